Source: an optimization exercise on an open RTL-to-GDS flow (aim: small area). Production flows keep margins and buffers that such runs may drop.
RTL that was checked went through simulation tests only; none was proved equivalent to the original.
Runs are listed by start time; runs that overlapped did not see each other's results, and the first one shown may already differ from the original design.
Some runs may be left out. An edit can pass the tests and still lose a function that they never use.
Function not checked in runs 4, 5, 8, 12 to 23, 25, 28, 30 and 32 to 35: the RTL went through the layout flow alone.
Power and IR drop assume default switching activity.

$ cat flow/run.sh
#!/bin/bash
# synth_recipe.tcl (not shown) runs the flow's synth.tcl, then flattens the netlist and writes it again
# the make line also repeats each setting of config.mk as NAME=value (left out here)
make -C /OpenROAD-flow-scripts/flow DESIGN_CONFIG=/design/flow/config.mk WORK_HOME=/design/flow/orfs CLKGATE_MAP_FILE= SYNTH_SCRIPT=/design/flow/synth_recipe.tcl finish
$ cat flow/constraint.sdc
create_clock -name core_clock -period 12.0 [get_ports {clk}]
set_input_delay 2.4000 -clock core_clock [delete_from_list [all_inputs] [get_ports {clk}]]
set_output_delay 2.4000 -clock core_clock [all_outputs]
set_load 0.01 [all_outputs]
$ cat flow/design.v
module DFT( output [31:0] real_value,
            output [31:0] imag_value,
            input [7:0] in,
            input clk, rst );
function [26:0] radd;
  input [26:0] a, b;
  input ci;
  integer i;
  reg c;
  begin
    c = ci;
    for (i = 0; i < 27; i = i + 1) begin
      radd[i] = a[i] ^ b[i] ^ c;
      c = (a[i] & b[i]) | (a[i] & c) | (b[i] & c);
    end
  end
endfunction
function [8:0] radd9;
  input [8:0] a, b;
  input ci;
  integer i;
  reg c;
  begin
    c = ci;
    for (i = 0; i < 9; i = i + 1) begin
      radd9[i] = a[i] ^ b[i] ^ c;
      c = (a[i] & b[i]) | (a[i] & c) | (b[i] & c);
    end
  end
endfunction
function [22:0] tab;
  input [2:0] c;
  input [2:0] d;
  begin
    case (c)
      3'd1: case (d) 3'd1: tab = 23'd1048576; 3'd2: tab = 23'd2097152; 3'd3: tab = 23'd3145728; 3'd4: tab = 23'd4194304; default: tab = 23'd0; endcase
      3'd2: case (d) 3'd1: tab = 23'd968758; 3'd2: tab = 23'd1937516; 3'd3: tab = 23'd2906274; 3'd4: tab = 23'd3875032; default: tab = 23'd0; endcase
      3'd3: case (d) 3'd1: tab = 23'd741456; 3'd2: tab = 23'd1482912; 3'd3: tab = 23'd2224368; 3'd4: tab = 23'd2965824; default: tab = 23'd0; endcase
      3'd4: case (d) 3'd1: tab = 23'd741455; 3'd2: tab = 23'd1482910; 3'd3: tab = 23'd2224365; 3'd4: tab = 23'd2965820; default: tab = 23'd0; endcase
      3'd5: case (d) 3'd1: tab = 23'd401272; 3'd2: tab = 23'd802544; 3'd3: tab = 23'd1203816; 3'd4: tab = 23'd1605088; default: tab = 23'd0; endcase
      3'd6: case (d) 3'd1: tab = 23'd401273; 3'd2: tab = 23'd802546; 3'd3: tab = 23'd1203819; 3'd4: tab = 23'd1605092; default: tab = 23'd0; endcase
      default: tab = 23'd0;
    endcase
  end
endfunction
reg [7:0] lo [0:7];    
reg [7:0] hi [0:7];    
reg [4:0] j;           
reg [3:0] k;           
reg ld;                
reg [26:0] accr, acci;
reg [25:0] outr, outi;
wire ldA = ld & ~k[0] & j[4] & j[0];
wire ldB = ld &  k[0] & ~j[4] & ~j[3] & j[0];
wire ldC = ld &  k[0] & ~j[4] &  j[3] & j[0];
wire ldD = ld &  k[0] &  j[4] & j[0];
integer q;
always @(posedge clk) begin
  lo[0] <= ldA ? in : lo[7];
  lo[1] <= ldB ? in : lo[0];
  hi[0] <= ldC ? in : hi[7];
  hi[1] <= ldD ? in : hi[0];
  for (q = 2; q < 8; q = q + 1) begin
    lo[q] <= lo[q-1];
    hi[q] <= hi[q-1];
  end
end
always @(posedge clk) begin
  if (rst) begin
    j <= 5'd16;
    k <= 4'd14;
    ld <= 1'b1;
  end else if (j == 5'd23) begin
    j <= 5'd0;
    k <= k + 4'd1;
    if (k == 4'd15) ld <= 1'b0;
  end else begin
    j <= j + 5'd1;
  end
end
wire [7:0] a = lo[0];
wire [7:0] b = hi[0];
wire [8:0] u = radd9({a[7], a}, {b[7], b} ^ {9{k[0]}}, k[0]);
reg [2:0] n;
always @(*) begin
  case (j[2:0])
    3'd0: n = 3'd3;
    3'd1: n = 3'd4;
    3'd2: n = 3'd0;
    3'd3: n = 3'd5;
    3'd4: n = 3'd1;
    3'd5: n = 3'd6;
    3'd6: n = 3'd2;
    3'd7: n = 3'd7;
  endcase
end
reg [3:0] g;
always @(*) begin
  case (j[4:3])
    2'd0: g = {u[2:0], 1'b0};
    2'd1: g = u[5:2];
    default: g = u[8:5];
  endcase
end
reg [2:0] dm;
reg dn;
always @(*) begin
  case (g)
    4'd0: begin dm = 3'd0; dn = 1'b0; end
    4'd1: begin dm = 3'd1; dn = 1'b0; end
    4'd2: begin dm = 3'd1; dn = 1'b0; end
    4'd3: begin dm = 3'd2; dn = 1'b0; end
    4'd4: begin dm = 3'd2; dn = 1'b0; end
    4'd5: begin dm = 3'd3; dn = 1'b0; end
    4'd6: begin dm = 3'd3; dn = 1'b0; end
    4'd7: begin dm = 3'd4; dn = 1'b0; end
    4'd8: begin dm = 3'd4; dn = 1'b1; end
    4'd9: begin dm = 3'd3; dn = 1'b1; end
    4'd10: begin dm = 3'd3; dn = 1'b1; end
    4'd11: begin dm = 3'd2; dn = 1'b1; end
    4'd12: begin dm = 3'd2; dn = 1'b1; end
    4'd13: begin dm = 3'd1; dn = 1'b1; end
    4'd14: begin dm = 3'd1; dn = 1'b1; end
    4'd15: begin dm = 3'd0; dn = 1'b0; end
  endcase
end
reg [2:0] rc, ic;
reg rs, is;
always @(*) begin
  case ({k, n})
    7'd0: begin rs = 1'b0; rc = 3'd1; is = 1'b0; ic = 3'd0; end
    7'd1: begin rs = 1'b0; rc = 3'd1; is = 1'b0; ic = 3'd0; end
    7'd2: begin rs = 1'b0; rc = 3'd1; is = 1'b0; ic = 3'd0; end
    7'd3: begin rs = 1'b0; rc = 3'd1; is = 1'b0; ic = 3'd0; end
    7'd4: begin rs = 1'b0; rc = 3'd1; is = 1'b0; ic = 3'd0; end
    7'd5: begin rs = 1'b0; rc = 3'd1; is = 1'b0; ic = 3'd0; end
    7'd6: begin rs = 1'b0; rc = 3'd1; is = 1'b0; ic = 3'd0; end
    7'd7: begin rs = 1'b0; rc = 3'd1; is = 1'b0; ic = 3'd0; end
    7'd8: begin rs = 1'b0; rc = 3'd1; is = 1'b0; ic = 3'd0; end
    7'd9: begin rs = 1'b0; rc = 3'd2; is = 1'b1; ic = 3'd5; end
    7'd10: begin rs = 1'b0; rc = 3'd4; is = 1'b1; ic = 3'd3; end
    7'd11: begin rs = 1'b0; rc = 3'd6; is = 1'b1; ic = 3'd2; end
    7'd12: begin rs = 1'b0; rc = 3'd0; is = 1'b1; ic = 3'd1; end
    7'd13: begin rs = 1'b1; rc = 3'd5; is = 1'b1; ic = 3'd2; end
    7'd14: begin rs = 1'b1; rc = 3'd3; is = 1'b1; ic = 3'd4; end
    7'd15: begin rs = 1'b1; rc = 3'd2; is = 1'b1; ic = 3'd6; end
    7'd16: begin rs = 1'b0; rc = 3'd1; is = 1'b0; ic = 3'd0; end
    7'd17: begin rs = 1'b0; rc = 3'd3; is = 1'b1; ic = 3'd3; end
    7'd18: begin rs = 1'b0; rc = 3'd0; is = 1'b1; ic = 3'd1; end
    7'd19: begin rs = 1'b1; rc = 3'd3; is = 1'b1; ic = 3'd3; end
    7'd20: begin rs = 1'b1; rc = 3'd1; is = 1'b0; ic = 3'd0; end
    7'd21: begin rs = 1'b1; rc = 3'd3; is = 1'b0; ic = 3'd3; end
    7'd22: begin rs = 1'b0; rc = 3'd0; is = 1'b0; ic = 3'd1; end
    7'd23: begin rs = 1'b0; rc = 3'd3; is = 1'b0; ic = 3'd3; end
    7'd24: begin rs = 1'b0; rc = 3'd1; is = 1'b0; ic = 3'd0; end
    7'd25: begin rs = 1'b0; rc = 3'd5; is = 1'b1; ic = 3'd2; end
    7'd26: begin rs = 1'b1; rc = 3'd3; is = 1'b1; ic = 3'd4; end
    7'd27: begin rs = 1'b1; rc = 3'd2; is = 1'b0; ic = 3'd6; end
    7'd28: begin rs = 1'b0; rc = 3'd0; is = 1'b0; ic = 3'd1; end
    7'd29: begin rs = 1'b0; rc = 3'd2; is = 1'b0; ic = 3'd5; end
    7'd30: begin rs = 1'b0; rc = 3'd4; is = 1'b1; ic = 3'd3; end
    7'd31: begin rs = 1'b1; rc = 3'd6; is = 1'b1; ic = 3'd2; end
    7'd32: begin rs = 1'b0; rc = 3'd1; is = 1'b0; ic = 3'd0; end
    7'd33: begin rs = 1'b0; rc = 3'd0; is = 1'b1; ic = 3'd1; end
    7'd34: begin rs = 1'b1; rc = 3'd1; is = 1'b0; ic = 3'd0; end
    7'd35: begin rs = 1'b0; rc = 3'd0; is = 1'b0; ic = 3'd1; end
    7'd36: begin rs = 1'b0; rc = 3'd1; is = 1'b0; ic = 3'd0; end
    7'd37: begin rs = 1'b0; rc = 3'd0; is = 1'b1; ic = 3'd1; end
    7'd38: begin rs = 1'b1; rc = 3'd1; is = 1'b0; ic = 3'd0; end
    7'd39: begin rs = 1'b0; rc = 3'd0; is = 1'b0; ic = 3'd1; end
    7'd40: begin rs = 1'b0; rc = 3'd1; is = 1'b0; ic = 3'd0; end
    7'd41: begin rs = 1'b1; rc = 3'd5; is = 1'b1; ic = 3'd2; end
    7'd42: begin rs = 1'b1; rc = 3'd3; is = 1'b0; ic = 3'd4; end
    7'd43: begin rs = 1'b0; rc = 3'd2; is = 1'b0; ic = 3'd6; end
    7'd44: begin rs = 1'b0; rc = 3'd0; is = 1'b1; ic = 3'd1; end
    7'd45: begin rs = 1'b1; rc = 3'd2; is = 1'b0; ic = 3'd5; end
    7'd46: begin rs = 1'b0; rc = 3'd4; is = 1'b0; ic = 3'd3; end
    7'd47: begin rs = 1'b0; rc = 3'd6; is = 1'b1; ic = 3'd2; end
    7'd48: begin rs = 1'b0; rc = 3'd1; is = 1'b0; ic = 3'd0; end
    7'd49: begin rs = 1'b1; rc = 3'd3; is = 1'b1; ic = 3'd3; end
    7'd50: begin rs = 1'b0; rc = 3'd0; is = 1'b0; ic = 3'd1; end
    7'd51: begin rs = 1'b0; rc = 3'd3; is = 1'b1; ic = 3'd3; end
    7'd52: begin rs = 1'b1; rc = 3'd1; is = 1'b0; ic = 3'd0; end
    7'd53: begin rs = 1'b0; rc = 3'd3; is = 1'b0; ic = 3'd3; end
    7'd54: begin rs = 1'b0; rc = 3'd0; is = 1'b1; ic = 3'd1; end
    7'd55: begin rs = 1'b1; rc = 3'd3; is = 1'b0; ic = 3'd3; end
    7'd56: begin rs = 1'b0; rc = 3'd1; is = 1'b0; ic = 3'd0; end
    7'd57: begin rs = 1'b1; rc = 3'd2; is = 1'b1; ic = 3'd5; end
    7'd58: begin rs = 1'b0; rc = 3'd4; is = 1'b0; ic = 3'd3; end
    7'd59: begin rs = 1'b1; rc = 3'd6; is = 1'b1; ic = 3'd2; end
    7'd60: begin rs = 1'b0; rc = 3'd0; is = 1'b0; ic = 3'd1; end
    7'd61: begin rs = 1'b0; rc = 3'd5; is = 1'b1; ic = 3'd2; end
    7'd62: begin rs = 1'b1; rc = 3'd3; is = 1'b0; ic = 3'd4; end
    7'd63: begin rs = 1'b0; rc = 3'd2; is = 1'b1; ic = 3'd6; end
    7'd64: begin rs = 1'b0; rc = 3'd1; is = 1'b0; ic = 3'd0; end
    7'd65: begin rs = 1'b1; rc = 3'd1; is = 1'b0; ic = 3'd0; end
    7'd66: begin rs = 1'b0; rc = 3'd1; is = 1'b0; ic = 3'd0; end
    7'd67: begin rs = 1'b1; rc = 3'd1; is = 1'b0; ic = 3'd0; end
    7'd68: begin rs = 1'b0; rc = 3'd1; is = 1'b0; ic = 3'd0; end
    7'd69: begin rs = 1'b1; rc = 3'd1; is = 1'b0; ic = 3'd0; end
    7'd70: begin rs = 1'b0; rc = 3'd1; is = 1'b0; ic = 3'd0; end
    7'd71: begin rs = 1'b1; rc = 3'd1; is = 1'b0; ic = 3'd0; end
    7'd72: begin rs = 1'b0; rc = 3'd1; is = 1'b0; ic = 3'd0; end
    7'd73: begin rs = 1'b1; rc = 3'd2; is = 1'b0; ic = 3'd5; end
    7'd74: begin rs = 1'b0; rc = 3'd4; is = 1'b1; ic = 3'd3; end
    7'd75: begin rs = 1'b1; rc = 3'd6; is = 1'b0; ic = 3'd2; end
    7'd76: begin rs = 1'b0; rc = 3'd0; is = 1'b1; ic = 3'd1; end
    7'd77: begin rs = 1'b0; rc = 3'd5; is = 1'b0; ic = 3'd2; end
    7'd78: begin rs = 1'b1; rc = 3'd3; is = 1'b1; ic = 3'd4; end
    7'd79: begin rs = 1'b0; rc = 3'd2; is = 1'b0; ic = 3'd6; end
    7'd80: begin rs = 1'b0; rc = 3'd1; is = 1'b0; ic = 3'd0; end
    7'd81: begin rs = 1'b1; rc = 3'd3; is = 1'b0; ic = 3'd3; end
    7'd82: begin rs = 1'b0; rc = 3'd0; is = 1'b1; ic = 3'd1; end
    7'd83: begin rs = 1'b0; rc = 3'd3; is = 1'b0; ic = 3'd3; end
    7'd84: begin rs = 1'b1; rc = 3'd1; is = 1'b0; ic = 3'd0; end
    7'd85: begin rs = 1'b0; rc = 3'd3; is = 1'b1; ic = 3'd3; end
    7'd86: begin rs = 1'b0; rc = 3'd0; is = 1'b0; ic = 3'd1; end
    7'd87: begin rs = 1'b1; rc = 3'd3; is = 1'b1; ic = 3'd3; end
    7'd88: begin rs = 1'b0; rc = 3'd1; is = 1'b0; ic = 3'd0; end
    7'd89: begin rs = 1'b1; rc = 3'd5; is = 1'b0; ic = 3'd2; end
    7'd90: begin rs = 1'b1; rc = 3'd3; is = 1'b1; ic = 3'd4; end
    7'd91: begin rs = 1'b0; rc = 3'd2; is = 1'b1; ic = 3'd6; end
    7'd92: begin rs = 1'b0; rc = 3'd0; is = 1'b0; ic = 3'd1; end
    7'd93: begin rs = 1'b1; rc = 3'd2; is = 1'b1; ic = 3'd5; end
    7'd94: begin rs = 1'b0; rc = 3'd4; is = 1'b1; ic = 3'd3; end
    7'd95: begin rs = 1'b0; rc = 3'd6; is = 1'b0; ic = 3'd2; end
    7'd96: begin rs = 1'b0; rc = 3'd1; is = 1'b0; ic = 3'd0; end
    7'd97: begin rs = 1'b0; rc = 3'd0; is = 1'b0; ic = 3'd1; end
    7'd98: begin rs = 1'b1; rc = 3'd1; is = 1'b0; ic = 3'd0; end
    7'd99: begin rs = 1'b0; rc = 3'd0; is = 1'b1; ic = 3'd1; end
    7'd100: begin rs = 1'b0; rc = 3'd1; is = 1'b0; ic = 3'd0; end
    7'd101: begin rs = 1'b0; rc = 3'd0; is = 1'b0; ic = 3'd1; end
    7'd102: begin rs = 1'b1; rc = 3'd1; is = 1'b0; ic = 3'd0; end
    7'd103: begin rs = 1'b0; rc = 3'd0; is = 1'b1; ic = 3'd1; end
    7'd104: begin rs = 1'b0; rc = 3'd1; is = 1'b0; ic = 3'd0; end
    7'd105: begin rs = 1'b0; rc = 3'd5; is = 1'b0; ic = 3'd2; end
    7'd106: begin rs = 1'b1; rc = 3'd3; is = 1'b0; ic = 3'd4; end
    7'd107: begin rs = 1'b1; rc = 3'd2; is = 1'b1; ic = 3'd6; end
    7'd108: begin rs = 1'b0; rc = 3'd0; is = 1'b1; ic = 3'd1; end
    7'd109: begin rs = 1'b0; rc = 3'd2; is = 1'b1; ic = 3'd5; end
    7'd110: begin rs = 1'b0; rc = 3'd4; is = 1'b0; ic = 3'd3; end
    7'd111: begin rs = 1'b1; rc = 3'd6; is = 1'b0; ic = 3'd2; end
    7'd112: begin rs = 1'b0; rc = 3'd1; is = 1'b0; ic = 3'd0; end
    7'd113: begin rs = 1'b0; rc = 3'd3; is = 1'b0; ic = 3'd3; end
    7'd114: begin rs = 1'b0; rc = 3'd0; is = 1'b0; ic = 3'd1; end
    7'd115: begin rs = 1'b1; rc = 3'd3; is = 1'b0; ic = 3'd3; end
    7'd116: begin rs = 1'b1; rc = 3'd1; is = 1'b0; ic = 3'd0; end
    7'd117: begin rs = 1'b1; rc = 3'd3; is = 1'b1; ic = 3'd3; end
    7'd118: begin rs = 1'b0; rc = 3'd0; is = 1'b1; ic = 3'd1; end
    7'd119: begin rs = 1'b0; rc = 3'd3; is = 1'b1; ic = 3'd3; end
    7'd120: begin rs = 1'b0; rc = 3'd1; is = 1'b0; ic = 3'd0; end
    7'd121: begin rs = 1'b0; rc = 3'd2; is = 1'b0; ic = 3'd5; end
    7'd122: begin rs = 1'b0; rc = 3'd4; is = 1'b0; ic = 3'd3; end
    7'd123: begin rs = 1'b0; rc = 3'd6; is = 1'b0; ic = 3'd2; end
    7'd124: begin rs = 1'b0; rc = 3'd0; is = 1'b0; ic = 3'd1; end
    7'd125: begin rs = 1'b1; rc = 3'd5; is = 1'b0; ic = 3'd2; end
    7'd126: begin rs = 1'b1; rc = 3'd3; is = 1'b0; ic = 3'd4; end
    7'd127: begin rs = 1'b1; rc = 3'd2; is = 1'b0; ic = 3'd6; end
  endcase
end
wire [22:0] mr = tab(rc, dm);
wire [22:0] mi = tab(ic, dm);
wire nr = dn ^ rs;
wire ni = dn ^ is;
wire first = (j == 5'd0);
wire shift = (j == 5'd8) | (j == 5'd16);
wire [26:0] br = first ? 27'd0  : shift ? {{3{accr[26]}}, accr[26:3]} : accr;
wire [26:0] bi = first ? 27'd63 : shift ? {{3{acci[26]}}, acci[26:3]} : acci;
wire [26:0] sr = radd(br, {4'd0, mr} ^ {27{nr}}, nr);
wire [26:0] si = radd(bi, {4'd0, mi} ^ {27{ni}}, ni);
always @(posedge clk) begin
  accr <= sr;
  acci <= si;
  if (j == 5'd23) begin
    outr <= sr[25:0];
    outi <= si[25:0];
  end
end
assign real_value = {{3{outr[25]}}, outr, 3'b000};
assign imag_value = {{3{outi[25]}}, outi, 3'b000};
endmodule
$ cat flow/config.mk
export PLATFORM = sky130hd
export DESIGN_NAME = DFT
export DESIGN_NICKNAME = DFT
export VERILOG_FILES = /design/flow/design.v
export SDC_FILE = /design/flow/constraint.sdc
export NUM_CORES = 4
export LEC_CHECK = 0
export ABC_AREA = 1
export CAP_MARGIN = 20
export CORE_MARGIN = 2
export CORE_UTILIZATION = 60
export SLEW_MARGIN = 20
==> reports/metrics.csv, run 1 <==
stage,metric,value,unit
worst_setup_path,cp_arrival,13.62,ns
synthesis,dominantRegCellSynth,dfxtp_1,
pwr,peakVddDrop,0.182,mV
timing,final_worst_clock_skew,0.0128,ns
pwr,power_density_over_the_cells,243,nW/µm²
place,dpl.cell_count,1507,
place,post_dp_cell_area,12400,µm²
global_routing,antenna_violations_before_repair,0,
drt,drc,0,
layout,instances_no_fill,1564,
worst_setup_path,setup.worst_path.end_class,register,
worst_setup_path,crit_path_end,outr[25]$_DFFE_PP_,
clocking,ctsHtreeMaxLevel,1,
worst_setup_path,crit_path_start,hi[0][0]$_DFF_P_,
synthesis,synthesis.area_per_instance,9.23,µm²
worst_setup_path,worstPathMaxFanout,6,
hold_path,worstHoldPathType,register to register,
drt,detailedRoute.firstIterationViolations,481,
layout,layout_cell_share_with_drive_strength_beyond_1,21.3,%
global_routing,groute.layer.met3.usage,3.07,%
global_routing,use_met2,44.1,%
synthesis,ys_async_sr_fraction,0,%
synthesis,synth-edff-count,52,
pwr,finalPower,3270,µW
synthesis,yosys.cell_types.count,36,
worst_setup_path,worst_r2r_path_depth,49,
place,dp_hpwl,16200,µm
worst_setup_path,slowest_delay,0.57,ns
clocking,cts.path.max_buffers,3,
clocking,tritoncts_num_sinks,247,
timing,layout_worst_path_cycle_share,111,%
global_routing,use_met1,31.9,%
outcome,outcome,failed layout checks,
timing,slew_viol_final,0,
timing,period_needed,13.34,ns
synthesis,syn_area,10900,µm²
die,rows,49,
drt,final_antenna_net_count,0,
place,portBuffers,67,
worst_setup_path,reg2reg_from,hi[0][0]$_DFF_P_,
worst_setup_path,setup.worst_path.start_class,register,
layout,postLayoutCoreUtil,75.4,%
die,initial_utilization,60.9,%
die,horizontal_die_dimension,139,µm
layout,antenna_cells_inserted,0,
timing,setup_violations,17,
global_routing,grt.busiest_layer,met2,
timing,worst_pin_slew,0.741,ns
clocking,worst_skew_pair.late_latency,0.53,ns
place,globalplace.congestion,0.949,
synthesis,ys_seq_elements,247,
clocking,cts_inserted_buffers,24,
drt,wl_final,23300,µm
drt,vias_per_cell,5.11,
synthesis,synth-seq-area-share,50.3,%
timing,clock.fmax,75.0,MHz
die,area_enclosed_by_the_die_boundary,19200,µm²
drt,vias,7989,
global_routing,groute.usage.overall,24.7,%
timing,rsz0062_at_grt,yes,
synthesis,postSynthCellCount,1177,
die,design.portCount,74,
clocking,cts_root_buffer,clkbuf_16,
synthesis,ys_warn_count,3,
global_routing,grt_pass1_vias,7950,
worst_setup_path,worst-endpoint-required,12.28,ns
timing,hold_violations,0,
clocking,cts_tree,done,
worst_setup_path,cpMaxStageDelayCell,fa_2,
global_routing,largest_net_degree_at_the_start_of_global_routing,57,
pwr,total_leakage_power,0.00617,µW
timing,worst_slew_margin_rel,50.6,%
global_routing,first_pass_grt_wire_length,39000,µm
layout,final_area,13500,µm²
clocking,clk_pin_slew_worst_paths,0.07,ns
worst_setup_path,worst-r2r-setup-slack,-1.34,ns
timing,timing.final.ws_setup,-1.34,ns
worst_setup_path,rr_endpoint,outr[25]$_DFFE_PP_,
die,fp.coreArea,17800,µm²
worst_setup_path,cpMostUsedCell,fa_2,
die,die_h,139,µm
drt,firstDrtPassIters,5,
flow_run,max_cap_violations,0,
drt,detail_route.wl_per_cell,14.9,µm
outcome,check-failures,negative setup slack,
layout,layout.cells.most_common,nand2_1,
worst_setup_path,path_class,register to register,
clocking,hold_fix_buffer_count_after_cts,0,
timing,final.hold.worst_slack,0.316,ns
layout,most-common-layout-cells,"286 x nand2_1, 192 x dfxtp_1, 113 x inv_1, 87 x buf_4, 84 x nand3_1",
global_routing,gr-total-overflow,0,
layout,area_growth_syn_to_layout,23.8,%
layout,finalNetCount,1400,
## power by group
part	leakage, µW	switching, µW	internal [µW]
combinational	0.00368	785	554
sequential	0.00210	58.2	1120
clock	0.000392	315	434
total	0.00617	1160	2110
## cell type report
type                            count  area (µm²)
Inverter                          142         546
Tap cell                          229         287
Multi-Input combinational cell    746        4970
Sequential cell                   247        5470
Clock buffer                       36         748
Clock inverter                      7        60.1
Fill cell                        1278        4390
Timing Repair Buffer              157        1370
## registers in the layout, summed over array words and instances, names as in the netlist
signal,cells
accr,27
ld,1
hi,64
lo,64
outi,26
n,3
outr,26
j,5
k,4
acci,27
## repair_timing
action,CTS,global route
resized for setup,37,16
buffers inserted,10,4
setup endpoints to repair,20,22
pin swaps,37,10
## worst min-delay path by stage
stage | startpoint | end | slack, ns | cells past startpoint
finish | lo[6][0]$_DFF_P_ | lo[7][0]$_DFF_P_ | 0.32 | 0
global placement | hi[4][1]$_DFF_P_ | hi[5][1]$_DFF_P_ | 0.31 | 0
detailed placement | lo[1][3]$_DFF_P_ | lo[2][3]$_DFF_P_ | 0.31 | 0
floorplan | hi[1][0]$_DFF_P_ | hi[2][0]$_DFF_P_ | 0.31 | 0
global route | lo[3][2]$_DFF_P_ | lo[4][2]$_DFF_P_ | 0.33 | 0
CTS | lo[6][0]$_DFF_P_ | lo[7][0]$_DFF_P_ | 0.32 | 0
## synthesized netlist by cell type (2+ instances only)
library cell	count	area, µm²
a21oi_1	35	175
buf_1	6	22.5
buf_2	7	35.0
buf_4	19	143
buf_6	2	22.5
clkbuf_1	13	48.8
dfxtp_1	195	3900
edfxtp_1	52	1560
fa_1	57	1140
ha_1	15	188
inv_1	129	484
inv_2	12	45.0
nand2_1	301	1130
nand2_2	20	125
nand2_4	5	56.3
nand3_1	88	440
nand3_2	4	40.0
nand4_1	15	93.8
nor2_1	38	143
nor2_2	2	12.5
nor2_4	3	33.8
nor3_1	5	25.0
o211ai_1	21	158
o21ai_0	80	400
o21ai_1	5	25.0
xnor2_1	14	123
xor2_1	25	219
## cells by family (layout without fill, tap and decap cells)
group	after synthesis	count (layout)	synth area share [%]
compound gates	144	144	7.17
xor+xnor	39	39	3.14
fa+ha+maj	72	72	12.2
buf+inv	189	342	7.43
flops	247	247	50.3
other cells	1	6	0.0345
simple gates	485	485	19.7
## worst max-delay path, delay by kind of cell (launching register included)
family                   cells  cell delay (ns)
AND/OR/NAND/NOR             11             0.94
flip-flops                   1             0.36
XOR/XNOR                     1             0.16
buffers and inverters        5             0.22
adder cells (fa/ha/maj)     32            11.41
## per-stage QoR
| step | TNS [ns] | setup WS [ns] |
|---|---|---|
| floorplan | -14.87 | -1.38 |
| global placement | -15.42 | -1.41 |
| detailed placement | -17.45 | -1.56 |
| CTS | -12.92 | -1.36 |
| global route | -19.90 | -1.80 |
| finish | -12.12 | -1.34 |
## metal layers
metal  vias to the layer above  part of all wire, %
li1                       4024                    -
met1                      3751                   43
met2                       173                   51
met3                        41                  3.9
met4                         0                  2.3
met5                         -                    0
==> run 2: changes to the inputs <==
==> flow/design.v (replaced) <==
module DFT( output [31:0] real_value,
            output [31:0] imag_value,
            input [7:0] in,
            input clk, rst );
function [16:0] raddl;
  input [15:0] a, b;
  input ci;
  integer i;
  reg c;
  begin
    c = ci;
    for (i = 0; i < 16; i = i + 1) begin
      raddl[i] = a[i] ^ b[i] ^ c;
      c = (a[i] & b[i]) | (a[i] & c) | (b[i] & c);
    end
    raddl[16] = c;
  end
endfunction
function [9:0] raddh;
  input [9:0] a, b;
  input ci;
  integer i;
  reg c;
  begin
    c = ci;
    for (i = 0; i < 10; i = i + 1) begin
      raddh[i] = a[i] ^ b[i] ^ c;
      c = (a[i] & b[i]) | (a[i] & c) | (b[i] & c);
    end
  end
endfunction
function [25:0] radd;
  input [25:0] a, b;
  input ci;
  reg [16:0] l;
  reg [9:0] h0, h1;
  begin
    l = raddl(a[15:0], b[15:0], ci);
    h0 = raddh(a[25:16], b[25:16], 1'b0);
    h1 = raddh(a[25:16], b[25:16], 1'b1);
    radd = {l[16] ? h1 : h0, l[15:0]};
  end
endfunction
function [8:0] radd9;
  input [8:0] a, b;
  input ci;
  integer i;
  reg c;
  begin
    c = ci;
    for (i = 0; i < 9; i = i + 1) begin
      radd9[i] = a[i] ^ b[i] ^ c;
      c = (a[i] & b[i]) | (a[i] & c) | (b[i] & c);
    end
  end
endfunction
function [22:0] tab;
  input [2:0] c;
  input [2:0] d;
  begin
    case (c)
      3'd1: case (d) 3'd1: tab = 23'd1048576; 3'd2: tab = 23'd2097152; 3'd3: tab = 23'd3145728; 3'd4: tab = 23'd4194304; default: tab = 23'd0; endcase
      3'd2: case (d) 3'd1: tab = 23'd968758; 3'd2: tab = 23'd1937516; 3'd3: tab = 23'd2906274; 3'd4: tab = 23'd3875032; default: tab = 23'd0; endcase
      3'd3: case (d) 3'd1: tab = 23'd741456; 3'd2: tab = 23'd1482912; 3'd3: tab = 23'd2224368; 3'd4: tab = 23'd2965824; default: tab = 23'd0; endcase
      3'd4: case (d) 3'd1: tab = 23'd741455; 3'd2: tab = 23'd1482910; 3'd3: tab = 23'd2224365; 3'd4: tab = 23'd2965820; default: tab = 23'd0; endcase
      3'd5: case (d) 3'd1: tab = 23'd401272; 3'd2: tab = 23'd802544; 3'd3: tab = 23'd1203816; 3'd4: tab = 23'd1605088; default: tab = 23'd0; endcase
      3'd6: case (d) 3'd1: tab = 23'd401273; 3'd2: tab = 23'd802546; 3'd3: tab = 23'd1203819; 3'd4: tab = 23'd1605092; default: tab = 23'd0; endcase
      default: tab = 23'd0;
    endcase
  end
endfunction
reg [7:0] lo [0:7];    
reg [7:0] hi [0:7];    
reg [4:0] j;           
reg [3:0] k;           
reg ld;                
reg [25:0] accr, acci;
reg [25:0] outr, outi;
wire ldA = ld & ~k[0] & j[4] & j[0];
wire ldB = ld &  k[0] & ~j[4] & ~j[3] & j[0];
wire ldC = ld &  k[0] & ~j[4] &  j[3] & j[0];
wire ldD = ld &  k[0] &  j[4] & j[0];
integer q;
always @(posedge clk) begin
  lo[0] <= ldA ? in : lo[7];
  lo[1] <= ldB ? in : lo[0];
  hi[0] <= ldC ? in : hi[7];
  hi[1] <= ldD ? in : hi[0];
  for (q = 2; q < 8; q = q + 1) begin
    lo[q] <= lo[q-1];
    hi[q] <= hi[q-1];
  end
end
always @(posedge clk) begin
  if (rst) begin
    j <= 5'd16;
    k <= 4'd14;
    ld <= 1'b1;
  end else if (j == 5'd23) begin
    j <= 5'd0;
    k <= k + 4'd1;
    if (k == 4'd15) ld <= 1'b0;
  end else begin
    j <= j + 5'd1;
  end
end
wire [7:0] a = lo[7];
wire [7:0] b = hi[7];
wire kn0 = k[0] ^ (j == 5'd23);    
wire [8:0] un = radd9({a[7], a}, {b[7], b} ^ {9{kn0}}, kn0);
reg [8:0] u;
always @(posedge clk) u <= un;
reg [2:0] n;
always @(*) begin
  case (j[2:0])
    3'd0: n = 3'd3;
    3'd1: n = 3'd4;
    3'd2: n = 3'd0;
    3'd3: n = 3'd5;
    3'd4: n = 3'd1;
    3'd5: n = 3'd6;
    3'd6: n = 3'd2;
    3'd7: n = 3'd7;
  endcase
end
reg [3:0] g;
always @(*) begin
  case (j[4:3])
    2'd0: g = {u[2:0], 1'b0};
    2'd1: g = u[5:2];
    default: g = u[8:5];
  endcase
end
reg [2:0] dm;
reg dn;
always @(*) begin
  case (g)
    4'd0: begin dm = 3'd0; dn = 1'b0; end
    4'd1: begin dm = 3'd1; dn = 1'b0; end
    4'd2: begin dm = 3'd1; dn = 1'b0; end
    4'd3: begin dm = 3'd2; dn = 1'b0; end
    4'd4: begin dm = 3'd2; dn = 1'b0; end
    4'd5: begin dm = 3'd3; dn = 1'b0; end
    4'd6: begin dm = 3'd3; dn = 1'b0; end
    4'd7: begin dm = 3'd4; dn = 1'b0; end
    4'd8: begin dm = 3'd4; dn = 1'b1; end
    4'd9: begin dm = 3'd3; dn = 1'b1; end
    4'd10: begin dm = 3'd3; dn = 1'b1; end
    4'd11: begin dm = 3'd2; dn = 1'b1; end
    4'd12: begin dm = 3'd2; dn = 1'b1; end
    4'd13: begin dm = 3'd1; dn = 1'b1; end
    4'd14: begin dm = 3'd1; dn = 1'b1; end
    4'd15: begin dm = 3'd0; dn = 1'b0; end
  endcase
end
wire [3:0] m = ({4{n[0]}} & k) + ({4{n[1]}} & {k[2:0], 1'b0}) + ({4{n[2]}} & {k[1:0], 2'b00});
wire altc = k[0] & n[1];
wire alt_r = altc & (n[2] == (k[1] ^ k[2]));
wire alt_i = altc & (n[2] != (k[1] ^ k[2]));
reg [2:0] rc, ic;
reg rs, is;
always @(*) begin
  case (m)
    4'd0: begin rs = 1'b0; rc = 3'd1; is = 1'b0; ic = 3'd0; end
    4'd1: begin rs = 1'b0; rc = 3'd2; is = 1'b1; ic = (alt_i ? 3'd6 : 3'd5); end
    4'd2: begin rs = 1'b0; rc = (alt_r ? 3'd4 : 3'd3); is = 1'b1; ic = (alt_i ? 3'd4 : 3'd3); end
    4'd3: begin rs = 1'b0; rc = (alt_r ? 3'd6 : 3'd5); is = 1'b1; ic = 3'd2; end
    4'd4: begin rs = 1'b0; rc = 3'd0; is = 1'b1; ic = 3'd1; end
    4'd5: begin rs = 1'b1; rc = (alt_r ? 3'd6 : 3'd5); is = 1'b1; ic = 3'd2; end
    4'd6: begin rs = 1'b1; rc = (alt_r ? 3'd4 : 3'd3); is = 1'b1; ic = (alt_i ? 3'd4 : 3'd3); end
    4'd7: begin rs = 1'b1; rc = 3'd2; is = 1'b1; ic = (alt_i ? 3'd6 : 3'd5); end
    4'd8: begin rs = 1'b1; rc = 3'd1; is = 1'b0; ic = 3'd0; end
    4'd9: begin rs = 1'b1; rc = 3'd2; is = 1'b0; ic = (alt_i ? 3'd6 : 3'd5); end
    4'd10: begin rs = 1'b1; rc = (alt_r ? 3'd4 : 3'd3); is = 1'b0; ic = (alt_i ? 3'd4 : 3'd3); end
    4'd11: begin rs = 1'b1; rc = (alt_r ? 3'd6 : 3'd5); is = 1'b0; ic = 3'd2; end
    4'd12: begin rs = 1'b0; rc = 3'd0; is = 1'b0; ic = 3'd1; end
    4'd13: begin rs = 1'b0; rc = (alt_r ? 3'd6 : 3'd5); is = 1'b0; ic = 3'd2; end
    4'd14: begin rs = 1'b0; rc = (alt_r ? 3'd4 : 3'd3); is = 1'b0; ic = (alt_i ? 3'd4 : 3'd3); end
    4'd15: begin rs = 1'b0; rc = 3'd2; is = 1'b0; ic = (alt_i ? 3'd6 : 3'd5); end
  endcase
end
wire [22:0] mr = tab(rc, dm);
wire [22:0] mi = tab(ic, dm);
wire nr = dn ^ rs;
wire ni = dn ^ is;
wire first = (j == 5'd0);
wire shift = (j == 5'd8) | (j == 5'd16);
wire [25:0] br = first ? 26'd0  : shift ? {{3{accr[25]}}, accr[25:3]} : accr;
wire [25:0] bi = first ? 26'd63 : shift ? {{3{acci[25]}}, acci[25:3]} : acci;
wire [25:0] sr = radd(br, {3'd0, mr} ^ {26{nr}}, nr);
wire [25:0] si = radd(bi, {3'd0, mi} ^ {26{ni}}, ni);
always @(posedge clk) begin
  accr <= sr;
  acci <= si;
  if (j == 5'd23) begin
    outr <= sr[25:0];
    outi <= si[25:0];
  end
end
assign real_value = {{3{outr[25]}}, outr, 3'b000};
assign imag_value = {{3{outi[25]}}, outi, 3'b000};
endmodule
==> run 2 against run 1 <==
  * Now clean on timing, DRC and antenna
  * Register-to-register slack improved by 2.5 ns
  * Via count down 9.4%
  * Total power is 13% higher
  * Count of clock-buffer cells in the layout shrank 1
  * Design area is 8.4% lower
  * Largest power group unchanged
==> reports/metrics.csv, run 2 <==
stage,metric,value,unit,change
outcome,outcome,timing/DRC/antenna clean,,
synthesis,synth.mux.area_fraction,0.0937,%,+0.094 points
hold_path,worstHoldPathType,register to register,,
flow_run,max_cap_violations,0,,unchanged
clocking,ctsHtreeMaxLevel,1,,unchanged
worst_setup_path,setup.worst_path.end_class,register,,
pwr,total_leakage_power,0.00564,µW,-8.6%
drt,vias,7237,,-9.4%
place,portBuffers,67,,unchanged
drt,detailedRoute.firstIterationViolations,374,,-22%
die,rows,48,,-2.0%
synthesis,postSynthCellCount,1095,,-7.0%
synthesis,dominantRegCellSynth,dfxtp_1,,
worst_setup_path,path_class,register to register,,
die,initial_utilization,61.5,%,+0.64 points
drt,detail_route.wl_per_cell,15.5,µm,+4.1%
synthesis,yosys.area.top_type,dfxtp_1,,
place,globalplace.congestion,0.969,,+2.1%
timing,setup_total_negative_slack,0,ns,+12.12 ns
layout,area_growth_syn_to_layout,15.4,%,
clocking,number_of_gates_resized_after_cts,0,,-100%
pwr,clock_power_share,20.0,%,-2.9 points
clocking,cts_root_buffer,clkbuf_16,,
global_routing,antenna_violations_before_repair,0,,unchanged
timing,worst_pin_slew,0.768,ns,+0.0264 ns
synthesis,ys_async_sr_fraction,0,%,unchanged
layout,antenna_cells_inserted,0,,unchanged
clocking,clk_pin_slew_worst_paths,0.07,ns,about the same
pwr,power_density_over_the_cells,300,nW/µm²,+23%
layout,layout_cell_share_with_drive_strength_beyond_1,8.80,%,-12 points
die,horizontal_die_dimension,137,µm,-0.83%
worst_setup_path,cp_arrival,11.08,ns,-2.54 ns
die,die_h,137,µm,-0.83%
timing,rsz0062_at_grt,no,,
pwr,seq_power_share,34.3,%,-1.8 points
synthesis,ys_warn_count,3,,unchanged
layout,most-common-layout-cells,"202 x dfxtp_1, 189 x nand2_1, 149 x inv_1, 83 x o21ai_0, 67 x clkdlybuf4s50_1",,
synthesis,synth-edff-count,52,,unchanged
timing,period_needed,10.81,ns,-2.53 ns
pwr,internal-power,2260,µW,+6.8%
layout,layout.cells.most_common,dfxtp_1,,
synthesis,yosys.cell_types.count,41,,+14%
clocking,cts_inserted_buffers,24,,unchanged
worst_setup_path,slowest_delay,0.54,ns,-0.03 ns
timing,hold_violations,0,,unchanged
layout,reg_top3,"hi: 64 flops, lo: 64 flops",,
global_routing,first_pass_grt_wire_length,35300,µm,-9.4%
worst_setup_path,cpMaxStageDelayCell,fa_1,,
pwr,power.combinational.fraction,45.7,%,+4.8 points
synthesis,yosys.area_share.simple,15.9,%,-3.8 points
worst_setup_path,cpMostUsedCell,fa_1,,
drt,drc,0,,unchanged
clocking,worst_skew_pair.late_latency,0.52,ns,about the same
timing,final.hold.worst_slack,0.323,ns,+0.00693 ns
synthesis,synthesis.area_per_instance,9.75,µm²,+5.7%
drt,firstDrtPassIters,6,,+1
global_routing,grt_pass1_vias,7216,,-9.2%
clocking,postCtsSetupBuffers,0,,-10
layout,multiInputGateArea,4330,µm²,-13%
layout,final-seq-area,5610,µm²,+2.4%
synthesis,post-synth-top-count-cell,dfxtp_1,,
global_routing,gr-total-overflow,0,,unchanged
die,design.portCount,74,,unchanged
clocking,hold_fix_buffer_count_after_cts,0,,unchanged
worst_setup_path,worstPathMaxFanout,7,,+1
worst_setup_path,worst-endpoint-required,12.27,ns,about the same
pwr,peakVddDrop,0.192,mV,+5.2%
synthesis,main_combinational_cell_family_by_area_after_synthesis,simple AND/OR/NAND/NOR gates,,
synthesis,synthTopCellsByCount,"202 x dfxtp_1, 189 x nand2_1, 149 x inv_1",,
timing,final_worst_clock_skew,0.0215,ns,+0.00864 ns
hold_path,worst_min_path_start,hi[4][6]$_DFF_P_,,
global_routing,largest_net_degree_at_the_start_of_global_routing,49,,-14%
worst_setup_path,setup.worst_path.start_class,register,,
timing,worst_slew_margin_rel,48.7,%,-1.9 points
clocking,cts_tree,done,,
die,area_enclosed_by_the_die_boundary,18900,µm²,-1.6%
timing,setup_violations,0,,-17
synthesis,synth_adder_area_share,11.1,%,-1.2 points
clocking,cts.path.max_buffers,3,,unchanged
synthesis,netlist_top_cells_area,"dfxtp_1 38%, edfxtp_1 15%, fa_1 7.3%",,
worst_setup_path,crit_path_start,k[0]$_SDFFE_PP0P_,,
synthesis,synth-compound-area-share,7.15,%,-0.017 points
timing,clock.fmax,92.5,MHz,+23%
synthesis,synth_largest_type_area_fraction,37.9,%,+1.9 points
die,fp.coreArea,17400,µm²,-2.7%
drt,wl_final,21800,µm,-6.3%
drt,vias_per_cell,5.14,,+0.70%
layout,finalNetCount,1245,,-11%
worst_setup_path,reg2reg_from,k[0]$_SDFFE_PP0P_,,
clocking,tritoncts_num_sinks,254,,+2.8%
worst_setup_path,worst-r2r-setup-slack,1.19,ns,+2.53 ns
layout,filler_cells,1303,,+2.0%
drt,final_antenna_net_count,0,,unchanged
synthesis,syn_area,10700,µm²,-1.7%
pwr,power.net_switching,1440,µW,+24%
synthesis,ys_seq_elements,254,,+2.8%
timing,slew_viol_final,0,,unchanged
synthesis,synth-seq-area-share,52.5,%,+2.2 points
place,dp_hpwl,15600,µm,-3.5%
pwr,power.switching_fraction,39.0,%,+3.6 points
synthesis,synthXorXnorAreaFrac,6.06,%,+2.9 points
global_routing,groute.usage.overall,24.0,%,-0.73 points
timing,layout_worst_path_cycle_share,90.1,%,-21 points
run 2: cell types whose count changed after synthesis, moves of 7 or more:
| cell | before | now |
|---|---|---|
| a21oi_1 | 35 | 23 |
| fa_1 | 57 | 39 |
| ha_1 | 15 | 32 |
| nand4_1 | 15 | 8 |
| nand3_1 | 88 | 52 |
| nand2_1 | 301 | 189 |
| nor2_1 | 38 | 58 |
| buf_4 | 19 | 12 |
| inv_2 | 12 | 4 |
| inv_1 | 129 | 149 |
| nand2_2 | 20 | 30 |
| dfxtp_1 | 195 | 202 |
| xor2_1 | 25 | 58 |
run 2: worst max-delay path, delay by kind of cell, from the launching register on:
kind / cells / cell delay [ns]
adders and majority gates: 17 / 7.67
and+or+nand+nor: 17 / 1.41
buffers and inverters: 5 / 0.60
DFF: 1 / 0.44
xor gates and xnor gates: 1 / 0.23
AOI/OAI and AO/OA: 1 / 0.20
run 2: layout make-up:
type                       count  area share [%]
timing repair buffer          75            5.93
sequential                   254            45.5
clock inverter                 9           0.589
tap                          225            2.29
multi-input combinational    656            35.2
inverter                     153            4.66
clock buffer                  35            5.87
run 2: metal layers:
metal  vias up  share of wire [%]  global-route usage (%)
met2       227                 49                    41.8
met4         0                4.1                    10.3
met1      3359                 42                    29.9
met3        56                4.7                    3.35
li1       3595                  -                       -
met5         -                  0                       0
run 2: final timing paths:
path / to / cells past startpoint
hold / removal: hi[5][6]$_DFF_P_ / 0
setup / recovery: outr[25]$_DFFE_PP_ / 41
hold reg to reg: hi[5][6]$_DFF_P_ / 0
setup reg to reg: outr[25]$_DFFE_PP_ / 41
run 2: through the flow:
step	instances	area [µm²]	utilization [%]	total power [µW]	setup slack, ns
finish	1407	12300	71.0	3700	1.19
global route	1407	12300	71.0	4000	0.594
CTS	1407	12300	71.0	3730	1.17
detailed placement	1363	11500	66.4	2970	1.18
global placement	1363	11500	66.4	2930	1.41
floorplan	1100	10700	-	2540	1.97
run 2: power by group through the flow:
stage	registers [µW]	logic [µW]	clock network, µW
after detailed placement	1280	1690	0
after global placement	1280	1650	0
after CTS	1270	1710	754
after floorplan	1260	1280	0
final	1270	1690	741
after global routing	1280	1940	787
run 2: cell families (layout without fill, tap and decap cells):
| logic type | count (synthesis) | count (layout) |
|---|---|---|
| and+or+nand+nor | 368 | 368 |
| xor gates and xnor gates | 73 | 73 |
| other | 1 | 6 |
| adders and majority gates | 71 | 71 |
| muxes | 1 | 1 |
| DFF | 254 | 254 |
| AOI/OAI and AO/OA | 137 | 137 |
| buffers and inverters | 190 | 272 |
==> run 3: changes to the inputs <==
--- a/flow/config.mk
+++ b/flow/config.mk
@@ -11,2 +11,3 @@
 export CORE_UTILIZATION = 60
+export CTS_BUF_LIST = sky130_fd_sc_hd__clkbuf_8
 export SLEW_MARGIN = 20
==> run 3 against run 2 <==
  * Clock power decreased by 3.0%
  * Die area did not move
  * Via count is 0.65% higher
  * Final cell count is 1.9% higher
  * Maximum frequency hardly changed
  * Worst hold slack gained 0.0011 ns
  * Non-clock buffer count did not move
  * Register-to-register slack about the same
  * Global-route usage down 0.097 points
  * Wire length down 0.87%
  * Synthesized cell count unchanged
  * Total power decreased by 0.79%
  * Critical path type unchanged
  * Largest cell class unchanged
==> reports/metrics.csv, run 3 <==
stage,metric,value,unit,change
clocking,cts_inserted_buffers,39,,+63%
worst_setup_path,slowest_delay,0.54,ns,about the same
timing,final.hold.worst_slack,0.325,ns,+0.00114 ns
layout,most-common-layout-cells,"202 x dfxtp_1, 189 x nand2_1, 157 x inv_1, 83 x o21ai_0, 67 x clkdlybuf4s50_1",,
timing,hold_violations,0,,unchanged
synthesis,ys_async_sr_fraction,0,%,unchanged
synthesis,ys_warn_count,3,,unchanged
layout,reg_top3,"hi: 64 flops, lo: 64 flops",,
pwr,clock_power_share,19.6,%,-0.4 points
timing,final_worst_clock_skew,0.0134,ns,-0.00811 ns
pwr,internal-power,2220,µW,-1.8%
synthesis,postSynthCellCount,1095,,unchanged
drt,vias_per_cell,5.08,,-1.2%
flow_run,max_cap_violations,0,,unchanged
die,rows,48,,unchanged
synthesis,synth-edff-count,52,,unchanged
clocking,ctsHtreeMaxLevel,2,,+1
timing,setup_violations,0,,unchanged
hold_path,holdPathEnd,lo[7][2]$_DFF_P_,,
worst_setup_path,rr_endpoint,outr[25]$_DFFE_PP_,,
timing,setup_total_negative_slack,0,ns,unchanged
clocking,cts.path.max_buffers,3,,unchanged
place,post-place-ws,1.18,ns,unchanged
synthesis,post-synth-top-count-cell,dfxtp_1,,
clocking,postCtsSetupBuffers,0,,unchanged
timing,timing.final.ws_setup,1.19,ns,-0.00684 ns
layout,finalNetCount,1260,,+1.2%
die,fp.coreArea,17400,µm²,unchanged
synthesis,synth-seq-area-share,52.5,%,unchanged
global_routing,groute.usage.overall,23.9,%,-0.097 points
timing,slew_viol_final,0,,unchanged
timing,period_needed,10.81,ns,+0.00684 ns
clocking,hold_fix_buffer_count_after_cts,0,,unchanged
clocking,number_of_gates_resized_after_cts,0,,unchanged
pwr,power.combinational.fraction,45.9,%,+0.2 points
worst_setup_path,cp_arrival,11.10,ns,+0.02 ns
hold_path,timing.hold.worst_path_depth,0,,unchanged
die,horizontal_die_dimension,137,µm,unchanged
pwr,power.switching_fraction,39.6,%,+0.60 points
pwr,peakVddDrop,0.210,mV,+9.5%
drt,drc,0,,unchanged
synthesis,dominantRegCellSynth,dfxtp_1,,
global_routing,largest_net_degree_at_the_start_of_global_routing,49,,unchanged
clocking,cts_tree,done,,
clocking,cts_root_buffer,clkbuf_8,,
pwr,total_leakage_power,0.00570,µW,+1.1%
layout,filler_cells,1329,,+2.0%
place,portBuffers,67,,unchanged
timing,rsz0062_at_grt,no,,
hold_path,worstHoldPathType,register to register,,
worst_setup_path,cpMostUsedCell,fa_1,,
global_routing,gr-total-overflow,0,,unchanged
synthesis,yosys.cell_types.count,41,,unchanged
pwr,finalPower,3670,µW,-0.79%
layout,instances_no_fill,1434,,+1.9%
worst_setup_path,setup.worst_path.end_class,register,,
drt,final_antenna_net_count,0,,unchanged
synthesis,yosys.area.top_type,dfxtp_1,,
layout,area_growth_syn_to_layout,15.4,%,about the same
pwr,power_density_over_the_cells,298,nW/µm²,-0.86%
global_routing,first_pass_grt_wire_length,35200,µm,-0.39%
synthesis,synthTopCellsByCount,"202 x dfxtp_1, 189 x nand2_1, 149 x inv_1",,
worst_setup_path,worstPathMaxFanout,7,,unchanged
timing,layout_worst_path_cycle_share,90.1,%,about the same
hold_path,worst_min_path_start,lo[6][2]$_DFF_P_,,
place,dpl.cell_count,1363,,unchanged
die,initial_utilization,61.5,%,unchanged
drt,firstDrtPassIters,5,,-1
worst_setup_path,worst-r2r-setup-slack,1.19,ns,about the same
layout,layout_cell_share_with_drive_strength_beyond_1,10.3,%,+1.5 points
worst_setup_path,cpMaxStageDelayCell,fa_1,,
global_routing,grt_pass1_vias,7288,,+1.0%
die,area_enclosed_by_the_die_boundary,18900,µm²,unchanged
clocking,clk_pin_slew_worst_paths,0.07,ns,about the same
drt,detailedRoute.firstIterationViolations,399,,+6.7%
layout,layout.cells.most_common,dfxtp_1,,
pwr,power.net_switching,1450,µW,+0.73%
worst_setup_path,setup.worst_path.start_class,register,,
worst_setup_path,path_class,register to register,,
worst_setup_path,reg2reg_from,k[0]$_SDFFE_PP0P_,,
synthesis,synth_largest_type_area_fraction,37.9,%,unchanged
place,globalplace.congestion,0.969,,unchanged
clocking,worst_skew_pair.late_latency,0.54,ns,+0.02 ns
timing,worst_pin_slew,0.738,ns,-0.0296 ns
clocking,tritoncts_num_sinks,254,,unchanged
timing,clock.fmax,92.5,MHz,about the same
worst_setup_path,worst_r2r_path_depth,41,,unchanged
layout,antenna_cells_inserted,0,,unchanged
worst_setup_path,worst-endpoint-required,12.28,ns,about the same
drt,detail_route.wl_per_cell,15.1,µm,-2.7%
synthesis,ys_seq_elements,254,,unchanged
place,dp_hpwl,15600,µm,unchanged
outcome,outcome,timing/DRC/antenna clean,,
synthesis,syn_area,10700,µm²,unchanged
synthesis,synthesis.area_per_instance,9.75,µm²,unchanged
global_routing,antenna_violations_before_repair,0,,unchanged
synthesis,netlist_top_cells_area,"dfxtp_1 38%, edfxtp_1 15%, fa_1 7.3%",,
drt,wl_final,21600,µm,-0.87%
die,die_h,137,µm,unchanged
timing,worst_slew_margin_rel,50.7,%,+2.0 points
die,design.portCount,74,,unchanged
pwr,seq_power_share,34.5,%,+0.2 points
drt,vias,7284,,+0.65%
==> run 3: cell count changes in the layout (fill, tap and decap cells not counted), moves of 2 or more <==
cell / previous run / this run
clkbuf_1: 4 / 0
clkbuf_16: 25 / 0
clkbuf_8: 6 / 47
clkinv_1: 0 / 3
clkinv_2: 2 / 9
inv_1: 149 / 157
inv_4: 2 / 0
==> run 3: worst max path at each step <==
| stage | from | end | slack [ns] | depth (start not counted) |
|---|---|---|---|---|
| 6_report | k[0]$_SDFFE_PP0P_ | outr[25]$_DFFE_PP_ | 1.19 | 41 |
| 5_1_grt | k[0]$_SDFFE_PP0P_ | outr[25]$_DFFE_PP_ | 0.62 | 41 |
| 4_1_cts | k[0]$_SDFFE_PP0P_ | outr[25]$_DFFE_PP_ | 1.17 | 41 |
| 3_5_place_dp | k[0]$_SDFFE_PP0P_ | outr[25]$_DFFE_PP_ | 1.18 | 41 |
| 3_3_place_gp | k[0]$_SDFFE_PP0P_ | outr[25]$_DFFE_PP_ | 1.41 | 41 |
| 2_1_floorplan | k[0]$_SDFFE_PP0P_ | outr[25]$_DFFE_PP_ | 1.97 | 41 |
==> run 3: layout make-up <==
cell class	instances	area [µm²]	area share, %
flip-flops and latches	254	5610	45.5
inverters	153	574	4.66
repair buffers	75	731	5.93
clock buffers	47	647	5.25
multi-input cells	656	4330	35.1
clock inverters	24	158	1.28
well taps	225	282	2.28
==> run 3: worst max-delay path, delay by kind of cell, from the launching register on <==
family	cells	cell delay (ns)
and+or+nand+nor	17	1.43
DFF	1	0.45
xor gates and xnor gates	1	0.23
buffers and inverters	5	0.60
AOI/OAI and AO/OA	1	0.20
adders and majority gates	17	7.67
==> run 3: kinds of logic after synthesis <==
group	synth area share, %
and+or+nand+nor	15.9
DFF	52.5
buffers and inverters	7.19
AOI/OAI and AO/OA	7.15
xor gates and xnor gates	6.06
adders and majority gates	11.1
other	0.0351
muxes	0.0937
==> run 3: power by group through the flow <==
stage	logic [µW]	registers, µW	clock network, µW
after CTS	1700	1270	736
after detailed placement	1690	1280	0
final	1680	1270	719
after floorplan	1280	1260	0
after global placement	1650	1280	0
after global routing	1930	1280	770
==> run 3: per-layer routing <==
layer | wire length (µm) | share of wire [%] | up-vias | GRT usage [%]
li1 | - | - | 3628 | -
met1 | 9200 | 43 | 3375 | 29.3
met2 | 10500 | 49 | 218 | 41.2
met3 | 964 | 4.5 | 63 | 4.01
met4 | 941 | 4.4 | 0 | 11.2
met5 | 0 | 0 | - | 0
==> run 3: metrics by stage <==
stage / instance area (µm²) / util, %
floorplan: 10700 / -
global placement: 11500 / 66.4
detailed placement: 11500 / 66.4
CTS: 12300 / 71.0
global route: 12300 / 71.0
finish: 12300 / 71.0
==> run 4: changes to the inputs <==
--- a/flow/design.v
+++ b/flow/design.v
@@ -4,4 +4,4 @@
             input clk, rst );
-function [16:0] raddl;
-  input [15:0] a, b;
+function [12:0] raddl;
+  input [11:0] a, b;
   input ci;
@@ -11,3 +11,3 @@
     c = ci;
-    for (i = 0; i < 16; i = i + 1) begin
+    for (i = 0; i < 12; i = i + 1) begin
       raddl[i] = a[i] ^ b[i] ^ c;
@@ -15,13 +15,12 @@
     end
-    raddl[16] = c;
-  end
-endfunction
-function [9:0] raddh;
-  input [9:0] a, b;
-  input ci;
-  integer i;
-  reg c;
-  begin
-    c = ci;
-    for (i = 0; i < 10; i = i + 1) begin
+    raddl[12] = c;
+  end
+endfunction
+function [13:0] raddh;
+  input [13:0] a, b;
+  integer i;
+  reg c;
+  begin
+    c = 1'b0;
+    for (i = 0; i < 14; i = i + 1) begin
       raddh[i] = a[i] ^ b[i] ^ c;
@@ -31,2 +30,15 @@
 endfunction
+function [13:0] rinc;
+  input [13:0] a;
+  input ci;
+  integer i;
+  reg c;
+  begin
+    c = ci;
+    for (i = 0; i < 14; i = i + 1) begin
+      rinc[i] = a[i] ^ c;
+      c = c & a[i];
+    end
+  end
+endfunction
 function [25:0] radd;
@@ -34,9 +46,6 @@
   input ci;
-  reg [16:0] l;
-  reg [9:0] h0, h1;
-  begin
-    l = raddl(a[15:0], b[15:0], ci);
-    h0 = raddh(a[25:16], b[25:16], 1'b0);
-    h1 = raddh(a[25:16], b[25:16], 1'b1);
-    radd = {l[16] ? h1 : h0, l[15:0]};
+  reg [12:0] l;
+  begin
+    l = raddl(a[11:0], b[11:0], ci);
+    radd = {rinc(raddh(a[25:12], b[25:12]), l[12]), l[11:0]};
   end
--- a/flow/config.mk
+++ b/flow/config.mk
@@ -11,3 +11,2 @@
 export CORE_UTILIZATION = 60
-export CTS_BUF_LIST = sky130_fd_sc_hd__clkbuf_8
 export SLEW_MARGIN = 20
==> run 4 against run 3 <==
  * Clock skew hardly changed
  * Largest cell class unchanged
  * Critical path depth shrank 1
  * Final cell count shrank 4.9%
  * Count of clock-buffer cells in the layout decreased by 12
  * Critical path type unchanged
  * Non-clock buffer count decreased by 3
  * Combinational power shrank 11%
==> reports/metrics.csv, run 4 <==
stage,metric,value,unit,change
synthesis,synthTopCellsByCount,"202 x dfxtp_1, 197 x nand2_1, 112 x inv_1",,
global_routing,antenna_violations_before_repair,0,,unchanged
clocking,postCtsSetupBuffers,0,,unchanged
global_routing,first_pass_grt_wire_length,35500,µm,+0.96%
drt,final_antenna_net_count,0,,unchanged
timing,timing.final.ws_setup,1.94,ns,+0.754 ns
synthesis,ys_async_sr_fraction,0,%,unchanged
synthesis,post-synth-top-count-cell,dfxtp_1,,
synthesis,synth-seq-area-share,52.1,%,-0.43 points
worst_setup_path,worstPathMaxFanout,9,,+2
drt,firstDrtPassIters,6,,+1
clocking,tritoncts_num_sinks,254,,unchanged
synthesis,dominantRegCellSynth,dfxtp_1,,
worst_setup_path,path_delay_family,adder cells,,
timing,hold_violations,0,,unchanged
place,portBuffers,67,,unchanged
layout,antenna_cells_inserted,0,,unchanged
pwr,finalPower,3520,µW,-4.0%
clocking,ctsHtreeMaxLevel,1,,-1
timing,layout_worst_path_cycle_share,83.8,%,-6.3 points
synthesis,syn_area,10800,µm²,+0.82%
outcome,outcome,timing/DRC/antenna clean,,
worst_setup_path,slowest_delay,0.57,ns,+0.03 ns
timing,slew_viol_final,0,,unchanged
layout,finalNetCount,1226,,-2.7%
timing,setup_total_negative_slack,0,ns,unchanged
timing,setup_violations,0,,unchanged
worst_setup_path,cpMostUsedCell,ha_1,,
synthesis,yosys.cell_types.count,40,,-2.4%
synthesis,yosys.area.top_type,dfxtp_1,,
flow_run,max_cap_violations,0,,unchanged
worst_setup_path,worst-endpoint-required,12.26,ns,-0.02 ns
drt,vias_per_cell,5.18,,+2.0%
synthesis,postSynthCellCount,1054,,-3.7%
worst_setup_path,timing.critical_path.buf_inv,4,,-1
pwr,total_leakage_power,0.00569,µW,-0.15%
die,design.portCount,74,,unchanged
pwr,power_density_over_the_cells,284,nW/µm²,-4.6%
die,fp.coreArea,17400,µm²,+0.35%
die,initial_utilization,61.8,%,+0.29 points
worst_setup_path,cp_arrival,10.32,ns,-0.78 ns
die,horizontal_die_dimension,138,µm,+0.40%
layout,reg_top3,"hi: 64 flops, lo: 64 flops",,
worst_setup_path,setup.worst_path.end_class,register,,
clocking,cts_tree,done,,
global_routing,largest_net_degree_at_the_start_of_global_routing,51,,+4.1%
place,post_dp_cell_area,11600,µm²,+0.51%
layout,layout_cell_share_with_drive_strength_beyond_1,9.31,%,-0.95 points
synthesis,synth_largest_type_area_fraction,37.6,%,-0.31 points
drt,detail_route.wl_per_cell,15.7,µm,+4.3%
place,dp_hpwl,15300,µm,-1.6%
drt,detailedRoute.firstIterationViolations,358,,-10%
layout,final_area,12400,µm²,+0.70%
drt,wl_final,21500,µm,-0.76%
layout,most-common-layout-cells,"202 x dfxtp_1, 197 x nand2_1, 112 x inv_1, 68 x nor2_1, 67 x clkdlybuf4s50_1",,
synthesis,ys_warn_count,3,,unchanged
worst_setup_path,path_class,register to register,,
timing,period_needed,10.06,ns,-0.754 ns
timing,rsz0062_at_grt,no,,
timing,clock.fmax,99.4,MHz,+7.5%
place,post-place-ws,1.99,ns,+0.811 ns
die,die_h,138,µm,+0.40%
global_routing,grt_pass1_vias,7178,,-1.5%
drt,vias,7070,,-2.9%
pwr,peakVddDrop,0.186,mV,-11%
synthesis,synth-edff-count,52,,unchanged
die,area_enclosed_by_the_die_boundary,19000,µm²,+0.80%
clocking,cts_root_buffer,clkbuf_16,,
worst_setup_path,cpMaxStageDelayCell,dfxtp_1,,
global_routing,gr-total-overflow,0,,unchanged
clocking,cts.path.max_buffers,3,,unchanged
layout,filler_cells,1278,,-3.8%
synthesis,ys_seq_elements,254,,unchanged
hold_path,worstHoldPathType,register to register,,
timing,worst_slew_margin_rel,44.1,%,-6.6 points
synthesis,netlist_top_cells_area,"dfxtp_1 38%, edfxtp_1 15%, fa_1 10%",,
worst_setup_path,setup.worst_path.start_class,register,,
clocking,hold_fix_buffer_count_after_cts,0,,unchanged
layout,layout.cells.most_common,dfxtp_1,,
timing,final_worst_clock_skew,0.0138,ns,+0.000462 ns
clocking,worst_skew_pair.late_latency,0.53,ns,about the same
clocking,clk_pin_slew_worst_paths,0.06,ns,about the same
timing,worst_pin_slew,0.837,ns,+0.0993 ns
synthesis,synthesis.area_per_instance,10.2,µm²,+4.7%
layout,final-seq-area,5610,µm²,unchanged
die,rows,48,,unchanged
layout,area_growth_syn_to_layout,15.3,%,
drt,drc,0,,unchanged
place,globalplace.congestion,0.939,,-3.1%
clocking,cts_inserted_buffers,24,,-38%
clocking,number_of_gates_resized_after_cts,0,,unchanged
layout,multiInputGateArea,4530,µm²,+4.5%
global_routing,groute.usage.overall,24.1,%,+0.15 points
run 4: cells by family (layout without fill, tap and decap cells):
kind of cell	after synthesis	after routing	share of synthesized area [%]
fa+ha+maj	95	95	14.9
flops	254	254	52.1
xor+xnor	43	43	3.67
buf+inv	158	238	6.19
other cells	1	6	0.0348
simple gates	388	388	17.2
compound gates	114	114	5.83
mux	1	1	0.0930
run 4: path summary, 6_finish.rpt:
check | startpoint | to | slack, ns | cells past startpoint
worst max-delay path | j[4]$_SDFF_PP1_ | outr[25]$_DFFE_PP_ | 1.94 | 40
worst min-delay path | lo[5][7]$_DFF_P_ | lo[6][7]$_DFF_P_ | 0.32 | 0
worst max register to register | j[4]$_SDFF_PP1_ | outr[25]$_DFFE_PP_ | 1.94 | 40
worst min register to register | lo[5][7]$_DFF_P_ | lo[6][7]$_DFF_P_ | 0.32 | 0
run 4: area by class of cell:
| cell class | instances | share of cell area, % |
|---|---|---|
| well taps | 225 | 2.27 |
| clock inverters | 9 | 0.968 |
| repair buffers | 72 | 5.71 |
| clock buffers | 35 | 5.74 |
| inverters | 122 | 3.70 |
| multi-input cells | 647 | 36.5 |
| flip-flops and latches | 254 | 45.2 |
run 4: per-layer routing:
metal  routed length, µm  part of all wire, %  track usage (%)
met3                1030                  4.8             3.58
met1                8770                   41             29.0
met5                   0                    0                0
met2               11000                   51             44.2
met4                 647                  3.0             7.37
run 4: where the power goes:
group | internal (µW) | switching (µW) | total [µW]
sequential | 1200 | 61.4 | 1260
combinational | 578 | 912 | 1490
clock | 457 | 311 | 768
run 4: stage by stage:
step	utilization (%)	instances	hold WS, ns
final	71.3	1364	0.322
after global routing	71.3	1364	0.326
after CTS	71.3	1364	0.322
after detailed placement	66.5	1320	0.312
after global placement	66.5	1320	0.311
after floorplan	-	1059	0.310
==> run 5: changes to the inputs <==
--- a/flow/config.mk
+++ b/flow/config.mk
@@ -11,2 +11,4 @@
 export CORE_UTILIZATION = 60
+export CTS_CLUSTER_DIAMETER = 80
+export CTS_CLUSTER_SIZE = 24
 export SLEW_MARGIN = 20
==> run 5 against run 4 <==
  * Still clean
  * Maximum frequency increased by 0.58%
  * Final cell count down 1.5%
  * First-iteration DRC count increased by 15%
  * Critical path depth unchanged
  * Area after synthesis stayed put
  * Register-to-register slack better by 0.06 ns
  * Core utilization fell by 2.1 points
  * Count of clock-buffer cells in the layout shrank 16
  * Largest cell class unchanged
==> reports/metrics.csv, run 5 <==
stage,metric,value,unit,change
drt,final_antenna_net_count,0,,unchanged
worst_setup_path,cp_arrival,10.24,ns,-0.08 ns
clocking,cts.path.max_buffers,3,,unchanged
clocking,cts_tree,done,,
clocking,postCtsSetupBuffers,0,,unchanged
place,globalplace.congestion,0.939,,unchanged
drt,wl_final,21100,µm,-1.7%
layout,reg_top3,"hi: 64 flops, lo: 64 flops",,
drt,vias_per_cell,5.19,,+0.21%
global_routing,first_pass_grt_wire_length,34800,µm,-2.0%
worst_setup_path,path_class,register to register,,
synthesis,syn_area,10800,µm²,unchanged
timing,final_worst_clock_skew,0.0228,ns,+0.00899 ns
synthesis,synthXorXnorAreaFrac,3.67,%,unchanged
global_routing,largest_net_degree_at_the_start_of_global_routing,51,,unchanged
die,design.portCount,74,,unchanged
timing,clock.fmax,100,MHz,+0.58%
worst_setup_path,setup.worst_path.start_class,register,,
worst_setup_path,worst-endpoint-required,12.24,ns,-0.02 ns
synthesis,yosys.cell_types.count,40,,unchanged
layout,most-common-layout-cells,"202 x dfxtp_1, 197 x nand2_1, 112 x inv_1, 68 x nor2_1, 67 x clkdlybuf4s50_1",,
layout,final-seq-area,5610,µm²,unchanged
synthesis,ys_async_sr_fraction,0,%,unchanged
global_routing,antenna_violations_before_repair,0,,unchanged
flow_run,max_cap_violations,0,,unchanged
place,portBuffers,67,,unchanged
die,die_h,138,µm,unchanged
timing,rsz0062_at_grt,no,,
pwr,finalPower,3280,µW,-6.8%
timing,worst_slew_margin_rel,43.9,%,-0.17 points
global_routing,groute.usage.overall,23.6,%,-0.46 points
synthesis,synth-edff-count,52,,unchanged
clocking,hold_fix_buffer_count_after_cts,0,,unchanged
synthesis,ys_warn_count,3,,unchanged
worst_setup_path,cpMostUsedCell,ha_1,,
outcome,outcome,timing/DRC/antenna clean,,
timing,worst_pin_slew,0.840,ns,+0.00259 ns
synthesis,yosys.area.top_type,dfxtp_1,,
layout,instances_no_fill,1343,,-1.5%
synthesis,synth_adder_area_share,14.9,%,unchanged
drt,detail_route.wl_per_cell,15.7,µm,-0.14%
clocking,worst_skew_pair.late_latency,0.50,ns,-0.03 ns
timing,final.hold.worst_slack,0.317,ns,-0.00429 ns
drt,firstDrtPassIters,5,,-1
pwr,peakVddDrop,0.171,mV,-8.0%
global_routing,grt_pass1_vias,7030,,-2.1%
synthesis,post-synth-top-count-cell,dfxtp_1,,
timing,hold_violations,0,,unchanged
pwr,power_density_over_the_cells,273,nW/µm²,-3.9%
place,dpl.cell_count,1320,,unchanged
worst_setup_path,cpMaxStageDelayCell,dfxtp_1,,
clocking,cts_root_buffer,clkbuf_16,,
timing,period_needed,10.00,ns,-0.0581 ns
layout,antenna_cells_inserted,0,,unchanged
timing,layout_worst_path_cycle_share,83.3,%,-0.48 points
synthesis,ys_seq_elements,254,,unchanged
timing,slew_viol_final,0,,unchanged
worst_setup_path,setup.worst_path.end_class,register,,
layout,layout.cells.most_common,dfxtp_1,,
layout,layout_cell_share_with_drive_strength_beyond_1,7.69,%,-1.6 points
drt,vias,6976,,-1.3%
clocking,tritoncts_num_sinks,254,,unchanged
worst_setup_path,slowest_delay,0.58,ns,about the same
layout,area_growth_syn_to_layout,11.9,%,
layout,filler_cells,1353,,+5.9%
synthesis,dominantRegCellSynth,dfxtp_1,,
synthesis,yosys.area_share.simple,17.2,%,unchanged
synthesis,synth.mux.area_fraction,0.0930,%,unchanged
clocking,cts_inserted_buffers,15,,-38%
timing,setup_total_negative_slack,0,ns,unchanged
pwr,total_leakage_power,0.00550,µW,-3.3%
synthesis,synth-seq-area-share,52.1,%,unchanged
place,dp_hpwl,15300,µm,unchanged
die,rows,48,,unchanged
synthesis,synth-compound-area-share,5.83,%,unchanged
clocking,clk_pin_slew_worst_paths,0.09,ns,+0.03 ns
synthesis,netlist_top_cells_area,"dfxtp_1 38%, edfxtp_1 15%, fa_1 10%",,
synthesis,synthesis.area_per_instance,10.2,µm²,unchanged
layout,multiInputGateArea,4530,µm²,unchanged
die,initial_utilization,61.8,%,unchanged
die,horizontal_die_dimension,138,µm,unchanged
die,area_enclosed_by_the_die_boundary,19000,µm²,unchanged
synthesis,main_combinational_cell_family_by_area_after_synthesis,simple AND/OR/NAND/NOR gates,,
synthesis,synth_largest_type_area_fraction,37.6,%,unchanged
worst_setup_path,worstPathMaxFanout,9,,unchanged
clocking,ctsHtreeMaxLevel,1,,unchanged
hold_path,worstHoldPathType,register to register,,
drt,drc,0,,unchanged
synthesis,postSynthCellCount,1054,,unchanged
timing,setup_violations,0,,unchanged
die,fp.coreArea,17400,µm²,unchanged
layout,finalNetCount,1217,,-0.73%
synthesis,synthTopCellsByCount,"202 x dfxtp_1, 197 x nand2_1, 112 x inv_1",,
drt,detailedRoute.firstIterationViolations,412,,+15%
global_routing,gr-total-overflow,0,,unchanged
clocking,number_of_gates_resized_after_cts,0,,unchanged
==> run 5: cell counts after synthesis <==
Identical to the previous run, type by type.
==> run 5: cells by family after synthesis <==
logic type,Yosys count
adders and majority gates,95
AOI/OAI and AO/OA,114
xor gates and xnor gates,43
buffers and inverters,158
and+or+nand+nor,388
other,1
muxes,1
DFF,254
==> run 5: stage by stage <==
stage          instance area, µm²  worst slack [ns]  utilization (%)
3_3_place_gp                11600              2.16             66.5
2_1_floorplan               10800              2.86                -
3_5_place_dp                11600              1.99             66.5
4_1_cts                     12000              1.98             69.2
6_report                    12000              2.00             69.2
5_1_grt                     12000              1.37             69.2
==> run 5: power by group <==
| group | internal, µW | switching (µW) | leakage, µW |
|---|---|---|---|
| registers | 1200 | 60.2 | 0.00216 |
| logic | 578 | 908 | 0.00312 |
| clock network | 261 | 275 | 0.000225 |
| total | 2040 | 1240 | 0.00550 |
==> run 5: critical path, delay by kind of cell (launching register included) <==
family | cells | cell delay [ns]
buffers and inverters | 4 | 0.43
adder cells (fa/ha/maj) | 25 | 6.90
XOR/XNOR | 4 | 0.65
AND/OR/NAND/NOR | 6 | 0.74
AO/OA/AOI/OAI | 1 | 0.43
flip-flops | 1 | 0.58
==> run 5: path summary, 6_finish.rpt <==
check / slack [ns] / depth (start not counted) / from / to
hold reg to reg: 0.32 / 0 / lo[4][5]$_DFF_P_ / lo[5][5]$_DFF_P_
hold / removal: 0.32 / 0 / lo[4][5]$_DFF_P_ / lo[5][5]$_DFF_P_
setup / recovery: 2.00 / 40 / j[4]$_SDFF_PP1_ / outr[25]$_DFFE_PP_
setup reg to reg: 2.00 / 40 / j[4]$_SDFF_PP1_ / outr[25]$_DFFE_PP_
==> run 5: final cells by class <==
type | instances | area share (%)
multi-input cells | 647 | 37.6
inverters | 122 | 3.81
clock inverters | 4 | 0.623
repair buffers | 72 | 5.88
flip-flops and latches | 254 | 46.5
well taps | 225 | 2.34
clock buffers | 19 | 3.24
==> run 5: routing by layer <==
| metal | share of wire, % | global-route usage, % |
|---|---|---|
| met5 | 0 | 0.278 |
| met4 | 2.8 | 6.63 |
| met3 | 4.0 | 3.11 |
| met2 | 51 | 43.0 |
| met1 | 43 | 29.3 |
==> run 6: changes to the inputs <==
--- a/flow/design.v
+++ b/flow/design.v
@@ -4,4 +4,4 @@
             input clk, rst );
-function [12:0] raddl;
-  input [11:0] a, b;
+function [16:0] raddl;
+  input [15:0] a, b;
   input ci;
@@ -11,3 +11,3 @@
     c = ci;
-    for (i = 0; i < 12; i = i + 1) begin
+    for (i = 0; i < 16; i = i + 1) begin
       raddl[i] = a[i] ^ b[i] ^ c;
@@ -15,7 +15,7 @@
     end
-    raddl[12] = c;
-  end
-endfunction
-function [13:0] raddh;
-  input [13:0] a, b;
+    raddl[16] = c;
+  end
+endfunction
+function [9:0] raddh0;
+  input [9:0] a, b;
   integer i;
@@ -24,18 +24,17 @@
     c = 1'b0;
-    for (i = 0; i < 14; i = i + 1) begin
-      raddh[i] = a[i] ^ b[i] ^ c;
-      c = (a[i] & b[i]) | (a[i] & c) | (b[i] & c);
-    end
-  end
-endfunction
-function [13:0] rinc;
-  input [13:0] a;
-  input ci;
-  integer i;
-  reg c;
-  begin
-    c = ci;
-    for (i = 0; i < 14; i = i + 1) begin
-      rinc[i] = a[i] ^ c;
-      c = c & a[i];
+    for (i = 0; i < 10; i = i + 1) begin
+      raddh0[i] = a[i] ^ b[i] ^ c;
+      c = (a[i] & b[i]) | (a[i] & c) | (b[i] & c);
+    end
+  end
+endfunction
+function [9:0] raddh1;
+  input [9:0] a, b;
+  integer i;
+  reg c;
+  begin
+    c = 1'b1;
+    for (i = 0; i < 10; i = i + 1) begin
+      raddh1[i] = a[i] ^ b[i] ^ c;
+      c = (a[i] & b[i]) | (a[i] & c) | (b[i] & c);
     end
@@ -46,6 +45,6 @@
   input ci;
-  reg [12:0] l;
-  begin
-    l = raddl(a[11:0], b[11:0], ci);
-    radd = {rinc(raddh(a[25:12], b[25:12]), l[12]), l[11:0]};
+  reg [16:0] l;
+  begin
+    l = raddl(a[15:0], b[15:0], ci);
+    radd = {l[16] ? raddh1(a[25:16], b[25:16]) : raddh0(a[25:16], b[25:16]), l[15:0]};
   end
==> run 6 against run 5 <==
  * Still clean on timing, DRC and antenna
  * Clock skew is 0.011 ns lower
  * Synthesized cell count grew 3.9%
  * Total power up 5.0%
  * Register-to-register slack worse by 0.83 ns
  * Worst setup slack lost 0.83 ns
  * Largest cell class unchanged
  * Largest power group unchanged
==> reports/metrics.csv, run 6 <==
stage,metric,value,unit,change
timing,rsz0062_at_grt,no,,
drt,wl_final,20900,µm,-1.2%
synthesis,syn_area,10700,µm²,-0.81%
synthesis,synthTopCellsByCount,"202 x dfxtp_1, 189 x nand2_1, 149 x inv_1",,
synthesis,dominantRegCellSynth,dfxtp_1,,
drt,final_antenna_net_count,0,,unchanged
timing,slew_viol_final,0,,unchanged
global_routing,antenna_violations_before_repair,0,,unchanged
timing,worst_pin_slew,0.756,ns,-0.0838 ns
flow_run,max_cap_violations,0,,unchanged
synthesis,post-synth-top-count-cell,dfxtp_1,,
global_routing,first_pass_grt_wire_length,33800,µm,-3.0%
die,area_enclosed_by_the_die_boundary,18900,µm²,-0.80%
die,die_h,137,µm,-0.40%
die,horizontal_die_dimension,137,µm,-0.40%
die,fp.coreArea,17400,µm²,-0.35%
timing,setup_total_negative_slack,0,ns,unchanged
outcome,outcome,timing/DRC/antenna clean,,
drt,firstDrtPassIters,5,,unchanged
clocking,worst_skew_pair.late_latency,0.48,ns,-0.02 ns
worst_setup_path,setup.worst_path.end_class,register,,
layout,finalNetCount,1235,,+1.5%
worst_setup_path,cpMostUsedCell,fa_1,,
layout,instances_no_fill,1385,,+3.1%
clocking,postCtsSetupBuffers,0,,unchanged
place,dpl.cell_count,1363,,+3.3%
drt,vias_per_cell,5.14,,-1.1%
die,design.portCount,74,,unchanged
clocking,clk_pin_slew_worst_paths,0.09,ns,about the same
drt,vias,7112,,+1.9%
worst_setup_path,worst-r2r-setup-slack,1.17,ns,-0.83 ns
clocking,cts.path.max_buffers,3,,unchanged
synthesis,postSynthCellCount,1095,,+3.9%
timing,timing.final.ws_setup,1.17,ns,-0.829 ns
synthesis,synth_largest_type_area_fraction,37.9,%,+0.31 points
drt,detailedRoute.firstIterationViolations,355,,-14%
timing,final_worst_clock_skew,0.0122,ns,-0.0106 ns
global_routing,grt_pass1_vias,6919,,-1.6%
synthesis,synth-seq-area-share,52.5,%,+0.43 points
timing,layout_worst_path_cycle_share,90.3,%,+6.9 points
drt,drc,0,,unchanged
clocking,tritoncts_num_sinks,254,,unchanged
timing,period_needed,10.83,ns,+0.829 ns
pwr,peakVddDrop,0.184,mV,+7.3%
pwr,total_leakage_power,0.00546,µW,-0.73%
clocking,ctsHtreeMaxLevel,1,,unchanged
worst_setup_path,worstPathMaxFanout,7,,-2
worst_setup_path,path_delay_family,adder cells,,
clocking,cts_root_buffer,clkbuf_16,,
synthesis,netlist_top_cells_area,"dfxtp_1 38%, edfxtp_1 15%, fa_1 7.3%",,
pwr,power_density_over_the_cells,288,nW/µm²,+5.8%
timing,worst_slew_margin_rel,49.4,%,+5.5 points
place,dp_hpwl,15600,µm,+1.6%
layout,reg_top3,"hi: 64 flops, lo: 64 flops",,
worst_setup_path,cp_arrival,11.06,ns,+0.82 ns
layout,area_growth_syn_to_layout,12.0,%,about the same
clocking,number_of_gates_resized_after_cts,0,,unchanged
layout,layout_cell_share_with_drive_strength_beyond_1,7.07,%,-0.62 points
place,portBuffers,67,,unchanged
place,post-place-ws,1.18,ns,-0.811 ns
timing,setup_violations,0,,unchanged
worst_setup_path,cpMaxStageDelayCell,fa_1,,
place,globalplace.congestion,0.969,,+3.2%
synthesis,ys_async_sr_fraction,0,%,unchanged
timing,hold_violations,0,,unchanged
die,initial_utilization,61.5,%,-0.29 points
worst_setup_path,setup.worst_path.start_class,register,,
synthesis,yosys.cell_types.count,41,,+2.5%
timing,clock.fmax,92.3,MHz,-7.7%
worst_setup_path,slowest_delay,0.54,ns,-0.04 ns
die,rows,48,,unchanged
layout,layout.cells.most_common,dfxtp_1,,
synthesis,synth-edff-count,52,,unchanged
synthesis,ys_warn_count,3,,unchanged
synthesis,yosys.area.top_type,dfxtp_1,,
global_routing,groute.usage.overall,22.9,%,-0.72 points
clocking,hold_fix_buffer_count_after_cts,0,,unchanged
worst_setup_path,worst-endpoint-required,12.23,ns,about the same
global_routing,largest_net_degree_at_the_start_of_global_routing,49,,-3.9%
layout,antenna_cells_inserted,0,,unchanged
layout,most-common-layout-cells,"202 x dfxtp_1, 189 x nand2_1, 150 x inv_1, 83 x o21ai_0, 67 x clkdlybuf4s50_1",,
hold_path,worstHoldPathType,register to register,,
clocking,cts_inserted_buffers,14,,-1
worst_setup_path,path_class,register to register,,
global_routing,gr-total-overflow,0,,unchanged
worst_setup_path,timing.critical_path.buf_inv,5,,+1
clocking,cts_tree,done,,
synthesis,ys_seq_elements,254,,unchanged
synthesis,synthesis.area_per_instance,9.75,µm²,-4.5%
drt,detail_route.wl_per_cell,15.1,µm,-4.2%
[run 6: changes by cell type after synthesis, sizes merged, moves of 9 or more]
cell,change
xor2,+23
nand3,+9
o21ai,+21
a21oi,-12
nor2,-11
inv,+34
nand4,-15
nand2,-9
fa,-16
[run 6: worst paths after layout]
path	start	end	depth (start not counted)
min reg2reg	lo[3][7]$_DFF_P_	lo[4][7]$_DFF_P_	0
min	lo[3][7]$_DFF_P_	lo[4][7]$_DFF_P_	0
max	k[0]$_SDFFE_PP0P_	outr[25]$_DFFE_PP_	41
max reg2reg	k[0]$_SDFFE_PP0P_	outr[25]$_DFFE_PP_	41
[run 6: metrics by stage]
| stage | utilization [%] | total power [µW] | hold WS, ns | cell area [µm²] |
|---|---|---|---|---|
| 6_report | 68.9 | 3450 | 0.323 | 12000 |
| 5_1_grt | 68.9 | 3750 | 0.328 | 12000 |
| 4_1_cts | 68.9 | 3480 | 0.324 | 12000 |
| 3_5_place_dp | 66.4 | 2970 | 0.312 | 11500 |
| 3_3_place_gp | 66.4 | 2930 | 0.310 | 11500 |
| 2_1_floorplan | - | 2540 | 0.310 | 10700 |
[run 6: power breakdown]
| group | total (µW) | switching (µW) | internal (µW) |
|---|---|---|---|
| Sequential | 1260 | 61.3 | 1200 |
| Combinational | 1680 | 1050 | 628 |
| Clock | 503 | 254 | 249 |
[run 6: final cells by class]
type	count	area, µm²
Sequential cell	254	5610
Fill cell	1367	5400
Multi-Input combinational cell	656	4330
Timing Repair Buffer	75	731
Inverter	153	574
Clock buffer	20	425
Tap cell	225	282
Clock inverter	2	8.76
[run 6: per-layer routing]
layer	up-vias	wire [µm]	global-route usage (%)
met5	-	0	0
met4	0	827	9.51
met3	45	906	2.76
met2	195	10000	39.4
met1	3314	9090	29.2
li1	3558	-	-
[run 6: logic make-up after synthesis]
| family | Yosys count | share of synthesized area, % |
|---|---|---|
| flops | 254 | 52.5 |
| other cells | 1 | 0.0351 |
| mux | 1 | 0.0937 |
| simple gates | 368 | 15.9 |
| compound gates | 137 | 7.15 |
| xor+xnor | 73 | 6.06 |
| fa+ha+maj | 71 | 11.1 |
| buf+inv | 190 | 7.19 |
==> run 7: changes to the inputs <==
==> flow/flow/run.sh (new file) <==
#!/bin/bash
# The standard layout, with the port buffers made from the smallest buffer cell.
set -euo pipefail
export BUFFER_PORTS_ARGS="-buffer_cell sky130_fd_sc_hd__buf_1"
bash standard.sh > standard.log 2>&1
==> flow/standard.sh (new file) <==
#!/bin/bash
# synth_recipe.tcl (not shown) runs the flow's synth.tcl, then flattens the netlist and writes it again
# the make line also repeats each setting of config.mk as NAME=value (left out here)
make -C /OpenROAD-flow-scripts/flow DESIGN_CONFIG=/design/flow/config.mk WORK_HOME=/design/flow/orfs CLKGATE_MAP_FILE= SYNTH_SCRIPT=/design/flow/synth_recipe.tcl "${@:-finish}"
removed: flow/run.sh
==> run 7 against run 6 <==
  * Still clean on timing, DRC and antenna
  * Die area unchanged
  * Clock skew grew 0.0094 ns
  * Sequential share of layout area grew 1.8 points
  * Worst hold slack lost 0.00097 ns
  * Area after synthesis stayed put
  * Critical path type unchanged
  * Non-clock buffer count unchanged
  * Via count up 0.18%
  * Largest cell class unchanged
  * Combinational power hardly changed
==> reports/metrics.csv, run 7 <==
stage,metric,value,unit,change
place,dp_hpwl,15500,µm,-0.87%
synthesis,yosys.area_share.simple,15.9,%,unchanged
clocking,tritoncts_num_sinks,254,,unchanged
clocking,number_of_gates_resized_after_cts,0,,unchanged
timing,layout_worst_path_cycle_share,89.8,%,-0.48 points
worst_setup_path,slowest_delay,0.58,ns,+0.04 ns
synthesis,synthXorXnorAreaFrac,6.06,%,unchanged
die,design.portCount,74,,unchanged
die,rows,48,,unchanged
drt,vias_per_cell,5.14,,+0.18%
drt,detail_route.wl_per_cell,15.2,µm,+0.75%
clocking,cts.path.max_buffers,3,,unchanged
layout,layout.cells.most_common,dfxtp_1,,
clocking,cts_root_buffer,clkbuf_16,,
layout,final_area,11500,µm²,-3.7%
die,fp.coreArea,17400,µm²,unchanged
worst_setup_path,worstPathMaxFanout,7,,unchanged
synthesis,yosys.cell_types.count,41,,unchanged
place,portBuffers,67,,unchanged
synthesis,post-synth-top-count-cell,dfxtp_1,,
clocking,hold_fix_buffer_count_after_cts,0,,unchanged
synthesis,yosys.area.top_type,dfxtp_1,,
clocking,worst_skew_pair.late_latency,0.49,ns,about the same
drt,drc,0,,unchanged
timing,setup_violations,0,,unchanged
drt,wl_final,21000,µm,+0.75%
layout,finalNetCount,1235,,unchanged
synthesis,ys_seq_elements,254,,unchanged
synthesis,synth-edff-count,52,,unchanged
place,globalplace.congestion,1.00,,+3.5%
global_routing,groute.layer.met3.usage,2.94,%,+0.18 points
hold_path,worstHoldPathType,register to register,,
timing,rsz0062_at_grt,no,,
clocking,cts_tree,done,,
worst_setup_path,cpMaxStageDelayCell,fa_1,,
pwr,peakVddDrop,0.157,mV,-15%
worst_setup_path,path_delay_family,adder cells,,
die,horizontal_die_dimension,137,µm,unchanged
synthesis,synth-compound-area-share,7.15,%,unchanged
drt,final_antenna_net_count,0,,unchanged
synthesis,syn_area,10700,µm²,unchanged
worst_setup_path,cp_arrival,11.02,ns,-0.04 ns
synthesis,ys_async_sr_fraction,0,%,unchanged
global_routing,groute.usage.overall,23.1,%,+0.27 points
timing,final_worst_clock_skew,0.0217,ns,+0.00944 ns
synthesis,synth-seq-area-share,52.5,%,unchanged
synthesis,dominantRegCellSynth,dfxtp_1,,
global_routing,use_met2,40.3,%,+0.88 points
synthesis,ys_warn_count,3,,unchanged
pwr,power_density_over_the_cells,298,nW/µm²,+3.5%
clocking,ctsHtreeMaxLevel,1,,unchanged
timing,worst_slew_margin_rel,50.9,%,+1.5 points
worst_setup_path,cpMostUsedCell,fa_1,,
global_routing,use_met1,30.0,%,+0.83 points
clocking,clk_pin_slew_worst_paths,0.09,ns,about the same
layout,layout_cell_share_with_drive_strength_beyond_1,6.98,%,-0.086 points
drt,vias,7125,,+0.18%
synthesis,synthesis.area_per_instance,9.75,µm²,unchanged
timing,setup_total_negative_slack,0,ns,unchanged
pwr,total_leakage_power,0.00526,µW,-3.7%
synthesis,synth_largest_type_area_fraction,37.9,%,unchanged
timing,worst_pin_slew,0.736,ns,-0.0200 ns
clocking,cts_inserted_buffers,14,,unchanged
global_routing,gr-total-overflow,0,,unchanged
synthesis,main_combinational_cell_family_by_area_after_synthesis,simple AND/OR/NAND/NOR gates,,
synthesis,synth.mux.area_fraction,0.0937,%,unchanged
drt,firstDrtPassIters,5,,unchanged
worst_setup_path,worst-endpoint-required,12.24,ns,about the same
timing,hold_violations,0,,unchanged
global_routing,antenna_violations_before_repair,0,,unchanged
layout,reg_top3,"hi: 64 flops, lo: 64 flops",,
global_routing,grt.busiest_layer,met2,,
worst_setup_path,setup.worst_path.end_class,register,,
synthesis,synthTopCellsByCount,"202 x dfxtp_1, 189 x nand2_1, 149 x inv_1",,
timing,final.hold.worst_slack,0.322,ns,-0.000969 ns
timing,slew_viol_final,0,,unchanged
place,post_dp_cell_area,11100,µm²,-3.6%
global_routing,grt_pass1_vias,6893,,-0.38%
worst_setup_path,path_class,register to register,,
timing,period_needed,10.77,ns,-0.0579 ns
die,area_enclosed_by_the_die_boundary,18900,µm²,unchanged
layout,antenna_cells_inserted,0,,unchanged
flow_run,max_cap_violations,0,,unchanged
die,die_h,137,µm,unchanged
timing,clock.fmax,92.8,MHz,+0.54%
clocking,postCtsSetupBuffers,0,,unchanged
global_routing,largest_net_degree_at_the_start_of_global_routing,57,,+16%
worst_setup_path,timing.critical_path.buf_inv,5,,unchanged
drt,detailedRoute.firstIterationViolations,328,,-7.6%
layout,most-common-layout-cells,"202 x dfxtp_1, 189 x nand2_1, 149 x inv_1, 83 x o21ai_0, 67 x buf_1",,
die,initial_utilization,61.5,%,unchanged
synthesis,synth_adder_area_share,11.1,%,unchanged
synthesis,postSynthCellCount,1095,,unchanged
synthesis,netlist_top_cells_area,"dfxtp_1 38%, edfxtp_1 15%, fa_1 7.3%",,
worst_setup_path,setup.worst_path.start_class,register,,
global_routing,first_pass_grt_wire_length,34300,µm,+1.7%
outcome,outcome,timing/DRC/antenna clean,,
layout,area_growth_syn_to_layout,7.80,%,
run 7: path summary, 6_finish.rpt:
check	start	end	slack, ns	depth (start not counted)
setup / recovery	k[0]$_SDFFE_PP0P_	outr[25]$_DFFE_PP_	1.23	41
hold reg to reg	lo[4][7]$_DFF_P_	lo[5][7]$_DFF_P_	0.32	0
setup reg to reg	k[0]$_SDFFE_PP0P_	outr[25]$_DFFE_PP_	1.23	41
hold / removal	lo[4][7]$_DFF_P_	lo[5][7]$_DFF_P_	0.32	0
run 7: cells by family after synthesis:
kind of cell	after synthesis
muxes	1
DFF	254
other	1
xor gates and xnor gates	73
buffers and inverters	190
and+or+nand+nor	368
adders and majority gates	71
AOI/OAI and AO/OA	137
run 7: routing by layer:
layer / part of all wire [%] / vias to the layer above
met5: 0 / -
met4: 2.8 / 0
met3: 4.4 / 44
met2: 49 / 179
met1: 44 / 3343
li1: - / 3559
run 7: area by class of cell:
cell class / count / area, µm²
fillers: 1372 / 5850
inverters: 153 / 574
multi-input cells: 656 / 4330
clock buffers: 21 / 399
well taps: 225 / 282
clock inverters: 1 / 8.76
repair buffers: 75 / 312
flip-flops and latches: 254 / 5610
run 7: report_power, final:
group          total [µW]  internal, µW  switching, µW
combinational        1680           615           1060
sequential           1270          1200           63.8
clock                 493           234            259
run 7: through the flow:
step	util, %	worst slack, ns	power, µW	cells
6_report	66.3	1.23	3430	1385
5_1_grt	66.3	0.645	3740	1385
4_1_cts	66.3	1.23	3470	1385
3_5_place_dp	64.0	1.26	2970	1363
3_3_place_gp	64.0	1.45	2930	1363
2_1_floorplan	-	1.97	2540	1100
==> run 8: changes to the inputs <==
--- a/flow/design.v
+++ b/flow/design.v
@@ -4,4 +4,4 @@
             input clk, rst );
-function [16:0] raddl;
-  input [15:0] a, b;
+function [20:0] raddl;
+  input [19:0] a, b;
   input ci;
@@ -11,3 +11,3 @@
     c = ci;
-    for (i = 0; i < 16; i = i + 1) begin
+    for (i = 0; i < 20; i = i + 1) begin
       raddl[i] = a[i] ^ b[i] ^ c;
@@ -15,7 +15,7 @@
     end
-    raddl[16] = c;
-  end
-endfunction
-function [9:0] raddh0;
-  input [9:0] a, b;
+    raddl[20] = c;
+  end
+endfunction
+function [5:0] raddh0;
+  input [5:0] a, b;
   integer i;
@@ -24,3 +24,3 @@
     c = 1'b0;
-    for (i = 0; i < 10; i = i + 1) begin
+    for (i = 0; i < 6; i = i + 1) begin
       raddh0[i] = a[i] ^ b[i] ^ c;
@@ -30,4 +30,4 @@
 endfunction
-function [9:0] raddh1;
-  input [9:0] a, b;
+function [5:0] raddh1;
+  input [5:0] a, b;
   integer i;
@@ -36,3 +36,3 @@
     c = 1'b1;
-    for (i = 0; i < 10; i = i + 1) begin
+    for (i = 0; i < 6; i = i + 1) begin
       raddh1[i] = a[i] ^ b[i] ^ c;
@@ -45,6 +45,6 @@
   input ci;
-  reg [16:0] l;
-  begin
-    l = raddl(a[15:0], b[15:0], ci);
-    radd = {l[16] ? raddh1(a[25:16], b[25:16]) : raddh0(a[25:16], b[25:16]), l[15:0]};
+  reg [20:0] l;
+  begin
+    l = raddl(a[19:0], b[19:0], ci);
+    radd = {l[20] ? raddh1(a[25:20], b[25:20]) : raddh0(a[25:20], b[25:20]), l[19:0]};
   end
@@ -118,4 +118,2 @@
 wire [8:0] un = radd9({a[7], a}, {b[7], b} ^ {9{kn0}}, kn0);
-reg [8:0] u;
-always @(posedge clk) u <= un;
 reg [2:0] n;
@@ -134,7 +132,30 @@
 reg [3:0] g;
-always @(*) begin
-  case (j[4:3])
-    2'd0: g = {u[2:0], 1'b0};
-    2'd1: g = u[5:2];
-    default: g = u[8:5];
+wire [1:0] pn = (j == 5'd23) ? 2'd0 : (j == 5'd7) ? 2'd1 : (j == 5'd15) ? 2'd2 : j[4:3];
+always @(*) begin
+  case (pn)
+    2'd0: g = {un[2:0], 1'b0};
+    2'd1: g = un[5:2];
+    default: g = un[8:5];
+  endcase
+end
+reg [2:0] dmn;
+reg dnn;
+always @(*) begin
+  case (g)
+    4'd0: begin dmn = 3'd0; dnn = 1'b0; end
+    4'd1: begin dmn = 3'd1; dnn = 1'b0; end
+    4'd2: begin dmn = 3'd1; dnn = 1'b0; end
+    4'd3: begin dmn = 3'd2; dnn = 1'b0; end
+    4'd4: begin dmn = 3'd2; dnn = 1'b0; end
+    4'd5: begin dmn = 3'd3; dnn = 1'b0; end
+    4'd6: begin dmn = 3'd3; dnn = 1'b0; end
+    4'd7: begin dmn = 3'd4; dnn = 1'b0; end
+    4'd8: begin dmn = 3'd4; dnn = 1'b1; end
+    4'd9: begin dmn = 3'd3; dnn = 1'b1; end
+    4'd10: begin dmn = 3'd3; dnn = 1'b1; end
+    4'd11: begin dmn = 3'd2; dnn = 1'b1; end
+    4'd12: begin dmn = 3'd2; dnn = 1'b1; end
+    4'd13: begin dmn = 3'd1; dnn = 1'b1; end
+    4'd14: begin dmn = 3'd1; dnn = 1'b1; end
+    4'd15: begin dmn = 3'd0; dnn = 1'b0; end
   endcase
@@ -143,21 +164,5 @@
 reg dn;
-always @(*) begin
-  case (g)
-    4'd0: begin dm = 3'd0; dn = 1'b0; end
-    4'd1: begin dm = 3'd1; dn = 1'b0; end
-    4'd2: begin dm = 3'd1; dn = 1'b0; end
-    4'd3: begin dm = 3'd2; dn = 1'b0; end
-    4'd4: begin dm = 3'd2; dn = 1'b0; end
-    4'd5: begin dm = 3'd3; dn = 1'b0; end
-    4'd6: begin dm = 3'd3; dn = 1'b0; end
-    4'd7: begin dm = 3'd4; dn = 1'b0; end
-    4'd8: begin dm = 3'd4; dn = 1'b1; end
-    4'd9: begin dm = 3'd3; dn = 1'b1; end
-    4'd10: begin dm = 3'd3; dn = 1'b1; end
-    4'd11: begin dm = 3'd2; dn = 1'b1; end
-    4'd12: begin dm = 3'd2; dn = 1'b1; end
-    4'd13: begin dm = 3'd1; dn = 1'b1; end
-    4'd14: begin dm = 3'd1; dn = 1'b1; end
-    4'd15: begin dm = 3'd0; dn = 1'b0; end
-  endcase
+always @(posedge clk) begin
+  dm <= dmn;
+  dn <= dnn;
 end
==> run 8 against run 7 <==
  * Still clean
  * Register-to-register slack got worse by 0.59 ns
  * Non-clock buffer count increased by 1
  * Via count decreased by 4.9%
  * Die area decreased by 3.9%
  * Sequential power decreased by 3%
  * Clock skew decreased by 0.0027 ns
  * Global-route usage increased by 0.27 points
  * Count of clock-buffer cells in the layout decreased by 4
  * Total power decreased by 8.7%
  * Wire length decreased by 2.8%
  * Worst hold slack got worse by 0.0015 ns
  * Highest routed layer unchanged
==> reports/metrics.csv, run 8 <==
stage,metric,value,unit,change
outcome,outcome,timing/DRC/antenna clean,,
place,globalplace.congestion,0.922,,-8.1%
worst_setup_path,cpMostUsedCell,fa_1,,
die,die_h,135,µm,-2.0%
die,horizontal_die_dimension,135,µm,-2.0%
worst_setup_path,worstPathMaxFanout,8,,+1
worst_setup_path,path_class,register to register,,
drt,detail_route.wl_per_cell,15.6,µm,+2.7%
clocking,ctsHtreeMaxLevel,1,,unchanged
clocking,tritoncts_num_sinks,249,,-2.0%
global_routing,gr-total-overflow,0,,unchanged
place,portBuffers,67,,unchanged
die,initial_utilization,61.6,%,+0.085 points
clocking,cts_inserted_buffers,14,,unchanged
synthesis,synth-compound-area-share,8.14,%,+0.99 points
timing,final.hold.worst_slack,0.320,ns,-0.00150 ns
clocking,postCtsSetupBuffers,0,,unchanged
drt,vias_per_cell,5.17,,+0.45%
synthesis,synth_largest_type_area_fraction,38.5,%,+0.60 points
clocking,cts_tree,done,,
worst_setup_path,setup.worst_path.start_class,register,,
clocking,cts_root_buffer,clkbuf_16,,
hold_path,worstHoldPathType,register to register,,
timing,setup_total_negative_slack,0,ns,unchanged
synthesis,ys_warn_count,3,,unchanged
layout,area_growth_syn_to_layout,8.32,%,
timing,slew_viol_final,0,,unchanged
global_routing,largest_net_degree_at_the_start_of_global_routing,56,,-1.8%
synthesis,synthTopCellsByCount,"197 x dfxtp_1, 178 x nand2_1, 137 x inv_1",,
timing,period_needed,11.36,ns,+0.591 ns
drt,firstDrtPassIters,5,,unchanged
synthesis,dominantRegCellSynth,dfxtp_1,,
die,design.portCount,74,,unchanged
layout,layout.cells.most_common,dfxtp_1,,
drt,final_antenna_net_count,0,,unchanged
pwr,power_density_over_the_cells,282,nW/µm²,-5.4%
synthesis,synth.mux.area_fraction,0.0976,%,+0.0039 points
synthesis,netlist_top_cells_area,"dfxtp_1 38%, edfxtp_1 15%, fa_1 9.0%",,
timing,worst_pin_slew,0.758,ns,+0.0220 ns
synthesis,yosys.area.top_type,dfxtp_1,,
layout,reg_top3,"hi: 64 flops, lo: 64 flops",,
synthesis,syn_area,10300,µm²,-4.0%
synthesis,yosys.area_share.simple,13.0,%,-2.9 points
layout,antenna_cells_inserted,0,,unchanged
synthesis,ys_seq_elements,249,,-2.0%
global_routing,antenna_violations_before_repair,0,,unchanged
synthesis,synthesis.area_per_instance,10.0,µm²,+2.9%
drt,wl_final,20400,µm,-2.8%
drt,vias,6775,,-4.9%
timing,worst_slew_margin_rel,49.2,%,-1.8 points
layout,filler_cells,1310,,-4.5%
drt,drc,0,,unchanged
worst_setup_path,cp_arrival,11.61,ns,+0.59 ns
flow_run,max_cap_violations,0,,unchanged
global_routing,groute.usage.overall,23.4,%,+0.27 points
layout,layout_cell_share_with_drive_strength_beyond_1,5.50,%,-1.5 points
layout,instances_no_fill,1311,,-5.3%
synthesis,synth_adder_area_share,12.2,%,+1.1 points
global_routing,first_pass_grt_wire_length,33600,µm,-2.2%
synthesis,postSynthCellCount,1022,,-6.7%
layout,most-common-layout-cells,"195 x dfxtp_1, 178 x nand2_1, 137 x inv_1, 73 x o21ai_0, 67 x buf_1",,
synthesis,post-synth-top-count-cell,dfxtp_1,,
pwr,total_leakage_power,0.00496,µW,-5.8%
worst_setup_path,cpMaxStageDelayCell,fa_1,,
global_routing,grt_pass1_vias,6719,,-2.5%
worst_setup_path,slowest_delay,0.54,ns,-0.04 ns
clocking,cts.path.max_buffers,3,,unchanged
timing,rsz0062_at_grt,no,,
timing,hold_violations,0,,unchanged
timing,layout_worst_path_cycle_share,94.7,%,+4.9 points
layout,finalNetCount,1168,,-5.4%
die,fp.coreArea,16600,µm²,-4.1%
pwr,peakVddDrop,0.158,mV,+0.55%
worst_setup_path,worst-endpoint-required,12.25,ns,about the same
timing,timing.final.ws_setup,0.637,ns,-0.591 ns
place,dpl.cell_count,1290,,-5.4%
place,post-place-ws,0.438,ns,-0.817 ns
synthesis,synth-seq-area-share,53.7,%,+1.2 points
synthesis,synth-edff-count,52,,unchanged
clocking,clk_pin_slew_worst_paths,0.09,ns,about the same
worst_setup_path,setup.worst_path.end_class,register,,
place,dp_hpwl,15000,µm,-3.1%
clocking,worst_skew_pair.late_latency,0.50,ns,about the same
synthesis,synthXorXnorAreaFrac,5.87,%,-0.19 points
drt,detailedRoute.firstIterationViolations,398,,+21%
timing,final_worst_clock_skew,0.0190,ns,-0.00270 ns
timing,setup_violations,0,,unchanged
synthesis,main_combinational_cell_family_by_area_after_synthesis,simple AND/OR/NAND/NOR gates,,
synthesis,yosys.cell_types.count,46,,+12%
die,area_enclosed_by_the_die_boundary,18100,µm²,-3.9%
timing,clock.fmax,88.0,MHz,-5.2%
die,rows,47,,-2.1%
synthesis,ys_async_sr_fraction,0,%,unchanged
run 8: what timing repair did:
item | CTS | global route
gates resized for setup | 0 | 4
setup endpoints to repair | 0 | 8
hold buffers | 0 | 0
run 8: area by class of cell:
cell class              count  area (µm²)  share of cell area (%)
flip-flops and latches    249        5510                    49.6
multi-input cells         601        4060                    36.6
inverters                 144         541                    4.87
clock buffers              17         362                    3.26
repair buffers             76         319                    2.87
well taps                 220         275                    2.48
clock inverters             4        37.5                   0.338
run 8: path summary, 6_finish.rpt:
kind	from	to	slack (ns)	depth (start not counted)
max	k[0]$_SDFFE_PP0P_	outr[23]$_DFFE_PP_	0.64	34
max reg2reg	k[0]$_SDFFE_PP0P_	outr[23]$_DFFE_PP_	0.64	34
min	lo[1][6]$_DFF_P_	lo[2][6]$_DFF_P_	0.32	0
min reg2reg	lo[1][6]$_DFF_P_	lo[2][6]$_DFF_P_	0.32	0
run 8: stage by stage:
stage	cell area [µm²]	power (µW)	util [%]
detailed placement	10700	2670	64.3
CTS	11100	3150	66.7
global placement	10700	2630	64.3
global route	11100	3420	66.7
floorplan	10300	2320	-
finish	11100	3130	66.7
run 8: where the power goes:
group	total [µW]	switching [µW]	internal, µW	leakage [µW]
logic	1420	890	535	0.00265
registers	1230	63.3	1170	0.00211
clock network	478	258	220	0.000197
run 8: logic make-up after synthesis:
kind of cell             after synthesis
other                                  1
adder cells (fa/ha/maj)               72
flip-flops                           249
buffers and inverters                177
multiplexers                           1
AO/OA/AOI/OAI                        145
XOR/XNOR                              67
AND/OR/NAND/NOR                      310
run 8: layer usage:
| layer | wire length (µm) | part of all wire [%] | GRT usage [%] | vias to the layer above |
|---|---|---|---|---|
| li1 | - | - | - | 3353 |
| met1 | 8740 | 43 | 30.0 | 3204 |
| met5 | 0 | 0 | 0 | - |
| met2 | 10100 | 50 | 40.7 | 175 |
| met3 | 842 | 4.1 | 3.23 | 43 |
| met4 | 732 | 3.6 | 8.60 | 0 |
run 8: critical path: cells and delay by family (launching register included):
family	cells	cell delay, ns
compound gates	3	0.49
simple gates	3	0.39
xor+xnor	3	0.53
flops	1	0.39
buf+inv	4	0.29
fa+ha+maj	21	9.01
==> run 9: changes to the inputs <==
--- a/flow/design.v
+++ b/flow/design.v
@@ -172,24 +172,26 @@
 wire alt_i = altc & (n[2] != (k[1] ^ k[2]));
-reg [2:0] rc, ic;
-reg rs, is;
+reg [2:0] rcn, icn;
+reg rsn, isn;
 always @(*) begin
   case (m)
-    4'd0: begin rs = 1'b0; rc = 3'd1; is = 1'b0; ic = 3'd0; end
-    4'd1: begin rs = 1'b0; rc = 3'd2; is = 1'b1; ic = (alt_i ? 3'd6 : 3'd5); end
-    4'd2: begin rs = 1'b0; rc = (alt_r ? 3'd4 : 3'd3); is = 1'b1; ic = (alt_i ? 3'd4 : 3'd3); end
-    4'd3: begin rs = 1'b0; rc = (alt_r ? 3'd6 : 3'd5); is = 1'b1; ic = 3'd2; end
-    4'd4: begin rs = 1'b0; rc = 3'd0; is = 1'b1; ic = 3'd1; end
-    4'd5: begin rs = 1'b1; rc = (alt_r ? 3'd6 : 3'd5); is = 1'b1; ic = 3'd2; end
-    4'd6: begin rs = 1'b1; rc = (alt_r ? 3'd4 : 3'd3); is = 1'b1; ic = (alt_i ? 3'd4 : 3'd3); end
-    4'd7: begin rs = 1'b1; rc = 3'd2; is = 1'b1; ic = (alt_i ? 3'd6 : 3'd5); end
-    4'd8: begin rs = 1'b1; rc = 3'd1; is = 1'b0; ic = 3'd0; end
-    4'd9: begin rs = 1'b1; rc = 3'd2; is = 1'b0; ic = (alt_i ? 3'd6 : 3'd5); end
-    4'd10: begin rs = 1'b1; rc = (alt_r ? 3'd4 : 3'd3); is = 1'b0; ic = (alt_i ? 3'd4 : 3'd3); end
-    4'd11: begin rs = 1'b1; rc = (alt_r ? 3'd6 : 3'd5); is = 1'b0; ic = 3'd2; end
-    4'd12: begin rs = 1'b0; rc = 3'd0; is = 1'b0; ic = 3'd1; end
-    4'd13: begin rs = 1'b0; rc = (alt_r ? 3'd6 : 3'd5); is = 1'b0; ic = 3'd2; end
-    4'd14: begin rs = 1'b0; rc = (alt_r ? 3'd4 : 3'd3); is = 1'b0; ic = (alt_i ? 3'd4 : 3'd3); end
-    4'd15: begin rs = 1'b0; rc = 3'd2; is = 1'b0; ic = (alt_i ? 3'd6 : 3'd5); end
-  endcase
-end
+    4'd0: begin rsn = 1'b0; rcn = 3'd1; isn = 1'b0; icn = 3'd0; end
+    4'd1: begin rsn = 1'b0; rcn = 3'd2; isn = 1'b1; icn = (alt_i ? 3'd6 : 3'd5); end
+    4'd2: begin rsn = 1'b0; rcn = (alt_r ? 3'd4 : 3'd3); isn = 1'b1; icn = (alt_i ? 3'd4 : 3'd3); end
+    4'd3: begin rsn = 1'b0; rcn = (alt_r ? 3'd6 : 3'd5); isn = 1'b1; icn = 3'd2; end
+    4'd4: begin rsn = 1'b0; rcn = 3'd0; isn = 1'b1; icn = 3'd1; end
+    4'd5: begin rsn = 1'b1; rcn = (alt_r ? 3'd6 : 3'd5); isn = 1'b1; icn = 3'd2; end
+    4'd6: begin rsn = 1'b1; rcn = (alt_r ? 3'd4 : 3'd3); isn = 1'b1; icn = (alt_i ? 3'd4 : 3'd3); end
+    4'd7: begin rsn = 1'b1; rcn = 3'd2; isn = 1'b1; icn = (alt_i ? 3'd6 : 3'd5); end
+    4'd8: begin rsn = 1'b1; rcn = 3'd1; isn = 1'b0; icn = 3'd0; end
+    4'd9: begin rsn = 1'b1; rcn = 3'd2; isn = 1'b0; icn = (alt_i ? 3'd6 : 3'd5); end
+    4'd10: begin rsn = 1'b1; rcn = (alt_r ? 3'd4 : 3'd3); isn = 1'b0; icn = (alt_i ? 3'd4 : 3'd3); end
+    4'd11: begin rsn = 1'b1; rcn = (alt_r ? 3'd6 : 3'd5); isn = 1'b0; icn = 3'd2; end
+    4'd12: begin rsn = 1'b0; rcn = 3'd0; isn = 1'b0; icn = 3'd1; end
+    4'd13: begin rsn = 1'b0; rcn = (alt_r ? 3'd6 : 3'd5); isn = 1'b0; icn = 3'd2; end
+    4'd14: begin rsn = 1'b0; rcn = (alt_r ? 3'd4 : 3'd3); isn = 1'b0; icn = (alt_i ? 3'd4 : 3'd3); end
+    4'd15: begin rsn = 1'b0; rcn = 3'd2; isn = 1'b0; icn = (alt_i ? 3'd6 : 3'd5); end
+  endcase
+end
+wire [2:0] rc = rcn, ic = icn;
+wire rs = rsn, is = isn;
 wire [22:0] mr = tab(rc, dm);
==> run 9 against run 8 <==
  * Critical path depth is the same
  * Clock skew unchanged
  * Final cell count did not move
  * Area after synthesis unchanged
  * Synthesized cell count is the same
  * Via count did not move
  * Core utilization stayed put
  * Largest power group unchanged
  * Worst hold slack unchanged
  * Die area is the same
  * Critical endpoint unchanged
==> reports/metrics.csv, run 9 <==
stage,metric,value,unit,change
outcome,outcome,timing/DRC/antenna clean,,
global_routing,largest_net_degree_at_the_start_of_global_routing,56,,unchanged
clocking,cts_inserted_buffers,14,,unchanged
drt,wl_final,20400,µm,unchanged
worst_setup_path,cpMostUsedCell,fa_1,,
worst_setup_path,setup.worst_path.end_class,register,,
clocking,ctsHtreeMaxLevel,1,,unchanged
clocking,hold_fix_buffer_count_after_cts,0,,unchanged
layout,antenna_cells_inserted,0,,unchanged
worst_setup_path,setup.worst_path.start_class,register,,
timing,slew_viol_final,0,,unchanged
timing,hold_violations,0,,unchanged
pwr,clock_power_share,15.2,%,about the same
synthesis,yosys.cell_types.count,46,,unchanged
timing,setup_total_negative_slack,0,ns,unchanged
synthesis,synthTopCellsByCount,"197 x dfxtp_1, 178 x nand2_1, 137 x inv_1",,
clocking,cts.path.max_buffers,3,,unchanged
layout,multiInputGateArea,4060,µm²,unchanged
worst_setup_path,slowest_delay,0.54,ns,about the same
die,fp.coreArea,16600,µm²,unchanged
pwr,power.combinational.fraction,45.5,%,about the same
pwr,power.switching_fraction,38.6,%,unchanged
synthesis,post-synth-top-count-cell,dfxtp_1,,
worst_setup_path,reg2reg_from,k[0]$_SDFFE_PP0P_,,
synthesis,postSynthCellCount,1022,,unchanged
hold_path,worstHoldPathType,register to register,,
synthesis,netlist_top_cells_area,"dfxtp_1 38%, edfxtp_1 15%, fa_1 9.0%",,
timing,setup_violations,0,,unchanged
die,rows,47,,unchanged
global_routing,groute.usage.overall,23.4,%,unchanged
drt,drc,0,,unchanged
die,design.portCount,74,,unchanged
synthesis,synth-edff-count,52,,unchanged
pwr,power.net_switching,1210,µW,unchanged
pwr,total_leakage_power,0.00496,µW,unchanged
worst_setup_path,cpMaxStageDelayCell,fa_1,,
layout,layout_cell_share_with_drive_strength_beyond_1,5.50,%,unchanged
pwr,seq_power_share,39.3,%,about the same
timing,rsz0062_at_grt,no,,
timing,period_needed,11.36,ns,unchanged
layout,most-common-layout-cells,"195 x dfxtp_1, 178 x nand2_1, 137 x inv_1, 73 x o21ai_0, 67 x buf_1",,
layout,reg_top3,"hi: 64 flops, lo: 64 flops",,
worst_setup_path,worst-endpoint-required,12.25,ns,about the same
die,horizontal_die_dimension,135,µm,unchanged
timing,clock.fmax,88.0,MHz,unchanged
synthesis,synth-seq-area-share,53.7,%,unchanged
timing,worst_pin_slew,0.758,ns,unchanged
place,dpl.cell_count,1290,,unchanged
drt,detailedRoute.firstIterationViolations,398,,unchanged
drt,vias,6775,,unchanged
pwr,power_density_over_the_cells,282,nW/µm²,unchanged
synthesis,dominantRegCellSynth,dfxtp_1,,
synthesis,yosys.area.top_type,dfxtp_1,,
clocking,clk_pin_slew_worst_paths,0.09,ns,about the same
drt,final_antenna_net_count,0,,unchanged
die,area_enclosed_by_the_die_boundary,18100,µm²,unchanged
timing,final_worst_clock_skew,0.0190,ns,unchanged
die,initial_utilization,61.6,%,unchanged
synthesis,ys_async_sr_fraction,0,%,unchanged
timing,layout_worst_path_cycle_share,94.7,%,unchanged
clocking,worst_skew_pair.late_latency,0.50,ns,about the same
global_routing,gr-total-overflow,0,,unchanged
die,die_h,135,µm,unchanged
place,portBuffers,67,,unchanged
synthesis,ys_seq_elements,249,,unchanged
drt,detail_route.wl_per_cell,15.6,µm,unchanged
place,dp_hpwl,15000,µm,unchanged
global_routing,antenna_violations_before_repair,0,,unchanged
drt,firstDrtPassIters,5,,unchanged
pwr,internal-power,1920,µW,unchanged
hold_path,worst_min_path_start,lo[1][6]$_DFF_P_,,
global_routing,first_pass_grt_wire_length,33600,µm,unchanged
synthesis,synth_largest_type_area_fraction,38.5,%,unchanged
drt,vias_per_cell,5.17,,unchanged
timing,timing.final.ws_setup,0.637,ns,unchanged
clocking,tritoncts_num_sinks,249,,unchanged
clocking,cts_root_buffer,clkbuf_16,,
synthesis,synthesis.area_per_instance,10.0,µm²,unchanged
place,post-place-ws,0.438,ns,unchanged
worst_setup_path,crit_path_start,k[0]$_SDFFE_PP0P_,,
synthesis,ys_warn_count,3,,unchanged
flow_run,max_cap_violations,0,,unchanged
worst_setup_path,path_class,register to register,,
layout,area_growth_syn_to_layout,8.32,%,unchanged
pwr,peakVddDrop,0.158,mV,unchanged
layout,final-seq-area,5510,µm²,unchanged
global_routing,grt_pass1_vias,6719,,unchanged
synthesis,syn_area,10300,µm²,unchanged
worst_setup_path,cp_arrival,11.61,ns,about the same
timing,worst_slew_margin_rel,49.2,%,unchanged
layout,instances_no_fill,1311,,unchanged
clocking,cts_tree,done,,
layout,finalNetCount,1168,,unchanged
place,globalplace.congestion,0.922,,unchanged
layout,layout.cells.most_common,dfxtp_1,,
worst_setup_path,worstPathMaxFanout,8,,unchanged
layout,filler_cells,1310,,unchanged
run 9: logic make-up after synthesis:
logic type	after synthesis	synth area share [%]
adders and majority gates	72	12.2
and+or+nand+nor	310	13.0
other	1	0.0366
buffers and inverters	177	6.98
muxes	1	0.0976
AOI/OAI and AO/OA	145	8.14
xor gates and xnor gates	67	5.87
DFF	249	53.7
run 9: path summary, 6_finish.rpt:
path / endpoint / slack [ns] / depth (start not counted)
setup / recovery: outr[23]$_DFFE_PP_ / 0.64 / 34
hold / removal: lo[2][6]$_DFF_P_ / 0.32 / 0
setup reg to reg: outr[23]$_DFFE_PP_ / 0.64 / 34
hold reg to reg: lo[2][6]$_DFF_P_ / 0.32 / 0
run 9: what timing repair did:
action,CTS,global route
buffers inserted,0,0
gates resized for setup,0,4
endpoints found under the setup margin,0,8
run 9: metal layers:
| metal | wire (µm) | vias to the layer above | track usage, % |
|---|---|---|---|
| met5 | 0 | - | 0 |
| met4 | 732 | 0 | 8.60 |
| met3 | 842 | 43 | 3.23 |
| met2 | 10100 | 175 | 40.7 |
| met1 | 8740 | 3204 | 30.0 |
| li1 | - | 3353 | - |
run 9: critical path: cells and delay by family (launching register included):
| family | cells | cell delay [ns] |
|---|---|---|
| DFF | 1 | 0.39 |
| buffers and inverters | 4 | 0.29 |
| adders and majority gates | 21 | 9.01 |
| AOI/OAI and AO/OA | 3 | 0.49 |
| xor gates and xnor gates | 3 | 0.53 |
| and+or+nand+nor | 3 | 0.39 |
run 9: metrics by stage:
| stage | util (%) | hold slack, ns | cell area (µm²) | power (µW) |
|---|---|---|---|---|
| floorplan | - | 0.310 | 10300 | 2320 |
| global placement | 64.3 | 0.310 | 10700 | 2630 |
| detailed placement | 64.3 | 0.312 | 10700 | 2670 |
| CTS | 66.7 | 0.323 | 11100 | 3150 |
| global route | 66.7 | 0.332 | 11100 | 3420 |
| finish | 66.7 | 0.320 | 11100 | 3130 |
run 9: final cells by class:
type	count	area share, %
Clock inverter	4	0.338
Tap cell	220	2.48
Timing Repair Buffer	76	2.87
Inverter	144	4.87
Clock buffer	17	3.26
Sequential cell	249	49.6
Multi-Input combinational cell	601	36.6
run 9: power groups by stage:
stage          clock network [µW]  logic (µW)  registers, µW
2_1_floorplan                   0        1100           1230
3_3_place_gp                    0        1380           1250
3_5_place_dp                    0        1420           1250
4_1_cts                       489        1430           1230
5_1_grt                       514        1660           1240
6_report                      478        1420           1230
==> run 10: changes to the inputs <==
--- a/flow/config.mk
+++ b/flow/config.mk
@@ -10,3 +10,3 @@
 export CORE_MARGIN = 2
-export CORE_UTILIZATION = 60
+export CORE_UTILIZATION = 75
 export CTS_CLUSTER_DIAMETER = 80
==> run 10 against run 9 <==
  * Flip-flop and latch count stayed put
  * Maximum frequency is 1.4% lower
  * Sequential share of layout area increased by 0.15 points
  * Final cell count shrank 3.2%
  * Wire length increased by 17%
  * Critical path depth unchanged
  * Area after synthesis unchanged
==> reports/metrics.csv, run 10 <==
stage,metric,value,unit,change
clocking,cts_inserted_buffers,14,,unchanged
global_routing,grt.busiest_layer,met2,,
synthesis,syn_area,10300,µm²,unchanged
worst_setup_path,worst-r2r-setup-slack,0.48,ns,-0.16 ns
worst_setup_path,rr_endpoint,outr[23]$_DFFE_PP_,,
drt,vias,7328,,+8.2%
worst_setup_path,crit_path_start,k[0]$_SDFFE_PP0P_,,
timing,setup_violations,0,,unchanged
clocking,number_of_gates_resized_after_cts,0,,unchanged
drt,wl_final,24000,µm,+17%
worst_setup_path,worst-endpoint-required,12.24,ns,about the same
layout,multiInputGateArea,4060,µm²,unchanged
outcome,outcome,timing/DRC/antenna clean,,
synthesis,post-synth-top-count-cell,dfxtp_1,,
place,globalplace.congestion,0.939,,+1.8%
synthesis,synthTopCellsByCount,"197 x dfxtp_1, 178 x nand2_1, 137 x inv_1",,
clocking,hold_fix_buffer_count_after_cts,0,,unchanged
pwr,power.net_switching,1270,µW,+4.9%
pwr,power.switching_fraction,39.4,%,+0.81 points
worst_setup_path,cp_arrival,11.76,ns,+0.15 ns
synthesis,postSynthCellCount,1022,,unchanged
timing,slew_viol_final,0,,unchanged
synthesis,synth_largest_type_area_fraction,38.5,%,unchanged
worst_setup_path,cpMostUsedCell,fa_1,,
clocking,clk_pin_slew_worst_paths,0.10,ns,about the same
synthesis,yosys.cell_types.count,46,,unchanged
layout,finalNetCount,1169,,+0.086%
worst_setup_path,slowest_delay,0.54,ns,about the same
timing,worst_slew_margin_rel,43.6,%,-5.6 points
clocking,tritoncts_num_sinks,249,,unchanged
layout,instances_no_fill,1269,,-3.2%
synthesis,ys_warn_count,3,,unchanged
die,design.portCount,74,,unchanged
global_routing,groute.usage.overall,33.8,%,+10 points
layout,reg_top3,"hi: 64 flops, lo: 64 flops",,
worst_setup_path,worst_r2r_path_depth,34,,unchanged
pwr,clock_power_share,15.3,%,about the same
synthesis,synthesis.area_per_instance,10.0,µm²,unchanged
timing,worst_pin_slew,0.841,ns,+0.0832 ns
layout,area_growth_syn_to_layout,8.02,%,
pwr,seq_power_share,38.4,%,-0.9 points
global_routing,groute.layer.met3.usage,4.98,%,+1.8 points
drt,vias_per_cell,5.77,,+12%
worst_setup_path,crit_path_end,outr[23]$_DFFE_PP_,,
worst_setup_path,timing.critical_path.buf_inv,4,,unchanged
layout,layout_cell_share_with_drive_strength_beyond_1,5.49,%,-0.010 points
timing,final_worst_clock_skew,0.0352,ns,+0.0163 ns
global_routing,use_met1,39.8,%,+9.8 points
clocking,ctsHtreeMaxLevel,1,,unchanged
pwr,peakVddDrop,0.194,mV,+23%
die,rows,42,,-11%
worst_setup_path,cp.depth,34,,unchanged
layout,final-seq-area,5510,µm²,about the same
drt,firstDrtPassIters,6,,+1
synthesis,synth-edff-count,52,,unchanged
clocking,cts_root_buffer,clkbuf_16,,
drt,detail_route.wl_per_cell,18.9,µm,+21%
worst_setup_path,path_class,register to register,,
timing,layout_worst_path_cycle_share,96.0,%,+1.3 points
global_routing,gr-total-overflow,0,,unchanged
global_routing,largest_net_degree_at_the_start_of_global_routing,56,,unchanged
place,post-place-ws,0.383,ns,-0.0547 ns
worst_setup_path,reg2reg_from,k[0]$_SDFFE_PP0P_,,
timing,clock.fmax,86.8,MHz,-1.4%
drt,drc,0,,unchanged
worst_setup_path,setup.worst_path.start_class,register,,
synthesis,netlist_top_cells_area,"dfxtp_1 38%, edfxtp_1 15%, fa_1 9.0%",,
die,initial_utilization,77.1,%,+16 points
die,fp.coreArea,13300,µm²,-20%
timing,hold_violations,0,,unchanged
global_routing,antenna_violations_before_repair,0,,unchanged
global_routing,grt_pass1_vias,7503,,+12%
die,die_h,121,µm,-10%
hold_path,worstHoldPathType,register to register,,
worst_setup_path,setup.worst_path.end_class,register,,
pwr,power.combinational.fraction,46.3,%,+0.8 points
timing,setup_total_negative_slack,0,ns,unchanged
worst_setup_path,worstPathMaxFanout,8,,unchanged
timing,period_needed,11.52,ns,+0.158 ns
place,portBuffers,67,,unchanged
worst_setup_path,path_delay_family,adder cells,,
die,area_enclosed_by_the_die_boundary,14600,µm²,-19%
place,dp_hpwl,16500,µm,+10%
synthesis,dominantRegCellSynth,dfxtp_1,,
clocking,cts_tree,done,,
synthesis,ys_async_sr_fraction,0,%,unchanged
clocking,cts.path.max_buffers,3,,unchanged
global_routing,use_met2,59.7,%,+19 points
pwr,power_density_over_the_cells,291,nW/µm²,+3.1%
pwr,total_leakage_power,0.00496,µW,+0.14%
drt,final_antenna_net_count,0,,unchanged
synthesis,yosys.area.top_type,dfxtp_1,,
global_routing,first_pass_grt_wire_length,38100,µm,+13%
layout,layout.cells.most_common,dfxtp_1,,
timing,timing.final.ws_setup,0.478,ns,-0.158 ns
synthesis,synth-seq-area-share,53.7,%,unchanged
flow_run,max_cap_violations,0,,unchanged
synthesis,ys_seq_elements,249,,unchanged
layout,postLayoutCoreUtil,83.3,%,+17 points
layout,most-common-layout-cells,"194 x dfxtp_1, 178 x nand2_1, 137 x inv_1, 73 x o21ai_0, 67 x buf_1",,
clocking,worst_skew_pair.late_latency,0.49,ns,about the same
layout,antenna_cells_inserted,0,,unchanged
die,horizontal_die_dimension,121,µm,-10%
clocking,postCtsSetupBuffers,0,,unchanged
place,dpl.cell_count,1247,,-3.3%
drt,detailedRoute.firstIterationViolations,639,,+61%
worst_setup_path,cpMaxStageDelayCell,fa_1,,
layout,filler_cells,749,,-43%
pwr,internal-power,1950,µW,+1.4%
-- run 10: worst register-to-register path, delay by kind of cell, from the launching register on --
family                     cells  cell delay [ns]
and+or+nand+nor                3             0.41
AOI/OAI and AO/OA              3             0.53
buffers and inverters          4             0.30
xor gates and xnor gates       3             0.54
adders and majority gates     21             9.13
DFF                            1             0.41
-- run 10: metal layers --
metal	vias to the layer above	share of wire, %	routed length (µm)
met4	0	5.5	1330
met3	101	6.4	1530
met1	3529	37	8820
li1	3372	-	-
met5	-	0	0
met2	326	51	12300
-- run 10: logic make-up after synthesis --
group | Yosys count | share of synthesized area (%)
XOR/XNOR | 67 | 5.87
multiplexers | 1 | 0.0976
other | 1 | 0.0366
buffers and inverters | 177 | 6.98
AO/OA/AOI/OAI | 145 | 8.14
adder cells (fa/ha/maj) | 72 | 12.2
AND/OR/NAND/NOR | 310 | 13.0
flip-flops | 249 | 53.7
-- run 10: power by group through the flow --
| stage | clock, µW | combinational (µW) | sequential [µW] |
|---|---|---|---|
| after global placement | 0 | 1360 | 1240 |
| after CTS | 498 | 1480 | 1240 |
| after floorplan | 0 | 1100 | 1230 |
| after detailed placement | 0 | 1450 | 1250 |
| final | 494 | 1490 | 1240 |
| after global routing | 525 | 1690 | 1250 |
-- run 10: how the worst min path moves through the flow --
stage | from | end | slack, ns | cells past startpoint
floorplan | hi[1][0]$_DFF_P_ | hi[2][0]$_DFF_P_ | 0.31 | 0
global placement | lo[3][3]$_DFF_P_ | lo[4][3]$_DFF_P_ | 0.31 | 0
detailed placement | hi[5][5]$_DFF_P_ | hi[6][5]$_DFF_P_ | 0.31 | 0
CTS | lo[6][2]$_DFF_P_ | lo[7][2]$_DFF_P_ | 0.32 | 0
global route | lo[3][3]$_DFF_P_ | lo[4][3]$_DFF_P_ | 0.33 | 0
finish | lo[6][2]$_DFF_P_ | lo[7][2]$_DFF_P_ | 0.32 | 0
-- run 10: stage by stage --
step	power (µW)	hold WS, ns	area (µm²)
global route	3470	0.331	11100
CTS	3210	0.322	11100
finish	3220	0.320	11100
floorplan	2320	0.310	10300
global placement	2600	0.310	10700
detailed placement	2700	0.312	10700
-- run 10: layout make-up --
cell class | count | area share (%)
clock buffer | 21 | 3.59
tap | 176 | 1.99
inverter | 144 | 4.88
sequential | 249 | 49.7
multi-input combinational | 601 | 36.7
timing repair buffer | 77 | 2.95
clock inverter | 1 | 0.147
==> run 11: changes to the inputs <==
--- a/flow/config.mk
+++ b/flow/config.mk
@@ -10,5 +10,5 @@
 export CORE_MARGIN = 2
-export CORE_UTILIZATION = 75
-export CTS_CLUSTER_DIAMETER = 80
-export CTS_CLUSTER_SIZE = 24
+export CORE_UTILIZATION = 60
+export CTS_CLUSTER_DIAMETER = 70
+export CTS_CLUSTER_SIZE = 30
 export SLEW_MARGIN = 20
==> run 11 against run 10 <==
  * Still clean on timing, DRC and antenna
  * Worst setup slack gained 0.12 ns
  * Core utilization shrank 16 points
  * Count of clock-buffer cells in the layout shrank 5
  * Synthesized cell count is the same
  * Critical path depth is the same
  * Die area grew 24%
  * Critical path type unchanged
  * Critical endpoint unchanged
  * Largest power group unchanged
==> reports/metrics.csv, run 11 <==
stage,metric,value,unit,change
outcome,outcome,timing/DRC/antenna clean,,
global_routing,antenna_violations_before_repair,0,,unchanged
worst_setup_path,cp_arrival,11.64,ns,-0.12 ns
pwr,clock_power_share,16.8,%,+1.5 points
hold_path,worst_min_path_start,lo[4][1]$_DFF_P_,,
timing,setup_violations,0,,unchanged
worst_setup_path,cpMaxStageDelayCell,fa_1,,
place,portBuffers,67,,unchanged
synthesis,ys_async_sr_fraction,0,%,unchanged
worst_setup_path,slowest_delay,0.54,ns,about the same
clocking,tritoncts_num_sinks,249,,unchanged
die,rows,47,,+12%
pwr,seq_power_share,38.5,%,about the same
clocking,clk_pin_slew_worst_paths,0.10,ns,about the same
clocking,ctsHtreeMaxLevel,1,,unchanged
drt,firstDrtPassIters,5,,-1
worst_setup_path,worstPathMaxFanout,8,,unchanged
global_routing,groute.usage.overall,23.7,%,-10 points
global_routing,first_pass_grt_wire_length,34100,µm,-11%
synthesis,synth_largest_type_area_fraction,38.5,%,unchanged
clocking,worst_skew_pair.late_latency,0.49,ns,about the same
synthesis,ys_warn_count,3,,unchanged
worst_setup_path,worst-endpoint-required,12.23,ns,about the same
synthesis,synth-edff-count,52,,unchanged
global_routing,gr-total-overflow,0,,unchanged
clocking,postCtsSetupBuffers,0,,unchanged
timing,final.hold.worst_slack,0.334,ns,+0.0139 ns
clocking,cts.path.max_buffers,3,,unchanged
worst_setup_path,rr_endpoint,outr[23]$_DFFE_PP_,,
timing,rsz0062_at_grt,no,,
layout,antenna_cells_inserted,0,,unchanged
synthesis,syn_area,10300,µm²,unchanged
layout,most-common-layout-cells,"194 x dfxtp_1, 178 x nand2_1, 137 x inv_1, 73 x o21ai_0, 67 x buf_1",,
drt,detail_route.wl_per_cell,15.7,µm,-17%
worst_setup_path,reg2reg_from,k[0]$_SDFFE_PP0P_,,
pwr,power.switching_fraction,39.0,%,-0.49 points
die,horizontal_die_dimension,135,µm,+11%
timing,period_needed,11.40,ns,-0.119 ns
place,dp_hpwl,15000,µm,-9.5%
global_routing,largest_net_degree_at_the_start_of_global_routing,56,,unchanged
global_routing,grt_pass1_vias,6812,,-9.2%
layout,layout_cell_share_with_drive_strength_beyond_1,6.04,%,+0.55 points
worst_setup_path,cpMostUsedCell,fa_1,,
worst_setup_path,worst_r2r_path_depth,34,,unchanged
synthesis,netlist_top_cells_area,"dfxtp_1 38%, edfxtp_1 15%, fa_1 9.0%",,
worst_setup_path,path_class,register to register,,
synthesis,synthTopCellsByCount,"197 x dfxtp_1, 178 x nand2_1, 137 x inv_1",,
synthesis,yosys.area.top_type,dfxtp_1,,
synthesis,postSynthCellCount,1022,,unchanged
hold_path,timing.hold.worst_path_depth,0,,unchanged
timing,hold_violations,0,,unchanged
timing,slew_viol_final,0,,unchanged
clocking,cts_inserted_buffers,14,,unchanged
clocking,cts_tree,done,,
synthesis,dominantRegCellSynth,dfxtp_1,,
layout,filler_cells,1313,,+75%
timing,worst_slew_margin_rel,48.8,%,+5.2 points
pwr,power_density_over_the_cells,286,nW/µm²,-1.6%
synthesis,post-synth-top-count-cell,dfxtp_1,,
pwr,internal-power,1960,µW,+0.25%
hold_path,holdPathEnd,lo[5][1]$_DFF_P_,,
layout,reg_top3,"hi: 64 flops, lo: 64 flops",,
pwr,total_leakage_power,0.00500,µW,+0.68%
worst_setup_path,setup.worst_path.start_class,register,,
timing,clock.fmax,87.7,MHz,+1.0%
drt,drc,0,,unchanged
drt,final_antenna_net_count,0,,unchanged
layout,layout.cells.most_common,dfxtp_1,,
timing,timing.final.ws_setup,0.597,ns,+0.119 ns
worst_setup_path,setup.worst_path.end_class,register,,
timing,final_worst_clock_skew,0.0152,ns,-0.0200 ns
pwr,power.net_switching,1250,µW,-1.8%
synthesis,synthesis.area_per_instance,10.0,µm²,unchanged
layout,finalNetCount,1168,,-0.086%
die,die_h,135,µm,+11%
synthesis,synth-seq-area-share,53.7,%,unchanged
timing,worst_pin_slew,0.764,ns,-0.0776 ns
timing,setup_total_negative_slack,0,ns,unchanged
pwr,power.combinational.fraction,44.8,%,-1.5 points
synthesis,ys_seq_elements,249,,unchanged
die,fp.coreArea,16600,µm²,+25%
layout,area_growth_syn_to_layout,9.15,%,
pwr,peakVddDrop,0.174,mV,-10%
synthesis,yosys.cell_types.count,46,,unchanged
drt,detailedRoute.firstIterationViolations,406,,-36%
clocking,cts_root_buffer,clkbuf_16,,
drt,vias_per_cell,5.18,,-10%
drt,vias,6796,,-7.3%
flow_run,max_cap_violations,0,,unchanged
worst_setup_path,worst-r2r-setup-slack,0.60,ns,+0.12 ns
clocking,number_of_gates_resized_after_cts,0,,unchanged
drt,wl_final,20600,µm,-14%
hold_path,worstHoldPathType,register to register,,
place,globalplace.congestion,0.922,,-1.8%
die,initial_utilization,61.6,%,-16 points
die,area_enclosed_by_the_die_boundary,18100,µm²,+24%
clocking,hold_fix_buffer_count_after_cts,0,,unchanged
timing,layout_worst_path_cycle_share,95.0,%,-0.99 points
place,post-place-ws,0.438,ns,+0.0547 ns
die,design.portCount,74,,unchanged
[run 11: how the worst max path moves through the flow]
| stage | start | to | slack [ns] | cells past startpoint |
|---|---|---|---|---|
| floorplan | k[0]$_SDFFE_PP0P_ | outr[23]$_DFFE_PP_ | 1.03 | 35 |
| global placement | k[0]$_SDFFE_PP0P_ | outr[23]$_DFFE_PP_ | 0.55 | 35 |
| detailed placement | k[0]$_SDFFE_PP0P_ | outr[23]$_DFFE_PP_ | 0.44 | 35 |
| finish | k[0]$_SDFFE_PP0P_ | outr[23]$_DFFE_PP_ | 0.60 | 34 |
| CTS | k[0]$_SDFFE_PP0P_ | outr[23]$_DFFE_PP_ | 0.38 | 36 |
| global route | k[0]$_SDFFE_PP0P_ | outr[23]$_DFFE_PP_ | 0.02 | 34 |
[run 11: area by class of cell]
cell class,instances,area [µm²],area share (%)
clock buffer,16,389,3.48
clock inverter,7,93.8,0.839
inverter,144,541,4.83
multi-input combinational,601,4060,36.3
sequential,249,5510,49.2
tap,220,275,2.46
timing repair buffer,76,319,2.85
[run 11: worst max-delay path: cells and delay by family, from the launching register on]
| kind | cells | cell delay, ns |
|---|---|---|
| fa+ha+maj | 21 | 9.04 |
| compound gates | 3 | 0.51 |
| buf+inv | 4 | 0.30 |
| flops | 1 | 0.40 |
| xor+xnor | 3 | 0.53 |
| simple gates | 3 | 0.39 |
[run 11: power groups by stage]
stage,Clock [µW],Sequential (µW),Combinational (µW)
2_1_floorplan,0,1230,1100
3_3_place_gp,0,1250,1380
3_5_place_dp,0,1250,1420
4_1_cts,551,1230,1440
5_1_grt,575,1240,1670
6_report,537,1230,1430
[run 11: cell families after synthesis]
family,share of synthesized area (%)
DFF,53.7
adders and majority gates,12.2
xor gates and xnor gates,5.87
and+or+nand+nor,13.0
other,0.0366
buffers and inverters,6.98
muxes,0.0976
AOI/OAI and AO/OA,8.14
[run 11: metrics by stage]
| step | total power (µW) | instances | utilization, % | cell area, µm² |
|---|---|---|---|---|
| finish | 3200 | 1313 | 67.2 | 11200 |
| global route | 3490 | 1313 | 67.2 | 11200 |
| CTS | 3220 | 1313 | 67.2 | 11200 |
| detailed placement | 2670 | 1290 | 64.3 | 10700 |
| global placement | 2630 | 1290 | 64.3 | 10700 |
| floorplan | 2320 | 1027 | - | 10300 |
[run 11: metal layers]
metal	global-route usage, %	wire length [µm]	up-vias
li1	-	-	3366
met1	30.4	8870	3213
met2	41.3	10200	175
met3	3.38	917	42
met4	7.95	600	0
met5	0	0	-
==> run 12: changes to the inputs <==
==> flow/design.v: back to that of run 8 <==
--- a/flow/config.mk
+++ b/flow/config.mk
@@ -11,4 +11,5 @@
 export CORE_UTILIZATION = 60
-export CTS_CLUSTER_DIAMETER = 70
-export CTS_CLUSTER_SIZE = 30
+export CTS_BUF_LIST = sky130_fd_sc_hd__clkbuf_4 sky130_fd_sc_hd__clkbuf_8 sky130_fd_sc_hd__clkbuf_16
+export CTS_CLUSTER_DIAMETER = 60
+export CTS_CLUSTER_SIZE = 16
 export SLEW_MARGIN = 20
==> run 12 against run 11 <==
  * Die area unchanged
  * Wire length increased by 0.47%
  * Design area is 0.69% higher
  * Area after synthesis unchanged
  * Sequential share of layout area fell by 0.35 points
  * Critical path depth grew 1
  * Clock skew rose by 0.0064 ns
  * First-iteration DRC count increased by 3.7%
  * Largest power group unchanged
  * Highest routed layer unchanged
==> reports/metrics.csv, run 12 <==
stage,metric,value,unit,change
flow_run,max_cap_violations,0,,unchanged
synthesis,synth-seq-area-share,53.7,%,unchanged
pwr,power_density_over_the_cells,289,nW/µm²,+0.99%
synthesis,synth-edff-count,52,,unchanged
drt,vias_per_cell,5.18,,+0.13%
die,initial_utilization,61.6,%,unchanged
drt,firstDrtPassIters,5,,unchanged
clocking,cts.path.max_buffers,3,,unchanged
timing,worst_pin_slew,0.761,ns,-0.00229 ns
global_routing,gr-total-overflow,0,,unchanged
place,portBuffers,67,,unchanged
global_routing,grt_pass1_vias,6827,,+0.22%
timing,setup_total_negative_slack,0,ns,unchanged
worst_setup_path,slowest_delay,0.54,ns,about the same
die,horizontal_die_dimension,135,µm,unchanged
hold_path,worstHoldPathType,register to register,,
clocking,worst_skew_pair.late_latency,0.51,ns,+0.02 ns
timing,hold_violations,0,,unchanged
layout,area_growth_syn_to_layout,9.91,%,
drt,vias,6836,,+0.59%
worst_setup_path,cp_arrival,11.72,ns,+0.08 ns
synthesis,ys_warn_count,3,,unchanged
clocking,cts_tree,done,,
layout,layout_cell_share_with_drive_strength_beyond_1,6.55,%,+0.51 points
timing,layout_worst_path_cycle_share,94.8,%,-0.19 points
timing,period_needed,11.38,ns,-0.0229 ns
clocking,postCtsSetupBuffers,0,,unchanged
pwr,power.switching_fraction,37.9,%,-1.1 points
die,fp.coreArea,16600,µm²,unchanged
place,dpl.cell_count,1290,,unchanged
drt,drc,0,,unchanged
pwr,peakVddDrop,0.183,mV,+4.9%
synthesis,yosys.cell_types.count,46,,unchanged
synthesis,post-synth-top-count-cell,dfxtp_1,,
clocking,hold_fix_buffer_count_after_cts,0,,unchanged
die,design.portCount,74,,unchanged
worst_setup_path,worst-endpoint-required,12.34,ns,+0.11 ns
die,rows,47,,unchanged
timing,slew_viol_final,0,,unchanged
worst_setup_path,worstPathMaxFanout,8,,unchanged
global_routing,antenna_violations_before_repair,0,,unchanged
layout,finalNetCount,1173,,+0.43%
clocking,number_of_gates_resized_after_cts,0,,unchanged
global_routing,largest_net_degree_at_the_start_of_global_routing,56,,unchanged
layout,antenna_cells_inserted,0,,unchanged
pwr,clock_power_share,18.1,%,+1.3 points
global_routing,groute.usage.overall,23.7,%,+0.064 points
worst_setup_path,path_class,register to register,,
synthesis,postSynthCellCount,1022,,unchanged
worst_setup_path,cpMaxStageDelayCell,fa_1,,
worst_setup_path,setup.worst_path.start_class,register,,
layout,layout.cells.most_common,dfxtp_1,,
drt,final_antenna_net_count,0,,unchanged
synthesis,dominantRegCellSynth,dfxtp_1,,
drt,detailedRoute.firstIterationViolations,421,,+3.7%
layout,multiInputGateArea,4070,µm²,about the same
place,post_dp_cell_area,10700,µm²,unchanged
synthesis,synthesis.area_per_instance,10.0,µm²,unchanged
pwr,seq_power_share,37.8,%,-0.7 points
clocking,cts_root_buffer,clkbuf_16,,
timing,clock.fmax,87.9,MHz,+0.20%
layout,instances_no_fill,1319,,+0.46%
pwr,internal-power,2020,µW,+3.5%
die,area_enclosed_by_the_die_boundary,18100,µm²,unchanged
timing,worst_slew_margin_rel,49.2,%,+0.46 points
timing,rsz0062_at_grt,no,,
synthesis,ys_seq_elements,249,,unchanged
worst_setup_path,setup.worst_path.end_class,register,,
synthesis,synthTopCellsByCount,"197 x dfxtp_1, 178 x nand2_1, 137 x inv_1",,
layout,reg_top3,"hi: 64 flops, lo: 64 flops",,
timing,setup_violations,0,,unchanged
layout,filler_cells,1297,,-1.2%
pwr,finalPower,3260,µW,+1.7%
global_routing,first_pass_grt_wire_length,34000,µm,-0.14%
clocking,ctsHtreeMaxLevel,1,,unchanged
worst_setup_path,cpMostUsedCell,fa_1,,
drt,wl_final,20700,µm,+0.47%
pwr,total_leakage_power,0.00504,µW,+0.85%
place,dp_hpwl,15000,µm,unchanged
pwr,power.combinational.fraction,44.1,%,-0.7 points
outcome,outcome,timing/DRC/antenna clean,,
layout,final-seq-area,5510,µm²,about the same
clocking,cts_inserted_buffers,19,,+5
synthesis,synth_largest_type_area_fraction,38.5,%,unchanged
clocking,tritoncts_num_sinks,249,,unchanged
layout,most-common-layout-cells,"195 x dfxtp_1, 178 x nand2_1, 137 x inv_1, 73 x o21ai_0, 67 x buf_1",,
layout,final_area,11300,µm²,+0.69%
place,globalplace.congestion,0.922,,unchanged
timing,final_worst_clock_skew,0.0216,ns,+0.00638 ns
drt,detail_route.wl_per_cell,15.7,µm,about the same
pwr,power.net_switching,1230,µW,-1.1%
synthesis,syn_area,10300,µm²,unchanged
synthesis,yosys.area.top_type,dfxtp_1,,
synthesis,netlist_top_cells_area,"dfxtp_1 38%, edfxtp_1 15%, fa_1 9.0%",,
die,die_h,135,µm,unchanged
clocking,clk_pin_slew_worst_paths,0.08,ns,-0.02 ns
synthesis,ys_async_sr_fraction,0,%,unchanged
[run 12: cell counts after synthesis]
No cell type changed its count.
[run 12: per-layer routing]
layer	wire length, µm	GRT usage [%]	vias up
li1	-	-	3362
met5	0	0	-
met4	704	8.65	0
met3	1020	4.02	41
met1	8770	30.1	3238
met2	10200	41.0	195
[run 12: path summary, 6_finish.rpt]
path / from / to / slack [ns] / cells after the start
worst min-delay path: lo[6][2]$_DFF_P_ / lo[7][2]$_DFF_P_ / 0.32 / 0
worst max register to register: k[0]$_SDFFE_PP0P_ / outr[23]$_DFFE_PP_ / 0.62 / 35
worst max-delay path: k[0]$_SDFFE_PP0P_ / outr[23]$_DFFE_PP_ / 0.62 / 35
worst min register to register: lo[6][2]$_DFF_P_ / lo[7][2]$_DFF_P_ / 0.32 / 0
[run 12: cell type report]
class / count / area share (%)
clock buffer: 27 / 4.81
multi-input combinational: 601 / 36.1
sequential: 249 / 48.9
tap: 220 / 2.44
clock inverter: 2 / 0.144
inverter: 144 / 4.80
timing repair buffer: 76 / 2.83
[run 12: kinds of logic after synthesis]
logic type / count (synthesis) / synth area share, %
flops: 249 / 53.7
other cells: 1 / 0.0366
fa+ha+maj: 72 / 12.2
buf+inv: 177 / 6.98
mux: 1 / 0.0976
simple gates: 310 / 13.0
xor+xnor: 67 / 5.87
compound gates: 145 / 8.14
[run 12: per-stage QoR]
stage | util (%) | hold WS [ns] | setup slack, ns
global placement | 64.3 | 0.310 | 0.546
floorplan | - | 0.310 | 1.03
global route | 67.7 | 0.326 | 0.0514
detailed placement | 64.3 | 0.312 | 0.438
CTS | 67.6 | 0.320 | 0.386
finish | 67.7 | 0.316 | 0.620
[run 12: worst max-delay path: cells and delay by family (launching register included)]
kind	cells	cell delay [ns]
xor gates and xnor gates	3	0.58
buffers and inverters	4	0.31
and+or+nand+nor	4	0.52
DFF	1	0.39
AOI/OAI and AO/OA	3	0.40
adders and majority gates	21	9.05
[run 12: power groups by stage]
stage	sequential, µW	clock, µW	combinational, µW
2_1_floorplan	1230	0	1100
3_3_place_gp	1250	0	1380
3_5_place_dp	1250	0	1420
4_1_cts	1230	601	1430
5_1_grt	1240	628	1660
6_report	1230	590	1440
==> run 13: changes to the inputs <==
--- a/flow/config.mk
+++ b/flow/config.mk
@@ -11,5 +11,5 @@
 export CORE_UTILIZATION = 60
-export CTS_BUF_LIST = sky130_fd_sc_hd__clkbuf_4 sky130_fd_sc_hd__clkbuf_8 sky130_fd_sc_hd__clkbuf_16
-export CTS_CLUSTER_DIAMETER = 60
-export CTS_CLUSTER_SIZE = 16
+export CTS_BUF_LIST = sky130_fd_sc_hd__clkbuf_8
+export CTS_CLUSTER_DIAMETER = 50
+export CTS_CLUSTER_SIZE = 12
 export SLEW_MARGIN = 20
==> run 13 against run 12 <==
  * Core utilization down 0.54 points
  * Count of clock-buffer cells in the layout is the same
  * Critical path type unchanged
  * Clock power down 14%
  * Wire length is 0.59% higher
  * Highest routed layer unchanged
  * Critical endpoint unchanged
  * Worst setup slack lost 0.0044 ns
  * Total power shrank 2.8%
  * Synthesized cell count stayed put
  * Non-clock buffer count did not move
==> reports/metrics.csv, run 13 <==
stage,metric,value,unit,change
global_routing,antenna_violations_before_repair,0,,unchanged
outcome,outcome,timing/DRC/antenna clean,,
drt,detail_route.wl_per_cell,15.6,µm,-0.39%
worst_setup_path,cp_arrival,11.71,ns,about the same
die,initial_utilization,61.6,%,unchanged
clocking,cts.path.max_buffers,3,,unchanged
synthesis,netlist_top_cells_area,"dfxtp_1 38%, edfxtp_1 15%, fa_1 9.0%",,
layout,final-seq-area,5510,µm²,about the same
place,dp_hpwl,15000,µm,unchanged
clocking,worst_skew_pair.late_latency,0.57,ns,+0.06 ns
synthesis,yosys.cell_types.count,46,,unchanged
die,horizontal_die_dimension,135,µm,unchanged
drt,wl_final,20800,µm,+0.59%
hold_path,worstHoldPathType,register to register,,
drt,detailedRoute.firstIterationViolations,385,,-8.6%
global_routing,largest_net_degree_at_the_start_of_global_routing,56,,unchanged
die,area_enclosed_by_the_die_boundary,18100,µm²,unchanged
worst_setup_path,cpMaxStageDelayCell,fa_1,,
die,die_h,135,µm,unchanged
worst_setup_path,rr_endpoint,outr[23]$_DFFE_PP_,,
layout,reg_top3,"hi: 64 flops, lo: 64 flops",,
worst_setup_path,setup.worst_path.start_class,register,,
clocking,cts_root_buffer,clkbuf_8,,
worst_setup_path,cpMostUsedCell,fa_1,,
die,design.portCount,74,,unchanged
global_routing,grt_pass1_vias,6884,,+0.83%
pwr,total_leakage_power,0.00504,µW,about the same
clocking,hold_fix_buffer_count_after_cts,0,,unchanged
clocking,ctsHtreeMaxLevel,1,,unchanged
synthesis,synth_largest_type_area_fraction,38.5,%,unchanged
clocking,cts_tree,done,,
hold_path,holdPathEnd,lo[6][0]$_DFF_P_,,
layout,multiInputGateArea,4060,µm²,about the same
clocking,tritoncts_num_sinks,249,,unchanged
synthesis,ys_seq_elements,249,,unchanged
hold_path,worst_min_path_start,lo[5][0]$_DFF_P_,,
hold_path,timing.hold.worst_path_depth,0,,unchanged
worst_setup_path,slowest_delay,0.54,ns,about the same
synthesis,post-synth-top-count-cell,dfxtp_1,,
synthesis,synthTopCellsByCount,"197 x dfxtp_1, 178 x nand2_1, 137 x inv_1",,
pwr,peakVddDrop,0.140,mV,-23%
global_routing,groute.usage.overall,23.8,%,+0.095 points
synthesis,synth-seq-area-share,53.7,%,unchanged
layout,most-common-layout-cells,"194 x dfxtp_1, 178 x nand2_1, 147 x inv_1, 73 x o21ai_0, 67 x buf_1",,
timing,worst_pin_slew,0.765,ns,+0.00405 ns
timing,worst_slew_margin_rel,49.0,%,-0.27 points
timing,layout_worst_path_cycle_share,94.9,%,about the same
layout,area_growth_syn_to_layout,9.03,%,
drt,final_antenna_net_count,0,,unchanged
layout,finalNetCount,1180,,+0.60%
timing,slew_viol_final,0,,unchanged
timing,setup_total_negative_slack,0,ns,unchanged
layout,layout.cells.most_common,dfxtp_1,,
synthesis,yosys.area.top_type,dfxtp_1,,
place,globalplace.congestion,0.922,,unchanged
global_routing,first_pass_grt_wire_length,34100,µm,+0.26%
die,fp.coreArea,16600,µm²,unchanged
die,rows,47,,unchanged
synthesis,postSynthCellCount,1022,,unchanged
timing,period_needed,11.38,ns,+0.00443 ns
synthesis,syn_area,10300,µm²,unchanged
synthesis,synthesis.area_per_instance,10.0,µm²,unchanged
worst_setup_path,worst_r2r_path_depth,34,,-2.9%
drt,firstDrtPassIters,5,,unchanged
layout,antenna_cells_inserted,0,,unchanged
synthesis,ys_async_sr_fraction,0,%,unchanged
drt,drc,0,,unchanged
timing,hold_violations,0,,unchanged
global_routing,gr-total-overflow,0,,unchanged
drt,vias_per_cell,5.13,,-1.0%
worst_setup_path,path_class,register to register,,
timing,final_worst_clock_skew,0.0298,ns,+0.00823 ns
place,portBuffers,67,,unchanged
worst_setup_path,worst-endpoint-required,12.32,ns,-0.02 ns
clocking,clk_pin_slew_worst_paths,0.09,ns,about the same
synthesis,synth-edff-count,52,,unchanged
worst_setup_path,worst-r2r-setup-slack,0.62,ns,about the same
synthesis,dominantRegCellSynth,dfxtp_1,,
layout,layout_cell_share_with_drive_strength_beyond_1,6.74,%,+0.19 points
timing,setup_violations,0,,unchanged
worst_setup_path,setup.worst_path.end_class,register,,
flow_run,max_cap_violations,0,,unchanged
clocking,cts_inserted_buffers,26,,+7
synthesis,ys_warn_count,3,,unchanged
timing,clock.fmax,87.8,MHz,about the same
timing,rsz0062_at_grt,no,,
worst_setup_path,worstPathMaxFanout,8,,unchanged
drt,vias,6832,,-0.059%
worst_setup_path,reg2reg_from,n[2]$_DFF_P_,,
layout,filler_cells,1332,,+2.7%
pwr,power_density_over_the_cells,283,nW/µm²,-2.0%
layout,postLayoutCoreUtil,67.2,%,-0.54 points
[run 13: cell counts after synthesis]
No cell type changed its count.
[run 13: logic make-up after synthesis]
family                     Yosys count  synth area share, %
other                                1               0.0366
AOI/OAI and AO/OA                  145                 8.14
DFF                                249                 53.7
muxes                                1               0.0976
adders and majority gates           72                 12.2
and+or+nand+nor                    310                 13.0
buffers and inverters              177                 6.98
xor gates and xnor gates            67                 5.87
[run 13: area by class of cell]
cell class | count | area share (%)
Clock buffer | 27 | 3.32
Clock inverter | 15 | 0.884
Timing Repair Buffer | 76 | 2.85
Inverter | 144 | 4.84
Sequential cell | 249 | 49.3
Tap cell | 220 | 2.46
Multi-Input combinational cell | 601 | 36.4
[run 13: what timing repair did]
item | in CTS | in global routing
endpoints found under the setup margin | 0 | 7
buffers inserted | 0 | 0
resized for setup | 0 | 5
endpoints found under the hold margin | 0 | 0
[run 13: worst max path at each step]
stage,start,end,slack [ns],cells after the start
6_report,n[2]$_DFF_P_,outr[23]$_DFFE_PP_,0.62,34
5_1_grt,n[2]$_DFF_P_,outr[23]$_DFFE_PP_,0.06,33
4_1_cts,k[0]$_SDFFE_PP0P_,outr[23]$_DFFE_PP_,0.38,36
3_5_place_dp,k[0]$_SDFFE_PP0P_,outr[23]$_DFFE_PP_,0.44,35
3_3_place_gp,k[0]$_SDFFE_PP0P_,outr[23]$_DFFE_PP_,0.55,35
2_1_floorplan,k[0]$_SDFFE_PP0P_,outr[23]$_DFFE_PP_,1.03,35
[run 13: worst max-delay path: cells and delay by family (launching register included)]
family	cells	cell delay (ns)
simple gates	3	0.41
flops	1	0.38
compound gates	3	0.50
xor+xnor	3	0.53
buf+inv	4	0.31
fa+ha+maj	21	9.05
[run 13: power by group]
| group | switching (µW) | internal, µW | total [µW] |
|---|---|---|---|
| Sequential | 64.1 | 1170 | 1230 |
| Clock | 276 | 232 | 508 |
| Combinational | 891 | 535 | 1430 |
| Total | 1230 | 1940 | 3170 |
[run 13: metal layers]
metal | vias up | track usage [%] | routed length, µm
li1 | 3385 | - | -
met1 | 3232 | 29.9 | 8840
met2 | 169 | 41.7 | 10400
met3 | 46 | 3.45 | 943
met4 | 0 | 9.24 | 692
met5 | - | 0 | 0
[run 13: metrics by stage]
step / worst slack, ns / total power [µW] / hold slack, ns / std cells / instance area (µm²)
detailed placement: 0.438 / 2670 / 0.312 / 1290 / 10700
CTS: 0.379 / 3190 / 0.322 / 1332 / 11200
global route: 0.0577 / 3450 / 0.329 / 1332 / 11200
floorplan: 1.03 / 2320 / 0.310 / 1027 / 10300
finish: 0.616 / 3170 / 0.320 / 1332 / 11200
global placement: 0.546 / 2630 / 0.310 / 1290 / 10700
==> run 14: changes to the inputs <==
--- a/flow/design.v
+++ b/flow/design.v
@@ -74,3 +74,2 @@
       3'd5: case (d) 3'd1: tab = 23'd401272; 3'd2: tab = 23'd802544; 3'd3: tab = 23'd1203816; 3'd4: tab = 23'd1605088; default: tab = 23'd0; endcase
-      3'd6: case (d) 3'd1: tab = 23'd401273; 3'd2: tab = 23'd802546; 3'd3: tab = 23'd1203819; 3'd4: tab = 23'd1605092; default: tab = 23'd0; endcase
       default: tab = 23'd0;
@@ -172,26 +171,31 @@
 wire alt_i = altc & (n[2] != (k[1] ^ k[2]));
-reg [2:0] rc, ic;
-reg rs, is;
+reg [2:0] rcn, icn;
+reg rsn, isn;
 always @(*) begin
   case (m)
-    4'd0: begin rs = 1'b0; rc = 3'd1; is = 1'b0; ic = 3'd0; end
-    4'd1: begin rs = 1'b0; rc = 3'd2; is = 1'b1; ic = (alt_i ? 3'd6 : 3'd5); end
-    4'd2: begin rs = 1'b0; rc = (alt_r ? 3'd4 : 3'd3); is = 1'b1; ic = (alt_i ? 3'd4 : 3'd3); end
-    4'd3: begin rs = 1'b0; rc = (alt_r ? 3'd6 : 3'd5); is = 1'b1; ic = 3'd2; end
-    4'd4: begin rs = 1'b0; rc = 3'd0; is = 1'b1; ic = 3'd1; end
-    4'd5: begin rs = 1'b1; rc = (alt_r ? 3'd6 : 3'd5); is = 1'b1; ic = 3'd2; end
-    4'd6: begin rs = 1'b1; rc = (alt_r ? 3'd4 : 3'd3); is = 1'b1; ic = (alt_i ? 3'd4 : 3'd3); end
-    4'd7: begin rs = 1'b1; rc = 3'd2; is = 1'b1; ic = (alt_i ? 3'd6 : 3'd5); end
-    4'd8: begin rs = 1'b1; rc = 3'd1; is = 1'b0; ic = 3'd0; end
-    4'd9: begin rs = 1'b1; rc = 3'd2; is = 1'b0; ic = (alt_i ? 3'd6 : 3'd5); end
-    4'd10: begin rs = 1'b1; rc = (alt_r ? 3'd4 : 3'd3); is = 1'b0; ic = (alt_i ? 3'd4 : 3'd3); end
-    4'd11: begin rs = 1'b1; rc = (alt_r ? 3'd6 : 3'd5); is = 1'b0; ic = 3'd2; end
-    4'd12: begin rs = 1'b0; rc = 3'd0; is = 1'b0; ic = 3'd1; end
-    4'd13: begin rs = 1'b0; rc = (alt_r ? 3'd6 : 3'd5); is = 1'b0; ic = 3'd2; end
-    4'd14: begin rs = 1'b0; rc = (alt_r ? 3'd4 : 3'd3); is = 1'b0; ic = (alt_i ? 3'd4 : 3'd3); end
-    4'd15: begin rs = 1'b0; rc = 3'd2; is = 1'b0; ic = (alt_i ? 3'd6 : 3'd5); end
-  endcase
-end
-wire [22:0] mr = tab(rc, dm);
-wire [22:0] mi = tab(ic, dm);
+    4'd0: begin rsn = 1'b0; rcn = 3'd1; isn = 1'b0; icn = 3'd0; end
+    4'd1: begin rsn = 1'b0; rcn = 3'd2; isn = 1'b1; icn = 3'd5; end
+    4'd2: begin rsn = 1'b0; rcn = (alt_r ? 3'd4 : 3'd3); isn = 1'b1; icn = (alt_i ? 3'd4 : 3'd3); end
+    4'd3: begin rsn = 1'b0; rcn = 3'd5; isn = 1'b1; icn = 3'd2; end
+    4'd4: begin rsn = 1'b0; rcn = 3'd0; isn = 1'b1; icn = 3'd1; end
+    4'd5: begin rsn = 1'b1; rcn = 3'd5; isn = 1'b1; icn = 3'd2; end
+    4'd6: begin rsn = 1'b1; rcn = (alt_r ? 3'd4 : 3'd3); isn = 1'b1; icn = (alt_i ? 3'd4 : 3'd3); end
+    4'd7: begin rsn = 1'b1; rcn = 3'd2; isn = 1'b1; icn = 3'd5; end
+    4'd8: begin rsn = 1'b1; rcn = 3'd1; isn = 1'b0; icn = 3'd0; end
+    4'd9: begin rsn = 1'b1; rcn = 3'd2; isn = 1'b0; icn = 3'd5; end
+    4'd10: begin rsn = 1'b1; rcn = (alt_r ? 3'd4 : 3'd3); isn = 1'b0; icn = (alt_i ? 3'd4 : 3'd3); end
+    4'd11: begin rsn = 1'b1; rcn = 3'd5; isn = 1'b0; icn = 3'd2; end
+    4'd12: begin rsn = 1'b0; rcn = 3'd0; isn = 1'b0; icn = 3'd1; end
+    4'd13: begin rsn = 1'b0; rcn = 3'd5; isn = 1'b0; icn = 3'd2; end
+    4'd14: begin rsn = 1'b0; rcn = (alt_r ? 3'd4 : 3'd3); isn = 1'b0; icn = (alt_i ? 3'd4 : 3'd3); end
+    4'd15: begin rsn = 1'b0; rcn = 3'd2; isn = 1'b0; icn = 3'd5; end
+  endcase
+end
+wire r3n = alt_r & ((m == 4'd3) | (m == 4'd5) | (m == 4'd11) | (m == 4'd13));
+wire i3n = alt_i & ((m == 4'd1) | (m == 4'd7) | (m == 4'd9) | (m == 4'd15));
+wire [2:0] rc = rcn, ic = icn;
+wire rs = rsn, is = isn;
+wire r3 = r3n, i3 = i3n;
+wire [22:0] mr = tab(rc, dm) | {20'd0, dm & {3{r3}}};
+wire [22:0] mi = tab(ic, dm) | {20'd0, dm & {3{i3}}};
 wire nr = dn ^ rs;
--- a/flow/config.mk
+++ b/flow/config.mk
@@ -11,5 +11,4 @@
 export CORE_UTILIZATION = 60
-export CTS_BUF_LIST = sky130_fd_sc_hd__clkbuf_8
-export CTS_CLUSTER_DIAMETER = 50
-export CTS_CLUSTER_SIZE = 12
+export CTS_CLUSTER_DIAMETER = 80
+export CTS_CLUSTER_SIZE = 24
 export SLEW_MARGIN = 20
==> run 14 against run 13 <==
  * Still clean
  * Sequential power grew 3%
  * Register-to-register slack gained 0.02 ns
  * Count of clock-buffer cells in the layout shrank 6
  * Largest cell class unchanged
==> reports/metrics.csv, run 14 <==
stage,metric,value,unit,change
worst_setup_path,cp_arrival,11.62,ns,-0.09 ns
worst_setup_path,setup.worst_path.start_class,register,,
die,horizontal_die_dimension,134,µm,-0.29%
synthesis,syn_area,10200,µm²,-0.59%
worst_setup_path,crit_path_start,k[2]$_SDFFE_PP1P_,,
synthesis,yosys.area_share.simple,12.8,%,-0.19 points
synthesis,main_combinational_cell_family_by_area_after_synthesis,simple AND/OR/NAND/NOR gates,,
drt,highest_routed_layer,met4,,
drt,met3WireLength,852,µm,-9.7%
timing,worst_slew_margin_rel,49.4,%,+0.39 points
drt,detailedRoute.firstIterationViolations,377,,-2.1%
synthesis,synthXorXnorAreaFrac,5.76,%,-0.11 points
flow_run,max_cap_violations,0,,unchanged
global_routing,groute.usage.overall,22.4,%,-1.4 points
global_routing,antenna_violations_before_repair,0,,unchanged
layout,antenna_cells_inserted,0,,unchanged
worst_setup_path,cp.depth,42,,+24%
layout,most-common-layout-cells,"195 x dfxtp_1, 175 x nand2_1, 141 x inv_1, 70 x o21ai_0, 67 x buf_1",,
drt,wl_final,19700,µm,-5.6%
global_routing,largest_net_degree_at_the_start_of_global_routing,56,,unchanged
clocking,clk_pin_slew_worst_paths,0.10,ns,about the same
hold_path,worstHoldPathType,register to register,,
timing,worst_pin_slew,0.757,ns,-0.00812 ns
worst_setup_path,path_class,register to register,,
clocking,hold_fix_buffer_count_after_cts,0,,unchanged
synthesis,synth-edff-count,52,,unchanged
drt,final_antenna_net_count,0,,unchanged
synthesis,synth_adder_area_share,12.2,%,+0.072 points
drt,vias,6656,,-2.6%
pwr,finalPower,3410,µW,+7.5%
worst_setup_path,setup.worst_path.end_class,register,,
timing,period_needed,11.37,ns,-0.0168 ns
worst_setup_path,slowest_delay,0.50,ns,-0.04 ns
global_routing,gr-total-overflow,0,,unchanged
clocking,tritoncts_num_sinks,249,,unchanged
layout,layout.cells.most_common,dfxtp_1,,
synthesis,ys_warn_count,3,,unchanged
drt,firstDrtPassIters,5,,unchanged
synthesis,netlist_top_cells_area,"dfxtp_1 39%, edfxtp_1 15%, fa_1 9.0%",,
timing,slew_viol_final,0,,unchanged
global_routing,grt_pass1_vias,6527,,-5.2%
synthesis,postSynthCellCount,1016,,-0.59%
drt,vias_per_cell,5.10,,-0.64%
synthesis,post-synth-top-count-cell,dfxtp_1,,
timing,layout_worst_path_cycle_share,94.7,%,-0.14 points
die,fp.coreArea,16600,µm²,-0.35%
die,initial_utilization,61.5,%,-0.14 points
clocking,cts.path.max_buffers,3,,unchanged
drt,detail_route.wl_per_cell,15.1,µm,-3.7%
clocking,cts_inserted_buffers,14,,-46%
outcome,outcome,timing/DRC/antenna clean,,
timing,setup_violations,0,,unchanged
pwr,total_leakage_power,0.00491,µW,-2.6%
clocking,ctsHtreeMaxLevel,1,,unchanged
place,dp_hpwl,14400,µm,-4.0%
worst_setup_path,crit_path_end,outr[25]$_DFFE_PP_,,
timing,final_worst_clock_skew,0.0187,ns,-0.0111 ns
timing,rsz0062_at_grt,no,,
worst_setup_path,reg2reg_from,k[2]$_SDFFE_PP1P_,,
clocking,cts_root_buffer,clkbuf_16,,
die,area_enclosed_by_the_die_boundary,18000,µm²,-0.57%
synthesis,synth.mux.area_fraction,0.0982,%,+0.00058 points
drt,route.met2.wl,9720,µm,-6.2%
synthesis,ys_seq_elements,249,,unchanged
worst_setup_path,worst-r2r-setup-slack,0.63,ns,+0.02 ns
synthesis,synthTopCellsByCount,"197 x dfxtp_1, 175 x nand2_1, 143 x inv_1",,
layout,area_growth_syn_to_layout,8.78,%,
layout,layout_cell_share_with_drive_strength_beyond_1,6.35,%,-0.39 points
timing,hold_violations,0,,unchanged
worst_setup_path,worst_r2r_path_depth,42,,+24%
worst_setup_path,worstPathMaxFanout,6,,-2
timing,clock.fmax,88.0,MHz,+0.15%
synthesis,synthesis.area_per_instance,10.0,µm²,about the same
worst_setup_path,rr_endpoint,outr[25]$_DFFE_PP_,,
die,rows,47,,unchanged
timing,setup_total_negative_slack,0,ns,unchanged
worst_setup_path,worst-endpoint-required,12.25,ns,-0.07 ns
drt,m1WireLength,8440,µm,-4.6%
clocking,worst_skew_pair.late_latency,0.49,ns,-0.08 ns
worst_setup_path,path_delay_family,adder cells,,
die,design.portCount,74,,unchanged
clocking,cts_tree,done,,
global_routing,first_pass_grt_wire_length,32200,µm,-5.5%
synthesis,yosys.cell_types.count,42,,-8.7%
synthesis,synth_largest_type_area_fraction,38.7,%,+0.23 points
place,globalplace.congestion,0.923,,about the same
worst_setup_path,cpMaxStageDelayCell,fa_1,,
place,portBuffers,67,,unchanged
synthesis,synth-compound-area-share,7.70,%,-0.44 points
layout,finalNetCount,1161,,-1.6%
drt,drc,0,,unchanged
worst_setup_path,cpMostUsedCell,fa_1,,
synthesis,dominantRegCellSynth,dfxtp_1,,
clocking,postCtsSetupBuffers,0,,unchanged
pwr,power_density_over_the_cells,307,nW/µm²,+8.4%
pwr,peakVddDrop,0.184,mV,+32%
layout,reg_top3,"hi: 64 flops, lo: 64 flops",,
worst_setup_path,timing.critical_path.buf_inv,4,,unchanged
synthesis,synth-seq-area-share,54.0,%,+0.32 points
synthesis,yosys.area.top_type,dfxtp_1,,
synthesis,ys_async_sr_fraction,0,%,unchanged
die,die_h,134,µm,-0.29%
[run 14: cell types whose count changed after synthesis, moves of 3 or more]
| cell | before | now |
|---|---|---|
| nand3_1 | 48 | 35 |
| inv_1 | 137 | 143 |
| xnor2_1 | 23 | 29 |
| nand2_2 | 7 | 12 |
| xor2_1 | 42 | 38 |
| inv_2 | 6 | 9 |
| nand2_1 | 178 | 175 |
[run 14: logic make-up after synthesis]
logic type | after synthesis
other | 1
and+or+nand+nor | 303
AOI/OAI and AO/OA | 137
DFF | 249
adders and majority gates | 72
buffers and inverters | 186
muxes | 1
xor gates and xnor gates | 67
[run 14: metrics by stage]
step / utilization (%) / cell area (µm²) / setup slack (ns) / hold slack [ns] / cells
floorplan: - / 10200 / 0.949 / 0.310 / 1021
global placement: 64.1 / 10600 / 0.496 / 0.310 / 1283
detailed placement: 64.1 / 10600 / 0.332 / 0.312 / 1283
CTS: 66.8 / 11100 / 0.255 / 0.321 / 1306
global route: 66.9 / 11100 / 0.00604 / 0.324 / 1306
finish: 66.9 / 11100 / 0.633 / 0.321 / 1306
[run 14: cell type report]
type	count	area, µm²
Clock inverter	2	46.3
Multi-Input combinational cell	586	3970
Fill cell	1337	5500
Clock buffer	21	398
Inverter	152	571
Timing Repair Buffer	76	319
Tap cell	220	275
Sequential cell	249	5510
[run 14: worst min-delay path by stage]
| stage | from | end | slack [ns] | depth (start not counted) |
|---|---|---|---|---|
| after floorplan | hi[1][0]$_DFF_P_ | hi[2][0]$_DFF_P_ | 0.31 | 0 |
| after global placement | lo[3][2]$_DFF_P_ | lo[4][2]$_DFF_P_ | 0.31 | 0 |
| after detailed placement | lo[1][0]$_DFF_P_ | lo[2][0]$_DFF_P_ | 0.31 | 0 |
| after CTS | lo[5][5]$_DFF_P_ | lo[6][5]$_DFF_P_ | 0.32 | 0 |
| after global routing | lo[5][5]$_DFF_P_ | lo[6][5]$_DFF_P_ | 0.32 | 0 |
| final | lo[5][0]$_DFF_P_ | lo[6][0]$_DFF_P_ | 0.32 | 0 |
[run 14: power breakdown]
part,internal [µW],total (µW),switching [µW]
clock,256,515,259
sequential,1200,1270,63.1
combinational,612,1620,1010
total,2070,3410,1330
[run 14: routing by layer]
metal  GRT usage, %  up-vias
li1               -     3311
met5              0        -
met4           7.25        0
met2           39.2      160
met1           28.9     3135
met3           3.14       50
[run 14: repair_timing]
action | in CTS | in global routing
endpoints found under the hold margin | 0 | 0
gates resized for setup | 0 | 8
endpoints found under the setup margin | 0 | 7
==> run 15: changes to the inputs <==
--- a/flow/design.v
+++ b/flow/design.v
@@ -4,4 +4,4 @@
             input clk, rst );
-function [20:0] raddl;
-  input [19:0] a, b;
+function [18:0] raddl;
+  input [17:0] a, b;
   input ci;
@@ -11,3 +11,3 @@
     c = ci;
-    for (i = 0; i < 20; i = i + 1) begin
+    for (i = 0; i < 18; i = i + 1) begin
       raddl[i] = a[i] ^ b[i] ^ c;
@@ -15,7 +15,7 @@
     end
-    raddl[20] = c;
-  end
-endfunction
-function [5:0] raddh0;
-  input [5:0] a, b;
+    raddl[18] = c;
+  end
+endfunction
+function [7:0] raddh0;
+  input [7:0] a, b;
   integer i;
@@ -24,3 +24,3 @@
     c = 1'b0;
-    for (i = 0; i < 6; i = i + 1) begin
+    for (i = 0; i < 8; i = i + 1) begin
       raddh0[i] = a[i] ^ b[i] ^ c;
@@ -30,4 +30,4 @@
 endfunction
-function [5:0] raddh1;
-  input [5:0] a, b;
+function [7:0] raddh1;
+  input [7:0] a, b;
   integer i;
@@ -36,3 +36,3 @@
     c = 1'b1;
-    for (i = 0; i < 6; i = i + 1) begin
+    for (i = 0; i < 8; i = i + 1) begin
       raddh1[i] = a[i] ^ b[i] ^ c;
@@ -45,6 +45,6 @@
   input ci;
-  reg [20:0] l;
-  begin
-    l = raddl(a[19:0], b[19:0], ci);
-    radd = {l[20] ? raddh1(a[25:20], b[25:20]) : raddh0(a[25:20], b[25:20]), l[19:0]};
+  reg [18:0] l;
+  begin
+    l = raddl(a[17:0], b[17:0], ci);
+    radd = {l[18] ? raddh1(a[25:18], b[25:18]) : raddh0(a[25:18], b[25:18]), l[17:0]};
   end
@@ -74,2 +74,3 @@
       3'd5: case (d) 3'd1: tab = 23'd401272; 3'd2: tab = 23'd802544; 3'd3: tab = 23'd1203816; 3'd4: tab = 23'd1605088; default: tab = 23'd0; endcase
+      3'd6: case (d) 3'd1: tab = 23'd401273; 3'd2: tab = 23'd802546; 3'd3: tab = 23'd1203819; 3'd4: tab = 23'd1605092; default: tab = 23'd0; endcase
       default: tab = 23'd0;
@@ -176,26 +177,23 @@
     4'd0: begin rsn = 1'b0; rcn = 3'd1; isn = 1'b0; icn = 3'd0; end
-    4'd1: begin rsn = 1'b0; rcn = 3'd2; isn = 1'b1; icn = 3'd5; end
+    4'd1: begin rsn = 1'b0; rcn = 3'd2; isn = 1'b1; icn = (alt_i ? 3'd6 : 3'd5); end
     4'd2: begin rsn = 1'b0; rcn = (alt_r ? 3'd4 : 3'd3); isn = 1'b1; icn = (alt_i ? 3'd4 : 3'd3); end
-    4'd3: begin rsn = 1'b0; rcn = 3'd5; isn = 1'b1; icn = 3'd2; end
+    4'd3: begin rsn = 1'b0; rcn = (alt_r ? 3'd6 : 3'd5); isn = 1'b1; icn = 3'd2; end
     4'd4: begin rsn = 1'b0; rcn = 3'd0; isn = 1'b1; icn = 3'd1; end
-    4'd5: begin rsn = 1'b1; rcn = 3'd5; isn = 1'b1; icn = 3'd2; end
+    4'd5: begin rsn = 1'b1; rcn = (alt_r ? 3'd6 : 3'd5); isn = 1'b1; icn = 3'd2; end
     4'd6: begin rsn = 1'b1; rcn = (alt_r ? 3'd4 : 3'd3); isn = 1'b1; icn = (alt_i ? 3'd4 : 3'd3); end
-    4'd7: begin rsn = 1'b1; rcn = 3'd2; isn = 1'b1; icn = 3'd5; end
+    4'd7: begin rsn = 1'b1; rcn = 3'd2; isn = 1'b1; icn = (alt_i ? 3'd6 : 3'd5); end
     4'd8: begin rsn = 1'b1; rcn = 3'd1; isn = 1'b0; icn = 3'd0; end
-    4'd9: begin rsn = 1'b1; rcn = 3'd2; isn = 1'b0; icn = 3'd5; end
+    4'd9: begin rsn = 1'b1; rcn = 3'd2; isn = 1'b0; icn = (alt_i ? 3'd6 : 3'd5); end
     4'd10: begin rsn = 1'b1; rcn = (alt_r ? 3'd4 : 3'd3); isn = 1'b0; icn = (alt_i ? 3'd4 : 3'd3); end
-    4'd11: begin rsn = 1'b1; rcn = 3'd5; isn = 1'b0; icn = 3'd2; end
+    4'd11: begin rsn = 1'b1; rcn = (alt_r ? 3'd6 : 3'd5); isn = 1'b0; icn = 3'd2; end
     4'd12: begin rsn = 1'b0; rcn = 3'd0; isn = 1'b0; icn = 3'd1; end
-    4'd13: begin rsn = 1'b0; rcn = 3'd5; isn = 1'b0; icn = 3'd2; end
+    4'd13: begin rsn = 1'b0; rcn = (alt_r ? 3'd6 : 3'd5); isn = 1'b0; icn = 3'd2; end
     4'd14: begin rsn = 1'b0; rcn = (alt_r ? 3'd4 : 3'd3); isn = 1'b0; icn = (alt_i ? 3'd4 : 3'd3); end
-    4'd15: begin rsn = 1'b0; rcn = 3'd2; isn = 1'b0; icn = 3'd5; end
-  endcase
-end
-wire r3n = alt_r & ((m == 4'd3) | (m == 4'd5) | (m == 4'd11) | (m == 4'd13));
-wire i3n = alt_i & ((m == 4'd1) | (m == 4'd7) | (m == 4'd9) | (m == 4'd15));
+    4'd15: begin rsn = 1'b0; rcn = 3'd2; isn = 1'b0; icn = (alt_i ? 3'd6 : 3'd5); end
+  endcase
+end
 wire [2:0] rc = rcn, ic = icn;
 wire rs = rsn, is = isn;
-wire r3 = r3n, i3 = i3n;
-wire [22:0] mr = tab(rc, dm) | {20'd0, dm & {3{r3}}};
-wire [22:0] mi = tab(ic, dm) | {20'd0, dm & {3{i3}}};
+wire [22:0] mr = tab(rc, dm);
+wire [22:0] mi = tab(ic, dm);
 wire nr = dn ^ rs;
==> run 15 against run 14 <==
  * Final cell count rose by 2.6%
  * Sequential share of layout area fell by 0.63 points
  * Critical path type unchanged
  * Synthesized cell count rose by 3.1%
  * Combinational power fell by 12%
  * Register-to-register slack improved by 0.02 ns
  * Non-clock buffer count fell by 1
  * Core utilization fell by 1.0 points
  * Highest routed layer unchanged
  * Clock skew fell by 0.0057 ns
  * Die area rose by 1.5%
  * Largest cell class unchanged
  * Area after synthesis rose by 1.6%
  * First-iteration DRC count fell by 7.2%
==> reports/metrics.csv, run 15 <==
stage,metric,value,unit,change
die,initial_utilization,60.7,%,-0.76 points
drt,firstDrtPassIters,4,,-1
pwr,power_density_over_the_cells,281,nW/µm²,-8.5%
die,die_h,135,µm,+0.76%
timing,hold_violations,0,,unchanged
synthesis,synth-edff-count,52,,unchanged
worst_setup_path,path_delay_family,adder cells,,
die,fp.coreArea,17100,µm²,+2.9%
worst_setup_path,reg2reg_from,k[0]$_SDFFE_PP0P_,,
die,horizontal_die_dimension,135,µm,+0.76%
timing,final_worst_clock_skew,0.0131,ns,-0.00566 ns
worst_setup_path,setup.worst_path.end_class,register,,
clocking,worst_skew_pair.late_latency,0.49,ns,about the same
layout,instances_no_fill,1340,,+2.6%
timing,rsz0062_at_grt,no,,
layout,layout.cells.most_common,dfxtp_1,,
drt,vias_per_cell,5.03,,-1.4%
pwr,peakVddDrop,0.160,mV,-13%
worst_setup_path,worstPathMaxFanout,6,,unchanged
synthesis,synth.mux.area_fraction,0.205,%,+0.11 points
timing,setup_violations,0,,unchanged
layout,finalNetCount,1191,,+2.6%
global_routing,grt_pass1_vias,6469,,-0.89%
drt,final_antenna_net_count,0,,unchanged
hold_path,timing.hold.worst_path_depth,0,,unchanged
drt,vias,6736,,+1.2%
drt,wl_final,19500,µm,-0.65%
timing,worst_slew_margin_rel,48.2,%,-1.2 points
drt,drc,0,,unchanged
worst_setup_path,path_class,register to register,,
layout,layout_cell_share_with_drive_strength_beyond_1,7.98,%,+1.6 points
synthesis,synth-compound-area-share,7.17,%,-0.53 points
synthesis,main_combinational_cell_family_by_area_after_synthesis,simple AND/OR/NAND/NOR gates,,
place,globalplace.congestion,0.922,,about the same
die,area_enclosed_by_the_die_boundary,18300,µm²,+1.5%
outcome,outcome,timing/DRC/antenna clean,,
place,dp_hpwl,14600,µm,+1.5%
clocking,cts_tree,done,,
flow_run,max_cap_violations,0,,unchanged
synthesis,yosys.area.top_type,dfxtp_1,,
worst_setup_path,crit_path_start,k[0]$_SDFFE_PP0P_,,
timing,worst_pin_slew,0.775,ns,+0.0179 ns
synthesis,ys_warn_count,3,,unchanged
synthesis,synth_largest_type_area_fraction,38.1,%,-0.60 points
synthesis,yosys.cell_types.count,43,,+2.4%
timing,setup_total_negative_slack,0,ns,unchanged
die,design.portCount,74,,unchanged
synthesis,ys_async_sr_fraction,0,%,unchanged
global_routing,first_pass_grt_wire_length,32000,µm,-0.77%
timing,slew_viol_final,0,,unchanged
worst_setup_path,cpMostUsedCell,fa_1,,
worst_setup_path,worst_r2r_path_depth,44,,+4.8%
synthesis,synthesis.area_per_instance,9.89,µm²,-1.4%
clocking,clk_pin_slew_worst_paths,0.09,ns,about the same
place,portBuffers,67,,unchanged
hold_path,worst_min_path_start,hi[4][5]$_DFF_P_,,
synthesis,synth-seq-area-share,53.2,%,-0.84 points
synthesis,post-synth-top-count-cell,dfxtp_1,,
synthesis,netlist_top_cells_area,"dfxtp_1 38%, edfxtp_1 15%, fa_1 8.1%",,
worst_setup_path,setup.worst_path.start_class,register,,
layout,antenna_cells_inserted,0,,unchanged
synthesis,yosys.area_share.simple,13.8,%,+0.98 points
worst_setup_path,slowest_delay,0.54,ns,+0.04 ns
worst_setup_path,cp.depth,44,,+4.8%
pwr,total_leakage_power,0.00502,µW,+2.4%
worst_setup_path,worst-endpoint-required,12.25,ns,about the same
synthesis,syn_area,10400,µm²,+1.6%
worst_setup_path,cp_arrival,11.59,ns,-0.03 ns
global_routing,largest_net_degree_at_the_start_of_global_routing,41,,-27%
drt,detail_route.wl_per_cell,14.6,µm,-3.2%
clocking,tritoncts_num_sinks,249,,unchanged
drt,detailedRoute.firstIterationViolations,350,,-7.2%
clocking,cts.path.max_buffers,3,,unchanged
clocking,ctsHtreeMaxLevel,1,,unchanged
global_routing,antenna_violations_before_repair,0,,unchanged
clocking,cts_root_buffer,clkbuf_16,,
worst_setup_path,cpMaxStageDelayCell,fa_1,,
synthesis,postSynthCellCount,1047,,+3.1%
synthesis,synthTopCellsByCount,"197 x dfxtp_1, 155 x inv_1, 150 x nand2_1",,
synthesis,ys_seq_elements,249,,unchanged
layout,most-common-layout-cells,"196 x dfxtp_1, 155 x inv_1, 150 x nand2_1, 76 x o21ai_0, 69 x nor2_1",,
synthesis,synthXorXnorAreaFrac,6.08,%,+0.32 points
layout,reg_top3,"hi: 64 flops, lo: 64 flops",,
timing,clock.fmax,88.1,MHz,+0.19%
hold_path,worstHoldPathType,register to register,,
global_routing,groute.usage.overall,22.1,%,-0.34 points
synthesis,dominantRegCellSynth,dfxtp_1,,
global_routing,gr-total-overflow,0,,unchanged
clocking,cts_inserted_buffers,14,,unchanged
timing,layout_worst_path_cycle_share,94.6,%,-0.18 points
worst_setup_path,timing.critical_path.buf_inv,5,,+1
die,rows,48,,+2.1%
timing,period_needed,11.35,ns,-0.0212 ns
synthesis,synth_adder_area_share,11.7,%,-0.48 points
place,dpl.cell_count,1318,,+2.7%
clocking,postCtsSetupBuffers,0,,unchanged
layout,area_growth_syn_to_layout,8.42,%,
==> run 15: path summary, 6_finish.rpt <==
path	endpoint	slack (ns)
max	outr[25]$_DFFE_PP_	0.65
max reg2reg	outr[25]$_DFFE_PP_	0.65
min	hi[5][5]$_DFF_P_	0.32
min reg2reg	hi[5][5]$_DFF_P_	0.32
==> run 15: metrics by stage <==
step	util, %	cell area [µm²]	hold WS (ns)	total power (µW)	setup WS (ns)
2_1_floorplan	-	10400	0.310	2340	1.00
3_3_place_gp	63.3	10800	0.309	2670	0.692
3_5_place_dp	63.3	10800	0.312	2700	0.553
4_1_cts	65.8	11200	0.325	3190	0.480
5_1_grt	65.8	11200	0.328	3440	0.0354
6_report	65.8	11200	0.322	3160	0.654
==> run 15: power by group <==
group          internal [µW]  switching [µW]
logic                    547             886
clock network            237             255
registers               1170            63.3
==> run 15: what timing repair did <==
| action | in CTS | in global routing |
|---|---|---|
| endpoints found under the hold margin | 0 | 0 |
| hold buffers | 0 | 0 |
| gates resized for setup | 0 | 3 |
| endpoints found under the setup margin | 0 | 3 |
==> run 15: final cells by class <==
type / count / area (µm²)
multi-input cells: 602 / 4080
repair buffers: 75 / 312
clock buffers: 19 / 400
clock inverters: 3 / 18.8
flip-flops and latches: 249 / 5510
fillers: 1430 / 5830
well taps: 225 / 282
inverters: 167 / 629
==> run 15: cells by family (layout without fill, tap and decap cells) <==
| kind of cell | after synthesis | after routing |
|---|---|---|
| buffers and inverters | 201 | 264 |
| xor gates and xnor gates | 71 | 71 |
| AOI/OAI and AO/OA | 131 | 131 |
| adders and majority gates | 72 | 72 |
| muxes | 2 | 2 |
| and+or+nand+nor | 320 | 320 |
| DFF | 249 | 249 |
| other | 1 | 6 |
==> run 15: per-layer routing <==
metal	wire length (µm)	vias to the layer above	track usage, %
met5	0	-	0
met4	386	0	5.67
met3	835	26	3.52
met2	9590	134	38.7
met1	8730	3186	28.7
li1	-	3390	-
==> run 16: changes to the inputs <==
--- a/flow/design.v
+++ b/flow/design.v
@@ -4,4 +4,4 @@
             input clk, rst );
-function [18:0] raddl;
-  input [17:0] a, b;
+function [21:0] raddl;
+  input [20:0] a, b;
   input ci;
@@ -11,3 +11,3 @@
     c = ci;
-    for (i = 0; i < 18; i = i + 1) begin
+    for (i = 0; i < 21; i = i + 1) begin
       raddl[i] = a[i] ^ b[i] ^ c;
@@ -15,7 +15,7 @@
     end
-    raddl[18] = c;
-  end
-endfunction
-function [7:0] raddh0;
-  input [7:0] a, b;
+    raddl[21] = c;
+  end
+endfunction
+function [4:0] raddh0;
+  input [4:0] a, b;
   integer i;
@@ -24,3 +24,3 @@
     c = 1'b0;
-    for (i = 0; i < 8; i = i + 1) begin
+    for (i = 0; i < 5; i = i + 1) begin
       raddh0[i] = a[i] ^ b[i] ^ c;
@@ -30,4 +30,4 @@
 endfunction
-function [7:0] raddh1;
-  input [7:0] a, b;
+function [4:0] raddh1;
+  input [4:0] a, b;
   integer i;
@@ -36,3 +36,3 @@
     c = 1'b1;
-    for (i = 0; i < 8; i = i + 1) begin
+    for (i = 0; i < 5; i = i + 1) begin
       raddh1[i] = a[i] ^ b[i] ^ c;
@@ -45,6 +45,6 @@
   input ci;
-  reg [18:0] l;
-  begin
-    l = raddl(a[17:0], b[17:0], ci);
-    radd = {l[18] ? raddh1(a[25:18], b[25:18]) : raddh0(a[25:18], b[25:18]), l[17:0]};
+  reg [21:0] l;
+  begin
+    l = raddl(a[20:0], b[20:0], ci);
+    radd = {l[21] ? raddh1(a[25:21], b[25:21]) : raddh0(a[25:21], b[25:21]), l[20:0]};
   end
==> run 16 against run 15 <==
  * Wire length fell by 0.73%
  * First-iteration DRC count shrank 22%
  * Total power up 10%
  * Largest power group unchanged
==> reports/metrics.csv, run 16 <==
stage,metric,value,unit,change
timing,rsz0062_at_grt,no,,
pwr,power.net_switching,1380,µW,+15%
outcome,outcome,timing/DRC/antenna clean,,
layout,instances_no_fill,1276,,-4.8%
place,dp_hpwl,14400,µm,-1.6%
synthesis,netlist_top_cells_area,"dfxtp_1 39%, edfxtp_1 15%, fa_1 9.5%",,
die,area_enclosed_by_the_die_boundary,17900,µm²,-2.4%
layout,layout.cells.most_common,dfxtp_1,,
clocking,cts_tree,done,,
pwr,power_density_over_the_cells,317,nW/µm²,+13%
drt,firstDrtPassIters,4,,unchanged
layout,antenna_cells_inserted,0,,unchanged
layout,final-seq-area,5510,µm²,+0.14%
die,rows,47,,-2.1%
drt,detailedRoute.firstIterationViolations,274,,-22%
timing,layout_worst_path_cycle_share,95.4,%,+0.85 points
drt,final_antenna_net_count,0,,unchanged
hold_path,worstHoldPathType,register to register,,
pwr,internal-power,2090,µW,+7.3%
clocking,clk_pin_slew_worst_paths,0.09,ns,about the same
clocking,cts_inserted_buffers,14,,unchanged
pwr,power.switching_fraction,39.7,%,+1.6 points
timing,setup_total_negative_slack,0,ns,unchanged
flow_run,max_cap_violations,0,,unchanged
worst_setup_path,slowest_delay,0.54,ns,about the same
layout,filler_cells,1329,,-7.1%
timing,period_needed,11.45,ns,+0.102 ns
place,dpl.cell_count,1253,,-4.9%
worst_setup_path,cpMaxStageDelayCell,fa_1,,
synthesis,synth_largest_type_area_fraction,39.0,%,+0.96 points
synthesis,ys_async_sr_fraction,0,%,unchanged
worst_setup_path,setup.worst_path.start_class,register,,
layout,reg_top3,"hi: 64 flops, lo: 64 flops",,
layout,multiInputGateArea,3910,µm²,-4.1%
synthesis,postSynthCellCount,987,,-5.7%
worst_setup_path,worst-endpoint-required,12.23,ns,-0.02 ns
timing,worst_pin_slew,0.733,ns,-0.0422 ns
worst_setup_path,setup.worst_path.end_class,register,,
timing,clock.fmax,87.4,MHz,-0.89%
worst_setup_path,cpMostUsedCell,fa_1,,
clocking,cts.path.max_buffers,3,,unchanged
timing,final_worst_clock_skew,0.0119,ns,-0.00120 ns
pwr,power.combinational.fraction,49.3,%,+3.9 points
place,globalplace.congestion,0.960,,+4.0%
synthesis,ys_warn_count,3,,unchanged
timing,setup_violations,0,,unchanged
die,initial_utilization,61.1,%,+0.42 points
timing,worst_slew_margin_rel,51.0,%,+2.8 points
synthesis,yosys.area.top_type,dfxtp_1,,
synthesis,syn_area,10100,µm²,-2.5%
place,portBuffers,67,,unchanged
clocking,cts_root_buffer,clkbuf_16,,
global_routing,gr-total-overflow,0,,unchanged
global_routing,antenna_violations_before_repair,0,,unchanged
worst_setup_path,worstPathMaxFanout,7,,+1
drt,detail_route.wl_per_cell,15.2,µm,+4.3%
global_routing,grt_pass1_vias,6498,,+0.45%
synthesis,dominantRegCellSynth,dfxtp_1,,
die,horizontal_die_dimension,134,µm,-1.2%
layout,layout_cell_share_with_drive_strength_beyond_1,7.95,%,-0.028 points
global_routing,groute.usage.overall,22.6,%,+0.50 points
layout,finalNetCount,1131,,-5.0%
drt,vias_per_cell,5.06,,+0.65%
synthesis,synth-seq-area-share,54.5,%,+1.3 points
clocking,hold_fix_buffer_count_after_cts,0,,unchanged
die,design.portCount,74,,unchanged
synthesis,post-synth-top-count-cell,dfxtp_1,,
die,fp.coreArea,16500,µm²,-3.1%
synthesis,synthTopCellsByCount,"197 x dfxtp_1, 153 x nand2_1, 132 x inv_1",,
synthesis,synth-edff-count,52,,unchanged
layout,most-common-layout-cells,"192 x dfxtp_1, 151 x nand2_1, 131 x inv_1, 67 x buf_1, 62 x o21ai_0",,
die,die_h,134,µm,-1.2%
layout,postLayoutCoreUtil,66.4,%,+0.60 points
clocking,ctsHtreeMaxLevel,1,,unchanged
global_routing,largest_net_degree_at_the_start_of_global_routing,51,,+24%
drt,drc,0,,unchanged
pwr,clock_power_share,13.9,%,-1.7 points
worst_setup_path,path_class,register to register,,
pwr,peakVddDrop,0.160,mV,about the same
layout,area_growth_syn_to_layout,8.66,%,
drt,wl_final,19400,µm,-0.73%
clocking,worst_skew_pair.late_latency,0.48,ns,about the same
synthesis,ys_seq_elements,249,,unchanged
pwr,seq_power_share,36.8,%,-2.2 points
synthesis,yosys.cell_types.count,33,,-23%
timing,slew_viol_final,0,,unchanged
timing,hold_violations,0,,unchanged
synthesis,synthesis.area_per_instance,10.2,µm²,+3.5%
clocking,tritoncts_num_sinks,249,,unchanged
drt,vias,6456,,-4.2%
clocking,postCtsSetupBuffers,0,,unchanged
worst_setup_path,cp_arrival,11.68,ns,+0.09 ns
pwr,total_leakage_power,0.00487,µW,-3.0%
global_routing,first_pass_grt_wire_length,32000,µm,about the same
run 16: cell types whose count changed after synthesis, moves of 6 or more:
cell	previous run	this run
ha_1	30	24
xor2_1	43	37
fa_1	42	48
nor2_1	71	56
inv_1	155	132
o21ai_0	76	64
nand3_1	52	34
o211ai_1	8	22
run 16: cell families (layout without fill, tap and decap cells):
group / count (synthesis) / after routing / share of synthesized area (%)
flip-flops: 249 / 249 / 54.5
multiplexers: 1 / 1 / 0.0991
adder cells (fa/ha/maj): 72 / 72 / 12.5
other: 1 / 6 / 0.0371
AND/OR/NAND/NOR: 285 / 285 / 12.4
XOR/XNOR: 66 / 66 / 5.72
AO/OA/AOI/OAI: 135 / 135 / 7.54
buffers and inverters: 178 / 242 / 7.19
run 16: final cells by class:
| class | instances | area share, % |
|---|---|---|
| Tap cell | 220 | 2.51 |
| Clock inverter | 3 | 0.182 |
| Inverter | 143 | 4.91 |
| Sequential cell | 249 | 50.2 |
| Clock buffer | 20 | 3.59 |
| Timing Repair Buffer | 76 | 2.91 |
| Multi-Input combinational cell | 565 | 35.7 |
run 16: final timing paths:
| check | from | endpoint | slack, ns | cells past startpoint |
|---|---|---|---|---|
| worst max-delay path | k[0]$_SDFFE_PP0P_ | outr[25]$_DFFE_PP_ | 0.55 | 40 |
| worst min-delay path | lo[2][6]$_DFF_P_ | lo[3][6]$_DFF_P_ | 0.32 | 0 |
| worst max register to register | k[0]$_SDFFE_PP0P_ | outr[25]$_DFFE_PP_ | 0.55 | 40 |
| worst min register to register | lo[2][6]$_DFF_P_ | lo[3][6]$_DFF_P_ | 0.32 | 0 |
run 16: power groups by stage:
stage | sequential, µW | combinational (µW) | clock, µW
floorplan | 1280 | 1280 | 0
global placement | 1300 | 1660 | 0
detailed placement | 1300 | 1730 | 0
CTS | 1280 | 1730 | 496
global route | 1290 | 1970 | 529
finish | 1280 | 1710 | 484
run 16: worst max-delay path: cells and delay by family, from the launching register on:
| family | cells | cell delay (ns) |
|---|---|---|
| AND/OR/NAND/NOR | 12 | 0.93 |
| flip-flops | 1 | 0.39 |
| AO/OA/AOI/OAI | 1 | 0.21 |
| buffers and inverters | 4 | 0.29 |
| adder cells (fa/ha/maj) | 22 | 9.13 |
| XOR/XNOR | 1 | 0.20 |
run 16: stage by stage:
| stage | total power [µW] | setup slack (ns) | cell area [µm²] | hold slack (ns) |
|---|---|---|---|---|
| after global routing | 3800 | 0.0384 | 11000 | 0.323 |
| after floorplan | 2560 | 0.677 | 10100 | 0.310 |
| after CTS | 3500 | 0.0836 | 10900 | 0.320 |
| final | 3470 | 0.552 | 11000 | 0.319 |
| after global placement | 2960 | 0.307 | 10500 | 0.310 |
| after detailed placement | 3020 | 0.0290 | 10500 | 0.312 |
run 16: layer usage:
metal / part of all wire [%] / up-vias / routed length (µm) / global-route usage [%]
met5: 0 / - / 0 / 0
met4: 2.9 / 0 / 570 / 8.45
met3: 3.5 / 40 / 670 / 3.04
met2: 50 / 135 / 9760 / 39.9
met1: 43 / 3041 / 8410 / 28.3
li1: - / 3240 / - / -
run 16: timing repair:
item                                    in CTS  in global routing
endpoints found under the setup margin       1                  8
pin swaps                                    0                  1
gates resized for setup                      1                 14
==> run 17: changes to the inputs <==
--- a/flow/design.v
+++ b/flow/design.v
@@ -4,4 +4,4 @@
             input clk, rst );
-function [21:0] raddl;
-  input [20:0] a, b;
+function [20:0] raddl;
+  input [19:0] a, b;
   input ci;
@@ -11,3 +11,3 @@
     c = ci;
-    for (i = 0; i < 21; i = i + 1) begin
+    for (i = 0; i < 20; i = i + 1) begin
       raddl[i] = a[i] ^ b[i] ^ c;
@@ -15,7 +15,7 @@
     end
-    raddl[21] = c;
-  end
-endfunction
-function [4:0] raddh0;
-  input [4:0] a, b;
+    raddl[20] = c;
+  end
+endfunction
+function [5:0] raddh0;
+  input [5:0] a, b;
   integer i;
@@ -24,3 +24,3 @@
     c = 1'b0;
-    for (i = 0; i < 5; i = i + 1) begin
+    for (i = 0; i < 6; i = i + 1) begin
       raddh0[i] = a[i] ^ b[i] ^ c;
@@ -30,4 +30,4 @@
 endfunction
-function [4:0] raddh1;
-  input [4:0] a, b;
+function [5:0] raddh1;
+  input [5:0] a, b;
   integer i;
@@ -36,3 +36,3 @@
     c = 1'b1;
-    for (i = 0; i < 5; i = i + 1) begin
+    for (i = 0; i < 6; i = i + 1) begin
       raddh1[i] = a[i] ^ b[i] ^ c;
@@ -45,6 +45,6 @@
   input ci;
-  reg [21:0] l;
-  begin
-    l = raddl(a[20:0], b[20:0], ci);
-    radd = {l[21] ? raddh1(a[25:21], b[25:21]) : raddh0(a[25:21], b[25:21]), l[20:0]};
+  reg [20:0] l;
+  begin
+    l = raddl(a[19:0], b[19:0], ci);
+    radd = {l[20] ? raddh1(a[25:20], b[25:20]) : raddh0(a[25:20], b[25:20]), l[19:0]};
   end
@@ -168,6 +168,21 @@
 end
-wire [3:0] m = ({4{n[0]}} & k) + ({4{n[1]}} & {k[2:0], 1'b0}) + ({4{n[2]}} & {k[1:0], 2'b00});
-wire altc = k[0] & n[1];
-wire alt_r = altc & (n[2] == (k[1] ^ k[2]));
-wire alt_i = altc & (n[2] != (k[1] ^ k[2]));
+wire [4:0] jn = (j == 5'd23) ? 5'd0 : j + 5'd1;
+wire [3:0] kk = (j == 5'd23) ? k + 4'd1 : k;
+reg [2:0] nn;
+always @(*) begin
+  case (jn[2:0])
+    3'd0: nn = 3'd3;
+    3'd1: nn = 3'd4;
+    3'd2: nn = 3'd0;
+    3'd3: nn = 3'd5;
+    3'd4: nn = 3'd1;
+    3'd5: nn = 3'd6;
+    3'd6: nn = 3'd2;
+    3'd7: nn = 3'd7;
+  endcase
+end
+wire [3:0] m = ({4{nn[0]}} & kk) + ({4{nn[1]}} & {kk[2:0], 1'b0}) + ({4{nn[2]}} & {kk[1:0], 2'b00});
+wire altc = kk[0] & nn[1];
+wire alt_r = altc & (nn[2] == (kk[1] ^ kk[2]));
+wire alt_i = altc & (nn[2] != (kk[1] ^ kk[2]));
 reg [2:0] rcn, icn;
@@ -194,4 +209,7 @@
 end
-wire [2:0] rc = rcn, ic = icn;
-wire rs = rsn, is = isn;
+reg [2:0] rc, ic;
+reg rs, is;
+always @(posedge clk) begin
+  rc <= rcn; rs <= rsn; ic <= icn; is <= isn;
+end
 wire [22:0] mr = tab(rc, dm);
==> run 17 against run 16 <==
  * Sequential share of layout area is 1.6 points lower
  * Total power is 5.0% higher
  * Worst setup slack better by 0.92 ns
  * Clock skew is 0.0050 ns higher
  * Wire length is 0.97% higher
  * Critical endpoint is now outr[25]$_DFFE_PN_
==> reports/metrics.csv, run 17 <==
stage,metric,value,unit,change
outcome,outcome,timing/DRC/antenna clean,,
drt,drc,0,,unchanged
drt,wl_final,19600,µm,+0.97%
synthesis,yosys.area.top_type,dfxtp_1,,
worst_setup_path,path_delay_family,adder cells,,
layout,most-common-layout-cells,"202 x dfxtp_1, 188 x nand2_1, 153 x inv_1, 77 x o21ai_0, 67 x buf_1",,
die,design.portCount,74,,unchanged
drt,vias_per_cell,5.05,,-0.27%
pwr,clock_power_share,13.5,%,-0.4 points
place,dp_hpwl,14600,µm,+1.7%
pwr,internal-power,2190,µW,+4.4%
drt,final_antenna_net_count,0,,unchanged
synthesis,ys_seq_elements,254,,+2.0%
synthesis,synth_largest_type_area_fraction,37.8,%,-1.3 points
global_routing,first_pass_grt_wire_length,32200,µm,+0.54%
clocking,cts_root_buffer,clkbuf_16,,
timing,layout_worst_path_cycle_share,87.7,%,-7.7 points
worst_setup_path,setup.worst_path.start_class,register,,
global_routing,gr-total-overflow,0,,unchanged
worst_setup_path,setup.worst_path.end_class,register,,
global_routing,antenna_violations_before_repair,0,,unchanged
layout,area_growth_syn_to_layout,7.64,%,
worst_setup_path,worst-r2r-setup-slack,1.47,ns,+0.92 ns
layout,multiInputGateArea,4300,µm²,+9.8%
timing,setup_total_negative_slack,0,ns,unchanged
die,horizontal_die_dimension,138,µm,+2.9%
layout,finalNetCount,1225,,+8.3%
global_routing,groute.usage.overall,21.5,%,-1.1 points
layout,filler_cells,1442,,+8.5%
worst_setup_path,reg2reg_from,j[0]$_SDFF_PP0_,,
clocking,ctsHtreeMaxLevel,1,,unchanged
clocking,cts.path.max_buffers,3,,unchanged
timing,final_worst_clock_skew,0.0168,ns,+0.00496 ns
flow_run,max_cap_violations,0,,unchanged
drt,firstDrtPassIters,7,,+3
global_routing,largest_net_degree_at_the_start_of_global_routing,56,,+9.8%
die,fp.coreArea,17400,µm²,+5.0%
die,die_h,138,µm,+2.9%
place,globalplace.congestion,1.01,,+5.4%
worst_setup_path,cp_arrival,10.76,ns,-0.92 ns
die,area_enclosed_by_the_die_boundary,18900,µm²,+5.8%
die,rows,48,,+2.1%
hold_path,timing.hold.worst_path_depth,0,,unchanged
worst_setup_path,worst-endpoint-required,12.24,ns,about the same
pwr,power.switching_fraction,40.1,%,+0.33 points
timing,slew_viol_final,0,,unchanged
clocking,cts_tree,done,,
clocking,postCtsSetupBuffers,0,,unchanged
synthesis,yosys.cell_types.count,51,,+55%
drt,vias,6943,,+7.5%
worst_setup_path,cpMaxStageDelayCell,fa_1,,
worst_setup_path,crit_path_end,outr[25]$_DFFE_PN_,,
global_routing,grt_pass1_vias,6835,,+5.2%
hold_path,worstHoldPathType,register to register,,
drt,detailedRoute.firstIterationViolations,316,,+15%
synthesis,ys_async_sr_fraction,0,%,unchanged
timing,clock.fmax,95.0,MHz,+8.7%
layout,layout_cell_share_with_drive_strength_beyond_1,5.82,%,-2.1 points
worst_setup_path,worstPathMaxFanout,46,,+39
synthesis,synth-seq-area-share,52.4,%,-2.1 points
synthesis,postSynthCellCount,1086,,+10%
pwr,seq_power_share,36.4,%,-0.4 points
global_routing,use_met1,27.2,%,-1.1 points
layout,reg_top3,"hi: 64 flops, lo: 64 flops",,
clocking,tritoncts_num_sinks,254,,+2.0%
clocking,hold_fix_buffer_count_after_cts,0,,unchanged
pwr,peakVddDrop,0.197,mV,+23%
synthesis,synth-edff-count,52,,unchanged
pwr,power.combinational.fraction,50.0,%,+0.7 points
clocking,number_of_gates_resized_after_cts,0,,-1
worst_setup_path,cp.depth,36,,-10%
timing,period_needed,10.53,ns,-0.919 ns
die,initial_utilization,61.7,%,+0.56 points
synthesis,synthesis.area_per_instance,9.86,µm²,-3.7%
clocking,cts_inserted_buffers,14,,unchanged
global_routing,grt.busiest_layer,met2,,
timing,worst_slew_margin_rel,54.7,%,+3.6 points
layout,antenna_cells_inserted,0,,unchanged
timing,setup_violations,0,,unchanged
pwr,power.net_switching,1460,µW,+5.8%
place,portBuffers,67,,unchanged
timing,final.hold.worst_slack,0.326,ns,+0.00673 ns
timing,worst_pin_slew,0.678,ns,-0.0549 ns
worst_setup_path,rr_endpoint,outr[25]$_DFFE_PN_,,
synthesis,ys_warn_count,3,,unchanged
synthesis,synthTopCellsByCount,"202 x dfxtp_1, 188 x nand2_1, 153 x inv_1",,
synthesis,netlist_top_cells_area,"dfxtp_1 38%, edfxtp_1 15%, fa_1 8.6%",,
timing,hold_violations,0,,unchanged
synthesis,syn_area,10700,µm²,+6.0%
worst_setup_path,path_class,register to register,,
pwr,power_density_over_the_cells,317,nW/µm²,about the same
pwr,total_leakage_power,0.00520,µW,+6.7%
clocking,worst_skew_pair.late_latency,0.48,ns,about the same
worst_setup_path,slowest_delay,0.52,ns,-0.02 ns
worst_setup_path,worst_r2r_path_depth,36,,-10%
worst_setup_path,crit_path_start,j[0]$_SDFF_PP0_,,
drt,detail_route.wl_per_cell,14.2,µm,-6.4%
synthesis,post-synth-top-count-cell,dfxtp_1,,
clocking,clk_pin_slew_worst_paths,0.09,ns,about the same
timing,rsz0062_at_grt,no,,
layout,layout.cells.most_common,dfxtp_1,,
worst_setup_path,cpMostUsedCell,fa_1,,
global_routing,use_met2,39.1,%,-0.80 points
layout,final-seq-area,5610,µm²,+1.7%
worst_setup_path,timing.critical_path.buf_inv,5,,+1
global_routing,groute.layer.met3.usage,2.87,%,-0.17 points
synthesis,dominantRegCellSynth,dfxtp_1,,
-- run 17: cell type report --
cell class                 count  share of cell area (%)
clock buffer                  21                    3.45
clock inverter                 1                  0.0977
inverter                     165                    5.44
multi-input combinational    636                    37.3
sequential                   254                    48.6
tap                          225                    2.44
timing repair buffer          74                    2.64
-- run 17: how the worst min path moves through the flow --
stage,slack (ns),start,to
global placement,0.31,hi[1][2]$_DFF_P_,hi[2][2]$_DFF_P_
floorplan,0.31,hi[1][0]$_DFF_P_,hi[2][0]$_DFF_P_
global route,0.33,hi[4][5]$_DFF_P_,hi[5][5]$_DFF_P_
CTS,0.32,hi[4][5]$_DFF_P_,hi[5][5]$_DFF_P_
finish,0.33,hi[3][6]$_DFF_P_,hi[4][6]$_DFF_P_
detailed placement,0.31,hi[4][2]$_DFF_P_,hi[5][2]$_DFF_P_
-- run 17: power by group through the flow --
stage	logic [µW]	registers, µW	clock network (µW)
CTS	1860	1330	505
global placement	1800	1350	0
floorplan	1420	1330	0
global route	2130	1340	537
detailed placement	1850	1350	0
finish	1820	1330	494
-- run 17: worst register-to-register path, delay by kind of cell, from the launching register on --
kind / cells / cell delay (ns)
DFF: 1 / 0.43
AOI/OAI and AO/OA: 2 / 0.27
buffers and inverters: 5 / 0.82
adders and majority gates: 20 / 8.03
and+or+nand+nor: 9 / 0.78
-- run 17: kinds of logic after synthesis --
family / share of synthesized area (%)
AOI/OAI and AO/OA: 8.02
xor gates and xnor gates: 6.45
adders and majority gates: 11.4
buffers and inverters: 7.75
DFF: 52.4
other: 0.0350
and+or+nand+nor: 14.0
-- run 17: stage by stage --
| stage | cell area, µm² | std cells | utilization [%] | power, µW | setup WS [ns] |
|---|---|---|---|---|---|
| floorplan | 10700 | 1091 | - | 2750 | 2.00 |
| global placement | 11100 | 1354 | 64.0 | 3140 | 1.62 |
| global route | 11500 | 1376 | 66.4 | 4010 | 0.921 |
| detailed placement | 11100 | 1354 | 64.0 | 3200 | 1.47 |
| finish | 11500 | 1376 | 66.4 | 3650 | 1.47 |
| CTS | 11500 | 1376 | 66.4 | 3690 | 1.46 |
-- run 17: metal layers --
metal / vias up / wire [µm]
met2: 145 / 9920
met1: 3249 / 8520
met5: - / 0
met4: 0 / 368
li1: 3519 / -
met3: 30 / 790
==> run 18: changes to the inputs <==
--- a/flow/design.v
+++ b/flow/design.v
@@ -4,4 +4,4 @@
             input clk, rst );
-function [20:0] raddl;
-  input [19:0] a, b;
+function [22:0] raddl;
+  input [21:0] a, b;
   input ci;
@@ -11,3 +11,3 @@
     c = ci;
-    for (i = 0; i < 20; i = i + 1) begin
+    for (i = 0; i < 22; i = i + 1) begin
       raddl[i] = a[i] ^ b[i] ^ c;
@@ -15,7 +15,7 @@
     end
-    raddl[20] = c;
-  end
-endfunction
-function [5:0] raddh0;
-  input [5:0] a, b;
+    raddl[22] = c;
+  end
+endfunction
+function [3:0] raddh0;
+  input [3:0] a, b;
   integer i;
@@ -24,3 +24,3 @@
     c = 1'b0;
-    for (i = 0; i < 6; i = i + 1) begin
+    for (i = 0; i < 4; i = i + 1) begin
       raddh0[i] = a[i] ^ b[i] ^ c;
@@ -30,4 +30,4 @@
 endfunction
-function [5:0] raddh1;
-  input [5:0] a, b;
+function [3:0] raddh1;
+  input [3:0] a, b;
   integer i;
@@ -36,3 +36,3 @@
     c = 1'b1;
-    for (i = 0; i < 6; i = i + 1) begin
+    for (i = 0; i < 4; i = i + 1) begin
       raddh1[i] = a[i] ^ b[i] ^ c;
@@ -45,6 +45,6 @@
   input ci;
-  reg [20:0] l;
-  begin
-    l = raddl(a[19:0], b[19:0], ci);
-    radd = {l[20] ? raddh1(a[25:20], b[25:20]) : raddh0(a[25:20], b[25:20]), l[19:0]};
+  reg [22:0] l;
+  begin
+    l = raddl(a[21:0], b[21:0], ci);
+    radd = {l[22] ? raddh1(a[25:22], b[25:22]) : raddh0(a[25:22], b[25:22]), l[21:0]};
   end
==> run 18 against run 17 <==
  * Largest power group unchanged
  * Clock power rose by 5.7%
  * Critical endpoint unchanged
  * Largest cell class unchanged
  * Worst hold slack got worse by 0.0059 ns
  * Flip-flop and latch count unchanged
  * Still clean
==> reports/metrics.csv, run 18 <==
stage,metric,value,unit,change
worst_setup_path,setup.worst_path.start_class,register,,
clocking,worst_skew_pair.late_latency,0.49,ns,about the same
drt,detailedRoute.firstIterationViolations,306,,-3.2%
die,design.portCount,74,,unchanged
layout,antenna_cells_inserted,0,,unchanged
synthesis,synthesis.area_per_instance,9.85,µm²,about the same
timing,final_worst_clock_skew,0.0149,ns,-0.00197 ns
die,area_enclosed_by_the_die_boundary,18700,µm²,-1.0%
drt,detail_route.wl_per_cell,14.8,µm,+3.7%
pwr,power.switching_fraction,38.8,%,-1.2 points
die,initial_utilization,61.2,%,-0.44 points
clocking,cts_root_buffer,clkbuf_16,,
synthesis,dominantRegCellSynth,dfxtp_1,,
pwr,power.combinational.fraction,46.2,%,-3.8 points
layout,layout.cells.most_common,nand2_1,,
clocking,clk_pin_slew_worst_paths,0.09,ns,about the same
hold_path,worstHoldPathType,register to register,,
global_routing,first_pass_grt_wire_length,32700,µm,+1.7%
synthesis,synthXorXnorAreaFrac,5.38,%,-1.1 points
drt,final_antenna_net_count,0,,unchanged
synthesis,yosys.cell_types.count,41,,-20%
die,fp.coreArea,17300,µm²,-0.35%
timing,rsz0062_at_grt,no,,
place,dp_hpwl,14800,µm,+1.1%
drt,vias_per_cell,4.99,,-1.2%
layout,finalNetCount,1214,,-0.90%
timing,hold_violations,0,,unchanged
synthesis,synth-edff-count,52,,unchanged
place,portBuffers,67,,unchanged
worst_setup_path,cp_arrival,11.64,ns,+0.88 ns
synthesis,ys_async_sr_fraction,0,%,unchanged
worst_setup_path,setup.worst_path.end_class,register,,
drt,vias,6797,,-2.1%
pwr,clock_power_share,15.4,%,+1.9 points
clocking,hold_fix_buffer_count_after_cts,0,,unchanged
clocking,ctsHtreeMaxLevel,1,,unchanged
synthesis,synth-compound-area-share,6.75,%,-1.3 points
global_routing,gr-total-overflow,0,,unchanged
pwr,seq_power_share,38.4,%,+2.0 points
global_routing,largest_net_degree_at_the_start_of_global_routing,60,,+7.1%
pwr,total_leakage_power,0.00524,µW,+0.72%
worst_setup_path,worstPathMaxFanout,26,,-43%
place,dpl.cell_count,1342,,-0.89%
timing,period_needed,11.39,ns,+0.860 ns
worst_setup_path,worst-endpoint-required,12.25,ns,about the same
timing,setup_violations,0,,unchanged
flow_run,max_cap_violations,0,,unchanged
clocking,cts_tree,done,,
layout,area_growth_syn_to_layout,7.95,%,
synthesis,synth-seq-area-share,52.9,%,+0.56 points
synthesis,yosys.area_share.simple,15.6,%,+1.6 points
global_routing,antenna_violations_before_repair,0,,unchanged
drt,firstDrtPassIters,4,,-3
synthesis,post-synth-top-count-cell,nand2_1,,
layout,postLayoutCoreUtil,66.1,%,-0.29 points
layout,instances_no_fill,1363,,-0.94%
synthesis,synth.mux.area_fraction,0,%,unchanged
die,rows,48,,unchanged
synthesis,synth_largest_type_area_fraction,38.2,%,+0.41 points
place,globalplace.congestion,0.872,,-14%
outcome,outcome,timing/DRC/antenna clean,,
synthesis,synth_adder_area_share,11.9,%,+0.52 points
synthesis,netlist_top_cells_area,"dfxtp_1 38%, edfxtp_1 15%, fa_1 9.5%",,
worst_setup_path,worst-r2r-setup-slack,0.61,ns,-0.86 ns
timing,worst_pin_slew,1.01,ns,+0.331 ns
timing,worst_slew_margin_rel,32.7,%,-22 points
synthesis,synthTopCellsByCount,"233 x nand2_1, 202 x dfxtp_1, 140 x inv_1",,
pwr,peakVddDrop,0.216,mV,+9.5%
layout,layout_cell_share_with_drive_strength_beyond_1,5.71,%,-0.11 points
die,die_h,137,µm,-0.52%
clocking,cts_inserted_buffers,14,,unchanged
global_routing,groute.usage.overall,22.2,%,+0.68 points
drt,wl_final,20100,µm,+2.8%
synthesis,ys_seq_elements,254,,unchanged
layout,most-common-layout-cells,"233 x nand2_1, 202 x dfxtp_1, 140 x inv_1, 67 x buf_1, 62 x o21ai_0",,
clocking,cts.path.max_buffers,3,,unchanged
synthesis,postSynthCellCount,1075,,-1.0%
worst_setup_path,cpMostUsedCell,fa_1,,
timing,setup_total_negative_slack,0,ns,unchanged
die,horizontal_die_dimension,137,µm,-0.52%
pwr,power_density_over_the_cells,296,nW/µm²,-6.4%
synthesis,syn_area,10600,µm²,-1.1%
clocking,number_of_gates_resized_after_cts,0,,unchanged
synthesis,main_combinational_cell_family_by_area_after_synthesis,simple AND/OR/NAND/NOR gates,,
worst_setup_path,cpMaxStageDelayCell,fa_1,,
layout,filler_cells,1412,,-2.1%
global_routing,grt_pass1_vias,6620,,-3.1%
drt,drc,0,,unchanged
timing,slew_viol_final,0,,unchanged
worst_setup_path,path_class,register to register,,
worst_setup_path,slowest_delay,0.49,ns,-0.03 ns
synthesis,ys_warn_count,3,,unchanged
timing,layout_worst_path_cycle_share,94.9,%,+7.2 points
timing,clock.fmax,87.8,MHz,-7.5%
clocking,postCtsSetupBuffers,0,,unchanged
synthesis,yosys.area.top_type,dfxtp_1,,
clocking,tritoncts_num_sinks,254,,unchanged
layout,reg_top3,"hi: 64 flops, lo: 64 flops",,
pwr,power.net_switching,1320,µW,-10%
pwr,internal-power,2070,µW,-5.2%
[run 18: cell count changes in the layout (fill, tap and decap cells not counted), moves of 5 or more]
cell	before	now
xor2_1	53	58
nand2_1	188	233
inv_1	153	140
o21ai_0	77	62
nand2_2	8	14
xnor2_1	18	5
nand4_1	5	12
nor2_1	66	37
nand3_1	38	58
[run 18: final cells by class]
class	instances	area, µm²	area share, %
Clock buffer	17	362	3.16
Clock inverter	4	80.1	0.700
Sequential cell	254	5610	49.0
Tap cell	225	282	2.46
Multi-Input combinational cell	641	4230	37.0
Timing Repair Buffer	76	319	2.79
Inverter	146	553	4.84
[run 18: layer usage]
layer	GRT usage [%]	share of wire [%]	up-vias
met5	0	0	-
met4	4.30	1.5	0
met3	2.78	3.2	23
met2	39.2	50	129
met1	29.5	45	3154
li1	-	-	3491
[run 18: logic make-up (layout without fill, tap and decap cells)]
| kind of cell | Yosys count | in the layout |
|---|---|---|
| simple gates | 375 | 375 |
| flops | 254 | 254 |
| buf+inv | 185 | 243 |
| compound gates | 124 | 124 |
| fa+ha+maj | 71 | 71 |
| xor+xnor | 65 | 65 |
| other cells | 1 | 6 |
[run 18: worst paths after layout]
kind	startpoint	to	cells past startpoint
max reg2reg	j[0]$_SDFF_PP0_	outr[25]$_DFFE_PN_	38
min	lo[6][1]$_DFF_P_	lo[7][1]$_DFF_P_	0
max	j[0]$_SDFF_PP0_	outr[25]$_DFFE_PN_	38
min reg2reg	lo[6][1]$_DFF_P_	lo[7][1]$_DFF_P_	0
[run 18: through the flow]
step / power, µW / hold slack, ns / setup WS, ns / instance area [µm²]
2_1_floorplan: 2480 / 0.310 / 1.39 / 10600
3_3_place_gp: 2840 / 0.310 / 0.746 / 11000
3_5_place_dp: 2900 / 0.312 / 0.490 / 11000
4_1_cts: 3420 / 0.317 / 0.437 / 11400
5_1_grt: 3690 / 0.322 / 0.0877 / 11400
6_report: 3390 / 0.320 / 0.612 / 11400
[run 18: power by group through the flow]
stage          Combinational (µW)  Clock [µW]  Sequential [µW]
6_report                     1560         522             1300
5_1_grt                      1820         562             1320
4_1_cts                      1580         538             1300
3_5_place_dp                 1580           0             1320
3_3_place_gp                 1520           0             1320
2_1_floorplan                1190           0             1300
[run 18: worst max-delay path: cells and delay by family, from the launching register on]
| family | cells | cell delay, ns |
|---|---|---|
| flip-flops | 1 | 0.36 |
| AO/OA/AOI/OAI | 3 | 0.56 |
| AND/OR/NAND/NOR | 9 | 0.89 |
| buffers and inverters | 4 | 0.46 |
| adder cells (fa/ha/maj) | 22 | 8.85 |
==> run 19: changes to the inputs <==
--- a/flow/design.v
+++ b/flow/design.v
@@ -4,4 +4,4 @@
             input clk, rst );
-function [22:0] raddl;
-  input [21:0] a, b;
+function [20:0] raddl;
+  input [19:0] a, b;
   input ci;
@@ -11,3 +11,3 @@
     c = ci;
-    for (i = 0; i < 22; i = i + 1) begin
+    for (i = 0; i < 20; i = i + 1) begin
       raddl[i] = a[i] ^ b[i] ^ c;
@@ -15,7 +15,7 @@
     end
-    raddl[22] = c;
-  end
-endfunction
-function [3:0] raddh0;
-  input [3:0] a, b;
+    raddl[20] = c;
+  end
+endfunction
+function [5:0] raddh0;
+  input [5:0] a, b;
   integer i;
@@ -24,3 +24,3 @@
     c = 1'b0;
-    for (i = 0; i < 4; i = i + 1) begin
+    for (i = 0; i < 6; i = i + 1) begin
       raddh0[i] = a[i] ^ b[i] ^ c;
@@ -30,4 +30,4 @@
 endfunction
-function [3:0] raddh1;
-  input [3:0] a, b;
+function [5:0] raddh1;
+  input [5:0] a, b;
   integer i;
@@ -36,3 +36,3 @@
     c = 1'b1;
-    for (i = 0; i < 4; i = i + 1) begin
+    for (i = 0; i < 6; i = i + 1) begin
       raddh1[i] = a[i] ^ b[i] ^ c;
@@ -45,6 +45,6 @@
   input ci;
-  reg [22:0] l;
-  begin
-    l = raddl(a[21:0], b[21:0], ci);
-    radd = {l[22] ? raddh1(a[25:22], b[25:22]) : raddh0(a[25:22], b[25:22]), l[21:0]};
+  reg [20:0] l;
+  begin
+    l = raddl(a[19:0], b[19:0], ci);
+    radd = {l[20] ? raddh1(a[25:20], b[25:20]) : raddh0(a[25:20], b[25:20]), l[19:0]};
   end
@@ -168,21 +168,6 @@
 end
-wire [4:0] jn = (j == 5'd23) ? 5'd0 : j + 5'd1;
-wire [3:0] kk = (j == 5'd23) ? k + 4'd1 : k;
-reg [2:0] nn;
-always @(*) begin
-  case (jn[2:0])
-    3'd0: nn = 3'd3;
-    3'd1: nn = 3'd4;
-    3'd2: nn = 3'd0;
-    3'd3: nn = 3'd5;
-    3'd4: nn = 3'd1;
-    3'd5: nn = 3'd6;
-    3'd6: nn = 3'd2;
-    3'd7: nn = 3'd7;
-  endcase
-end
-wire [3:0] m = ({4{nn[0]}} & kk) + ({4{nn[1]}} & {kk[2:0], 1'b0}) + ({4{nn[2]}} & {kk[1:0], 2'b00});
-wire altc = kk[0] & nn[1];
-wire alt_r = altc & (nn[2] == (kk[1] ^ kk[2]));
-wire alt_i = altc & (nn[2] != (kk[1] ^ kk[2]));
+wire [3:0] m = ({4{n[0]}} & k) + ({4{n[1]}} & {k[2:0], 1'b0}) + ({4{n[2]}} & {k[1:0], 2'b00});
+wire altc = k[0] & n[1];
+wire alt_r = altc & (n[2] == (k[1] ^ k[2]));
+wire alt_i = altc & (n[2] != (k[1] ^ k[2]));
 reg [2:0] rcn, icn;
@@ -209,7 +194,4 @@
 end
-reg [2:0] rc, ic;
-reg rs, is;
-always @(posedge clk) begin
-  rc <= rcn; rs <= rsn; ic <= icn; is <= isn;
-end
+wire [2:0] rc = rcn, ic = icn;
+wire rs = rsn, is = isn;
 wire [22:0] mr = tab(rc, dm);
@@ -220,6 +202,6 @@
 wire shift = (j == 5'd8) | (j == 5'd16);
-wire [25:0] br = first ? 26'd0  : shift ? {{3{accr[25]}}, accr[25:3]} : accr;
-wire [25:0] bi = first ? 26'd63 : shift ? {{3{acci[25]}}, acci[25:3]} : acci;
-wire [25:0] sr = radd(br, {3'd0, mr} ^ {26{nr}}, nr);
-wire [25:0] si = radd(bi, {3'd0, mi} ^ {26{ni}}, ni);
+wire [25:0] br = first ? ~26'd0  : shift ? {{3{accr[25]}}, accr[25:3]} : accr;
+wire [25:0] bi = first ? ~26'd63 : shift ? {{3{acci[25]}}, acci[25:3]} : acci;
+wire [25:0] sr = radd(br, ~({3'd0, mr} ^ {26{nr}}), ~nr);
+wire [25:0] si = radd(bi, ~({3'd0, mi} ^ {26{ni}}), ~ni);
 always @(posedge clk) begin
@@ -228,4 +210,4 @@
   if (j == 5'd23) begin
-    outr <= sr[25:0];
-    outi <= si[25:0];
+    outr <= ~sr[25:0];
+    outi <= ~si[25:0];
   end
==> run 19 against run 18 <==
  * Still clean
  * Flip-flop and latch count decreased by 5
  * Via count decreased by 3.3%
  * Clock skew increased by 0.0080 ns
  * Global-route usage increased by 0.15 points
  * Final cell count decreased by 3.0%
==> reports/metrics.csv, run 19 <==
stage,metric,value,unit,change
global_routing,grt_pass1_vias,6575,,-0.68%
timing,setup_total_negative_slack,0,ns,unchanged
die,die_h,136,µm,-0.97%
synthesis,netlist_top_cells_area,"dfxtp_1 38%, edfxtp_1 15%, fa_1 8.9%",,
synthesis,synthTopCellsByCount,"197 x dfxtp_1, 193 x nand2_1, 149 x inv_1",,
clocking,cts_tree,done,,
drt,detail_route.wl_per_cell,14.8,µm,about the same
synthesis,yosys.area.top_type,dfxtp_1,,
pwr,peakVddDrop,0.163,mV,-25%
timing,period_needed,10.99,ns,-0.401 ns
die,fp.coreArea,17100,µm²,-1.0%
hold_path,worstHoldPathType,register to register,,
synthesis,synthesis.area_per_instance,10.1,µm²,+2.1%
synthesis,postSynthCellCount,1032,,-4.0%
place,portBuffers,67,,unchanged
timing,final_worst_clock_skew,0.0229,ns,+0.00800 ns
drt,vias,6570,,-3.3%
place,dpl.cell_count,1299,,-3.2%
timing,worst_slew_margin_rel,39.5,%,+6.7 points
outcome,outcome,timing/DRC/antenna clean,,
die,initial_utilization,60.6,%,-0.59 points
clocking,cts_inserted_buffers,14,,unchanged
timing,layout_worst_path_cycle_share,91.6,%,-3.3 points
place,globalplace.congestion,0.954,,+9.3%
timing,clock.fmax,91.0,MHz,+3.7%
flow_run,max_cap_violations,0,,unchanged
global_routing,antenna_violations_before_repair,0,,unchanged
clocking,worst_skew_pair.late_latency,0.48,ns,about the same
die,design.portCount,74,,unchanged
clocking,cts_root_buffer,clkbuf_16,,
clocking,ctsHtreeMaxLevel,1,,unchanged
layout,layout.cells.most_common,dfxtp_1,,
synthesis,dominantRegCellSynth,dfxtp_1,,
pwr,clock_power_share,14.1,%,-1.3 points
global_routing,gr-total-overflow,0,,unchanged
synthesis,syn_area,10400,µm²,-2.0%
worst_setup_path,worstPathMaxFanout,7,,-73%
clocking,tritoncts_num_sinks,249,,-2.0%
worst_setup_path,setup.worst_path.start_class,register,,
pwr,power_density_over_the_cells,314,nW/µm²,+6.0%
worst_setup_path,slowest_delay,0.54,ns,+0.05 ns
worst_setup_path,path_class,register to register,,
clocking,number_of_gates_resized_after_cts,0,,unchanged
layout,filler_cells,1423,,+0.78%
layout,area_growth_syn_to_layout,8.04,%,about the same
synthesis,yosys.cell_types.count,45,,+9.8%
synthesis,ys_warn_count,3,,unchanged
pwr,power.combinational.fraction,50.1,%,+3.9 points
layout,antenna_cells_inserted,0,,unchanged
die,area_enclosed_by_the_die_boundary,18400,µm²,-1.9%
global_routing,groute.usage.overall,22.3,%,+0.15 points
timing,rsz0062_at_grt,no,,
layout,layout_cell_share_with_drive_strength_beyond_1,7.84,%,+2.1 points
drt,detailedRoute.firstIterationViolations,193,,-37%
pwr,seq_power_share,35.9,%,-2.5 points
worst_setup_path,cpMostUsedCell,fa_1,,
layout,finalNetCount,1172,,-3.5%
worst_setup_path,worst-r2r-setup-slack,1.01,ns,+0.40 ns
timing,worst_pin_slew,0.906,ns,-0.103 ns
drt,wl_final,19500,µm,-2.9%
pwr,total_leakage_power,0.00511,µW,-2.3%
drt,drc,0,,unchanged
worst_setup_path,cp_arrival,11.24,ns,-0.40 ns
layout,most-common-layout-cells,"197 x dfxtp_1, 193 x nand2_1, 149 x inv_1, 67 x buf_1, 56 x nand3_1",,
drt,final_antenna_net_count,0,,unchanged
pwr,internal-power,2130,µW,+2.7%
clocking,cts.path.max_buffers,3,,unchanged
synthesis,ys_async_sr_fraction,0,%,unchanged
pwr,power.net_switching,1390,µW,+5.9%
die,horizontal_die_dimension,136,µm,-0.97%
synthesis,synth-edff-count,52,,unchanged
timing,setup_violations,0,,unchanged
place,dp_hpwl,14500,µm,-1.5%
clocking,clk_pin_slew_worst_paths,0.09,ns,about the same
global_routing,largest_net_degree_at_the_start_of_global_routing,56,,-6.7%
timing,hold_violations,0,,unchanged
synthesis,synth_largest_type_area_fraction,38.0,%,-0.19 points
worst_setup_path,setup.worst_path.end_class,register,,
layout,reg_top3,"hi: 64 flops, lo: 64 flops",,
drt,firstDrtPassIters,5,,+1
global_routing,first_pass_grt_wire_length,32500,µm,-0.55%
drt,vias_per_cell,4.97,,-0.34%
die,rows,48,,unchanged
worst_setup_path,worst-endpoint-required,12.25,ns,about the same
pwr,power.switching_fraction,39.5,%,+0.72 points
synthesis,ys_seq_elements,249,,-2.0%
layout,instances_no_fill,1322,,-3.0%
timing,slew_viol_final,0,,unchanged
synthesis,post-synth-top-count-cell,dfxtp_1,,
synthesis,synth-seq-area-share,53.0,%,+0.11 points
clocking,postCtsSetupBuffers,0,,unchanged
worst_setup_path,cpMaxStageDelayCell,fa_1,,
clocking,hold_fix_buffer_count_after_cts,0,,unchanged
run 19: changes by cell type after synthesis, sizes merged, moves of 6 or more:
cell / change
clkbuf: +6
xor2: -18
or2: +6
buf: -10
o21ai: -25
nor2: +11
inv: +10
nand4: -11
nand2: -29
xnor2: +20
run 19: worst paths after layout:
path | from | endpoint | cells after the start
max | k[0]$_SDFFE_PP0P_ | outr[24]$_DFFE_PP_ | 44
min | hi[3][6]$_DFF_P_ | hi[4][6]$_DFF_P_ | 0
max reg2reg | k[0]$_SDFFE_PP0P_ | outr[24]$_DFFE_PP_ | 44
min reg2reg | hi[3][6]$_DFF_P_ | hi[4][6]$_DFF_P_ | 0
run 19: kinds of logic after synthesis:
family                   Yosys count  share of synthesized area [%]
XOR/XNOR                          67                           5.87
other                              1                         0.0361
AND/OR/NAND/NOR                  353                           15.8
buffers and inverters            191                           7.43
AO/OA/AOI/OAI                     98                           5.73
multiplexers                       1                         0.0964
adder cells (fa/ha/maj)           72                           12.0
flip-flops                       249                           53.0
run 19: layout make-up:
cell class              instances  area [µm²]  share of cell area (%)
clock inverters                 2        15.0                   0.134
multi-input cells             597        4130                    36.8
inverters                     156         586                    5.22
repair buffers                 72         289                    2.58
clock buffers                  21         408                    3.64
flip-flops and latches        249        5510                    49.1
well taps                     225         282                    2.51
run 19: metrics by stage:
| stage | power, µW | setup WS (ns) | hold WS [ns] | utilization, % | cell area (µm²) |
|---|---|---|---|---|---|
| after floorplan | 2600 | 1.57 | 0.310 | - | 10400 |
| after global placement | 3010 | 1.13 | 0.310 | 63.0 | 10800 |
| final | 3520 | 1.01 | 0.324 | 65.5 | 11200 |
| after CTS | 3570 | 0.940 | 0.327 | 65.5 | 11200 |
| after detailed placement | 3060 | 0.924 | 0.312 | 63.0 | 10800 |
| after global routing | 3850 | 0.343 | 0.334 | 65.5 | 11200 |
run 19: critical path, delay by kind of cell, from the launching register on:
family / cells / cell delay (ns)
buffers and inverters: 7 / 0.53
adders and majority gates: 21 / 8.05
xor gates and xnor gates: 1 / 0.15
AOI/OAI and AO/OA: 3 / 0.50
and+or+nand+nor: 12 / 1.07
DFF: 1 / 0.46
run 19: per-layer routing:
layer  track usage (%)  wire, µm  up-vias
met1              28.2      8380     3076
met2              40.2      9870      130
met4              6.71       551        0
li1                  -         -     3328
met5                 0         0        -
met3              2.92       744       36
run 19: power groups by stage:
stage | clock network, µW | logic, µW | registers [µW]
6_report | 495 | 1760 | 1260
5_1_grt | 534 | 2040 | 1280
4_1_cts | 511 | 1790 | 1260
3_5_place_dp | 0 | 1780 | 1280
3_3_place_gp | 0 | 1730 | 1280
2_1_floorplan | 0 | 1340 | 1270
==> run 20: changes to the inputs <==
--- a/flow/design.v
+++ b/flow/design.v
@@ -74,3 +74,2 @@
       3'd5: case (d) 3'd1: tab = 23'd401272; 3'd2: tab = 23'd802544; 3'd3: tab = 23'd1203816; 3'd4: tab = 23'd1605088; default: tab = 23'd0; endcase
-      3'd6: case (d) 3'd1: tab = 23'd401273; 3'd2: tab = 23'd802546; 3'd3: tab = 23'd1203819; 3'd4: tab = 23'd1605092; default: tab = 23'd0; endcase
       default: tab = 23'd0;
@@ -177,23 +176,26 @@
     4'd0: begin rsn = 1'b0; rcn = 3'd1; isn = 1'b0; icn = 3'd0; end
-    4'd1: begin rsn = 1'b0; rcn = 3'd2; isn = 1'b1; icn = (alt_i ? 3'd6 : 3'd5); end
+    4'd1: begin rsn = 1'b0; rcn = 3'd2; isn = 1'b1; icn = 3'd5; end
     4'd2: begin rsn = 1'b0; rcn = (alt_r ? 3'd4 : 3'd3); isn = 1'b1; icn = (alt_i ? 3'd4 : 3'd3); end
-    4'd3: begin rsn = 1'b0; rcn = (alt_r ? 3'd6 : 3'd5); isn = 1'b1; icn = 3'd2; end
+    4'd3: begin rsn = 1'b0; rcn = 3'd5; isn = 1'b1; icn = 3'd2; end
     4'd4: begin rsn = 1'b0; rcn = 3'd0; isn = 1'b1; icn = 3'd1; end
-    4'd5: begin rsn = 1'b1; rcn = (alt_r ? 3'd6 : 3'd5); isn = 1'b1; icn = 3'd2; end
+    4'd5: begin rsn = 1'b1; rcn = 3'd5; isn = 1'b1; icn = 3'd2; end
     4'd6: begin rsn = 1'b1; rcn = (alt_r ? 3'd4 : 3'd3); isn = 1'b1; icn = (alt_i ? 3'd4 : 3'd3); end
-    4'd7: begin rsn = 1'b1; rcn = 3'd2; isn = 1'b1; icn = (alt_i ? 3'd6 : 3'd5); end
+    4'd7: begin rsn = 1'b1; rcn = 3'd2; isn = 1'b1; icn = 3'd5; end
     4'd8: begin rsn = 1'b1; rcn = 3'd1; isn = 1'b0; icn = 3'd0; end
-    4'd9: begin rsn = 1'b1; rcn = 3'd2; isn = 1'b0; icn = (alt_i ? 3'd6 : 3'd5); end
+    4'd9: begin rsn = 1'b1; rcn = 3'd2; isn = 1'b0; icn = 3'd5; end
     4'd10: begin rsn = 1'b1; rcn = (alt_r ? 3'd4 : 3'd3); isn = 1'b0; icn = (alt_i ? 3'd4 : 3'd3); end
-    4'd11: begin rsn = 1'b1; rcn = (alt_r ? 3'd6 : 3'd5); isn = 1'b0; icn = 3'd2; end
+    4'd11: begin rsn = 1'b1; rcn = 3'd5; isn = 1'b0; icn = 3'd2; end
     4'd12: begin rsn = 1'b0; rcn = 3'd0; isn = 1'b0; icn = 3'd1; end
-    4'd13: begin rsn = 1'b0; rcn = (alt_r ? 3'd6 : 3'd5); isn = 1'b0; icn = 3'd2; end
+    4'd13: begin rsn = 1'b0; rcn = 3'd5; isn = 1'b0; icn = 3'd2; end
     4'd14: begin rsn = 1'b0; rcn = (alt_r ? 3'd4 : 3'd3); isn = 1'b0; icn = (alt_i ? 3'd4 : 3'd3); end
-    4'd15: begin rsn = 1'b0; rcn = 3'd2; isn = 1'b0; icn = (alt_i ? 3'd6 : 3'd5); end
-  endcase
-end
+    4'd15: begin rsn = 1'b0; rcn = 3'd2; isn = 1'b0; icn = 3'd5; end
+  endcase
+end
+wire r3n = alt_r & ((m == 4'd3) | (m == 4'd5) | (m == 4'd11) | (m == 4'd13));
+wire i3n = alt_i & ((m == 4'd1) | (m == 4'd7) | (m == 4'd9) | (m == 4'd15));
 wire [2:0] rc = rcn, ic = icn;
 wire rs = rsn, is = isn;
-wire [22:0] mr = tab(rc, dm);
-wire [22:0] mi = tab(ic, dm);
+wire r3 = r3n, i3 = i3n;
+wire [22:0] mr = tab(rc, dm) | {20'd0, dm & {3{r3}}};
+wire [22:0] mi = tab(ic, dm) | {20'd0, dm & {3{i3}}};
 wire nr = dn ^ rs;
==> run 20 against run 19 <==
  * Still clean on timing, DRC and antenna
  * Worst setup slack worse by 0.24 ns
  * Final cell count is 0.76% higher
  * Die area decreased by 0.65%
  * Worst hold slack worse by 0.0030 ns
  * Maximum frequency down 2.2%
  * Synthesized cell count is 1.3% higher
==> reports/metrics.csv, run 20 <==
stage,metric,value,unit,change
synthesis,dominantRegCellSynth,dfxtp_1,,
drt,vias,6749,,+2.7%
drt,final_antenna_net_count,0,,unchanged
drt,vias_per_cell,5.07,,+2.0%
timing,worst_slew_margin_rel,44.3,%,+4.9 points
clocking,hold_fix_buffer_count_after_cts,0,,unchanged
drt,m1WireLength,8740,µm,+4.4%
clocking,worst_skew_pair.late_latency,0.49,ns,about the same
layout,area_growth_syn_to_layout,8.29,%,
synthesis,post-synth-top-count-cell,nand2_1,,
timing,layout_worst_path_cycle_share,93.6,%,+2.0 points
layout,most-common-layout-cells,"209 x nand2_1, 197 x dfxtp_1, 153 x inv_1, 67 x buf_1, 60 x nand3_1",,
synthesis,yosys.area.top_type,dfxtp_1,,
die,area_enclosed_by_the_die_boundary,18200,µm²,-0.65%
synthesis,netlist_top_cells_area,"dfxtp_1 38%, edfxtp_1 15%, fa_1 8.9%",,
clocking,cts_tree,done,,
die,horizontal_die_dimension,135,µm,-0.32%
pwr,finalPower,3710,µW,+5.4%
drt,route.met2.wl,10400,µm,+5.1%
layout,layout.cells.most_common,nand2_1,,
place,post-place-ws,0.832,ns,-0.0928 ns
synthesis,synth-seq-area-share,53.4,%,+0.35 points
global_routing,first_pass_grt_wire_length,33600,µm,+3.4%
synthesis,synth_largest_type_area_fraction,38.2,%,+0.25 points
pwr,peakVddDrop,0.150,mV,-7.9%
synthesis,syn_area,10300,µm²,-0.66%
drt,detail_route.wl_per_cell,15.4,µm,+4.1%
timing,final_worst_clock_skew,0.0245,ns,+0.00159 ns
layout,multiInputGateArea,4060,µm²,-1.7%
clocking,number_of_gates_resized_after_cts,0,,unchanged
clocking,cts.path.max_buffers,3,,unchanged
layout,final-seq-area,5510,µm²,unchanged
pwr,power_density_over_the_cells,332,nW/µm²,+5.8%
clocking,cts_inserted_buffers,14,,unchanged
drt,detailedRoute.firstIterationViolations,343,,+78%
synthesis,ys_seq_elements,249,,unchanged
die,rows,47,,-2.1%
die,die_h,135,µm,-0.32%
die,design.portCount,74,,unchanged
hold_path,worst_min_path_start,hi[6][5]$_DFF_P_,,
worst_setup_path,worst_r2r_path_depth,39,,-11%
synthesis,ys_warn_count,3,,unchanged
clocking,tritoncts_num_sinks,249,,unchanged
layout,finalNetCount,1188,,+1.4%
pwr,total_leakage_power,0.00513,µW,+0.24%
clocking,postCtsSetupBuffers,0,,unchanged
hold_path,holdPathEnd,hi[7][5]$_DFF_P_,,
timing,worst_pin_slew,0.814,ns,-0.0918 ns
place,post_dp_cell_area,10700,µm²,-0.51%
layout,filler_cells,1358,,-4.6%
synthesis,synth-edff-count,52,,unchanged
synthesis,yosys.cell_types.count,42,,-6.7%
timing,clock.fmax,89.0,MHz,-2.2%
drt,highest_routed_layer,met4,,
drt,drc,0,,unchanged
timing,setup_violations,0,,unchanged
worst_setup_path,cpMaxStageDelayCell,fa_1,,
place,dpl.cell_count,1310,,+0.85%
clocking,cts_root_buffer,clkbuf_16,,
synthesis,postSynthCellCount,1045,,+1.3%
layout,instances_no_fill,1332,,+0.76%
hold_path,timing.hold.worst_path_depth,0,,unchanged
timing,timing.final.ws_setup,0.769,ns,-0.244 ns
timing,period_needed,11.23,ns,+0.244 ns
global_routing,groute.usage.overall,23.3,%,+1.0 points
drt,met3WireLength,866,µm,+16%
worst_setup_path,setup.worst_path.start_class,register,,
worst_setup_path,worst-endpoint-required,12.26,ns,about the same
worst_setup_path,cpMostUsedCell,fa_1,,
layout,antenna_cells_inserted,0,,unchanged
synthesis,synthTopCellsByCount,"209 x nand2_1, 197 x dfxtp_1, 153 x inv_1",,
place,globalplace.congestion,0.963,,+1.0%
clocking,ctsHtreeMaxLevel,1,,unchanged
worst_setup_path,worst-r2r-setup-slack,0.77,ns,-0.24 ns
synthesis,synthesis.area_per_instance,9.87,µm²,-1.9%
place,dp_hpwl,15000,µm,+3.5%
worst_setup_path,rr_endpoint,outr[24]$_DFFE_PP_,,
drt,wl_final,20500,µm,+4.9%
worst_setup_path,path_class,register to register,,
place,portBuffers,67,,unchanged
layout,layout_cell_share_with_drive_strength_beyond_1,5.85,%,-2.0 points
drt,firstDrtPassIters,5,,unchanged
worst_setup_path,worstPathMaxFanout,7,,unchanged
global_routing,grt_pass1_vias,6770,,+3.0%
global_routing,antenna_violations_before_repair,0,,unchanged
worst_setup_path,setup.worst_path.end_class,register,,
timing,rsz0062_at_grt,no,,
flow_run,max_cap_violations,0,,unchanged
outcome,outcome,timing/DRC/antenna clean,,
global_routing,gr-total-overflow,0,,unchanged
worst_setup_path,cp_arrival,11.49,ns,+0.25 ns
worst_setup_path,reg2reg_from,k[0]$_SDFFE_PP0P_,,
layout,final_area,11200,µm²,-0.44%
worst_setup_path,slowest_delay,0.54,ns,about the same
timing,slew_viol_final,0,,unchanged
layout,reg_top3,"hi: 64 flops, lo: 64 flops",,
timing,hold_violations,0,,unchanged
die,fp.coreArea,16700,µm²,-2.4%
global_routing,largest_net_degree_at_the_start_of_global_routing,56,,unchanged
die,initial_utilization,61.7,%,+1.1 points
clocking,clk_pin_slew_worst_paths,0.10,ns,about the same
synthesis,ys_async_sr_fraction,0,%,unchanged
timing,setup_total_negative_slack,0,ns,unchanged
hold_path,worstHoldPathType,register to register,,
## run 20: kinds of logic (layout without fill, tap and decap cells)
kind of cell             Yosys count  after routing  synth area share, %
AO/OA/AOI/OAI                     99             99                 5.63
XOR/XNOR                          67             67                 5.84
adder cells (fa/ha/maj)           72             72                 12.1
buffers and inverters            191            253                 7.49
flip-flops                       249            249                 53.4
multiplexers                       1              1               0.0971
other                              1              6               0.0364
AND/OR/NAND/NOR                  365            365                 15.4
## run 20: layout make-up
cell class	instances	share of cell area (%)
clock buffers	20	3.72
clock inverters	2	0.123
inverters	157	5.30
multi-input cells	610	36.4
flip-flops and latches	249	49.3
well taps	220	2.47
repair buffers	74	2.72
## run 20: how the worst max path moves through the flow
| stage | to | slack, ns | startpoint |
|---|---|---|---|
| 2_1_floorplan | outr[24]$_DFFE_PP_ | 1.19 | k[0]$_SDFFE_PP0P_ |
| 3_3_place_gp | outr[24]$_DFFE_PP_ | 1.09 | k[0]$_SDFFE_PP0P_ |
| 3_5_place_dp | outr[24]$_DFFE_PP_ | 0.83 | k[0]$_SDFFE_PP0P_ |
| 4_1_cts | outr[24]$_DFFE_PP_ | 0.82 | k[0]$_SDFFE_PP0P_ |
| 5_1_grt | outr[25]$_DFFE_PP_ | 0.34 | k[0]$_SDFFE_PP0P_ |
| 6_report | outr[24]$_DFFE_PP_ | 0.77 | k[0]$_SDFFE_PP0P_ |
## run 20: stage by stage
step / utilization, % / hold slack, ns
2_1_floorplan: - / 0.310
3_3_place_gp: 64.3 / 0.311
3_5_place_dp: 64.3 / 0.312
4_1_cts: 66.9 / 0.321
5_1_grt: 66.9 / 0.330
6_report: 66.9 / 0.321
## run 20: power breakdown
| group | switching, µW | internal (µW) |
|---|---|---|
| Clock | 260 | 245 |
| Sequential | 65.2 | 1220 |
| Combinational | 1180 | 744 |
## run 20: worst max-delay path, delay by kind of cell (launching register included)
| kind | cells | cell delay, ns |
|---|---|---|
| buffers and inverters | 4 | 0.24 |
| XOR/XNOR | 1 | 0.17 |
| adder cells (fa/ha/maj) | 21 | 8.38 |
| AND/OR/NAND/NOR | 10 | 0.95 |
| flip-flops | 1 | 0.45 |
| AO/OA/AOI/OAI | 3 | 0.81 |
## run 20: per-layer routing
| metal | vias to the layer above | global-route usage (%) |
|---|---|---|
| met5 | - | 0 |
| met4 | 0 | 7.35 |
| met3 | 40 | 3.57 |
| met2 | 143 | 41.1 |
| met1 | 3202 | 29.8 |
| li1 | 3364 | - |
==> run 21: changes to the inputs <==
==> flow/design.v: back to that of run 8 <==
--- a/flow/config.mk
+++ b/flow/config.mk
@@ -11,4 +11,4 @@
 export CORE_UTILIZATION = 60
-export CTS_CLUSTER_DIAMETER = 80
-export CTS_CLUSTER_SIZE = 24
+export CTS_CLUSTER_DIAMETER = 120
+export CTS_CLUSTER_SIZE = 34
 export SLEW_MARGIN = 20
==> run 21 against run 20 <==
  * Largest power group unchanged
  * First-iteration DRC count increased by 16%
  * Critical path type unchanged
  * Flip-flop and latch count is the same
  * Synthesized cell count down 2.2%
  * Sequential share of layout area grew 0.65 points
==> reports/metrics.csv, run 21 <==
stage,metric,value,unit,change
outcome,outcome,timing/DRC/antenna clean,,
timing,setup_violations,0,,unchanged
layout,layout_cell_share_with_drive_strength_beyond_1,5.06,%,-0.78 points
timing,hold_violations,0,,unchanged
drt,detailedRoute.firstIterationViolations,398,,+16%
worst_setup_path,setup.worst_path.start_class,register,,
timing,setup_total_negative_slack,0,ns,unchanged
timing,final_worst_clock_skew,0.0345,ns,+0.0100 ns
timing,worst_slew_margin_rel,49.8,%,+5.5 points
place,dp_hpwl,15000,µm,-0.43%
synthesis,dominantRegCellSynth,dfxtp_1,,
pwr,power_density_over_the_cells,279,nW/µm²,-16%
pwr,power.net_switching,1200,µW,-20%
hold_path,timing.hold.worst_path_depth,0,,unchanged
worst_setup_path,worst_r2r_path_depth,34,,-13%
global_routing,groute.usage.overall,23.3,%,-0.059 points
clocking,clk_pin_slew_worst_paths,0.12,ns,+0.02 ns
pwr,seq_power_share,40.0,%,+5.4 points
place,post-place-ws,0.438,ns,-0.393 ns
synthesis,post-synth-top-count-cell,dfxtp_1,,
layout,final_area,11000,µm²,-1.2%
timing,layout_worst_path_cycle_share,94.9,%,+1.4 points
place,globalplace.congestion,0.922,,-4.2%
worst_setup_path,cpMostUsedCell,fa_1,,
drt,final_antenna_net_count,0,,unchanged
place,post_dp_cell_area,10700,µm²,-0.36%
die,fp.coreArea,16600,µm²,-0.35%
die,area_enclosed_by_the_die_boundary,18100,µm²,-0.55%
worst_setup_path,cpMaxStageDelayCell,fa_1,,
worst_setup_path,reg2reg_from,k[0]$_SDFFE_PP0P_,,
global_routing,grt_pass1_vias,6699,,-1.0%
synthesis,yosys.cell_types.count,46,,+9.5%
pwr,internal-power,1880,µW,-15%
drt,vias,6717,,-0.47%
clocking,cts_root_buffer,clkbuf_16,,
timing,rsz0062_at_grt,no,,
pwr,power.combinational.fraction,46.4,%,-5.4 points
layout,layout.cells.most_common,dfxtp_1,,
clocking,cts_tree,done,,
worst_setup_path,crit_path_start,k[0]$_SDFFE_PP0P_,,
synthesis,synthTopCellsByCount,"197 x dfxtp_1, 178 x nand2_1, 137 x inv_1",,
die,initial_utilization,61.6,%,-0.14 points
clocking,worst_skew_pair.late_latency,0.48,ns,about the same
pwr,finalPower,3080,µW,-17%
drt,drc,0,,unchanged
synthesis,yosys.area.top_type,dfxtp_1,,
place,portBuffers,67,,unchanged
die,design.portCount,74,,unchanged
global_routing,gr-total-overflow,0,,unchanged
hold_path,worstHoldPathType,register to register,,
worst_setup_path,worstPathMaxFanout,8,,+1
drt,wl_final,20300,µm,-1.2%
clocking,hold_fix_buffer_count_after_cts,0,,unchanged
clocking,tritoncts_num_sinks,249,,unchanged
global_routing,first_pass_grt_wire_length,33400,µm,-0.66%
flow_run,max_cap_violations,0,,unchanged
timing,period_needed,11.39,ns,+0.162 ns
global_routing,largest_net_degree_at_the_start_of_global_routing,56,,unchanged
layout,most-common-layout-cells,"194 x dfxtp_1, 178 x nand2_1, 137 x inv_1, 73 x o21ai_0, 67 x buf_1",,
pwr,power.switching_fraction,38.9,%,-1.6 points
drt,firstDrtPassIters,5,,unchanged
die,die_h,135,µm,-0.27%
layout,finalNetCount,1165,,-1.9%
worst_setup_path,setup.worst_path.end_class,register,,
global_routing,antenna_violations_before_repair,0,,unchanged
die,horizontal_die_dimension,135,µm,-0.27%
timing,slew_viol_final,0,,unchanged
clocking,ctsHtreeMaxLevel,1,,unchanged
layout,postLayoutCoreUtil,66.3,%,-0.59 points
synthesis,netlist_top_cells_area,"dfxtp_1 38%, edfxtp_1 15%, fa_1 9.0%",,
pwr,clock_power_share,13.7,%,about the same
synthesis,syn_area,10300,µm²,-0.57%
worst_setup_path,slowest_delay,0.54,ns,about the same
synthesis,ys_seq_elements,249,,unchanged
synthesis,synthesis.area_per_instance,10.0,µm²,+1.7%
drt,detail_route.wl_per_cell,15.5,µm,+0.80%
clocking,cts_inserted_buffers,11,,-3
timing,worst_pin_slew,0.753,ns,-0.0608 ns
synthesis,synth-seq-area-share,53.7,%,+0.31 points
worst_setup_path,path_class,register to register,,
layout,reg_top3,"hi: 64 flops, lo: 64 flops",,
synthesis,synth-edff-count,52,,unchanged
pwr,peakVddDrop,0.169,mV,+13%
synthesis,ys_async_sr_fraction,0,%,unchanged
worst_setup_path,worst-endpoint-required,12.24,ns,-0.02 ns
layout,antenna_cells_inserted,0,,unchanged
drt,vias_per_cell,5.14,,+1.5%
clocking,cts.path.max_buffers,3,,unchanged
layout,area_growth_syn_to_layout,7.57,%,
worst_setup_path,cp_arrival,11.64,ns,+0.15 ns
synthesis,synth_largest_type_area_fraction,38.5,%,+0.22 points
die,rows,47,,unchanged
synthesis,postSynthCellCount,1022,,-2.2%
timing,clock.fmax,87.8,MHz,-1.4%
synthesis,ys_warn_count,3,,unchanged
timing,timing.final.ws_setup,0.606,ns,-0.162 ns
hold_path,worst_min_path_start,hi[3][0]$_DFF_P_,,
pwr,total_leakage_power,0.00491,µW,-4.2%
run 21: cell count changes after synthesis, moves of 4 or more:
cell	previous run	this run
or2_2	5	1
o21ai_0	44	73
nand3_1	60	48
a21oi_1	25	31
inv_1	153	137
o21ai_1	0	4
nand2_2	15	7
nand2_1	209	178
run 21: metal layers:
metal,track usage [%],up-vias,routed length [µm]
li1,-,3351,-
met2,40.5,145,10100
met3,3.64,39,761
met5,0,-,0
met1,30.0,3182,8800
met4,7.54,0,624
run 21: cell type report:
cell class,instances,area (µm²)
clock inverters,1,30.0
repair buffers,76,319
clock buffers,15,290
multi-input cells,601,4060
fillers,1324,5610
flip-flops and latches,249,5510
well taps,220,275
inverters,144,541
run 21: worst paths after layout:
path	endpoint	slack, ns
setup / recovery	outr[23]$_DFFE_PP_	0.61
hold / removal	hi[4][0]$_DFF_P_	0.32
setup reg to reg	outr[23]$_DFFE_PP_	0.61
hold reg to reg	hi[4][0]$_DFF_P_	0.32
run 21: worst max-delay path, delay by kind of cell (launching register included):
family	cells	cell delay [ns]
buf+inv	4	0.30
flops	1	0.40
xor+xnor	3	0.54
simple gates	3	0.39
compound gates	3	0.50
fa+ha+maj	21	9.04
run 21: power by group through the flow:
| stage | sequential [µW] | combinational [µW] | clock, µW |
|---|---|---|---|
| 5_1_grt | 1240 | 1660 | 461 |
| 3_3_place_gp | 1250 | 1380 | 0 |
| 2_1_floorplan | 1230 | 1100 | 0 |
| 4_1_cts | 1230 | 1440 | 434 |
| 3_5_place_dp | 1250 | 1420 | 0 |
| 6_report | 1230 | 1430 | 420 |
run 21: timing repair:
item / in CTS / in global routing
gates resized for setup: 0 / 5
endpoints found under the setup margin: 0 / 8
buffers inserted: 0 / 0
run 21: logic make-up (layout without fill, tap and decap cells):
| group | after synthesis | in the layout | share of synthesized area [%] |
|---|---|---|---|
| AO/OA/AOI/OAI | 145 | 145 | 8.14 |
| XOR/XNOR | 67 | 67 | 5.87 |
| adder cells (fa/ha/maj) | 72 | 72 | 12.2 |
| buffers and inverters | 177 | 236 | 6.98 |
| flip-flops | 249 | 249 | 53.7 |
| multiplexers | 1 | 1 | 0.0976 |
| other | 1 | 6 | 0.0366 |
| AND/OR/NAND/NOR | 310 | 310 | 13.0 |
run 21: stage by stage:
step,hold slack (ns),cells
3_3_place_gp,0.310,1290
3_5_place_dp,0.312,1290
2_1_floorplan,0.310,1027
6_report,0.322,1306
4_1_cts,0.329,1306
5_1_grt,0.332,1306
==> run 22: changes to the inputs <==
--- a/flow/config.mk
+++ b/flow/config.mk
@@ -12,3 +12,3 @@
 export CTS_CLUSTER_DIAMETER = 120
-export CTS_CLUSTER_SIZE = 34
+export CTS_CLUSTER_SIZE = 28
 export SLEW_MARGIN = 20
==> run 22 against run 21 <==
  * First-iteration DRC count rose by 1.5%
  * Worst setup slack got worse by 0.0014 ns
  * Critical path type unchanged
  * Critical endpoint unchanged
  * Via count is 0.21% higher
  * Clock skew is 0.015 ns lower
==> reports/metrics.csv, run 22 <==
stage,metric,value,unit,change
synthesis,synth_adder_area_share,12.2,%,unchanged
drt,met3WireLength,843,µm,+11%
place,post-place-ws,0.438,ns,unchanged
drt,detail_route.wl_per_cell,15.5,µm,about the same
synthesis,ys_seq_elements,249,,unchanged
place,globalplace.congestion,0.922,,unchanged
timing,hold_violations,0,,unchanged
drt,m1WireLength,8710,µm,-1.0%
drt,vias,6731,,+0.21%
worst_setup_path,path_delay_family,adder cells,,
drt,vias_per_cell,5.15,,about the same
die,die_h,135,µm,unchanged
synthesis,postSynthCellCount,1022,,unchanged
place,post_dp_cell_area,10700,µm²,unchanged
timing,setup_total_negative_slack,0,ns,unchanged
timing,setup_violations,0,,unchanged
synthesis,synthTopCellsByCount,"197 x dfxtp_1, 178 x nand2_1, 137 x inv_1",,
worst_setup_path,rr_endpoint,outr[23]$_DFFE_PP_,,
die,design.portCount,74,,unchanged
layout,finalNetCount,1166,,+0.086%
layout,layout.cells.most_common,dfxtp_1,,
clocking,cts.path.max_buffers,3,,unchanged
place,dp_hpwl,15000,µm,unchanged
drt,firstDrtPassIters,5,,unchanged
drt,final_antenna_net_count,0,,unchanged
worst_setup_path,worst-r2r-setup-slack,0.61,ns,about the same
die,initial_utilization,61.6,%,unchanged
worst_setup_path,cpMaxStageDelayCell,fa_1,,
synthesis,synthesis.area_per_instance,10.0,µm²,unchanged
clocking,worst_skew_pair.late_latency,0.49,ns,about the same
timing,rsz0062_at_grt,no,,
die,fp.coreArea,16600,µm²,unchanged
layout,area_growth_syn_to_layout,7.72,%,
timing,worst_slew_margin_rel,49.1,%,-0.70 points
layout,reg_top3,"hi: 64 flops, lo: 64 flops",,
worst_setup_path,cpMostUsedCell,fa_1,,
place,portBuffers,67,,unchanged
synthesis,synth-edff-count,52,,unchanged
clocking,clk_pin_slew_worst_paths,0.11,ns,about the same
timing,clock.fmax,87.8,MHz,about the same
layout,antenna_cells_inserted,0,,unchanged
worst_setup_path,worst-endpoint-required,12.25,ns,about the same
clocking,cts_tree,done,,
synthesis,ys_async_sr_fraction,0,%,unchanged
timing,slew_viol_final,0,,unchanged
synthesis,syn_area,10300,µm²,unchanged
synthesis,ys_warn_count,3,,unchanged
worst_setup_path,worstPathMaxFanout,8,,unchanged
clocking,hold_fix_buffer_count_after_cts,0,,unchanged
drt,wl_final,20300,µm,+0.14%
pwr,finalPower,3090,µW,+0.42%
global_routing,largest_net_degree_at_the_start_of_global_routing,56,,unchanged
drt,route.met2.wl,10000,µm,-0.37%
synthesis,synth.mux.area_fraction,0.0976,%,unchanged
clocking,cts_root_buffer,clkbuf_16,,
hold_path,worstHoldPathType,register to register,,
worst_setup_path,worst_r2r_path_depth,34,,unchanged
worst_setup_path,slowest_delay,0.54,ns,about the same
global_routing,antenna_violations_before_repair,0,,unchanged
drt,drc,0,,unchanged
layout,final_area,11000,µm²,+0.15%
global_routing,gr-total-overflow,0,,unchanged
synthesis,yosys.area.top_type,dfxtp_1,,
hold_path,timing.hold.worst_path_depth,0,,unchanged
timing,final.hold.worst_slack,0.327,ns,+0.00477 ns
synthesis,synth_largest_type_area_fraction,38.5,%,unchanged
layout,layout_cell_share_with_drive_strength_beyond_1,5.24,%,+0.17 points
drt,detailedRoute.firstIterationViolations,404,,+1.5%
pwr,total_leakage_power,0.00492,µW,+0.24%
die,horizontal_die_dimension,135,µm,unchanged
outcome,outcome,timing/DRC/antenna clean,,
worst_setup_path,path_class,register to register,,
worst_setup_path,reg2reg_from,k[0]$_SDFFE_PP0P_,,
drt,highest_routed_layer,met4,,
synthesis,synthXorXnorAreaFrac,5.87,%,unchanged
synthesis,main_combinational_cell_family_by_area_after_synthesis,simple AND/OR/NAND/NOR gates,,
worst_setup_path,crit_path_end,outr[23]$_DFFE_PP_,,
worst_setup_path,setup.worst_path.start_class,register,,
timing,layout_worst_path_cycle_share,95.0,%,about the same
timing,worst_pin_slew,0.764,ns,+0.0105 ns
worst_setup_path,timing.critical_path.buf_inv,4,,unchanged
synthesis,yosys.cell_types.count,46,,unchanged
synthesis,synth-seq-area-share,53.7,%,unchanged
synthesis,dominantRegCellSynth,dfxtp_1,,
clocking,tritoncts_num_sinks,249,,unchanged
timing,timing.final.ws_setup,0.605,ns,-0.00138 ns
worst_setup_path,setup.worst_path.end_class,register,,
worst_setup_path,crit_path_start,k[0]$_SDFFE_PP0P_,,
timing,period_needed,11.39,ns,+0.00138 ns
synthesis,post-synth-top-count-cell,dfxtp_1,,
pwr,peakVddDrop,0.167,mV,-1.2%
clocking,cts_inserted_buffers,12,,+1
timing,final_worst_clock_skew,0.0193,ns,-0.0152 ns
clocking,ctsHtreeMaxLevel,1,,unchanged
pwr,power_density_over_the_cells,280,nW/µm²,+0.27%
flow_run,max_cap_violations,0,,unchanged
global_routing,groute.usage.overall,23.2,%,-0.079 points
synthesis,yosys.area_share.simple,13.0,%,unchanged
global_routing,first_pass_grt_wire_length,33300,µm,-0.29%
layout,most-common-layout-cells,"194 x dfxtp_1, 178 x nand2_1, 137 x inv_1, 73 x o21ai_0, 67 x buf_1",,
worst_setup_path,cp_arrival,11.64,ns,about the same
synthesis,netlist_top_cells_area,"dfxtp_1 38%, edfxtp_1 15%, fa_1 9.0%",,
worst_setup_path,cp.depth,34,,unchanged
die,rows,47,,unchanged
die,area_enclosed_by_the_die_boundary,18100,µm²,unchanged
synthesis,synth-compound-area-share,8.14,%,unchanged
global_routing,grt_pass1_vias,6664,,-0.52%
-- run 22: cell counts after synthesis --
Identical to the previous run, type by type.
-- run 22: worst register-to-register path, delay by kind of cell, from the launching register on --
family	cells	cell delay, ns
AND/OR/NAND/NOR	3	0.39
XOR/XNOR	3	0.54
AO/OA/AOI/OAI	3	0.50
adder cells (fa/ha/maj)	21	9.04
flip-flops	1	0.40
buffers and inverters	4	0.31
-- run 22: metal layers --
metal	global-route usage, %	vias up
met2	40.2	161
met5	0	-
met4	8.30	0
met1	29.9	3180
li1	-	3351
met3	3.12	39
-- run 22: layout make-up --
type,instances,area [µm²]
clock buffer,16,315
clock inverter,2,21.3
fill,1326,5600
inverter,144,541
multi-input combinational,601,4060
sequential,249,5510
tap,220,275
timing repair buffer,76,319
-- run 22: kinds of logic after synthesis --
logic type,Yosys count
other,1
DFF,249
xor gates and xnor gates,67
adders and majority gates,72
muxes,1
and+or+nand+nor,310
buffers and inverters,177
AOI/OAI and AO/OA,145
-- run 22: timing repair --
action                                  4_1_cts  5_1_grt
gates resized for setup                       0        5
endpoints found under the setup margin        0        8
setup buffers                                 0        0
-- run 22: worst min path at each step --
| stage | startpoint | to | slack (ns) |
|---|---|---|---|
| after floorplan | hi[1][0]$_DFF_P_ | hi[2][0]$_DFF_P_ | 0.31 |
| after global placement | lo[3][6]$_DFF_P_ | lo[4][6]$_DFF_P_ | 0.31 |
| after detailed placement | hi[3][2]$_DFF_P_ | hi[4][2]$_DFF_P_ | 0.31 |
| after CTS | lo[3][1]$_DFF_P_ | lo[4][1]$_DFF_P_ | 0.33 |
| after global routing | hi[4][0]$_DFF_P_ | hi[5][0]$_DFF_P_ | 0.34 |
| final | lo[3][1]$_DFF_P_ | lo[4][1]$_DFF_P_ | 0.33 |
-- run 22: per-stage QoR --
stage | cells | util, %
final | 1308 | 66.4
after detailed placement | 1290 | 64.3
after global routing | 1308 | 66.4
after global placement | 1290 | 64.3
after CTS | 1308 | 66.3
after floorplan | 1027 | -
-- run 22: report_power, final --
part | switching [µW] | internal, µW | leakage (µW) | total (µW)
Sequential | 63.0 | 1170 | 0.00211 | 1230
Clock | 245 | 190 | 0.000163 | 435
Combinational | 891 | 535 | 0.00265 | 1430
Total | 1200 | 1890 | 0.00492 | 3090
==> run 23: changes to the inputs <==
--- a/flow/design.v
+++ b/flow/design.v
@@ -4,4 +4,4 @@
             input clk, rst );
-function [20:0] raddl;
-  input [19:0] a, b;
+function [25:0] radd;
+  input [25:0] a, b;
   input ci;
@@ -11,40 +11,6 @@
     c = ci;
-    for (i = 0; i < 20; i = i + 1) begin
-      raddl[i] = a[i] ^ b[i] ^ c;
+    for (i = 0; i < 26; i = i + 1) begin
+      radd[i] = a[i] ^ b[i] ^ c;
       c = (a[i] & b[i]) | (a[i] & c) | (b[i] & c);
     end
-    raddl[20] = c;
-  end
-endfunction
-function [5:0] raddh0;
-  input [5:0] a, b;
-  integer i;
-  reg c;
-  begin
-    c = 1'b0;
-    for (i = 0; i < 6; i = i + 1) begin
-      raddh0[i] = a[i] ^ b[i] ^ c;
-      c = (a[i] & b[i]) | (a[i] & c) | (b[i] & c);
-    end
-  end
-endfunction
-function [5:0] raddh1;
-  input [5:0] a, b;
-  integer i;
-  reg c;
-  begin
-    c = 1'b1;
-    for (i = 0; i < 6; i = i + 1) begin
-      raddh1[i] = a[i] ^ b[i] ^ c;
-      c = (a[i] & b[i]) | (a[i] & c) | (b[i] & c);
-    end
-  end
-endfunction
-function [25:0] radd;
-  input [25:0] a, b;
-  input ci;
-  reg [20:0] l;
-  begin
-    l = raddl(a[19:0], b[19:0], ci);
-    radd = {l[20] ? raddh1(a[25:20], b[25:20]) : raddh0(a[25:20], b[25:20]), l[19:0]};
   end
@@ -172,24 +138,26 @@
 wire alt_i = altc & (n[2] != (k[1] ^ k[2]));
-reg [2:0] rc, ic;
-reg rs, is;
+reg [2:0] rcn, icn;
+reg rsn, isn;
 always @(*) begin
   case (m)
-    4'd0: begin rs = 1'b0; rc = 3'd1; is = 1'b0; ic = 3'd0; end
-    4'd1: begin rs = 1'b0; rc = 3'd2; is = 1'b1; ic = (alt_i ? 3'd6 : 3'd5); end
-    4'd2: begin rs = 1'b0; rc = (alt_r ? 3'd4 : 3'd3); is = 1'b1; ic = (alt_i ? 3'd4 : 3'd3); end
-    4'd3: begin rs = 1'b0; rc = (alt_r ? 3'd6 : 3'd5); is = 1'b1; ic = 3'd2; end
-    4'd4: begin rs = 1'b0; rc = 3'd0; is = 1'b1; ic = 3'd1; end
-    4'd5: begin rs = 1'b1; rc = (alt_r ? 3'd6 : 3'd5); is = 1'b1; ic = 3'd2; end
-    4'd6: begin rs = 1'b1; rc = (alt_r ? 3'd4 : 3'd3); is = 1'b1; ic = (alt_i ? 3'd4 : 3'd3); end
-    4'd7: begin rs = 1'b1; rc = 3'd2; is = 1'b1; ic = (alt_i ? 3'd6 : 3'd5); end
-    4'd8: begin rs = 1'b1; rc = 3'd1; is = 1'b0; ic = 3'd0; end
-    4'd9: begin rs = 1'b1; rc = 3'd2; is = 1'b0; ic = (alt_i ? 3'd6 : 3'd5); end
-    4'd10: begin rs = 1'b1; rc = (alt_r ? 3'd4 : 3'd3); is = 1'b0; ic = (alt_i ? 3'd4 : 3'd3); end
-    4'd11: begin rs = 1'b1; rc = (alt_r ? 3'd6 : 3'd5); is = 1'b0; ic = 3'd2; end
-    4'd12: begin rs = 1'b0; rc = 3'd0; is = 1'b0; ic = 3'd1; end
-    4'd13: begin rs = 1'b0; rc = (alt_r ? 3'd6 : 3'd5); is = 1'b0; ic = 3'd2; end
-    4'd14: begin rs = 1'b0; rc = (alt_r ? 3'd4 : 3'd3); is = 1'b0; ic = (alt_i ? 3'd4 : 3'd3); end
-    4'd15: begin rs = 1'b0; rc = 3'd2; is = 1'b0; ic = (alt_i ? 3'd6 : 3'd5); end
+    4'd0: begin rsn = 1'b0; rcn = 3'd1; isn = 1'b0; icn = 3'd0; end
+    4'd1: begin rsn = 1'b0; rcn = 3'd2; isn = 1'b1; icn = (alt_i ? 3'd6 : 3'd5); end
+    4'd2: begin rsn = 1'b0; rcn = (alt_r ? 3'd4 : 3'd3); isn = 1'b1; icn = (alt_i ? 3'd4 : 3'd3); end
+    4'd3: begin rsn = 1'b0; rcn = (alt_r ? 3'd6 : 3'd5); isn = 1'b1; icn = 3'd2; end
+    4'd4: begin rsn = 1'b0; rcn = 3'd0; isn = 1'b1; icn = 3'd1; end
+    4'd5: begin rsn = 1'b1; rcn = (alt_r ? 3'd6 : 3'd5); isn = 1'b1; icn = 3'd2; end
+    4'd6: begin rsn = 1'b1; rcn = (alt_r ? 3'd4 : 3'd3); isn = 1'b1; icn = (alt_i ? 3'd4 : 3'd3); end
+    4'd7: begin rsn = 1'b1; rcn = 3'd2; isn = 1'b1; icn = (alt_i ? 3'd6 : 3'd5); end
+    4'd8: begin rsn = 1'b1; rcn = 3'd1; isn = 1'b0; icn = 3'd0; end
+    4'd9: begin rsn = 1'b1; rcn = 3'd2; isn = 1'b0; icn = (alt_i ? 3'd6 : 3'd5); end
+    4'd10: begin rsn = 1'b1; rcn = (alt_r ? 3'd4 : 3'd3); isn = 1'b0; icn = (alt_i ? 3'd4 : 3'd3); end
+    4'd11: begin rsn = 1'b1; rcn = (alt_r ? 3'd6 : 3'd5); isn = 1'b0; icn = 3'd2; end
+    4'd12: begin rsn = 1'b0; rcn = 3'd0; isn = 1'b0; icn = 3'd1; end
+    4'd13: begin rsn = 1'b0; rcn = (alt_r ? 3'd6 : 3'd5); isn = 1'b0; icn = 3'd2; end
+    4'd14: begin rsn = 1'b0; rcn = (alt_r ? 3'd4 : 3'd3); isn = 1'b0; icn = (alt_i ? 3'd4 : 3'd3); end
+    4'd15: begin rsn = 1'b0; rcn = 3'd2; isn = 1'b0; icn = (alt_i ? 3'd6 : 3'd5); end
   endcase
 end
+wire [2:0] rc = rcn, ic = icn;
+wire rs = rsn, is = isn;
 wire [22:0] mr = tab(rc, dm);
--- a/flow/config.mk
+++ b/flow/config.mk
@@ -11,4 +11,4 @@
 export CORE_UTILIZATION = 60
-export CTS_CLUSTER_DIAMETER = 120
-export CTS_CLUSTER_SIZE = 28
+export CTS_CLUSTER_DIAMETER = 80
+export CTS_CLUSTER_SIZE = 24
 export SLEW_MARGIN = 20
==> run 23 against run 22 <==
  * Total power increased by 6.9%
  * Non-clock buffer count up 15
  * Area after synthesis hardly changed
  * Via count fell by 0.79%
  * Synthesized cell count increased by 3.2%
  * Critical path type unchanged
  * Largest power group unchanged
==> reports/metrics.csv, run 23 <==
stage,metric,value,unit,change
outcome,outcome,timing/DRC/antenna clean,,
timing,worst_pin_slew,0.728,ns,-0.0361 ns
layout,most-common-layout-cells,"196 x dfxtp_1, 194 x nand2_1, 167 x inv_1, 76 x nor2_1, 67 x buf_1",,
timing,final_worst_clock_skew,0.0194,ns,+0.000181 ns
drt,final_antenna_net_count,0,,unchanged
worst_setup_path,setup.worst_path.start_class,register,,
global_routing,largest_net_degree_at_the_start_of_global_routing,57,,+1.8%
synthesis,ys_warn_count,3,,unchanged
place,dpl.cell_count,1328,,+2.9%
layout,instances_no_fill,1351,,+3.3%
worst_setup_path,worstPathMaxFanout,6,,-2
global_routing,antenna_violations_before_repair,0,,unchanged
timing,final.hold.worst_slack,0.320,ns,-0.00737 ns
synthesis,postSynthCellCount,1055,,+3.2%
drt,wl_final,18800,µm,-7.4%
drt,drc,0,,unchanged
drt,vias_per_cell,4.94,,-3.9%
synthesis,synth-seq-area-share,53.7,%,about the same
synthesis,ys_seq_elements,249,,unchanged
hold_path,worstHoldPathType,register to register,,
synthesis,post-synth-top-count-cell,dfxtp_1,,
die,design.portCount,74,,unchanged
worst_setup_path,worst-endpoint-required,12.25,ns,about the same
clocking,cts_inserted_buffers,14,,+2
timing,worst_slew_margin_rel,51.5,%,+2.4 points
worst_setup_path,cp_arrival,11.75,ns,+0.11 ns
drt,vias,6678,,-0.79%
timing,layout_worst_path_cycle_share,95.8,%,+0.86 points
layout,layout.cells.most_common,dfxtp_1,,
worst_setup_path,cpMostUsedCell,fa_1,,
clocking,ctsHtreeMaxLevel,1,,unchanged
worst_setup_path,slowest_delay,0.53,ns,about the same
drt,detailedRoute.firstIterationViolations,365,,-9.7%
worst_setup_path,crit_path_start,k[0]$_SDFFE_PP0P_,,
worst_setup_path,cpMaxStageDelayCell,fa_1,,
timing,clock.fmax,87.0,MHz,-0.90%
timing,period_needed,11.50,ns,+0.103 ns
timing,rsz0062_at_grt,no,,
drt,detail_route.wl_per_cell,13.9,µm,-10%
global_routing,grt_pass1_vias,6548,,-1.7%
global_routing,gr-total-overflow,0,,unchanged
layout,antenna_cells_inserted,0,,unchanged
die,die_h,135,µm,about the same
synthesis,synthesis.area_per_instance,9.71,µm²,-3.2%
synthesis,synth-edff-count,52,,unchanged
timing,slew_viol_final,0,,unchanged
die,fp.coreArea,16600,µm²,unchanged
layout,finalNetCount,1205,,+3.3%
hold_path,worst_min_path_start,hi[3][6]$_DFF_P_,,
global_routing,first_pass_grt_wire_length,31200,µm,-6.4%
timing,hold_violations,0,,unchanged
synthesis,ys_async_sr_fraction,0,%,unchanged
timing,setup_total_negative_slack,0,ns,unchanged
worst_setup_path,reg2reg_from,k[0]$_SDFFE_PP0P_,,
global_routing,groute.usage.overall,21.5,%,-1.7 points
place,portBuffers,67,,unchanged
clocking,clk_pin_slew_worst_paths,0.09,ns,-0.02 ns
die,rows,47,,unchanged
synthesis,yosys.area.top_type,dfxtp_1,,
clocking,cts_root_buffer,clkbuf_16,,
die,area_enclosed_by_the_die_boundary,18100,µm²,about the same
worst_setup_path,path_delay_family,adder cells,,
clocking,cts.path.max_buffers,3,,unchanged
drt,firstDrtPassIters,6,,+1
clocking,tritoncts_num_sinks,249,,unchanged
synthesis,netlist_top_cells_area,"dfxtp_1 38%, edfxtp_1 15%, fa_1 11%",,
pwr,total_leakage_power,0.00510,µW,+3.6%
place,globalplace.congestion,0.923,,about the same
flow_run,max_cap_violations,0,,unchanged
timing,setup_violations,0,,unchanged
synthesis,dominantRegCellSynth,dfxtp_1,,
pwr,power_density_over_the_cells,295,nW/µm²,+5.3%
clocking,cts_tree,done,,
die,initial_utilization,61.6,%,about the same
layout,reg_top3,"hi: 64 flops, lo: 64 flops",,
layout,layout_cell_share_with_drive_strength_beyond_1,6.98,%,+1.7 points
synthesis,synthTopCellsByCount,"197 x dfxtp_1, 195 x nand2_1, 167 x inv_1",,
worst_setup_path,setup.worst_path.end_class,register,,
synthesis,synth_largest_type_area_fraction,38.5,%,about the same
worst_setup_path,path_class,register to register,,
synthesis,yosys.cell_types.count,39,,-15%
clocking,worst_skew_pair.late_latency,0.48,ns,about the same
die,horizontal_die_dimension,135,µm,about the same
layout,area_growth_syn_to_layout,9.39,%,
place,dp_hpwl,13900,µm,-7.4%
worst_setup_path,timing.critical_path.buf_inv,6,,+2
synthesis,syn_area,10200,µm²,about the same
pwr,peakVddDrop,0.163,mV,-2.6%
[run 23: changes by cell type after synthesis, moves of 6 or more]
| cell | change |
|---|---|
| fa_1 | +10 |
| ha_1 | -12 |
| inv_1 | +30 |
| nand2_1 | +17 |
| nor2_1 | +20 |
| o21ai_0 | -9 |
| xnor2_1 | -6 |
| xor2_1 | -22 |
[run 23: stage by stage]
| step | worst slack [ns] | util [%] | power [µW] | area, µm² |
|---|---|---|---|---|
| floorplan | 0.136 | - | 2420 | 10300 |
| global placement | 0.155 | 64.4 | 2800 | 10700 |
| detailed placement | -0.0791 | 64.4 | 2840 | 10700 |
| CTS | 0.0611 | 67.0 | 3330 | 11200 |
| global route | 0.0225 | 67.4 | 3620 | 11200 |
| finish | 0.502 | 67.4 | 3310 | 11200 |
[run 23: power breakdown]
part	switching [µW]	internal (µW)	leakage [µW]	total [µW]
clock network	254	233	0.000202	487
logic	982	587	0.00278	1570
registers	53.1	1200	0.00211	1250
total	1290	2020	0.00510	3310
[run 23: worst paths after layout]
| path | endpoint | slack (ns) | depth (start not counted) |
|---|---|---|---|
| worst max register to register | outr[25]$_DFFE_PP_ | 0.50 | 43 |
| worst max-delay path | outr[25]$_DFFE_PP_ | 0.50 | 43 |
| worst min register to register | hi[4][6]$_DFF_P_ | 0.32 | 0 |
| worst min-delay path | hi[4][6]$_DFF_P_ | 0.32 | 0 |
[run 23: what timing repair did]
item	in CTS	in global routing
hold buffers	0	0
pin swaps	1	0
cloned	0	0
setup endpoints to repair	1	4
resized for setup	3	14
buffers inserted	1	0
[run 23: worst reg2reg max path: cells and delay by family, from the launching register on]
family	cells	cell delay, ns
buffers and inverters	6	0.35
AOI/OAI and AO/OA	2	0.20
DFF	1	0.34
and+or+nand+nor	8	0.68
xor gates and xnor gates	1	0.08
adders and majority gates	26	9.65
[run 23: cell type report]
type / instances / area [µm²]
Clock inverter: 2 / 21.3
Fill cell: 1376 / 5430
Inverter: 174 / 653
Sequential cell: 249 / 5510
Timing Repair Buffer: 91 / 432
Multi-Input combinational cell: 595 / 3930
Tap cell: 220 / 275
Clock buffer: 20 / 394
[run 23: kinds of logic (layout without fill, tap and decap cells)]
logic type               count (synthesis)  after routing  share of synthesized area, %
flip-flops                             249            249                          53.7
adder cells (fa/ha/maj)                 70             70                          12.6
AO/OA/AOI/OAI                          125            125                          6.75
buffers and inverters                  216            287                          8.89
other                                    1              6                        0.0366
XOR/XNOR                                37             37                          3.16
AND/OR/NAND/NOR                        356            356                          14.7
multiplexers                             1              1                        0.0977
[run 23: layer usage]
| metal | track usage [%] | vias to the layer above | part of all wire [%] |
|---|---|---|---|
| met4 | 7.25 | 0 | 2.7 |
| li1 | - | 3400 | - |
| met1 | 27.2 | 3095 | 43 |
| met3 | 2.97 | 39 | 4.2 |
| met5 | 0 | - | 0 |
| met2 | 38.0 | 144 | 50 |
==> run 24: changes to the inputs <==
--- a/flow/design.v
+++ b/flow/design.v
@@ -4,2 +4,40 @@
             input clk, rst );
+function [22:0] raddl;
+  input [21:0] a, b;
+  input ci;
+  integer i;
+  reg c;
+  begin
+    c = ci;
+    for (i = 0; i < 22; i = i + 1) begin
+      raddl[i] = a[i] ^ b[i] ^ c;
+      c = (a[i] & b[i]) | (a[i] & c) | (b[i] & c);
+    end
+    raddl[22] = c;
+  end
+endfunction
+function [3:0] raddh0;
+  input [3:0] a, b;
+  integer i;
+  reg c;
+  begin
+    c = 1'b0;
+    for (i = 0; i < 4; i = i + 1) begin
+      raddh0[i] = a[i] ^ b[i] ^ c;
+      c = (a[i] & b[i]) | (a[i] & c) | (b[i] & c);
+    end
+  end
+endfunction
+function [3:0] raddh1;
+  input [3:0] a, b;
+  integer i;
+  reg c;
+  begin
+    c = 1'b1;
+    for (i = 0; i < 4; i = i + 1) begin
+      raddh1[i] = a[i] ^ b[i] ^ c;
+      c = (a[i] & b[i]) | (a[i] & c) | (b[i] & c);
+    end
+  end
+endfunction
 function [25:0] radd;
@@ -7,10 +45,6 @@
   input ci;
-  integer i;
-  reg c;
-  begin
-    c = ci;
-    for (i = 0; i < 26; i = i + 1) begin
-      radd[i] = a[i] ^ b[i] ^ c;
-      c = (a[i] & b[i]) | (a[i] & c) | (b[i] & c);
-    end
+  reg [22:0] l;
+  begin
+    l = raddl(a[21:0], b[21:0], ci);
+    radd = {l[22] ? raddh1(a[25:22], b[25:22]) : raddh0(a[25:22], b[25:22]), l[21:0]};
   end
==> run 24 against run 23 <==
  * Sequential share of layout area rose by 1.3 points
  * Area after synthesis fell by 2.0%
  * Combinational power fell by 4%
  * Register-to-register slack improved by 0.09 ns
  * First-iteration DRC count fell by 6.8%
  * Worst hold slack improved by 0.0023 ns
  * Total power fell by 1.5%
  * Highest routed layer unchanged
  * Wire length rose by 8.6%
  * Clock power barely moved
  * Design area fell by 2.5%
  * Flip-flop and latch count did not move
  * Clock skew fell by 0.0037 ns
==> reports/metrics.csv, run 24 <==
stage,metric,value,unit,change
worst_setup_path,timing.critical_path.buf_inv,4,,-2
worst_setup_path,worst-endpoint-required,12.24,ns,about the same
worst_setup_path,cp_arrival,11.64,ns,-0.11 ns
timing,clock.fmax,87.7,MHz,+0.79%
synthesis,dominantRegCellSynth,dfxtp_1,,
clocking,cts_tree,done,,
drt,firstDrtPassIters,8,,+2
die,die_h,133,µm,-0.98%
synthesis,ys_async_sr_fraction,0,%,unchanged
die,initial_utilization,61.0,%,-0.59 points
timing,worst_pin_slew,0.756,ns,+0.0284 ns
synthesis,postSynthCellCount,966,,-8.4%
synthesis,ys_warn_count,3,,unchanged
die,rows,47,,unchanged
pwr,power_density_over_the_cells,298,nW/µm²,+1.0%
synthesis,post-synth-top-count-cell,dfxtp_1,,
worst_setup_path,cpMaxStageDelayCell,fa_1,,
worst_setup_path,path_class,register to register,,
worst_setup_path,reg2reg_from,n[2]$_DFF_P_,,
worst_setup_path,cp.depth,39,,-9.3%
clocking,hold_fix_buffer_count_after_cts,0,,unchanged
clocking,postCtsSetupBuffers,0,,-1
die,design.portCount,74,,unchanged
worst_setup_path,cpMostUsedCell,fa_1,,
global_routing,groute.usage.overall,23.8,%,+2.3 points
worst_setup_path,path_delay_family,adder cells,,
layout,instances_no_fill,1257,,-7.0%
timing,setup_violations,0,,unchanged
synthesis,ys_seq_elements,249,,unchanged
layout,final_area,10900,µm²,-2.5%
timing,rsz0062_at_grt,no,,
synthesis,netlist_top_cells_area,"dfxtp_1 39%, edfxtp_1 16%, fa_1 10%",,
layout,layout.cells.most_common,dfxtp_1,,
worst_setup_path,slowest_delay,0.53,ns,about the same
drt,vias_per_cell,5.19,,+5.1%
timing,final_worst_clock_skew,0.0157,ns,-0.00372 ns
timing,hold_violations,0,,unchanged
worst_setup_path,worst_r2r_path_depth,39,,-9.3%
clocking,ctsHtreeMaxLevel,1,,unchanged
global_routing,gr-total-overflow,0,,unchanged
worst_setup_path,setup.worst_path.start_class,register,,
place,post_dp_cell_area,10500,µm²,-2.3%
synthesis,synth-edff-count,52,,unchanged
global_routing,antenna_violations_before_repair,0,,unchanged
place,globalplace.congestion,0.892,,-3.4%
timing,slew_viol_final,0,,unchanged
worst_setup_path,crit_path_start,n[2]$_DFF_P_,,
clocking,worst_skew_pair.late_latency,0.48,ns,about the same
drt,final_antenna_net_count,0,,unchanged
clocking,cts_root_buffer,clkbuf_16,,
pwr,total_leakage_power,0.00484,µW,-5.0%
synthesis,syn_area,10000,µm²,-2.0%
place,dp_hpwl,15000,µm,+8.1%
clocking,cts.path.max_buffers,3,,unchanged
die,fp.coreArea,16500,µm²,-1.1%
synthesis,yosys.cell_types.count,43,,+10%
die,horizontal_die_dimension,133,µm,-0.98%
clocking,cts_inserted_buffers,14,,unchanged
worst_setup_path,worst-r2r-setup-slack,0.59,ns,+0.09 ns
drt,wl_final,20400,µm,+8.6%
layout,finalNetCount,1113,,-7.6%
worst_setup_path,rr_endpoint,outr[25]$_DFFE_PP_,,
global_routing,groute.layer.met3.usage,2.82,%,-0.15 points
place,dpl.cell_count,1235,,-7.0%
worst_setup_path,worstPathMaxFanout,6,,unchanged
synthesis,synth-seq-area-share,54.8,%,+1.1 points
pwr,peakVddDrop,0.170,mV,+4.3%
drt,vias,6529,,-2.2%
clocking,clk_pin_slew_worst_paths,0.09,ns,about the same
global_routing,largest_net_degree_at_the_start_of_global_routing,56,,-1.8%
drt,detailedRoute.firstIterationViolations,340,,-6.8%
layout,most-common-layout-cells,"192 x dfxtp_1, 146 x nand2_1, 133 x inv_1, 67 x buf_1, 60 x o21ai_0",,
layout,reg_top3,"hi: 64 flops, lo: 64 flops",,
flow_run,max_cap_violations,0,,unchanged
synthesis,yosys.area.top_type,dfxtp_1,,
synthesis,synth_largest_type_area_fraction,39.3,%,+0.79 points
die,area_enclosed_by_the_die_boundary,17800,µm²,-2.0%
hold_path,worstHoldPathType,register to register,,
clocking,tritoncts_num_sinks,249,,unchanged
global_routing,use_met1,27.9,%,+0.79 points
timing,period_needed,11.41,ns,-0.0902 ns
global_routing,first_pass_grt_wire_length,33700,µm,+8.1%
layout,area_growth_syn_to_layout,8.87,%,
global_routing,use_met2,45.2,%,+7.1 points
drt,drc,0,,unchanged
worst_setup_path,setup.worst_path.end_class,register,,
timing,layout_worst_path_cycle_share,95.1,%,-0.75 points
drt,detail_route.wl_per_cell,16.2,µm,+17%
synthesis,synthesis.area_per_instance,10.4,µm²,+7.0%
synthesis,synthTopCellsByCount,"197 x dfxtp_1, 147 x nand2_1, 133 x inv_1",,
timing,setup_total_negative_slack,0,ns,unchanged
global_routing,grt.busiest_layer,met2,,
hold_path,worst_min_path_start,hi[3][0]$_DFF_P_,,
global_routing,grt_pass1_vias,6815,,+4.1%
layout,antenna_cells_inserted,0,,unchanged
layout,layout_cell_share_with_drive_strength_beyond_1,6.94,%,-0.042 points
worst_setup_path,crit_path_end,outr[25]$_DFFE_PP_,,
timing,final.hold.worst_slack,0.322,ns,+0.00232 ns
timing,worst_slew_margin_rel,49.4,%,-2.0 points
outcome,outcome,timing/DRC/antenna clean,,
place,portBuffers,67,,unchanged
## run 24: cell types whose count changed in the layout (fill, tap and decap cells not counted), sizes merged, moves of 8 or more
cell and change:
nor2 -25, inv -26, nand3 -14, nor3 -9, nand2 -50, ha +8
xor2 +25, buf -11
## run 24: worst reg2reg max path: cells and delay by family, from the launching register on
kind	cells	cell delay, ns
simple gates	8	0.68
compound gates	3	0.43
flops	1	0.36
buf+inv	4	0.35
fa+ha+maj	23	9.10
xor+xnor	1	0.24
## run 24: routing by layer
metal	share of wire, %	wire length, µm
met1	40	8110
met5	0	0
met4	2.8	578
met3	3.8	778
met2	54	11000
## run 24: report_power, final
group / switching (µW) / internal, µW / total [µW]
combinational: 944 / 568 / 1510
sequential: 61.9 / 1200 / 1260
clock: 252 / 235 / 487
## run 24: kinds of logic after synthesis
kind of cell | Yosys count | synth area share [%]
AO/OA/AOI/OAI | 142 | 8.46
XOR/XNOR | 66 | 5.94
adder cells (fa/ha/maj) | 72 | 12.7
buffers and inverters | 181 | 7.61
flip-flops | 249 | 54.8
multiplexers | 1 | 0.0997
other | 1 | 0.0373
AND/OR/NAND/NOR | 254 | 10.3
## run 24: through the flow
step,utilization (%),setup WS (ns),power (µW)
after floorplan,-,0.452,2390
after global placement,63.6,0.246,2690
after detailed placement,63.6,0.00308,2780
after CTS,66.1,0.0490,3260
after global routing,66.4,0.0605,3560
final,66.4,0.592,3260
## run 24: how the worst min path moves through the flow
stage,cells past startpoint,slack (ns),to
global placement,0,0.31,hi[6][3]$_DFF_P_
CTS,0,0.32,hi[4][0]$_DFF_P_
finish,0,0.32,hi[4][0]$_DFF_P_
global route,0,0.33,hi[4][0]$_DFF_P_
detailed placement,0,0.31,lo[7][1]$_DFF_P_
floorplan,0,0.31,hi[2][0]$_DFF_P_
## run 24: area by class of cell
class | count | area [µm²]
well taps | 220 | 275
inverters | 145 | 547
flip-flops and latches | 249 | 5510
clock buffers | 21 | 398
clock inverters | 1 | 16.3
multi-input cells | 541 | 3830
repair buffers | 80 | 349
fillers | 1277 | 5530
## run 24: repair_timing
item | CTS | global route
setup endpoints to repair | 1 | 9
pin swaps | 0 | 1
gates resized for setup | 1 | 15
==> run 25: changes to the inputs <==
--- a/flow/design.v
+++ b/flow/design.v
@@ -4,4 +4,4 @@
             input clk, rst );
-function [22:0] raddl;
-  input [21:0] a, b;
+function [21:0] raddl;
+  input [20:0] a, b;
   input ci;
@@ -11,3 +11,3 @@
     c = ci;
-    for (i = 0; i < 22; i = i + 1) begin
+    for (i = 0; i < 21; i = i + 1) begin
       raddl[i] = a[i] ^ b[i] ^ c;
@@ -15,7 +15,7 @@
     end
-    raddl[22] = c;
-  end
-endfunction
-function [3:0] raddh0;
-  input [3:0] a, b;
+    raddl[21] = c;
+  end
+endfunction
+function [4:0] raddh0;
+  input [4:0] a, b;
   integer i;
@@ -24,3 +24,3 @@
     c = 1'b0;
-    for (i = 0; i < 4; i = i + 1) begin
+    for (i = 0; i < 5; i = i + 1) begin
       raddh0[i] = a[i] ^ b[i] ^ c;
@@ -30,4 +30,4 @@
 endfunction
-function [3:0] raddh1;
-  input [3:0] a, b;
+function [4:0] raddh1;
+  input [4:0] a, b;
   integer i;
@@ -36,3 +36,3 @@
     c = 1'b1;
-    for (i = 0; i < 4; i = i + 1) begin
+    for (i = 0; i < 5; i = i + 1) begin
       raddh1[i] = a[i] ^ b[i] ^ c;
@@ -45,6 +45,6 @@
   input ci;
-  reg [22:0] l;
-  begin
-    l = raddl(a[21:0], b[21:0], ci);
-    radd = {l[22] ? raddh1(a[25:22], b[25:22]) : raddh0(a[25:22], b[25:22]), l[21:0]};
+  reg [21:0] l;
+  begin
+    l = raddl(a[20:0], b[20:0], ci);
+    radd = {l[21] ? raddh1(a[25:21], b[25:21]) : raddh0(a[25:21], b[25:21]), l[20:0]};
   end
@@ -74,3 +74,2 @@
       3'd5: case (d) 3'd1: tab = 23'd401272; 3'd2: tab = 23'd802544; 3'd3: tab = 23'd1203816; 3'd4: tab = 23'd1605088; default: tab = 23'd0; endcase
-      3'd6: case (d) 3'd1: tab = 23'd401273; 3'd2: tab = 23'd802546; 3'd3: tab = 23'd1203819; 3'd4: tab = 23'd1605092; default: tab = 23'd0; endcase
       default: tab = 23'd0;
@@ -177,23 +176,26 @@
     4'd0: begin rsn = 1'b0; rcn = 3'd1; isn = 1'b0; icn = 3'd0; end
-    4'd1: begin rsn = 1'b0; rcn = 3'd2; isn = 1'b1; icn = (alt_i ? 3'd6 : 3'd5); end
+    4'd1: begin rsn = 1'b0; rcn = 3'd2; isn = 1'b1; icn = 3'd5; end
     4'd2: begin rsn = 1'b0; rcn = (alt_r ? 3'd4 : 3'd3); isn = 1'b1; icn = (alt_i ? 3'd4 : 3'd3); end
-    4'd3: begin rsn = 1'b0; rcn = (alt_r ? 3'd6 : 3'd5); isn = 1'b1; icn = 3'd2; end
+    4'd3: begin rsn = 1'b0; rcn = 3'd5; isn = 1'b1; icn = 3'd2; end
     4'd4: begin rsn = 1'b0; rcn = 3'd0; isn = 1'b1; icn = 3'd1; end
-    4'd5: begin rsn = 1'b1; rcn = (alt_r ? 3'd6 : 3'd5); isn = 1'b1; icn = 3'd2; end
+    4'd5: begin rsn = 1'b1; rcn = 3'd5; isn = 1'b1; icn = 3'd2; end
     4'd6: begin rsn = 1'b1; rcn = (alt_r ? 3'd4 : 3'd3); isn = 1'b1; icn = (alt_i ? 3'd4 : 3'd3); end
-    4'd7: begin rsn = 1'b1; rcn = 3'd2; isn = 1'b1; icn = (alt_i ? 3'd6 : 3'd5); end
+    4'd7: begin rsn = 1'b1; rcn = 3'd2; isn = 1'b1; icn = 3'd5; end
     4'd8: begin rsn = 1'b1; rcn = 3'd1; isn = 1'b0; icn = 3'd0; end
-    4'd9: begin rsn = 1'b1; rcn = 3'd2; isn = 1'b0; icn = (alt_i ? 3'd6 : 3'd5); end
+    4'd9: begin rsn = 1'b1; rcn = 3'd2; isn = 1'b0; icn = 3'd5; end
     4'd10: begin rsn = 1'b1; rcn = (alt_r ? 3'd4 : 3'd3); isn = 1'b0; icn = (alt_i ? 3'd4 : 3'd3); end
-    4'd11: begin rsn = 1'b1; rcn = (alt_r ? 3'd6 : 3'd5); isn = 1'b0; icn = 3'd2; end
+    4'd11: begin rsn = 1'b1; rcn = 3'd5; isn = 1'b0; icn = 3'd2; end
     4'd12: begin rsn = 1'b0; rcn = 3'd0; isn = 1'b0; icn = 3'd1; end
-    4'd13: begin rsn = 1'b0; rcn = (alt_r ? 3'd6 : 3'd5); isn = 1'b0; icn = 3'd2; end
+    4'd13: begin rsn = 1'b0; rcn = 3'd5; isn = 1'b0; icn = 3'd2; end
     4'd14: begin rsn = 1'b0; rcn = (alt_r ? 3'd4 : 3'd3); isn = 1'b0; icn = (alt_i ? 3'd4 : 3'd3); end
-    4'd15: begin rsn = 1'b0; rcn = 3'd2; isn = 1'b0; icn = (alt_i ? 3'd6 : 3'd5); end
-  endcase
-end
+    4'd15: begin rsn = 1'b0; rcn = 3'd2; isn = 1'b0; icn = 3'd5; end
+  endcase
+end
+wire r3n = alt_r & ((m == 4'd3) | (m == 4'd5) | (m == 4'd11) | (m == 4'd13));
+wire i3n = alt_i & ((m == 4'd1) | (m == 4'd7) | (m == 4'd9) | (m == 4'd15));
 wire [2:0] rc = rcn, ic = icn;
 wire rs = rsn, is = isn;
-wire [22:0] mr = tab(rc, dm);
-wire [22:0] mi = tab(ic, dm);
+wire r3 = r3n, i3 = i3n;
+wire [22:0] mr = tab(rc, dm) | {20'd0, dm & {3{r3}}};
+wire [22:0] mi = tab(ic, dm) | {20'd0, dm & {3{i3}}};
 wire nr = dn ^ rs;
==> run 25 against run 24 <==
  * Critical path depth up 1
  * Global-route usage down 1.6 points
  * Flip-flop and latch count unchanged
  * Register-to-register slack better by 0.03 ns
  * Total power up 6.4%
  * Combinational power up 13%
  * Clock skew down 0.0012 ns
  * Maximum frequency up 0.27%
  * Area after synthesis up 0.72%
  * Synthesized cell count up 3.1%
  * Clock power about the same
  * Highest routed layer unchanged
==> reports/metrics.csv, run 25 <==
stage,metric,value,unit,change
outcome,outcome,timing/DRC/antenna clean,,
layout,layout.cells.most_common,dfxtp_1,,
die,die_h,134,µm,+0.35%
clocking,cts_root_buffer,clkbuf_16,,
worst_setup_path,slowest_delay,0.50,ns,-0.03 ns
timing,hold_violations,0,,unchanged
pwr,power.net_switching,1380,µW,+10%
synthesis,synth-seq-area-share,54.4,%,-0.39 points
place,dp_hpwl,14700,µm,-1.7%
synthesis,yosys.area.top_type,dfxtp_1,,
layout,layout_cell_share_with_drive_strength_beyond_1,6.67,%,-0.27 points
pwr,power_density_over_the_cells,316,nW/µm²,+6.0%
place,portBuffers,67,,unchanged
synthesis,ys_warn_count,3,,unchanged
clocking,tritoncts_num_sinks,249,,unchanged
drt,wl_final,19600,µm,-4.0%
synthesis,synth-edff-count,52,,unchanged
synthesis,syn_area,10100,µm²,+0.72%
global_routing,gr-total-overflow,0,,unchanged
synthesis,netlist_top_cells_area,"dfxtp_1 39%, edfxtp_1 15%, fa_1 9.5%",,
pwr,power.combinational.fraction,49.1,%,+2.7 points
clocking,cts_tree,done,,
timing,worst_slew_margin_rel,46.9,%,-2.5 points
die,area_enclosed_by_the_die_boundary,17900,µm²,+0.70%
synthesis,synth_largest_type_area_fraction,39.0,%,-0.28 points
worst_setup_path,worst-endpoint-required,12.24,ns,about the same
timing,worst_pin_slew,0.794,ns,+0.0381 ns
pwr,clock_power_share,14.0,%,-0.9 points
layout,most-common-layout-cells,"194 x dfxtp_1, 160 x nand2_1, 133 x inv_1, 67 x buf_1, 59 x nor2_1",,
pwr,power.switching_fraction,39.9,%,+1.3 points
clocking,clk_pin_slew_worst_paths,0.10,ns,about the same
die,horizontal_die_dimension,134,µm,+0.35%
drt,detail_route.wl_per_cell,15.3,µm,-6.0%
synthesis,dominantRegCellSynth,dfxtp_1,,
synthesis,synthesis.area_per_instance,10.2,µm²,-2.3%
drt,detailedRoute.firstIterationViolations,273,,-20%
layout,finalNetCount,1140,,+2.4%
worst_setup_path,cpMostUsedCell,fa_1,,
worst_setup_path,cpMaxStageDelayCell,fa_1,,
clocking,worst_skew_pair.late_latency,0.48,ns,about the same
clocking,ctsHtreeMaxLevel,1,,unchanged
synthesis,ys_seq_elements,249,,unchanged
drt,final_antenna_net_count,0,,unchanged
place,globalplace.congestion,0.944,,+5.8%
layout,area_growth_syn_to_layout,8.46,%,
global_routing,first_pass_grt_wire_length,31300,µm,-7.3%
pwr,internal-power,2080,µW,+4.1%
timing,setup_total_negative_slack,0,ns,unchanged
timing,final_worst_clock_skew,0.0145,ns,-0.00124 ns
pwr,seq_power_share,36.9,%,-1.7 points
global_routing,groute.usage.overall,22.2,%,-1.6 points
synthesis,post-synth-top-count-cell,dfxtp_1,,
timing,layout_worst_path_cycle_share,94.8,%,-0.26 points
timing,rsz0062_at_grt,no,,
global_routing,grt_pass1_vias,6383,,-6.3%
synthesis,yosys.cell_types.count,37,,-14%
worst_setup_path,setup.worst_path.start_class,register,,
flow_run,max_cap_violations,0,,unchanged
synthesis,ys_async_sr_fraction,0,%,unchanged
clocking,cts_inserted_buffers,14,,unchanged
worst_setup_path,cp_arrival,11.62,ns,-0.02 ns
global_routing,largest_net_degree_at_the_start_of_global_routing,56,,unchanged
drt,drc,0,,unchanged
die,design.portCount,74,,unchanged
worst_setup_path,path_class,register to register,,
drt,firstDrtPassIters,4,,-4
die,rows,47,,unchanged
synthesis,postSynthCellCount,996,,+3.1%
die,fp.coreArea,16500,µm²,+0.36%
hold_path,worstHoldPathType,register to register,,
layout,filler_cells,1368,,+7.1%
layout,postLayoutCoreUtil,66.4,%,about the same
die,initial_utilization,61.2,%,+0.22 points
synthesis,synthTopCellsByCount,"197 x dfxtp_1, 160 x nand2_1, 133 x inv_1",,
timing,slew_viol_final,0,,unchanged
clocking,cts.path.max_buffers,3,,unchanged
layout,reg_top3,"hi: 64 flops, lo: 64 flops",,
worst_setup_path,setup.worst_path.end_class,register,,
timing,setup_violations,0,,unchanged
clocking,hold_fix_buffer_count_after_cts,0,,unchanged
global_routing,antenna_violations_before_repair,0,,unchanged
worst_setup_path,worstPathMaxFanout,6,,unchanged
timing,clock.fmax,87.9,MHz,+0.27%
drt,vias_per_cell,5.07,,-2.3%
layout,antenna_cells_inserted,0,,unchanged
pwr,peakVddDrop,0.187,mV,+10%
pwr,total_leakage_power,0.00484,µW,about the same
drt,vias,6516,,-0.20%
timing,period_needed,11.38,ns,-0.0307 ns
[run 25: per-layer routing]
metal / part of all wire, % / vias to the layer above / global-route usage, %
li1: - / 3250 / -
met4: 3.3 / 0 / 8.27
met5: 0 / - / 0
met3: 3.6 / 39 / 2.53
met2: 51 / 134 / 40.2
met1: 42 / 3093 / 27.3
[run 25: through the flow]
| step | power [µW] | instance area, µm² | setup slack [ns] | hold WS (ns) | cells |
|---|---|---|---|---|---|
| finish | 3470 | 11000 | 0.623 | 0.318 | 1284 |
| global route | 3780 | 11000 | 0.0386 | 0.326 | 1284 |
| CTS | 3500 | 11000 | 0.347 | 0.326 | 1284 |
| detailed placement | 3010 | 10500 | 0.350 | 0.312 | 1262 |
| global placement | 2960 | 10500 | 0.581 | 0.310 | 1262 |
| floorplan | 2550 | 10100 | 0.995 | 0.310 | 1001 |
[run 25: timing repair]
action | CTS | global route
setup buffers | 0 | 0
setup endpoints to repair | 0 | 5
resized for setup | 0 | 7
[run 25: power groups by stage]
stage	Combinational (µW)	Clock, µW	Sequential, µW
global route	1960	527	1290
finish	1700	486	1280
global placement	1670	0	1290
CTS	1720	500	1280
detailed placement	1720	0	1300
floorplan	1270	0	1280
[run 25: critical path, delay by kind of cell, from the launching register on]
family                   cells  cell delay [ns]
AND/OR/NAND/NOR             11             0.91
flip-flops                   1             0.45
AO/OA/AOI/OAI                2             0.33
adder cells (fa/ha/maj)     22             8.96
XOR/XNOR                     1             0.22
buffers and inverters        4             0.31
[run 25: cell families (layout without fill, tap and decap cells)]
logic type | Yosys count | count (layout) | synth area share (%)
AOI/OAI and AO/OA | 137 | 137 | 7.70
xor gates and xnor gates | 66 | 66 | 5.72
adders and majority gates | 72 | 72 | 12.5
buffers and inverters | 184 | 247 | 7.46
DFF | 249 | 249 | 54.4
muxes | 1 | 1 | 0.0990
other | 1 | 6 | 0.0371
and+or+nand+nor | 286 | 286 | 12.1
[run 25: final timing paths]
| path | cells past startpoint | start | slack [ns] | to |
|---|---|---|---|---|
| hold reg to reg | 0 | lo[5][0]$_DFF_P_ | 0.32 | lo[6][0]$_DFF_P_ |
| setup reg to reg | 40 | k[2]$_SDFFE_PP1P_ | 0.62 | outr[25]$_DFFE_PP_ |
| setup / recovery | 40 | k[2]$_SDFFE_PP1P_ | 0.62 | outr[25]$_DFFE_PP_ |
| hold / removal | 0 | lo[5][0]$_DFF_P_ | 0.32 | lo[6][0]$_DFF_P_ |
[run 25: layout make-up]
| class | count | area [µm²] | area share (%) |
|---|---|---|---|
| clock buffers | 20 | 394 | 3.59 |
| clock inverters | 2 | 17.5 | 0.160 |
| inverters | 148 | 558 | 5.09 |
| multi-input cells | 568 | 3890 | 35.5 |
| flip-flops and latches | 249 | 5510 | 50.2 |
| well taps | 220 | 275 | 2.51 |
| repair buffers | 77 | 327 | 2.98 |
==> run 26: changes to the inputs <==
==> flow/design.v: back to that of run 24 <==
--- a/flow/config.mk
+++ b/flow/config.mk
@@ -8,7 +8,7 @@
 export ABC_AREA = 1
-export CAP_MARGIN = 20
+export CAP_MARGIN = 10
 export CORE_MARGIN = 2
 export CORE_UTILIZATION = 60
-export CTS_CLUSTER_DIAMETER = 80
-export CTS_CLUSTER_SIZE = 24
-export SLEW_MARGIN = 20
+export CTS_CLUSTER_DIAMETER = 120
+export CTS_CLUSTER_SIZE = 28
+export SLEW_MARGIN = 10
==> run 26 against run 25 <==
  * Largest power group unchanged
  * Core utilization decreased by 0.46 points
  * Worst hold slack better by 0.0044 ns
  * Clock power is 11% lower
  * Combinational power is 12% lower
  * Largest cell class unchanged
  * Count of clock-buffer cells in the layout is 4 lower
  * Highest routed layer unchanged
  * Sequential share of layout area is 0.58 points higher
==> reports/metrics.csv, run 26 <==
stage,metric,value,unit,change
outcome,outcome,timing/DRC/antenna clean,,
pwr,power.switching_fraction,38.9,%,-1.0 points
pwr,power.net_switching,1240,µW,-10%
layout,instances_no_fill,1253,,-2.4%
clocking,ctsHtreeMaxLevel,1,,unchanged
worst_setup_path,worst-endpoint-required,12.25,ns,about the same
pwr,power.combinational.fraction,47.0,%,-2.1 points
layout,finalNetCount,1111,,-2.5%
timing,slew_viol_final,0,,unchanged
pwr,peakVddDrop,0.174,mV,-7.0%
clocking,postCtsSetupBuffers,0,,unchanged
clocking,tritoncts_num_sinks,249,,unchanged
clocking,clk_pin_slew_worst_paths,0.10,ns,about the same
clocking,hold_fix_buffer_count_after_cts,0,,unchanged
synthesis,synthTopCellsByCount,"197 x dfxtp_1, 147 x nand2_1, 133 x inv_1",,
hold_path,worstHoldPathType,register to register,,
hold_path,holdPathEnd,lo[5][6]$_DFF_P_,,
synthesis,synth_largest_type_area_fraction,39.3,%,+0.28 points
synthesis,yosys.cell_types.count,43,,+16%
clocking,cts_tree,done,,
worst_setup_path,setup.worst_path.start_class,register,,
die,design.portCount,74,,unchanged
place,globalplace.congestion,0.892,,-5.5%
timing,layout_worst_path_cycle_share,95.1,%,+0.32 points
synthesis,ys_warn_count,3,,unchanged
flow_run,max_cap_violations,0,,unchanged
synthesis,synth-seq-area-share,54.8,%,+0.39 points
timing,setup_violations,0,,unchanged
synthesis,postSynthCellCount,966,,-3.0%
die,initial_utilization,61.0,%,-0.22 points
timing,worst_slew_margin_rel,48.9,%,+2.0 points
timing,final_worst_clock_skew,0.0220,ns,+0.00756 ns
place,dp_hpwl,15000,µm,+1.7%
layout,layout_cell_share_with_drive_strength_beyond_1,6.78,%,+0.10 points
die,horizontal_die_dimension,133,µm,-0.35%
timing,period_needed,11.41,ns,+0.0379 ns
place,portBuffers,67,,unchanged
worst_setup_path,setup.worst_path.end_class,register,,
place,dpl.cell_count,1235,,-2.1%
layout,layout.cells.most_common,dfxtp_1,,
synthesis,netlist_top_cells_area,"dfxtp_1 39%, edfxtp_1 16%, fa_1 10%",,
global_routing,antenna_violations_before_repair,0,,unchanged
timing,hold_violations,0,,unchanged
pwr,seq_power_share,39.4,%,+2.5 points
worst_setup_path,path_class,register to register,,
clocking,cts_root_buffer,clkbuf_16,,
synthesis,synthesis.area_per_instance,10.4,µm²,+2.4%
die,rows,47,,unchanged
clocking,worst_skew_pair.late_latency,0.49,ns,about the same
synthesis,ys_async_sr_fraction,0,%,unchanged
timing,rsz0062_at_grt,no,,
global_routing,grt_pass1_vias,6790,,+6.4%
worst_setup_path,cpMostUsedCell,fa_1,,
worst_setup_path,worst-r2r-setup-slack,0.59,ns,-0.04 ns
pwr,clock_power_share,13.6,%,-0.4 points
clocking,cts_inserted_buffers,12,,-2
synthesis,yosys.area.top_type,dfxtp_1,,
worst_setup_path,slowest_delay,0.53,ns,+0.03 ns
drt,vias,6479,,-0.57%
worst_setup_path,cpMaxStageDelayCell,fa_1,,
global_routing,gr-total-overflow,0,,unchanged
worst_setup_path,rr_endpoint,outr[25]$_DFFE_PP_,,
clocking,cts.path.max_buffers,3,,unchanged
layout,reg_top3,"hi: 64 flops, lo: 64 flops",,
die,die_h,133,µm,-0.35%
global_routing,groute.usage.overall,23.7,%,+1.5 points
global_routing,largest_net_degree_at_the_start_of_global_routing,56,,unchanged
drt,drc,0,,unchanged
synthesis,syn_area,10000,µm²,-0.72%
layout,area_growth_syn_to_layout,8.10,%,
synthesis,synth-edff-count,52,,unchanged
synthesis,dominantRegCellSynth,dfxtp_1,,
hold_path,worst_min_path_start,lo[4][6]$_DFF_P_,,
drt,firstDrtPassIters,5,,+1
synthesis,post-synth-top-count-cell,dfxtp_1,,
drt,vias_per_cell,5.17,,+1.9%
timing,worst_pin_slew,0.764,ns,-0.0306 ns
worst_setup_path,cp_arrival,11.67,ns,+0.05 ns
timing,setup_total_negative_slack,0,ns,unchanged
worst_setup_path,worstPathMaxFanout,6,,unchanged
worst_setup_path,worst_r2r_path_depth,39,,-2.5%
die,fp.coreArea,16500,µm²,-0.36%
worst_setup_path,reg2reg_from,n[2]$_DFF_P_,,
layout,antenna_cells_inserted,0,,unchanged
timing,clock.fmax,87.6,MHz,-0.33%
synthesis,ys_seq_elements,249,,unchanged
pwr,internal-power,1950,µW,-6.2%
die,area_enclosed_by_the_die_boundary,17800,µm²,-0.69%
pwr,total_leakage_power,0.00481,µW,-0.71%
global_routing,first_pass_grt_wire_length,33500,µm,+7.1%
drt,detailedRoute.firstIterationViolations,316,,+16%
hold_path,timing.hold.worst_path_depth,0,,unchanged
layout,most-common-layout-cells,"192 x dfxtp_1, 146 x nand2_1, 133 x inv_1, 67 x buf_1, 60 x o21ai_0",,
drt,final_antenna_net_count,0,,unchanged
pwr,power_density_over_the_cells,294,nW/µm²,-6.8%
drt,wl_final,20200,µm,+3.1%
drt,detail_route.wl_per_cell,16.1,µm,+5.6%
==> run 26: logic make-up after synthesis <==
| logic type | after synthesis | synth area share (%) |
|---|---|---|
| adders and majority gates | 72 | 12.7 |
| and+or+nand+nor | 254 | 10.3 |
| buffers and inverters | 181 | 7.61 |
| xor gates and xnor gates | 66 | 5.94 |
| DFF | 249 | 54.8 |
| muxes | 1 | 0.0997 |
| other | 1 | 0.0373 |
| AOI/OAI and AO/OA | 142 | 8.46 |
==> run 26: worst max path at each step <==
stage	startpoint	endpoint	slack [ns]	depth (start not counted)
2_1_floorplan	k[0]$_SDFFE_PP0P_	outr[25]$_DFFE_PP_	0.45	41
3_3_place_gp	k[1]$_SDFFE_PP1P_	outr[25]$_DFFE_PP_	0.25	40
3_5_place_dp	k[1]$_SDFFE_PP1P_	outr[25]$_DFFE_PP_	0.003	41
4_1_cts	k[1]$_SDFFE_PP1P_	outr[25]$_DFFE_PP_	0.05	41
5_1_grt	n[2]$_DFF_P_	outr[25]$_DFFE_PP_	0.04	45
6_report	n[2]$_DFF_P_	outr[25]$_DFFE_PP_	0.59	39
==> run 26: timing repair <==
item / 4_1_cts / 5_1_grt
pin swaps: 0 / 1
setup endpoints to repair: 1 / 9
gates resized for setup: 1 / 15
==> run 26: cell type report <==
| class | count | area (µm²) |
|---|---|---|
| Sequential cell | 249 | 5510 |
| Clock buffer | 16 | 315 |
| Multi-Input combinational cell | 541 | 3830 |
| Inverter | 145 | 547 |
| Clock inverter | 2 | 21.3 |
| Fill cell | 1288 | 5610 |
| Timing Repair Buffer | 80 | 349 |
| Tap cell | 220 | 275 |
==> run 26: through the flow <==
| step | setup slack, ns | power [µW] | area [µm²] | hold WS [ns] | utilization [%] |
|---|---|---|---|---|---|
| floorplan | 0.452 | 2390 | 10100 | 0.310 | - |
| global placement | 0.246 | 2690 | 10500 | 0.311 | 63.6 |
| detailed placement | 0.00308 | 2780 | 10500 | 0.313 | 63.6 |
| CTS | 0.0459 | 3200 | 10800 | 0.326 | 65.7 |
| global route | 0.0428 | 3500 | 10900 | 0.328 | 65.9 |
| finish | 0.585 | 3190 | 10900 | 0.322 | 65.9 |
==> run 26: metal layers <==
layer,up-vias,GRT usage [%],share of wire (%)
li1,3171,-,-
met1,3114,28.0,40
met3,46,2.66,3.1
met5,-,0,0
met2,148,44.1,54
met4,0,9.04,3.4
==> run 26: worst max-delay path, delay by kind of cell, from the launching register on <==
family / cells / cell delay, ns
flip-flops: 1 / 0.37
AND/OR/NAND/NOR: 8 / 0.68
XOR/XNOR: 1 / 0.24
buffers and inverters: 4 / 0.35
AO/OA/AOI/OAI: 3 / 0.42
adder cells (fa/ha/maj): 23 / 9.09
==> run 26: power by group through the flow <==
stage	sequential, µW	clock [µW]	combinational [µW]
final	1260	433	1500
after global routing	1270	471	1750
after CTS	1260	442	1500
after detailed placement	1270	0	1500
after global placement	1270	0	1420
after floorplan	1260	0	1130
==> run 27: changes to the inputs <==
--- a/flow/config.mk
+++ b/flow/config.mk
@@ -8,3 +8,3 @@
 export ABC_AREA = 1
-export CAP_MARGIN = 10
+export CAP_MARGIN = 20
 export CORE_MARGIN = 2
@@ -13,2 +13,3 @@
 export CTS_CLUSTER_SIZE = 28
-export SLEW_MARGIN = 10
+export PLACE_DENSITY = 0.8
+export SLEW_MARGIN = 20
==> run 27 against run 26 <==
  * Still clean on timing, DRC and antenna
  * Synthesized cell count stayed put
  * Clock power hardly changed
  * Total power is 2.0% higher
  * Core utilization is 0.14 points higher
  * Design area is 0.22% higher
  * Worst hold slack better by 0.0017 ns
  * Worst setup slack worse by 0.092 ns
  * Via count is 0.20% higher
  * Register-to-register slack worse by 0.09 ns
  * Sequential power hardly changed
  * Non-clock buffer count is 5 higher
  * Final cell count is 0.32% higher
  * Critical path type unchanged
  * Largest cell class unchanged
  * Highest routed layer unchanged
==> reports/metrics.csv, run 27 <==
stage,metric,value,unit,change
synthesis,ys_warn_count,3,,unchanged
worst_setup_path,timing.critical_path.buf_inv,3,,-1
clocking,cts.path.max_buffers,3,,unchanged
synthesis,synthTopCellsByCount,"197 x dfxtp_1, 147 x nand2_1, 133 x inv_1",,
worst_setup_path,worstPathMaxFanout,5,,-1
worst_setup_path,cp.depth,42,,+7.7%
clocking,cts_inserted_buffers,12,,unchanged
timing,final_worst_clock_skew,0.0256,ns,+0.00357 ns
layout,area_growth_syn_to_layout,8.34,%,
clocking,hold_fix_buffer_count_after_cts,0,,unchanged
layout,postLayoutCoreUtil,66.1,%,+0.14 points
timing,period_needed,11.51,ns,+0.0920 ns
timing,worst_pin_slew,0.767,ns,+0.00291 ns
hold_path,timing.hold.worst_path_depth,0,,unchanged
hold_path,worstHoldPathType,register to register,,
pwr,total_leakage_power,0.00483,µW,+0.47%
drt,wl_final,19900,µm,-1.4%
die,fp.coreArea,16500,µm²,unchanged
clocking,cts_root_buffer,clkbuf_16,,
clocking,cts_tree,done,,
timing,slew_viol_final,0,,unchanged
drt,drc,0,,unchanged
global_routing,gr-total-overflow,0,,unchanged
clocking,ctsHtreeMaxLevel,1,,unchanged
drt,detailedRoute.firstIterationViolations,415,,+31%
layout,layout_cell_share_with_drive_strength_beyond_1,6.94,%,+0.17 points
synthesis,synth-seq-area-share,54.8,%,unchanged
synthesis,dominantRegCellSynth,dfxtp_1,,
synthesis,netlist_top_cells_area,"dfxtp_1 39%, edfxtp_1 16%, fa_1 10%",,
worst_setup_path,setup.worst_path.start_class,register,,
die,horizontal_die_dimension,133,µm,unchanged
synthesis,synth-edff-count,52,,unchanged
layout,layout.cells.most_common,dfxtp_1,,
layout,reg_top3,"hi: 64 flops, lo: 64 flops",,
pwr,power_density_over_the_cells,300,nW/µm²,+1.8%
synthesis,ys_async_sr_fraction,0,%,unchanged
synthesis,post-synth-top-count-cell,dfxtp_1,,
global_routing,first_pass_grt_wire_length,32300,µm,-3.6%
place,globalplace.congestion,0.983,,+10%
drt,vias_per_cell,5.16,,-0.12%
synthesis,ys_seq_elements,249,,unchanged
layout,finalNetCount,1116,,+0.45%
global_routing,grt_pass1_vias,6485,,-4.5%
timing,setup_total_negative_slack,0,ns,unchanged
die,area_enclosed_by_the_die_boundary,17800,µm²,unchanged
layout,antenna_cells_inserted,0,,unchanged
timing,setup_violations,0,,unchanged
global_routing,antenna_violations_before_repair,0,,unchanged
worst_setup_path,worst-endpoint-required,12.26,ns,about the same
synthesis,yosys.cell_types.count,43,,unchanged
die,initial_utilization,61.0,%,unchanged
drt,vias,6492,,+0.20%
pwr,peakVddDrop,0.191,mV,+9.5%
die,die_h,133,µm,unchanged
worst_setup_path,cpMaxStageDelayCell,fa_1,,
worst_setup_path,slowest_delay,0.55,ns,+0.02 ns
timing,layout_worst_path_cycle_share,95.9,%,+0.77 points
synthesis,syn_area,10000,µm²,unchanged
die,design.portCount,74,,unchanged
worst_setup_path,cpMostUsedCell,fa_1,,
clocking,worst_skew_pair.late_latency,0.49,ns,about the same
drt,final_antenna_net_count,0,,unchanged
place,dp_hpwl,14800,µm,-1.4%
die,rows,47,,unchanged
clocking,tritoncts_num_sinks,249,,unchanged
worst_setup_path,path_class,register to register,,
worst_setup_path,cp_arrival,11.77,ns,+0.10 ns
global_routing,groute.usage.overall,22.9,%,-0.80 points
synthesis,synthesis.area_per_instance,10.4,µm²,unchanged
drt,detail_route.wl_per_cell,15.9,µm,-1.7%
timing,clock.fmax,86.9,MHz,-0.80%
outcome,outcome,timing/DRC/antenna clean,,
timing,hold_violations,0,,unchanged
drt,firstDrtPassIters,5,,unchanged
worst_setup_path,setup.worst_path.end_class,register,,
flow_run,max_cap_violations,0,,unchanged
global_routing,largest_net_degree_at_the_start_of_global_routing,56,,unchanged
worst_setup_path,path_delay_family,adder cells,,
synthesis,synth_largest_type_area_fraction,39.3,%,unchanged
clocking,clk_pin_slew_worst_paths,0.10,ns,about the same
worst_setup_path,worst_r2r_path_depth,42,,+7.7%
place,portBuffers,67,,unchanged
layout,most-common-layout-cells,"194 x dfxtp_1, 146 x nand2_1, 133 x inv_1, 67 x buf_1, 60 x o21ai_0",,
timing,worst_slew_margin_rel,48.7,%,-0.19 points
synthesis,postSynthCellCount,966,,unchanged
synthesis,yosys.area.top_type,dfxtp_1,,
[run 27: path summary, 6_finish.rpt]
kind              slack [ns]             start            endpoint
setup / recovery        0.49      n[2]$_DFF_P_  outr[25]$_DFFE_PP_
hold / removal          0.32  hi[5][0]$_DFF_P_    hi[6][0]$_DFF_P_
setup reg to reg        0.49      n[2]$_DFF_P_  outr[25]$_DFFE_PP_
hold reg to reg         0.32  hi[5][0]$_DFF_P_    hi[6][0]$_DFF_P_
[run 27: where the power goes]
part | switching (µW) | internal (µW)
combinational | 980 | 582
clock | 245 | 188
sequential | 66.7 | 1200
[run 27: area by class of cell]
type	count	area, µm²
Fill cell	1337	5590
Sequential cell	249	5510
Tap cell	220	275
Timing Repair Buffer	85	387
Inverter	145	547
Multi-Input combinational cell	541	3830
Clock buffer	15	312
Clock inverter	2	21.3
[run 27: per-stage QoR]
stage | std cells | worst slack (ns) | total power [µW] | area (µm²) | hold WS [ns]
after floorplan | 971 | 0.452 | 2390 | 10100 | 0.310
after global placement | 1238 | 0.263 | 2720 | 10500 | 0.310
after detailed placement | 1238 | -0.0637 | 2810 | 10500 | 0.312
after CTS | 1255 | 0.0150 | 3240 | 10800 | 0.323
after global routing | 1257 | -0.0353 | 3540 | 10900 | 0.333
final | 1257 | 0.493 | 3260 | 10900 | 0.324
[run 27: cells by family after synthesis]
kind of cell / after synthesis / synth area share [%]
adders and majority gates: 72 / 12.7
and+or+nand+nor: 254 / 10.3
xor gates and xnor gates: 66 / 5.94
muxes: 1 / 0.0997
AOI/OAI and AO/OA: 142 / 8.46
buffers and inverters: 181 / 7.61
DFF: 249 / 54.8
other: 1 / 0.0373
[run 27: layer usage]
layer	wire length, µm	up-vias	GRT usage [%]
met5	0	-	0
met4	740	0	8.98
met3	815	40	2.89
met2	10400	174	41.7
met1	8040	3110	27.6
li1	-	3168	-
[run 27: repair_timing]
item / 4_1_cts / 5_1_grt
setup endpoints to repair: 1 / 7
pin swaps: 0 / 4
resized for setup: 1 / 12
cloned: 0 / 0
setup buffers: 0 / 2
==> run 28: changes to the inputs <==
--- a/flow/design.v
+++ b/flow/design.v
@@ -4,4 +4,4 @@
             input clk, rst );
-function [22:0] raddl;
-  input [21:0] a, b;
+function [23:0] raddl;
+  input [22:0] a, b;
   input ci;
@@ -11,3 +11,3 @@
     c = ci;
-    for (i = 0; i < 22; i = i + 1) begin
+    for (i = 0; i < 23; i = i + 1) begin
       raddl[i] = a[i] ^ b[i] ^ c;
@@ -15,7 +15,7 @@
     end
-    raddl[22] = c;
-  end
-endfunction
-function [3:0] raddh0;
-  input [3:0] a, b;
+    raddl[23] = c;
+  end
+endfunction
+function [2:0] raddh0;
+  input [2:0] a, b;
   integer i;
@@ -24,3 +24,3 @@
     c = 1'b0;
-    for (i = 0; i < 4; i = i + 1) begin
+    for (i = 0; i < 3; i = i + 1) begin
       raddh0[i] = a[i] ^ b[i] ^ c;
@@ -30,4 +30,4 @@
 endfunction
-function [3:0] raddh1;
-  input [3:0] a, b;
+function [2:0] raddh1;
+  input [2:0] a, b;
   integer i;
@@ -36,3 +36,3 @@
     c = 1'b1;
-    for (i = 0; i < 4; i = i + 1) begin
+    for (i = 0; i < 3; i = i + 1) begin
       raddh1[i] = a[i] ^ b[i] ^ c;
@@ -45,6 +45,6 @@
   input ci;
-  reg [22:0] l;
-  begin
-    l = raddl(a[21:0], b[21:0], ci);
-    radd = {l[22] ? raddh1(a[25:22], b[25:22]) : raddh0(a[25:22], b[25:22]), l[21:0]};
+  reg [23:0] l;
+  begin
+    l = raddl(a[22:0], b[22:0], ci);
+    radd = {l[23] ? raddh1(a[25:23], b[25:23]) : raddh0(a[25:23], b[25:23]), l[22:0]};
   end
--- a/flow/config.mk
+++ b/flow/config.mk
@@ -13,3 +13,2 @@
 export CTS_CLUSTER_SIZE = 28
-export PLACE_DENSITY = 0.8
 export SLEW_MARGIN = 20
==> run 28 against run 27 <==
  * Combinational power grew 6%
  * Clock skew decreased by 0.0094 ns
  * Non-clock buffer count fell by 7
  * Still clean
  * Core utilization grew 0.35 points
  * Die area increased by 2.4%
  * Clock power up 3%
  * Area after synthesis rose by 2.5%
  * Register-to-register slack is essentially flat
==> reports/metrics.csv, run 28 <==
stage,metric,value,unit,change
layout,reg_top3,"hi: 64 flops, lo: 64 flops",,
global_routing,first_pass_grt_wire_length,31600,µm,-2.0%
worst_setup_path,setup.worst_path.start_class,register,,
synthesis,ys_warn_count,3,,unchanged
timing,clock.fmax,87.0,MHz,about the same
die,horizontal_die_dimension,135,µm,+1.2%
pwr,seq_power_share,37.5,%,-1.3 points
synthesis,synth-edff-count,52,,unchanged
clocking,ctsHtreeMaxLevel,1,,unchanged
pwr,power.switching_fraction,39.5,%,-0.13 points
clocking,cts.path.max_buffers,3,,unchanged
pwr,total_leakage_power,0.00482,µW,-0.26%
worst_setup_path,crit_path_end,outr[25]$_DFFE_PP_,,
drt,wl_final,19000,µm,-4.7%
layout,antenna_cells_inserted,0,,unchanged
pwr,peakVddDrop,0.149,mV,-22%
synthesis,synthesis.area_per_instance,10.5,µm²,+0.64%
synthesis,ys_async_sr_fraction,0,%,unchanged
drt,final_antenna_net_count,0,,unchanged
synthesis,postSynthCellCount,984,,+1.9%
clocking,worst_skew_pair.late_latency,0.48,ns,about the same
worst_setup_path,cp_arrival,11.75,ns,-0.02 ns
clocking,cts_root_buffer,clkbuf_16,,
synthesis,synth-seq-area-share,53.5,%,-1.3 points
worst_setup_path,cpMaxStageDelayCell,fa_1,,
place,dp_hpwl,14000,µm,-5.5%
synthesis,synthTopCellsByCount,"197 x dfxtp_1, 156 x nand2_1, 127 x inv_1",,
synthesis,post-synth-top-count-cell,dfxtp_1,,
die,initial_utilization,61.6,%,+0.65 points
synthesis,yosys.area.top_type,dfxtp_1,,
timing,final.hold.worst_slack,0.323,ns,-0.000626 ns
layout,layout.cells.most_common,dfxtp_1,,
worst_setup_path,path_class,register to register,,
drt,detailedRoute.firstIterationViolations,351,,-15%
timing,slew_viol_final,0,,unchanged
worst_setup_path,worst-endpoint-required,12.25,ns,about the same
global_routing,largest_net_degree_at_the_start_of_global_routing,56,,unchanged
drt,firstDrtPassIters,5,,unchanged
layout,area_growth_syn_to_layout,7.76,%,
die,fp.coreArea,16700,µm²,+1.4%
pwr,power.combinational.fraction,49.3,%,+1.4 points
pwr,internal-power,2040,µW,+3.6%
drt,met3WireLength,797,µm,-2.2%
global_routing,grt_pass1_vias,6476,,-0.14%
flow_run,max_cap_violations,0,,unchanged
layout,finalNetCount,1130,,+1.3%
layout,postLayoutCoreUtil,66.4,%,+0.35 points
drt,vias,6361,,-2.0%
layout,most-common-layout-cells,"192 x dfxtp_1, 156 x nand2_1, 127 x inv_1, 68 x o21ai_0, 67 x buf_1",,
synthesis,ys_seq_elements,249,,unchanged
synthesis,synth_largest_type_area_fraction,38.3,%,-0.96 points
drt,drc,0,,unchanged
worst_setup_path,rr_endpoint,outr[25]$_DFFE_PP_,,
global_routing,groute.usage.overall,21.9,%,-0.99 points
clocking,tritoncts_num_sinks,249,,unchanged
timing,layout_worst_path_cycle_share,95.8,%,about the same
timing,worst_slew_margin_rel,48.3,%,-0.48 points
clocking,clk_pin_slew_worst_paths,0.11,ns,about the same
place,globalplace.congestion,0.968,,-1.5%
synthesis,yosys.cell_types.count,46,,+7.0%
worst_setup_path,worstPathMaxFanout,7,,+2
synthesis,syn_area,10300,µm²,+2.5%
worst_setup_path,reg2reg_from,k[0]$_SDFFE_PP0P_,,
synthesis,dominantRegCellSynth,dfxtp_1,,
die,die_h,135,µm,+1.2%
global_routing,gr-total-overflow,0,,unchanged
worst_setup_path,setup.worst_path.end_class,register,,
pwr,power.net_switching,1330,µW,+3.0%
timing,setup_violations,0,,unchanged
worst_setup_path,crit_path_start,k[0]$_SDFFE_PP0P_,,
synthesis,netlist_top_cells_area,"dfxtp_1 38%, edfxtp_1 15%, fa_1 10%",,
die,area_enclosed_by_the_die_boundary,18200,µm²,+2.4%
worst_setup_path,worst_r2r_path_depth,40,,-4.8%
drt,detail_route.wl_per_cell,15.0,µm,-5.7%
clocking,hold_fix_buffer_count_after_cts,0,,unchanged
global_routing,antenna_violations_before_repair,0,,unchanged
worst_setup_path,cpMostUsedCell,fa_1,,
outcome,outcome,timing/DRC/antenna clean,,
clocking,cts_tree,done,,
drt,vias_per_cell,5.00,,-3.1%
die,rows,47,,unchanged
worst_setup_path,slowest_delay,0.54,ns,about the same
drt,highest_routed_layer,met4,,
clocking,postCtsSetupBuffers,0,,unchanged
timing,final_worst_clock_skew,0.0162,ns,-0.00943 ns
worst_setup_path,worst-r2r-setup-slack,0.50,ns,about the same
drt,route.met2.wl,9640,µm,-6.8%
die,design.portCount,74,,unchanged
timing,period_needed,11.50,ns,-0.0113 ns
hold_path,worstHoldPathType,register to register,,
pwr,power_density_over_the_cells,304,nW/µm²,+1.4%
pwr,clock_power_share,13.2,%,about the same
drt,m1WireLength,8120,µm,+1.0%
layout,layout_cell_share_with_drive_strength_beyond_1,9.61,%,+2.7 points
clocking,cts_inserted_buffers,12,,unchanged
place,portBuffers,67,,unchanged
timing,worst_pin_slew,0.774,ns,+0.00721 ns
timing,hold_violations,0,,unchanged
[run 28: cell types whose count changed after synthesis, moves of 6 or more]
cell and change:
inv_1 -6, xnor2_1 +8, a21oi_1 -8, xor2_2 +14, nand2_1 +9, inv_2 +8
xor2_1 -26, o21ai_0 +7
[run 28: area by class of cell]
class | instances | area [µm²]
Multi-Input combinational cell | 558 | 4070
Clock buffer | 18 | 344
Fill cell | 1342 | 5610
Tap cell | 220 | 275
Clock inverter | 1 | 5.00
Timing Repair Buffer | 78 | 334
Sequential cell | 249 | 5520
Inverter | 147 | 552
[run 28: cells by family after synthesis]
family | share of synthesized area, %
other | 0.0364
xor gates and xnor gates | 6.21
muxes | 0.0972
AOI/OAI and AO/OA | 7.80
and+or+nand+nor | 12.0
buffers and inverters | 7.60
DFF | 53.5
adders and majority gates | 12.8
[run 28: worst min path at each step]
stage	startpoint	endpoint	slack, ns	cells after the start
after global placement	lo[4][2]$_DFF_P_	lo[5][2]$_DFF_P_	0.31	0
after global routing	lo[3][1]$_DFF_P_	lo[4][1]$_DFF_P_	0.33	0
final	lo[2][5]$_DFF_P_	lo[3][5]$_DFF_P_	0.32	0
after CTS	lo[2][5]$_DFF_P_	lo[3][5]$_DFF_P_	0.32	0
after floorplan	hi[1][0]$_DFF_P_	hi[2][0]$_DFF_P_	0.31	0
after detailed placement	hi[2][6]$_DFF_P_	hi[3][6]$_DFF_P_	0.31	0
[run 28: what timing repair did]
action	4_1_cts	5_1_grt
setup endpoints to repair	1	8
gates resized for setup	2	15
pin swaps	0	2
[run 28: stage by stage]
stage	instance area [µm²]	instances	TNS (ns)	total power, µW	setup WS [ns]
3_3_place_gp	10700	1252	0	2900	0.280
2_1_floorplan	10300	989	0	2510	0.471
5_1_grt	11100	1271	-0.0150	3690	-0.0150
6_report	11100	1271	0	3370	0.504
4_1_cts	11100	1271	0	3390	0.0344
3_5_place_dp	10700	1252	0	2950	0.0310
[run 28: layer usage]
layer / vias to the layer above / global-route usage [%]
li1: 3194 / -
met1: 3002 / 27.7
met2: 134 / 39.4
met3: 31 / 2.82
met4: 0 / 6.48
met5: - / 0
[run 28: power groups by stage]
stage / logic (µW) / registers (µW) / clock network, µW
after floorplan: 1250 / 1260 / 0
after global placement: 1620 / 1280 / 0
after detailed placement: 1670 / 1280 / 0
after CTS: 1670 / 1260 / 460
after global routing: 1930 / 1280 / 488
final: 1660 / 1260 / 446
[run 28: critical path, delay by kind of cell, from the launching register on]
family                   cells  cell delay, ns
AO/OA/AOI/OAI                1            0.23
flip-flops                   1            0.39
AND/OR/NAND/NOR              9            0.63
adder cells (fa/ha/maj)     24            9.48
XOR/XNOR                     1            0.18
buffers and inverters        5            0.32
==> run 29: changes to the inputs <==
--- a/flow/design.v
+++ b/flow/design.v
@@ -4,4 +4,4 @@
             input clk, rst );
-function [23:0] raddl;
-  input [22:0] a, b;
+function [22:0] raddl;
+  input [21:0] a, b;
   input ci;
@@ -11,3 +11,3 @@
     c = ci;
-    for (i = 0; i < 23; i = i + 1) begin
+    for (i = 0; i < 22; i = i + 1) begin
       raddl[i] = a[i] ^ b[i] ^ c;
@@ -15,7 +15,7 @@
     end
-    raddl[23] = c;
-  end
-endfunction
-function [2:0] raddh0;
-  input [2:0] a, b;
+    raddl[22] = c;
+  end
+endfunction
+function [3:0] raddh0;
+  input [3:0] a, b;
   integer i;
@@ -24,3 +24,3 @@
     c = 1'b0;
-    for (i = 0; i < 3; i = i + 1) begin
+    for (i = 0; i < 4; i = i + 1) begin
       raddh0[i] = a[i] ^ b[i] ^ c;
@@ -30,4 +30,4 @@
 endfunction
-function [2:0] raddh1;
-  input [2:0] a, b;
+function [3:0] raddh1;
+  input [3:0] a, b;
   integer i;
@@ -36,3 +36,3 @@
     c = 1'b1;
-    for (i = 0; i < 3; i = i + 1) begin
+    for (i = 0; i < 4; i = i + 1) begin
       raddh1[i] = a[i] ^ b[i] ^ c;
@@ -45,6 +45,6 @@
   input ci;
-  reg [23:0] l;
-  begin
-    l = raddl(a[22:0], b[22:0], ci);
-    radd = {l[23] ? raddh1(a[25:23], b[25:23]) : raddh0(a[25:23], b[25:23]), l[22:0]};
+  reg [22:0] l;
+  begin
+    l = raddl(a[21:0], b[21:0], ci);
+    radd = {l[22] ? raddh1(a[25:22], b[25:22]) : raddh0(a[25:22], b[25:22]), l[21:0]};
   end
--- a/flow/config.mk
+++ b/flow/config.mk
@@ -13,2 +13,3 @@
 export CTS_CLUSTER_SIZE = 28
+export GPL_TIMING_DRIVEN = 0
 export SLEW_MARGIN = 20
==> run 29 against run 28 <==
  * Die area fell by 2.4%
  * Clock power fell by 3%
  * Register-to-register slack got worse by 0.05 ns
  * Combinational power fell by 8%
  * Flip-flop and latch count did not move
  * Core utilization rose by 0.88 points
  * Maximum frequency fell by 0.44%
  * First-iteration DRC count rose by 6.0%
  * Sequential power barely moved
  * Sequential share of layout area barely moved
  * Critical path depth rose by 3
==> reports/metrics.csv, run 29 <==
stage,metric,value,unit,change
clocking,ctsHtreeMaxLevel,1,,unchanged
place,globalplace.congestion,0.988,,+2.1%
global_routing,groute.usage.overall,23.2,%,+1.3 points
die,die_h,133,µm,-1.2%
pwr,peakVddDrop,0.161,mV,+8.3%
synthesis,yosys.cell_types.count,43,,-6.5%
global_routing,grt_pass1_vias,6608,,+2.0%
layout,finalNetCount,1142,,+1.1%
synthesis,synth_largest_type_area_fraction,39.3,%,+0.96 points
drt,vias,6456,,+1.5%
drt,final_antenna_net_count,0,,unchanged
hold_path,worstHoldPathType,register to register,,
place,post-place-ws,-0.596,ns,-0.627 ns
clocking,clk_pin_slew_worst_paths,0.10,ns,about the same
worst_setup_path,worst-endpoint-required,12.24,ns,about the same
synthesis,ys_async_sr_fraction,0,%,unchanged
synthesis,main_combinational_cell_family_by_area_after_synthesis,adder cells,,
timing,rsz0062_at_grt,no,,
timing,worst_slew_margin_rel,35.8,%,-13 points
drt,firstDrtPassIters,5,,unchanged
timing,period_needed,11.55,ns,+0.0507 ns
worst_setup_path,cpMaxStageDelayCell,fa_1,,
worst_setup_path,path_class,register to register,,
clocking,cts_tree,done,,
timing,hold_violations,0,,unchanged
outcome,outcome,timing/DRC/antenna clean,,
worst_setup_path,path_delay_family,adder cells,,
synthesis,yosys.area.top_type,dfxtp_1,,
layout,most-common-layout-cells,"191 x dfxtp_1, 145 x nand2_1, 133 x inv_1, 68 x buf_1, 60 x o21ai_0",,
layout,final-seq-area,5520,µm²,about the same
global_routing,antenna_violations_before_repair,0,,unchanged
synthesis,synthesis.area_per_instance,10.4,µm²,-0.64%
synthesis,yosys.area_share.simple,10.3,%,-1.7 points
timing,timing.final.ws_setup,0.454,ns,-0.0507 ns
synthesis,post-synth-top-count-cell,dfxtp_1,,
drt,vias_per_cell,5.03,,+0.47%
drt,drc,0,,unchanged
layout,filler_cells,1321,,-1.6%
global_routing,gr-total-overflow,0,,unchanged
synthesis,ys_seq_elements,249,,unchanged
place,dp_hpwl,15100,µm,+7.8%
synthesis,synthXorXnorAreaFrac,5.94,%,-0.27 points
die,rows,47,,unchanged
timing,setup_total_negative_slack,0,ns,unchanged
die,design.portCount,74,,unchanged
die,area_enclosed_by_the_die_boundary,17800,µm²,-2.4%
synthesis,dominantRegCellSynth,dfxtp_1,,
layout,layout.cells.most_common,dfxtp_1,,
clocking,hold_fix_buffer_count_after_cts,0,,unchanged
synthesis,netlist_top_cells_area,"dfxtp_1 39%, edfxtp_1 16%, fa_1 10%",,
synthesis,synth-seq-area-share,54.8,%,+1.3 points
synthesis,postSynthCellCount,966,,-1.8%
worst_setup_path,setup.worst_path.end_class,register,,
worst_setup_path,timing.critical_path.buf_inv,5,,unchanged
timing,final_worst_clock_skew,0.0196,ns,+0.00344 ns
hold_path,worst_min_path_start,lo[3][5]$_DFF_P_,,
clocking,worst_skew_pair.late_latency,0.49,ns,about the same
timing,layout_worst_path_cycle_share,96.2,%,+0.42 points
synthesis,synth.mux.area_fraction,0.0997,%,+0.0024 points
clocking,cts_inserted_buffers,12,,unchanged
layout,area_growth_syn_to_layout,10.4,%,
drt,wl_final,19900,µm,+4.5%
synthesis,synth-edff-count,52,,unchanged
timing,clock.fmax,86.6,MHz,-0.44%
layout,reg_top3,"hi: 64 flops, lo: 64 flops",,
worst_setup_path,slowest_delay,0.54,ns,about the same
synthesis,synth-compound-area-share,8.46,%,+0.66 points
worst_setup_path,cpMostUsedCell,fa_1,,
worst_setup_path,reg2reg_from,k[0]$_SDFFE_PP0P_,,
layout,antenna_cells_inserted,0,,unchanged
global_routing,first_pass_grt_wire_length,32600,µm,+3.1%
pwr,power_density_over_the_cells,290,nW/µm²,-4.5%
timing,worst_pin_slew,0.956,ns,+0.182 ns
timing,setup_violations,0,,unchanged
worst_setup_path,setup.worst_path.start_class,register,,
global_routing,largest_net_degree_at_the_start_of_global_routing,30,,-46%
clocking,cts.path.max_buffers,3,,unchanged
clocking,cts_root_buffer,clkbuf_16,,
layout,multiInputGateArea,3850,µm²,-5.2%
layout,layout_cell_share_with_drive_strength_beyond_1,8.65,%,-0.96 points
die,horizontal_die_dimension,133,µm,-1.2%
worst_setup_path,crit_path_start,k[0]$_SDFFE_PP0P_,,
die,fp.coreArea,16500,µm²,-1.4%
synthesis,synth_adder_area_share,12.7,%,-0.077 points
worst_setup_path,cp_arrival,11.78,ns,+0.03 ns
synthesis,synthTopCellsByCount,"197 x dfxtp_1, 147 x nand2_1, 133 x inv_1",,
die,initial_utilization,61.0,%,-0.65 points
place,portBuffers,67,,unchanged
worst_setup_path,worstPathMaxFanout,8,,+1
synthesis,syn_area,10000,µm²,-2.5%
pwr,finalPower,3210,µW,-4.6%
synthesis,ys_warn_count,3,,unchanged
pwr,total_leakage_power,0.00492,µW,+2.1%
timing,final.hold.worst_slack,0.329,ns,+0.00583 ns
clocking,tritoncts_num_sinks,249,,unchanged
timing,slew_viol_final,0,,unchanged
drt,detailedRoute.firstIterationViolations,372,,+6.0%
flow_run,max_cap_violations,0,,unchanged
drt,detail_route.wl_per_cell,15.5,µm,+3.4%
run 29: cell count changes in the layout (fill, tap and decap cells not counted), moves of 3 or more:
cell / change
inv_1: +6
nand4_1: -4
clkbuf_1: +14
xor2_2: -14
buf_2: +3
inv_2: -8
o21ai_0: -8
nand2_1: -11
xnor2_1: -9
xor2_1: +26
buf_4: +9
a21oi_1: +6
run 29: layout make-up:
class / instances / share of cell area (%)
clock inverters: 2 / 0.192
clock buffers: 16 / 2.85
flip-flops and latches: 249 / 49.8
plain buffers: 36 / 1.96
inverters: 145 / 4.93
multi-input cells: 541 / 34.8
repair buffers: 75 / 3.04
well taps: 220 / 2.48
run 29: timing repair:
action / 4_1_cts / 5_1_grt
setup buffers: 3 / 3
resized for setup: 12 / 12
pin swaps: 2 / 3
setup endpoints to repair: 8 / 9
endpoints found under the hold margin: 0 / 0
run 29: kinds of logic (layout without fill, tap and decap cells):
kind of cell | Yosys count | after routing
and+or+nand+nor | 254 | 254
DFF | 249 | 249
buffers and inverters | 181 | 274
AOI/OAI and AO/OA | 142 | 142
adders and majority gates | 72 | 72
xor gates and xnor gates | 66 | 66
other | 1 | 6
muxes | 1 | 1
run 29: per-stage QoR:
step | cell area (µm²) | utilization, % | std cells
finish | 11100 | 67.3 | 1284
floorplan | 10100 | - | 971
global route | 11100 | 67.3 | 1284
CTS | 11000 | 66.9 | 1281
global placement | 10600 | 64.3 | 1258
detailed placement | 10600 | 64.6 | 1260
run 29: path summary, 6_finish.rpt:
path	end	slack, ns	cells past startpoint
worst min register to register	lo[4][5]$_DFF_P_	0.33	0
worst max register to register	outr[25]$_DFFE_PP_	0.45	43
worst min-delay path	lo[4][5]$_DFF_P_	0.33	0
worst max-delay path	outr[25]$_DFFE_PP_	0.45	43
run 29: power breakdown:
group | switching (µW) | internal, µW
logic | 937 | 585
clock network | 245 | 189
registers | 60.0 | 1200
run 29: routing by layer:
layer  routed length [µm]  GRT usage [%]
met3                  725           3.08
met1                 8170           27.9
met5                    0              0
met2                10300           42.7
met4                  706           7.74
==> run 30: changes to the inputs <==
--- a/flow/design.v
+++ b/flow/design.v
@@ -4,4 +4,4 @@
             input clk, rst );
-function [22:0] raddl;
-  input [21:0] a, b;
+function [21:0] raddl;
+  input [20:0] a, b;
   input ci;
@@ -11,3 +11,3 @@
     c = ci;
-    for (i = 0; i < 22; i = i + 1) begin
+    for (i = 0; i < 21; i = i + 1) begin
       raddl[i] = a[i] ^ b[i] ^ c;
@@ -15,7 +15,7 @@
     end
-    raddl[22] = c;
-  end
-endfunction
-function [3:0] raddh0;
-  input [3:0] a, b;
+    raddl[21] = c;
+  end
+endfunction
+function [4:0] raddh0;
+  input [4:0] a, b;
   integer i;
@@ -24,3 +24,3 @@
     c = 1'b0;
-    for (i = 0; i < 4; i = i + 1) begin
+    for (i = 0; i < 5; i = i + 1) begin
       raddh0[i] = a[i] ^ b[i] ^ c;
@@ -30,4 +30,4 @@
 endfunction
-function [3:0] raddh1;
-  input [3:0] a, b;
+function [4:0] raddh1;
+  input [4:0] a, b;
   integer i;
@@ -36,3 +36,3 @@
     c = 1'b1;
-    for (i = 0; i < 4; i = i + 1) begin
+    for (i = 0; i < 5; i = i + 1) begin
       raddh1[i] = a[i] ^ b[i] ^ c;
@@ -45,6 +45,6 @@
   input ci;
-  reg [22:0] l;
-  begin
-    l = raddl(a[21:0], b[21:0], ci);
-    radd = {l[22] ? raddh1(a[25:22], b[25:22]) : raddh0(a[25:22], b[25:22]), l[21:0]};
+  reg [21:0] l;
+  begin
+    l = raddl(a[20:0], b[20:0], ci);
+    radd = {l[21] ? raddh1(a[25:21], b[25:21]) : raddh0(a[25:21], b[25:21]), l[20:0]};
   end
--- a/flow/config.mk
+++ b/flow/config.mk
@@ -13,3 +13,2 @@
 export CTS_CLUSTER_SIZE = 28
-export GPL_TIMING_DRIVEN = 0
 export SLEW_MARGIN = 20
==> run 30 against run 29 <==
  * Still clean
  * Flip-flop and latch count did not move
  * Sequential power about the same
  * Register-to-register slack better by 0.11 ns
  * First-iteration DRC count fell by 33%
  * Area after synthesis rose by 0.59%
  * Design area down 1.5%
  * Count of clock-buffer cells in the layout is 3 higher
  * Via count is 0.50% lower
  * Critical path type unchanged
  * Largest power group unchanged
  * Highest routed layer unchanged
==> reports/metrics.csv, run 30 <==
stage,metric,value,unit,change
outcome,outcome,timing/DRC/antenna clean,,
die,initial_utilization,61.1,%,+0.14 points
clocking,cts_inserted_buffers,12,,unchanged
place,portBuffers,67,,unchanged
drt,detail_route.wl_per_cell,15.1,µm,-2.4%
synthesis,yosys.area_share.simple,12.4,%,+2.1 points
synthesis,synthTopCellsByCount,"197 x dfxtp_1, 153 x nand2_1, 132 x inv_1",,
worst_setup_path,worst_r2r_path_depth,42,,-2.3%
layout,layout_cell_share_with_drive_strength_beyond_1,7.60,%,-1.0 points
synthesis,synthXorXnorAreaFrac,5.72,%,-0.22 points
global_routing,antenna_violations_before_repair,0,,unchanged
synthesis,yosys.area.top_type,dfxtp_1,,
synthesis,post-synth-top-count-cell,dfxtp_1,,
synthesis,postSynthCellCount,987,,+2.2%
worst_setup_path,setup.worst_path.start_class,register,,
layout,finalNetCount,1129,,-1.1%
drt,detailedRoute.firstIterationViolations,248,,-33%
drt,wl_final,19200,µm,-3.2%
synthesis,main_combinational_cell_family_by_area_after_synthesis,adder cells,,
layout,antenna_cells_inserted,0,,unchanged
die,area_enclosed_by_the_die_boundary,17900,µm²,+0.56%
clocking,cts_root_buffer,clkbuf_16,,
clocking,cts.path.max_buffers,3,,unchanged
die,design.portCount,74,,unchanged
synthesis,ys_async_sr_fraction,0,%,unchanged
pwr,total_leakage_power,0.00484,µW,-1.6%
timing,layout_worst_path_cycle_share,95.3,%,-0.93 points
worst_setup_path,worst-endpoint-required,12.24,ns,about the same
clocking,cts_tree,done,,
die,horizontal_die_dimension,134,µm,+0.28%
die,fp.coreArea,16500,µm²,+0.36%
synthesis,synth-seq-area-share,54.5,%,-0.32 points
drt,firstDrtPassIters,4,,-1
synthesis,synth_adder_area_share,12.5,%,-0.22 points
layout,postLayoutCoreUtil,66.0,%,-1.3 points
clocking,worst_skew_pair.late_latency,0.48,ns,about the same
synthesis,yosys.cell_types.count,33,,-23%
timing,clock.fmax,87.5,MHz,+0.98%
global_routing,first_pass_grt_wire_length,31600,µm,-3.2%
clocking,clk_pin_slew_worst_paths,0.12,ns,+0.02 ns
synthesis,synthesis.area_per_instance,10.2,µm²,-1.6%
global_routing,largest_net_degree_at_the_start_of_global_routing,51,,+70%
synthesis,syn_area,10100,µm²,+0.59%
worst_setup_path,path_class,register to register,,
pwr,power_density_over_the_cells,314,nW/µm²,+8.3%
flow_run,max_cap_violations,0,,unchanged
global_routing,grt_pass1_vias,6429,,-2.7%
worst_setup_path,rr_endpoint,outr[25]$_DFFE_PP_,,
synthesis,ys_seq_elements,249,,unchanged
worst_setup_path,worstPathMaxFanout,7,,-1
synthesis,dominantRegCellSynth,dfxtp_1,,
timing,final.hold.worst_slack,0.323,ns,-0.00597 ns
timing,worst_slew_margin_rel,50.5,%,+15 points
timing,setup_violations,0,,unchanged
drt,final_antenna_net_count,0,,unchanged
layout,instances_no_fill,1273,,-0.86%
synthesis,ys_warn_count,3,,unchanged
place,dp_hpwl,14400,µm,-4.7%
timing,worst_pin_slew,0.740,ns,-0.216 ns
pwr,peakVddDrop,0.200,mV,+24%
timing,setup_total_negative_slack,0,ns,unchanged
place,globalplace.congestion,0.960,,-2.9%
worst_setup_path,crit_path_end,outr[25]$_DFFE_PP_,,
timing,rsz0062_at_grt,no,,
place,dpl.cell_count,1253,,-0.56%
synthesis,synth-compound-area-share,7.54,%,-0.92 points
synthesis,synth-edff-count,52,,unchanged
pwr,finalPower,3430,µW,+6.6%
worst_setup_path,crit_path_start,k[0]$_SDFFE_PP0P_,,
timing,hold_violations,0,,unchanged
global_routing,groute.usage.overall,22.3,%,-0.81 points
layout,reg_top3,"hi: 64 flops, lo: 64 flops",,
global_routing,gr-total-overflow,0,,unchanged
synthesis,synth_largest_type_area_fraction,39.0,%,-0.23 points
layout,most-common-layout-cells,"192 x dfxtp_1, 151 x nand2_1, 131 x inv_1, 67 x buf_1, 62 x o21ai_0",,
synthesis,netlist_top_cells_area,"dfxtp_1 39%, edfxtp_1 15%, fa_1 9.5%",,
drt,vias,6424,,-0.50%
clocking,tritoncts_num_sinks,249,,unchanged
drt,drc,0,,unchanged
worst_setup_path,cpMostUsedCell,fa_1,,
timing,period_needed,11.43,ns,-0.112 ns
worst_setup_path,setup.worst_path.end_class,register,,
worst_setup_path,reg2reg_from,k[0]$_SDFFE_PP0P_,,
layout,layout.cells.most_common,dfxtp_1,,
timing,final_worst_clock_skew,0.0194,ns,-0.000162 ns
clocking,ctsHtreeMaxLevel,1,,unchanged
timing,slew_viol_final,0,,unchanged
die,die_h,134,µm,+0.28%
worst_setup_path,slowest_delay,0.55,ns,about the same
worst_setup_path,worst-r2r-setup-slack,0.57,ns,+0.11 ns
worst_setup_path,cpMaxStageDelayCell,fa_1,,
layout,area_growth_syn_to_layout,8.05,%,
worst_setup_path,cp_arrival,11.68,ns,-0.10 ns
die,rows,47,,unchanged
hold_path,worstHoldPathType,register to register,,
drt,vias_per_cell,5.05,,+0.36%
synthesis,synth.mux.area_fraction,0.0991,%,-0.00058 points
## run 30: worst min-delay path by stage
stage | slack [ns] | from | cells past startpoint | endpoint
2_1_floorplan | 0.31 | hi[1][0]$_DFF_P_ | 0 | hi[2][0]$_DFF_P_
5_1_grt | 0.33 | lo[4][6]$_DFF_P_ | 0 | lo[5][6]$_DFF_P_
3_5_place_dp | 0.31 | lo[3][6]$_DFF_P_ | 0 | lo[4][6]$_DFF_P_
6_report | 0.32 | hi[6][0]$_DFF_P_ | 0 | hi[7][0]$_DFF_P_
3_3_place_gp | 0.31 | hi[3][1]$_DFF_P_ | 0 | hi[4][1]$_DFF_P_
4_1_cts | 0.33 | hi[6][0]$_DFF_P_ | 0 | hi[7][0]$_DFF_P_
## run 30: cell type report
| class | count | area [µm²] |
|---|---|---|
| Clock inverter | 1 | 5.00 |
| Multi-Input combinational cell | 565 | 3910 |
| Timing Repair Buffer | 76 | 319 |
| Tap cell | 220 | 275 |
| Inverter | 143 | 539 |
| Fill cell | 1331 | 5610 |
| Sequential cell | 249 | 5510 |
| Clock buffer | 19 | 348 |
## run 30: kinds of logic (layout without fill, tap and decap cells)
kind of cell,count (synthesis),count (layout)
flops,249,249
compound gates,135,135
simple gates,285,285
buf+inv,178,239
fa+ha+maj,72,72
other cells,1,6
xor+xnor,66,66
mux,1,1
## run 30: power by group
group / switching, µW / total, µW / leakage, µW / internal [µW]
Sequential: 58.0 / 1280 / 0.00211 / 1220
Clock: 238 / 441 / 0.000171 / 203
Combinational: 1070 / 1710 / 0.00255 / 639
Total: 1360 / 3430 / 0.00484 / 2060
## run 30: per-stage QoR
step,setup WS [ns],area [µm²]
CTS,0.0479,10900
global route,0.0433,10900
finish,0.565,10900
floorplan,0.677,10100
detailed placement,0.0290,10500
global placement,0.307,10500
## run 30: routing by layer
metal  part of all wire [%]  GRT usage (%)
met1                     42           27.8
met5                      0              0
met4                    3.0           8.57
met3                    4.1           3.01
met2                     51           39.6
## run 30: what timing repair did
action                     in CTS  in global routing
pin swaps                       0                  2
setup buffers                   0                  0
setup endpoints to repair       1                  8
resized for setup               1                 14
hold buffers                    0                  0
gates cloned                    0                  0
## run 30: critical path, delay by kind of cell, from the launching register on
| family | cells | cell delay, ns |
|---|---|---|
| fa+ha+maj | 22 | 9.18 |
| xor+xnor | 1 | 0.19 |
| buf+inv | 4 | 0.30 |
| compound gates | 1 | 0.08 |
| simple gates | 14 | 1.08 |
| flops | 1 | 0.40 |
==> run 31: changes to the inputs <==
--- a/flow/design.v
+++ b/flow/design.v
@@ -4,4 +4,4 @@
             input clk, rst );
-function [21:0] raddl;
-  input [20:0] a, b;
+function [22:0] raddl;
+  input [21:0] a, b;
   input ci;
@@ -11,3 +11,3 @@
     c = ci;
-    for (i = 0; i < 21; i = i + 1) begin
+    for (i = 0; i < 22; i = i + 1) begin
       raddl[i] = a[i] ^ b[i] ^ c;
@@ -15,7 +15,7 @@
     end
-    raddl[21] = c;
-  end
-endfunction
-function [4:0] raddh0;
-  input [4:0] a, b;
+    raddl[22] = c;
+  end
+endfunction
+function [3:0] raddh0;
+  input [3:0] a, b;
   integer i;
@@ -24,3 +24,3 @@
     c = 1'b0;
-    for (i = 0; i < 5; i = i + 1) begin
+    for (i = 0; i < 4; i = i + 1) begin
       raddh0[i] = a[i] ^ b[i] ^ c;
@@ -30,4 +30,4 @@
 endfunction
-function [4:0] raddh1;
-  input [4:0] a, b;
+function [3:0] raddh1;
+  input [3:0] a, b;
   integer i;
@@ -36,3 +36,3 @@
     c = 1'b1;
-    for (i = 0; i < 5; i = i + 1) begin
+    for (i = 0; i < 4; i = i + 1) begin
       raddh1[i] = a[i] ^ b[i] ^ c;
@@ -45,6 +45,6 @@
   input ci;
-  reg [21:0] l;
-  begin
-    l = raddl(a[20:0], b[20:0], ci);
-    radd = {l[21] ? raddh1(a[25:21], b[25:21]) : raddh0(a[25:21], b[25:21]), l[20:0]};
+  reg [22:0] l;
+  begin
+    l = raddl(a[21:0], b[21:0], ci);
+    radd = {l[22] ? raddh1(a[25:22], b[25:22]) : raddh0(a[25:22], b[25:22]), l[21:0]};
   end
==> run 31 against run 30 <==
  * Still clean on timing, DRC and antenna
  * Synthesized cell count fell by 2.1%
  * Non-clock buffer count rose by 4
  * Critical endpoint unchanged
  * Count of clock-buffer cells in the layout fell by 3
  * Wire length rose by 5.2%
==> reports/metrics.csv, run 31 <==
stage,metric,value,unit,change
timing,final_worst_clock_skew,0.0220,ns,+0.00259 ns
synthesis,ys_async_sr_fraction,0,%,unchanged
pwr,internal-power,1950,µW,-5.4%
clocking,cts_tree,done,,
global_routing,grt_pass1_vias,6790,,+5.6%
clocking,cts_inserted_buffers,12,,unchanged
timing,rsz0062_at_grt,no,,
drt,detailedRoute.firstIterationViolations,316,,+27%
synthesis,yosys.area.top_type,dfxtp_1,,
worst_setup_path,setup.worst_path.start_class,register,,
pwr,clock_power_share,13.6,%,+0.7 points
timing,period_needed,11.41,ns,-0.0198 ns
pwr,power.combinational.fraction,47.0,%,-2.8 points
die,rows,47,,unchanged
clocking,cts_root_buffer,clkbuf_16,,
worst_setup_path,cpMostUsedCell,fa_1,,
drt,detail_route.wl_per_cell,16.1,µm,+6.9%
worst_setup_path,timing.critical_path.buf_inv,4,,unchanged
synthesis,synthTopCellsByCount,"197 x dfxtp_1, 147 x nand2_1, 133 x inv_1",,
synthesis,synth-seq-area-share,54.8,%,+0.32 points
layout,finalNetCount,1111,,-1.6%
outcome,outcome,timing/DRC/antenna clean,,
timing,worst_slew_margin_rel,48.9,%,-1.6 points
timing,layout_worst_path_cycle_share,95.1,%,-0.17 points
drt,vias,6479,,+0.86%
clocking,worst_skew_pair.late_latency,0.49,ns,about the same
die,fp.coreArea,16500,µm²,-0.36%
worst_setup_path,path_delay_family,adder cells,,
clocking,cts.path.max_buffers,3,,unchanged
hold_path,worstHoldPathType,register to register,,
timing,clock.fmax,87.6,MHz,+0.17%
drt,vias_per_cell,5.17,,+2.5%
die,design.portCount,74,,unchanged
layout,most-common-layout-cells,"192 x dfxtp_1, 146 x nand2_1, 133 x inv_1, 67 x buf_1, 60 x o21ai_0",,
pwr,seq_power_share,39.4,%,+2.1 points
place,dp_hpwl,15000,µm,+4.4%
layout,reg_top3,"hi: 64 flops, lo: 64 flops",,
global_routing,gr-total-overflow,0,,unchanged
clocking,tritoncts_num_sinks,249,,unchanged
timing,worst_pin_slew,0.764,ns,+0.0234 ns
pwr,total_leakage_power,0.00481,µW,-0.67%
die,area_enclosed_by_the_die_boundary,17800,µm²,-0.56%
synthesis,yosys.cell_types.count,43,,+30%
die,die_h,133,µm,-0.28%
clocking,postCtsSetupBuffers,0,,unchanged
worst_setup_path,worst-endpoint-required,12.25,ns,about the same
global_routing,largest_net_degree_at_the_start_of_global_routing,56,,+9.8%
synthesis,postSynthCellCount,966,,-2.1%
drt,firstDrtPassIters,5,,+1
worst_setup_path,cpMaxStageDelayCell,fa_1,,
drt,wl_final,20200,µm,+5.2%
timing,hold_violations,0,,unchanged
worst_setup_path,setup.worst_path.end_class,register,,
pwr,peakVddDrop,0.174,mV,-13%
layout,area_growth_syn_to_layout,8.10,%,about the same
synthesis,ys_warn_count,3,,unchanged
worst_setup_path,cp_arrival,11.67,ns,about the same
flow_run,max_cap_violations,0,,unchanged
timing,slew_viol_final,0,,unchanged
clocking,clk_pin_slew_worst_paths,0.10,ns,-0.02 ns
drt,final_antenna_net_count,0,,unchanged
synthesis,post-synth-top-count-cell,dfxtp_1,,
die,horizontal_die_dimension,133,µm,-0.28%
place,portBuffers,67,,unchanged
synthesis,synth-edff-count,52,,unchanged
global_routing,first_pass_grt_wire_length,33500,µm,+6.1%
layout,antenna_cells_inserted,0,,unchanged
place,globalplace.congestion,0.892,,-7.1%
synthesis,dominantRegCellSynth,dfxtp_1,,
worst_setup_path,worstPathMaxFanout,6,,-1
worst_setup_path,path_class,register to register,,
die,initial_utilization,61.0,%,-0.14 points
layout,layout_cell_share_with_drive_strength_beyond_1,6.78,%,-0.82 points
timing,setup_total_negative_slack,0,ns,unchanged
pwr,power_density_over_the_cells,294,nW/µm²,-6.2%
worst_setup_path,slowest_delay,0.53,ns,-0.02 ns
timing,setup_violations,0,,unchanged
synthesis,syn_area,10000,µm²,-0.58%
pwr,power.switching_fraction,38.9,%,-0.90 points
timing,final.hold.worst_slack,0.322,ns,-0.000953 ns
synthesis,netlist_top_cells_area,"dfxtp_1 39%, edfxtp_1 16%, fa_1 10%",,
drt,drc,0,,unchanged
global_routing,groute.usage.overall,23.7,%,+1.3 points
layout,layout.cells.most_common,dfxtp_1,,
global_routing,antenna_violations_before_repair,0,,unchanged
synthesis,ys_seq_elements,249,,unchanged
synthesis,synth_largest_type_area_fraction,39.3,%,+0.23 points
clocking,ctsHtreeMaxLevel,1,,unchanged
pwr,power.net_switching,1240,µW,-8.9%
synthesis,synthesis.area_per_instance,10.4,µm²,+1.6%
-- run 31: final timing paths --
check / slack, ns / cells past startpoint / endpoint / from
worst min register to register: 0.32 / 0 / lo[5][6]$_DFF_P_ / lo[4][6]$_DFF_P_
worst min-delay path: 0.32 / 0 / lo[5][6]$_DFF_P_ / lo[4][6]$_DFF_P_
worst max register to register: 0.59 / 39 / outr[25]$_DFFE_PP_ / n[2]$_DFF_P_
worst max-delay path: 0.59 / 39 / outr[25]$_DFFE_PP_ / n[2]$_DFF_P_
-- run 31: cells by family (layout without fill, tap and decap cells) --
group	after synthesis	count (layout)	synth area share (%)
flops	249	249	54.8
buf+inv	181	243	7.61
simple gates	254	254	10.3
compound gates	142	142	8.46
mux	1	1	0.0997
other cells	1	6	0.0373
fa+ha+maj	72	72	12.7
xor+xnor	66	66	5.94
-- run 31: routing by layer --
| metal | GRT usage [%] | routed length (µm) |
|---|---|---|
| met3 | 2.66 | 622 |
| met4 | 9.04 | 690 |
| met2 | 44.1 | 10800 |
| met5 | 0 | 0 |
| met1 | 28.0 | 8090 |
-- run 31: area by class of cell --
class	instances	area, µm²
inverters	145	547
well taps	220	275
fillers	1288	5610
repair buffers	80	349
clock buffers	16	315
flip-flops and latches	249	5510
multi-input cells	541	3830
clock inverters	2	21.3
-- run 31: power groups by stage --
stage          Combinational (µW)  Clock, µW  Sequential [µW]
6_report                     1500        433             1260
3_3_place_gp                 1420          0             1270
2_1_floorplan                1130          0             1260
4_1_cts                      1500        442             1260
5_1_grt                      1750        471             1270
3_5_place_dp                 1500          0             1270
-- run 31: through the flow --
| step | util, % | power [µW] | instances | setup WS (ns) | cell area (µm²) |
|---|---|---|---|---|---|
| floorplan | - | 2390 | 971 | 0.452 | 10100 |
| global placement | 63.6 | 2690 | 1235 | 0.246 | 10500 |
| detailed placement | 63.6 | 2780 | 1235 | 0.00308 | 10500 |
| CTS | 65.7 | 3200 | 1253 | 0.0459 | 10800 |
| global route | 65.9 | 3500 | 1253 | 0.0428 | 10900 |
| finish | 65.9 | 3190 | 1253 | 0.585 | 10900 |
-- run 31: timing repair --
| item | 4_1_cts | 5_1_grt |
|---|---|---|
| gates resized for setup | 1 | 15 |
| pin swaps | 0 | 1 |
| endpoints found under the setup margin | 1 | 9 |
| hold buffers | 0 | 0 |
| hold endpoints to repair | 0 | 0 |
==> run 32: changes to the inputs <==
--- a/flow/design.v
+++ b/flow/design.v
@@ -74,3 +74,2 @@
       3'd5: case (d) 3'd1: tab = 23'd401272; 3'd2: tab = 23'd802544; 3'd3: tab = 23'd1203816; 3'd4: tab = 23'd1605088; default: tab = 23'd0; endcase
-      3'd6: case (d) 3'd1: tab = 23'd401273; 3'd2: tab = 23'd802546; 3'd3: tab = 23'd1203819; 3'd4: tab = 23'd1605092; default: tab = 23'd0; endcase
       default: tab = 23'd0;
@@ -177,23 +176,26 @@
     4'd0: begin rsn = 1'b0; rcn = 3'd1; isn = 1'b0; icn = 3'd0; end
-    4'd1: begin rsn = 1'b0; rcn = 3'd2; isn = 1'b1; icn = (alt_i ? 3'd6 : 3'd5); end
+    4'd1: begin rsn = 1'b0; rcn = 3'd2; isn = 1'b1; icn = 3'd5; end
     4'd2: begin rsn = 1'b0; rcn = (alt_r ? 3'd4 : 3'd3); isn = 1'b1; icn = (alt_i ? 3'd4 : 3'd3); end
-    4'd3: begin rsn = 1'b0; rcn = (alt_r ? 3'd6 : 3'd5); isn = 1'b1; icn = 3'd2; end
+    4'd3: begin rsn = 1'b0; rcn = 3'd5; isn = 1'b1; icn = 3'd2; end
     4'd4: begin rsn = 1'b0; rcn = 3'd0; isn = 1'b1; icn = 3'd1; end
-    4'd5: begin rsn = 1'b1; rcn = (alt_r ? 3'd6 : 3'd5); isn = 1'b1; icn = 3'd2; end
+    4'd5: begin rsn = 1'b1; rcn = 3'd5; isn = 1'b1; icn = 3'd2; end
     4'd6: begin rsn = 1'b1; rcn = (alt_r ? 3'd4 : 3'd3); isn = 1'b1; icn = (alt_i ? 3'd4 : 3'd3); end
-    4'd7: begin rsn = 1'b1; rcn = 3'd2; isn = 1'b1; icn = (alt_i ? 3'd6 : 3'd5); end
+    4'd7: begin rsn = 1'b1; rcn = 3'd2; isn = 1'b1; icn = 3'd5; end
     4'd8: begin rsn = 1'b1; rcn = 3'd1; isn = 1'b0; icn = 3'd0; end
-    4'd9: begin rsn = 1'b1; rcn = 3'd2; isn = 1'b0; icn = (alt_i ? 3'd6 : 3'd5); end
+    4'd9: begin rsn = 1'b1; rcn = 3'd2; isn = 1'b0; icn = 3'd5; end
     4'd10: begin rsn = 1'b1; rcn = (alt_r ? 3'd4 : 3'd3); isn = 1'b0; icn = (alt_i ? 3'd4 : 3'd3); end
-    4'd11: begin rsn = 1'b1; rcn = (alt_r ? 3'd6 : 3'd5); isn = 1'b0; icn = 3'd2; end
+    4'd11: begin rsn = 1'b1; rcn = 3'd5; isn = 1'b0; icn = 3'd2; end
     4'd12: begin rsn = 1'b0; rcn = 3'd0; isn = 1'b0; icn = 3'd1; end
-    4'd13: begin rsn = 1'b0; rcn = (alt_r ? 3'd6 : 3'd5); isn = 1'b0; icn = 3'd2; end
+    4'd13: begin rsn = 1'b0; rcn = 3'd5; isn = 1'b0; icn = 3'd2; end
     4'd14: begin rsn = 1'b0; rcn = (alt_r ? 3'd4 : 3'd3); isn = 1'b0; icn = (alt_i ? 3'd4 : 3'd3); end
-    4'd15: begin rsn = 1'b0; rcn = 3'd2; isn = 1'b0; icn = (alt_i ? 3'd6 : 3'd5); end
-  endcase
-end
+    4'd15: begin rsn = 1'b0; rcn = 3'd2; isn = 1'b0; icn = 3'd5; end
+  endcase
+end
+wire r3n = alt_r & ((m == 4'd3) | (m == 4'd5) | (m == 4'd11) | (m == 4'd13));
+wire i3n = alt_i & ((m == 4'd1) | (m == 4'd7) | (m == 4'd9) | (m == 4'd15));
 wire [2:0] rc = rcn, ic = icn;
 wire rs = rsn, is = isn;
-wire [22:0] mr = tab(rc, dm);
-wire [22:0] mi = tab(ic, dm);
+wire r3 = r3n, i3 = i3n;
+wire [22:0] mr = tab(rc, dm) | {20'd0, dm & {3{r3}}};
+wire [22:0] mi = tab(ic, dm) | {20'd0, dm & {3{i3}}};
 wire nr = dn ^ rs;
==> run 32 against run 31 <==
  * Count of clock-buffer cells in the layout shrank 1
  * Global-route usage decreased by 1.5 points
  * Via count down 1.6%
  * Maximum frequency barely moved
  * Clock power about the same
  * Non-clock buffer count is 2 lower
  * Critical path type unchanged
  * Design area up 0.92%
  * Worst setup slack got worse by 0.0069 ns
  * Worst hold slack improved by 0.0063 ns
  * Wire length is 4.3% lower
  * Still clean on timing, DRC and antenna
==> reports/metrics.csv, run 32 <==
stage,metric,value,unit,change
worst_setup_path,worst-r2r-setup-slack,0.58,ns,about the same
outcome,outcome,timing/DRC/antenna clean,,
worst_setup_path,worst_r2r_path_depth,39,,unchanged
synthesis,post-synth-top-count-cell,dfxtp_1,,
synthesis,yosys.cell_types.count,42,,-2.3%
global_routing,groute.usage.overall,22.2,%,-1.5 points
worst_setup_path,worst-endpoint-required,12.25,ns,about the same
drt,detailedRoute.firstIterationViolations,375,,+19%
timing,final.hold.worst_slack,0.328,ns,+0.00628 ns
timing,hold_violations,0,,unchanged
synthesis,synthesis.area_per_instance,10.4,µm²,-0.38%
clocking,worst_skew_pair.late_latency,0.48,ns,about the same
die,design.portCount,74,,unchanged
die,rows,47,,unchanged
worst_setup_path,setup.worst_path.end_class,register,,
synthesis,synth-seq-area-share,54.2,%,-0.63 points
hold_path,worst_min_path_start,hi[4][5]$_DFF_P_,,
global_routing,antenna_violations_before_repair,0,,unchanged
drt,wl_final,19400,µm,-4.3%
die,area_enclosed_by_the_die_boundary,18000,µm²,+1.1%
synthesis,dominantRegCellSynth,dfxtp_1,,
drt,firstDrtPassIters,5,,unchanged
synthesis,postSynthCellCount,981,,+1.6%
layout,antenna_cells_inserted,0,,unchanged
clocking,postCtsSetupBuffers,0,,unchanged
synthesis,ys_seq_elements,249,,unchanged
drt,vias_per_cell,5.04,,-2.6%
die,horizontal_die_dimension,134,µm,+0.57%
global_routing,grt_pass1_vias,6444,,-5.1%
pwr,power_density_over_the_cells,313,nW/µm²,+6.4%
worst_setup_path,rr_endpoint,outr[25]$_DFFE_PP_,,
synthesis,yosys.area.top_type,dfxtp_1,,
worst_setup_path,worstPathMaxFanout,7,,+1
timing,rsz0062_at_grt,no,,
clocking,cts_inserted_buffers,12,,unchanged
place,globalplace.congestion,0.942,,+5.7%
global_routing,largest_net_degree_at_the_start_of_global_routing,56,,unchanged
timing,layout_worst_path_cycle_share,95.2,%,about the same
timing,worst_pin_slew,0.736,ns,-0.0272 ns
clocking,tritoncts_num_sinks,249,,unchanged
hold_path,holdPathEnd,hi[5][5]$_DFF_P_,,
die,die_h,134,µm,+0.57%
clocking,hold_fix_buffer_count_after_cts,0,,unchanged
layout,reg_top3,"hi: 64 flops, lo: 64 flops",,
layout,layout_cell_share_with_drive_strength_beyond_1,8.70,%,+1.9 points
layout,area_growth_syn_to_layout,7.83,%,
place,dp_hpwl,14500,µm,-3.6%
flow_run,max_cap_violations,0,,unchanged
layout,layout.cells.most_common,dfxtp_1,,
layout,finalNetCount,1125,,+1.3%
place,portBuffers,67,,unchanged
timing,worst_slew_margin_rel,50.9,%,+2.0 points
synthesis,syn_area,10200,µm²,+1.2%
synthesis,synthTopCellsByCount,"197 x dfxtp_1, 150 x nand2_1, 131 x inv_1",,
synthesis,ys_warn_count,3,,unchanged
clocking,clk_pin_slew_worst_paths,0.10,ns,about the same
clocking,ctsHtreeMaxLevel,1,,unchanged
hold_path,timing.hold.worst_path_depth,0,,unchanged
global_routing,first_pass_grt_wire_length,31700,µm,-5.3%
layout,most-common-layout-cells,"193 x dfxtp_1, 150 x nand2_1, 130 x inv_1, 67 x buf_1, 60 x o21ai_0",,
synthesis,ys_async_sr_fraction,0,%,unchanged
global_routing,gr-total-overflow,0,,unchanged
timing,setup_total_negative_slack,0,ns,unchanged
worst_setup_path,cpMaxStageDelayCell,fa_1,,
drt,detail_route.wl_per_cell,15.3,µm,-5.3%
die,initial_utilization,61.3,%,+0.28 points
hold_path,worstHoldPathType,register to register,,
synthesis,synth-edff-count,52,,unchanged
worst_setup_path,cp_arrival,11.67,ns,about the same
clocking,cts.path.max_buffers,3,,unchanged
worst_setup_path,path_class,register to register,,
pwr,finalPower,3430,µW,+7.3%
synthesis,netlist_top_cells_area,"dfxtp_1 39%, edfxtp_1 15%, fa_1 9.9%",,
pwr,total_leakage_power,0.00477,µW,-0.69%
die,fp.coreArea,16600,µm²,+0.71%
worst_setup_path,setup.worst_path.start_class,register,,
clocking,cts_root_buffer,clkbuf_16,,
synthesis,synth_largest_type_area_fraction,38.8,%,-0.45 points
worst_setup_path,reg2reg_from,k[0]$_SDFFE_PP0P_,,
drt,vias,6377,,-1.6%
worst_setup_path,slowest_delay,0.54,ns,about the same
timing,setup_violations,0,,unchanged
timing,clock.fmax,87.6,MHz,about the same
worst_setup_path,cpMostUsedCell,fa_1,,
timing,final_worst_clock_skew,0.0175,ns,-0.00456 ns
drt,drc,0,,unchanged
drt,final_antenna_net_count,0,,unchanged
clocking,number_of_gates_resized_after_cts,0,,-1
pwr,peakVddDrop,0.184,mV,+5.7%
place,post-place-ws,0.0840,ns,+0.0809 ns
timing,slew_viol_final,0,,unchanged
timing,timing.final.ws_setup,0.578,ns,-0.00688 ns
timing,period_needed,11.42,ns,+0.00688 ns
clocking,cts_tree,done,,
-- run 32: changes by cell type in the layout (fill, tap and decap cells not counted), sizes merged, moves of 4 or more --
cell	before	now
nand2	152	161
o21ai	66	72
o211ai	25	21
xor2	45	28
xnor2	21	38
nor2	59	67
-- run 32: worst max-delay path: cells and delay by family (launching register included) --
family | cells | cell delay [ns]
fa+ha+maj | 23 | 9.15
xor+xnor | 1 | 0.19
buf+inv | 4 | 0.27
simple gates | 9 | 0.75
compound gates | 2 | 0.43
flops | 1 | 0.39
-- run 32: final cells by class --
class	instances	area [µm²]
fill	1378	5630
sequential	249	5520
multi-input combinational	557	3950
inverter	145	544
timing repair buffer	78	334
clock buffer	15	312
tap	220	275
clock inverter	2	21.3
-- run 32: logic make-up after synthesis --
logic type | synth area share, %
simple gates | 11.8
compound gates | 7.85
xor+xnor | 5.99
fa+ha+maj | 12.6
buf+inv | 7.51
mux | 0.0985
other cells | 0.0369
flops | 54.2
-- run 32: per-stage QoR --
step | util (%) | area [µm²] | instances
after detailed placement | 63.7 | 10600 | 1248
final | 66.1 | 11000 | 1266
after CTS | 65.7 | 10900 | 1265
after floorplan | - | 10200 | 986
after global placement | 63.7 | 10600 | 1248
after global routing | 66.1 | 11000 | 1266
-- run 32: worst max path at each step --
stage | cells after the start | slack [ns] | startpoint | end
4_1_cts | 39 | 0.05 | k[0]$_SDFFE_PP0P_ | outr[25]$_DFFE_PP_
5_1_grt | 39 | 0.04 | k[0]$_SDFFE_PP0P_ | outr[25]$_DFFE_PP_
3_3_place_gp | 39 | 0.29 | k[0]$_SDFFE_PP0P_ | outr[25]$_DFFE_PP_
2_1_floorplan | 39 | 0.80 | k[0]$_SDFFE_PP0P_ | outr[25]$_DFFE_PP_
6_report | 39 | 0.58 | k[0]$_SDFFE_PP0P_ | outr[25]$_DFFE_PP_
3_5_place_dp | 39 | 0.08 | k[0]$_SDFFE_PP0P_ | outr[25]$_DFFE_PP_
-- run 32: metal layers --
layer	up-vias	share of wire, %	track usage [%]
li1	3188	-	-
met1	3035	43	28.3
met2	124	51	40.7
met3	30	3.5	2.72
met4	0	2.1	4.74
met5	-	0	0
-- run 32: power by group --
group	switching [µW]	leakage [µW]	total, µW	internal [µW]
Combinational	1060	0.00250	1710	653
Sequential	66.2	0.00211	1290	1220
Clock	244	0.000162	432	188
Total	1370	0.00477	3430	2060
==> run 33: changes to the inputs <==
--- a/flow/design.v
+++ b/flow/design.v
@@ -69,7 +69,8 @@
     case (c)
-      3'd1: case (d) 3'd1: tab = 23'd1048576; 3'd2: tab = 23'd2097152; 3'd3: tab = 23'd3145728; 3'd4: tab = 23'd4194304; default: tab = 23'd0; endcase
-      3'd2: case (d) 3'd1: tab = 23'd968758; 3'd2: tab = 23'd1937516; 3'd3: tab = 23'd2906274; 3'd4: tab = 23'd3875032; default: tab = 23'd0; endcase
+      3'd7: case (d) 3'd1: tab = 23'd1048576; 3'd2: tab = 23'd2097152; 3'd3: tab = 23'd3145728; 3'd4: tab = 23'd4194304; default: tab = 23'd0; endcase
+      3'd4: case (d) 3'd1: tab = 23'd968758; 3'd2: tab = 23'd1937516; 3'd3: tab = 23'd2906274; 3'd4: tab = 23'd3875032; default: tab = 23'd0; endcase
       3'd3: case (d) 3'd1: tab = 23'd741456; 3'd2: tab = 23'd1482912; 3'd3: tab = 23'd2224368; 3'd4: tab = 23'd2965824; default: tab = 23'd0; endcase
-      3'd4: case (d) 3'd1: tab = 23'd741455; 3'd2: tab = 23'd1482910; 3'd3: tab = 23'd2224365; 3'd4: tab = 23'd2965820; default: tab = 23'd0; endcase
-      3'd5: case (d) 3'd1: tab = 23'd401272; 3'd2: tab = 23'd802544; 3'd3: tab = 23'd1203816; 3'd4: tab = 23'd1605088; default: tab = 23'd0; endcase
+      3'd5: case (d) 3'd1: tab = 23'd741455; 3'd2: tab = 23'd1482910; 3'd3: tab = 23'd2224365; 3'd4: tab = 23'd2965820; default: tab = 23'd0; endcase
+      3'd6: case (d) 3'd1: tab = 23'd401272; 3'd2: tab = 23'd802544; 3'd3: tab = 23'd1203816; 3'd4: tab = 23'd1605088; default: tab = 23'd0; endcase
+      3'd2: case (d) 3'd1: tab = 23'd401273; 3'd2: tab = 23'd802546; 3'd3: tab = 23'd1203819; 3'd4: tab = 23'd1605092; default: tab = 23'd0; endcase
       default: tab = 23'd0;
@@ -175,27 +176,24 @@
   case (m)
-    4'd0: begin rsn = 1'b0; rcn = 3'd1; isn = 1'b0; icn = 3'd0; end
-    4'd1: begin rsn = 1'b0; rcn = 3'd2; isn = 1'b1; icn = 3'd5; end
-    4'd2: begin rsn = 1'b0; rcn = (alt_r ? 3'd4 : 3'd3); isn = 1'b1; icn = (alt_i ? 3'd4 : 3'd3); end
-    4'd3: begin rsn = 1'b0; rcn = 3'd5; isn = 1'b1; icn = 3'd2; end
-    4'd4: begin rsn = 1'b0; rcn = 3'd0; isn = 1'b1; icn = 3'd1; end
-    4'd5: begin rsn = 1'b1; rcn = 3'd5; isn = 1'b1; icn = 3'd2; end
-    4'd6: begin rsn = 1'b1; rcn = (alt_r ? 3'd4 : 3'd3); isn = 1'b1; icn = (alt_i ? 3'd4 : 3'd3); end
-    4'd7: begin rsn = 1'b1; rcn = 3'd2; isn = 1'b1; icn = 3'd5; end
-    4'd8: begin rsn = 1'b1; rcn = 3'd1; isn = 1'b0; icn = 3'd0; end
-    4'd9: begin rsn = 1'b1; rcn = 3'd2; isn = 1'b0; icn = 3'd5; end
-    4'd10: begin rsn = 1'b1; rcn = (alt_r ? 3'd4 : 3'd3); isn = 1'b0; icn = (alt_i ? 3'd4 : 3'd3); end
-    4'd11: begin rsn = 1'b1; rcn = 3'd5; isn = 1'b0; icn = 3'd2; end
-    4'd12: begin rsn = 1'b0; rcn = 3'd0; isn = 1'b0; icn = 3'd1; end
-    4'd13: begin rsn = 1'b0; rcn = 3'd5; isn = 1'b0; icn = 3'd2; end
-    4'd14: begin rsn = 1'b0; rcn = (alt_r ? 3'd4 : 3'd3); isn = 1'b0; icn = (alt_i ? 3'd4 : 3'd3); end
-    4'd15: begin rsn = 1'b0; rcn = 3'd2; isn = 1'b0; icn = 3'd5; end
-  endcase
-end
-wire r3n = alt_r & ((m == 4'd3) | (m == 4'd5) | (m == 4'd11) | (m == 4'd13));
-wire i3n = alt_i & ((m == 4'd1) | (m == 4'd7) | (m == 4'd9) | (m == 4'd15));
+    4'd0: begin rsn = 1'b0; rcn = 3'd7; isn = 1'b0; icn = 3'd0; end
+    4'd1: begin rsn = 1'b0; rcn = 3'd4; isn = 1'b1; icn = (alt_i ? 3'd2 : 3'd6); end
+    4'd2: begin rsn = 1'b0; rcn = (alt_r ? 3'd5 : 3'd3); isn = 1'b1; icn = (alt_i ? 3'd5 : 3'd3); end
+    4'd3: begin rsn = 1'b0; rcn = (alt_r ? 3'd2 : 3'd6); isn = 1'b1; icn = 3'd4; end
+    4'd4: begin rsn = 1'b0; rcn = 3'd0; isn = 1'b1; icn = 3'd7; end
+    4'd5: begin rsn = 1'b1; rcn = (alt_r ? 3'd2 : 3'd6); isn = 1'b1; icn = 3'd4; end
+    4'd6: begin rsn = 1'b1; rcn = (alt_r ? 3'd5 : 3'd3); isn = 1'b1; icn = (alt_i ? 3'd5 : 3'd3); end
+    4'd7: begin rsn = 1'b1; rcn = 3'd4; isn = 1'b1; icn = (alt_i ? 3'd2 : 3'd6); end
+    4'd8: begin rsn = 1'b1; rcn = 3'd7; isn = 1'b0; icn = 3'd0; end
+    4'd9: begin rsn = 1'b1; rcn = 3'd4; isn = 1'b0; icn = (alt_i ? 3'd2 : 3'd6); end
+    4'd10: begin rsn = 1'b1; rcn = (alt_r ? 3'd5 : 3'd3); isn = 1'b0; icn = (alt_i ? 3'd5 : 3'd3); end
+    4'd11: begin rsn = 1'b1; rcn = (alt_r ? 3'd2 : 3'd6); isn = 1'b0; icn = 3'd4; end
+    4'd12: begin rsn = 1'b0; rcn = 3'd0; isn = 1'b0; icn = 3'd7; end
+    4'd13: begin rsn = 1'b0; rcn = (alt_r ? 3'd2 : 3'd6); isn = 1'b0; icn = 3'd4; end
+    4'd14: begin rsn = 1'b0; rcn = (alt_r ? 3'd5 : 3'd3); isn = 1'b0; icn = (alt_i ? 3'd5 : 3'd3); end
+    4'd15: begin rsn = 1'b0; rcn = 3'd4; isn = 1'b0; icn = (alt_i ? 3'd2 : 3'd6); end
+  endcase
+end
 wire [2:0] rc = rcn, ic = icn;
 wire rs = rsn, is = isn;
-wire r3 = r3n, i3 = i3n;
-wire [22:0] mr = tab(rc, dm) | {20'd0, dm & {3{r3}}};
-wire [22:0] mi = tab(ic, dm) | {20'd0, dm & {3{i3}}};
+wire [22:0] mr = tab(rc, dm);
+wire [22:0] mi = tab(ic, dm);
 wire nr = dn ^ rs;
==> run 33 against run 32 <==
  * Maximum frequency is essentially flat
  * Area after synthesis shrank 1.1%
  * Still clean
  * First-iteration DRC count shrank 27%
  * Sequential power shrank 5%
  * Sequential share of layout area grew 0.53 points
  * Critical endpoint unchanged
==> reports/metrics.csv, run 33 <==
stage,metric,value,unit,change
timing,timing.final.ws_setup,0.573,ns,-0.00517 ns
synthesis,postSynthCellCount,966,,-1.5%
global_routing,gr-total-overflow,0,,unchanged
synthesis,ys_warn_count,3,,unchanged
clocking,cts_root_buffer,clkbuf_16,,
pwr,total_leakage_power,0.00469,µW,-1.7%
worst_setup_path,path_class,register to register,,
place,post_dp_cell_area,10400,µm²,-1.3%
timing,setup_violations,0,,unchanged
global_routing,grt_pass1_vias,6639,,+3.0%
timing,setup_total_negative_slack,0,ns,unchanged
synthesis,synthTopCellsByCount,"197 x dfxtp_1, 165 x nand2_1, 124 x inv_1",,
drt,firstDrtPassIters,6,,+1
synthesis,syn_area,10000,µm²,-1.1%
global_routing,first_pass_grt_wire_length,32800,µm,+3.4%
timing,worst_pin_slew,0.740,ns,+0.00321 ns
pwr,power_density_over_the_cells,275,nW/µm²,-12%
clocking,clk_pin_slew_worst_paths,0.10,ns,about the same
place,dpl.cell_count,1229,,-1.5%
synthesis,post-synth-top-count-cell,dfxtp_1,,
synthesis,ys_async_sr_fraction,0,%,unchanged
timing,final_worst_clock_skew,0.0128,ns,-0.00463 ns
layout,final_area,10800,µm²,-1.1%
synthesis,synth_adder_area_share,12.7,%,+0.14 points
layout,finalNetCount,1105,,-1.8%
layout,layout.cells.most_common,dfxtp_1,,
place,portBuffers,67,,unchanged
layout,area_growth_syn_to_layout,7.85,%,about the same
drt,detailedRoute.firstIterationViolations,272,,-27%
layout,postLayoutCoreUtil,65.8,%,-0.25 points
place,post-place-ws,0.0903,ns,+0.00637 ns
synthesis,yosys.area_share.simple,11.2,%,-0.57 points
clocking,cts_inserted_buffers,12,,unchanged
global_routing,largest_net_degree_at_the_start_of_global_routing,56,,unchanged
clocking,postCtsSetupBuffers,0,,unchanged
synthesis,synthXorXnorAreaFrac,5.75,%,-0.23 points
drt,detail_route.wl_per_cell,16.0,µm,+4.8%
synthesis,yosys.cell_types.count,39,,-7.1%
hold_path,worstHoldPathType,register to register,,
pwr,peakVddDrop,0.167,mV,-9.3%
flow_run,max_cap_violations,0,,unchanged
clocking,cts_tree,done,,
die,area_enclosed_by_the_die_boundary,17800,µm²,-1.1%
clocking,cts.path.max_buffers,3,,unchanged
drt,drc,0,,unchanged
place,globalplace.congestion,0.925,,-1.8%
global_routing,groute.usage.overall,23.1,%,+0.92 points
drt,vias_per_cell,5.12,,+1.7%
timing,period_needed,11.43,ns,+0.00517 ns
synthesis,yosys.area.top_type,dfxtp_1,,
die,die_h,133,µm,-0.53%
layout,antenna_cells_inserted,0,,unchanged
worst_setup_path,setup.worst_path.start_class,register,,
timing,layout_worst_path_cycle_share,95.2,%,about the same
place,dp_hpwl,14800,µm,+2.2%
worst_setup_path,worst-endpoint-required,12.24,ns,about the same
drt,vias,6392,,+0.24%
layout,most-common-layout-cells,"193 x dfxtp_1, 164 x nand2_1, 124 x inv_1, 68 x o21ai_0, 67 x buf_1",,
synthesis,synthesis.area_per_instance,10.4,µm²,+0.44%
outcome,outcome,timing/DRC/antenna clean,,
synthesis,ys_seq_elements,249,,unchanged
worst_setup_path,slowest_delay,0.54,ns,about the same
timing,worst_slew_margin_rel,50.7,%,-0.21 points
drt,wl_final,20000,µm,+3.3%
layout,reg_top3,"hi: 64 flops, lo: 64 flops",,
die,initial_utilization,61.0,%,-0.24 points
clocking,tritoncts_num_sinks,249,,unchanged
layout,layout_cell_share_with_drive_strength_beyond_1,6.81,%,-1.9 points
die,rows,47,,unchanged
die,design.portCount,74,,unchanged
synthesis,synth_largest_type_area_fraction,39.3,%,+0.43 points
synthesis,synth.mux.area_fraction,0.0996,%,+0.0011 points
worst_setup_path,worstPathMaxFanout,8,,+1
die,fp.coreArea,16500,µm²,-0.71%
clocking,worst_skew_pair.late_latency,0.48,ns,about the same
timing,slew_viol_final,0,,unchanged
worst_setup_path,cpMostUsedCell,fa_1,,
timing,rsz0062_at_grt,no,,
layout,instances_no_fill,1248,,-1.4%
clocking,ctsHtreeMaxLevel,1,,unchanged
timing,hold_violations,0,,unchanged
worst_setup_path,cpMaxStageDelayCell,fa_1,,
worst_setup_path,cp_arrival,11.67,ns,about the same
synthesis,dominantRegCellSynth,dfxtp_1,,
global_routing,antenna_violations_before_repair,0,,unchanged
synthesis,netlist_top_cells_area,"dfxtp_1 39%, edfxtp_1 16%, fa_1 10%",,
die,horizontal_die_dimension,133,µm,-0.53%
drt,final_antenna_net_count,0,,unchanged
synthesis,synth-seq-area-share,54.8,%,+0.60 points
synthesis,synth-edff-count,52,,unchanged
worst_setup_path,setup.worst_path.end_class,register,,
synthesis,synth-compound-area-share,8.09,%,+0.25 points
synthesis,main_combinational_cell_family_by_area_after_synthesis,adder cells,,
timing,clock.fmax,87.5,MHz,about the same
run 33: cell count changes after synthesis, sizes merged, moves of 5 or more:
cell,delta
a21oi,-8
inv,-5
nand2,+12
nor2,-20
run 33: where the power goes:
part           internal [µW]  switching, µW
Combinational            499            808
Clock                    202            243
Sequential              1170           63.3
run 33: cells by family (layout without fill, tap and decap cells):
kind of cell / after synthesis / count (layout)
AOI/OAI and AO/OA: 138 / 138
xor gates and xnor gates: 66 / 66
adders and majority gates: 72 / 72
buffers and inverters: 174 / 231
DFF: 249 / 249
muxes: 1 / 1
other: 1 / 6
and+or+nand+nor: 265 / 265
run 33: worst paths after layout:
check             slack, ns               from                  to  cells after the start
setup / recovery       0.57  k[0]$_SDFFE_PP0P_  outr[25]$_DFFE_PP_                     38
hold / removal         0.32   lo[1][0]$_DFF_P_    lo[2][0]$_DFF_P_                      0
setup reg to reg       0.57  k[0]$_SDFFE_PP0P_  outr[25]$_DFFE_PP_                     38
hold reg to reg        0.32   lo[1][0]$_DFF_P_    lo[2][0]$_DFF_P_                      0
run 33: final cells by class:
type	count	area, µm²
timing repair buffer	72	289
sequential	249	5510
inverter	140	526
clock buffer	18	344
multi-input combinational	548	3880
tap	220	275
fill	1322	5630
clock inverter	1	5.00
run 33: repair_timing:
item / in CTS / in global routing
setup endpoints to repair: 0 / 6
hold buffers: 0 / 0
resized for setup: 0 / 18
run 33: stage by stage:
step | power (µW) | hold WS, ns
after floorplan | 2230 | 0.310
after detailed placement | 2550 | 0.312
after global placement | 2480 | 0.311
after CTS | 3000 | 0.325
after global routing | 3250 | 0.331
final | 2980 | 0.323
run 33: worst max-delay path: cells and delay by family (launching register included):
| kind | cells | cell delay (ns) |
|---|---|---|
| XOR/XNOR | 1 | 0.23 |
| buffers and inverters | 2 | 0.11 |
| adder cells (fa/ha/maj) | 23 | 9.00 |
| AO/OA/AOI/OAI | 2 | 0.42 |
| flip-flops | 1 | 0.40 |
| AND/OR/NAND/NOR | 10 | 1.03 |
run 33: metal layers:
metal  GRT usage, %  share of wire (%)
met2           43.1                 53
met5              0                  0
met3           3.04                3.4
met4           7.74                3.0
met1           27.5                 41
==> run 34: changes to the inputs <==
--- a/flow/design.v
+++ b/flow/design.v
@@ -69,8 +69,8 @@
     case (c)
-      3'd7: case (d) 3'd1: tab = 23'd1048576; 3'd2: tab = 23'd2097152; 3'd3: tab = 23'd3145728; 3'd4: tab = 23'd4194304; default: tab = 23'd0; endcase
-      3'd4: case (d) 3'd1: tab = 23'd968758; 3'd2: tab = 23'd1937516; 3'd3: tab = 23'd2906274; 3'd4: tab = 23'd3875032; default: tab = 23'd0; endcase
-      3'd3: case (d) 3'd1: tab = 23'd741456; 3'd2: tab = 23'd1482912; 3'd3: tab = 23'd2224368; 3'd4: tab = 23'd2965824; default: tab = 23'd0; endcase
-      3'd5: case (d) 3'd1: tab = 23'd741455; 3'd2: tab = 23'd1482910; 3'd3: tab = 23'd2224365; 3'd4: tab = 23'd2965820; default: tab = 23'd0; endcase
-      3'd6: case (d) 3'd1: tab = 23'd401272; 3'd2: tab = 23'd802544; 3'd3: tab = 23'd1203816; 3'd4: tab = 23'd1605088; default: tab = 23'd0; endcase
-      3'd2: case (d) 3'd1: tab = 23'd401273; 3'd2: tab = 23'd802546; 3'd3: tab = 23'd1203819; 3'd4: tab = 23'd1605092; default: tab = 23'd0; endcase
+      3'd3: case (d) 3'd1: tab = 23'd1048576; 3'd2: tab = 23'd2097152; 3'd3: tab = 23'd3145728; 3'd4: tab = 23'd4194304; default: tab = 23'd0; endcase
+      3'd1: case (d) 3'd1: tab = 23'd968758; 3'd2: tab = 23'd1937516; 3'd3: tab = 23'd2906274; 3'd4: tab = 23'd3875032; default: tab = 23'd0; endcase
+      3'd0: case (d) 3'd1: tab = 23'd741456; 3'd2: tab = 23'd1482912; 3'd3: tab = 23'd2224368; 3'd4: tab = 23'd2965824; default: tab = 23'd0; endcase
+      3'd7: case (d) 3'd1: tab = 23'd741455; 3'd2: tab = 23'd1482910; 3'd3: tab = 23'd2224365; 3'd4: tab = 23'd2965820; default: tab = 23'd0; endcase
+      3'd2: case (d) 3'd1: tab = 23'd401272; 3'd2: tab = 23'd802544; 3'd3: tab = 23'd1203816; 3'd4: tab = 23'd1605088; default: tab = 23'd0; endcase
+      3'd5: case (d) 3'd1: tab = 23'd401273; 3'd2: tab = 23'd802546; 3'd3: tab = 23'd1203819; 3'd4: tab = 23'd1605092; default: tab = 23'd0; endcase
       default: tab = 23'd0;
@@ -176,18 +176,18 @@
   case (m)
-    4'd0: begin rsn = 1'b0; rcn = 3'd7; isn = 1'b0; icn = 3'd0; end
-    4'd1: begin rsn = 1'b0; rcn = 3'd4; isn = 1'b1; icn = (alt_i ? 3'd2 : 3'd6); end
-    4'd2: begin rsn = 1'b0; rcn = (alt_r ? 3'd5 : 3'd3); isn = 1'b1; icn = (alt_i ? 3'd5 : 3'd3); end
-    4'd3: begin rsn = 1'b0; rcn = (alt_r ? 3'd2 : 3'd6); isn = 1'b1; icn = 3'd4; end
-    4'd4: begin rsn = 1'b0; rcn = 3'd0; isn = 1'b1; icn = 3'd7; end
-    4'd5: begin rsn = 1'b1; rcn = (alt_r ? 3'd2 : 3'd6); isn = 1'b1; icn = 3'd4; end
-    4'd6: begin rsn = 1'b1; rcn = (alt_r ? 3'd5 : 3'd3); isn = 1'b1; icn = (alt_i ? 3'd5 : 3'd3); end
-    4'd7: begin rsn = 1'b1; rcn = 3'd4; isn = 1'b1; icn = (alt_i ? 3'd2 : 3'd6); end
-    4'd8: begin rsn = 1'b1; rcn = 3'd7; isn = 1'b0; icn = 3'd0; end
-    4'd9: begin rsn = 1'b1; rcn = 3'd4; isn = 1'b0; icn = (alt_i ? 3'd2 : 3'd6); end
-    4'd10: begin rsn = 1'b1; rcn = (alt_r ? 3'd5 : 3'd3); isn = 1'b0; icn = (alt_i ? 3'd5 : 3'd3); end
-    4'd11: begin rsn = 1'b1; rcn = (alt_r ? 3'd2 : 3'd6); isn = 1'b0; icn = 3'd4; end
-    4'd12: begin rsn = 1'b0; rcn = 3'd0; isn = 1'b0; icn = 3'd7; end
-    4'd13: begin rsn = 1'b0; rcn = (alt_r ? 3'd2 : 3'd6); isn = 1'b0; icn = 3'd4; end
-    4'd14: begin rsn = 1'b0; rcn = (alt_r ? 3'd5 : 3'd3); isn = 1'b0; icn = (alt_i ? 3'd5 : 3'd3); end
-    4'd15: begin rsn = 1'b0; rcn = 3'd4; isn = 1'b0; icn = (alt_i ? 3'd2 : 3'd6); end
+    4'd0: begin rsn = 1'b0; rcn = 3'd3; isn = 1'b0; icn = 3'd6; end
+    4'd1: begin rsn = 1'b0; rcn = 3'd1; isn = 1'b1; icn = (alt_i ? 3'd5 : 3'd2); end
+    4'd2: begin rsn = 1'b0; rcn = (alt_r ? 3'd7 : 3'd0); isn = 1'b1; icn = (alt_i ? 3'd7 : 3'd0); end
+    4'd3: begin rsn = 1'b0; rcn = (alt_r ? 3'd5 : 3'd2); isn = 1'b1; icn = 3'd1; end
+    4'd4: begin rsn = 1'b0; rcn = 3'd6; isn = 1'b1; icn = 3'd3; end
+    4'd5: begin rsn = 1'b1; rcn = (alt_r ? 3'd5 : 3'd2); isn = 1'b1; icn = 3'd1; end
+    4'd6: begin rsn = 1'b1; rcn = (alt_r ? 3'd7 : 3'd0); isn = 1'b1; icn = (alt_i ? 3'd7 : 3'd0); end
+    4'd7: begin rsn = 1'b1; rcn = 3'd1; isn = 1'b1; icn = (alt_i ? 3'd5 : 3'd2); end
+    4'd8: begin rsn = 1'b1; rcn = 3'd3; isn = 1'b0; icn = 3'd6; end
+    4'd9: begin rsn = 1'b1; rcn = 3'd1; isn = 1'b0; icn = (alt_i ? 3'd5 : 3'd2); end
+    4'd10: begin rsn = 1'b1; rcn = (alt_r ? 3'd7 : 3'd0); isn = 1'b0; icn = (alt_i ? 3'd7 : 3'd0); end
+    4'd11: begin rsn = 1'b1; rcn = (alt_r ? 3'd5 : 3'd2); isn = 1'b0; icn = 3'd1; end
+    4'd12: begin rsn = 1'b0; rcn = 3'd6; isn = 1'b0; icn = 3'd3; end
+    4'd13: begin rsn = 1'b0; rcn = (alt_r ? 3'd5 : 3'd2); isn = 1'b0; icn = 3'd1; end
+    4'd14: begin rsn = 1'b0; rcn = (alt_r ? 3'd7 : 3'd0); isn = 1'b0; icn = (alt_i ? 3'd7 : 3'd0); end
+    4'd15: begin rsn = 1'b0; rcn = 3'd1; isn = 1'b0; icn = (alt_i ? 3'd5 : 3'd2); end
   endcase
==> run 34 against run 33 <==
  * Still clean on timing, DRC and antenna
  * Critical endpoint unchanged
  * Critical path type unchanged
  * Critical path depth unchanged
  * Largest cell class unchanged
  * Global-route usage down 1.5 points
  * Die area up 0.80%
==> reports/metrics.csv, run 34 <==
stage,metric,value,unit,change
worst_setup_path,slowest_delay,0.54,ns,about the same
layout,area_growth_syn_to_layout,7.43,%,
global_routing,antenna_violations_before_repair,0,,unchanged
synthesis,synth_largest_type_area_fraction,38.9,%,-0.32 points
die,horizontal_die_dimension,134,µm,+0.40%
pwr,finalPower,2950,µW,-1.2%
drt,detail_route.wl_per_cell,15.1,µm,-5.5%
timing,final_worst_clock_skew,0.0253,ns,+0.0125 ns
timing,setup_total_negative_slack,0,ns,unchanged
global_routing,largest_net_degree_at_the_start_of_global_routing,48,,-14%
synthesis,syn_area,10100,µm²,+0.83%
place,globalplace.congestion,0.956,,+3.3%
synthesis,ys_async_sr_fraction,0,%,unchanged
synthesis,synthesis.area_per_instance,10.5,µm²,+0.73%
global_routing,gr-total-overflow,0,,unchanged
timing,setup_violations,0,,unchanged
hold_path,worstHoldPathType,register to register,,
timing,worst_pin_slew,0.737,ns,-0.00254 ns
worst_setup_path,worstPathMaxFanout,5,,-3
outcome,outcome,timing/DRC/antenna clean,,
synthesis,dominantRegCellSynth,dfxtp_1,,
worst_setup_path,path_class,register to register,,
die,design.portCount,74,,unchanged
synthesis,yosys.cell_types.count,41,,+5.1%
die,area_enclosed_by_the_die_boundary,17900,µm²,+0.80%
die,die_h,134,µm,+0.40%
synthesis,synthTopCellsByCount,"197 x dfxtp_1, 150 x nand2_1, 124 x inv_1",,
place,dp_hpwl,14100,µm,-4.7%
synthesis,ys_warn_count,3,,unchanged
clocking,cts_tree,done,,
pwr,total_leakage_power,0.00472,µW,+0.53%
layout,layout.cells.most_common,dfxtp_1,,
die,rows,47,,unchanged
timing,hold_violations,0,,unchanged
worst_setup_path,setup.worst_path.end_class,register,,
synthesis,postSynthCellCount,967,,+0.10%
timing,rsz0062_at_grt,no,,
layout,reg_top3,"hi: 64 flops, lo: 64 flops",,
drt,firstDrtPassIters,5,,-1
flow_run,max_cap_violations,0,,unchanged
layout,most-common-layout-cells,"194 x dfxtp_1, 150 x nand2_1, 124 x inv_1, 73 x o21ai_0, 67 x buf_1",,
place,portBuffers,67,,unchanged
timing,slew_viol_final,0,,unchanged
drt,detailedRoute.firstIterationViolations,301,,+11%
clocking,cts.path.max_buffers,3,,unchanged
synthesis,ys_seq_elements,249,,unchanged
global_routing,grt_pass1_vias,6353,,-4.3%
global_routing,groute.usage.overall,21.6,%,-1.5 points
clocking,cts_inserted_buffers,12,,unchanged
synthesis,synth-edff-count,52,,unchanged
worst_setup_path,cpMostUsedCell,fa_1,,
global_routing,first_pass_grt_wire_length,30900,µm,-5.9%
pwr,peakVddDrop,0.141,mV,-15%
layout,layout_cell_share_with_drive_strength_beyond_1,8.16,%,+1.3 points
drt,final_antenna_net_count,0,,unchanged
clocking,tritoncts_num_sinks,249,,unchanged
drt,vias,6270,,-1.9%
synthesis,post-synth-top-count-cell,dfxtp_1,,
drt,drc,0,,unchanged
clocking,hold_fix_buffer_count_after_cts,0,,unchanged
synthesis,yosys.area.top_type,dfxtp_1,,
synthesis,netlist_top_cells_area,"dfxtp_1 39%, edfxtp_1 15%, fa_1 9.9%",,
worst_setup_path,worst-endpoint-required,12.26,ns,+0.02 ns
synthesis,synth-seq-area-share,54.3,%,-0.45 points
pwr,power_density_over_the_cells,271,nW/µm²,-1.6%
timing,clock.fmax,87.1,MHz,-0.52%
die,initial_utilization,61.3,%,+0.29 points
timing,worst_slew_margin_rel,49.6,%,-1.1 points
drt,vias_per_cell,5.02,,-2.1%
clocking,ctsHtreeMaxLevel,1,,unchanged
timing,layout_worst_path_cycle_share,95.7,%,+0.50 points
worst_setup_path,cp_arrival,11.74,ns,+0.07 ns
worst_setup_path,cpMaxStageDelayCell,fa_1,,
timing,period_needed,11.49,ns,+0.0599 ns
clocking,clk_pin_slew_worst_paths,0.10,ns,about the same
worst_setup_path,setup.worst_path.start_class,register,,
layout,filler_cells,1371,,+3.7%
drt,wl_final,18900,µm,-5.3%
clocking,cts_root_buffer,clkbuf_16,,
layout,finalNetCount,1108,,+0.27%
die,fp.coreArea,16500,µm²,+0.36%
layout,antenna_cells_inserted,0,,unchanged
clocking,worst_skew_pair.late_latency,0.50,ns,+0.02 ns
==> run 34: cell type report <==
type                    count  area, µm²  share of cell area [%]
well taps                 220        275                    2.53
flip-flops and latches    249       5510                    50.6
inverters                 137        514                    4.72
repair buffers             75        312                    2.86
multi-input cells         551       3940                    36.2
clock buffers              16        315                    2.90
clock inverters             2       21.3                   0.195
==> run 34: per-stage QoR <==
stage / hold WS [ns] / setup WS (ns) / std cells / instance area (µm²) / util (%)
3_5_place_dp: 0.312 / 0.210 / 1232 / 10500 / 63.7
6_report: 0.324 / 0.513 / 1250 / 10900 / 65.9
3_3_place_gp: 0.310 / 0.436 / 1232 / 10500 / 63.7
4_1_cts: 0.323 / 0.158 / 1250 / 10900 / 65.7
2_1_floorplan: 0.310 / 0.747 / 972 / 10100 / -
5_1_grt: 0.329 / 0.000400 / 1250 / 10900 / 65.9
==> run 34: final timing paths <==
check	end	cells past startpoint	startpoint	slack [ns]
worst max-delay path	outr[25]$_DFFE_PP_	38	n[2]$_DFF_P_	0.51
worst min-delay path	hi[5][6]$_DFF_P_	0	hi[4][6]$_DFF_P_	0.32
worst max register to register	outr[25]$_DFFE_PP_	38	n[2]$_DFF_P_	0.51
worst min register to register	hi[5][6]$_DFF_P_	0	hi[4][6]$_DFF_P_	0.32
==> run 34: worst max-delay path, delay by kind of cell, from the launching register on <==
family	cells	cell delay, ns
fa+ha+maj	23	9.21
simple gates	8	0.66
xor+xnor	2	0.44
buf+inv	3	0.17
flops	1	0.41
compound gates	2	0.38
==> run 34: what timing repair did <==
action	in CTS	in global routing
endpoints found under the hold margin	0	0
setup endpoints to repair	0	6
buffers inserted	0	0
resized for setup	0	8
==> run 34: cell families (layout without fill, tap and decap cells) <==
logic type	after synthesis	in the layout	synth area share, %
flip-flops	249	249	54.3
other	1	6	0.0370
AO/OA/AOI/OAI	142	142	8.14
AND/OR/NAND/NOR	265	265	12.0
buffers and inverters	172	230	7.21
adder cells (fa/ha/maj)	72	72	12.6
XOR/XNOR	65	65	5.62
multiplexers	1	1	0.0988
==> run 34: layer usage <==
metal  part of all wire [%]  routed length (µm)  global-route usage, %
met3                    3.4                 634                   2.80
met4                    3.5                 671                   7.68
met2                     50                9510                   38.8
met1                     43                8110                   26.9
met5                      0                   0                      0
==> run 34: power by group <==
| part | internal (µW) | leakage, µW | switching [µW] |
|---|---|---|---|
| Combinational | 488 | 0.00244 | 800 |
| Clock | 189 | 0.000163 | 245 |
| Sequential | 1170 | 0.00211 | 59.7 |
==> run 35: changes to the inputs <==
--- a/flow/design.v
+++ b/flow/design.v
@@ -69,8 +69,8 @@
     case (c)
-      3'd3: case (d) 3'd1: tab = 23'd1048576; 3'd2: tab = 23'd2097152; 3'd3: tab = 23'd3145728; 3'd4: tab = 23'd4194304; default: tab = 23'd0; endcase
-      3'd1: case (d) 3'd1: tab = 23'd968758; 3'd2: tab = 23'd1937516; 3'd3: tab = 23'd2906274; 3'd4: tab = 23'd3875032; default: tab = 23'd0; endcase
-      3'd0: case (d) 3'd1: tab = 23'd741456; 3'd2: tab = 23'd1482912; 3'd3: tab = 23'd2224368; 3'd4: tab = 23'd2965824; default: tab = 23'd0; endcase
+      3'd4: case (d) 3'd1: tab = 23'd1048576; 3'd2: tab = 23'd2097152; 3'd3: tab = 23'd3145728; 3'd4: tab = 23'd4194304; default: tab = 23'd0; endcase
+      3'd5: case (d) 3'd1: tab = 23'd968758; 3'd2: tab = 23'd1937516; 3'd3: tab = 23'd2906274; 3'd4: tab = 23'd3875032; default: tab = 23'd0; endcase
+      3'd3: case (d) 3'd1: tab = 23'd741456; 3'd2: tab = 23'd1482912; 3'd3: tab = 23'd2224368; 3'd4: tab = 23'd2965824; default: tab = 23'd0; endcase
       3'd7: case (d) 3'd1: tab = 23'd741455; 3'd2: tab = 23'd1482910; 3'd3: tab = 23'd2224365; 3'd4: tab = 23'd2965820; default: tab = 23'd0; endcase
-      3'd2: case (d) 3'd1: tab = 23'd401272; 3'd2: tab = 23'd802544; 3'd3: tab = 23'd1203816; 3'd4: tab = 23'd1605088; default: tab = 23'd0; endcase
-      3'd5: case (d) 3'd1: tab = 23'd401273; 3'd2: tab = 23'd802546; 3'd3: tab = 23'd1203819; 3'd4: tab = 23'd1605092; default: tab = 23'd0; endcase
+      3'd0: case (d) 3'd1: tab = 23'd401272; 3'd2: tab = 23'd802544; 3'd3: tab = 23'd1203816; 3'd4: tab = 23'd1605088; default: tab = 23'd0; endcase
+      3'd2: case (d) 3'd1: tab = 23'd401273; 3'd2: tab = 23'd802546; 3'd3: tab = 23'd1203819; 3'd4: tab = 23'd1605092; default: tab = 23'd0; endcase
       default: tab = 23'd0;
@@ -176,18 +176,18 @@
   case (m)
-    4'd0: begin rsn = 1'b0; rcn = 3'd3; isn = 1'b0; icn = 3'd6; end
-    4'd1: begin rsn = 1'b0; rcn = 3'd1; isn = 1'b1; icn = (alt_i ? 3'd5 : 3'd2); end
-    4'd2: begin rsn = 1'b0; rcn = (alt_r ? 3'd7 : 3'd0); isn = 1'b1; icn = (alt_i ? 3'd7 : 3'd0); end
-    4'd3: begin rsn = 1'b0; rcn = (alt_r ? 3'd5 : 3'd2); isn = 1'b1; icn = 3'd1; end
-    4'd4: begin rsn = 1'b0; rcn = 3'd6; isn = 1'b1; icn = 3'd3; end
-    4'd5: begin rsn = 1'b1; rcn = (alt_r ? 3'd5 : 3'd2); isn = 1'b1; icn = 3'd1; end
-    4'd6: begin rsn = 1'b1; rcn = (alt_r ? 3'd7 : 3'd0); isn = 1'b1; icn = (alt_i ? 3'd7 : 3'd0); end
-    4'd7: begin rsn = 1'b1; rcn = 3'd1; isn = 1'b1; icn = (alt_i ? 3'd5 : 3'd2); end
-    4'd8: begin rsn = 1'b1; rcn = 3'd3; isn = 1'b0; icn = 3'd6; end
-    4'd9: begin rsn = 1'b1; rcn = 3'd1; isn = 1'b0; icn = (alt_i ? 3'd5 : 3'd2); end
-    4'd10: begin rsn = 1'b1; rcn = (alt_r ? 3'd7 : 3'd0); isn = 1'b0; icn = (alt_i ? 3'd7 : 3'd0); end
-    4'd11: begin rsn = 1'b1; rcn = (alt_r ? 3'd5 : 3'd2); isn = 1'b0; icn = 3'd1; end
-    4'd12: begin rsn = 1'b0; rcn = 3'd6; isn = 1'b0; icn = 3'd3; end
-    4'd13: begin rsn = 1'b0; rcn = (alt_r ? 3'd5 : 3'd2); isn = 1'b0; icn = 3'd1; end
-    4'd14: begin rsn = 1'b0; rcn = (alt_r ? 3'd7 : 3'd0); isn = 1'b0; icn = (alt_i ? 3'd7 : 3'd0); end
-    4'd15: begin rsn = 1'b0; rcn = 3'd1; isn = 1'b0; icn = (alt_i ? 3'd5 : 3'd2); end
+    4'd0: begin rsn = 1'b0; rcn = 3'd4; isn = 1'b0; icn = 3'd1; end
+    4'd1: begin rsn = 1'b0; rcn = 3'd5; isn = 1'b1; icn = (alt_i ? 3'd2 : 3'd0); end
+    4'd2: begin rsn = 1'b0; rcn = (alt_r ? 3'd7 : 3'd3); isn = 1'b1; icn = (alt_i ? 3'd7 : 3'd3); end
+    4'd3: begin rsn = 1'b0; rcn = (alt_r ? 3'd2 : 3'd0); isn = 1'b1; icn = 3'd5; end
+    4'd4: begin rsn = 1'b0; rcn = 3'd1; isn = 1'b1; icn = 3'd4; end
+    4'd5: begin rsn = 1'b1; rcn = (alt_r ? 3'd2 : 3'd0); isn = 1'b1; icn = 3'd5; end
+    4'd6: begin rsn = 1'b1; rcn = (alt_r ? 3'd7 : 3'd3); isn = 1'b1; icn = (alt_i ? 3'd7 : 3'd3); end
+    4'd7: begin rsn = 1'b1; rcn = 3'd5; isn = 1'b1; icn = (alt_i ? 3'd2 : 3'd0); end
+    4'd8: begin rsn = 1'b1; rcn = 3'd4; isn = 1'b0; icn = 3'd1; end
+    4'd9: begin rsn = 1'b1; rcn = 3'd5; isn = 1'b0; icn = (alt_i ? 3'd2 : 3'd0); end
+    4'd10: begin rsn = 1'b1; rcn = (alt_r ? 3'd7 : 3'd3); isn = 1'b0; icn = (alt_i ? 3'd7 : 3'd3); end
+    4'd11: begin rsn = 1'b1; rcn = (alt_r ? 3'd2 : 3'd0); isn = 1'b0; icn = 3'd5; end
+    4'd12: begin rsn = 1'b0; rcn = 3'd1; isn = 1'b0; icn = 3'd4; end
+    4'd13: begin rsn = 1'b0; rcn = (alt_r ? 3'd2 : 3'd0); isn = 1'b0; icn = 3'd5; end
+    4'd14: begin rsn = 1'b0; rcn = (alt_r ? 3'd7 : 3'd3); isn = 1'b0; icn = (alt_i ? 3'd7 : 3'd3); end
+    4'd15: begin rsn = 1'b0; rcn = 3'd5; isn = 1'b0; icn = (alt_i ? 3'd2 : 3'd0); end
   endcase
==> run 35 against run 34 <==
  * Flip-flop and latch count did not move
  * Still clean on timing, DRC and antenna
  * Final cell count rose by 0.40%
  * First-iteration DRC count fell by 5.6%
  * Synthesized cell count rose by 0.41%
  * Die area fell by 0.77%
  * Largest power group unchanged
  * Clock skew fell by 0.0079 ns
  * Critical endpoint unchanged
  * Combinational power rose by 31%
==> reports/metrics.csv, run 35 <==
stage,metric,value,unit,change
layout,layout_cell_share_with_drive_strength_beyond_1,6.67,%,-1.5 points
clocking,hold_fix_buffer_count_after_cts,0,,unchanged
die,area_enclosed_by_the_die_boundary,17800,µm²,-0.77%
die,design.portCount,74,,unchanged
worst_setup_path,worst_r2r_path_depth,41,,+7.9%
global_routing,groute.usage.overall,22.3,%,+0.70 points
drt,drc,0,,unchanged
clocking,tritoncts_num_sinks,249,,unchanged
place,portBuffers,67,,unchanged
synthesis,ys_seq_elements,249,,unchanged
worst_setup_path,worstPathMaxFanout,6,,+1
synthesis,yosys.cell_types.count,38,,-7.3%
layout,antenna_cells_inserted,0,,unchanged
timing,slew_viol_final,0,,unchanged
pwr,power_density_over_the_cells,315,nW/µm²,+16%
synthesis,post-synth-top-count-cell,dfxtp_1,,
synthesis,synth_largest_type_area_fraction,39.2,%,+0.31 points
drt,wl_final,19100,µm,+0.81%
clocking,cts_tree,done,,
hold_path,holdPathEnd,hi[4][6]$_DFF_P_,,
die,horizontal_die_dimension,133,µm,-0.38%
worst_setup_path,worst-endpoint-required,12.26,ns,about the same
global_routing,grt_pass1_vias,6402,,+0.77%
place,post_dp_cell_area,10500,µm²,-0.71%
die,rows,47,,unchanged
clocking,ctsHtreeMaxLevel,1,,unchanged
synthesis,synth-seq-area-share,54.8,%,+0.43 points
flow_run,max_cap_violations,0,,unchanged
timing,final_worst_clock_skew,0.0174,ns,-0.00791 ns
worst_setup_path,cp_arrival,11.70,ns,-0.04 ns
die,die_h,133,µm,-0.38%
timing,hold_violations,0,,unchanged
layout,most-common-layout-cells,"194 x dfxtp_1, 150 x nand2_1, 125 x inv_1, 67 x buf_1, 61 x o21ai_0",,
clocking,cts.path.max_buffers,3,,unchanged
layout,finalNetCount,1113,,+0.45%
timing,clock.fmax,87.4,MHz,+0.39%
worst_setup_path,cpMostUsedCell,fa_1,,
layout,postLayoutCoreUtil,65.8,%,-0.11 points
synthesis,yosys.area.top_type,dfxtp_1,,
synthesis,ys_warn_count,3,,unchanged
hold_path,timing.hold.worst_path_depth,0,,unchanged
global_routing,gr-total-overflow,0,,unchanged
synthesis,synthTopCellsByCount,"197 x dfxtp_1, 150 x nand2_1, 125 x inv_1",,
hold_path,worst_min_path_start,hi[3][6]$_DFF_P_,,
worst_setup_path,worst-r2r-setup-slack,0.56,ns,+0.04 ns
pwr,peakVddDrop,0.179,mV,+27%
global_routing,antenna_violations_before_repair,0,,unchanged
outcome,outcome,timing/DRC/antenna clean,,
drt,firstDrtPassIters,5,,unchanged
place,dp_hpwl,13800,µm,-1.7%
global_routing,largest_net_degree_at_the_start_of_global_routing,56,,+17%
layout,layout.cells.most_common,dfxtp_1,,
die,initial_utilization,61.0,%,-0.27 points
timing,worst_pin_slew,0.733,ns,-0.00430 ns
worst_setup_path,path_class,register to register,,
layout,reg_top3,"hi: 64 flops, lo: 64 flops",,
clocking,clk_pin_slew_worst_paths,0.10,ns,about the same
clocking,worst_skew_pair.late_latency,0.50,ns,about the same
clocking,cts_inserted_buffers,12,,unchanged
layout,final_area,10800,µm²,-0.52%
worst_setup_path,cpMaxStageDelayCell,fa_1,,
synthesis,netlist_top_cells_area,"dfxtp_1 39%, edfxtp_1 16%, fa_1 10%",,
timing,setup_total_negative_slack,0,ns,unchanged
drt,detailedRoute.firstIterationViolations,284,,-5.6%
drt,final_antenna_net_count,0,,unchanged
worst_setup_path,slowest_delay,0.53,ns,about the same
layout,area_growth_syn_to_layout,7.73,%,
drt,vias,6296,,+0.41%
drt,vias_per_cell,5.02,,about the same
die,fp.coreArea,16500,µm²,-0.36%
timing,setup_violations,0,,unchanged
place,globalplace.congestion,0.911,,-4.7%
synthesis,ys_async_sr_fraction,0,%,unchanged
worst_setup_path,rr_endpoint,outr[25]$_DFFE_PP_,,
drt,detail_route.wl_per_cell,15.2,µm,+0.41%
global_routing,first_pass_grt_wire_length,31500,µm,+1.9%
timing,layout_worst_path_cycle_share,95.4,%,-0.37 points
worst_setup_path,reg2reg_from,n[2]$_DFF_P_,,
synthesis,postSynthCellCount,971,,+0.41%
synthesis,syn_area,10100,µm²,-0.79%
synthesis,synthesis.area_per_instance,10.4,µm²,-1.2%
worst_setup_path,setup.worst_path.end_class,register,,
synthesis,dominantRegCellSynth,dfxtp_1,,
hold_path,worstHoldPathType,register to register,,
timing,worst_slew_margin_rel,51.0,%,+1.4 points
worst_setup_path,setup.worst_path.start_class,register,,
pwr,total_leakage_power,0.00471,µW,-0.27%
timing,period_needed,11.44,ns,-0.0441 ns
clocking,cts_root_buffer,clkbuf_16,,
synthesis,synth-edff-count,52,,unchanged
[run 35: where the power goes]
part           leakage, µW  total, µW  internal [µW]  switching, µW
Clock             0.000163        440            190            251
Combinational      0.00243       1690            638           1050
Sequential         0.00211       1280           1220           61.0
Total              0.00471       3410           2050           1360
[run 35: final cells by class]
type                       count  area (µm²)
clock buffer                  16         315
clock inverter                 2        21.3
fill                        1375        5640
inverter                     141         529
multi-input combinational    551        3860
sequential                   249        5510
tap                          220         275
timing repair buffer          76         319
[run 35: kinds of logic (layout without fill, tap and decap cells)]
group / after synthesis / count (layout) / share of synthesized area (%)
AOI/OAI and AO/OA: 140 / 140 / 8.10
xor gates and xnor gates: 66 / 66 / 5.75
adders and majority gates: 72 / 72 / 12.7
buffers and inverters: 176 / 235 / 7.37
DFF: 249 / 249 / 54.8
muxes: 1 / 1 / 0.0996
other: 1 / 6 / 0.0373
and+or+nand+nor: 266 / 266 / 11.2
[run 35: repair_timing]
action,in CTS,in global routing
buffers inserted,0,1
gates resized for setup,0,9
hold endpoints to repair,0,0
setup endpoints to repair,0,5
[run 35: critical path: cells and delay by family (launching register included)]
family,cells,cell delay [ns]
buffers and inverters,4,0.27
XOR/XNOR,1,0.22
adder cells (fa/ha/maj),23,9.18
AO/OA/AOI/OAI,2,0.26
AND/OR/NAND/NOR,11,0.90
flip-flops,1,0.39
[run 35: metrics by stage]
stage                     total power (µW)  setup WS (ns)  instances  hold slack [ns]
after global routing                  3730       -0.00165       1255            0.320
after detailed placement              3000          0.236       1236            0.312
final                                 3410          0.557       1255            0.321
after floorplan                       2540          0.884        976            0.310
after CTS                             3440          0.190       1254            0.322
after global placement                2940          0.453       1236            0.310
[run 35: worst max path at each step]
| stage | startpoint | to | slack, ns | depth (start not counted) |
|---|---|---|---|---|
| 2_1_floorplan | k[0]$_SDFFE_PP0P_ | outr[25]$_DFFE_PP_ | 0.88 | 39 |
| 4_1_cts | k[0]$_SDFFE_PP0P_ | outr[25]$_DFFE_PP_ | 0.19 | 39 |
| 3_3_place_gp | k[0]$_SDFFE_PP0P_ | outr[25]$_DFFE_PP_ | 0.45 | 39 |
| 3_5_place_dp | k[0]$_SDFFE_PP0P_ | outr[25]$_DFFE_PP_ | 0.24 | 39 |
| 6_report | n[2]$_DFF_P_ | outr[25]$_DFFE_PP_ | 0.56 | 41 |
| 5_1_grt | k[0]$_SDFFE_PP0P_ | outr[25]$_DFFE_PP_ | -0.002 | 41 |
[run 35: layer usage]
metal	routed length, µm	share of wire [%]	track usage [%]
met1	8250	43	27.9
met2	9480	50	39.0
met3	593	3.1	3.20
met4	757	4.0	9.28
met5	0	0	0
==> run 36: changes to the inputs <==
==> flow/design.v: back to that of run 24 <==
--- a/flow/config.mk
+++ b/flow/config.mk
@@ -7,3 +7,3 @@
 export LEC_CHECK = 0
-export ABC_AREA = 1
+export ABC_AREA = 0
 export CAP_MARGIN = 20
==> run 36 against run 35 <==
  * First-iteration DRC count increased by 58%
  * Flip-flop and latch count did not move
  * Sequential power about the same
  * Worst hold slack improved by 0.0072 ns
  * Die area is 6.0% higher
  * Final cell count increased by 5.7%
  * Maximum frequency decreased by 1.5%
  * Via count grew 10%
  * Global-route usage is 0.68 points higher
  * Wire length rose by 9.3%
  * Design area up 7.6%
  * Clock skew grew 0.0032 ns
  * Critical path type unchanged
==> reports/metrics.csv, run 36 <==
stage,metric,value,unit,change
synthesis,postSynthCellCount,1025,,+5.6%
timing,final_worst_clock_skew,0.0205,ns,+0.00315 ns
layout,most-common-layout-cells,"215 x nand2_1, 196 x dfxtp_1, 67 x buf_1, 64 x inv_1, 61 x xnor2_1",,
clocking,clk_pin_slew_worst_paths,0.10,ns,about the same
die,area_enclosed_by_the_die_boundary,18900,µm²,+6.0%
synthesis,dominantRegCellSynth,dfxtp_1,,
synthesis,synthesis.area_per_instance,10.4,µm²,+0.56%
global_routing,antenna_violations_before_repair,0,,unchanged
synthesis,yosys.area.top_type,dfxtp_1,,
worst_setup_path,setup.worst_path.start_class,register,,
timing,period_needed,11.62,ns,+0.177 ns
drt,vias,6955,,+10%
synthesis,ys_async_sr_fraction,0,%,unchanged
layout,area_growth_syn_to_layout,9.22,%,
clocking,tritoncts_num_sinks,249,,unchanged
timing,clock.fmax,86.1,MHz,-1.5%
layout,layout.cells.most_common,nand2_1,,
worst_setup_path,reg2reg_from,n[2]$_DFF_P_,,
hold_path,worstHoldPathType,register to register,,
clocking,cts_root_buffer,clkbuf_16,,
drt,detailedRoute.firstIterationViolations,450,,+58%
layout,antenna_cells_inserted,0,,unchanged
clocking,cts.path.max_buffers,3,,unchanged
global_routing,groute.usage.overall,23.0,%,+0.68 points
place,portBuffers,67,,unchanged
timing,slew_viol_final,0,,unchanged
layout,layout_cell_share_with_drive_strength_beyond_1,10.5,%,+3.9 points
die,initial_utilization,61.5,%,+0.43 points
drt,detail_route.wl_per_cell,15.7,µm,+3.4%
die,rows,48,,+2.1%
die,horizontal_die_dimension,137,µm,+2.9%
pwr,peakVddDrop,0.176,mV,-1.6%
worst_setup_path,cp_arrival,11.97,ns,+0.27 ns
synthesis,netlist_top_cells_area,"dfxtp_1 37%, edfxtp_1 15%, fa_1 9.4%",,
timing,worst_slew_margin_rel,32.1,%,-19 points
layout,reg_top3,"hi: 64 flops, lo: 64 flops",,
synthesis,synth_largest_type_area_fraction,37.0,%,-2.3 points
pwr,total_leakage_power,0.00494,µW,+4.9%
place,globalplace.congestion,0.952,,+4.5%
worst_setup_path,worstPathMaxFanout,3,,-3
drt,drc,0,,unchanged
synthesis,synth-edff-count,52,,unchanged
flow_run,max_cap_violations,0,,unchanged
synthesis,syn_area,10700,µm²,+6.1%
clocking,ctsHtreeMaxLevel,1,,unchanged
drt,vias_per_cell,5.25,,+4.6%
timing,final.hold.worst_slack,0.329,ns,+0.00724 ns
die,fp.coreArea,17400,µm²,+5.4%
pwr,power_density_over_the_cells,309,nW/µm²,-1.9%
worst_setup_path,path_delay_family,adder cells,,
place,dp_hpwl,15300,µm,+10%
drt,final_antenna_net_count,0,,unchanged
layout,finalNetCount,1179,,+5.9%
worst_setup_path,timing.critical_path.buf_inv,2,,-2
outcome,outcome,timing/DRC/antenna clean,,
worst_setup_path,worst-endpoint-required,12.35,ns,+0.09 ns
clocking,cts_inserted_buffers,12,,unchanged
timing,rsz0062_at_grt,yes,,
synthesis,ys_warn_count,3,,unchanged
synthesis,ys_seq_elements,249,,unchanged
timing,hold_violations,0,,unchanged
worst_setup_path,crit_path_start,n[2]$_DFF_P_,,
synthesis,post-synth-top-count-cell,nand2_1,,
pwr,finalPower,3600,µW,+5.6%
synthesis,synth-seq-area-share,51.6,%,-3.2 points
clocking,cts_tree,done,,
synthesis,yosys.cell_types.count,56,,+47%
global_routing,gr-total-overflow,0,,unchanged
timing,setup_violations,0,,unchanged
worst_setup_path,setup.worst_path.end_class,register,,
drt,wl_final,20900,µm,+9.3%
worst_setup_path,slowest_delay,0.62,ns,+0.09 ns
synthesis,synthTopCellsByCount,"215 x nand2_1, 197 x dfxtp_1, 64 x inv_1",,
die,die_h,137,µm,+2.9%
global_routing,grt_pass1_vias,6805,,+6.3%
worst_setup_path,cpMostUsedCell,fa_1,,
die,design.portCount,74,,unchanged
timing,layout_worst_path_cycle_share,96.8,%,+1.5 points
global_routing,first_pass_grt_wire_length,33900,µm,+7.6%
worst_setup_path,path_class,register to register,,
clocking,worst_skew_pair.late_latency,0.49,ns,about the same
timing,worst_pin_slew,1.01,ns,+0.282 ns
hold_path,worst_min_path_start,lo[2][7]$_DFF_P_,,
drt,firstDrtPassIters,5,,unchanged
worst_setup_path,cpMaxStageDelayCell,or4b_2,,
global_routing,largest_net_degree_at_the_start_of_global_routing,64,,+14%
## run 36: cell types whose count changed after synthesis, moves of 18 or more
cell	before	now
clkbuf_1	14	36
inv_1	125	64
mux2_2	0	34
nand2_1	150	215
nand3_1	37	17
o211ai_1	21	3
o21ai_0	62	29
xnor2_1	37	61
## run 36: per-layer routing
metal | GRT usage, % | wire (µm) | vias to the layer above | share of wire (%)
met5 | 0 | 0 | - | 0
met4 | 10.1 | 878 | 0 | 4.2
met3 | 3.13 | 824 | 62 | 4.0
met2 | 40.0 | 10300 | 185 | 49
met1 | 28.6 | 8830 | 3250 | 42
li1 | - | - | 3458 | -
## run 36: where the power goes
part           total (µW)  switching [µW]  internal (µW)
clock                 433             243            189
combinational        1860            1080            783
sequential           1310            82.9           1230
## run 36: kinds of logic (layout without fill, tap and decap cells)
kind of cell	after synthesis	in the layout	synth area share, %
AND/OR/NAND/NOR	336	336	13.3
flip-flops	249	249	51.6
AO/OA/AOI/OAI	124	124	7.08
buffers and inverters	122	193	4.91
XOR/XNOR	78	78	6.65
adder cells (fa/ha/maj)	72	72	12.0
multiplexers	43	43	4.47
other	1	6	0.0351
## run 36: what timing repair did
item | in CTS | in global routing
endpoints found under the setup margin | 3 | 7
buffers inserted | 5 | 0
resized for setup | 4 | 7
pin swaps | 1 | 1
hold buffers | 0 | 0
## run 36: metrics by stage
stage	TNS (ns)	worst slack, ns	cell area (µm²)	utilization (%)	cells
after global placement	0	0.161	11200	64.8	1303
after global routing	-0.0304	-0.0304	11700	67.1	1326
after CTS	0	0.0159	11600	67.0	1326
final	0	0.380	11700	67.1	1326
after floorplan	0	0.0211	10700	-	1030
after detailed placement	-0.240	-0.138	11200	64.8	1303
## run 36: path summary, 6_finish.rpt
| path | endpoint | slack, ns | cells past startpoint |
|---|---|---|---|
| worst max register to register | outr[24]$_DFFE_PP_ | 0.38 | 35 |
| worst min register to register | lo[3][7]$_DFF_P_ | 0.33 | 0 |
| worst max-delay path | outr[24]$_DFFE_PP_ | 0.38 | 35 |
| worst min-delay path | lo[3][7]$_DFF_P_ | 0.33 | 0 |
## run 36: layout make-up
class | count | area (µm²)
Multi-Input combinational cell | 659 | 4710
Clock inverter | 2 | 21.3
Clock buffer | 16 | 315
Tap cell | 225 | 282
Inverter | 65 | 244
Fill cell | 1412 | 5700
Sequential cell | 249 | 5510
Timing Repair Buffer | 110 | 574
==> run 37: changes to the inputs <==
--- a/flow/config.mk
+++ b/flow/config.mk
@@ -7,3 +7,3 @@
 export LEC_CHECK = 0
-export ABC_AREA = 0
+export ABC_AREA = 1
 export CAP_MARGIN = 20
@@ -12,3 +12,3 @@
 export CTS_CLUSTER_DIAMETER = 120
-export CTS_CLUSTER_SIZE = 28
+export CTS_CLUSTER_SIZE = 31
 export SLEW_MARGIN = 20
==> run 37 against run 36 <==
  * Die area is 5.7% lower
  * Register-to-register slack gained 0.21 ns
  * Critical path depth is 4 higher
==> reports/metrics.csv, run 37 <==
stage,metric,value,unit,change
place,dpl.cell_count,1235,,-5.2%
clocking,clk_pin_slew_worst_paths,0.12,ns,+0.02 ns
timing,worst_pin_slew,0.780,ns,-0.235 ns
synthesis,syn_area,10000,µm²,-5.9%
synthesis,ys_async_sr_fraction,0,%,unchanged
synthesis,postSynthCellCount,966,,-5.8%
timing,layout_worst_path_cycle_share,95.0,%,-1.8 points
synthesis,synth.mux.area_fraction,0.0997,%,-4.4 points
die,design.portCount,74,,unchanged
drt,vias,6548,,-5.9%
timing,rsz0062_at_grt,no,,
timing,setup_violations,0,,unchanged
clocking,cts.path.max_buffers,3,,unchanged
synthesis,yosys.cell_types.count,43,,-23%
place,dp_hpwl,15000,µm,-2.0%
drt,detailedRoute.firstIterationViolations,359,,-20%
timing,final_worst_clock_skew,0.0348,ns,+0.0143 ns
synthesis,synth_adder_area_share,12.7,%,+0.75 points
synthesis,synthesis.area_per_instance,10.4,µm²,-0.14%
die,initial_utilization,61.0,%,-0.49 points
place,portBuffers,67,,unchanged
drt,firstDrtPassIters,5,,unchanged
global_routing,use_met1,28.3,%,-0.23 points
worst_setup_path,worst-endpoint-required,12.26,ns,-0.09 ns
worst_setup_path,cpMostUsedCell,fa_1,,
synthesis,synthXorXnorAreaFrac,5.94,%,-0.71 points
clocking,tritoncts_num_sinks,249,,unchanged
layout,most-common-layout-cells,"192 x dfxtp_1, 146 x nand2_1, 133 x inv_1, 67 x buf_1, 60 x o21ai_0",,
clocking,worst_skew_pair.late_latency,0.49,ns,about the same
synthesis,netlist_top_cells_area,"dfxtp_1 39%, edfxtp_1 16%, fa_1 10%",,
worst_setup_path,cpMaxStageDelayCell,fa_1,,
clocking,cts_inserted_buffers,12,,unchanged
worst_setup_path,path_class,register to register,,
layout,layout.cells.most_common,dfxtp_1,,
synthesis,main_combinational_cell_family_by_area_after_synthesis,adder cells,,
global_routing,grt.busiest_layer,met2,,
die,horizontal_die_dimension,133,µm,-2.9%
flow_run,max_cap_violations,0,,unchanged
global_routing,groute.usage.overall,24.2,%,+1.2 points
global_routing,first_pass_grt_wire_length,34100,µm,+0.79%
global_routing,grt_pass1_vias,6867,,+0.91%
worst_setup_path,setup.worst_path.end_class,register,,
synthesis,yosys.area.top_type,dfxtp_1,,
clocking,ctsHtreeMaxLevel,1,,unchanged
global_routing,groute.layer.met3.usage,2.74,%,-0.39 points
worst_setup_path,setup.worst_path.start_class,register,,
global_routing,gr-total-overflow,0,,unchanged
synthesis,post-synth-top-count-cell,dfxtp_1,,
die,area_enclosed_by_the_die_boundary,17800,µm²,-5.7%
die,die_h,133,µm,-2.9%
worst_setup_path,worstPathMaxFanout,6,,+3
synthesis,ys_warn_count,3,,unchanged
die,fp.coreArea,16500,µm²,-5.1%
timing,setup_total_negative_slack,0,ns,unchanged
layout,layout_cell_share_with_drive_strength_beyond_1,6.76,%,-3.8 points
die,rows,47,,-2.1%
global_routing,largest_net_degree_at_the_start_of_global_routing,56,,-13%
worst_setup_path,cp_arrival,11.66,ns,-0.31 ns
drt,drc,0,,unchanged
layout,finalNetCount,1111,,-5.8%
drt,detail_route.wl_per_cell,16.6,µm,+5.8%
place,globalplace.congestion,0.892,,-6.3%
pwr,power_density_over_the_cells,297,nW/µm²,-4.0%
drt,final_antenna_net_count,0,,unchanged
layout,antenna_cells_inserted,0,,unchanged
timing,hold_violations,0,,unchanged
global_routing,antenna_violations_before_repair,0,,unchanged
synthesis,ys_seq_elements,249,,unchanged
layout,area_growth_syn_to_layout,8.51,%,
timing,slew_viol_final,0,,unchanged
clocking,cts_tree,done,,
clocking,cts_root_buffer,clkbuf_16,,
drt,wl_final,20900,µm,+0.12%
synthesis,yosys.area_share.simple,10.3,%,-3.0 points
synthesis,synthTopCellsByCount,"197 x dfxtp_1, 147 x nand2_1, 133 x inv_1",,
hold_path,worstHoldPathType,register to register,,
synthesis,synth-seq-area-share,54.8,%,+3.2 points
outcome,outcome,timing/DRC/antenna clean,,
synthesis,synth_largest_type_area_fraction,39.3,%,+2.3 points
global_routing,use_met2,46.0,%,+6.0 points
layout,instances_no_fill,1255,,-5.4%
timing,clock.fmax,87.7,MHz,+1.9%
worst_setup_path,slowest_delay,0.53,ns,-0.09 ns
timing,worst_slew_margin_rel,47.8,%,+16 points
drt,vias_per_cell,5.22,,-0.53%
pwr,peakVddDrop,0.179,mV,+1.6%
synthesis,dominantRegCellSynth,dfxtp_1,,
pwr,total_leakage_power,0.00482,µW,-2.3%
synthesis,synth-compound-area-share,8.46,%,+1.4 points
clocking,hold_fix_buffer_count_after_cts,0,,unchanged
timing,period_needed,11.41,ns,-0.215 ns
synthesis,synth-edff-count,52,,unchanged
layout,reg_top3,"hi: 64 flops, lo: 64 flops",,
run 37: logic make-up after synthesis:
family | after synthesis
fa+ha+maj | 72
other cells | 1
simple gates | 254
mux | 1
xor+xnor | 66
flops | 249
compound gates | 142
buf+inv | 181
run 37: area by class of cell:
| cell class | count | area (µm²) |
|---|---|---|
| clock buffer | 19 | 348 |
| sequential | 249 | 5510 |
| inverter | 145 | 547 |
| timing repair buffer | 80 | 349 |
| multi-input combinational | 541 | 3830 |
| clock inverter | 1 | 30.0 |
| fill | 1280 | 5570 |
| tap | 220 | 275 |
run 37: through the flow:
step                area (µm²)  hold WS (ns)  utilization, %  setup slack [ns]  total power (µW)
floorplan                10100         0.310               -             0.452              2390
detailed placement       10500         0.313            63.6           0.00308              2780
finish                   10900         0.309            66.2             0.594              3230
global placement         10500         0.311            63.6             0.246              2690
CTS                      10900         0.304            65.9            0.0397              3240
global route             10900         0.293            66.2            0.0443              3530
run 37: final timing paths:
check,start,endpoint,slack (ns),cells past startpoint
worst max-delay path,n[2]$_DFF_P_,outr[25]$_DFFE_PP_,0.59,39
worst min register to register,hi[6][7]$_DFF_P_,hi[7][7]$_DFF_P_,0.31,0
worst max register to register,n[2]$_DFF_P_,outr[25]$_DFFE_PP_,0.59,39
worst min-delay path,hi[6][7]$_DFF_P_,hi[7][7]$_DFF_P_,0.31,0
run 37: timing repair:
action | 4_1_cts | 5_1_grt
endpoints found under the setup margin | 1 | 9
gates resized for setup | 1 | 15
pin swaps | 0 | 1
buffers inserted | 0 | 0
run 37: metal layers:
metal | up-vias | share of wire, %
met4 | 0 | 2.6
met3 | 43 | 3.6
met5 | - | 0
met2 | 174 | 54
li1 | 3168 | -
met1 | 3163 | 40
run 37: report_power, final:
group	switching (µW)	internal, µW	leakage (µW)
logic	943	569	0.00253
clock network	253	208	0.000179
registers	62.4	1200	0.00211
run 37: critical path: cells and delay by family (launching register included):
kind / cells / cell delay (ns)
adder cells (fa/ha/maj): 23 / 9.10
AND/OR/NAND/NOR: 8 / 0.68
AO/OA/AOI/OAI: 3 / 0.42
flip-flops: 1 / 0.37
buffers and inverters: 4 / 0.35
XOR/XNOR: 1 / 0.24

==> separate check: timing with driven ports <==
The results above use ideal ports. As a check the final layouts listed here were re-extracted and re-timed, cells and wires unchanged. Step 1: set_driving_cell puts a clkbuf_16 on clk and a buf_2 on each other input, an assumption about the parent block. Step 2 also shifts input and output timing later by t, the mid clock arrival at the registers, as if the neighbouring blocks saw the same clock. a / b / c = no drivers / after step 1 / after step 2; a / b = the first two.
run	t, ns	slack for setup (ns)	worst setup path at the end	latest minus earliest clock arrival (ns)
run 1	0.568	-1.337 / -1.337 / -1.337	register to register	0.013 / 0.013
run 2	0.550	1.193 / 1.193 / 1.193	register to register	0.022 / 0.022
run 3	0.568	1.186 / 1.186 / 1.186	register to register	0.013 / 0.014
run 4	0.569	1.940 / 1.940 / 1.940	register to register	0.014 / 0.015
run 5	0.532	1.998 / 1.998 / 1.998	register to register	0.024 / 0.023
run 6	0.514	1.169 / 1.169 / 1.169	register to register	0.013 / 0.013
run 7	0.520	1.227 / 1.227 / 1.227	register to register	0.027 / 0.026
run 8	0.532	0.637 / 0.637 / 0.637	register to register	0.019 / 0.019
run 9	0.532	0.637 / 0.637 / 0.637	register to register	0.019 / 0.019
run 10	0.514	0.478 / 0.478 / 0.478	register to register	0.036 / 0.035
run 11	0.523	0.597 / 0.597 / 0.597	register to register	0.016 / 0.016
run 12	0.547	0.620 / 0.620 / 0.620	register to register	0.022 / 0.022
run 13	0.595	0.616 / 0.616 / 0.616	register to register	0.029 / 0.029
run 14	0.520	0.633 / 0.633 / 0.633	register to register	0.019 / 0.019
run 15	0.524	0.654 / 0.654 / 0.654	register to register	0.013 / 0.014
run 16	0.513	0.552 / 0.552 / 0.552	register to register	0.012 / 0.012
run 17	0.515	1.471 / 1.471 / 1.471	register to register	0.020 / 0.020
run 18	0.528	0.612 / 0.612 / 0.612	register to register	0.016 / 0.016
run 19	0.514	1.013 / 1.013 / 1.013	register to register	0.023 / 0.023
run 20	0.524	0.769 / 0.769 / 0.769	register to register	0.025 / 0.025
run 21	0.514	0.606 / 0.606 / 0.606	register to register	0.036 / 0.037
run 22	0.526	0.605 / 0.605 / 0.605	register to register	0.021 / 0.021
run 23	0.522	0.502 / 0.502 / 0.502	register to register	0.022 / 0.022
run 24	0.514	0.592 / 0.592 / 0.592	register to register	0.016 / 0.015
run 25	0.520	0.623 / 0.623 / 0.623	register to register	0.015 / 0.015
run 26	0.528	0.585 / 0.585 / 0.585	register to register	0.022 / 0.022
run 27	0.524	0.493 / 0.493 / 0.493	register to register	0.026 / 0.026
run 28	0.518	0.504 / 0.504 / 0.504	register to register	0.018 / 0.019
run 29	0.526	0.454 / 0.454 / 0.454	register to register	0.020 / 0.020
run 30	0.512	0.565 / 0.565 / 0.565	register to register	0.021 / 0.021
run 31	0.528	0.585 / 0.585 / 0.585	register to register	0.022 / 0.022
run 32	0.519	0.578 / 0.578 / 0.578	register to register	0.018 / 0.018
run 33	0.518	0.573 / 0.573 / 0.573	register to register	0.017 / 0.017
run 34	0.526	0.513 / 0.513 / 0.513	register to register	0.025 / 0.025
run 35	0.540	0.557 / 0.557 / 0.557	register to register	0.019 / 0.019
run 36	0.526	0.380 / 0.380 / 0.380	register to register	0.020 / 0.020
run 37	0.516	0.594 / 0.594 / 0.594	register to register	0.040 / 0.041
